This is an optimization exercise on Yosys and OpenROAD, whose aim is small area, a short achievable clock period and few clock cycles per item, not a production implementation.
At most, simulation tests tie the RTL to the original design; equivalence was not proved.
The runs stand in the order in which they began. Some may have run side by side, so a run need not build on the results above it, and the first need not be the original design.
Some runs may be left out. An edit can pass the tests and still lose a function that they never use.
Function not checked in run 1: the RTL went through the layout flow alone.

==> flow/design.v <==
module coeff_calc (
    coeff
);
  parameter coeffIndex = 0;
  parameter ones = 0;
  output reg [16:0] coeff;
  always @ (*) begin
    if (ones) coeff = 17'd1;  
    else
      case ( coeffIndex )
        12'd0: coeff   =  17'd442;  
        12'd1: coeff   = -17'd373;
        12'd2: coeff   = -17'd169;
        12'd3: coeff   = -17'd37;
        12'd4: coeff   =  17'd20;
        12'd5: coeff   =  17'd15;
        12'd6: coeff   = -17'd21;
        12'd7: coeff   = -17'd61;
        12'd8: coeff   = -17'd80;
        12'd9: coeff   = -17'd70;
        12'd10: coeff  = -17'd37;
        12'd11: coeff  =  17'd4;
        12'd12: coeff  =  17'd35;
        12'd13: coeff  =  17'd45;
        12'd14: coeff  =  17'd32;
        12'd15: coeff  =  17'd3;
        12'd16: coeff  = -17'd29;
        12'd17: coeff  = -17'd49;
        12'd18: coeff  = -17'd49;
        12'd19: coeff  = -17'd30;
        12'd20: coeff  =  17'd0;
        12'd21: coeff  =  17'd29;
        12'd22: coeff  =  17'd44;
        12'd23: coeff  =  17'd41;
        12'd24: coeff  =  17'd22;
        12'd25: coeff  = -17'd6;
        12'd26: coeff  = -17'd31;
        12'd27: coeff  = -17'd43;
        12'd28: coeff  = -17'd37;
        12'd29: coeff  = -17'd18;
        12'd30: coeff  =  17'd8;
        12'd31: coeff  =  17'd29;
        12'd32: coeff  =  17'd38;
        12'd33: coeff  =  17'd31;
        12'd34: coeff  =  17'd13;
        12'd35: coeff  = -17'd9;
        12'd36: coeff  = -17'd25;
        12'd37: coeff  = -17'd31;
        12'd38: coeff  = -17'd24;
        12'd39: coeff  = -17'd9;
        12'd40: coeff  =  17'd8;
        12'd41: coeff  =  17'd19;
        12'd42: coeff  =  17'd21;
        12'd43: coeff  =  17'd15;
        12'd44: coeff  =  17'd4;
        12'd45: coeff  = -17'd6;
        12'd46: coeff  = -17'd11;
        12'd47: coeff  = -17'd10;
        12'd48: coeff  = -17'd4;
        12'd49: coeff  =  17'd1;
        12'd50: coeff  =  17'd3;
        12'd51: coeff  =  17'd1;
        12'd52: coeff  = -17'd4;
        12'd53: coeff  = -17'd7;
        12'd54: coeff  = -17'd7;
        12'd55: coeff  = -17'd1;
        12'd56: coeff  =  17'd10;
        12'd57: coeff  =  17'd19;
        12'd58: coeff  =  17'd21;
        12'd59: coeff  =  17'd13;
        12'd60: coeff  = -17'd3;
        12'd61: coeff  = -17'd21;
        12'd62: coeff  = -17'd34;
        12'd63: coeff  = -17'd34;
        12'd64: coeff  = -17'd19;
        12'd65: coeff  =  17'd7;
        12'd66: coeff  =  17'd33;
        12'd67: coeff  =  17'd49;
        12'd68: coeff  =  17'd47;
        12'd69: coeff  =  17'd25;
        12'd70: coeff  = -17'd10;
        12'd71: coeff  = -17'd44;
        12'd72: coeff  = -17'd63;
        12'd73: coeff  = -17'd58;
        12'd74: coeff  = -17'd29;
        12'd75: coeff  =  17'd13;
        12'd76: coeff  =  17'd52;
        12'd77: coeff  =  17'd73;
        12'd78: coeff  =  17'd66;
        12'd79: coeff  =  17'd33;
        12'd80: coeff  = -17'd15;
        12'd81: coeff  = -17'd58;
        12'd82: coeff  = -17'd80;
        12'd83: coeff  = -17'd70;
        12'd84: coeff  = -17'd34;
        12'd85: coeff  =  17'd16;
        12'd86: coeff  =  17'd60;
        12'd87: coeff  =  17'd80;
        12'd88: coeff  =  17'd69;
        12'd89: coeff  =  17'd32;
        12'd90: coeff  = -17'd16;
        12'd91: coeff  = -17'd57;
        12'd92: coeff  = -17'd75;
        12'd93: coeff  = -17'd63;
        12'd94: coeff  = -17'd29;
        12'd95: coeff  =  17'd15;
        12'd96: coeff  =  17'd50;
        12'd97: coeff  =  17'd63;
        12'd98: coeff  =  17'd51;
        12'd99: coeff  =  17'd22;
        12'd100: coeff = -17'd12;
        12'd101: coeff = -17'd37;
        12'd102: coeff = -17'd44;
        12'd103: coeff = -17'd34;
        12'd104: coeff = -17'd13;
        12'd105: coeff =  17'd7;
        12'd106: coeff =  17'd19;
        12'd107: coeff =  17'd19;
        12'd108: coeff =  17'd11;
        12'd109: coeff =  17'd2;
        12'd110: coeff = -17'd1;
        12'd111: coeff =  17'd3;
        12'd112: coeff =  17'd11;
        12'd113: coeff =  17'd16;
        12'd114: coeff =  17'd10;
        12'd115: coeff = -17'd7;
        12'd116: coeff = -17'd29;
        12'd117: coeff = -17'd46;
        12'd118: coeff = -17'd46;
        12'd119: coeff = -17'd24;
        12'd120: coeff =  17'd15;
        12'd121: coeff =  17'd56;
        12'd122: coeff =  17'd81;
        12'd123: coeff =  17'd76;
        12'd124: coeff =  17'd37;
        12'd125: coeff = -17'd24;
        12'd126: coeff = -17'd83;
        12'd127: coeff = -17'd116;
        12'd128: coeff = -17'd105;
        12'd129: coeff = -17'd50;
        12'd130: coeff =  17'd32;
        12'd131: coeff =  17'd109;
        12'd132: coeff =  17'd148;
        12'd133: coeff =  17'd131;
        12'd134: coeff =  17'd60;
        12'd135: coeff = -17'd39;
        12'd136: coeff = -17'd130;
        12'd137: coeff = -17'd173;
        12'd138: coeff = -17'd151;
        12'd139: coeff = -17'd68;
        12'd140: coeff =  17'd45;
        12'd141: coeff =  17'd144;
        12'd142: coeff =  17'd190;
        12'd143: coeff =  17'd162;
        12'd144: coeff =  17'd71;
        12'd145: coeff = -17'd48;
        12'd146: coeff = -17'd150;
        12'd147: coeff = -17'd194;
        12'd148: coeff = -17'd163;
        12'd149: coeff = -17'd70;
        12'd150: coeff =  17'd48;
        12'd151: coeff =  17'd145;
        12'd152: coeff =  17'd184;
        12'd153: coeff =  17'd152;
        12'd154: coeff =  17'd64;
        12'd155: coeff = -17'd44;
        12'd156: coeff = -17'd128;
        12'd157: coeff = -17'd159;
        12'd158: coeff = -17'd127;
        12'd159: coeff = -17'd51;
        12'd160: coeff =  17'd35;
        12'd161: coeff =  17'd98;
        12'd162: coeff =  17'd116;
        12'd163: coeff =  17'd88;
        12'd164: coeff =  17'd33;
        12'd165: coeff = -17'd22;
        12'd166: coeff = -17'd55;
        12'd167: coeff = -17'd57;
        12'd168: coeff = -17'd36;
        12'd169: coeff = -17'd10;
        12'd170: coeff =  17'd4;
        12'd171: coeff = -17'd2;
        12'd172: coeff = -17'd19;
        12'd173: coeff = -17'd30;
        12'd174: coeff = -17'd19;
        12'd175: coeff =  17'd19;
        12'd176: coeff =  17'd71;
        12'd177: coeff =  17'd110;
        12'd178: coeff =  17'd108;
        12'd179: coeff =  17'd52;
        12'd180: coeff = -17'd47;
        12'd181: coeff = -17'd151;
        12'd182: coeff = -17'd214;
        12'd183: coeff = -17'd196;
        12'd184: coeff = -17'd88;
        12'd185: coeff =  17'd78;
        12'd186: coeff =  17'd240;
        12'd187: coeff =  17'd327;
        12'd188: coeff =  17'd290;
        12'd189: coeff =  17'd126;
        12'd190: coeff = -17'd111;
        12'd191: coeff = -17'd333;
        12'd192: coeff = -17'd445;
        12'd193: coeff = -17'd387;
        12'd194: coeff = -17'd165;
        12'd195: coeff =  17'd147;
        12'd196: coeff =  17'd429;
        12'd197: coeff =  17'd564;
        12'd198: coeff =  17'd484;
        12'd199: coeff =  17'd202;
        12'd200: coeff = -17'd183;
        12'd201: coeff = -17'd523;
        12'd202: coeff = -17'd680;
        12'd203: coeff = -17'd577;
        12'd204: coeff = -17'd237;
        12'd205: coeff =  17'd217;
        12'd206: coeff =  17'd613;
        12'd207: coeff =  17'd788;
        12'd208: coeff =  17'd662;
        12'd209: coeff =  17'd269;
        12'd210: coeff = -17'd249;
        12'd211: coeff = -17'd693;
        12'd212: coeff = -17'd883;
        12'd213: coeff = -17'd736;
        12'd214: coeff = -17'd294;
        12'd215: coeff =  17'd278;
        12'd216: coeff =  17'd761;
        12'd217: coeff =  17'd962;
        12'd218: coeff =  17'd795;
        12'd219: coeff =  17'd314;
        12'd220: coeff = -17'd301;
        12'd221: coeff = -17'd813;
        12'd222: coeff = -17'd1021;
        12'd223: coeff = -17'd837;
        12'd224: coeff = -17'd326;
        12'd225: coeff =  17'd318;
        12'd226: coeff =  17'd848;
        12'd227: coeff =  17'd1057;
        12'd228: coeff =  17'd861;
        12'd229: coeff =  17'd331;
        12'd230: coeff = -17'd329;
        12'd231: coeff = -17'd865;
        12'd232: coeff =  17'd31698;
        12'd233: coeff = -17'd865;
        12'd234: coeff = -17'd329;
        12'd235: coeff =  17'd331;
        12'd236: coeff =  17'd861;
        12'd237: coeff =  17'd1057;
        12'd238: coeff =  17'd848;
        12'd239: coeff =  17'd318;
        12'd240: coeff = -17'd326;
        12'd241: coeff = -17'd837;
        12'd242: coeff = -17'd1021;
        12'd243: coeff = -17'd813;
        12'd244: coeff = -17'd301;
        12'd245: coeff =  17'd314;
        12'd246: coeff =  17'd795;
        12'd247: coeff =  17'd962;
        12'd248: coeff =  17'd761;
        12'd249: coeff =  17'd278;
        12'd250: coeff = -17'd294;
        12'd251: coeff = -17'd736;
        12'd252: coeff = -17'd883;
        12'd253: coeff = -17'd693;
        12'd254: coeff = -17'd249;
        12'd255: coeff =  17'd269;
        12'd256: coeff =  17'd662;
        12'd257: coeff =  17'd788;
        12'd258: coeff =  17'd613;
        12'd259: coeff =  17'd217;
        12'd260: coeff = -17'd237;
        12'd261: coeff = -17'd577;
        12'd262: coeff = -17'd680;
        12'd263: coeff = -17'd523;
        12'd264: coeff = -17'd183;
        12'd265: coeff =  17'd202;
        12'd266: coeff =  17'd484;
        12'd267: coeff =  17'd564;
        12'd268: coeff =  17'd429;
        12'd269: coeff =  17'd147;
        12'd270: coeff = -17'd165;
        12'd271: coeff = -17'd387;
        12'd272: coeff = -17'd445;
        12'd273: coeff = -17'd333;
        12'd274: coeff = -17'd111;
        12'd275: coeff =  17'd126;
        12'd276: coeff =  17'd290;
        12'd277: coeff =  17'd327;
        12'd278: coeff =  17'd240;
        12'd279: coeff =  17'd78;
        12'd280: coeff = -17'd88;
        12'd281: coeff = -17'd196;
        12'd282: coeff = -17'd214;
        12'd283: coeff = -17'd151;
        12'd284: coeff = -17'd47;
        12'd285: coeff =  17'd52;
        12'd286: coeff =  17'd108;
        12'd287: coeff =  17'd110;
        12'd288: coeff =  17'd71;
        12'd289: coeff =  17'd19;
        12'd290: coeff = -17'd19;
        12'd291: coeff = -17'd30;
        12'd292: coeff = -17'd19;
        12'd293: coeff = -17'd2;
        12'd294: coeff =  17'd4;
        12'd295: coeff = -17'd10;
        12'd296: coeff = -17'd36;
        12'd297: coeff = -17'd57;
        12'd298: coeff = -17'd55;
        12'd299: coeff = -17'd22;
        12'd300: coeff =  17'd33;
        12'd301: coeff =  17'd88;
        12'd302: coeff =  17'd116;
        12'd303: coeff =  17'd98;
        12'd304: coeff =  17'd35;
        12'd305: coeff = -17'd51;
        12'd306: coeff = -17'd127;
        12'd307: coeff = -17'd159;
        12'd308: coeff = -17'd128;
        12'd309: coeff = -17'd44;
        12'd310: coeff =  17'd64;
        12'd311: coeff =  17'd152;
        12'd312: coeff =  17'd184;
        12'd313: coeff =  17'd145;
        12'd314: coeff =  17'd48;
        12'd315: coeff = -17'd70;
        12'd316: coeff = -17'd163;
        12'd317: coeff = -17'd194;
        12'd318: coeff = -17'd150;
        12'd319: coeff = -17'd48;
        12'd320: coeff =  17'd71;
        12'd321: coeff =  17'd162;
        12'd322: coeff =  17'd190;
        12'd323: coeff =  17'd144;
        12'd324: coeff =  17'd45;
        12'd325: coeff = -17'd68;
        12'd326: coeff = -17'd151;
        12'd327: coeff = -17'd173;
        12'd328: coeff = -17'd130;
        12'd329: coeff = -17'd39;
        12'd330: coeff =  17'd60;
        12'd331: coeff =  17'd131;
        12'd332: coeff =  17'd148;
        12'd333: coeff =  17'd109;
        12'd334: coeff =  17'd32;
        12'd335: coeff = -17'd50;
        12'd336: coeff = -17'd105;
        12'd337: coeff = -17'd116;
        12'd338: coeff = -17'd83;
        12'd339: coeff = -17'd24;
        12'd340: coeff =  17'd37;
        12'd341: coeff =  17'd76;
        12'd342: coeff =  17'd81;
        12'd343: coeff =  17'd56;
        12'd344: coeff =  17'd15;
        12'd345: coeff = -17'd24;
        12'd346: coeff = -17'd46;
        12'd347: coeff = -17'd46;
        12'd348: coeff = -17'd29;
        12'd349: coeff = -17'd7;
        12'd350: coeff =  17'd10;
        12'd351: coeff =  17'd16;
        12'd352: coeff =  17'd11;
        12'd353: coeff =  17'd3;
        12'd354: coeff = -17'd1;
        12'd355: coeff =  17'd2;
        12'd356: coeff =  17'd11;
        12'd357: coeff =  17'd19;
        12'd358: coeff =  17'd19;
        12'd359: coeff =  17'd7;
        12'd360: coeff = -17'd13;
        12'd361: coeff = -17'd34;
        12'd362: coeff = -17'd44;
        12'd363: coeff = -17'd37;
        12'd364: coeff = -17'd12;
        12'd365: coeff =  17'd22;
        12'd366: coeff =  17'd51;
        12'd367: coeff =  17'd63;
        12'd368: coeff =  17'd50;
        12'd369: coeff =  17'd15;
        12'd370: coeff = -17'd29;
        12'd371: coeff = -17'd63;
        12'd372: coeff = -17'd75;
        12'd373: coeff = -17'd57;
        12'd374: coeff = -17'd16;
        12'd375: coeff =  17'd32;
        12'd376: coeff =  17'd69;
        12'd377: coeff =  17'd80;
        12'd378: coeff =  17'd60;
        12'd379: coeff =  17'd16;
        12'd380: coeff = -17'd34;
        12'd381: coeff = -17'd70;
        12'd382: coeff = -17'd80;
        12'd383: coeff = -17'd58;
        12'd384: coeff = -17'd15;
        12'd385: coeff =  17'd33;
        12'd386: coeff =  17'd66;
        12'd387: coeff =  17'd73;
        12'd388: coeff =  17'd52;
        12'd389: coeff =  17'd13;
        12'd390: coeff = -17'd29;
        12'd391: coeff = -17'd58;
        12'd392: coeff = -17'd63;
        12'd393: coeff = -17'd44;
        12'd394: coeff = -17'd10;
        12'd395: coeff =  17'd25;
        12'd396: coeff =  17'd47;
        12'd397: coeff =  17'd49;
        12'd398: coeff =  17'd33;
        12'd399: coeff =  17'd7;
        12'd400: coeff = -17'd19;
        12'd401: coeff = -17'd34;
        12'd402: coeff = -17'd34;
        12'd403: coeff = -17'd21;
        12'd404: coeff = -17'd3;
        12'd405: coeff =  17'd13;
        12'd406: coeff =  17'd21;
        12'd407: coeff =  17'd19;
        12'd408: coeff =  17'd10;
        12'd409: coeff = -17'd1;
        12'd410: coeff = -17'd7;
        12'd411: coeff = -17'd7;
        12'd412: coeff = -17'd4;
        12'd413: coeff =  17'd1;
        12'd414: coeff =  17'd3;
        12'd415: coeff =  17'd1;
        12'd416: coeff = -17'd4;
        12'd417: coeff = -17'd10;
        12'd418: coeff = -17'd11;
        12'd419: coeff = -17'd6;
        12'd420: coeff =  17'd4;
        12'd421: coeff =  17'd15;
        12'd422: coeff =  17'd21;
        12'd423: coeff =  17'd19;
        12'd424: coeff =  17'd8;
        12'd425: coeff = -17'd9;
        12'd426: coeff = -17'd24;
        12'd427: coeff = -17'd31;
        12'd428: coeff = -17'd25;
        12'd429: coeff = -17'd9;
        12'd430: coeff =  17'd13;
        12'd431: coeff =  17'd31;
        12'd432: coeff =  17'd38;
        12'd433: coeff =  17'd29;
        12'd434: coeff =  17'd8;
        12'd435: coeff = -17'd18;
        12'd436: coeff = -17'd37;
        12'd437: coeff = -17'd43;
        12'd438: coeff = -17'd31;
        12'd439: coeff = -17'd6;
        12'd440: coeff =  17'd22;
        12'd441: coeff =  17'd41;
        12'd442: coeff =  17'd44;
        12'd443: coeff =  17'd29;
        12'd444: coeff =  17'd0;
        12'd445: coeff = -17'd30;
        12'd446: coeff = -17'd49;
        12'd447: coeff = -17'd49;
        12'd448: coeff = -17'd29;
        12'd449: coeff =  17'd3;
        12'd450: coeff =  17'd32;
        12'd451: coeff =  17'd45;
        12'd452: coeff =  17'd35;
        12'd453: coeff =  17'd4;
        12'd454: coeff = -17'd37;
        12'd455: coeff = -17'd70;
        12'd456: coeff = -17'd80;
        12'd457: coeff = -17'd61;
        12'd458: coeff = -17'd21;
        12'd459: coeff =  17'd15;
        12'd460: coeff =  17'd20;
        12'd461: coeff = -17'd37;
        12'd462: coeff = -17'd169;
        12'd463: coeff = -17'd373;
        12'd464: coeff =  17'd442;    
        default: coeff =  17'h0000;
      endcase
  end
endmodule
module fir(
  clock,
  reset,
  calculate,
  data_in,
  data_out,
  data_good
);
  parameter width = 10;
  parameter length = 80;
  parameter n_coeffs = 465;
  parameter ones = 0;
  parameter n = 5;
  localparam lanes = length / n;
  localparam accw  = width + 17;
  input clock;
  input reset;
  input calculate;
  input      [width-1:0] data_in;
  output reg [width-1:0] data_out;
  output     data_good;
  reg run;
  reg [2:0] cycle;
  reg  [width*length-1:0] history;
  wire [width-1:0]        data_value [length-1:0];
  wire [16:0] coeff [length-1:0];
  wire signed [accw-1:0] mult_value [(length/n)-1:0];
  wire signed [accw-1:0] sum_value  [(length/n)-1:0];
  reg signed [accw-1:0] accumulator;
  assign data_good = ~run;
  always @(posedge clock or negedge reset) begin
    if (reset == 0) begin
      run         <= 0;
      cycle       <= 0;
      accumulator <= 0;
      data_out    <= 0;
      history     <= 0;
    end
    else if (run) begin
      if (cycle > n - 1) begin
        data_out <= accumulator[width+14:15];
        run      <= 0;
      end
      else begin
        cycle       <= cycle + 1;
        accumulator <= accumulator + sum_value[lanes-1];
      end
    end
    else if (calculate) begin
      history     <= {history[width*(length-1)-1:0], data_in};
      run         <= 1;
      cycle       <= 0;
      accumulator <= 0;
    end
  end
  genvar i;
  generate
    for (i = 0; i < length; i = i+1) begin:coeff_gen
      assign data_value[i] = history[width*i +: width];
      coeff_calc #((n_coeffs-1) - i, ones) ARRAY_CELL(coeff[i]);
    end
  endgenerate
  generate
    for (i = 0; i < lanes; i = i + 1) begin:fir_gen
      reg [width-1:0] mux_data;
      reg [16:0]      mux_coeff;
      integer j;
      always @(*) begin
        mux_data  = {width{1'b0}};
        mux_coeff = 17'd0;
        for (j = 0; j < n; j = j + 1) begin
          if (cycle == j) begin
            mux_data  = data_value[i*n + j];
            mux_coeff = coeff[i*n + j];
          end
        end
      end
      assign mult_value[i] = $signed({1'b0, mux_data}) * $signed(mux_coeff);
      if (i == 0) assign sum_value[i] = mult_value[i];
      else        assign sum_value[i] = sum_value[i-1] + mult_value[i];
    end
  endgenerate
endmodule
==> flow/run.sh <==
#!/bin/bash
# synth_recipe.tcl (not shown) runs the flow's synth.tcl, then flattens the netlist and writes it again
# the make line also repeats each setting of config.mk as NAME=value (left out here)
make -C /OpenROAD-flow-scripts/flow DESIGN_CONFIG=/design/flow/config.mk WORK_HOME=/design/flow/orfs CLKGATE_MAP_FILE= SYNTH_SCRIPT=/design/flow/synth_recipe.tcl finish
==> flow/config.mk <==
export PLATFORM = sky130hd
export DESIGN_NAME = fir
export DESIGN_NICKNAME = fir
export VERILOG_FILES = /design/flow/design.v
export SDC_FILE = /design/flow/constraint.sdc
export NUM_CORES = 4
export LEC_CHECK = 0
export CAP_MARGIN = 20
export CORE_MARGIN = 2
export CORE_UTILIZATION = 40
export SLEW_MARGIN = 20
==> flow/constraint.sdc <==
create_clock -name core_clock -period 13.0 [get_ports {clock}]
set_input_delay 2.6000 -clock core_clock [delete_from_list [all_inputs] [get_ports {clock}]]
set_output_delay 2.6000 -clock core_clock [all_outputs]
set_load 0.01 [all_outputs]
==> run notes, run 1 <==
metal2 WL=~140 mm; Core Footprint=0.219 sq mm; All-Layer GR Usage=27.5%; worst skew pair latency=between 700 and 800 ps; cts bufs inserted=99; I/O pins=24; most common cell after layout, fill and taps aside=nand2_1; initial core utilization=between 40 and 50%; Post-CTS Setup Inserts=0; Tcrit/Tclk final=98.0%; Worst-Margin Slew=1310 ps; # hold bufs at CTS=0; WL final=roughly 300 mm; WHS Endpoint=history[483]; worst reg2reg startpoint=cycle[1]; gpl congestion=0.988; FF-to-FF End=accumulator[18]; met3 WL=22.5 mm; Top Metal Used=met5; initial antenna violation count=24; root buf cell=clkbuf_16; FMAX=a little under 80 MHz; vias per cell=5.18; final setup vio count=0; Tmin final=approximately 13,000 ps; R2R cell count=34; HP Class=reg -> reg; clk buf depth=3; status=complete, no violations; clock-pin slew on the worst setup and hold paths=60 ps; Syn Inst Count=9,746; largest net degree at the start of global routing=232; Final nets=~12,000; Synth Area per Inst=9.04 sq um; port bufs=23; Max-slew headroom=roughly an eighth; chip width=473 um; Critical Path RT=13,680 ps; Std-Cell Rows=between 150 and 200; most frequent cells in the layout=nand2_1 (2,807), inv_1 (1,870), fa_1 (1,495), dfrtp_1 (839), ha_1 (609); Hold Path Depth=2; Layout area overhead=7.96%; layout cells sized above 1=4.90%; initial DRC count=around 6,300; max-slew violations=0; main flop type after synthesis=dfrtp_1; warnings from Yosys=81; post-route ant nets=0; via count=65,153; die area=between 0.2 and 0.25 sq mm; CTS H-tree depth=3; crit path kind=reg -> reg; crit path DAT=13,410 ps; drt wl/cell=24.2 um; Hold Vio Cnt, Final=0; asr flop ratio synth=100%; Post-CTS Resized=0; first-pass GRT wire length=453 mm; TNS Setup=0 ps; MaxCap Viol Count=0; Overflow after GRT=0; Remaining DRCs=0; Slowest cell on crit path=nor2_2; chip height=around 470 um; crit path max fanout=11; R2R setup slack=270 ps; critical path launch point type=flop; RSZ-0062 raised after global routing=no; met1 wire length=133 mm; vias in the first global route=68,416; slowest stage delay, CP=between 900 and 1000 ps; dpl cells=12,383; FF+latch count, synth=839; Post-synth EDFFs=0; Netlist cell types=79; hold_ws=464 ps; post-DP HPWL=241 mm; HP Start=history[473]; TritonRoute pass-1 iters=6; register area share after synthesis=23.8%; CTS sink cnt=839; mapped cell area=0.0881 sq mm; clock skew=51.6 ps; CTS tree=done; CP dominant cell by count=fa_1; crit end category=flop; fin cells=12,574
## synthesized netlist by cell type, types with 24 or more instances
cell      instances  area (sq um)
a21oi_1          87           435
a221o_1          28           280
a221oi_1         98           858
and2_1           39           244
and3_1           34           213
buf_1            27           101
buf_2           108           541
clkbuf_1        252           946
dfrtp_1         839         21000
fa_1           1495         29900
ha_1            611          7640
inv_1          1871          7020
mux2i_1          29           290
nand2_1        2809         10500
nand2b_1         38           238
nand3_1          25           125
nor2_1          567          2130
nor3_1           88           440
o21ai_0         174           871
o21ai_1          25           125
o31ai_1          24           180
or2_2            53           332
or3_1            86           538
xnor2_1          30           263
## registers in the layout, summed over array words and instances, names as in the netlist
register / cells
accumulator: 25
cycle: 3
data_out: 10
history: 800
run: 1
## critical path, delay by kind of cell, from the launching register on
kind / cells / cell delay [ps]
and+or+nand+nor: 6 / 2510
AOI/OAI and AO/OA: 5 / 1620
DFF: 1 / 530
buffers and inverters: 9 / 1070
adders and majority gates: 14 / 6850
## through the flow
step / instance area [sq um] / worst slack [ps] / utilization (%)
5_1_grt: 95100 / 102 / 43.4
3_5_place_dp: 91700 / 607 / 41.8
2_1_floorplan: 88100 / 1680 / -
4_1_cts: 95000 / 606 / 43.3
6_report: 95100 / 266 / 43.4
3_3_place_gp: 91700 / 683 / 41.8
## worst max-delay path by stage
| stage | endpoint | slack [ps] | startpoint |
|---|---|---|---|
| after floorplan | accumulator[21] | 1680 | cycle[1] |
| after global placement | accumulator[18] | 680 | cycle[1] |
| final | accumulator[18] | 270 | cycle[1] |
| after CTS | accumulator[18] | 610 | cycle[1] |
| after detailed placement | accumulator[18] | 610 | cycle[1] |
| after global routing | accumulator[22] | 100 | cycle[1] |
## logic make-up after synthesis
| family | synth area share [%] |
|---|---|
| xor gates and xnor gates | 0.428 |
| and+or+nand+nor | 17.2 |
| adders and majority gates | 42.7 |
| DFF | 23.8 |
| buffers and inverters | 10.1 |
| AOI/OAI and AO/OA | 5.38 |
| muxes | 0.446 |
## area by class of cell
type / count / area (sq um)
clock inverter: 44 / 536
multi-input combinational: 6621 / 58400
timing repair buffer: 182 / 1770
antenna: 9 / 22.5
tap: 2871 / 3590
fill: 21439 / 124000
sequential: 839 / 21000
inverter: 1872 / 7030
clock buffer: 136 / 2790
## metal layers
metal  global-route usage (%)  up-vias
li1                         -    28967
met2                     42.6     2263
met4                     9.14        2
met3                     5.07      408
met1                     38.8    33513
met5                        0        -
Power of run 1 is not shown: default switching activity piles up to over one toggle a cycle in this logic, so the estimate is an artifact.
## Run 2: large edit since run 1, in outline
flow/design.v: 562 -> 5426 lines; modules unchanged: 1
  fir: edited, 83 -> 4947 lines, shown in part
==> module fir, changes in run 2, first 68 of 5007 lines <==
@@ -8,9 +8,2 @@
 );
-  parameter width = 10;
-  parameter length = 80;
-  parameter n_coeffs = 465;
-  parameter ones = 0;
-  parameter n = 5;
-  localparam lanes = length / n;
-  localparam accw  = width + 17;
   input clock;
@@ -18,66 +11,4937 @@
   input calculate;
-  input      [width-1:0] data_in;
-  output reg [width-1:0] data_out;
-  output     data_good;
-  reg run;
-  reg [2:0] cycle;
-  reg  [width*length-1:0] history;
-  wire [width-1:0]        data_value [length-1:0];
-  wire [16:0] coeff [length-1:0];
-  wire signed [accw-1:0] mult_value [(length/n)-1:0];
-  wire signed [accw-1:0] sum_value  [(length/n)-1:0];
-  reg signed [accw-1:0] accumulator;
-  assign data_good = ~run;
+  input [9:0] data_in;
+  output [9:0] data_out;
+  output data_good;
+  reg [6:0] clr_cnt;
+  reg clearing;
+  assign data_good = ~clearing;
   always @(posedge clock or negedge reset) begin
     if (reset == 0) begin
-      run         <= 0;
-      cycle       <= 0;
-      accumulator <= 0;
-      data_out    <= 0;
-      history     <= 0;
-    end
-    else if (run) begin
-      if (cycle > n - 1) begin
-        data_out <= accumulator[width+14:15];
-        run      <= 0;
-      end
-      else begin
-        cycle       <= cycle + 1;
-        accumulator <= accumulator + sum_value[lanes-1];
-      end
-    end
-    else if (calculate) begin
-      history     <= {history[width*(length-1)-1:0], data_in};
-      run         <= 1;
-      cycle       <= 0;
-      accumulator <= 0;
+      clr_cnt  <= 0;
+      clearing <= 1;
+    end
+    else if (clearing) begin
+      clr_cnt <= clr_cnt + 1;
+      if (&clr_cnt) clearing <= 0;
+    end
+  end
+  wire shift = calculate | clearing;
+  reg [9:0] H0;
+  reg [9:0] H1;
+  reg [9:0] H2;
+  reg [9:0] H3;
+  reg [9:0] H4;
+  reg [9:0] H5;
==> run 2 against run 1 <==
  * Non-clock buffer count fell by 146
  * Cell area fell by 9.1%
  * Via count fell by 40%
  * Critical endpoint is now data_out[9]
  * Critical path depth fell by 25
  * Die area fell by 10%
  * Sequential share of layout area rose by 10 points
  * Register-to-register slack improved by 6300 ps
  * Highest routed layer is now met4
  * Cell count fell by 32%
  * Core utilization rose by 0.51 points
  * Maximum frequency rose by 94%
  * Global-route usage fell by 5.2 points
  * Synthesized area fell by 10%
==> run notes, run 2 <==
status=complete, no violations (unchanged); vias in the first global route=45,335 (was 68,416); register area share after synthesis=35.5% (was 23.8%); CTS H-tree depth=3 (unchanged); post-DP HPWL=185 mm (was 241 mm); TritonRoute pass-1 iters=7 (was 6); clock skew=36.6 ps (was 51.6 ps); TNS Setup=0 ps (unchanged); Netlist cell types=39 (was 79); Worst-Margin Slew=1100 ps (was 1310 ps); final setup vio count=0 (unchanged); Layout area overhead=9.09% (was 7.96%); layout cells sized above 1=3.22% (was 4.90%); clock-pin slew on the worst setup and hold paths=60 ps (about the same); most frequent cells in the layout=inv_1 (2,518), fa_1 (1,907), edfxtp_1 (931), ha_1 (220), clkbuf_16 (108) (was nand2_1 (2,807), inv_1 (1,870), fa_1 (1,495), dfrtp_1 (839), ha_1 (609)); most frequent cells after synthesis=inv_1 (2,518), fa_1 (1,907), edfxtp_1 (931) (was nand2_1 (2,809), inv_1 (1,871), fa_1 (1,495)); All-Layer GR Usage=22.3% (was 27.5%); slowest stage delay, CP=600 ps (was 970 ps); gpl congestion=0.968 (was 0.988); area share of fa/ha/maj cells after synthesis=51.7% (was 42.7%); Synth Area per Inst=13.9 sq um (was 9.04 sq um); CP bufs+invs=1 (was 9); most common cell after layout, fill and taps aside=inv_1 (was nand2_1); RSZ-0062 raised after global routing=no (unchanged); chip width=449 um (was 473 um); warnings from Yosys=1 (was 81); worst skew pair latency=760 ps (was 790 ps); top-area cell type share of the netlist area=48.2% (was 34.0%); I/O pins=24 (unchanged); crit path DAT=3950 ps (was 13,410 ps); CTS tree=done (unchanged); Remaining DRCs=0 (unchanged); post-synthesis xor/xnor area fraction=0.199% (was 0.428%); critical path launch point type=flop (unchanged); HP Class=reg -> reg (unchanged); port bufs=23 (unchanged); drt wl/cell=25.3 um (was 24.2 um); initial DRC count=3,245 (was 6,318); Final nets=7,973 (was 11,734); mapped cell area=0.0792 sq mm (was 0.0881 sq mm); post-synthesis compound-gate area fraction=0.291% (was 5.38%); Filler cells=18,019 (was 21,439); Critical Path RT=10,400 ps (was 13,680 ps); worst-path cell chain=ha_1, and3_1, or4_2, nand3_1, a21oi_1, o21ai_1, o21ai_0, xnor2_1, clkdlybuf4s50_1; initial core utilization=40.2% (about the same); Overflow after GRT=0 (unchanged); area leader, netlist=fa_1 (unchanged); # hold bufs at CTS=0 (unchanged); FF+latch count, synth=939 (was 839); register area=0.0282 sq mm (was 0.0210 sq mm); max-slew violations=0 (unchanged); chip height=449 um (was 473 um); largest net degree at the start of global routing=176 (was 232); Tcrit/Tclk final=50.4% (was 98.0%); mux share of post-synthesis cell area=0.0142% (was 0.446%); Max-slew headroom=26.7% (was 12.8%); crit path kind=reg -> out (was reg -> reg); crit end category=output port (was flop); initial antenna violation count=2 (was 24); asr flop ratio synth=0.852% (was 100%); first-pass GRT wire length=318 mm (was 453 mm); via count=39,412 (was 65,153); clk buf depth=3 (unchanged); Post-synth EDFFs=931 (was 0); Slowest cell on crit path=clkdlybuf4s50_1 (was nor2_2); cts bufs inserted=108 (was 99); Syn Inst Count=5,692 (was 9,746); Hold Vio Cnt, Final=0 (unchanged); MaxCap Viol Count=0 (unchanged); die area=0.202 sq mm (was 0.224 sq mm); CTS sink cnt=939 (was 839); Post-CTS Setup Inserts=0 (unchanged); vias per cell=4.60 (was 5.18); M1 GR Usage=29.7% (was 38.8%); post-synthesis simple-gate area fraction=0.336% (was 17.2%); main flop type after synthesis=edfxtp_1 (was dfrtp_1); crit path max fanout=4 (was 11); most frequent cell after synthesis=inv_1 (was nand2_1); FMAX=153 MHz (was 78.5 MHz); Area contributors post-synth=fa_1 (48%), edfxtp_1 (35%), inv_1 (12%) (was fa_1 (34%), dfrtp_1 (24%), nand2_1 (12%)); post-route ant nets=0 (unchanged); WL final=217 mm (was 304 mm); Post-CTS Resized=0 (unchanged); root buf cell=clkbuf_16 (unchanged); largest family of logic cells by synthesized area=adder cells (unchanged); Core Footprint=0.197 sq mm (was 0.219 sq mm); grt met3 use=3.38% (was 5.07%); Std-Cell Rows=163 (was 172); Tmin final=6550 ps (was 12,730 ps); area occupied by multi-input gates=0.0416 sq mm (was 0.0584 sq mm); grt peak-use layer=met2 (unchanged); met2 usage in global routing=37.9% (was 42.6%); CP top delay family=simple AND/OR/NAND/NOR gates (was adder cells)
## run 2: final timing paths
check | slack, ps | from | endpoint | depth (start not counted)
min in group asynchronous | 2120 | reset | clr_cnt[6] | 1
min reg2reg | 440 | clr_cnt[6] | clearing | 1
max | 6450 | O_1_1 | data_out[9] | 9
max in group asynchronous | 10570 | reset | clearing | 1
min | 440 | clr_cnt[6] | clearing | 1
max reg2reg | 6570 | H63[4] | R3_15_1 | 15
## run 2: cell families after synthesis
family / after synthesis
buffers and inverters: 2523
XOR/XNOR: 18
AO/OA/AOI/OAI: 31
AND/OR/NAND/NOR: 53
adder cells (fa/ha/maj): 2127
multiplexers: 1
flip-flops: 939
## run 2: stage by stage
stage                     utilization [%]  instance area, sq um  hold slack, ps  cells  worst slack (ps)
after floorplan                         -                 79200             407   5692              3550
after global placement               42.1                 82900             416   8362              6580
after detailed placement             42.1                 82900             422   8362              6550
after CTS                            43.9                 86400             441   8566              6420
after global routing                 43.9                 86400             452   8569              6270
final                                43.9                 86400             439   8569              6450
## run 2: routing by layer
metal | part of all wire, % | vias to the layer above
li1 | - | 16219
met1 | 40 | 21716
met2 | 51 | 1188
met3 | 5.2 | 289
met4 | 3.5 | 0
met5 | 0 | -
## run 2: final cells by class
class                   instances  area share (%)
clock inverters                80           0.897
well taps                    2640            3.82
diodes                          2         0.00579
flip-flops and latches        939            32.6
inverters                    2518            10.9
clock buffers                 124            3.20
repair buffers                 36           0.440
multi-input cells            2230            48.1
Testbench counts for the RTL of run 2, summed over its fixed seeds: cycles 4,000, items 4,000.
Power of run 2 is left out for the same reason.
==> run 3: too many edits to list; what changed since run 2 <==
flow/design.v: 5426 -> 5434 lines; modules unchanged: 1
  fir: edited, 4947 -> 4947 lines, shown in part
  fir_fa: new, 4 lines
  fir_ha: new, 4 lines
==> module fir as of run 3, first 102 of 4947 lines <==
module fir(
  clock,
  reset,
  calculate,
  data_in,
  data_out,
  data_good
);
  input clock;
  input reset;
  input calculate;
  input [9:0] data_in;
  output [9:0] data_out;
  output data_good;
  reg [6:0] clr_cnt;
  reg clearing;
  assign data_good = ~clearing;
  always @(posedge clock or negedge reset) begin
    if (reset == 0) begin
      clr_cnt  <= 0;
      clearing <= 1;
    end
    else if (clearing) begin
      clr_cnt <= clr_cnt + 1;
      if (&clr_cnt) clearing <= 0;
    end
  end
  wire shift = calculate | clearing;
  reg [9:0] H0;
  reg [9:0] H1;
  reg [9:0] H2;
  reg [9:0] H3;
  reg [9:0] H4;
  reg [9:0] H5;
  reg [9:0] H6;
  reg [9:0] H7;
  reg [9:0] H8;
  reg [9:0] H9;
  reg [9:0] H10;
  reg [9:0] H11;
  reg [9:0] H12;
  reg [9:0] H13;
  reg [9:0] H14;
  reg [9:0] H15;
  reg [9:0] H16;
  reg [9:0] H17;
  reg [9:0] H18;
  reg [9:0] H19;
  reg [9:0] H20;
  reg [9:0] H21;
  reg [9:0] H22;
  reg [9:0] H23;
  reg [9:0] H24;
  reg [9:0] H25;
  reg [9:0] H26;
  reg [9:0] H27;
  reg [9:0] H28;
  reg [9:0] H29;
  reg [9:0] H30;
  reg [9:0] H31;
  reg [9:0] H32;
  reg [9:0] H33;
  reg [9:0] H34;
  reg [9:0] H35;
  reg [9:0] H36;
  reg [9:0] H37;
  reg [9:0] H38;
  reg [9:0] H39;
  reg [9:0] H40;
  reg [9:0] H41;
  reg [9:0] H42;
  reg [9:0] H43;
  reg [9:0] H44;
  reg [9:0] H45;
  reg [9:0] H46;
  reg [9:0] H47;
  reg [9:0] H48;
  reg [9:0] H49;
  reg [9:0] H50;
  reg [9:0] H51;
  reg [9:0] H52;
  reg [9:0] H53;
  reg [9:0] H54;
  reg [9:0] H55;
  reg [9:0] H56;
  reg [9:0] H57;
  reg [9:0] H58;
  reg [9:0] H59;
  reg [9:0] H60;
  reg [9:0] H61;
  reg [9:0] H62;
  reg [9:0] H63;
  reg [9:0] H64;
  reg [9:0] H65;
  reg [9:0] H66;
  reg [9:0] H67;
  reg [9:0] H68;
  reg [9:0] H69;
  reg [9:0] H70;
  reg [9:0] H71;
  reg [9:0] H72;
  reg [9:0] H73;
==> module fir_fa as of run 3 <==
module fir_fa(input a, input b, input c, output s, output co);
  assign s = a ^ b ^ c;
  assign co = (a & b) | (a & c) | (b & c);
endmodule
==> module fir_ha as of run 3 <==
module fir_ha(input a, input b, output s, output co);
  assign s = a ^ b;
  assign co = a & b;
endmodule
--- a/flow/config.mk
+++ b/flow/config.mk
@@ -11 +11,2 @@
 export SLEW_MARGIN = 20
+export SYNTH_HIERARCHICAL = 1
==> run 3 against run 2 <==
  * Clock-buffer cell count did not move
  * Critical path depth fell by 1
  * Sequential share of layout area rose by 3.8 points
  * Synthesized cell count fell by 41%
  * Setup slack got worse by 150 ps
  * Maximum frequency fell by 2.2%
  * Global-route usage rose by 1.7 points
  * Cell area fell by 10%
  * Largest cell class unchanged
  * Core utilization rose by 0.23 points
  * Still clean on timing, DRC and antenna
  * Via count fell by 20%
  * First-iteration DRC count rose by 2.1%
==> run notes, run 3 <==
status=complete, no violations (unchanged); RSZ-0062 raised after global routing=no (unchanged); FF+latch count, synth=939 (unchanged); WHS Endpoint=clearing (unchanged); FMAX=149 MHz (was 153 MHz); TNS Setup=0 ps (unchanged); mapped cell area=0.0705 sq mm (was 0.0792 sq mm); most frequent cells in the layout=fa_1 (1,910), edfxtp_1 (931), ha_1 (222), inv_1 (166), clkbuf_16 (109) (was inv_1 (2,518), fa_1 (1,907), edfxtp_1 (931), ha_1 (220), clkbuf_16 (108)); vias per cell=5.32 (was 4.60); Std-Cell Rows=154 (was 163); most frequent cells after synthesis=fa_1 (1,910), edfxtp_1 (931), ha_1 (222) (was inv_1 (2,518), fa_1 (1,907), edfxtp_1 (931)); top-area cell type share of the netlist area=54.2% (was 48.2%); Layout area overhead=9.91% (was 9.09%); area leader, netlist=fa_1 (unchanged); Synth Area per Inst=21.0 sq um (was 13.9 sq um); WL final=205 mm (was 217 mm); post-route cell area=0.0775 sq mm (was 0.0864 sq mm); Hold Vio Cnt, Final=0 (unchanged); Remaining DRCs=0 (unchanged); via count=31,585 (was 39,412); cts bufs inserted=109 (was 108); worst setup margin=6300 ps (was 6450 ps); gpl congestion=0.932 (was 0.968); chip width=424 um (was 449 um); initial DRC count=3,312 (was 3,245); crit end category=output port (unchanged); Overflow after GRT=0 (unchanged); Area contributors post-synth=fa_1 (54%), edfxtp_1 (40%), ha_1 (3.9%) (was fa_1 (48%), edfxtp_1 (35%), inv_1 (12%)); clock skew=73.1 ps (was 36.6 ps); worst reg2reg startpoint=H53[5] (was H63[4]); All-Layer GR Usage=24.0% (was 22.3%); Post-synth EDFFs=931 (unchanged); main flop type after synthesis=edfxtp_1 (unchanged); R2R cell count=13 (was 15); critical path launch point type=flop (unchanged); chip height=424 um (was 449 um); die area=0.180 sq mm (was 0.202 sq mm); CTS sink cnt=939 (unchanged); # hold bufs at CTS=0 (unchanged); asr flop ratio synth=0.852% (unchanged); TritonRoute pass-1 iters=5 (was 7); vias in the first global route=36,991 (was 45,335); root buf cell=clkbuf_16 (unchanged); Tmin final=6700 ps (was 6550 ps); register area share after synthesis=39.9% (was 35.5%); final setup vio count=0 (unchanged); clk buf depth=3 (unchanged); Slowest cell on crit path=nor3_1 (was clkdlybuf4s50_1); first-pass GRT wire length=295 mm (was 318 mm); worst-path cell chain=ha_1, nand2_1, nor3_1, o2111ai_1, o211ai_1, nand3_1, o311ai_0, clkdlybuf4s50_1 (was ha_1, and3_1, or4_2, nand3_1, a21oi_1, o21ai_1, o21ai_0, xnor2_1, clkdlybuf4s50_1); crit path max fanout=6 (was 4); post-placement setup slack=6730 ps (was 6550 ps); HP Start=clr_cnt[6] (unchanged); Core Footprint=0.176 sq mm (was 0.197 sq mm); post-route ant nets=0 (unchanged); drt wl/cell=34.6 um (was 25.3 um); Max-slew headroom=25.4% (was 26.7%); CP bufs+invs=1 (unchanged); warnings from Yosys=7 (was 1); Final nets=5,643 (was 7,973); post-DP HPWL=173 mm (was 185 mm); FF-to-FF End=R3_14_1 (was R3_15_1); MaxCap Viol Count=0 (unchanged); max-slew violations=0 (unchanged); CTS tree=done (unchanged); initial core utilization=40.1% (was 40.2%); port bufs=23 (unchanged); slowest stage delay, CP=720 ps (was 600 ps); Post-CTS Setup Inserts=0 (unchanged); Syn Inst Count=3,359 (was 5,692); crit path kind=reg -> out (unchanged); most common cell after layout, fill and taps aside=fa_1 (was inv_1); largest net degree at the start of global routing=168 (was 176); initial antenna violation count=5 (was 2); I/O pins=24 (unchanged); CP top delay family=simple AND/OR/NAND/NOR gates (unchanged); CTS H-tree depth=3 (unchanged); Worst-Margin Slew=1120 ps (was 1100 ps); Post-DP Area=0.0738 sq mm (was 0.0829 sq mm); Hold Path Depth=1 (unchanged); R2R setup slack=6990 ps (was 6570 ps); layout cells sized above 1=5.43% (was 3.22%); most frequent cell after synthesis=fa_1 (was inv_1); Post-CTS Resized=0 (unchanged); HP Class=reg -> reg (unchanged); worst skew pair latency=780 ps (was 760 ps); Critical Path RT=10,400 ps (about the same); Filler cells=15,084 (was 18,019); clock-pin slew on the worst setup and hold paths=60 ps (about the same); crit path DAT=4100 ps (was 3950 ps); Netlist cell types=39 (unchanged); Tcrit/Tclk final=51.5% (was 50.4%)
## run 3: cell count changes in the layout (fill, tap and decap cells not counted), sizes merged, moves of 3 or more
| cell | change |
|---|---|
| nand2 | +11 |
| bufinv | +7 |
| xnor2 | -7 |
| fa | +3 |
| a41oi | +3 |
| clkinv | -5 |
| a21oi | +7 |
| buf | -3 |
| inv | -2351 |
## run 3: cells by family (layout without fill, tap and decap cells)
| kind of cell | Yosys count | after routing | share of synthesized area [%] |
|---|---|---|---|
| AND/OR/NAND/NOR | 56 | 56 | 0.362 |
| multiplexers | 1 | 1 | 0.0160 |
| XOR/XNOR | 12 | 12 | 0.149 |
| flip-flops | 939 | 939 | 39.9 |
| buffers and inverters | 171 | 404 | 0.926 |
| AO/OA/AOI/OAI | 46 | 46 | 0.438 |
| other | 2 | 4 | 0.0107 |
| adder cells (fa/ha/maj) | 2132 | 2132 | 58.2 |
## run 3: area by class of cell
cell class | instances | area (sq um) | area share [%]
multi-input cells | 2249 | 41700 | 53.8
flip-flops and latches | 939 | 28200 | 36.3
well taps | 2340 | 2930 | 3.78
clock buffers | 124 | 2780 | 3.59
clock inverters | 81 | 935 | 1.21
inverters | 166 | 623 | 0.804
repair buffers | 33 | 363 | 0.468
diodes | 2 | 5.00 | 0.00646
## run 3: how the worst max path moves through the flow
stage | startpoint | to | slack [ps] | cells after the start
after floorplan | calculate | H0[0] | 3550 | 1
after global placement | calculate | H58[8] | 6800 | 5
after detailed placement | calculate | H68[8] | 6730 | 5
after CTS | O_16_0 | data_out[9] | 6250 | 8
after global routing | O_16_0 | data_out[9] | 5940 | 8
final | O_16_0 | data_out[9] | 6300 | 8
## run 3: worst reg2reg max path: stages (launching register included)
cell and delay, ps:
edfxtp_1 590, fa_1 560, fa_1 510, fa_1 590
fa_1 470, fa_1 460, fa_1 430, fa_1 440
fa_1 520, inv_1 40, ha_1 180, inv_1 80
fa_1 420, fa_1 440
## run 3: metal layers
layer / global-route usage (%) / up-vias / wire length, um
met5: 0 / - / 0
met4: 6.11 / 0 / 5770
met1: 34.5 / 18525 / 85800
met2: 38.3 / 1229 / 101000
li1: - / 11581 / -
met3: 3.97 / 250 / 12700
## run 3: metrics by stage
step	instances	utilization [%]	hold slack (ps)
3_3_place_gp	5727	42.0	414
4_1_cts	5932	44.1	433
3_5_place_dp	5727	42.0	424
6_report	5934	44.1	434
5_1_grt	5933	44.1	450
2_1_floorplan	3359	-	407
## run 3: modules after synthesis (local to each module, per instance)
module  cells  area (sq um)
fir_fa      1          20.0
fir      1254         29800
fir_ha      1          12.5
Testbench counts for the RTL of run 3, summed over its fixed seeds: cycles 4,000, items 4,000.
Power of run 3 is left out for the same reason.
==> run 4: too many edits to list; what changed since run 3 <==
flow/design.v: 5434 -> 5541 lines; modules unchanged: 3
  fir: edited, 4947 -> 5054 lines, shown in part
==> module fir, changes in run 4, first 115 of 9657 lines <==
@@ -99,7 +99,4532 @@
   reg [9:0] H70;
-  reg [9:0] H71;
-  reg [9:0] H72;
-  reg [9:0] H73;
-  reg [9:0] H74;
-  reg [9:0] H75;
+  reg R1_0_0;
+  reg R1_0_1;
+  reg R1_1_0;
+  reg R1_1_1;
+  reg R1_2_0;
+  reg R1_2_1;
+  reg R1_3_0;
+  reg R1_3_1;
+  reg R1_4_0;
+  reg R1_4_1;
+  reg R1_5_0;
+  reg R1_5_1;
+  reg R1_6_0;
+  reg R1_6_1;
+  reg R1_7_0;
+  reg R1_7_1;
+  reg R1_8_0;
+  reg R1_8_1;
+  reg R1_9_0;
+  reg R1_9_1;
+  reg R1_10_0;
+  reg R1_10_1;
+  reg R1_11_0;
+  reg R1_11_1;
+  reg R1_12_0;
+  reg R1_12_1;
+  reg R1_13_0;
+  reg R1_13_1;
+  reg R1_14_0;
+  reg R1_14_1;
+  reg R1_15_0;
+  reg R1_15_1;
+  reg R1_16_0;
+  reg R1_16_1;
+  reg R1_17_0;
+  reg R1_17_1;
+  reg R1_18_0;
+  reg R1_18_1;
+  reg R1_19_0;
+  reg R1_19_1;
+  reg R1_20_0;
+  reg R1_20_1;
+  reg R1_21_0;
+  reg R1_21_1;
+  reg R2_0_0;
+  reg R2_0_1;
+  reg R2_1_0;
+  reg R2_1_1;
+  reg R2_2_0;
+  reg R2_2_1;
+  reg R2_3_0;
+  reg R2_3_1;
+  reg R2_4_0;
+  reg R2_4_1;
+  reg R2_5_0;
+  reg R2_5_1;
+  reg R2_6_0;
+  reg R2_6_1;
+  reg R2_7_0;
+  reg R2_7_1;
+  reg R2_8_0;
+  reg R2_8_1;
+  reg R2_9_0;
+  reg R2_9_1;
+  reg R2_10_0;
+  reg R2_10_1;
+  reg R2_11_0;
+  reg R2_11_1;
+  reg R2_12_0;
+  reg R2_12_1;
+  reg R2_13_0;
+  reg R2_13_1;
+  reg R2_14_0;
+  reg R2_14_1;
+  reg R2_15_0;
+  reg R2_15_1;
+  reg R2_16_0;
+  reg R2_16_1;
+  reg R2_17_0;
+  reg R2_17_1;
+  reg R2_18_0;
+  reg R2_18_1;
+  reg R2_19_0;
+  reg R2_19_1;
+  reg R2_20_0;
+  reg R2_20_1;
+  reg R2_21_0;
+  reg R2_21_1;
+  reg R3_0_0;
+  reg R3_0_1;
+  reg R3_1_0;
+  reg R3_1_1;
+  reg R3_2_0;
+  reg R3_2_1;
+  reg R3_3_0;
+  reg R3_3_1;
+  reg R3_4_0;
+  reg R3_4_1;
+  reg R3_5_0;
+  reg R3_5_1;
+  reg R3_6_0;
+  reg R3_6_1;
+  reg R3_7_0;
+  reg R3_7_1;
+  reg R3_8_0;
+  reg R3_8_1;
+  reg R3_9_0;
+  reg R3_9_1;
--- a/flow/config.mk
+++ b/flow/config.mk
@@ -7,5 +7,6 @@
 export LEC_CHECK = 0
+export ABC_CLOCK_PERIOD_IN_PS = 2000
 export CAP_MARGIN = 20
 export CORE_MARGIN = 2
-export CORE_UTILIZATION = 40
+export CORE_UTILIZATION = 55
 export SLEW_MARGIN = 20
==> run 4 against run 3 <==
  * Still clean
  * Maximum frequency up 15%
  * Core utilization up 16 points
  * Setup slack better by 850 ps
  * Non-clock buffer count up 1
  * Critical path depth up 4
  * Synthesized area up 6.5%
  * Clock skew down 39 ps
  * Wire length down 17%
  * Cell count down 1.4%
  * Largest cell class unchanged
  * Highest routed layer is now met5
==> run notes, run 4 <==
status=complete, no violations (unchanged); max-slew violations=0 (unchanged); post-DP HPWL=143 mm (was 173 mm); crit path max fanout=4 (was 6); Post-CTS Setup Inserts=0 (unchanged); vias per cell=5.49 (was 5.32); Overflow after GRT=0 (unchanged); Synth Area per Inst=19.7 sq um (was 21.0 sq um); metal2 WL=83.4 mm (was 101 mm); cts bufs inserted=119 (was 109); FMAX=171 MHz (was 149 MHz); Remaining DRCs=0 (unchanged); CTS H-tree depth=3 (unchanged); CTS tree=done (unchanged); first-pass GRT wire length=265 mm (was 295 mm); Area contributors post-synth=fa_1 (51%), edfxtp_1 (42%), ha_1 (3.2%) (was fa_1 (54%), edfxtp_1 (40%), ha_1 (3.9%)); mapped cell area=0.0751 sq mm (was 0.0705 sq mm); TritonRoute pass-1 iters=5 (unchanged); HP Class=reg -> reg (unchanged); All-Layer GR Usage=26.4% (was 24.0%); largest net degree at the start of global routing=180 (was 168); drt wl/cell=29.1 um (was 34.6 um); worst-path cell chain=clkdlybuf4s50_1, inv_1, fa_1, fa_1, fa_1, ha_1, fa_1, a211oi_1, nor2_1, xor2_1, nand3_1, xnor2_1 (was ha_1, nand2_1, nor3_1, o2111ai_1, o211ai_1, nand3_1, o311ai_0, clkdlybuf4s50_1); clk buf depth=3 (unchanged); HP Start=H16[1] (was clr_cnt[6]); register area share after synthesis=42.7% (was 39.9%); vias in the first global route=40,164 (was 36,991); Post-CTS Resized=0 (unchanged); slowest stage delay, CP=630 ps (was 720 ps); port bufs=23 (unchanged); Top Metal Used=met5 (was met4); R2R setup slack=7200 ps (was 6990 ps); chip height=374 um (was 424 um); top-area cell type share of the netlist area=50.5% (was 54.2%); crit end category=flop (was output port); initial DRC count=2,730 (was 3,312); main flop type after synthesis=edfxtp_1 (unchanged); warnings from Yosys=7 (unchanged); I/O pins=24 (unchanged); root buf cell=clkbuf_16 (unchanged); met3 WL=9.95 mm (was 12.7 mm); Critical Path RT=13,480 ps (was 10,400 ps); Syn Inst Count=3,814 (was 3,359); asr flop ratio synth=0.748% (was 0.852%); crit path kind=in -> reg (was reg -> out); FF+latch count, synth=1,069 (was 939); Final nets=6,063 (was 5,643); Filler cells=9,883 (was 15,084); clock-pin slew on the worst setup and hold paths=60 ps (about the same); most frequent cell after synthesis=fa_1 (unchanged); Netlist cell types=32 (was 39); chip width=374 um (was 424 um); RSZ-0062 raised after global routing=no (unchanged); most common cell after layout, fill and taps aside=fa_1 (unchanged); worst reg2reg startpoint=H0[8] (was H53[5]); TNS Setup=0 ps (unchanged); gpl congestion=0.934 (was 0.932); Post-synth EDFFs=1,061 (was 931); # hold bufs at CTS=0 (unchanged); R2R cell count=15 (was 13); via count=32,131 (was 31,585); WHS Endpoint=H17[1] (was clearing); Std-Cell Rows=135 (was 154); MaxCap Viol Count=0 (unchanged); CP bufs+invs=2 (was 1); WL final=170 mm (was 205 mm); final setup vio count=0 (unchanged); Hold Vio Cnt, Final=0 (unchanged); initial core utilization=55.5% (was 40.1%); critical path launch point type=primary input (was flop); Core Footprint=0.135 sq mm (was 0.176 sq mm); Tmin final=5850 ps (was 6700 ps); die area=0.140 sq mm (was 0.180 sq mm); CP dominant cell by count=fa_1; worst skew pair latency=750 ps (was 780 ps); Layout area overhead=8.57% (was 9.91%); area leader, netlist=fa_1 (unchanged); post-placement setup slack=6390 ps (was 6730 ps); layout cells sized above 1=4.89% (was 5.43%); post-route ant nets=0 (unchanged); CP top delay family=adder cells (was simple AND/OR/NAND/NOR gates); clock skew=34.2 ps (was 73.1 ps); CTS sink cnt=1,069 (was 939); initial antenna violation count=2 (was 5); worst setup margin=7150 ps (was 6300 ps); met1 wire length=73.5 mm (was 85.8 mm); most frequent cells in the layout=fa_1 (1,895), edfxtp_1 (1,061), inv_1 (569), ha_1 (190), clkbuf_16 (119) (was fa_1 (1,910), edfxtp_1 (931), ha_1 (222), inv_1 (166), clkbuf_16 (109)); Worst-Margin Slew=1080 ps (was 1120 ps); Hold Path Depth=0 (was 1); most frequent cells after synthesis=fa_1 (1,895), edfxtp_1 (1,061), inv_1 (569) (was fa_1 (1,910), edfxtp_1 (931), ha_1 (222)); crit path DAT=6330 ps (was 4100 ps); Slowest cell on crit path=clkdlybuf4s50_1 (was nor3_1); Tcrit/Tclk final=45.0% (was 51.5%); Max-slew headroom=28.0% (was 25.4%); FF-to-FF End=Y1[5] (was R3_14_1)
run 4: how the worst max path moves through the flow:
stage / from / endpoint / slack [ps] / cells after the start
floorplan: calculate / H0[0] / 2400 / 1
global placement: data_in[7] / Y1[5] / 6380 / 12
detailed placement: calculate / H34[5] / 6390 / 4
CTS: H0[8] / Y1[5] / 7130 / 15
global route: H0[8] / Y1[5] / 6810 / 15
finish: data_in[7] / Y1[5] / 7150 / 12
run 4: logic make-up after synthesis:
kind of cell               Yosys count  share of synthesized area (%)
and+or+nand+nor                     38                          0.250
DFF                               1069                           42.7
adders and majority gates         2085                           53.7
buffers and inverters              575                           2.89
muxes                                8                          0.120
AOI/OAI and AO/OA                   23                          0.215
xor gates and xnor gates            15                          0.175
other                                1                        0.00499
run 4: cell type report:
cell class	count	area, sq um	share of cell area (%)
tap	1781	2230	2.73
clock buffer	144	3070	3.77
sequential	1069	32100	39.3
multi-input combinational	2172	40900	50.1
clock inverter	78	807	0.989
antenna	1	2.50	0.00307
inverter	569	2140	2.62
timing repair buffer	34	354	0.434
run 4: metal layers:
metal,vias to the layer above,track usage [%]
li1,12656,-
met1,18434,39.5
met2,872,41.6
met3,167,4.75
met4,2,5.60
met5,-,0
run 4: worst register-to-register path, delay by kind of cell (launching register included):
family | cells | cell delay, ps
AO/OA/AOI/OAI | 1 | 280
flip-flops | 1 | 470
XOR/XNOR | 2 | 490
adder cells (fa/ha/maj) | 9 | 3610
AND/OR/NAND/NOR | 2 | 260
buffers and inverters | 1 | 450
run 4: stage by stage:
stage,cell area [sq um],hold WS [ps],util [%],std cells
final,81600,419,60.2,5848
after global routing,81600,426,60.2,5847
after CTS,81600,418,60.2,5847
after detailed placement,77700,405,57.3,5625
after global placement,77700,403,57.3,5625
after floorplan,75100,400,-,3816
run 4: per-module statistics from Yosys (local to each module, per instance):
module,cells inside,flops+latches,cell area (sq um),times used
fir,1760,1069,35200,1
fir_ha,1,0,12.5,160
fir_fa,1,0,20.0,1894
Testbench counts for the RTL of run 4, summed over its fixed seeds: cycles 4,000, items 4,000.
Power of run 4 is left out for the same reason.
==> run 5: changes to the inputs <==
==> flow/flow/run.sh (new file) <==
#!/bin/bash
set -euo pipefail
W=$(pwd)
MARGIN=$(cat flow/margin.txt)
# synthesis exactly as standard.sh does it
bash standard.sh synth > synth.log 2>&1
# the remaining steps: same make command with the repair margin added
sed -e "s|CLKGATE_MAP_FILE= |CLKGATE_MAP_FILE= SETUP_SLACK_MARGIN=$MARGIN TNS_END_PERCENT=100 |" \
    standard.sh > flow_layout.sh
bash flow_layout.sh finish > layout.log 2>&1
test -f out/final.def
==> flow/flow/margin.txt (new file) <==
8.8
==> flow/standard.sh (new file) <==
#!/bin/bash
# synth_recipe.tcl (not shown) runs the flow's synth.tcl, then flattens the netlist and writes it again
# the make line also repeats each setting of config.mk as NAME=value (left out here)
make -C /OpenROAD-flow-scripts/flow DESIGN_CONFIG=/design/flow/config.mk WORK_HOME=/design/flow/orfs CLKGATE_MAP_FILE= SYNTH_SCRIPT=/design/flow/synth_recipe.tcl "${@:-finish}"
removed: flow/run.sh
==> run 5 against run 4 <==
  * Die area did not move
  * Synthesized area unchanged
  * Non-clock buffer count rose by 402
  * Cell area rose by 5.5%
  * Wire length rose by 4.7%
  * Cell count up 6.8%
  * Core utilization is 3.3 points higher
  * Setup slack better by 800 ps
  * Clock-buffer cell count shrank 1
  * First-iteration DRC count decreased by 1.2%
  * Via count up 5.8%
  * Highest routed layer is now met4
==> run notes, run 5 <==
status=complete, no violations (unchanged); RSZ-0062 raised after global routing=yes (was no); final setup vio count=0 (unchanged); initial antenna violation count=1 (was 2); Critical Path RT=13,490 ps (was 13,480 ps); vias in the first global route=41,743 (was 40,164); drt wl/cell=28.5 um (was 29.1 um); Std-Cell Rows=135 (unchanged); first-pass GRT wire length=274 mm (was 265 mm); Post-synth EDFFs=1,061 (unchanged); most frequent cell after synthesis=fa_1 (unchanged); crit path max fanout=4 (unchanged); via count=34,005 (was 32,131); clk buf depth=3 (unchanged); TritonRoute pass-1 iters=5 (unchanged); main flop type after synthesis=edfxtp_1 (unchanged); worst setup margin=7950 ps (was 7150 ps); Overflow after GRT=0 (unchanged); met1 wire length=75.7 mm (was 73.5 mm); most frequent cells after synthesis=fa_1 (1,895), edfxtp_1 (1,061), inv_1 (569) (unchanged); Worst-Margin Slew=1010 ps (was 1080 ps); Max-slew headroom=32.8% (was 28.0%); critical path launch point type=flop (was primary input); cts bufs inserted=118 (was 119); largest net degree at the start of global routing=85 (was 180); Remaining DRCs=0 (unchanged); initial core utilization=55.5% (unchanged); post-DP HPWL=144 mm (was 143 mm); I/O pins=24 (unchanged); Final nets=6,466 (was 6,063); Syn Inst Count=3,814 (unchanged); top-area cell type share of the netlist area=50.5% (unchanged); crit path DAT=5540 ps (was 6330 ps); Core Footprint=0.135 sq mm (unchanged); mapped cell area=0.0751 sq mm (unchanged); CTS tree=done (unchanged); CTS H-tree depth=3 (unchanged); Tmin final=5050 ps (was 5850 ps); chip width=374 um (unchanged); asr flop ratio synth=0.748% (unchanged); max-slew violations=0 (unchanged); post-placement setup slack=6120 ps (was 6390 ps); Hold Vio Cnt, Final=0 (unchanged); Tcrit/Tclk final=38.8% (was 45.0%); HP Start=H16[6] (was H16[1]); metal2 WL=87.3 mm (was 83.4 mm); met3 WL=11.3 mm (was 9.95 mm); initial DRC count=2,698 (was 2,730); most frequent cells in the layout=fa_1 (1,542), edfxtp_1 (1,061), inv_1 (400), buf_4 (370), fa_2 (353) (was fa_1 (1,895), edfxtp_1 (1,061), inv_1 (569), ha_1 (190), clkbuf_16 (119)); area leader, netlist=fa_1 (unchanged); FF+latch count, synth=1,069 (unchanged); MaxCap Viol Count=0 (unchanged); most common cell after layout, fill and taps aside=fa_1 (unchanged); warnings from Yosys=7 (unchanged); chip height=374 um (unchanged); # diodes=0 (was 1); post-route ant nets=0 (unchanged); layout cells sized above 1=26.0% (was 4.89%); clock skew=32.4 ps (was 34.2 ps); worst skew pair latency=740 ps (was 750 ps); # hold bufs at CTS=0 (unchanged); HP Class=reg -> reg (unchanged); port bufs=23 (unchanged); worst reg2reg startpoint=H0[9] (was H0[8]); CTS sink cnt=1,069 (unchanged); fin cells=6,246 (was 5,848); Top Metal Used=met4 (was met5); Layout area overhead=14.5% (was 8.57%); WL final=178 mm (was 170 mm); FMAX=198 MHz (was 171 MHz); dpl cells=5,627 (was 5,625); Synth Area per Inst=19.7 sq um (unchanged); die area=0.140 sq mm (unchanged); register area share after synthesis=42.7% (unchanged); All-Layer GR Usage=27.5% (was 26.4%); critical path launch point=H0[9] (was data_in[7]); gpl congestion=0.946 (was 0.934); crit path kind=reg -> reg (was in -> reg); root buf cell=clkbuf_16 (unchanged); TNS Setup=0 ps (unchanged); Area contributors post-synth=fa_1 (51%), edfxtp_1 (42%), ha_1 (3.2%) (unchanged); vias per cell=5.44 (was 5.49); crit end category=flop (unchanged); Netlist cell types=32 (unchanged); clock-pin slew on the worst setup and hold paths=60 ps (about the same)
==> run 5: cell types whose count changed in the layout (fill, tap and decap cells not counted), sizes merged <==
cell and change:
buf +415, clkbuf -1, clkdlybuf4s15 +5, clkdlybuf4s50 -21, clkinvlp +22, diode -1, dlygate4sd2 +3, inv -26
or2 +2
==> run 5: logic make-up after synthesis <==
family	share of synthesized area, %
DFF	42.7
other	0.00499
adders and majority gates	53.7
xor gates and xnor gates	0.175
buffers and inverters	2.89
AOI/OAI and AO/OA	0.215
muxes	0.120
and+or+nand+nor	0.250
==> run 5: cell type report <==
| type | count | area [sq um] |
|---|---|---|
| clock buffer | 143 | 3150 |
| inverter | 569 | 2270 |
| fill | 9499 | 49500 |
| sequential | 1069 | 32100 |
| multi-input combinational | 2174 | 42000 |
| tap | 1781 | 2230 |
| timing repair buffer | 436 | 3620 |
| clock inverter | 74 | 692 |
==> run 5: metrics by stage <==
stage / util (%) / area (sq um) / hold WS (ps)
after CTS: 62.5 / 84600 / 419
after detailed placement: 57.4 / 77800 / 405
final: 63.5 / 86000 / 418
after global placement: 57.4 / 77800 / 402
after floorplan: - / 75200 / 400
after global routing: 63.5 / 86000 / 430
==> run 5: path summary, 6_finish.rpt <==
check | to | slack [ps] | cells after the start
max | C15 | 7950 | 14
min reg2reg | H17[6] | 420 | 0
max in group asynchronous | clearing | 10540 | 1
min in group asynchronous | clr_cnt[6] | 2160 | 1
min | H17[6] | 420 | 0
max reg2reg | C15 | 7950 | 14
==> run 5: what timing repair did <==
| action | in CTS | in global routing |
|---|---|---|
| gates cloned | 3 | 0 |
| setup endpoints to repair | 1158 | 409 |
| resized for setup | 467 | 212 |
| pin swaps | 134 | 121 |
| buffers inserted | 281 | 118 |
==> run 5: routing by layer <==
layer  vias up  GRT usage [%]
li1      13466              -
met1     19366           40.5
met2       982           43.2
met3       191           6.09
met4         0           5.74
met5         -              0
==> run 5: Yosys stat by module, one instance, submodules excluded <==
module / area (sq um) / times used
fir_ha: 12.5 / 160
fir: 35200 / 1
fir_fa: 20.0 / 1894
==> run 5: critical path, cell delays in order, from the launching register on <==
cell and delay [ps]:
edfxtp_1 400, clkinvlp_4 210, ha_4 270, fa_2 330, fa_1 470, fa_2 560, fa_2 440, fa_1 510
fa_1 420, ha_1 290, a21o_1 180, a21o_1 180, a221oi_2 210, o21ai_1 90, a31o_2 230
Power of run 5 is left out for the same reason.
==> run 6: too many edits to list; what changed since run 5 <==
flow/design.v: 5541 -> 5491 lines; modules unchanged: 3
  fir: edited, 5054 -> 5004 lines, shown in part
==> module fir, changes in run 6, first 80 of 7061 lines <==
@@ -100,45 +100,23 @@
   reg R1_0_0;
-  reg R1_0_1;
   reg R1_1_0;
-  reg R1_1_1;
   reg R1_2_0;
-  reg R1_2_1;
   reg R1_3_0;
-  reg R1_3_1;
   reg R1_4_0;
-  reg R1_4_1;
   reg R1_5_0;
-  reg R1_5_1;
   reg R1_6_0;
-  reg R1_6_1;
   reg R1_7_0;
-  reg R1_7_1;
   reg R1_8_0;
-  reg R1_8_1;
   reg R1_9_0;
-  reg R1_9_1;
   reg R1_10_0;
-  reg R1_10_1;
   reg R1_11_0;
-  reg R1_11_1;
   reg R1_12_0;
-  reg R1_12_1;
   reg R1_13_0;
-  reg R1_13_1;
   reg R1_14_0;
-  reg R1_14_1;
   reg R1_15_0;
-  reg R1_15_1;
   reg R1_16_0;
-  reg R1_16_1;
   reg R1_17_0;
-  reg R1_17_1;
   reg R1_18_0;
-  reg R1_18_1;
   reg R1_19_0;
-  reg R1_19_1;
   reg R1_20_0;
-  reg R1_20_1;
   reg R1_21_0;
-  reg R1_21_1;
   reg R2_0_0;
@@ -359,3 +337,3 @@
   reg R6_20_0;
-  reg R6_20_1;
+  reg R6_21_0;
   reg R7_0_0;
@@ -400,3 +378,3 @@
   reg R7_19_1;
-  reg R7_20_0;
+  reg R7_21_0;
   reg R8_0_0;
@@ -438,5 +416,4 @@
   reg R8_18_0;
-  reg R8_18_1;
   reg R8_19_0;
-  reg R8_20_0;
+  reg R8_21_0;
   reg [6:0] Y0, Y1;
@@ -497,766 +474,767 @@
   wire [9:0] nH1 = ~H1;
-  wire s8_s0 = ~(nH61[4] ^ nH61[2]);
-  wire s8_c1 = nH61[4] | nH61[2];
-  wire s8_s2, s8_c2;
-  fir_fa u_s8_s2 (.a(nH61[5]), .b(nH61[3]), .c(H62[4]), .s(s8_s2), .co(s8_c2));
+  wire s8_s0, s8_c0;
+  fir_ha u_s8_s0 (.a(nH61[4]), .b(nH61[2]), .s(s8_s0), .co(s8_c0));
+  wire s8_s1 = ~(nH61[5] ^ nH61[3]);
+  wire s8_c2 = nH61[5] | nH61[3];
   wire s8_s3, s8_c3;
-  fir_fa u_s8_s3 (.a(H62[2]), .b(nH62[0]), .c(H63[6]), .s(s8_s3), .co(s8_c3));
+  fir_fa u_s8_s3 (.a(H62[4]), .b(H62[2]), .c(nH62[0]), .s(s8_s3), .co(s8_c3));
   wire s8_s4, s8_c4;
-  fir_fa u_s8_s4 (.a(nH63[0]), .b(nH64[5]), .c(H64[3]), .s(s8_s4), .co(s8_c4));
+  fir_fa u_s8_s4 (.a(H63[6]), .b(nH63[0]), .c(nH64[5]), .s(s8_s4), .co(s8_c4));
   wire s8_s5, s8_c5;
==> flow/flow/run.sh (replaced) <==
#!/bin/bash
set -euo pipefail
MARGIN=$(cat flow/margin.txt)
# synthesis exactly as standard.sh does it
bash standard.sh synth > synth.log 2>&1
# the remaining steps: same make command with the repair margin added
sed -e "s|CLKGATE_MAP_FILE= |CLKGATE_MAP_FILE= SETUP_SLACK_MARGIN=$MARGIN TNS_END_PERCENT=100 'BUFFER_PORTS_ARGS=-buffer_cell sky130_fd_sc_hd__buf_4' |" \
    standard.sh > flow_layout.sh
bash flow_layout.sh finish > layout.log 2>&1
test -f out/final.def
==> flow/flow/margin.txt (replaced) <==
9.0
==> run 6 against run 5 <==
  * Still clean
  * Sequential share of layout area down 1.8 points
  * Cell count up 10%
  * Synthesized area up 3.2%
  * Critical path type is now in -> reg
==> run notes, run 6 <==
status=complete, no violations (unchanged); R2R setup slack=8080 ps (was 7950 ps); port bufs=23 (unchanged); drt wl/cell=26.9 um (was 28.5 um); post-synthesis xor/xnor area fraction=0.720% (was 0.175%); crit path kind=in -> reg (was reg -> reg); CTS sink cnt=1,075 (was 1,069); final setup vio count=0 (unchanged); crit path max fanout=5 (was 4); TNS Setup=0 ps (unchanged); largest net degree at the start of global routing=84 (was 85); Remaining DRCs=0 (unchanged); MaxCap Viol Count=0 (unchanged); Overflow after GRT=0 (unchanged); RSZ-0062 raised after global routing=yes (unchanged); Hold Vio Cnt, Final=0 (unchanged); Tmin final=5020 ps (was 5050 ps); most frequent cell after synthesis=fa_1 (unchanged); crit path DAT=5490 ps (was 5540 ps); asr flop ratio synth=0.744% (was 0.748%); Final nets=7,002 (was 6,466); CP bufs+invs=4 (was 1); largest family of logic cells by synthesized area=adder cells (unchanged); post-DP HPWL=146 mm (was 144 mm); mapped cell area=0.0775 sq mm (was 0.0751 sq mm); Synth Area per Inst=17.9 sq um (was 19.7 sq um); Critical Path RT=13,480 ps (was 13,490 ps); area leader, netlist=fa_1 (unchanged); I/O pins=24 (unchanged); FMAX=199 MHz (was 198 MHz); Layout area overhead=16.3% (was 14.5%); warnings from Yosys=7 (unchanged); chip width=379 um (was 374 um); most frequent cells in the layout=fa_1 (1,274), edfxtp_1 (1,037), fa_2 (558), inv_1 (399), buf_4 (398) (was fa_1 (1,542), edfxtp_1 (1,061), inv_1 (400), buf_4 (370), fa_2 (353)); gpl congestion=0.876 (was 0.946); register area share after synthesis=41.2% (was 42.7%); worst-path cell chain=buf_12, clkinvlp_4, ha_4, nor2_2, o21ai_1, o21ai_1, a21oi_2, ha_1, ha_2, fa_2, a21oi_2, nor2_1, nor2_2, buf_4, buf_6, nor2b_4, a311oi_2, mux2i_1, xor2_1 (was clkinvlp_4, ha_4, fa_2, fa_1, fa_2, fa_2, fa_1, fa_1, ha_1, a21o_1, a21o_1, a221oi_2, o21ai_1, a31o_2); HP Class=reg -> reg (unchanged); CP top delay family=adder cells (unchanged); Syn Inst Count=4,332 (was 3,814); TritonRoute pass-1 iters=6 (was 5); worst skew pair latency=750 ps (was 740 ps); Netlist cell types=64 (was 32); Area contributors post-synth=fa_1 (47%), edfxtp_1 (40%), ha_1 (3.9%) (was fa_1 (51%), edfxtp_1 (42%), ha_1 (3.2%)); layout cells sized above 1=30.5% (was 26.0%); mux share of post-synthesis cell area=0.392% (was 0.120%); Std-Cell Rows=137 (was 135); M1 GR Usage=41.4% (was 40.5%); CTS H-tree depth=4 (was 3); post-synthesis simple-gate area fraction=1.27% (was 0.250%); CTS tree=done (unchanged); cts bufs inserted=130 (was 118); clock-pin slew on the worst setup and hold paths=60 ps (about the same); WL final=185 mm (was 178 mm); top-area cell type share of the netlist area=47.3% (was 50.5%); # diodes=0 (unchanged); Tcrit/Tclk final=38.6% (was 38.8%); post-route ant nets=0 (unchanged); initial DRC count=3,035 (was 2,698); met2 usage in global routing=42.7% (was 43.2%); grt met3 use=6.28% (was 6.09%); critical path launch point type=primary input (was flop); vias in the first global route=43,403 (was 41,743); post-synthesis compound-gate area fraction=2.11% (was 0.215%); Core Footprint=0.140 sq mm (was 0.135 sq mm); most frequent cells after synthesis=fa_1 (1,832), edfxtp_1 (1,037), inv_1 (579) (was fa_1 (1,895), edfxtp_1 (1,061), inv_1 (569)); initial core utilization=55.5% (about the same); FF+latch count, synth=1,075 (was 1,069); slowest stage delay, CP=350 ps (was 560 ps); initial antenna violation count=2 (was 1); # hold bufs at CTS=0 (unchanged); clock skew=22.4 ps (was 32.4 ps); clk buf depth=3 (unchanged); crit end category=flop (unchanged); main flop type after synthesis=edfxtp_1 (unchanged); chip height=379 um (was 374 um); Max-slew headroom=45.4% (was 32.8%); vias per cell=5.40 (was 5.44); Slowest cell on crit path=fa_2 (unchanged); area share of fa/ha/maj cells after synthesis=51.3% (was 53.7%); Worst-Margin Slew=819 ps (was 1010 ps); All-Layer GR Usage=27.7% (was 27.5%); die area=0.144 sq mm (was 0.140 sq mm); grt peak-use layer=met2 (unchanged); first-pass GRT wire length=281 mm (was 274 mm); most common cell after layout, fill and taps aside=fa_1 (unchanged); max-slew violations=0 (unchanged); root buf cell=clkbuf_16 (unchanged); via count=37,216 (was 34,005); Post-synth EDFFs=1,037 (was 1,061); Filler cells=9,854 (was 9,499)
-- run 6: changes by cell type in the layout (fill, tap and decap cells not counted), moves of 16 or more --
cell,before,now
fa_2,353,558
xnor2_1,8,39
a21oi_1,5,64
buf_4,370,398
a21o_1,5,21
mux2i_1,0,17
nand2_1,4,56
buf_6,37,69
fa_1,1542,1274
edfxtp_1,1061,1037
ha_1,183,227
dfxtp_1,0,29
o21ai_0,2,44
nor2_1,19,69
-- run 6: through the flow --
stage	utilization (%)	setup slack [ps]	hold WS (ps)	std cells	cell area, sq um
finish	64.5	7980	411	6887	90100
global route	64.5	7910	425	6887	90100
CTS	63.8	8080	418	6820	89200
detailed placement	57.4	6760	406	6202	80200
global placement	57.4	6750	401	6202	80200
floorplan	-	2440	400	4333	77700
-- run 6: what timing repair did --
action / 4_1_cts / 5_1_grt
setup endpoints to repair: 1000 / 689
gates cloned: 5 / 0
gates resized for setup: 771 / 156
pin swaps: 295 / 203
buffers inserted: 383 / 67
-- run 6: layout make-up --
class	count	area, sq um	area share, %
Timing Repair Buffer	487	4230	4.70
Tap cell	1876	2350	2.60
Multi-Input combinational cell	2639	45100	50.1
Clock inverter	64	582	0.646
Inverter	580	2340	2.60
Clock buffer	166	3540	3.92
Sequential cell	1075	31900	35.4
-- run 6: per-module statistics from Yosys (local to each module, per instance) --
module  cell area [sq um]  cells  copies in the design  flip-flops and latches
fir_ha               12.5      1                   146                       0
fir_fa               20.0      1                  1829                       0
fir                 39100   2357                     1                    1075
-- run 6: logic make-up after synthesis --
| kind of cell | after synthesis |
|---|---|
| adders and majority gates | 2076 |
| DFF | 1075 |
| buffers and inverters | 620 |
| AOI/OAI and AO/OA | 254 |
| and+or+nand+nor | 216 |
| xor gates and xnor gates | 62 |
| muxes | 28 |
| other | 1 |
-- run 6: metal layers --
layer	wire length (um)	share of wire (%)
met1	81100	44
met2	88400	48
met3	12100	6.5
met4	3310	1.8
met5	0	0
-- run 6: path summary, 6_finish.rpt --
kind,to,cells after the start,start
setup / recovery,Y1[6],19,data_in[6]
min in group asynchronous,clr_cnt[1],1,reset
hold reg to reg,H17[8],0,H16[8]
max in group asynchronous,clearing,1,reset
setup reg to reg,Y1[6],21,R1_6_0
hold / removal,H17[8],0,H16[8]
-- run 6: worst reg2reg max path, stage by stage (launching register included) --
cell	delay (ps)
edfxtp_1	420
fa_1	450
ha_1	370
nand2_1	100
a2bb2oi_1	200
o211ai_1	200
a31oi_2	350
o21ai_0	150
a211oi_1	310
nor2_1	100
ha_1	310
ha_2	190
fa_2	350
a21oi_2	130
nor2_1	60
nor2_2	190
buf_4	150
buf_6	90
nor2b_4	40
a311oi_2	220
mux2i_1	130
xor2_1	170
Testbench counts for the RTL of run 6, summed over its fixed seeds: cycles 4,000, items 4,000.
Power of run 6 is left out for the same reason.
## Run 7: large edit since run 6, in outline
flow/design.v: 5491 -> 5185 lines; modules unchanged: 3
  fir: edited, 5004 -> 4698 lines, shown in part
==> module fir as of run 7, first 103 of 4698 lines <==
module fir(
  clock,
  reset,
  calculate,
  data_in,
  data_out,
  data_good
);
  input clock;
  input reset;
  input calculate;
  input [9:0] data_in;
  output [9:0] data_out;
  output data_good;
  reg [6:0] clr_cnt;
  reg clearing;
  assign data_good = ~clearing;
  always @(posedge clock or negedge reset) begin
    if (reset == 0) begin
      clr_cnt  <= 0;
      clearing <= 1;
    end
    else if (clearing) begin
      clr_cnt <= clr_cnt + 1;
      if (&clr_cnt) clearing <= 0;
    end
  end
  wire shift = calculate | clearing;
  reg [9:0] H0;
  reg [9:0] H1;
  reg [9:0] H2;
  reg [9:0] H3;
  reg [9:0] H4;
  reg [9:0] H5;
  reg [9:0] H6;
  reg [9:0] H7;
  reg [9:0] H8;
  reg [9:0] H9;
  reg [9:0] H10;
  reg [9:0] H11;
  reg [9:0] H12;
  reg [9:0] H13;
  reg [9:0] H14;
  reg [9:0] H15;
  reg [9:0] H16;
  reg [9:0] H17;
  reg [9:0] H18;
  reg [9:0] H19;
  reg [9:0] H20;
  reg [9:0] H21;
  reg [9:0] H22;
  reg [9:0] H23;
  reg [9:0] H24;
  reg [9:0] H25;
  reg [9:0] H26;
  reg [9:0] H27;
  reg [9:0] H28;
  reg [9:0] H29;
  reg [9:0] H30;
  reg [9:0] H31;
  reg [9:0] H32;
  reg [9:0] H33;
  reg [9:0] H34;
  reg [9:0] H35;
  reg [9:0] H36;
  reg [9:0] H37;
  reg [9:0] H38;
  reg [9:0] H39;
  reg [9:0] H40;
  reg [9:0] H41;
  reg [9:0] H42;
  reg [9:0] H43;
  reg [9:0] H44;
  reg [9:0] H45;
  reg [9:0] H46;
  reg [9:0] H47;
  reg [9:0] H48;
  reg [9:0] H49;
  reg [9:0] H50;
  reg [9:0] H51;
  reg [9:0] H52;
  reg [9:0] H53;
  reg [9:0] H54;
  reg [9:0] H55;
  reg [9:0] H56;
  reg [9:0] H57;
  reg [9:0] H58;
  reg [9:0] H59;
  reg [9:0] H60;
  reg [9:0] H61;
  reg [9:0] H62;
  reg [9:0] H63;
  reg [9:0] H64;
  reg [9:0] H65;
  reg [9:0] H66;
  reg [9:0] H67;
  reg [9:0] H68;
  reg [9:0] H69;
  reg [9:0] H70;
  reg [9:0] H71;
  reg [9:0] H72;
  reg R1_0_0;
  reg R1_1_0;
==> flow/flow/run.sh (replaced) <==
#!/bin/bash
set -euo pipefail
MARGIN=$(cat flow/margin.txt)
TNS=$(cat flow/tns.txt)
# synthesis exactly as standard.sh does it
bash standard.sh synth > synth.log 2>&1
# the remaining steps: the same make command with the repair target added
sed -e "s|CLKGATE_MAP_FILE= |CLKGATE_MAP_FILE= SETUP_SLACK_MARGIN=$MARGIN TNS_END_PERCENT=$TNS 'BUFFER_PORTS_ARGS=-buffer_cell sky130_fd_sc_hd__buf_4' |" \
    standard.sh > flow_layout.sh
bash flow_layout.sh finish > layout.log 2>&1
test -f out/final.def
==> flow/flow/margin.txt (replaced) <==
8.4
==> flow/flow/tns.txt (new file) <==
10
==> run 7 against run 6 <==
  * Still clean on timing, DRC and antenna
  * Flip-flop and latch count is 98 lower
  * Via count decreased by 12%
  * Critical path depth shrank 6
  * Cell area shrank 11%
  * Wire length fell by 1.9%
  * Hold slack improved by 8.3 ps
  * Clock-buffer cell count is 34 lower
  * First-iteration DRC count is 7.2% lower
  * Sequential share of layout area rose by 0.89 points
  * Setup slack gained 37 ps
  * Largest cell class unchanged
==> run notes, run 7 <==
status=complete, no violations (unchanged); warnings from Yosys=7 (unchanged); crit path kind=in -> reg (unchanged); area leader, netlist=fa_1 (unchanged); most common cell after layout, fill and taps aside=fa_1 (unchanged); mapped cell area=0.0718 sq mm (was 0.0775 sq mm); CP bufs+invs=2 (was 4); CTS tree=done (unchanged); most frequent cell after synthesis=fa_1 (unchanged); Filler cells=9,307 (was 9,854); critical path launch point type=primary input (unchanged); HP Class=reg -> reg (unchanged); # hold bufs at CTS=0 (unchanged); register area share after synthesis=40.8% (was 41.2%); Critical Path RT=13,450 ps (was 13,480 ps); CTS H-tree depth=3 (was 4); post-synthesis simple-gate area fraction=0.521% (was 1.27%); MaxCap Viol Count=0 (unchanged); Hold Vio Cnt, Final=0 (unchanged); Remaining DRCs=0 (unchanged); slowest stage delay, CP=510 ps (was 350 ps); area share of fa/ha/maj cells after synthesis=55.4% (was 51.3%); clock-pin slew on the worst setup and hold paths=60 ps (about the same); main flop type after synthesis=edfxtp_1 (unchanged); post-route ant nets=0 (unchanged); Layout area overhead=12.3% (was 16.3%); most frequent cells after synthesis=fa_1 (1,880), edfxtp_1 (969), inv_1 (363) (was fa_1 (1,832), edfxtp_1 (1,037), inv_1 (579)); Area contributors post-synth=fa_1 (52%), edfxtp_1 (41%), ha_1 (3.0%) (was fa_1 (47%), edfxtp_1 (40%), ha_1 (3.9%)); worst skew pair latency=730 ps (was 750 ps); cts bufs inserted=109 (was 130); gpl congestion=0.929 (was 0.876); RSZ-0062 raised after global routing=yes (unchanged); layout cells sized above 1=18.7% (was 30.5%); largest net degree at the start of global routing=163 (was 84); worst-path cell chain=buf_12, inv_8, fa_2, fa_2, fa_1, ha_4, fa_2, a21o_1, a21oi_4, xnor2_2, and2_4, nand4_1, xnor2_1 (was buf_12, clkinvlp_4, ha_4, nor2_2, o21ai_1, o21ai_1, a21oi_2, ha_1, ha_2, fa_2, a21oi_2, nor2_1, nor2_2, buf_4, buf_6, nor2b_4, a311oi_2, mux2i_1, xor2_1); die area=0.133 sq mm (was 0.144 sq mm); Max-slew headroom=32.7% (was 45.4%); TritonRoute pass-1 iters=5 (was 6); # diodes=0 (unchanged); most frequent cells in the layout=fa_1 (1,637), edfxtp_1 (969), inv_1 (323), buf_4 (266), fa_2 (243) (was fa_1 (1,274), edfxtp_1 (1,037), fa_2 (558), inv_1 (399), buf_4 (398)); WL final=182 mm (was 185 mm); Overflow after GRT=0 (unchanged); CTS sink cnt=977 (was 1,075); Worst-Margin Slew=1010 ps (was 819 ps); drt wl/cell=31.2 um (was 26.9 um); I/O pins=24 (unchanged); Tcrit/Tclk final=38.3% (was 38.6%); top-area cell type share of the netlist area=52.4% (was 47.3%); port bufs=23 (unchanged); crit path max fanout=2 (was 5); vias per cell=5.61 (was 5.40); CP dominant cell by count=fa_2; TNS Setup=0 ps (unchanged); vias in the first global route=39,804 (was 43,403); FF+latch count, synth=977 (was 1,075); Post-synth EDFFs=969 (was 1,037); post-DP HPWL=148 mm (was 146 mm); initial antenna violation count=0 (was 2); largest family of logic cells by synthesized area=adder cells (unchanged); clock skew=35.2 ps (was 22.4 ps); mux share of post-synthesis cell area=0.126% (was 0.392%); Slowest cell on crit path=fa_1 (was fa_2); post-synthesis xor/xnor area fraction=0.391% (was 0.720%); chip width=365 um (was 379 um); Final nets=6,049 (was 7,002); Std-Cell Rows=132 (was 137); Tmin final=4980 ps (was 5020 ps); initial core utilization=55.4% (was 55.5%); CP top delay family=adder cells (unchanged); crit path DAT=5430 ps (was 5490 ps); Syn Inst Count=3,598 (was 4,332); Netlist cell types=49 (was 64); Synth Area per Inst=19.9 sq um (was 17.9 sq um); first-pass GRT wire length=273 mm (was 281 mm); post-synthesis compound-gate area fraction=0.750% (was 2.11%); root buf cell=clkbuf_16 (unchanged); final setup vio count=0 (unchanged); via count=32,680 (was 37,216); FMAX=201 MHz (was 199 MHz); crit end category=flop (unchanged); All-Layer GR Usage=29.5% (was 27.7%); clk buf depth=3 (unchanged); chip height=365 um (was 379 um); max-slew violations=0 (unchanged); Core Footprint=0.129 sq mm (was 0.140 sq mm); initial DRC count=2,815 (was 3,035); asr flop ratio synth=0.819% (was 0.744%)
run 7: layer usage:
layer | up-vias | GRT usage [%] | share of wire, %
met1 | 18766 | 42.4 | 42
met2 | 1009 | 47.0 | 50
met4 | 0 | 9.28 | 3.6
met3 | 250 | 4.92 | 5.3
met5 | - | 0 | 0
li1 | 12655 | - | -
run 7: layout make-up:
cell class | count | area, sq um | area share, %
Multi-Input combinational cell | 2250 | 41800 | 51.8
Sequential cell | 977 | 29300 | 36.3
Clock buffer | 132 | 2860 | 3.54
Timing Repair Buffer | 284 | 2280 | 2.83
Tap cell | 1742 | 2180 | 2.70
Inverter | 363 | 1410 | 1.75
Clock inverter | 73 | 800 | 0.992
run 7: what timing repair did:
item	4_1_cts	5_1_grt
gates resized for setup	319	11
pin swaps	179	13
setup endpoints to repair	607	501
gates cloned	1	1
buffers inserted	242	7
run 7: final timing paths:
kind	startpoint	endpoint	slack [ps]	cells after the start
max	data_in[7]	Y1[6]	8020	13
min	H16[9]	H17[9]	420	0
max reg2reg	H47[6]	R5_12_1	8030	9
min reg2reg	H16[9]	H17[9]	420	0
max in group asynchronous	reset	clearing	11090	1
min in group asynchronous	reset	clr_cnt[1]	1690	1
run 7: cells by family (layout without fill, tap and decap cells):
kind of cell    count (synthesis)  after routing
buf+inv                       372            852
mux                             8              8
xor+xnor                       32             32
flops                         977            977
fa+ha+maj                    2051           2051
compound gates                 81             81
simple gates                   77             78
run 7: stage by stage:
stage | util (%) | setup WS [ps] | instances | hold WS, ps | cell area [sq um]
floorplan | - | 3080 | 3598 | 400 | 71800
global placement | 57.3 | 6880 | 5364 | 402 | 74200
detailed placement | 57.3 | 6800 | 5364 | 405 | 74200
CTS | 62.2 | 8010 | 5812 | 418 | 80500
global route | 62.3 | 7860 | 5821 | 422 | 80600
finish | 62.3 | 8020 | 5821 | 419 | 80600
run 7: modules after synthesis, one instance, submodules excluded:
module  flops+latches  times used  area, sq um  cells inside
fir               977           1        32700          1599
fir_ha              0         121         12.5             1
fir_fa              0        1878         20.0             1
Testbench counts for the RTL of run 7, summed over its fixed seeds: cycles 4,000, items 4,000.
Power of run 7 is left out for the same reason.
==> run 8: changes to the inputs <==
--- a/flow/config.mk
+++ b/flow/config.mk
@@ -11,2 +11,3 @@
 export CORE_UTILIZATION = 55
+export CTS_BUF_LIST = sky130_fd_sc_hd__clkbuf_4 sky130_fd_sc_hd__clkbuf_8
 export SLEW_MARGIN = 20
==> run 8 against run 7 <==
  * Still clean on timing, DRC and antenna
  * Critical path depth unchanged
  * Global-route usage increased by 0.16 points
  * First-iteration DRC count increased by 4.8%
  * Non-clock buffer count increased by 19
  * Critical path type unchanged
  * Critical endpoint unchanged
  * Largest cell class unchanged
==> run notes, run 8 <==
chip height=365 um (unchanged); WHS Endpoint=H17[6] (was H17[9]); fin cells=5,955 (was 5,821); CP dominant cell by count=fa_2 (unchanged); TritonRoute pass-1 iters=7 (was 5); worst-path cell chain=buf_4, inv_1, fa_2, fa_2, fa_1, ha_2, fa_2, a21o_1, a21oi_4, xnor2_2, and2_4, nand4_1, xnor2_1 (was buf_12, inv_8, fa_2, fa_2, fa_1, ha_4, fa_2, a21o_1, a21oi_4, xnor2_2, and2_4, nand4_1, xnor2_1); Hold Vio Cnt, Final=0 (unchanged); Worst-Margin Slew=1300 ps (was 1010 ps); R2R cell count=8 (was 9); HP Class=reg -> reg (unchanged); Area contributors post-synth=fa_1 (52%), edfxtp_1 (41%), ha_1 (3.0%) (unchanged); crit path max fanout=4 (was 2); I/O pins=24 (unchanged); Tmin final=4960 ps (was 4980 ps); crit path DAT=5580 ps (was 5430 ps); CTS sink cnt=977 (unchanged); All-Layer GR Usage=29.6% (was 29.5%); mapped cell area=0.0718 sq mm (unchanged); HP Start=H16[6] (was H16[9]); gpl congestion=0.929 (unchanged); most frequent cells in the layout=fa_1 (1,605), edfxtp_1 (969), inv_1 (318), fa_2 (275), buf_4 (275) (was fa_1 (1,637), edfxtp_1 (969), inv_1 (323), buf_4 (266), fa_2 (243)); Core Footprint=0.129 sq mm (unchanged); initial core utilization=55.4% (unchanged); largest net degree at the start of global routing=194 (was 163); first-pass GRT wire length=275 mm (was 273 mm); Post-synth EDFFs=969 (unchanged); vias in the first global route=40,405 (was 39,804); max-slew violations=0 (unchanged); cts bufs inserted=173 (was 109); layout cells sized above 1=22.5% (was 18.7%); Final nets=6,132 (was 6,049); most common cell after layout, fill and taps aside=fa_1 (unchanged); root buf cell=clkbuf_8 (was clkbuf_16); Netlist cell types=49 (unchanged); clk buf depth=3 (unchanged); Overflow after GRT=0 (unchanged); asr flop ratio synth=0.819% (unchanged); Syn Inst Count=3,598 (unchanged); chip width=365 um (unchanged); Remaining DRCs=0 (unchanged); slowest stage delay, CP=430 ps (was 510 ps); met3 WL=10.5 mm (was 9.64 mm); final setup vio count=0 (unchanged); most frequent cell after synthesis=fa_1 (unchanged); critical path launch point type=primary input (unchanged); warnings from Yosys=7 (unchanged); CP top delay family=adder cells (unchanged); register area share after synthesis=40.8% (unchanged); crit end category=flop (unchanged); WL final=183 mm (was 182 mm); area leader, netlist=fa_1 (unchanged); dpl cells=5,364 (unchanged); initial antenna violation count=2 (was 0); drt wl/cell=30.7 um (was 31.2 um); Tcrit/Tclk final=38.2% (was 38.3%); Finished Core Util=62.5% (was 62.3%); port bufs=23 (unchanged); via count=33,118 (was 32,680); status=complete, no violations (unchanged); CTS tree=done (unchanged); Slowest cell on crit path=fa_2 (was fa_1); FF-to-FF End=R5_12_1 (unchanged); TNS Setup=0 ps (unchanged); initial DRC count=2,951 (was 2,815); crit path kind=in -> reg (unchanged); Synth Area per Inst=19.9 sq um (unchanged); post-DP HPWL=148 mm (unchanged); FF+latch count, synth=977 (unchanged); vias per cell=5.56 (was 5.61); worst skew pair latency=900 ps (was 730 ps); clock skew=46.0 ps (was 35.2 ps); most frequent cells after synthesis=fa_1 (1,880), edfxtp_1 (969), inv_1 (363) (unchanged); Top Metal Used=met4 (unchanged); main flop type after synthesis=edfxtp_1 (unchanged); Hold Path Depth=0 (unchanged); R2R setup slack=8090 ps (was 8030 ps); Critical Path RT=13,610 ps (was 13,450 ps); CTS H-tree depth=4 (was 3); met1 wire length=75.5 mm (was 75.4 mm); post-route ant nets=0 (unchanged); worst reg2reg startpoint=H42[7] (was H47[6]); RSZ-0062 raised after global routing=yes (unchanged); CP bufs+invs=2 (unchanged); metal2 WL=90.7 mm (was 89.8 mm); clock-pin slew on the worst setup and hold paths=70 ps (was 60 ps); FMAX=202 MHz (was 201 MHz); Max-slew headroom=13.1% (was 32.7%); top-area cell type share of the netlist area=52.4% (unchanged); Layout area overhead=12.8% (was 12.3%); Std-Cell Rows=132 (unchanged); die area=0.133 sq mm (unchanged); MaxCap Viol Count=0 (unchanged)
[run 8: cell counts after synthesis]
Identical to the previous run, type by type.
[run 8: what timing repair did]
action | CTS | global route
setup endpoints to repair | 609 | 599
gates cloned | 0 | 1
hold buffers | 0 | 0
buffers inserted | 261 | 8
pin swaps | 215 | 9
resized for setup | 367 | 25
[run 8: worst max-delay path by stage]
stage,startpoint,to,slack (ps),cells after the start
after CTS,H42[2],R5_8_1,8070,8
after detailed placement,data_in[7],Y1[6],6800,13
after global placement,data_in[9],Y1[6],6880,13
after floorplan,calculate,H0[0],3080,1
after global routing,H0[8],Y1[6],7940,16
final,data_in[7],Y1[6],8040,13
[run 8: final cells by class]
cell class / instances / area (sq um)
flip-flops and latches: 977 / 29300
well taps: 1742 / 2180
clock buffers: 219 / 2730
multi-input cells: 2250 / 42000
fillers: 9354 / 48600
clock inverters: 97 / 888
inverters: 363 / 1410
repair buffers: 303 / 2440
diodes: 4 / 10.0
[run 8: kinds of logic after synthesis]
group	share of synthesized area, %
adders and majority gates	55.4
DFF	40.8
buffers and inverters	1.96
AOI/OAI and AO/OA	0.750
and+or+nand+nor	0.521
xor gates and xnor gates	0.391
muxes	0.126
[run 8: metal layers]
metal / GRT usage, % / vias up
met5: 0 / -
met4: 9.29 / 0
met3: 5.46 / 265
met2: 47.2 / 1090
met1: 42.3 / 18921
li1: - / 12842
[run 8: metrics by stage]
step	hold slack (ps)	setup WS, ps	area (sq um)
after floorplan	400	3080	71800
after global placement	402	6880	74200
after detailed placement	405	6800	74200
after CTS	417	8070	80700
after global routing	425	7940	80900
final	414	8040	80900
[run 8: Yosys stat by module (local to each module, per instance)]
module  cell area, sq um  times used  cells  flip-flops and latches
fir                32700           1   1599                     977
fir_fa              20.0        1878      1                       0
fir_ha              12.5         121      1                       0
Power of run 8 is left out for the same reason.
==> run 9: changes to the inputs <==
==> flow/flow/margin.txt (replaced) <==
8.2
==> flow/flow/tns.txt (replaced) <==
100
--- a/flow/config.mk
+++ b/flow/config.mk
@@ -10,4 +10,3 @@
 export CORE_MARGIN = 2
-export CORE_UTILIZATION = 55
-export CTS_BUF_LIST = sky130_fd_sc_hd__clkbuf_4 sky130_fd_sc_hd__clkbuf_8
+export CORE_UTILIZATION = 65
 export SLEW_MARGIN = 20
==> run 9 against run 8 <==
  * First-iteration DRC count decreased by 3.4%
  * Wire length decreased by 6.6%
  * Clock skew decreased by 14 ps
  * Still clean on timing, DRC and antenna
  * Synthesized cell count unchanged
  * Largest cell class unchanged
  * Sequential share of layout area increased by 0.53 points
  * Hold slack improved by 6.5 ps
==> run notes, run 9 <==
crit end category=flop (unchanged); mux share of post-synthesis cell area=0.126% (unchanged); post-DP HPWL=140 mm (was 148 mm); Syn Inst Count=3,598 (unchanged); initial DRC count=2,852 (was 2,951); HP Class=reg -> reg (unchanged); slowest stage delay, CP=440 ps (was 430 ps); post-placement setup slack=6930 ps (was 6800 ps); CP top delay family=adder cells (unchanged); Core Footprint=0.109 sq mm (was 0.129 sq mm); max-slew violations=0 (unchanged); TritonRoute pass-1 iters=5 (was 7); worst setup margin=8060 ps (was 8040 ps); Overflow after GRT=0 (unchanged); Slowest cell on crit path=fa_2 (unchanged); clk buf depth=3 (unchanged); post-route cell area=0.0797 sq mm (was 0.0809 sq mm); CTS tree=done (unchanged); Layout area overhead=11.1% (was 12.8%); WL final=171 mm (was 183 mm); critical path launch point type=primary input (unchanged); CP bufs+invs=2 (unchanged); root buf cell=clkbuf_16 (was clkbuf_8); layout cells sized above 1=16.1% (was 22.5%); gpl congestion=0.972 (was 0.929); CTS H-tree depth=3 (was 4); Hold Vio Cnt, Final=0 (unchanged); FF+latch count, synth=977 (unchanged); crit path max fanout=3 (was 4); Worst-Margin Slew=1110 ps (was 1300 ps); die area=0.113 sq mm (was 0.133 sq mm); area share of fa/ha/maj cells after synthesis=55.4% (unchanged); Synth Area per Inst=19.9 sq um (unchanged); All-Layer GR Usage=32.8% (was 29.6%); MaxCap Viol Count=0 (unchanged); # hold bufs at CTS=0 (unchanged); top-area cell type share of the netlist area=52.4% (unchanged); largest family of logic cells by synthesized area=adder cells (unchanged); post-synthesis simple-gate area fraction=0.521% (unchanged); CP dominant cell by count=fa_2 (unchanged); initial core utilization=65.7% (was 55.4%); most frequent cell after synthesis=fa_1 (unchanged); worst skew pair latency=720 ps (was 900 ps); drt wl/cell=31.0 um (was 30.7 um); vias per cell=5.89 (was 5.56); most frequent cells in the layout=fa_1 (1,722), edfxtp_1 (969), inv_1 (324), buf_4 (234), ha_1 (167) (was fa_1 (1,605), edfxtp_1 (969), inv_1 (318), fa_2 (275), buf_4 (275)); clock skew=32.0 ps (was 46.0 ps); status=complete, no violations (unchanged); RSZ-0062 raised after global routing=yes (unchanged); R2R cell count=15 (was 8); port bufs=23 (unchanged); Tcrit/Tclk final=38.0% (was 38.2%); register area share after synthesis=40.8% (unchanged); Critical Path RT=13,440 ps (was 13,610 ps); cts bufs inserted=107 (was 173); chip height=336 um (was 365 um); initial antenna violation count=0 (was 2); asr flop ratio synth=0.819% (unchanged); CTS sink cnt=977 (unchanged); I/O pins=24 (unchanged); vias in the first global route=38,844 (was 40,405); post-route ant nets=0 (unchanged); Post-DP Area=0.0740 sq mm (was 0.0742 sq mm); Remaining DRCs=0 (unchanged); most frequent cells after synthesis=fa_1 (1,880), edfxtp_1 (969), inv_1 (363) (unchanged); HP Start=H16[1] (was H16[6]); post-synthesis xor/xnor area fraction=0.391% (unchanged); Post-synth EDFFs=969 (unchanged); Final nets=6,011 (was 6,132); first-pass GRT wire length=257 mm (was 275 mm); Max-slew headroom=26.1% (was 13.1%); crit path kind=in -> reg (unchanged); chip width=336 um (was 365 um); largest net degree at the start of global routing=183 (was 194); post-synthesis compound-gate area fraction=0.750% (unchanged); main flop type after synthesis=edfxtp_1 (unchanged); TNS Setup=0 ps (unchanged); Hold Path Depth=0 (unchanged); Std-Cell Rows=121 (was 132); R2R setup slack=8150 ps (was 8090 ps); Tmin final=4940 ps (was 4960 ps); Netlist cell types=49 (unchanged); mapped cell area=0.0718 sq mm (unchanged); final setup vio count=0 (unchanged); Area contributors post-synth=fa_1 (52%), edfxtp_1 (41%), ha_1 (3.0%) (unchanged); area leader, netlist=fa_1 (unchanged); warnings from Yosys=7 (unchanged); worst reg2reg startpoint=H0[3] (was H42[7]); worst-path cell chain=buf_12, inv_12, fa_2, fa_2, fa_2, ha_4, fa_2, a21o_1, a21oi_4, xnor2_2, and2_4, nand4_1, xnor2_1 (was buf_4, inv_1, fa_2, fa_2, fa_1, ha_2, fa_2, a21o_1, a21oi_4, xnor2_2, and2_4, nand4_1, xnor2_1); FF-to-FF End=Y1[6] (was R5_12_1); via count=32,498 (was 33,118); most common cell after layout, fill and taps aside=fa_1 (unchanged); FMAX=203 MHz (was 202 MHz); crit path DAT=5380 ps (was 5580 ps); # diodes=0 (was 4); clock-pin slew on the worst setup and hold paths=60 ps (was 70 ps); WHS Endpoint=H17[1] (was H17[6])
-- run 9: cell types whose count changed in the layout (fill, tap and decap cells not counted), moves of 16 or more --
cell	before	now
fa_1	1605	1722
buf_6	22	6
clkinv_1	41	17
clkbuf_4	45	0
clkbuf_16	0	107
buf_4	275	234
clkbuf_1	0	22
clkbuf_8	174	2
fa_2	275	158
-- run 9: Yosys stat by module, one instance, submodules excluded --
| module | cells inside | copies in the design | flip-flops and latches |
|---|---|---|---|
| fir | 1599 | 1 | 977 |
| fir_fa | 1 | 1878 | 0 |
| fir_ha | 1 | 121 | 0 |
-- run 9: how the worst max path moves through the flow --
| stage | end | startpoint | depth (start not counted) | slack, ps |
|---|---|---|---|---|
| final | Y1[6] | data_in[7] | 13 | 8060 |
| after global routing | Y1[6] | data_in[7] | 13 | 8000 |
| after CTS | Y1[6] | data_in[9] | 13 | 8100 |
| after detailed placement | H57[9] | calculate | 5 | 6930 |
| after global placement | H60[8] | calculate | 5 | 7100 |
| after floorplan | H0[0] | calculate | 1 | 3080 |
-- run 9: kinds of logic (layout without fill, tap and decap cells) --
logic type / Yosys count / count (layout)
buffers and inverters: 372 / 812
and+or+nand+nor: 77 / 77
adders and majority gates: 2051 / 2051
muxes: 8 / 8
xor gates and xnor gates: 32 / 32
AOI/OAI and AO/OA: 81 / 81
DFF: 977 / 977
-- run 9: final cells by class --
type                       count  area [sq um]
clock buffer                 131          2790
clock inverter                69           772
fill                        6433         29400
inverter                     363          1430
multi-input combinational   2249         41600
sequential                   977         29300
tap                         1476          1850
timing repair buffer         249          1990
-- run 9: worst register-to-register path: cells and delay by family, from the launching register on --
kind                       cells  cell delay, ps
DFF                            1             400
adders and majority gates      8            3060
buffers and inverters          1             170
xor gates and xnor gates       2             300
AOI/OAI and AO/OA              2             370
and+or+nand+nor                2             290
-- run 9: layer usage --
metal	share of wire [%]	GRT usage [%]	wire [um]	vias to the layer above
li1	-	-	-	12578
met1	38	45.8	65600	18399
met2	49	51.0	83800	1237
met3	7.8	8.13	13400	284
met4	4.7	13.2	8090	0
met5	0	0	0	-
-- run 9: per-stage QoR --
step                      util (%)  cells  hold slack, ps
final                         73.1   5514             421
after detailed placement      67.8   5100             405
after global placement        67.8   5100             402
after floorplan                  -   3598             400
after CTS                     71.9   5401             419
after global routing          73.1   5514             429
-- run 9: what timing repair did --
action                                  4_1_cts  5_1_grt
endpoints found under the setup margin      181      390
pin swaps                                    21       87
buffers inserted                            101      113
resized for setup                            57      174
Power of run 9 is left out for the same reason.
## Run 10: large edit since run 9, in outline
flow/design.v: 5185 -> 5425 lines; modules unchanged: 3
  fir: edited, 4698 -> 4938 lines, shown in part
==> module fir, changes in run 10, first 111 of 8286 lines <==
@@ -99,4 +99,2 @@
   reg [9:0] H70;
-  reg [9:0] H71;
-  reg [9:0] H72;
   reg R1_0_0;
@@ -166,2 +164,3 @@
   reg R2_21_0;
+  reg R2_21_1;
   reg R3_0_0;
@@ -207,3 +206,5 @@
   reg R3_20_0;
+  reg R3_20_1;
   reg R3_21_0;
+  reg R3_21_1;
   reg R4_0_0;
@@ -248,2 +249,4 @@
   reg R4_19_1;
+  reg R4_20_0;
+  reg R4_20_1;
   reg R4_21_0;
@@ -288,2 +291,4 @@
   reg R5_19_0;
+  reg R5_19_1;
+  reg R5_20_0;
   reg R5_21_0;
@@ -327,3 +332,83 @@
   reg R6_18_1;
+  reg R6_19_0;
+  reg R6_19_1;
   reg R6_21_0;
+  reg R7_0_0;
+  reg R7_0_1;
+  reg R7_1_0;
+  reg R7_1_1;
+  reg R7_2_0;
+  reg R7_2_1;
+  reg R7_3_0;
+  reg R7_3_1;
+  reg R7_4_0;
+  reg R7_4_1;
+  reg R7_5_0;
+  reg R7_5_1;
+  reg R7_6_0;
+  reg R7_6_1;
+  reg R7_7_0;
+  reg R7_7_1;
+  reg R7_8_0;
+  reg R7_8_1;
+  reg R7_9_0;
+  reg R7_9_1;
+  reg R7_10_0;
+  reg R7_10_1;
+  reg R7_11_0;
+  reg R7_11_1;
+  reg R7_12_0;
+  reg R7_12_1;
+  reg R7_13_0;
+  reg R7_13_1;
+  reg R7_14_0;
+  reg R7_14_1;
+  reg R7_15_0;
+  reg R7_15_1;
+  reg R7_16_0;
+  reg R7_16_1;
+  reg R7_17_0;
+  reg R7_17_1;
+  reg R7_18_0;
+  reg R7_18_1;
+  reg R7_19_0;
+  reg R7_21_0;
+  reg R8_0_0;
+  reg R8_0_1;
+  reg R8_1_0;
+  reg R8_1_1;
+  reg R8_2_0;
+  reg R8_2_1;
+  reg R8_3_0;
+  reg R8_3_1;
+  reg R8_4_0;
+  reg R8_4_1;
+  reg R8_5_0;
+  reg R8_5_1;
+  reg R8_6_0;
+  reg R8_6_1;
+  reg R8_7_0;
+  reg R8_7_1;
+  reg R8_8_0;
+  reg R8_8_1;
+  reg R8_9_0;
+  reg R8_9_1;
+  reg R8_10_0;
+  reg R8_10_1;
+  reg R8_11_0;
+  reg R8_11_1;
+  reg R8_12_0;
+  reg R8_12_1;
+  reg R8_13_0;
+  reg R8_13_1;
+  reg R8_14_0;
+  reg R8_14_1;
+  reg R8_15_0;
+  reg R8_15_1;
+  reg R8_16_0;
+  reg R8_16_1;
+  reg R8_17_0;
+  reg R8_17_1;
+  reg R8_18_0;
+  reg R8_21_0;
   reg [6:0] Y0, Y1;
@@ -331,2 +416,3 @@
   wire [9:0] nH61 = ~H61;
==> run 10 against run 9 <==
  * Flip-flop and latch count grew 66
  * Synthesized area is 3.5% higher
  * Highest routed layer unchanged
  * Register-to-register slack hardly changed
  * Cell area rose by 1.1%
  * Die area is 3.4% higher
  * Setup slack worse by 9.9 ps
  * Wire length is 3.8% lower
  * Cell count is 0.45% lower
  * Sequential share of layout area is 2.0 points higher
  * Critical path type unchanged
  * Maximum frequency down 0.20%
==> run notes, run 10 <==
status=complete, no violations (unchanged); crit path DAT=5400 ps (was 5380 ps); CTS sink cnt=1,043 (was 977); most frequent cells after synthesis=fa_1 (1,876), edfxtp_1 (1,035), inv_1 (378) (was fa_1 (1,880), edfxtp_1 (969), inv_1 (363)); most frequent cells in the layout=fa_1 (1,865), edfxtp_1 (1,035), inv_1 (376), ha_1 (207), clkbuf_16 (119) (was fa_1 (1,722), edfxtp_1 (969), inv_1 (324), buf_4 (234), ha_1 (167)); Hold Vio Cnt, Final=0 (unchanged); CP dominant cell by count=fa_2 (unchanged); Hold Path Depth=0 (unchanged); drt wl/cell=29.9 um (was 31.0 um); Tmin final=4950 ps (was 4940 ps); post-route ant nets=0 (unchanged); vias per cell=5.98 (was 5.89); area share of fa/ha/maj cells after synthesis=54.1% (was 55.4%); chip height=342 um (was 336 um); gpl congestion=0.944 (was 0.972); port bufs=23 (unchanged); HP Class=reg -> reg (unchanged); slowest stage delay, CP=490 ps (was 440 ps); TritonRoute pass-1 iters=5 (unchanged); clk buf depth=3 (unchanged); Syn Inst Count=3,717 (was 3,598); TNS Setup=0 ps (unchanged); FF+latch count, synth=1,043 (was 977); worst reg2reg startpoint=H0[8] (was H0[3]); post-synthesis compound-gate area fraction=0.756% (was 0.750%); initial DRC count=2,791 (was 2,852); warnings from Yosys=7 (unchanged); Area contributors post-synth=fa_1 (51%), edfxtp_1 (42%), ha_1 (3.5%) (was fa_1 (52%), edfxtp_1 (41%), ha_1 (3.0%)); R2R setup slack=8140 ps (was 8150 ps); crit path max fanout=3 (unchanged); post-synthesis simple-gate area fraction=0.465% (was 0.521%); Slowest cell on crit path=fa_2 (unchanged); CP bufs+invs=2 (unchanged); Synth Area per Inst=20.0 sq um (was 19.9 sq um); area leader, netlist=fa_1 (unchanged); first-pass GRT wire length=254 mm (was 257 mm); Post-synth EDFFs=1,035 (was 969); register area share after synthesis=42.1% (was 40.8%); Critical Path RT=13,460 ps (was 13,440 ps); crit end category=flop (unchanged); FF-to-FF End=Y1[6] (unchanged); chip width=342 um (was 336 um); Worst-Margin Slew=1340 ps (was 1110 ps); largest family of logic cells by synthesized area=adder cells (unchanged); cts bufs inserted=113 (was 107); post-synthesis xor/xnor area fraction=0.436% (was 0.391%); clock-pin slew on the worst setup and hold paths=60 ps (about the same); CTS tree=done (unchanged); HP Start=H16[4] (was H16[1]); mux share of post-synthesis cell area=0.121% (was 0.126%); via count=32,824 (was 32,498); critical path launch point type=primary input (unchanged); largest net degree at the start of global routing=193 (was 183); Final nets=5,978 (was 6,011); Netlist cell types=47 (was 49); vias in the first global route=39,840 (was 38,844); worst skew pair latency=710 ps (was 720 ps); top-area cell type share of the netlist area=50.6% (was 52.4%); I/O pins=24 (unchanged); CTS H-tree depth=3 (unchanged); # hold bufs at CTS=0 (unchanged); mapped cell area=0.0743 sq mm (was 0.0718 sq mm); most frequent cell after synthesis=fa_1 (unchanged); worst-path cell chain=buf_12, inv_12, fa_2, fa_2, fa_2, ha_4, fa_2, a21o_1, a21oi_4, xnor2_2, and2_4, nand4_1, xnor2_1 (unchanged); max-slew violations=0 (unchanged); initial core utilization=65.2% (was 65.7%); RSZ-0062 raised after global routing=yes (unchanged); MaxCap Viol Count=0 (unchanged); clock skew=25.3 ps (was 32.0 ps); initial antenna violation count=0 (unchanged); R2R cell count=15 (unchanged); root buf cell=clkbuf_16 (unchanged); layout cells sized above 1=6.94% (was 16.1%); Layout area overhead=8.59% (was 11.1%); die area=0.117 sq mm (was 0.113 sq mm); # diodes=0 (unchanged); main flop type after synthesis=edfxtp_1 (unchanged); WL final=164 mm (was 171 mm); asr flop ratio synth=0.767% (was 0.819%); post-DP HPWL=134 mm (was 140 mm); final setup vio count=0 (unchanged); CP top delay family=adder cells (unchanged); All-Layer GR Usage=30.5% (was 32.8%); Tcrit/Tclk final=38.0% (about the same); crit path kind=in -> reg (unchanged); Remaining DRCs=0 (unchanged); Max-slew headroom=10.5% (was 26.1%); Core Footprint=0.114 sq mm (was 0.109 sq mm); most common cell after layout, fill and taps aside=fa_1 (unchanged); Std-Cell Rows=124 (was 121); Overflow after GRT=0 (unchanged); WHS Endpoint=H17[4] (was H17[1]); FMAX=202 MHz (was 203 MHz)
-- run 10: cell types whose count changed in the layout (fill, tap and decap cells not counted), sizes merged, moves of 5 or more --
cell and change:
nor2 +6, clkinv +5, buf -192, edfxtp +66
inv +25, ha +38, xnor2 +6
-- run 10: cell type report --
cell class	instances	area, sq um
Multi-Input combinational cell	2285	41600
Tap cell	1512	1890
Timing Repair Buffer	59	566
Inverter	378	1440
Clock inverter	83	870
Fill cell	7106	33200
Clock buffer	129	2970
Sequential cell	1043	31300
-- run 10: how the worst max path moves through the flow --
stage | endpoint | depth (start not counted) | slack (ps) | from
after floorplan | H0[0] | 1 | 2610 | calculate
after global placement | Y1[6] | 13 | 7230 | data_in[7]
after detailed placement | Y1[6] | 13 | 7200 | data_in[7]
after CTS | Y1[6] | 13 | 8060 | data_in[7]
after global routing | Y1[6] | 13 | 7980 | data_in[7]
final | Y1[6] | 13 | 8050 | data_in[7]
-- run 10: repair_timing --
action                     CTS  global route
buffers inserted            15            10
resized for setup           11            11
setup endpoints to repair  535           430
pin swaps                    5            14
cloned                       0             2
-- run 10: cell families (layout without fill, tap and decap cells) --
logic type / count (synthesis) / count (layout)
adder cells (fa/ha/maj): 2085 / 2085
flip-flops: 1043 / 1043
buffers and inverters: 389 / 649
AO/OA/AOI/OAI: 79 / 79
AND/OR/NAND/NOR: 75 / 75
XOR/XNOR: 37 / 37
multiplexers: 8 / 8
other: 1 / 1
-- run 10: modules after synthesis (local to each module, per instance) --
module  flip-flops and latches  cells inside  copies in the design  cell area [sq um]
fir_ha                       0             1                   156               12.5
fir_fa                       0             1                  1874               20.0
fir                       1043          1687                     1              34800
-- run 10: stage by stage --
step	cells	worst slack [ps]	util, %	cell area [sq um]	hold slack (ps)
2_1_floorplan	3717	2610	-	74400	400
3_3_place_gp	5250	7230	67.1	76500	403
3_5_place_dp	5250	7200	67.1	76500	406
4_1_cts	5477	8060	70.7	80500	419
5_1_grt	5489	7980	70.8	80600	428
6_report	5489	8050	70.8	80600	420
-- run 10: layer usage --
| layer | routed length [um] | share of wire [%] | GRT usage, % | vias to the layer above |
|---|---|---|---|---|
| met3 | 11400 | 6.9 | 5.99 | 228 |
| met5 | 0 | 0 | 0 | - |
| met2 | 82400 | 50 | 48.2 | 1205 |
| met4 | 4270 | 2.6 | 7.10 | 0 |
| met1 | 66300 | 40 | 45.4 | 18741 |
| li1 | - | - | - | 12650 |
-- run 10: worst reg2reg max path, delay by kind of cell (launching register included) --
kind	cells	cell delay [ps]
and+or+nand+nor	2	260
adders and majority gates	8	3090
DFF	1	420
buffers and inverters	1	180
xor gates and xnor gates	2	300
AOI/OAI and AO/OA	2	380
Testbench counts for the RTL of run 10, summed over its fixed seeds: cycles 4,000, items 4,000.
Power of run 10 is left out for the same reason.
## Run 11: large edit since run 10, in outline
flow/design.v: 5425 -> 5460 lines; modules unchanged: 3
  fir: edited, 4938 -> 4973 lines, shown in part
==> module fir as of run 11, first 103 of 4973 lines <==
module fir(
  clock,
  reset,
  calculate,
  data_in,
  data_out,
  data_good
);
  input clock;
  input reset;
  input calculate;
  input [9:0] data_in;
  output [9:0] data_out;
  output data_good;
  reg [6:0] clr_cnt;
  reg clearing;
  assign data_good = ~clearing;
  always @(posedge clock or negedge reset) begin
    if (reset == 0) begin
      clr_cnt  <= 0;
      clearing <= 1;
    end
    else if (clearing) begin
      clr_cnt <= clr_cnt + 1;
      if (&clr_cnt) clearing <= 0;
    end
  end
  wire shift = calculate | clearing;
  reg [9:0] H0;
  reg [9:0] H1;
  reg [9:0] H2;
  reg [9:0] H3;
  reg [9:0] H4;
  reg [9:0] H5;
  reg [9:0] H6;
  reg [9:0] H7;
  reg [9:0] H8;
  reg [9:0] H9;
  reg [9:0] H10;
  reg [9:0] H11;
  reg [9:0] H12;
  reg [9:0] H13;
  reg [9:0] H14;
  reg [9:0] H15;
  reg [9:0] H16;
  reg [9:0] H17;
  reg [9:0] H18;
  reg [9:0] H19;
  reg [9:0] H20;
  reg [9:0] H21;
  reg [9:0] H22;
  reg [9:0] H23;
  reg [9:0] H24;
  reg [9:0] H25;
  reg [9:0] H26;
  reg [9:0] H27;
  reg [9:0] H28;
  reg [9:0] H29;
  reg [9:0] H30;
  reg [9:0] H31;
  reg [9:0] H32;
  reg [9:0] H33;
  reg [9:0] H34;
  reg [9:0] H35;
  reg [9:0] H36;
  reg [9:0] H37;
  reg [9:0] H38;
  reg [9:0] H39;
  reg [9:0] H40;
  reg [9:0] H41;
  reg [9:0] H42;
  reg [9:0] H43;
  reg [9:0] H44;
  reg [9:0] H45;
  reg [9:0] H46;
  reg [9:0] H47;
  reg [9:0] H48;
  reg [9:0] H49;
  reg [9:0] H50;
  reg [9:0] H51;
  reg [9:0] H52;
  reg [9:0] H53;
  reg [9:0] H54;
  reg [9:0] H55;
  reg [9:0] H56;
  reg [9:0] H57;
  reg [9:0] H58;
  reg [9:0] H59;
  reg [9:0] H60;
  reg [9:0] H61;
  reg [9:0] H62;
  reg [9:0] H63;
  reg [9:0] H64;
  reg [9:0] H65;
  reg [9:0] H66;
  reg [9:0] H67;
  reg [9:0] H68;
  reg [9:0] H69;
  reg [9:0] H70;
  reg [9:0] H71;
  reg [9:0] H72;
  reg R1_0_0;
  reg R1_1_0;
==> run 11 against run 10 <==
  * Cell area decreased by 1.0%
  * Die area fell by 3.4%
  * Still clean
  * Largest cell class unchanged
  * Sequential share of layout area fell by 2.2 points
==> run notes, run 11 <==
FF+latch count, synth=975 (was 1,043); Worst-Margin Slew=1070 ps (was 1340 ps); CTS H-tree depth=3 (unchanged); Syn Inst Count=3,589 (was 3,717); initial antenna violation count=0 (unchanged); mapped cell area=0.0717 sq mm (was 0.0743 sq mm); HP Class=reg -> reg (unchanged); drt wl/cell=30.9 um (was 29.9 um); cts bufs inserted=108 (was 113); TritonRoute pass-1 iters=7 (was 5); Layout area overhead=11.3% (was 8.59%); status=complete, no violations (unchanged); largest net degree at the start of global routing=178 (was 193); RSZ-0062 raised after global routing=yes (unchanged); Core Footprint=0.109 sq mm (was 0.114 sq mm); asr flop ratio synth=0.821% (was 0.767%); Max-slew headroom=29.0% (was 10.5%); MaxCap Viol Count=0 (unchanged); FMAX=206 MHz (was 202 MHz); worst setup margin=8150 ps (was 8050 ps); worst-path cell chain=buf_12, inv_12, fa_2, fa_2, fa_2, ha_4, inv_2, fa_2, inv_1, a21oi_2, o21bai_2, a41oi_2, o21bai_1, a21oi_1, xnor2_1 (was buf_12, inv_12, fa_2, fa_2, fa_2, ha_4, fa_2, a21o_1, a21oi_4, xnor2_2, and2_4, nand4_1, xnor2_1); most frequent cell after synthesis=fa_1 (unchanged); crit end category=flop (unchanged); chip width=336 um (was 342 um); area leader, netlist=fa_1 (unchanged); HP Start=H16[2] (was H16[4]); TNS Setup=0 ps (unchanged); chip height=336 um (was 342 um); R2R cell count=17 (was 15); initial core utilization=65.7% (was 65.2%); All-Layer GR Usage=32.9% (was 30.5%); Hold Vio Cnt, Final=0 (unchanged); FF-to-FF End=Y1[6] (unchanged); max-slew violations=0 (unchanged); vias per cell=5.95 (was 5.98); critical path launch point type=primary input (unchanged); CP top delay family=adder cells (unchanged); slowest stage delay, CP=570 ps (was 490 ps); most frequent cells in the layout=fa_1 (1,782), edfxtp_1 (967), inv_1 (332), buf_4 (271), ha_1 (169) (was fa_1 (1,865), edfxtp_1 (1,035), inv_1 (376), ha_1 (207), clkbuf_16 (119)); Overflow after GRT=0 (unchanged); main flop type after synthesis=edfxtp_1 (unchanged); layout cells sized above 1=15.4% (was 6.94%); # hold bufs at CTS=0 (unchanged); crit path DAT=5290 ps (was 5400 ps); most frequent cells after synthesis=fa_1 (1,880), edfxtp_1 (967), inv_1 (367) (was fa_1 (1,876), edfxtp_1 (1,035), inv_1 (378)); root buf cell=clkbuf_16 (unchanged); hold_ws=420 ps (about the same); gpl congestion=0.979 (was 0.944); Slowest cell on crit path=fa_2 (unchanged); dpl cells=5,092 (was 5,250); Critical Path RT=13,450 ps (was 13,460 ps); worst skew pair latency=720 ps (was 710 ps); Synth Area per Inst=20.0 sq um (about the same); # diodes=0 (unchanged); Hold Path Depth=0 (unchanged); Post-synth EDFFs=967 (was 1,035); clock skew=29.7 ps (was 25.3 ps); first-pass GRT wire length=259 mm (was 254 mm); warnings from Yosys=7 (unchanged); die area=0.113 sq mm (was 0.117 sq mm); final setup vio count=0 (unchanged); WL final=171 mm (was 164 mm); Tmin final=4850 ps (was 4950 ps); post-DP HPWL=140 mm (was 134 mm); CP dominant cell by count=fa_2 (unchanged); Remaining DRCs=0 (unchanged); Final nets=6,038 (was 5,978); top-area cell type share of the netlist area=52.5% (was 50.6%); crit path max fanout=4 (was 3); CP bufs+invs=4 (was 2); Netlist cell types=51 (was 47); port bufs=23 (unchanged); WHS Endpoint=H17[2] (was H17[4]); crit path kind=in -> reg (unchanged); post-placement setup slack=7060 ps (was 7200 ps); fin cells=5,539 (was 5,489); Std-Cell Rows=121 (was 124); register area share after synthesis=40.8% (was 42.1%); vias in the first global route=39,221 (was 39,840); CTS sink cnt=975 (was 1,043); Tcrit/Tclk final=37.3% (was 38.0%); post-route ant nets=0 (unchanged); clock-pin slew on the worst setup and hold paths=60 ps (about the same); clk buf depth=3 (unchanged); R2R setup slack=8240 ps (was 8140 ps); CTS tree=done (unchanged); worst reg2reg startpoint=H0[8] (unchanged); initial DRC count=3,066 (was 2,791); most common cell after layout, fill and taps aside=fa_1 (unchanged); Area contributors post-synth=fa_1 (52%), edfxtp_1 (40%), ha_1 (3.0%) (was fa_1 (51%), edfxtp_1 (42%), ha_1 (3.5%)); via count=32,977 (was 32,824); I/O pins=24 (unchanged)
[run 11: area by class of cell]
type,count,area [sq um]
well taps,1476,1850
fillers,6457,29300
multi-input cells,2240,41400
clock inverters,81,1010
repair buffers,282,2200
inverters,367,1420
flip-flops and latches,975,29200
clock buffers,118,2740
[run 11: repair_timing]
action | CTS | global route
buffers inserted | 99 | 149
endpoints found under the setup margin | 377 | 347
gates resized for setup | 31 | 118
pin swaps | 2 | 58
[run 11: per-module statistics from Yosys, one instance, submodules excluded]
module  times used  flip-flops and latches  cell area [sq um]
fir              1                     975              32600
fir_ha         121                       0               12.5
fir_fa        1878                       0               20.0
[run 11: stage by stage]
step	area, sq um	util [%]
global route	79800	73.1
CTS	78400	71.9
finish	79800	73.1
detailed placement	73900	67.7
global placement	73900	67.7
floorplan	71800	-
[run 11: kinds of logic after synthesis]
family | count (synthesis) | synth area share (%)
adders and majority gates | 2051 | 55.5
DFF | 975 | 40.8
buffers and inverters | 374 | 1.97
and+or+nand+nor | 75 | 0.501
AOI/OAI and AO/OA | 73 | 0.750
xor gates and xnor gates | 33 | 0.403
muxes | 8 | 0.126
[run 11: routing by layer]
| layer | vias to the layer above | wire (um) | GRT usage, % |
|---|---|---|---|
| met5 | - | 0 | 0 |
| met4 | 0 | 7090 | 11.0 |
| met3 | 279 | 11800 | 5.72 |
| met2 | 1439 | 85700 | 52.4 |
| met1 | 18661 | 66500 | 47.7 |
| li1 | 12598 | - | - |
[run 11: worst max-delay path by stage]
| stage | startpoint | to | slack [ps] | cells after the start |
|---|---|---|---|---|
| global route | H0[3] | Y1[6] | 8100 | 17 |
| CTS | data_in[7] | Y1[6] | 8090 | 15 |
| global placement | calculate | H43[1] | 7160 | 5 |
| detailed placement | calculate | H45[1] | 7060 | 5 |
| finish | data_in[7] | Y1[6] | 8150 | 15 |
| floorplan | calculate | H0[0] | 3080 | 1 |
Testbench counts for the RTL of run 11, summed over its fixed seeds: cycles 4,000, items 4,000.
Power of run 11 is left out for the same reason.
--- run 12: outline of the changes from run 11 ---
flow/design.v: 5460 -> 5700 lines; modules unchanged: 3
  fir: edited, 4973 -> 5213 lines, shown in part
==> module fir, changes in run 12, first 111 of 8290 lines <==
@@ -99,4 +99,2 @@
   reg [9:0] H70;
-  reg [9:0] H71;
-  reg [9:0] H72;
   reg R1_0_0;
@@ -166,2 +164,3 @@
   reg R2_21_0;
+  reg R2_21_1;
   reg R3_0_0;
@@ -207,3 +206,5 @@
   reg R3_20_0;
+  reg R3_20_1;
   reg R3_21_0;
+  reg R3_21_1;
   reg R4_0_0;
@@ -248,2 +249,4 @@
   reg R4_19_1;
+  reg R4_20_0;
+  reg R4_20_1;
   reg R4_21_0;
@@ -288,2 +291,4 @@
   reg R5_19_0;
+  reg R5_19_1;
+  reg R5_20_0;
   reg R5_21_0;
@@ -327,3 +332,83 @@
   reg R6_18_1;
+  reg R6_19_0;
+  reg R6_19_1;
   reg R6_21_0;
+  reg R7_0_0;
+  reg R7_0_1;
+  reg R7_1_0;
+  reg R7_1_1;
+  reg R7_2_0;
+  reg R7_2_1;
+  reg R7_3_0;
+  reg R7_3_1;
+  reg R7_4_0;
+  reg R7_4_1;
+  reg R7_5_0;
+  reg R7_5_1;
+  reg R7_6_0;
+  reg R7_6_1;
+  reg R7_7_0;
+  reg R7_7_1;
+  reg R7_8_0;
+  reg R7_8_1;
+  reg R7_9_0;
+  reg R7_9_1;
+  reg R7_10_0;
+  reg R7_10_1;
+  reg R7_11_0;
+  reg R7_11_1;
+  reg R7_12_0;
+  reg R7_12_1;
+  reg R7_13_0;
+  reg R7_13_1;
+  reg R7_14_0;
+  reg R7_14_1;
+  reg R7_15_0;
+  reg R7_15_1;
+  reg R7_16_0;
+  reg R7_16_1;
+  reg R7_17_0;
+  reg R7_17_1;
+  reg R7_18_0;
+  reg R7_18_1;
+  reg R7_19_0;
+  reg R7_21_0;
+  reg R8_0_0;
+  reg R8_0_1;
+  reg R8_1_0;
+  reg R8_1_1;
+  reg R8_2_0;
+  reg R8_2_1;
+  reg R8_3_0;
+  reg R8_3_1;
+  reg R8_4_0;
+  reg R8_4_1;
+  reg R8_5_0;
+  reg R8_5_1;
+  reg R8_6_0;
+  reg R8_6_1;
+  reg R8_7_0;
+  reg R8_7_1;
+  reg R8_8_0;
+  reg R8_8_1;
+  reg R8_9_0;
+  reg R8_9_1;
+  reg R8_10_0;
+  reg R8_10_1;
+  reg R8_11_0;
+  reg R8_11_1;
+  reg R8_12_0;
+  reg R8_12_1;
+  reg R8_13_0;
+  reg R8_13_1;
+  reg R8_14_0;
+  reg R8_14_1;
+  reg R8_15_0;
+  reg R8_15_1;
+  reg R8_16_0;
+  reg R8_16_1;
+  reg R8_17_0;
+  reg R8_17_1;
+  reg R8_18_0;
+  reg R8_21_0;
   reg [6:0] Y0, Y1;
@@ -331,2 +416,3 @@
   wire [9:0] nH61 = ~H61;
==> run 12 against run 11 <==
  * Global-route usage decreased by 2.6 points
  * Wire length fell by 4.6%
  * Sequential share of layout area up 2.1 points
  * Critical path depth shrank 6
  * Via count fell by 0.35%
  * Hold slack worse by 7.9 ps
  * Synthesized cell count up 3.8%
  * Critical endpoint is now C15
  * First-iteration DRC count rose by 3.5%
  * Highest routed layer unchanged
  * Register-to-register slack better by 100 ps
  * Non-clock buffer count down 231
  * Still clean on timing, DRC and antenna
  * Clock-buffer cell count is 8 higher
  * Cell count decreased by 1.0%
==> run notes, run 12 <==
main flop type after synthesis=edfxtp_1 (unchanged); Layout area overhead=8.56% (was 11.3%); vias in the first global route=39,475 (was 39,221); Filler cells=6,979 (was 6,457); R2R cell count=12 (was 17); warnings from Yosys=7 (unchanged); RSZ-0062 raised after global routing=no (was yes); # hold bufs at CTS=0 (unchanged); I/O pins=24 (unchanged); asr flop ratio synth=0.768% (was 0.821%); clock skew=32.3 ps (was 29.7 ps); slowest stage delay, CP=530 ps (was 570 ps); chip width=342 um (was 336 um); cts bufs inserted=112 (was 108); CTS tree=done (unchanged); TNS Setup=0 ps (unchanged); FF+latch count, synth=1,041 (was 975); post-DP HPWL=135 mm (was 140 mm); crit end category=flop (unchanged); most frequent cells in the layout=fa_1 (1,866), edfxtp_1 (1,033), inv_1 (380), ha_1 (205), clkbuf_16 (115) (was fa_1 (1,782), edfxtp_1 (967), inv_1 (332), buf_4 (271), ha_1 (169)); worst-path cell chain=buf_4, fa_1, fa_1, fa_1, ha_1, a21o_1, a21o_1, a221oi_4, o21ai_2 (was buf_12, inv_12, fa_2, fa_2, fa_2, ha_4, inv_2, fa_2, inv_1, a21oi_2, o21bai_2, a41oi_2, o21bai_1, a21oi_1, xnor2_1); Worst-Margin Slew=921 ps (was 1070 ps); Post-synth EDFFs=1,033 (was 967); Hold Path Depth=0 (unchanged); Critical Path RT=13,440 ps (was 13,450 ps); # diodes=0 (unchanged); area leader, netlist=fa_1 (unchanged); initial core utilization=65.7% (about the same); WL final=163 mm (was 171 mm); Area contributors post-synth=fa_1 (51%), edfxtp_1 (42%), ha_1 (3.5%) (was fa_1 (52%), edfxtp_1 (40%), ha_1 (3.0%)); FMAX=210 MHz (was 206 MHz); initial DRC count=3,174 (was 3,066); max-slew violations=0 (unchanged); status=complete, no violations (unchanged); All-Layer GR Usage=30.3% (was 32.9%); post-route ant nets=0 (unchanged); first-pass GRT wire length=253 mm (was 259 mm); crit path max fanout=4 (unchanged); most frequent cells after synthesis=fa_1 (1,876), edfxtp_1 (1,033), inv_1 (383) (was fa_1 (1,880), edfxtp_1 (967), inv_1 (367)); most common cell after layout, fill and taps aside=fa_1 (unchanged); layout cells sized above 1=7.08% (was 15.4%); Final nets=5,983 (was 6,038); Syn Inst Count=3,726 (was 3,589); Core Footprint=0.113 sq mm (was 0.109 sq mm); initial antenna violation count=1 (was 0); drt wl/cell=29.8 um (was 30.9 um); CP dominant cell by count=fa_1 (was fa_2); Overflow after GRT=0 (unchanged); Post-DP Area=0.0764 sq mm (was 0.0739 sq mm); Std-Cell Rows=123 (was 121); final setup vio count=0 (unchanged); port bufs=23 (unchanged); HP Start=R5_20_0 (was H16[2]); TritonRoute pass-1 iters=7 (unchanged); chip height=342 um (was 336 um); Remaining DRCs=0 (unchanged); Synth Area per Inst=19.9 sq um (was 20.0 sq um); die area=0.117 sq mm (was 0.113 sq mm); crit path DAT=5210 ps (was 5290 ps); Tcrit/Tclk final=36.7% (was 37.3%); HP Class=reg -> reg (unchanged); CTS sink cnt=1,041 (was 975); Netlist cell types=50 (was 51); Tmin final=4770 ps (was 4850 ps); top-area cell type share of the netlist area=50.6% (was 52.5%); root buf cell=clkbuf_16 (unchanged); WHS Endpoint=R4_20_0 (was H17[2]); FF-to-FF End=C15 (was Y1[6]); worst skew pair latency=710 ps (was 720 ps); Max-slew headroom=38.6% (was 29.0%); Slowest cell on crit path=fa_1 (was fa_2); register area share after synthesis=42.1% (was 40.8%); most frequent cell after synthesis=fa_1 (unchanged); crit path kind=in -> reg (unchanged); critical path launch point type=primary input (unchanged); clk buf depth=3 (unchanged); largest net degree at the start of global routing=165 (was 178); CTS H-tree depth=3 (unchanged); Hold Vio Cnt, Final=0 (unchanged); post-placement setup slack=7230 ps (was 7060 ps); clock-pin slew on the worst setup and hold paths=60 ps (about the same); worst setup margin=8230 ps (was 8150 ps); mapped cell area=0.0742 sq mm (was 0.0717 sq mm); vias per cell=6.00 (was 5.95); via count=32,862 (was 32,977); R2R setup slack=8340 ps (was 8240 ps); MaxCap Viol Count=0 (unchanged); post-route cell area=0.0806 sq mm (was 0.0798 sq mm); worst reg2reg startpoint=H0[8] (unchanged); gpl congestion=0.958 (was 0.979)
-- run 12: per-layer routing --
layer | share of wire [%] | GRT usage [%] | wire (um)
met4 | 2.6 | 7.17 | 4320
met3 | 6.5 | 5.19 | 10600
met5 | 0 | 0 | 0
met1 | 41 | 46.2 | 67400
met2 | 50 | 47.5 | 81000
-- run 12: worst max-delay path by stage --
stage,startpoint,to,cells after the start
6_report,data_in[6],C15,9
2_1_floorplan,calculate,H0[0],1
3_3_place_gp,calculate,H39[1],4
4_1_cts,data_in[7],Y1[6],14
5_1_grt,H0[9],Y0[6],15
3_5_place_dp,calculate,H37[3],4
-- run 12: modules after synthesis (local to each module, per instance) --
module  cells  flip-flops and latches
fir_ha      1                       0
fir_fa      1                       0
fir      1696                    1041
-- run 12: area by class of cell --
class	count	area, sq um	share of cell area [%]
multi-input combinational	2296	41700	51.7
sequential	1041	31200	38.7
clock buffer	126	2920	3.62
tap	1500	1880	2.33
inverter	383	1450	1.80
clock inverter	84	993	1.23
timing repair buffer	51	469	0.582
-- run 12: cells by family after synthesis --
logic type / share of synthesized area, %
fa+ha+maj: 54.1
flops: 42.1
buf+inv: 1.99
simple gates: 0.585
compound gates: 0.716
xor+xnor: 0.413
mux: 0.121
other cells: 0.00505
-- run 12: metrics by stage --
| step | hold slack (ps) | util [%] | cells |
|---|---|---|---|
| finish | 412 | 71.3 | 5481 |
| global route | 427 | 71.3 | 5481 |
| CTS | 416 | 71.2 | 5475 |
| detailed placement | 405 | 67.7 | 5250 |
| global placement | 403 | 67.7 | 5250 |
| floorplan | 400 | - | 3726 |
-- run 12: timing repair --
action | CTS | global route
resized for setup | 4 | 12
endpoints found under the setup margin | 275 | 433
gates cloned | 0 | 1
buffers inserted | 15 | 5
pin swaps | 0 | 6
hold endpoints to repair | 0 | 0
-- run 12: critical path, delay by kind of cell --
family / cells / cell delay, ps
buffers and inverters: 1 / 140
AOI/OAI and AO/OA: 4 / 820
adders and majority gates: 4 / 1670
Testbench counts for the RTL of run 12, summed over its fixed seeds: cycles 4,000, items 4,000.
Power of run 12 is left out for the same reason.
==> run 13: changes to the inputs <==
==> flow/flow/margin.txt (replaced) <==
8.5
==> run 13 against run 12 <==
  * Still clean
  * First-iteration DRC count down 8.2%
  * Cell area up 1.1%
  * Synthesized area unchanged
  * Sequential share of layout area down 0.43 points
  * Largest cell class unchanged
==> run notes, run 13 <==
Filler cells=6,903 (was 6,979); FF-to-FF End=Y1[6] (was C15); main flop type after synthesis=edfxtp_1 (unchanged); # hold bufs at CTS=0 (unchanged); mapped cell area=0.0742 sq mm (unchanged); first-pass GRT wire length=255 mm (was 253 mm); Tmin final=4750 ps (was 4770 ps); largest net degree at the start of global routing=96 (was 165); Syn Inst Count=3,726 (unchanged); top-area cell type share of the netlist area=50.6% (unchanged); Critical Path RT=13,450 ps (was 13,440 ps); worst skew pair latency=730 ps (was 710 ps); CTS sink cnt=1,041 (unchanged); Slowest cell on crit path=fa_2 (was fa_1); FMAX=210 MHz (about the same); post-synthesis simple-gate area fraction=0.585% (unchanged); CP bufs+invs=3 (was 1); MaxCap Viol Count=0 (unchanged); most frequent cell after synthesis=fa_1 (unchanged); HP Start=R5_20_0 (unchanged); TNS Setup=0 ps (unchanged); most frequent cells in the layout=fa_1 (1,844), edfxtp_1 (1,033), inv_1 (365), ha_1 (196), buf_4 (119) (was fa_1 (1,866), edfxtp_1 (1,033), inv_1 (380), ha_1 (205), clkbuf_16 (115)); drt wl/cell=29.6 um (was 29.8 um); Worst-Margin Slew=1040 ps (was 921 ps); area share of fa/ha/maj cells after synthesis=54.1% (unchanged); warnings from Yosys=7 (unchanged); TritonRoute pass-1 iters=7 (unchanged); mux share of post-synthesis cell area=0.121% (unchanged); worst-path cell chain=buf_12, inv_12, fa_2, fa_2, fa_2, ha_4, inv_2, fa_2, nor2b_2, o21ai_2, nand3b_1, a21o_1, a21oi_1, xnor2_1 (was buf_4, fa_1, fa_1, fa_1, ha_1, a21o_1, a21o_1, a221oi_4, o21ai_2); most frequent cells after synthesis=fa_1 (1,876), edfxtp_1 (1,033), inv_1 (383) (unchanged); Layout area overhead=9.79% (was 8.56%); WHS Endpoint=R4_20_0 (unchanged); chip height=342 um (unchanged); Area contributors post-synth=fa_1 (51%), edfxtp_1 (42%), ha_1 (3.5%) (unchanged); post-route ant nets=0 (unchanged); gpl congestion=0.957 (was 0.958); Max-slew headroom=30.5% (was 38.6%); CTS H-tree depth=3 (unchanged); clk buf depth=3 (unchanged); Core Footprint=0.113 sq mm (unchanged); HP Class=reg -> reg (unchanged); register area share after synthesis=42.1% (unchanged); layout cells sized above 1=10.0% (was 7.08%); Overflow after GRT=0 (unchanged); crit end category=flop (unchanged); Synth Area per Inst=19.9 sq um (unchanged); clock skew=45.0 ps (was 32.3 ps); Hold Vio Cnt, Final=0 (unchanged); clock-pin slew on the worst setup and hold paths=60 ps (about the same); asr flop ratio synth=0.768% (unchanged); root buf cell=clkbuf_16 (unchanged); via count=33,189 (was 32,862); die area=0.117 sq mm (unchanged); Tcrit/Tclk final=36.6% (was 36.7%); worst reg2reg startpoint=H0[3] (was H0[8]); vias in the first global route=39,801 (was 39,475); R2R setup slack=8380 ps (was 8340 ps); Final nets=6,070 (was 5,983); Std-Cell Rows=123 (unchanged); I/O pins=24 (unchanged); final setup vio count=0 (unchanged); Hold Path Depth=0 (unchanged); crit path kind=in -> reg (unchanged); post-synthesis xor/xnor area fraction=0.413% (unchanged); post-DP HPWL=134 mm (was 135 mm); largest family of logic cells by synthesized area=adder cells (unchanged); status=complete, no violations (unchanged); Post-synth EDFFs=1,033 (unchanged); FF+latch count, synth=1,041 (unchanged); max-slew violations=0 (unchanged); crit path DAT=5200 ps (was 5210 ps); port bufs=23 (unchanged); Netlist cell types=50 (unchanged); R2R cell count=16 (was 12); WL final=165 mm (was 163 mm); # diodes=0 (unchanged); Crit. path cell count=14 (was 9); All-Layer GR Usage=30.6% (was 30.3%); post-synthesis compound-gate area fraction=0.716% (unchanged); area leader, netlist=fa_1 (unchanged); CTS tree=done (unchanged); RSZ-0062 raised after global routing=yes (was no); CP dominant cell by count=fa_2 (was fa_1); initial core utilization=65.7% (unchanged); crit path max fanout=2 (was 4); most common cell after layout, fill and taps aside=fa_1 (unchanged); CP top delay family=adder cells (unchanged); vias per cell=5.96 (was 6.00); cts bufs inserted=113 (was 112); critical path launch point=data_in[7] (was data_in[6]); initial DRC count=2,914 (was 3,174); chip width=342 um (unchanged); initial antenna violation count=0 (was 1); critical path launch point type=primary input (unchanged); Remaining DRCs=0 (unchanged); slowest stage delay, CP=570 ps (was 530 ps)
run 13: cell count changes in the layout (fill, tap and decap cells not counted), moves of 10 or more:
cell / before / now
inv_1: 380 / 365
fa_1: 1866 / 1844
fa_2: 10 / 32
clkbuf_1: 11 / 21
buf_4: 42 / 119
run 13: metrics by stage:
step                worst slack [ps]  hold WS [ps]  cells  area (sq um)  util (%)
finish                          8250           417   5568         81500      72.1
floorplan                       2610           400   3726         74300         -
global placement                7450           403   5253         76400      67.7
CTS                             8320           419   5503         80800      71.5
detailed placement              7390           406   5253         76400      67.7
global route                    8190           427   5568         81500      72.1
run 13: timing repair:
action                                  in CTS  in global routing
endpoints found under the setup margin     410                246
setup buffers                               37                 64
cloned                                       2                  1
pin swaps                                   11                 43
gates resized for setup                     25                 60
hold endpoints to repair                     0                  0
run 13: cell families after synthesis:
family | after synthesis
multiplexers | 8
AO/OA/AOI/OAI | 78
XOR/XNOR | 35
flip-flops | 1041
buffers and inverters | 390
adder cells (fa/ha/maj) | 2085
other | 1
AND/OR/NAND/NOR | 88
run 13: worst max-delay path by stage:
stage / to / slack [ps]
floorplan: H0[0] / 2610
global placement: C15 / 7450
detailed placement: H24[2] / 7390
CTS: Y1[6] / 8320
global route: Y1[6] / 8190
finish: Y1[6] / 8250
run 13: cell type report:
cell class | instances | area, sq um | area share, %
multi-input combinational | 2296 | 41800 | 51.3
sequential | 1041 | 31200 | 38.3
clock buffer | 138 | 2970 | 3.65
tap | 1500 | 1880 | 2.30
inverter | 383 | 1490 | 1.83
timing repair buffer | 137 | 1190 | 1.46
clock inverter | 73 | 942 | 1.16
run 13: Yosys stat by module, one instance, submodules excluded:
module / cells / cell area (sq um) / flip-flops and latches / times used
fir: 1696 / 34800 / 1041 / 1
fir_fa: 1 / 20.0 / 0 / 1874
fir_ha: 1 / 12.5 / 0 / 156
run 13: metal layers:
| metal | wire length [um] | GRT usage (%) |
|---|---|---|
| met1 | 67800 | 46.4 |
| met2 | 82800 | 48.3 |
| met3 | 10500 | 5.63 |
| met4 | 3750 | 6.51 |
| met5 | 0 | 0 |
Power of run 13 is left out for the same reason.
==> run 14: changes to the inputs <==
==> flow/flow/margin.txt (replaced) <==
8.2
--- a/flow/config.mk
+++ b/flow/config.mk
@@ -10,3 +10,3 @@
 export CORE_MARGIN = 2
-export CORE_UTILIZATION = 65
+export CORE_UTILIZATION = 75
 export SLEW_MARGIN = 20
==> run 14 against run 13 <==
  * Still clean on timing, DRC and antenna
  * Clock-buffer cell count down 16
  * Core utilization rose by 9.5 points
  * Clock skew down 20 ps
  * Register-to-register slack worse by 100 ps
  * Global-route usage grew 5.1 points
  * Non-clock buffer count down 80
  * Synthesized cell count unchanged
  * Flip-flop and latch count stayed put
  * Critical path type unchanged
==> run notes, run 14 <==
status=complete, no violations (unchanged); All-Layer GR Usage=35.8% (was 30.6%); largest net degree at the start of global routing=203 (was 96); worst skew pair latency=710 ps (was 730 ps); top-area cell type share of the netlist area=50.6% (unchanged); Hold Vio Cnt, Final=0 (unchanged); initial antenna violation count=1 (was 0); layout cells sized above 1=6.85% (was 10.0%); worst reg2reg startpoint=H0[3] (unchanged); critical path launch point type=primary input (unchanged); Post-synth EDFFs=1,033 (unchanged); warnings from Yosys=7 (unchanged); Tcrit/Tclk final=36.7% (was 36.6%); Area contributors post-synth=fa_1 (51%), edfxtp_1 (42%), ha_1 (3.5%) (unchanged); most frequent cells in the layout=fa_1 (1,865), edfxtp_1 (1,033), inv_1 (380), ha_1 (207), clkbuf_16 (111) (was fa_1 (1,844), edfxtp_1 (1,033), inv_1 (365), ha_1 (196), buf_4 (119)); asr flop ratio synth=0.768% (unchanged); root buf cell=clkbuf_16 (unchanged); Core Footprint=0.0983 sq mm (was 0.113 sq mm); TritonRoute pass-1 iters=5 (was 7); critical path launch point=data_in[7] (unchanged); CTS sink cnt=1,041 (unchanged); first-pass GRT wire length=258 mm (was 255 mm); # hold bufs at CTS=0 (unchanged); Final nets=5,987 (was 6,070); final setup vio count=0 (unchanged); HP Class=reg -> reg (unchanged); main flop type after synthesis=edfxtp_1 (unchanged); die area=0.102 sq mm (was 0.117 sq mm); Worst-Margin Slew=778 ps (was 1040 ps); Synth Area per Inst=19.9 sq um (unchanged); initial DRC count=3,718 (was 2,914); max-slew violations=0 (unchanged); register area share after synthesis=42.1% (unchanged); CTS H-tree depth=3 (unchanged); gpl congestion=0.986 (was 0.957); slowest stage delay, CP=580 ps (was 570 ps); Remaining DRCs=0 (unchanged); most frequent cells after synthesis=fa_1 (1,876), edfxtp_1 (1,033), inv_1 (383) (unchanged); post-DP HPWL=133 mm (was 134 mm); FF-to-FF End=Y1[6] (unchanged); Filler cells=4,662 (was 6,903); worst-path cell chain=buf_12, inv_12, fa_2, fa_2, fa_2, ha_4, inv_2, fa_2, nor2b_1, o21ai_1, nand3b_1, a21o_1, a21oi_1, xnor2_1 (was buf_12, inv_12, fa_2, fa_2, fa_2, ha_4, inv_2, fa_2, nor2b_2, o21ai_2, nand3b_1, a21o_1, a21oi_1, xnor2_1); Std-Cell Rows=115 (was 123); vias per cell=6.45 (was 5.96); Netlist cell types=50 (unchanged); port bufs=23 (unchanged); most common cell after layout, fill and taps aside=fa_1 (unchanged); FF+latch count, synth=1,041 (unchanged); Critical Path RT=13,450 ps (about the same); clock skew=24.9 ps (was 45.0 ps); R2R cell count=16 (unchanged); CTS tree=done (unchanged); chip height=319 um (was 342 um); post-route ant nets=0 (unchanged); Slowest cell on crit path=fa_2 (unchanged); WHS Endpoint=H17[7] (was R4_20_0); crit path kind=in -> reg (unchanged); Hold Path Depth=0 (unchanged); Overflow after GRT=0 (unchanged); chip width=319 um (was 342 um); area occupied by multi-input gates=0.0416 sq mm (was 0.0418 sq mm); TNS Setup=0 ps (unchanged); I/O pins=24 (unchanged); most frequent cell after synthesis=fa_1 (unchanged); crit end category=flop (unchanged); Layout area overhead=8.05% (was 9.79%); register area=0.0312 sq mm (unchanged); clk buf depth=3 (unchanged); R2R setup slack=8280 ps (was 8380 ps); MaxCap Viol Count=0 (unchanged); cts bufs inserted=110 (was 113); vias in the first global route=40,801 (was 39,801); FMAX=209 MHz (was 210 MHz); drt wl/cell=31.6 um (was 29.6 um); mapped cell area=0.0742 sq mm (unchanged); initial core utilization=75.5% (was 65.7%); WL final=167 mm (was 165 mm); Tmin final=4770 ps (was 4750 ps); HP Start=H16[7] (was R5_20_0); via count=34,024 (was 33,189); crit path DAT=5220 ps (was 5200 ps); CP dominant cell by count=fa_2 (unchanged); clock-pin slew on the worst setup and hold paths=60 ps (about the same); Max-slew headroom=48.1% (was 30.5%); Finished Core Util=81.6% (was 72.1%); Syn Inst Count=3,726 (unchanged); area leader, netlist=fa_1 (unchanged); crit path max fanout=4 (was 2); RSZ-0062 raised after global routing=yes (unchanged)
run 14: final cells by class:
class,instances,share of cell area (%)
Clock buffer,122,3.51
Antenna cell,1,0.00312
Multi-Input combinational cell,2296,51.9
Clock inverter,85,1.07
Inverter,383,1.81
Tap cell,1287,2.01
Sequential cell,1041,38.9
Timing Repair Buffer,57,0.786
run 14: metrics by stage:
| stage | worst slack [ps] | std cells | instance area, sq um | hold slack, ps |
|---|---|---|---|---|
| CTS | 8230 | 5262 | 80100 | 416 |
| floorplan | 2610 | 3726 | 74300 | 400 |
| global route | 8170 | 5271 | 80200 | 422 |
| global placement | 6910 | 5038 | 76200 | 402 |
| detailed placement | 6720 | 5038 | 76200 | 405 |
| finish | 8230 | 5272 | 80200 | 413 |
run 14: routing by layer:
metal	up-vias	part of all wire [%]	wire, um	GRT usage, %
met5	-	0	0	0
met4	0	3.2	5360	10.0
met3	319	8.4	14000	7.21
met2	1778	51	84600	57.0
met1	19271	38	62800	52.7
li1	12656	-	-	-
run 14: kinds of logic after synthesis:
family | synth area share (%)
simple gates | 0.585
fa+ha+maj | 54.1
buf+inv | 1.99
other cells | 0.00505
compound gates | 0.716
flops | 42.1
mux | 0.121
xor+xnor | 0.413
run 14: how the worst max path moves through the flow:
stage | to | slack [ps] | depth (start not counted)
2_1_floorplan | H0[0] | 2610 | 1
3_3_place_gp | H23[2] | 6910 | 5
3_5_place_dp | H23[2] | 6720 | 5
4_1_cts | Y1[6] | 8230 | 14
5_1_grt | Y0[6] | 8170 | 16
6_report | Y1[6] | 8230 | 14
run 14: timing repair:
| item | CTS | global route |
|---|---|---|
| buffers inserted | 13 | 8 |
| gates cloned | 4 | 0 |
| pin swaps | 2 | 3 |
| hold endpoints to repair | 0 | 0 |
| gates resized for setup | 8 | 11 |
| setup endpoints to repair | 507 | 295 |
run 14: critical path: cells and delay by family:
family	cells	cell delay [ps]
AOI/OAI and AO/OA	3	290
xor gates and xnor gates	1	130
adders and majority gates	5	1760
buffers and inverters	3	170
and+or+nand+nor	2	260
run 14: per-module statistics from Yosys, one instance, submodules excluded:
module / times used / cells
fir_ha: 156 / 1
fir: 1 / 1696
fir_fa: 1874 / 1
Power of run 14 is left out for the same reason.
==> run 15: changes to the inputs <==
--- a/flow/design.v
+++ b/flow/design.v
@@ -893,3 +893,3 @@
   reg [6:0] Y0, Y1;
-  reg C15;
+  reg GL, GH, PH;
   wire [9:0] nH61 = ~H61;
@@ -5174,92 +5174,68 @@
   wire [6:0] hg = hi_a & hi_b;
-  wire kl_g0_1 = lg[1] | (lp[1] & lg[0]);
-  wire kl_p0_1 = lp[1] & lp[0];
-  wire kl_g0_2 = lg[2] | (lp[2] & lg[1]);
-  wire kl_p0_2 = lp[2] & lp[1];
-  wire kl_g0_3 = lg[3] | (lp[3] & lg[2]);
-  wire kl_p0_3 = lp[3] & lp[2];
-  wire kl_g0_4 = lg[4] | (lp[4] & lg[3]);
-  wire kl_p0_4 = lp[4] & lp[3];
-  wire kl_g0_5 = lg[5] | (lp[5] & lg[4]);
-  wire kl_p0_5 = lp[5] & lp[4];
-  wire kl_g0_6 = lg[6] | (lp[6] & lg[5]);
-  wire kl_p0_6 = lp[6] & lp[5];
-  wire kl_g0_7 = lg[7] | (lp[7] & lg[6]);
-  wire kl_p0_7 = lp[7] & lp[6];
-  wire kl_g0_8 = lg[8] | (lp[8] & lg[7]);
-  wire kl_p0_8 = lp[8] & lp[7];
-  wire kl_g0_9 = lg[9] | (lp[9] & lg[8]);
-  wire kl_p0_9 = lp[9] & lp[8];
-  wire kl_g0_10 = lg[10] | (lp[10] & lg[9]);
-  wire kl_p0_10 = lp[10] & lp[9];
-  wire kl_g0_11 = lg[11] | (lp[11] & lg[10]);
-  wire kl_p0_11 = lp[11] & lp[10];
-  wire kl_g0_12 = lg[12] | (lp[12] & lg[11]);
-  wire kl_p0_12 = lp[12] & lp[11];
-  wire kl_g0_13 = lg[13] | (lp[13] & lg[12]);
-  wire kl_p0_13 = lp[13] & lp[12];
-  wire kl_g0_14 = lg[14] | (lp[14] & lg[13]);
-  wire kl_p0_14 = lp[14] & lp[13];
-  wire kl_g1_2 = kl_g0_2 | (kl_p0_2 & lg[0]);
-  wire kl_p1_2 = kl_p0_2 & lp[0];
-  wire kl_g1_3 = kl_g0_3 | (kl_p0_3 & kl_g0_1);
-  wire kl_p1_3 = kl_p0_3 & kl_p0_1;
-  wire kl_g1_4 = kl_g0_4 | (kl_p0_4 & kl_g0_2);
-  wire kl_p1_4 = kl_p0_4 & kl_p0_2;
-  wire kl_g1_5 = kl_g0_5 | (kl_p0_5 & kl_g0_3);
-  wire kl_p1_5 = kl_p0_5 & kl_p0_3;
-  wire kl_g1_6 = kl_g0_6 | (kl_p0_6 & kl_g0_4);
-  wire kl_p1_6 = kl_p0_6 & kl_p0_4;
-  wire kl_g1_7 = kl_g0_7 | (kl_p0_7 & kl_g0_5);
-  wire kl_p1_7 = kl_p0_7 & kl_p0_5;
-  wire kl_g1_8 = kl_g0_8 | (kl_p0_8 & kl_g0_6);
-  wire kl_p1_8 = kl_p0_8 & kl_p0_6;
-  wire kl_g1_9 = kl_g0_9 | (kl_p0_9 & kl_g0_7);
-  wire kl_p1_9 = kl_p0_9 & kl_p0_7;
-  wire kl_g1_10 = kl_g0_10 | (kl_p0_10 & kl_g0_8);
-  wire kl_p1_10 = kl_p0_10 & kl_p0_8;
-  wire kl_g1_11 = kl_g0_11 | (kl_p0_11 & kl_g0_9);
-  wire kl_p1_11 = kl_p0_11 & kl_p0_9;
-  wire kl_g1_12 = kl_g0_12 | (kl_p0_12 & kl_g0_10);
-  wire kl_p1_12 = kl_p0_12 & kl_p0_10;
-  wire kl_g1_13 = kl_g0_13 | (kl_p0_13 & kl_g0_11);
-  wire kl_p1_13 = kl_p0_13 & kl_p0_11;
-  wire kl_g1_14 = kl_g0_14 | (kl_p0_14 & kl_g0_12);
-  wire kl_p1_14 = kl_p0_14 & kl_p0_12;
-  wire kl_g2_4 = kl_g1_4 | (kl_p1_4 & lg[0]);
-  wire kl_p2_4 = kl_p1_4 & lp[0];
-  wire kl_g2_5 = kl_g1_5 | (kl_p1_5 & kl_g0_1);
-  wire kl_p2_5 = kl_p1_5 & kl_p0_1;
-  wire kl_g2_6 = kl_g1_6 | (kl_p1_6 & kl_g1_2);
-  wire kl_p2_6 = kl_p1_6 & kl_p1_2;
-  wire kl_g2_7 = kl_g1_7 | (kl_p1_7 & kl_g1_3);
-  wire kl_p2_7 = kl_p1_7 & kl_p1_3;
-  wire kl_g2_8 = kl_g1_8 | (kl_p1_8 & kl_g1_4);
-  wire kl_p2_8 = kl_p1_8 & kl_p1_4;
-  wire kl_g2_9 = kl_g1_9 | (kl_p1_9 & kl_g1_5);
-  wire kl_p2_9 = kl_p1_9 & kl_p1_5;
-  wire kl_g2_10 = kl_g1_10 | (kl_p1_10 & kl_g1_6);
-  wire kl_p2_10 = kl_p1_10 & kl_p1_6;
-  wire kl_g2_11 = kl_g1_11 | (kl_p1_11 & kl_g1_7);
-  wire kl_p2_11 = kl_p1_11 & kl_p1_7;
-  wire kl_g2_12 = kl_g1_12 | (kl_p1_12 & kl_g1_8);
-  wire kl_p2_12 = kl_p1_12 & kl_p1_8;
-  wire kl_g2_13 = kl_g1_13 | (kl_p1_13 & kl_g1_9);
-  wire kl_p2_13 = kl_p1_13 & kl_p1_9;
-  wire kl_g2_14 = kl_g1_14 | (kl_p1_14 & kl_g1_10);
-  wire kl_p2_14 = kl_p1_14 & kl_p1_10;
-  wire kl_g3_8 = kl_g2_8 | (kl_p2_8 & lg[0]);
-  wire kl_p3_8 = kl_p2_8 & lp[0];
-  wire kl_g3_9 = kl_g2_9 | (kl_p2_9 & kl_g0_1);
-  wire kl_p3_9 = kl_p2_9 & kl_p0_1;
-  wire kl_g3_10 = kl_g2_10 | (kl_p2_10 & kl_g1_2);
-  wire kl_p3_10 = kl_p2_10 & kl_p1_2;
-  wire kl_g3_11 = kl_g2_11 | (kl_p2_11 & kl_g1_3);
-  wire kl_p3_11 = kl_p2_11 & kl_p1_3;
-  wire kl_g3_12 = kl_g2_12 | (kl_p2_12 & kl_g2_4);
-  wire kl_p3_12 = kl_p2_12 & kl_p2_4;
-  wire kl_g3_13 = kl_g2_13 | (kl_p2_13 & kl_g2_5);
-  wire kl_p3_13 = kl_p2_13 & kl_p2_5;
-  wire kl_g3_14 = kl_g2_14 | (kl_p2_14 & kl_g2_6);
-  wire kl_p3_14 = kl_p2_14 & kl_p2_6;
+  wire [7:0] lpa = lp[7:0];
+  wire [7:0] lga = lg[7:0];
+  wire [6:0] lpb = lp[14:8];
+  wire [6:0] lgb = lg[14:8];
+  wire ka_g0_1 = lga[1] | (lpa[1] & lga[0]);
+  wire ka_p0_1 = lpa[1] & lpa[0];
+  wire ka_g0_2 = lga[2] | (lpa[2] & lga[1]);
+  wire ka_p0_2 = lpa[2] & lpa[1];
+  wire ka_g0_3 = lga[3] | (lpa[3] & lga[2]);
+  wire ka_p0_3 = lpa[3] & lpa[2];
+  wire ka_g0_4 = lga[4] | (lpa[4] & lga[3]);
+  wire ka_p0_4 = lpa[4] & lpa[3];
+  wire ka_g0_5 = lga[5] | (lpa[5] & lga[4]);
+  wire ka_p0_5 = lpa[5] & lpa[4];
+  wire ka_g0_6 = lga[6] | (lpa[6] & lga[5]);
+  wire ka_p0_6 = lpa[6] & lpa[5];
+  wire ka_g0_7 = lga[7] | (lpa[7] & lga[6]);
+  wire ka_p0_7 = lpa[7] & lpa[6];
+  wire ka_g1_2 = ka_g0_2 | (ka_p0_2 & lga[0]);
+  wire ka_p1_2 = ka_p0_2 & lpa[0];
+  wire ka_g1_3 = ka_g0_3 | (ka_p0_3 & ka_g0_1);
+  wire ka_p1_3 = ka_p0_3 & ka_p0_1;
+  wire ka_g1_4 = ka_g0_4 | (ka_p0_4 & ka_g0_2);
+  wire ka_p1_4 = ka_p0_4 & ka_p0_2;
+  wire ka_g1_5 = ka_g0_5 | (ka_p0_5 & ka_g0_3);
+  wire ka_p1_5 = ka_p0_5 & ka_p0_3;
+  wire ka_g1_6 = ka_g0_6 | (ka_p0_6 & ka_g0_4);
+  wire ka_p1_6 = ka_p0_6 & ka_p0_4;
+  wire ka_g1_7 = ka_g0_7 | (ka_p0_7 & ka_g0_5);
+  wire ka_p1_7 = ka_p0_7 & ka_p0_5;
+  wire ka_g2_4 = ka_g1_4 | (ka_p1_4 & lga[0]);
+  wire ka_p2_4 = ka_p1_4 & lpa[0];
+  wire ka_g2_5 = ka_g1_5 | (ka_p1_5 & ka_g0_1);
+  wire ka_p2_5 = ka_p1_5 & ka_p0_1;
+  wire ka_g2_6 = ka_g1_6 | (ka_p1_6 & ka_g1_2);
+  wire ka_p2_6 = ka_p1_6 & ka_p1_2;
+  wire ka_g2_7 = ka_g1_7 | (ka_p1_7 & ka_g1_3);
+  wire ka_p2_7 = ka_p1_7 & ka_p1_3;
+  wire kb_g0_1 = lgb[1] | (lpb[1] & lgb[0]);
+  wire kb_p0_1 = lpb[1] & lpb[0];
+  wire kb_g0_2 = lgb[2] | (lpb[2] & lgb[1]);
+  wire kb_p0_2 = lpb[2] & lpb[1];
+  wire kb_g0_3 = lgb[3] | (lpb[3] & lgb[2]);
+  wire kb_p0_3 = lpb[3] & lpb[2];
+  wire kb_g0_4 = lgb[4] | (lpb[4] & lgb[3]);
+  wire kb_p0_4 = lpb[4] & lpb[3];
+  wire kb_g0_5 = lgb[5] | (lpb[5] & lgb[4]);
+  wire kb_p0_5 = lpb[5] & lpb[4];
+  wire kb_g0_6 = lgb[6] | (lpb[6] & lgb[5]);
+  wire kb_p0_6 = lpb[6] & lpb[5];
+  wire kb_g1_2 = kb_g0_2 | (kb_p0_2 & lgb[0]);
+  wire kb_p1_2 = kb_p0_2 & lpb[0];
+  wire kb_g1_3 = kb_g0_3 | (kb_p0_3 & kb_g0_1);
+  wire kb_p1_3 = kb_p0_3 & kb_p0_1;
+  wire kb_g1_4 = kb_g0_4 | (kb_p0_4 & kb_g0_2);
+  wire kb_p1_4 = kb_p0_4 & kb_p0_2;
+  wire kb_g1_5 = kb_g0_5 | (kb_p0_5 & kb_g0_3);
+  wire kb_p1_5 = kb_p0_5 & kb_p0_3;
+  wire kb_g1_6 = kb_g0_6 | (kb_p0_6 & kb_g0_4);
+  wire kb_p1_6 = kb_p0_6 & kb_p0_4;
+  wire kb_g2_4 = kb_g1_4 | (kb_p1_4 & lgb[0]);
+  wire kb_p2_4 = kb_p1_4 & lpb[0];
+  wire kb_g2_5 = kb_g1_5 | (kb_p1_5 & kb_g0_1);
+  wire kb_p2_5 = kb_p1_5 & kb_p0_1;
+  wire kb_g2_6 = kb_g1_6 | (kb_p1_6 & kb_g1_2);
+  wire kb_p2_6 = kb_p1_6 & kb_p1_2;
   wire kh_g0_1 = hg[1] | (hp[1] & hg[0]);
@@ -5292,3 +5268,5 @@
   wire kh_p2_6 = kh_p1_6 & kh_p1_2;
-  wire c15 = kl_g3_14;
+  wire g_lo = ka_g2_7;
+  wire g_hi = kb_g2_6;
+  wire p_hi = kb_p2_6;
   wire [6:0] hi0 = {hp[6] ^ kh_g2_5, hp[5] ^ kh_g2_4, hp[4] ^ kh_g1_3, hp[3] ^ kh_g1_2, hp[2] ^ kh_g0_1, hp[1] ^ hg[0], hp[0]};
@@ -5686,6 +5664,9 @@
       Y1  <= hi1;
-      C15 <= c15;
+      GL <= g_lo;
+      GH <= g_hi;
+      PH <= p_hi;
     end
   end
-  wire [6:0] y_hi = C15 ? Y1 : Y0;
+  wire c15 = GH | (PH & GL);
+  wire [6:0] y_hi = c15 ? Y1 : Y0;
   assign data_out = {{3{y_hi[6]}}, y_hi};
==> flow/flow/margin.txt (replaced) <==
8.4
--- a/flow/config.mk
+++ b/flow/config.mk
@@ -10,3 +10,3 @@
 export CORE_MARGIN = 2
-export CORE_UTILIZATION = 75
+export CORE_UTILIZATION = 65
 export SLEW_MARGIN = 20
==> run 15 against run 14 <==
  * Clock-buffer cell count grew 12
  * Core utilization shrank 9.9 points
  * Synthesized area is essentially flat
  * Die area grew 15%
  * Hold slack gained 6.8 ps
  * Critical endpoint is now GH
  * Wire length shrank 1.1%
  * Highest routed layer unchanged
  * Non-clock buffer count grew 44
  * Synthesized cell count shrank 0.56%
  * Sequential share of layout area shrank 0.23 points
==> run notes, run 15 <==
Synth Area per Inst=20.0 sq um (was 19.9 sq um); post-DP HPWL=135 mm (was 133 mm); Max-slew headroom=36.4% (was 48.1%); Final nets=6,011 (was 5,987); vias in the first global route=39,746 (was 40,801); # hold bufs at CTS=0 (unchanged); Std-Cell Rows=123 (was 115); CTS H-tree depth=3 (unchanged); Netlist cell types=45 (was 50); crit path max fanout=4 (unchanged); asr flop ratio synth=0.767% (was 0.768%); final setup vio count=0 (unchanged); WHS Endpoint=R4_20_0 (was H17[7]); register area share after synthesis=42.2% (was 42.1%); WL final=165 mm (was 167 mm); layout cells sized above 1=8.69% (was 6.85%); TritonRoute pass-1 iters=7 (was 5); warnings from Yosys=7 (unchanged); Overflow after GRT=0 (unchanged); slowest stage delay, CP=550 ps (was 580 ps); FF-to-FF End=GH (was Y1[6]); clk buf depth=3 (unchanged); vias per cell=5.94 (was 6.45); worst-path cell chain=buf_4, fa_1, fa_1, fa_1, ha_4, a21o_1, a21o_1, a21o_1, a21oi_2, nor2b_1, o21ai_1, nand2b_1 (was buf_12, inv_12, fa_2, fa_2, fa_2, ha_4, inv_2, fa_2, nor2b_1, o21ai_1, nand3b_1, a21o_1, a21oi_1, xnor2_1); top-area cell type share of the netlist area=50.6% (about the same); critical path launch point type=primary input (unchanged); CTS sink cnt=1,043 (was 1,041); All-Layer GR Usage=30.8% (was 35.8%); MaxCap Viol Count=0 (unchanged); largest net degree at the start of global routing=157 (was 203); Remaining DRCs=0 (unchanged); post-route ant nets=0 (unchanged); I/O pins=24 (unchanged); Layout area overhead=9.00% (was 8.05%); max-slew violations=0 (unchanged); chip height=342 um (was 319 um); FF+latch count, synth=1,043 (was 1,041); drt wl/cell=30.0 um (was 31.6 um); Tmin final=4900 ps (was 4770 ps); R2R cell count=15 (was 16); first-pass GRT wire length=255 mm (was 258 mm); die area=0.117 sq mm (was 0.102 sq mm); Worst-Margin Slew=954 ps (was 778 ps); via count=32,725 (was 34,024); chip width=342 um (was 319 um); RSZ-0062 raised after global routing=yes (unchanged); root buf cell=clkbuf_16 (unchanged); Slowest cell on crit path=fa_1 (was fa_2); most frequent cells in the layout=fa_1 (1,854), edfxtp_1 (1,035), inv_1 (370), ha_1 (199), clkbuf_16 (113) (was fa_1 (1,865), edfxtp_1 (1,033), inv_1 (380), ha_1 (207), clkbuf_16 (111)); worst skew pair latency=710 ps (about the same); initial DRC count=3,184 (was 3,718); Hold Path Depth=0 (unchanged); clock-pin slew on the worst setup and hold paths=60 ps (about the same); crit path kind=in -> reg (unchanged); initial antenna violation count=0 (was 1); # diodes=0 (was 1); most frequent cells after synthesis=fa_1 (1,876), edfxtp_1 (1,035), inv_1 (384) (was fa_1 (1,876), edfxtp_1 (1,033), inv_1 (383)); HP Start=R5_20_0 (was H16[7]); Hold Vio Cnt, Final=0 (unchanged); port bufs=23 (unchanged); area leader, netlist=fa_1 (unchanged); Post-synth EDFFs=1,035 (was 1,033); CP top delay family=adder cells (unchanged); FMAX=204 MHz (was 209 MHz); cts bufs inserted=110 (unchanged); critical path launch point=data_in[8] (was data_in[7]); crit end category=flop (unchanged); crit path DAT=5350 ps (was 5220 ps); post-route cell area=0.0808 sq mm (was 0.0802 sq mm); main flop type after synthesis=edfxtp_1 (unchanged); Area contributors post-synth=fa_1 (51%), edfxtp_1 (42%), ha_1 (3.5%) (unchanged); R2R setup slack=8140 ps (was 8280 ps); Post-DP Area=0.0764 sq mm (was 0.0762 sq mm); most common cell after layout, fill and taps aside=fa_1 (unchanged); most frequent cell after synthesis=fa_1 (unchanged); status=complete, no violations (unchanged); Syn Inst Count=3,705 (was 3,726); worst reg2reg startpoint=H0[7] (was H0[3]); initial core utilization=65.7% (was 75.5%); gpl congestion=0.947 (was 0.986); Critical Path RT=13,450 ps (about the same); HP Class=reg -> reg (unchanged); clock skew=31.9 ps (was 24.9 ps); TNS Setup=0 ps (unchanged); CTS tree=done (unchanged); Core Footprint=0.113 sq mm (was 0.0983 sq mm); Tcrit/Tclk final=37.7% (was 36.7%); mapped cell area=0.0742 sq mm (about the same); CP bufs+invs=1 (was 3)
run 15: cell count changes in the layout (fill, tap and decap cells not counted), sizes merged, moves of 3 or more:
| cell | change |
|---|---|
| xnor2 | +3 |
| nor2 | -6 |
| a21o | +7 |
| clkinv | -7 |
| nand3 | -4 |
| buf | +44 |
| bufinv | -4 |
| nand2 | -9 |
| nor3 | -4 |
| inv | -6 |
| o21bai | +4 |
| xor2 | -3 |
| clkinvlp | +3 |
| clkbuf | +12 |
run 15: layer usage:
| metal | part of all wire (%) | up-vias | GRT usage (%) |
|---|---|---|---|
| met1 | 41 | 18671 | 46.2 |
| met4 | 2.5 | 0 | 7.37 |
| met5 | 0 | - | 0 |
| met3 | 6.7 | 209 | 6.08 |
| li1 | - | 12684 | - |
| met2 | 50 | 1161 | 48.2 |
run 15: timing repair:
| action | 4_1_cts | 5_1_grt |
|---|---|---|
| endpoints found under the setup margin | 581 | 474 |
| resized for setup | 24 | 39 |
| cloned | 3 | 1 |
| pin swaps | 21 | 38 |
| setup buffers | 36 | 31 |
run 15: cell type report:
cell class | count | area, sq um
clock inverter | 70 | 688
timing repair buffer | 101 | 965
inverter | 384 | 1480
tap | 1500 | 1880
clock buffer | 134 | 2930
sequential | 1043 | 31300
fill | 6757 | 32000
multi-input combinational | 2273 | 41600
run 15: per-stage QoR:
step                      util (%)  setup WS (ps)  hold WS, ps  cells
after global routing          71.7           8030          422   5505
after detailed placement      67.7           7220          405   5230
after CTS                     71.3           8060          419   5473
after global placement        67.7           7260          401   5230
after floorplan                  -           2610          400   3705
final                         71.7           8100          420   5505
run 15: worst max-delay path by stage:
stage,end,slack [ps],cells past startpoint
global route,GH,8030,15
global placement,Y1[6],7260,15
detailed placement,Y1[6],7220,15
CTS,GH,8060,15
finish,GH,8100,12
floorplan,H0[0],2610,1
run 15: modules after synthesis (local to each module, per instance):
module | flip-flops and latches | area [sq um]
fir_fa | 0 | 20.0
fir_ha | 0 | 12.5
fir | 1043 | 34700
run 15: cells by family (layout without fill, tap and decap cells):
family | Yosys count | in the layout | synth area share, %
AO/OA/AOI/OAI | 83 | 83 | 0.746
buffers and inverters | 390 | 689 | 1.99
AND/OR/NAND/NOR | 60 | 61 | 0.390
adder cells (fa/ha/maj) | 2085 | 2085 | 54.2
other | 1 | 1 | 0.00506
flip-flops | 1043 | 1043 | 42.2
multiplexers | 8 | 8 | 0.121
XOR/XNOR | 35 | 35 | 0.413
Testbench counts for the RTL of run 15, summed over its fixed seeds: cycles 4,000, items 4,000.
Power of run 15 is left out for the same reason.
==> run 16: changes to the inputs <==
==> flow/design.v: back to that of run 12 <==
==> flow/flow/margin.txt (replaced) <==
8.2
--- a/flow/config.mk
+++ b/flow/config.mk
@@ -11,2 +11,4 @@
 export CORE_UTILIZATION = 65
+export CTS_CLUSTER_DIAMETER = 100
+export CTS_CLUSTER_SIZE = 30
 export SLEW_MARGIN = 20
==> run 16 against run 15 <==
  * Die area hardly changed
  * Synthesized area barely moved
  * Sequential share of layout area increased by 1.2 points
  * Register-to-register slack better by 200 ps
  * Hold slack gained 13 ps
  * Synthesized cell count up 0.57%
  * Critical endpoint is now Y1[6]
==> run notes, run 16 <==
drt wl/cell=30.1 um (was 30.0 um); worst setup margin=8270 ps (was 8100 ps); most frequent cell after synthesis=fa_1 (unchanged); CTS tree=done (unchanged); clk buf depth=3 (unchanged); M1 GR Usage=45.8% (was 46.2%); cts bufs inserted=47 (was 110); largest net degree at the start of global routing=165 (was 157); chip width=342 um (about the same); port bufs=23 (unchanged); warnings from Yosys=7 (unchanged); Hold Vio Cnt, Final=0 (unchanged); worst reg2reg startpoint=H29[5] (was H0[7]); MaxCap Viol Count=0 (unchanged); via count=32,255 (was 32,725); CTS sink cnt=1,041 (was 1,043); crit end category=flop (unchanged); crit path kind=in -> reg (unchanged); post-DP HPWL=135 mm (about the same); TritonRoute pass-1 iters=5 (was 7); asr flop ratio synth=0.768% (was 0.767%); crit path DAT=5180 ps (was 5350 ps); most frequent cells in the layout=fa_1 (1,865), edfxtp_1 (1,033), inv_1 (379), ha_1 (207), clkbuf_16 (47) (was fa_1 (1,854), edfxtp_1 (1,035), inv_1 (370), ha_1 (199), clkbuf_16 (113)); FF-to-FF End=R5_9_1 (was GH); I/O pins=24 (unchanged); Syn Inst Count=3,726 (was 3,705); Max-slew headroom=39.5% (was 36.4%); R2R setup slack=8340 ps (was 8140 ps); Post-synth EDFFs=1,033 (was 1,035); top-area cell type share of the netlist area=50.6% (about the same); vias in the first global route=38,658 (was 39,746); die area=0.117 sq mm (about the same); first-pass GRT wire length=249 mm (was 255 mm); grt peak-use layer=met2 (unchanged); max-slew violations=0 (unchanged); FF+latch count, synth=1,041 (was 1,043); FMAX=211 MHz (was 204 MHz); Std-Cell Rows=123 (unchanged); # diodes=0 (unchanged); RSZ-0062 raised after global routing=yes (unchanged); Final nets=5,918 (was 6,011); Synth Area per Inst=19.9 sq um (was 20.0 sq um); worst skew pair latency=710 ps (about the same); Netlist cell types=50 (was 45); CTS H-tree depth=2 (was 3); met2 usage in global routing=47.6% (was 48.2%); most frequent cells after synthesis=fa_1 (1,876), edfxtp_1 (1,033), inv_1 (383) (was fa_1 (1,876), edfxtp_1 (1,035), inv_1 (384)); clock-pin slew on the worst setup and hold paths=120 ps (was 60 ps); critical path launch point type=primary input (unchanged); post-route ant nets=0 (unchanged); clock skew=42.4 ps (was 31.9 ps); critical path launch point=data_in[7] (was data_in[8]); Slowest cell on crit path=fa_2 (was fa_1); initial DRC count=3,099 (was 3,184); slowest stage delay, CP=570 ps (was 550 ps); mapped cell area=0.0742 sq mm (about the same); initial antenna violation count=0 (unchanged); most common cell after layout, fill and taps aside=fa_1 (unchanged); layout cells sized above 1=4.27% (was 8.69%); WL final=161 mm (was 165 mm); vias per cell=6.03 (was 5.94); Layout area overhead=5.34% (was 9.00%); chip height=342 um (about the same); hold_ws=433 ps (was 420 ps); main flop type after synthesis=edfxtp_1 (unchanged); Hold Path Depth=0 (unchanged); Critical Path RT=13,450 ps (about the same); fin cells=5,345 (was 5,505); All-Layer GR Usage=29.8% (was 30.8%); Tcrit/Tclk final=36.4% (was 37.7%); HP Class=reg -> reg (unchanged); CP bufs+invs=3 (was 1); gpl congestion=0.958 (was 0.947); status=complete, no violations (unchanged); crit path max fanout=4 (unchanged); Core Footprint=0.113 sq mm (about the same); Area contributors post-synth=fa_1 (51%), edfxtp_1 (42%), ha_1 (3.5%) (unchanged); R2R cell count=8 (was 15); HP Start=H16[0] (was R5_20_0); CP dominant cell by count=fa_2; CP top delay family=adder cells (unchanged); worst-path cell chain=buf_12, inv_12, fa_2, fa_2, fa_2, ha_4, inv_2, fa_2, nor2b_1, o21ai_1, nand3b_1, a21o_1, a21oi_1, xnor2_1 (was buf_4, fa_1, fa_1, fa_1, ha_4, a21o_1, a21o_1, a21o_1, a21oi_2, nor2b_1, o21ai_1, nand2b_1); register area share after synthesis=42.1% (was 42.2%); Tmin final=4730 ps (was 4900 ps); Worst-Margin Slew=908 ps (was 954 ps); initial core utilization=65.7% (about the same); post-placement setup slack=7230 ps (was 7220 ps); dpl cells=5,250 (was 5,230); grt met3 use=4.37% (was 6.08%); final setup vio count=0 (unchanged); root buf cell=clkbuf_16 (unchanged); TNS Setup=0 ps (unchanged); Remaining DRCs=0 (unchanged); Overflow after GRT=0 (unchanged); area leader, netlist=fa_1 (unchanged); WHS Endpoint=H17[0] (was R4_20_0)
[run 16: changes by cell type after synthesis, moves of 3 or more]
cell and change:
a21o_1 -5, nand3_1 +3, nor2_1 +6, nand2_1 +9, xor2_1 +3, xnor2_1 -3, o21bai_1 -4
[run 16: cell type report]
| class | instances | area, sq um |
|---|---|---|
| multi-input cells | 2296 | 41600 |
| clock buffers | 47 | 1180 |
| inverters | 383 | 1450 |
| flip-flops and latches | 1041 | 31200 |
| repair buffers | 51 | 482 |
| well taps | 1500 | 1880 |
| fillers | 7234 | 34800 |
| clock inverters | 27 | 359 |
[run 16: per-layer routing]
metal	part of all wire, %	wire length (um)	vias to the layer above
met2	50	80800	1074
met1	42	67100	18595
met3	6.1	9900	150
met4	2.0	3190	0
li1	-	-	12436
met5	0	0	-
[run 16: how the worst max path moves through the flow]
stage | to | slack, ps | cells after the start
floorplan | H0[0] | 2610 | 1
global placement | H39[1] | 7390 | 4
detailed placement | H37[3] | 7230 | 4
CTS | Y1[6] | 8220 | 14
global route | Y1[6] | 8180 | 14
finish | Y1[6] | 8270 | 14
[run 16: logic make-up (layout without fill, tap and decap cells)]
kind of cell               after synthesis  in the layout  synth area share, %
buffers and inverters                  390            508                 1.99
AOI/OAI and AO/OA                       78             78                0.716
DFF                                   1041           1041                 42.1
other                                    1              1              0.00505
xor gates and xnor gates                35             35                0.413
adders and majority gates             2085           2085                 54.1
and+or+nand+nor                         88             89                0.585
muxes                                    8              8                0.121
[run 16: worst reg2reg max path: stages, from the launching register on]
cell and delay [ps]:
edfxtp_1 560, inv_1 410, fa_1 540, fa_1 520, fa_1 540, fa_1 440, fa_1 400, fa_1 550
fa_1 450
[run 16: Yosys stat by module (local to each module, per instance)]
module  cells inside  times used  cell area (sq um)  flops+latches
fir             1696           1              34800           1041
fir_ha             1         156               12.5              0
fir_fa             1        1874               20.0              0
[run 16: stage by stage]
step	area, sq um	utilization (%)
CTS	78100	69.2
global placement	76400	67.7
floorplan	74300	-
global route	78200	69.2
detailed placement	76400	67.7
finish	78200	69.2
[run 16: what timing repair did]
| action | in CTS | in global routing |
|---|---|---|
| resized for setup | 4 | 11 |
| setup endpoints to repair | 291 | 498 |
| hold buffers | 0 | 0 |
| gates cloned | 0 | 1 |
| pin swaps | 0 | 5 |
| setup buffers | 15 | 5 |
Testbench counts for the RTL of run 16, summed over its fixed seeds: cycles 4,000, items 4,000.
Power of run 16 is left out for the same reason.
==> run 17: changes to the inputs <==
--- a/flow/config.mk
+++ b/flow/config.mk
@@ -12,3 +12,3 @@
 export CTS_CLUSTER_DIAMETER = 100
-export CTS_CLUSTER_SIZE = 30
+export CTS_CLUSTER_SIZE = 24
 export SLEW_MARGIN = 20
==> run 17 against run 16 <==
  * Synthesized area is the same
  * Wire length hardly changed
  * Clock skew is 8.7 ps lower
  * Core utilization is 0.060 points higher
  * Die area is the same
  * Still clean on timing, DRC and antenna
  * First-iteration DRC count increased by 1.5%
  * Flip-flop and latch count is the same
==> run notes, run 17 <==
layout cells sized above 1=4.41% (was 4.27%); main flop type after synthesis=edfxtp_1 (unchanged); initial core utilization=65.7% (unchanged); top-area cell type share of the netlist area=50.6% (unchanged); final setup vio count=0 (unchanged); mapped cell area=0.0742 sq mm (unchanged); Syn Inst Count=3,726 (unchanged); cts bufs inserted=53 (was 47); All-Layer GR Usage=29.9% (was 29.8%); asr flop ratio synth=0.768% (unchanged); crit path DAT=5180 ps (about the same); drt wl/cell=30.1 um (about the same); post-route ant nets=0 (unchanged); most frequent cells in the layout=fa_1 (1,865), edfxtp_1 (1,033), inv_1 (380), ha_1 (206), clkbuf_16 (55) (was fa_1 (1,865), edfxtp_1 (1,033), inv_1 (379), ha_1 (207), clkbuf_16 (47)); via count=32,298 (was 32,255); root buf cell=clkbuf_16 (unchanged); clk buf depth=3 (unchanged); vias per cell=6.03 (about the same); slowest stage delay, CP=570 ps (about the same); most frequent cells after synthesis=fa_1 (1,876), edfxtp_1 (1,033), inv_1 (383) (unchanged); crit end category=flop (unchanged); register area share after synthesis=42.1% (unchanged); Slowest cell on crit path=fa_2 (unchanged); Tmin final=4750 ps (was 4730 ps); Max-slew headroom=39.0% (was 39.5%); CTS sink cnt=1,041 (unchanged); Post-synth EDFFs=1,033 (unchanged); die area=0.117 sq mm (unchanged); Filler cells=7,228 (was 7,234); initial antenna violation count=2 (was 0); I/O pins=24 (unchanged); Core Footprint=0.113 sq mm (unchanged); worst-path cell chain=buf_12, inv_12, fa_2, fa_2, fa_2, ha_4, inv_2, fa_2, nor2b_1, o21ai_1, nand3b_1, a21o_1, a21oi_1, xnor2_1 (unchanged); TNS Setup=0 ps (unchanged); warnings from Yosys=7 (unchanged); WL final=161 mm (about the same); CTS tree=done (unchanged); RSZ-0062 raised after global routing=yes (unchanged); Synth Area per Inst=19.9 sq um (unchanged); clock-pin slew on the worst setup and hold paths=90 ps (was 120 ps); worst skew pair latency=700 ps (was 710 ps); status=complete, no violations (unchanged); chip width=342 um (unchanged); gpl congestion=0.958 (unchanged); most common cell after layout, fill and taps aside=fa_1 (unchanged); # hold bufs at CTS=0 (unchanged); CP dominant cell by count=fa_2 (unchanged); # diodes=0 (unchanged); Final nets=5,929 (was 5,918); most frequent cell after synthesis=fa_1 (unchanged); Worst-Margin Slew=915 ps (was 908 ps); Remaining DRCs=0 (unchanged); area leader, netlist=fa_1 (unchanged); clock skew=33.6 ps (was 42.4 ps); Hold Vio Cnt, Final=0 (unchanged); Area contributors post-synth=fa_1 (51%), edfxtp_1 (42%), ha_1 (3.5%) (unchanged); TritonRoute pass-1 iters=5 (unchanged); post-DP HPWL=135 mm (unchanged); critical path launch point type=primary input (unchanged); chip height=342 um (unchanged); Critical Path RT=13,430 ps (was 13,450 ps); max-slew violations=0 (unchanged); Layout area overhead=5.43% (was 5.34%); CTS H-tree depth=2 (unchanged); MaxCap Viol Count=0 (unchanged); first-pass GRT wire length=249 mm (about the same); initial DRC count=3,145 (was 3,099); HP Class=reg -> reg (unchanged); Overflow after GRT=0 (unchanged); Netlist cell types=50 (unchanged); Std-Cell Rows=123 (unchanged); crit path max fanout=4 (unchanged); vias in the first global route=38,766 (was 38,658); crit path kind=in -> reg (unchanged); largest net degree at the start of global routing=165 (unchanged); FF+latch count, synth=1,041 (unchanged); Tcrit/Tclk final=36.6% (was 36.4%); port bufs=23 (unchanged); FMAX=210 MHz (was 211 MHz)
==> run 17: cell counts after synthesis <==
Identical to the previous run, type by type.
==> run 17: metrics by stage <==
step                      utilization [%]  hold slack [ps]  worst slack, ps  std cells  instance area, sq um
after floorplan                         -              400             2610       3726                 74300
after global placement               67.7              403             7390       5250                 76400
after detailed placement             67.7              405             7230       5250                 76400
after CTS                            69.2              426             8210       5342                 78100
after global routing                 69.3              437             8170       5353                 78300
final                                69.3              427             8250       5353                 78300
==> run 17: worst paths after layout <==
| path | to | slack, ps | cells after the start | from |
|---|---|---|---|---|
| hold reg to reg | H17[0] | 430 | 0 | H16[0] |
| min in group asynchronous | clr_cnt[1] | 1720 | 1 | reset |
| max in group asynchronous | clearing | 11070 | 1 | reset |
| setup / recovery | Y1[6] | 8250 | 14 | data_in[7] |
| setup reg to reg | C15 | 8340 | 11 | H0[6] |
| hold / removal | H17[0] | 430 | 0 | H16[0] |
==> run 17: layout make-up <==
type                            instances  area (sq um)  area share, %
Sequential cell                      1041         31200           39.9
Inverter                              383          1450           1.85
Multi-Input combinational cell       2296         41600           53.2
Clock buffer                           61          1400           1.79
Timing Repair Buffer                   56           519          0.663
Tap cell                             1500          1880           2.40
Clock inverter                         16           154          0.197
==> run 17: per-module statistics from Yosys (local to each module, per instance) <==
| module | copies in the design | cell area [sq um] |
|---|---|---|
| fir_ha | 156 | 12.5 |
| fir | 1 | 34800 |
| fir_fa | 1874 | 20.0 |
==> run 17: critical path, delay by kind of cell <==
family | cells | cell delay (ps)
adder cells (fa/ha/maj) | 5 | 1730
AND/OR/NAND/NOR | 2 | 250
XOR/XNOR | 1 | 130
buffers and inverters | 3 | 170
AO/OA/AOI/OAI | 3 | 280
==> run 17: repair_timing <==
action	4_1_cts	5_1_grt
pin swaps	0	5
endpoints found under the setup margin	236	460
buffers inserted	15	10
gates cloned	0	1
gates resized for setup	4	11
==> run 17: cell families after synthesis <==
kind of cell / Yosys count / synth area share, %
other cells: 1 / 0.00505
fa+ha+maj: 2085 / 54.1
mux: 8 / 0.121
xor+xnor: 35 / 0.413
buf+inv: 390 / 1.99
simple gates: 88 / 0.585
compound gates: 78 / 0.716
flops: 1041 / 42.1
==> run 17: metal layers <==
layer | routed length [um] | global-route usage [%] | vias to the layer above
li1 | - | - | 12464
met1 | 66300 | 45.9 | 18591
met2 | 80500 | 47.2 | 1082
met3 | 10500 | 4.56 | 159
met4 | 3570 | 6.26 | 2
met5 | 15 | 0 | -
Power of run 17 is left out for the same reason.
==> run 18: changes to the inputs <==
--- a/flow/config.mk
+++ b/flow/config.mk
@@ -11,4 +11,4 @@
 export CORE_UTILIZATION = 65
-export CTS_CLUSTER_DIAMETER = 100
-export CTS_CLUSTER_SIZE = 24
+export CTS_CLUSTER_DIAMETER = 60
+export CTS_CLUSTER_SIZE = 30
 export SLEW_MARGIN = 20
==> run 18 against run 17 <==
  * Non-clock buffer count shrank 3
  * Die area is the same
  * Clock-buffer cell count grew 48
  * First-iteration DRC count shrank 6.6%
  * Register-to-register slack is essentially flat
  * Global-route usage grew 0.52 points
  * Synthesized area is the same
  * Cell area grew 2.9%
  * Clock skew grew 9.7 ps
  * Wire length grew 1.4%
  * Critical endpoint is now C15
  * Still clean
  * Via count grew 1.6%
  * Sequential share of layout area shrank 1.1 points
==> run notes, run 18 <==
Syn Inst Count=3,726 (unchanged); first-pass GRT wire length=253 mm (was 249 mm); Hold Vio Cnt, Final=0 (unchanged); chip height=342 um (unchanged); CTS sink cnt=1,041 (unchanged); top-area cell type share of the netlist area=50.6% (unchanged); post-synthesis compound-gate area fraction=0.716% (unchanged); I/O pins=24 (unchanged); # diodes=0 (unchanged); post-DP HPWL=135 mm (unchanged); post-route ant nets=0 (unchanged); initial antenna violation count=1 (was 2); root buf cell=clkbuf_16 (unchanged); post-route cell area=0.0805 sq mm (was 0.0783 sq mm); FMAX=211 MHz (was 210 MHz); FF+latch count, synth=1,041 (unchanged); hold_ws=421 ps (was 427 ps); crit end category=flop (unchanged); TritonRoute pass-1 iters=5 (unchanged); drt wl/cell=29.9 um (was 30.1 um); port bufs=23 (unchanged); warnings from Yosys=7 (unchanged); mux share of post-synthesis cell area=0.121% (unchanged); vias in the first global route=39,452 (was 38,766); max-slew violations=0 (unchanged); status=complete, no violations (unchanged); layout cells sized above 1=7.19% (was 4.41%); clock skew=43.3 ps (was 33.6 ps); CTS tree=done (unchanged); crit path DAT=5180 ps (about the same); clk buf depth=3 (unchanged); Area contributors post-synth=fa_1 (51%), edfxtp_1 (42%), ha_1 (3.5%) (unchanged); asr flop ratio synth=0.768% (unchanged); Max-slew headroom=37.1% (was 39.0%); gpl congestion=0.958 (unchanged); Core Footprint=0.113 sq mm (unchanged); HP Class=reg -> reg (unchanged); Final nets=5,975 (was 5,929); final setup vio count=0 (unchanged); area share of fa/ha/maj cells after synthesis=54.1% (unchanged); Tcrit/Tclk final=36.5% (was 36.6%); Critical Path RT=13,440 ps (was 13,430 ps); initial DRC count=2,938 (was 3,145); worst skew pair latency=730 ps (was 700 ps); Worst-Margin Slew=943 ps (was 915 ps); Netlist cell types=50 (unchanged); Overflow after GRT=0 (unchanged); main flop type after synthesis=edfxtp_1 (unchanged); die area=0.117 sq mm (unchanged); most frequent cell after synthesis=fa_1 (unchanged); largest family of logic cells by synthesized area=adder cells (unchanged); crit path kind=in -> reg (unchanged); area leader, netlist=fa_1 (unchanged); RSZ-0062 raised after global routing=yes (unchanged); Remaining DRCs=0 (unchanged); Layout area overhead=8.50% (was 5.43%); Synth Area per Inst=19.9 sq um (unchanged); mapped cell area=0.0742 sq mm (unchanged); vias per cell=6.00 (was 6.03); All-Layer GR Usage=30.4% (was 29.9%); MaxCap Viol Count=0 (unchanged); TNS Setup=0 ps (unchanged); most common cell after layout, fill and taps aside=fa_1 (unchanged); register area share after synthesis=42.1% (unchanged); Post-DP Area=0.0764 sq mm (unchanged); chip width=342 um (unchanged); critical path launch point type=primary input (unchanged); Std-Cell Rows=123 (unchanged); Tmin final=4750 ps (about the same); initial core utilization=65.7% (unchanged); CTS H-tree depth=3 (was 2); post-synthesis xor/xnor area fraction=0.413% (unchanged); most frequent cells after synthesis=fa_1 (1,876), edfxtp_1 (1,033), inv_1 (383) (unchanged); largest net degree at the start of global routing=165 (unchanged); via count=32,805 (was 32,298); WL final=163 mm (was 161 mm); Filler cells=6,974 (was 7,228); most frequent cells in the layout=fa_1 (1,866), edfxtp_1 (1,033), inv_1 (379), ha_1 (206), clkbuf_16 (104) (was fa_1 (1,865), edfxtp_1 (1,033), inv_1 (380), ha_1 (206), clkbuf_16 (55)); Post-synth EDFFs=1,033 (unchanged); cts bufs inserted=102 (was 53); crit path max fanout=4 (unchanged); clock-pin slew on the worst setup and hold paths=70 ps (was 90 ps); post-synthesis simple-gate area fraction=0.585% (unchanged)
-- run 18: cell counts after synthesis --
No cell type changed its count.
-- run 18: routing by layer --
layer	routed length, um	GRT usage [%]
met1	66600	45.9
met2	82000	48.2
met3	10700	5.48
met4	3920	6.62
met5	0	0
-- run 18: kinds of logic after synthesis --
group           count (synthesis)
buf+inv                       390
other cells                     1
flops                        1041
simple gates                   88
xor+xnor                       35
mux                             8
compound gates                 78
fa+ha+maj                    2085
-- run 18: repair_timing --
item | 4_1_cts | 5_1_grt
gates cloned | 0 | 1
resized for setup | 4 | 11
endpoints found under the setup margin | 198 | 419
setup buffers | 15 | 7
hold buffers | 0 | 0
pin swaps | 0 | 5
hold endpoints to repair | 0 | 0
-- run 18: through the flow --
stage,worst slack (ps),instances,utilization [%]
3_3_place_gp,7390,5250,67.7
6_report,8250,5466,71.3
4_1_cts,8240,5458,71.2
3_5_place_dp,7230,5250,67.7
5_1_grt,8190,5466,71.3
2_1_floorplan,2610,3726,-
-- run 18: worst paths after layout --
check / start / slack [ps] / cells after the start / end
max: data_in[6] / 8250 / 9 / C15
max reg2reg: H29[5] / 8330 / 9 / R5_7_1
max in group asynchronous: reset / 11090 / 1 / clearing
min: H16[0] / 420 / 0 / H17[0]
min in group asynchronous: reset / 1700 / 1 / clr_cnt[2]
min reg2reg: H16[0] / 420 / 0 / H17[0]
-- run 18: area by class of cell --
cell class	instances	area (sq um)	share of cell area [%]
Multi-Input combinational cell	2296	41600	51.7
Sequential cell	1041	31200	38.8
Clock buffer	109	2620	3.25
Tap cell	1500	1880	2.33
Inverter	383	1450	1.81
Clock inverter	84	1240	1.55
Timing Repair Buffer	53	484	0.601
-- run 18: modules after synthesis (local to each module, per instance) --
module / cell area, sq um / flops+latches / times used
fir: 34800 / 1041 / 1
fir_ha: 12.5 / 0 / 156
fir_fa: 20.0 / 0 / 1874
-- run 18: worst max-delay path, cell delays in order --
cell and delay, ps:
buf_4 140, fa_1 390, fa_1 530, fa_1 420, ha_1 310, a21o_1 170
a21o_1 200, a221oi_4 310, o21ai_1 110
Power of run 18 is left out for the same reason.
==> run 19: changes to the inputs <==
--- a/flow/config.mk
+++ b/flow/config.mk
@@ -11,4 +11,4 @@
 export CORE_UTILIZATION = 65
-export CTS_CLUSTER_DIAMETER = 60
-export CTS_CLUSTER_SIZE = 30
+export CTS_CLUSTER_DIAMETER = 110
+export CTS_CLUSTER_SIZE = 27
 export SLEW_MARGIN = 20
==> run 19 against run 18 <==
  * Hold slack better by 7.9 ps
  * Core utilization shrank 2.3 points
  * Flip-flop and latch count unchanged
  * Sequential share of layout area increased by 1.3 points
  * Wire length shrank 1.4%
  * Setup slack got worse by 5.8 ps
  * Via count down 2.0%
  * Clock-buffer cell count decreased by 56
  * Cell count is 2.4% lower
==> run notes, run 19 <==
CTS H-tree depth=2 (was 3); largest net degree at the start of global routing=165 (unchanged); most common cell after layout, fill and taps aside=fa_1 (unchanged); asr flop ratio synth=0.768% (unchanged); Area contributors post-synth=fa_1 (51%), edfxtp_1 (42%), ha_1 (3.5%) (unchanged); RSZ-0062 raised after global routing=yes (unchanged); max-slew violations=0 (unchanged); vias in the first global route=38,603 (was 39,452); initial antenna violation count=1 (unchanged); status=complete, no violations (unchanged); clk buf depth=3 (unchanged); Tmin final=4750 ps (about the same); port bufs=23 (unchanged); area leader, netlist=fa_1 (unchanged); vias per cell=6.03 (was 6.00); All-Layer GR Usage=29.9% (was 30.4%); I/O pins=24 (unchanged); Final nets=5,917 (was 5,975); FMAX=210 MHz (was 211 MHz); drt wl/cell=30.2 um (was 29.9 um); register area share after synthesis=42.1% (unchanged); Crit. path cell count=14 (was 9); crit path max fanout=4 (unchanged); CTS tree=done (unchanged); crit end category=flop (unchanged); Hold Vio Cnt, Final=0 (unchanged); Slowest cell on crit path=fa_2 (was fa_1); main flop type after synthesis=edfxtp_1 (unchanged); initial DRC count=2,883 (was 2,938); # diodes=0 (unchanged); post-route ant nets=0 (unchanged); clock skew=34.2 ps (was 43.3 ps); chip width=342 um (unchanged); chip height=342 um (unchanged); Max-slew headroom=35.7% (was 37.1%); CP dominant cell by count=fa_2 (was fa_1); clock-pin slew on the worst setup and hold paths=100 ps (was 70 ps); FF+latch count, synth=1,041 (unchanged); crit path DAT=5170 ps (was 5180 ps); HP Class=reg -> reg (unchanged); gpl congestion=0.958 (unchanged); slowest stage delay, CP=570 ps (was 530 ps); CP top delay family=adder cells (unchanged); WL final=161 mm (was 163 mm); Syn Inst Count=3,726 (unchanged); worst-path cell chain=buf_12, inv_12, fa_2, fa_2, fa_2, ha_4, inv_2, fa_2, nor2b_1, o21ai_1, nand3b_1, a21o_1, a21oi_1, xnor2_1 (was buf_4, fa_1, fa_1, fa_1, ha_1, a21o_1, a21o_1, a221oi_4, o21ai_1); Core Footprint=0.113 sq mm (unchanged); Remaining DRCs=0 (unchanged); most frequent cells after synthesis=fa_1 (1,876), edfxtp_1 (1,033), inv_1 (383) (unchanged); fin cells=5,333 (was 5,466); Layout area overhead=5.04% (was 8.50%); CTS sink cnt=1,041 (unchanged); Overflow after GRT=0 (unchanged); Hold Path Depth=0 (unchanged); Netlist cell types=50 (unchanged); worst skew pair latency=690 ps (was 730 ps); TritonRoute pass-1 iters=8 (was 5); CP bufs+invs=3 (was 1); warnings from Yosys=7 (unchanged); initial core utilization=65.7% (unchanged); critical path launch point type=primary input (unchanged); dpl cells=5,250 (unchanged); Filler cells=7,247 (was 6,974); most frequent cell after synthesis=fa_1 (unchanged); die area=0.117 sq mm (unchanged); Post-synth EDFFs=1,033 (unchanged); post-DP HPWL=135 mm (unchanged); MaxCap Viol Count=0 (unchanged); Critical Path RT=13,420 ps (was 13,440 ps); most frequent cells in the layout=fa_1 (1,866), edfxtp_1 (1,033), inv_1 (379), ha_1 (207), clkbuf_16 (47) (was fa_1 (1,866), edfxtp_1 (1,033), inv_1 (379), ha_1 (206), clkbuf_16 (104)); first-pass GRT wire length=249 mm (was 253 mm); cts bufs inserted=46 (was 102); R2R cell count=11 (was 9); final setup vio count=0 (unchanged); # hold bufs at CTS=0 (unchanged); Worst-Margin Slew=964 ps (was 943 ps); top-area cell type share of the netlist area=50.6% (unchanged); crit path kind=in -> reg (unchanged); Tcrit/Tclk final=36.6% (was 36.5%); TNS Setup=0 ps (unchanged); mapped cell area=0.0742 sq mm (unchanged); Synth Area per Inst=19.9 sq um (unchanged); Std-Cell Rows=123 (unchanged); via count=32,158 (was 32,805); layout cells sized above 1=3.89% (was 7.19%); root buf cell=clkbuf_16 (unchanged)
[run 19: cell counts after synthesis]
Identical to the previous run, type by type.
[run 19: kinds of logic after synthesis]
group | after synthesis | share of synthesized area, %
flip-flops | 1041 | 42.1
AO/OA/AOI/OAI | 78 | 0.716
other | 1 | 0.00505
XOR/XNOR | 35 | 0.413
AND/OR/NAND/NOR | 88 | 0.585
adder cells (fa/ha/maj) | 2085 | 54.1
multiplexers | 8 | 0.121
buffers and inverters | 390 | 1.99
[run 19: routing by layer]
| metal | vias to the layer above | routed length (um) | GRT usage, % |
|---|---|---|---|
| li1 | 12429 | - | - |
| met1 | 18504 | 67000 | 46.0 |
| met2 | 1082 | 80700 | 47.5 |
| met3 | 141 | 9850 | 4.28 |
| met4 | 2 | 3340 | 5.90 |
| met5 | - | 17 | 0 |
[run 19: worst paths after layout]
kind / startpoint / end / slack [ps]
min in group asynchronous: reset / clr_cnt[1] / 1730
min: H16[9] / H17[9] / 430
max: data_in[7] / Y1[6] / 8250
max reg2reg: H0[7] / C15 / 8340
max in group asynchronous: reset / clearing / 11070
min reg2reg: H16[9] / H17[9] / 430
[run 19: modules after synthesis (local to each module, per instance)]
module  copies in the design  cell area [sq um]  cells inside
fir                        1              34800          1696
fir_fa                  1874               20.0             1
fir_ha                   156               12.5             1
[run 19: through the flow]
| step | setup WS [ps] | util (%) | instance area, sq um | hold slack (ps) |
|---|---|---|---|---|
| 2_1_floorplan | 2610 | - | 74300 | 400 |
| 3_3_place_gp | 7390 | 67.7 | 76400 | 403 |
| 3_5_place_dp | 7230 | 67.7 | 76400 | 405 |
| 6_report | 8250 | 69.0 | 78000 | 429 |
| 4_1_cts | 8210 | 69.0 | 77900 | 431 |
| 5_1_grt | 8160 | 69.0 | 78000 | 438 |
[run 19: layout make-up]
class | instances | area, sq um | area share [%]
clock buffer | 53 | 1200 | 1.54
clock inverter | 9 | 116 | 0.149
inverter | 383 | 1450 | 1.86
multi-input combinational | 2296 | 41600 | 53.4
sequential | 1041 | 31200 | 40.0
tap | 1500 | 1880 | 2.41
timing repair buffer | 51 | 482 | 0.618
[run 19: repair_timing]
| item | in CTS | in global routing |
|---|---|---|
| pin swaps | 0 | 5 |
| endpoints found under the hold margin | 0 | 0 |
| gates cloned | 0 | 1 |
| setup buffers | 15 | 5 |
| setup endpoints to repair | 294 | 487 |
| resized for setup | 4 | 10 |
Power of run 19 is left out for the same reason.
==> run 20: changes to the inputs <==
--- a/flow/config.mk
+++ b/flow/config.mk
@@ -10,5 +10,5 @@
 export CORE_MARGIN = 2
-export CORE_UTILIZATION = 65
-export CTS_CLUSTER_DIAMETER = 110
-export CTS_CLUSTER_SIZE = 27
+export CORE_UTILIZATION = 75
+export CTS_CLUSTER_DIAMETER = 100
+export CTS_CLUSTER_SIZE = 24
 export SLEW_MARGIN = 20
==> run 20 against run 19 <==
  * Still clean
  * Non-clock buffer count increased by 7
  * Cell area about the same
  * Register-to-register slack got worse by 40 ps
  * Hold slack got worse by 2.9 ps
  * Clock-buffer cell count increased by 7
  * Cell count decreased by 3.7%
  * Wire length decreased by 0.33%
  * Core utilization increased by 10 points
  * Sequential share of layout area about the same
  * Synthesized cell count unchanged
  * Global-route usage increased by 4.7 points
==> run notes, run 20 <==
Std-Cell Rows=115 (was 123); worst skew pair latency=700 ps (was 690 ps); critical path launch point type=primary input (unchanged); CP Capture Point=Y1[6] (unchanged); initial core utilization=75.5% (was 65.7%); # hold bufs at CTS=0 (unchanged); register area share after synthesis=42.1% (unchanged); die area=0.102 sq mm (was 0.117 sq mm); area occupied by multi-input gates=0.0416 sq mm (about the same); critical path launch point=data_in[7] (unchanged); Critical Path RT=13,430 ps (was 13,420 ps); grt peak-use layer=met2 (unchanged); Synth Area per Inst=19.9 sq um (unchanged); grt met3 use=6.09% (was 4.28%); first-pass GRT wire length=250 mm (was 249 mm); cts bufs inserted=51 (was 46); Overflow after GRT=0 (unchanged); Remaining DRCs=0 (unchanged); Syn Inst Count=3,726 (unchanged); post-DP HPWL=133 mm (was 135 mm); FF-to-FF End=C15 (unchanged); Max-slew headroom=50.5% (was 35.7%); CTS H-tree depth=2 (unchanged); crit end category=flop (unchanged); Tmin final=4790 ps (was 4750 ps); most common cell after layout, fill and taps aside=fa_1 (unchanged); M1 GR Usage=52.2% (was 46.0%); I/O pins=24 (unchanged); worst reg2reg startpoint=H0[9] (was H0[7]); FMAX=209 MHz (was 210 MHz); crit path DAT=5230 ps (was 5170 ps); port bufs=23 (unchanged); crit path max fanout=4 (unchanged); CTS tree=done (unchanged); met2 usage in global routing=54.9% (was 47.5%); main flop type after synthesis=edfxtp_1 (unchanged); Area contributors post-synth=fa_1 (51%), edfxtp_1 (42%), ha_1 (3.5%) (unchanged); Final nets=5,929 (was 5,917); most frequent cells after synthesis=fa_1 (1,876), edfxtp_1 (1,033), inv_1 (383) (unchanged); MaxCap Viol Count=0 (unchanged); CP dominant cell by count=fa_2 (unchanged); Slowest cell on crit path=fa_2 (unchanged); top-area cell type share of the netlist area=50.6% (unchanged); warnings from Yosys=7 (unchanged); clock skew=42.0 ps (was 34.2 ps); RSZ-0062 raised after global routing=yes (unchanged); post-route ant nets=0 (unchanged); Post-synth EDFFs=1,033 (unchanged); TNS Setup=0 ps (unchanged); status=complete, no violations (unchanged); most frequent cell after synthesis=fa_1 (unchanged); initial DRC count=3,578 (was 2,883); CTS sink cnt=1,041 (unchanged); largest net degree at the start of global routing=203 (was 165); layout cells sized above 1=4.13% (was 3.89%); Netlist cell types=50 (unchanged); WL final=160 mm (was 161 mm); max-slew violations=0 (unchanged); area leader, netlist=fa_1 (unchanged); Hold Vio Cnt, Final=0 (unchanged); Worst-Margin Slew=743 ps (was 964 ps); final setup vio count=0 (unchanged); Layout area overhead=5.06% (was 5.04%); slowest stage delay, CP=580 ps (was 570 ps); drt wl/cell=31.2 um (was 30.2 um); Tcrit/Tclk final=36.9% (was 36.6%); worst-path cell chain=buf_12, inv_12, fa_2, fa_2, fa_2, ha_4, inv_2, fa_2, nor2b_1, o21ai_1, nand3b_1, a21o_1, a21oi_1, xnor2_1 (unchanged); asr flop ratio synth=0.768% (unchanged); register area=0.0312 sq mm (unchanged); root buf cell=clkbuf_16 (unchanged); most frequent cells in the layout=fa_1 (1,867), edfxtp_1 (1,033), inv_1 (380), ha_1 (207), clkbuf_16 (53) (was fa_1 (1,866), edfxtp_1 (1,033), inv_1 (379), ha_1 (207), clkbuf_16 (47)); TritonRoute pass-1 iters=6 (was 8); crit path kind=in -> reg (unchanged); via count=33,126 (was 32,158); chip width=319 um (was 342 um); R2R setup slack=8300 ps (was 8340 ps); chip height=319 um (was 342 um); gpl congestion=0.986 (was 0.958); All-Layer GR Usage=34.6% (was 29.9%); # diodes=0 (unchanged); Filler cells=5,009 (was 7,247); R2R cell count=11 (unchanged); Hold Path Depth=0 (unchanged); clock-pin slew on the worst setup and hold paths=100 ps (about the same); FF+latch count, synth=1,041 (unchanged); Core Footprint=0.0983 sq mm (was 0.113 sq mm); HP Class=reg -> reg (unchanged); mapped cell area=0.0742 sq mm (unchanged); vias in the first global route=39,723 (was 38,603); vias per cell=6.45 (was 6.03); clk buf depth=3 (unchanged); initial antenna violation count=1 (unchanged)
-- run 20: worst min path at each step --
stage / startpoint / to
finish: H16[7] / H17[7]
global route: H16[7] / H17[7]
CTS: H16[5] / H17[5]
detailed placement: H16[2] / H17[2]
global placement: H16[6] / H17[6]
floorplan: H16[0] / H17[0]
-- run 20: critical path: cells and delay by family --
| family | cells | cell delay, ps |
|---|---|---|
| compound gates | 3 | 290 |
| buf+inv | 3 | 170 |
| xor+xnor | 1 | 130 |
| simple gates | 2 | 260 |
| fa+ha+maj | 5 | 1770 |
-- run 20: final cells by class --
type,count,area share (%)
sequential,1041,40.0
multi-input combinational,2296,53.4
inverter,383,1.86
timing repair buffer,58,0.823
tap,1287,2.06
clock inverter,11,0.127
clock buffer,60,1.73
-- run 20: modules after synthesis, one instance, submodules excluded --
module / flip-flops and latches / times used / cells inside
fir: 1041 / 1 / 1696
fir_fa: 0 / 1874 / 1
fir_ha: 0 / 156 / 1
-- run 20: what timing repair did --
action,in CTS,in global routing
endpoints found under the setup margin,497,333
pin swaps,2,4
setup buffers,13,9
gates cloned,4,0
resized for setup,8,11
-- run 20: logic make-up (layout without fill, tap and decap cells) --
kind of cell	after synthesis	after routing	synth area share, %
xor gates and xnor gates	35	35	0.413
other	1	1	0.00505
muxes	8	8	0.121
AOI/OAI and AO/OA	78	78	0.716
and+or+nand+nor	88	89	0.585
buffers and inverters	390	512	1.99
DFF	1041	1041	42.1
adders and majority gates	2085	2085	54.1
-- run 20: per-layer routing --
layer,share of wire [%],vias to the layer above
met4,2.8,2
met5,0.0081,-
li1,-,12477
met2,51,1564
met1,39,18853
met3,7.8,230
-- run 20: metrics by stage --
stage | utilization, % | std cells | instance area [sq um] | hold slack, ps | setup WS [ps]
after global routing | 79.4 | 5136 | 78000 | 433 | 8140
after floorplan | - | 3726 | 74300 | 400 | 2610
after CTS | 79.2 | 5126 | 77900 | 427 | 8210
after detailed placement | 77.5 | 5038 | 76200 | 405 | 6720
after global placement | 77.5 | 5038 | 76200 | 402 | 6910
final | 79.4 | 5136 | 78000 | 426 | 8210
Power of run 20 is left out for the same reason.
==> run 21: changes to the inputs <==
--- a/flow/config.mk
+++ b/flow/config.mk
@@ -10,5 +10,6 @@
 export CORE_MARGIN = 2
-export CORE_UTILIZATION = 75
+export CORE_UTILIZATION = 65
 export CTS_CLUSTER_DIAMETER = 100
 export CTS_CLUSTER_SIZE = 24
+export PLACE_DENSITY = 0.75
 export SLEW_MARGIN = 20
==> run 21 against run 20 <==
  * Still clean on timing, DRC and antenna
  * Setup slack improved by 36 ps
  * Wire length decreased by 1.1%
  * Clock skew down 4.2 ps
  * Critical path depth is the same
  * Core utilization is 10 points lower
  * Synthesized cell count unchanged
  * Die area is 15% higher
  * Flip-flop and latch count stayed put
  * Via count fell by 3.7%
  * Maximum frequency increased by 0.75%
  * Register-to-register slack better by 60 ps
  * Critical path type unchanged
  * Critical endpoint unchanged
==> run notes, run 21 <==
post-route ant nets=0 (unchanged); area occupied by multi-input gates=0.0416 sq mm (about the same); met1 wire length=64.1 mm (was 62.2 mm); clock-pin slew on the worst setup and hold paths=100 ps (about the same); via count=31,899 (was 33,126); HP Class=reg -> reg (unchanged); layout cells sized above 1=4.16% (was 4.13%); Tmin final=4760 ps (was 4790 ps); TritonRoute pass-1 iters=5 (was 6); Max-slew headroom=36.3% (was 50.5%); crit end category=flop (unchanged); most frequent cell after synthesis=fa_1 (unchanged); FF+latch count, synth=1,041 (unchanged); clock skew=37.9 ps (was 42.0 ps); FMAX=210 MHz (was 209 MHz); status=complete, no violations (unchanged); gpl congestion=0.960 (was 0.986); RSZ-0062 raised after global routing=yes (unchanged); Final nets=5,920 (was 5,929); Tcrit/Tclk final=36.6% (was 36.9%); drt wl/cell=29.7 um (was 31.2 um); MaxCap Viol Count=0 (unchanged); Netlist cell types=50 (unchanged); Layout area overhead=5.37% (was 5.06%); initial core utilization=65.7% (was 75.5%); clk buf depth=3 (unchanged); die area=0.117 sq mm (was 0.102 sq mm); warnings from Yosys=7 (unchanged); most common cell after layout, fill and taps aside=fa_1 (unchanged); Overflow after GRT=0 (unchanged); largest net degree at the start of global routing=173 (was 203); WL final=159 mm (was 160 mm); asr flop ratio synth=0.768% (unchanged); Filler cells=7,167 (was 5,009); Top Metal Used=met4 (was met5); max-slew violations=0 (unchanged); Post-synth EDFFs=1,033 (unchanged); post-DP HPWL=132 mm (was 133 mm); register area share after synthesis=42.1% (unchanged); CTS H-tree depth=2 (unchanged); register area=0.0312 sq mm (unchanged); Hold Vio Cnt, Final=0 (unchanged); main flop type after synthesis=edfxtp_1 (unchanged); root buf cell=clkbuf_16 (unchanged); Std-Cell Rows=123 (was 115); metal2 WL=78.8 mm (was 81.0 mm); final setup vio count=0 (unchanged); initial antenna violation count=1 (unchanged); Syn Inst Count=3,726 (unchanged); All-Layer GR Usage=29.4% (was 34.6%); Area contributors post-synth=fa_1 (51%), edfxtp_1 (42%), ha_1 (3.5%) (unchanged); met3 WL=12.1 mm (was 12.6 mm); top-area cell type share of the netlist area=50.6% (unchanged); worst skew pair latency=710 ps (was 700 ps); port bufs=23 (unchanged); chip height=342 um (was 319 um); TNS Setup=0 ps (unchanged); critical path launch point type=primary input (unchanged); I/O pins=24 (unchanged); most frequent cells after synthesis=fa_1 (1,876), edfxtp_1 (1,033), inv_1 (383) (unchanged); CTS sink cnt=1,041 (unchanged); chip width=342 um (was 319 um); crit path max fanout=4 (unchanged); most frequent cells in the layout=fa_1 (1,866), edfxtp_1 (1,033), inv_1 (379), ha_1 (207), clkbuf_16 (53) (was fa_1 (1,867), edfxtp_1 (1,033), inv_1 (380), ha_1 (207), clkbuf_16 (53)); cts bufs inserted=52 (was 51); Critical Path RT=13,430 ps (about the same); Worst-Margin Slew=956 ps (was 743 ps); crit path kind=in -> reg (unchanged); vias in the first global route=38,675 (was 39,723); vias per cell=5.97 (was 6.45); Remaining DRCs=0 (unchanged); crit path DAT=5190 ps (was 5230 ps); initial DRC count=2,942 (was 3,578); Synth Area per Inst=19.9 sq um (unchanged); area leader, netlist=fa_1 (unchanged); mapped cell area=0.0742 sq mm (unchanged); Core Footprint=0.113 sq mm (was 0.0983 sq mm); first-pass GRT wire length=245 mm (was 250 mm); CTS tree=done (unchanged)
## run 21: layer usage
metal	GRT usage [%]	vias to the layer above
met5	0	-
met1	43.3	18165
met3	7.11	154
met4	6.41	0
li1	-	12448
met2	46.3	1132
## run 21: layout make-up
type | count | share of cell area (%)
antenna | 1 | 0.00320
clock inverter | 16 | 0.294
sequential | 1041 | 39.9
multi-input combinational | 2296 | 53.2
timing repair buffer | 48 | 0.600
inverter | 383 | 1.85
tap | 1500 | 2.40
clock buffer | 59 | 1.72
## run 21: cells by family after synthesis
group / after synthesis / share of synthesized area, %
AO/OA/AOI/OAI: 78 / 0.716
XOR/XNOR: 35 / 0.413
adder cells (fa/ha/maj): 2085 / 54.1
buffers and inverters: 390 / 1.99
flip-flops: 1041 / 42.1
multiplexers: 8 / 0.121
other: 1 / 0.00505
AND/OR/NAND/NOR: 88 / 0.585
## run 21: repair_timing
| item | CTS | global route |
|---|---|---|
| endpoints found under the setup margin | 701 | 3 |
| gates cloned | 2 | 0 |
| pin swaps | 1 | 4 |
| hold buffers | 0 | 0 |
| setup buffers | 12 | 3 |
| resized for setup | 5 | 10 |
## run 21: modules after synthesis, one instance, submodules excluded
module | cells inside | copies in the design | flops+latches
fir | 1696 | 1 | 1041
fir_fa | 1 | 1874 | 0
fir_ha | 1 | 156 | 0
## run 21: worst max-delay path: stages
cell      delay, ps
buf_8           120
inv_12           30
fa_2            330
fa_2            350
fa_2            570
ha_4            140
inv_2            30
fa_2            340
nor2b_2         120
o21ai_1          90
nand3b_1        130
a21o_1          150
a21oi_2          60
xnor2_1         130
## run 21: path summary, 6_finish.rpt
| check | startpoint | to | slack, ps | cells past startpoint |
|---|---|---|---|---|
| max in group asynchronous | reset | clearing | 11070 | 1 |
| min in group asynchronous | reset | clr_cnt[1] | 1720 | 1 |
| setup reg to reg | H0[8] | Y1[6] | 8360 | 16 |
| setup / recovery | data_in[7] | Y1[6] | 8240 | 14 |
| hold reg to reg | H16[6] | H17[6] | 430 | 0 |
| hold / removal | H16[6] | H17[6] | 430 | 0 |
## run 21: stage by stage
stage | worst slack (ps) | hold slack (ps) | util (%) | instances | instance area [sq um]
after CTS | 8120 | 429 | 69.2 | 5340 | 78200
after global routing | 8160 | 436 | 69.2 | 5343 | 78200
after detailed placement | 7160 | 405 | 67.7 | 5251 | 76400
final | 8240 | 429 | 69.2 | 5344 | 78200
after global placement | 7300 | 401 | 67.7 | 5251 | 76400
after floorplan | 2610 | 400 | - | 3726 | 74300
Power of run 21 is left out for the same reason.
==> run 22: changes to the inputs <==
==> flow/flow/margin.txt (replaced) <==
8.3
--- a/flow/config.mk
+++ b/flow/config.mk
@@ -13,3 +13,2 @@
 export CTS_CLUSTER_SIZE = 24
-export PLACE_DENSITY = 0.75
 export SLEW_MARGIN = 20
==> run 22 against run 21 <==
  * Wire length up 2.1%
  * Still clean
  * Register-to-register slack got worse by 50 ps
  * Clock skew grew 8.2 ps
  * Maximum frequency shrank 0.23%
  * Synthesized area unchanged
  * Clock-buffer cell count up 1
  * Core utilization increased by 0.10 points
  * Via count rose by 0.82%
  * Synthesized cell count did not move
  * Hold slack worse by 0.85 ps
  * Setup slack lost 11 ps
==> run notes, run 22 <==
status=complete, no violations (unchanged); CTS sink cnt=1,041 (unchanged); CTS H-tree depth=2 (unchanged); drt wl/cell=30.2 um (was 29.7 um); # hold bufs at CTS=0 (unchanged); register area share after synthesis=42.1% (unchanged); RSZ-0062 raised after global routing=yes (unchanged); chip width=342 um (unchanged); top-area cell type share of the netlist area=50.6% (unchanged); clock-pin slew on the worst setup and hold paths=100 ps (about the same); slowest stage delay, CP=570 ps (about the same); CTS tree=done (unchanged); HP Class=reg -> reg (unchanged); most frequent cell after synthesis=fa_1 (unchanged); Post-synth EDFFs=1,033 (unchanged); via count=32,162 (was 31,899); initial DRC count=3,152 (was 2,942); Synth Area per Inst=19.9 sq um (unchanged); post-DP HPWL=135 mm (was 132 mm); FF+latch count, synth=1,041 (unchanged); Tcrit/Tclk final=36.7% (was 36.6%); final setup vio count=0 (unchanged); max-slew violations=0 (unchanged); area occupied by multi-input gates=0.0416 sq mm (about the same); vias per cell=6.01 (was 5.97); Remaining DRCs=0 (unchanged); TritonRoute pass-1 iters=7 (was 5); Worst-Margin Slew=1020 ps (was 956 ps); All-Layer GR Usage=30.1% (was 29.4%); WL final=162 mm (was 159 mm); I/O pins=24 (unchanged); clk buf depth=3 (unchanged); Max-slew headroom=32.3% (was 36.3%); crit path kind=in -> reg (unchanged); FMAX=210 MHz (about the same); most common cell after layout, fill and taps aside=fa_1 (unchanged); most frequent cells in the layout=fa_1 (1,863), edfxtp_1 (1,033), inv_1 (378), ha_1 (207), clkbuf_16 (56) (was fa_1 (1,866), edfxtp_1 (1,033), inv_1 (379), ha_1 (207), clkbuf_16 (53)); crit end category=flop (unchanged); vias in the first global route=38,962 (was 38,675); # diodes=0 (was 1); critical path launch point type=primary input (unchanged); worst-path cell chain=buf_12, inv_12, fa_2, fa_2, fa_2, ha_4, inv_2, fa_2, nor2b_1, o21ai_1, nand3b_1, a21o_1, a21oi_1, xnor2_1 (was buf_8, inv_12, fa_2, fa_2, fa_2, ha_4, inv_2, fa_2, nor2b_2, o21ai_1, nand3b_1, a21o_1, a21oi_2, xnor2_1); first-pass GRT wire length=251 mm (was 245 mm); mapped cell area=0.0742 sq mm (unchanged); Layout area overhead=5.53% (was 5.37%); crit path DAT=5200 ps (was 5190 ps); worst skew pair latency=700 ps (was 710 ps); CP dominant cell by count=fa_2 (unchanged); R2R setup slack=8310 ps (was 8360 ps); Final nets=5,931 (was 5,920); MaxCap Viol Count=0 (unchanged); warnings from Yosys=7 (unchanged); most frequent cells after synthesis=fa_1 (1,876), edfxtp_1 (1,033), inv_1 (383) (unchanged); chip height=342 um (unchanged); Slowest cell on crit path=fa_2 (unchanged); asr flop ratio synth=0.768% (unchanged); initial core utilization=65.7% (unchanged); crit path max fanout=3 (was 4); Syn Inst Count=3,726 (unchanged); TNS Setup=0 ps (unchanged); register area=0.0312 sq mm (unchanged); post-route ant nets=0 (unchanged); Core Footprint=0.113 sq mm (unchanged); Overflow after GRT=0 (unchanged); Netlist cell types=50 (unchanged); layout cells sized above 1=4.51% (was 4.16%); Hold Vio Cnt, Final=0 (unchanged); Std-Cell Rows=123 (unchanged); cts bufs inserted=52 (unchanged); Tmin final=4770 ps (was 4760 ps); Area contributors post-synth=fa_1 (51%), edfxtp_1 (42%), ha_1 (3.5%) (unchanged); area leader, netlist=fa_1 (unchanged); initial antenna violation count=1 (unchanged); largest net degree at the start of global routing=176 (was 173); Filler cells=7,222 (was 7,167); port bufs=23 (unchanged); root buf cell=clkbuf_16 (unchanged); gpl congestion=0.956 (was 0.960); Critical Path RT=13,430 ps (about the same); die area=0.117 sq mm (unchanged); main flop type after synthesis=edfxtp_1 (unchanged); clock skew=46.0 ps (was 37.9 ps)
==> run 22: cell counts after synthesis <==
No cell type changed its count.
==> run 22: routing by layer <==
metal	vias to the layer above	global-route usage, %	wire, um
met2	1071	48.1	81500
met3	143	5.32	10100
li1	12469	-	-
met1	18477	45.7	67200
met5	-	0	20
met4	2	5.38	3060
==> run 22: worst max-delay path, delay by kind of cell <==
kind                       cells  cell delay [ps]
buffers and inverters          3              160
adders and majority gates      5             1740
AOI/OAI and AO/OA              3              280
and+or+nand+nor                2              270
xor gates and xnor gates       1              130
==> run 22: per-stage QoR <==
step,utilization (%),cells,hold slack [ps],worst slack (ps),area [sq um]
CTS,69.2,5341,429,8240,78200
global placement,67.7,5250,401,7280,76400
finish,69.3,5354,428,8230,78300
detailed placement,67.7,5250,406,7110,76400
floorplan,-,3726,400,2610,74300
global route,69.3,5354,439,8140,78300
==> run 22: cell families after synthesis <==
group / synth area share [%]
flip-flops: 42.1
AO/OA/AOI/OAI: 0.716
multiplexers: 0.121
XOR/XNOR: 0.413
adder cells (fa/ha/maj): 54.1
other: 0.00505
AND/OR/NAND/NOR: 0.585
buffers and inverters: 1.99
==> run 22: path summary, 6_finish.rpt <==
check / cells after the start / from / to
max reg2reg: 11 / H0[7] / C15
min in group asynchronous: 1 / reset / clr_cnt[5]
max: 14 / data_in[7] / Y1[6]
min reg2reg: 0 / H16[4] / H17[4]
min: 0 / H16[4] / H17[4]
max in group asynchronous: 1 / reset / clearing
==> run 22: what timing repair did <==
action	CTS	global route
setup endpoints to repair	651	546
resized for setup	8	15
pin swaps	3	8
cloned	1	2
buffers inserted	15	11
==> run 22: final cells by class <==
type | instances | area share (%)
Multi-Input combinational cell | 2296 | 53.1
Sequential cell | 1041 | 39.9
Tap cell | 1500 | 2.40
Inverter | 383 | 1.86
Clock buffer | 60 | 1.75
Timing Repair Buffer | 59 | 0.746
Clock inverter | 15 | 0.251
==> run 22: per-module statistics from Yosys, one instance, submodules excluded <==
module  flops+latches  cell area, sq um  cells  copies in the design
fir_fa              0              20.0      1                  1874
fir              1041             34800   1696                     1
fir_ha              0              12.5      1                   156
Power of run 22 is left out for the same reason.
==> run 23: changes to the inputs <==
==> flow/flow/margin.txt (replaced) <==
8.2
--- a/flow/config.mk
+++ b/flow/config.mk
@@ -7,3 +7,3 @@
 export LEC_CHECK = 0
-export ABC_CLOCK_PERIOD_IN_PS = 2000
+export ABC_CLOCK_PERIOD_IN_PS = 1000
 export CAP_MARGIN = 20
==> run 23 against run 22 <==
  * Critical path type unchanged
  * Register-to-register slack better by 30 ps
  * Highest routed layer unchanged
  * Critical endpoint unchanged
  * Critical path depth did not move
  * Largest cell class unchanged
  * Setup slack gained 15 ps
  * Core utilization fell by 0.063 points
  * Cell area barely moved
  * Non-clock buffer count fell by 3
==> run notes, run 23 <==
status=complete, no violations (unchanged); initial core utilization=65.7% (unchanged); warnings from Yosys=7 (unchanged); FF+latch count, synth=1,041 (unchanged); worst skew pair latency=700 ps (about the same); initial antenna violation count=2 (was 1); clk buf depth=3 (unchanged); mapped cell area=0.0742 sq mm (unchanged); R2R cell count=11 (unchanged); crit path DAT=5180 ps (was 5200 ps); critical path launch point type=primary input (unchanged); CTS tree=done (unchanged); Remaining DRCs=0 (unchanged); vias in the first global route=38,766 (was 38,962); Hold Path Depth=0 (unchanged); Worst-Margin Slew=915 ps (was 1020 ps); All-Layer GR Usage=29.9% (was 30.1%); initial DRC count=3,145 (was 3,152); TritonRoute pass-1 iters=5 (was 7); post-route ant nets=0 (unchanged); register area share after synthesis=42.1% (unchanged); HP Start=H16[0] (was H16[4]); most frequent cells after synthesis=fa_1 (1,876), edfxtp_1 (1,033), inv_1 (383) (unchanged); max-slew violations=0 (unchanged); layout cells sized above 1=4.41% (was 4.51%); RSZ-0062 raised after global routing=yes (unchanged); largest net degree at the start of global routing=165 (was 176); chip width=342 um (unchanged); WHS Endpoint=H17[0] (was H17[4]); CP dominant cell by count=fa_2 (unchanged); CTS H-tree depth=2 (unchanged); HP Class=reg -> reg (unchanged); clock skew=33.6 ps (was 46.0 ps); crit path kind=in -> reg (unchanged); Final nets=5,929 (was 5,931); MaxCap Viol Count=0 (unchanged); worst reg2reg startpoint=H0[6] (was H0[7]); I/O pins=24 (unchanged); crit end category=flop (unchanged); drt wl/cell=30.1 um (was 30.2 um); Slowest cell on crit path=fa_2 (unchanged); worst-path cell chain=buf_12, inv_12, fa_2, fa_2, fa_2, ha_4, inv_2, fa_2, nor2b_1, o21ai_1, nand3b_1, a21o_1, a21oi_1, xnor2_1 (unchanged); CP top delay family=adder cells (unchanged); Post-synth EDFFs=1,033 (unchanged); Max-slew headroom=39.0% (was 32.3%); Core Footprint=0.113 sq mm (unchanged); post-DP HPWL=135 mm (about the same); main flop type after synthesis=edfxtp_1 (unchanged); most frequent cell after synthesis=fa_1 (unchanged); Area contributors post-synth=fa_1 (51%), edfxtp_1 (42%), ha_1 (3.5%) (unchanged); top-area cell type share of the netlist area=50.6% (unchanged); most common cell after layout, fill and taps aside=fa_1 (unchanged); die area=0.117 sq mm (unchanged); FF-to-FF End=C15 (unchanged); crit path max fanout=4 (was 3); Overflow after GRT=0 (unchanged); area leader, netlist=fa_1 (unchanged); root buf cell=clkbuf_16 (unchanged); Critical Path RT=13,430 ps (about the same); # diodes=0 (unchanged); cts bufs inserted=53 (was 52); port bufs=23 (unchanged); most frequent cells in the layout=fa_1 (1,865), edfxtp_1 (1,033), inv_1 (380), ha_1 (206), clkbuf_16 (55) (was fa_1 (1,863), edfxtp_1 (1,033), inv_1 (378), ha_1 (207), clkbuf_16 (56)); via count=32,298 (was 32,162); CP bufs+invs=3 (unchanged); R2R setup slack=8340 ps (was 8310 ps); Synth Area per Inst=19.9 sq um (unchanged); Syn Inst Count=3,726 (unchanged); FMAX=210 MHz (about the same); Tcrit/Tclk final=36.6% (was 36.7%); vias per cell=6.03 (was 6.01); chip height=342 um (unchanged); first-pass GRT wire length=249 mm (was 251 mm); Layout area overhead=5.43% (was 5.53%); TNS Setup=0 ps (unchanged); WL final=161 mm (was 162 mm); Filler cells=7,228 (was 7,222); Std-Cell Rows=123 (unchanged); clock-pin slew on the worst setup and hold paths=90 ps (was 100 ps); slowest stage delay, CP=570 ps (about the same); Hold Vio Cnt, Final=0 (unchanged); asr flop ratio synth=0.768% (unchanged); Netlist cell types=50 (unchanged); CTS sink cnt=1,041 (unchanged); gpl congestion=0.958 (was 0.956); Tmin final=4750 ps (was 4770 ps); final setup vio count=0 (unchanged)
run 23: how the worst max path moves through the flow:
stage,startpoint,endpoint,cells past startpoint
detailed placement,calculate,H37[3],4
finish,data_in[7],Y1[6],14
floorplan,calculate,H0[0],1
global route,data_in[9],Y1[6],14
CTS,data_in[7],Y1[6],14
global placement,calculate,H39[1],4
run 23: area by class of cell:
cell class	instances	area, sq um	area share (%)
multi-input combinational	2296	41600	53.2
sequential	1041	31200	39.9
tap	1500	1880	2.40
inverter	383	1450	1.85
clock buffer	61	1400	1.79
timing repair buffer	56	519	0.663
clock inverter	16	154	0.197
run 23: cells by family (layout without fill, tap and decap cells):
| kind of cell | after synthesis | count (layout) | share of synthesized area (%) |
|---|---|---|---|
| fa+ha+maj | 2085 | 2085 | 54.1 |
| flops | 1041 | 1041 | 42.1 |
| buf+inv | 390 | 516 | 1.99 |
| simple gates | 88 | 89 | 0.585 |
| compound gates | 78 | 78 | 0.716 |
| xor+xnor | 35 | 35 | 0.413 |
| mux | 8 | 8 | 0.121 |
| other cells | 1 | 1 | 0.00505 |
run 23: what timing repair did:
item / in CTS / in global routing
gates cloned: 0 / 1
endpoints found under the setup margin: 236 / 460
hold buffers: 0 / 0
buffers inserted: 15 / 10
gates resized for setup: 4 / 11
endpoints found under the hold margin: 0 / 0
pin swaps: 0 / 5
run 23: stage by stage:
step	cells	util (%)	worst slack (ps)	hold WS, ps	area (sq um)
floorplan	3726	-	2610	400	74300
global placement	5250	67.7	7390	403	76400
detailed placement	5250	67.7	7230	405	76400
CTS	5342	69.2	8210	426	78100
global route	5353	69.3	8170	437	78300
finish	5353	69.3	8250	427	78300
run 23: routing by layer:
layer  vias to the layer above  share of wire (%)  GRT usage [%]
met5                         -             0.0093              0
met4                         2                2.2           6.26
met3                       159                6.5           4.56
met2                      1082                 50           47.2
met1                     18591                 41           45.9
li1                      12464                  -              -
run 23: Yosys stat by module (local to each module, per instance):
module  flops+latches  times used
fir_ha              0         156
fir_fa              0        1874
fir              1041           1
Power of run 23 is left out for the same reason.
==> run 24: changes to the inputs <==
--- a/flow/config.mk
+++ b/flow/config.mk
@@ -7,3 +7,3 @@
 export LEC_CHECK = 0
-export ABC_CLOCK_PERIOD_IN_PS = 1000
+export ABC_CLOCK_PERIOD_IN_PS = 4000
 export CAP_MARGIN = 20
==> run 24 against run 23 <==
  * First-iteration DRC count unchanged
  * Sequential share of layout area unchanged
  * Cell area unchanged
  * Register-to-register slack about the same
  * Die area unchanged
  * Highest routed layer unchanged
==> run notes, run 24 <==
Post-DP Area=0.0764 sq mm (unchanged); crit path DAT=5180 ps (about the same); crit end category=flop (unchanged); drt wl/cell=30.1 um (unchanged); via count=32,298 (unchanged); CTS H-tree depth=2 (unchanged); I/O pins=24 (unchanged); chip width=342 um (unchanged); root buf cell=clkbuf_16 (unchanged); layout cells sized above 1=4.41% (unchanged); critical path launch point type=primary input (unchanged); area leader, netlist=fa_1 (unchanged); worst reg2reg startpoint=H0[6] (unchanged); max-slew violations=0 (unchanged); RSZ-0062 raised after global routing=yes (unchanged); largest net degree at the start of global routing=165 (unchanged); TritonRoute pass-1 iters=5 (unchanged); most frequent cells in the layout=fa_1 (1,865), edfxtp_1 (1,033), inv_1 (380), ha_1 (206), clkbuf_16 (55) (unchanged); All-Layer GR Usage=29.9% (unchanged); worst skew pair latency=700 ps (about the same); R2R cell count=11 (unchanged); TNS Setup=0 ps (unchanged); Hold Path Depth=0 (unchanged); FF-to-FF End=C15 (unchanged); Std-Cell Rows=123 (unchanged); clock-pin slew on the worst setup and hold paths=90 ps (about the same); FF+latch count, synth=1,041 (unchanged); clock skew=33.6 ps (unchanged); # diodes=0 (unchanged); chip height=342 um (unchanged); Hold Vio Cnt, Final=0 (unchanged); most frequent cell after synthesis=fa_1 (unchanged); Synth Area per Inst=19.9 sq um (unchanged); Post-synth EDFFs=1,033 (unchanged); Tcrit/Tclk final=36.6% (unchanged); Critical Path RT=13,430 ps (about the same); Core Footprint=0.113 sq mm (unchanged); post-route ant nets=0 (unchanged); gpl congestion=0.958 (unchanged); initial core utilization=65.7% (unchanged); Layout area overhead=5.43% (unchanged); final setup vio count=0 (unchanged); WL final=161 mm (unchanged); asr flop ratio synth=0.768% (unchanged); mapped cell area=0.0742 sq mm (unchanged); MaxCap Viol Count=0 (unchanged); cts bufs inserted=53 (unchanged); initial antenna violation count=2 (unchanged); vias per cell=6.03 (unchanged); vias in the first global route=38,766 (unchanged); initial DRC count=3,145 (unchanged); register area=0.0312 sq mm (unchanged); post-route cell area=0.0783 sq mm (unchanged); die area=0.117 sq mm (unchanged); register area share after synthesis=42.1% (unchanged); CTS sink cnt=1,041 (unchanged); status=complete, no violations (unchanged); post-DP HPWL=135 mm (unchanged); port bufs=23 (unchanged); CTS tree=done (unchanged); top-area cell type share of the netlist area=50.6% (unchanged); most common cell after layout, fill and taps aside=fa_1 (unchanged); most frequent cells after synthesis=fa_1 (1,876), edfxtp_1 (1,033), inv_1 (383) (unchanged); clk buf depth=3 (unchanged); HP Class=reg -> reg (unchanged); Tmin final=4750 ps (unchanged); Syn Inst Count=3,726 (unchanged); Finished Core Util=69.3% (unchanged); warnings from Yosys=7 (unchanged); first-pass GRT wire length=249 mm (unchanged); Netlist cell types=50 (unchanged); WHS Endpoint=H17[0] (unchanged); Filler cells=7,228 (unchanged); crit path max fanout=4 (unchanged); Area contributors post-synth=fa_1 (51%), edfxtp_1 (42%), ha_1 (3.5%) (unchanged); Worst-Margin Slew=915 ps (unchanged); R2R setup slack=8340 ps (about the same); area occupied by multi-input gates=0.0416 sq mm (unchanged); FMAX=210 MHz (unchanged); Remaining DRCs=0 (unchanged); HP Start=H16[0] (unchanged); Max-slew headroom=39.0% (unchanged); crit path kind=in -> reg (unchanged); Overflow after GRT=0 (unchanged); Final nets=5,929 (unchanged); main flop type after synthesis=edfxtp_1 (unchanged)
==> run 24: kinds of logic (layout without fill, tap and decap cells) <==
group,count (synthesis),after routing,synth area share (%)
AO/OA/AOI/OAI,78,78,0.716
XOR/XNOR,35,35,0.413
adder cells (fa/ha/maj),2085,2085,54.1
buffers and inverters,390,516,1.99
flip-flops,1041,1041,42.1
multiplexers,8,8,0.121
other,1,1,0.00505
AND/OR/NAND/NOR,88,89,0.585
==> run 24: how the worst max path moves through the flow <==
| stage | from | end | slack [ps] | cells after the start |
|---|---|---|---|---|
| floorplan | calculate | H0[0] | 2610 | 1 |
| global placement | calculate | H39[1] | 7390 | 4 |
| detailed placement | calculate | H37[3] | 7230 | 4 |
| CTS | data_in[7] | Y1[6] | 8210 | 14 |
| global route | data_in[9] | Y1[6] | 8170 | 14 |
| finish | data_in[7] | Y1[6] | 8250 | 14 |
==> run 24: per-module statistics from Yosys, one instance, submodules excluded <==
module,cell area [sq um],copies in the design
fir_ha,12.5,156
fir,34800,1
fir_fa,20.0,1874
==> run 24: through the flow <==
step                hold WS [ps]  worst slack, ps  cells
floorplan                    400             2610   3726
global placement             403             7390   5250
detailed placement           405             7230   5250
CTS                          426             8210   5342
finish                       427             8250   5353
global route                 437             8170   5353
==> run 24: critical path, cell delays in order <==
cell      delay [ps]
buf_12           110
inv_12            30
fa_2             330
fa_2             340
fa_2             570
ha_4             140
inv_2             30
fa_2             350
nor2b_1          120
o21ai_1           90
nand3b_1         130
a21o_1           120
a21oi_1           70
xnor2_1          130
==> run 24: cell type report <==
class	instances	share of cell area, %
tap	1500	2.40
clock inverter	16	0.197
sequential	1041	39.9
inverter	383	1.85
multi-input combinational	2296	53.2
clock buffer	61	1.79
timing repair buffer	56	0.663
==> run 24: layer usage <==
metal / vias to the layer above / part of all wire (%) / track usage, % / routed length (um)
met3: 159 / 6.5 / 4.56 / 10500
met1: 18591 / 41 / 45.9 / 66300
met4: 2 / 2.2 / 6.26 / 3570
met5: - / 0.0093 / 0 / 15
li1: 12464 / - / - / -
met2: 1082 / 50 / 47.2 / 80500
==> run 24: repair_timing <==
| action | 4_1_cts | 5_1_grt |
|---|---|---|
| gates resized for setup | 4 | 11 |
| setup endpoints to repair | 236 | 460 |
| hold buffers | 0 | 0 |
| gates cloned | 0 | 1 |
| pin swaps | 0 | 5 |
| setup buffers | 15 | 10 |
Power of run 24 is left out for the same reason.
## Run 25: large edit since run 24, in outline
flow/design.v: 5700 -> 5450 lines; modules unchanged: 3
  fir: edited, 5213 -> 4963 lines, shown in part
==> module fir as of run 25, first 103 of 4963 lines <==
module fir(
  clock,
  reset,
  calculate,
  data_in,
  data_out,
  data_good
);
  input clock;
  input reset;
  input calculate;
  input [9:0] data_in;
  output [9:0] data_out;
  output data_good;
  reg [6:0] clr_cnt;
  reg clearing;
  assign data_good = ~clearing;
  always @(posedge clock or negedge reset) begin
    if (reset == 0) begin
      clr_cnt  <= 0;
      clearing <= 1;
    end
    else if (clearing) begin
      clr_cnt <= clr_cnt + 1;
      if (&clr_cnt) clearing <= 0;
    end
  end
  wire shift = calculate | clearing;
  reg [9:0] H0;
  reg [9:0] H1;
  reg [9:0] H2;
  reg [9:0] H3;
  reg [9:0] H4;
  reg [9:0] H5;
  reg [9:0] H6;
  reg [9:0] H7;
  reg [9:0] H8;
  reg [9:0] H9;
  reg [9:0] H10;
  reg [9:0] H11;
  reg [9:0] H12;
  reg [9:0] H13;
  reg [9:0] H14;
  reg [9:0] H15;
  reg [9:0] H16;
  reg [9:0] H17;
  reg [9:0] H18;
  reg [9:0] H19;
  reg [9:0] H20;
  reg [9:0] H21;
  reg [9:0] H22;
  reg [9:0] H23;
  reg [9:0] H24;
  reg [9:0] H25;
  reg [9:0] H26;
  reg [9:0] H27;
  reg [9:0] H28;
  reg [9:0] H29;
  reg [9:0] H30;
  reg [9:0] H31;
  reg [9:0] H32;
  reg [9:0] H33;
  reg [9:0] H34;
  reg [9:0] H35;
  reg [9:0] H36;
  reg [9:0] H37;
  reg [9:0] H38;
  reg [9:0] H39;
  reg [9:0] H40;
  reg [9:0] H41;
  reg [9:0] H42;
  reg [9:0] H43;
  reg [9:0] H44;
  reg [9:0] H45;
  reg [9:0] H46;
  reg [9:0] H47;
  reg [9:0] H48;
  reg [9:0] H49;
  reg [9:0] H50;
  reg [9:0] H51;
  reg [9:0] H52;
  reg [9:0] H53;
  reg [9:0] H54;
  reg [9:0] H55;
  reg [9:0] H56;
  reg [9:0] H57;
  reg [9:0] H58;
  reg [9:0] H59;
  reg [9:0] H60;
  reg [9:0] H61;
  reg [9:0] H62;
  reg [9:0] H63;
  reg [9:0] H64;
  reg [9:0] H65;
  reg [9:0] H66;
  reg [9:0] H67;
  reg [9:0] H68;
  reg [9:0] H69;
  reg [9:0] H70;
  reg R1_0_0;
  reg R1_1_0;
  reg R1_2_0;
  reg R1_3_0;
--- a/flow/config.mk
+++ b/flow/config.mk
@@ -7,3 +7,3 @@
 export LEC_CHECK = 0
-export ABC_CLOCK_PERIOD_IN_PS = 4000
+export ABC_CLOCK_PERIOD_IN_PS = 2000
 export CAP_MARGIN = 20
==> run 25 against run 24 <==
  * Register-to-register slack got worse by 70 ps
  * Cell area fell by 3.2%
  * Hold slack got worse by 4.5 ps
  * Non-clock buffer count fell by 3
  * Synthesized area fell by 3.2%
  * Core utilization barely moved
  * Flip-flop and latch count fell by 38
  * First-iteration DRC count fell by 7.0%
==> run notes, run 25 <==
CTS tree=done (unchanged); CP dominant cell by count=fa_2 (unchanged); initial DRC count=2,926 (was 3,145); Synth Area per Inst=20.1 sq um (was 19.9 sq um); Hold Path Depth=0 (unchanged); clock skew=23.7 ps (was 33.6 ps); Max-slew headroom=23.1% (was 39.0%); I/O pins=24 (unchanged); crit path max fanout=4 (unchanged); MaxCap Viol Count=0 (unchanged); WL final=156 mm (was 161 mm); gpl congestion=0.937 (was 0.958); Post-synth EDFFs=995 (was 1,033); dpl cells=5,066 (was 5,250); crit path DAT=5290 ps (was 5180 ps); RSZ-0062 raised after global routing=yes (unchanged); R2R setup slack=8270 ps (was 8340 ps); FF+latch count, synth=1,003 (was 1,041); register area share after synthesis=41.9% (was 42.1%); post-route ant nets=0 (unchanged); fin cells=5,162 (was 5,353); Slowest cell on crit path=fa_2 (unchanged); slowest stage delay, CP=580 ps (was 570 ps); area leader, netlist=fa_1 (unchanged); post-DP HPWL=130 mm (was 135 mm); Tcrit/Tclk final=37.3% (was 36.6%); drt wl/cell=30.3 um (was 30.1 um); mapped cell area=0.0718 sq mm (was 0.0742 sq mm); max-slew violations=0 (unchanged); warnings from Yosys=7 (unchanged); port bufs=23 (unchanged); FF-to-FF End=Y1[6] (was C15); top-area cell type share of the netlist area=52.6% (was 50.6%); status=complete, no violations (unchanged); most frequent cell after synthesis=fa_1 (unchanged); cts bufs inserted=52 (was 53); clock-pin slew on the worst setup and hold paths=100 ps (was 90 ps); final setup vio count=0 (unchanged); critical path launch point type=primary input (unchanged); initial antenna violation count=0 (was 2); TritonRoute pass-1 iters=5 (unchanged); FMAX=206 MHz (was 210 MHz); vias per cell=5.98 (was 6.03); Final nets=5,666 (was 5,929); chip height=336 um (was 342 um); main flop type after synthesis=edfxtp_1 (unchanged); Hold Vio Cnt, Final=0 (unchanged); most frequent cells after synthesis=fa_1 (1,887), edfxtp_1 (995), inv_1 (384) (was fa_1 (1,876), edfxtp_1 (1,033), inv_1 (383)); HP Start=R3_20_0 (was H16[0]); Remaining DRCs=0 (unchanged); CTS sink cnt=1,003 (was 1,041); crit end category=flop (unchanged); vias in the first global route=37,499 (was 38,766); largest net degree at the start of global routing=176 (was 165); Core Footprint=0.109 sq mm (was 0.113 sq mm); # diodes=0 (unchanged); Worst-Margin Slew=1150 ps (was 915 ps); Layout area overhead=5.50% (was 5.43%); WHS Endpoint=R2_20_0 (was H17[0]); layout cells sized above 1=4.40% (was 4.41%); Netlist cell types=46 (was 50); worst-path cell chain=buf_12, inv_8, fa_1, fa_2, fa_2, inv_2, fa_2, nor2b_1, o21ai_1, nand2b_1, a41o_1, a31oi_1, xnor2_1 (was buf_12, inv_12, fa_2, fa_2, fa_2, ha_4, inv_2, fa_2, nor2b_1, o21ai_1, nand3b_1, a21o_1, a21oi_1, xnor2_1); Syn Inst Count=3,567 (was 3,726); root buf cell=clkbuf_16 (unchanged); via count=30,850 (was 32,298); CTS H-tree depth=2 (unchanged); post-placement setup slack=7250 ps (was 7230 ps); Std-Cell Rows=121 (was 123); most frequent cells in the layout=fa_1 (1,878), edfxtp_1 (995), inv_1 (379), ha_1 (96), clkbuf_16 (53) (was fa_1 (1,865), edfxtp_1 (1,033), inv_1 (380), ha_1 (206), clkbuf_16 (55)); first-pass GRT wire length=242 mm (was 249 mm); Critical Path RT=13,430 ps (about the same); worst reg2reg startpoint=H0[9] (was H0[6]); worst skew pair latency=680 ps (was 700 ps); HP Class=reg -> reg (unchanged); die area=0.113 sq mm (was 0.117 sq mm); Area contributors post-synth=fa_1 (53%), edfxtp_1 (42%), inv_1 (2.0%) (was fa_1 (51%), edfxtp_1 (42%), ha_1 (3.5%)); asr flop ratio synth=0.798% (was 0.768%); chip width=336 um (was 342 um); clk buf depth=3 (unchanged); Tmin final=4850 ps (was 4750 ps); All-Layer GR Usage=30.3% (was 29.9%); R2R cell count=17 (was 11); # hold bufs at CTS=0 (unchanged); crit path kind=in -> reg (unchanged); initial core utilization=65.7% (about the same); Overflow after GRT=0 (unchanged); worst setup margin=8150 ps (was 8250 ps); TNS Setup=0 ps (unchanged); most common cell after layout, fill and taps aside=fa_1 (unchanged)
run 25: changes by cell type after synthesis, moves of 3 or more:
cell / previous run / this run
ha_1: 209 / 101
a21o_1: 13 / 10
nor2_1: 18 / 11
fa_1: 1876 / 1887
buf_6: 0 / 3
a21oi_1: 26 / 19
nand2_1: 33 / 30
nand3b_1: 3 / 0
a31oi_1: 3 / 6
nand3_1: 7 / 10
edfxtp_1: 1033 / 995
run 25: logic make-up (layout without fill, tap and decap cells):
kind of cell | Yosys count | after routing | synth area share (%)
AND/OR/NAND/NOR | 72 | 72 | 0.472
AO/OA/AOI/OAI | 69 | 69 | 0.662
XOR/XNOR | 34 | 34 | 0.415
buffers and inverters | 393 | 512 | 2.10
flip-flops | 1003 | 1003 | 41.9
multiplexers | 8 | 8 | 0.125
adder cells (fa/ha/maj) | 1988 | 1988 | 54.3
run 25: routing by layer:
metal,vias to the layer above,part of all wire (%),track usage [%]
li1,11817,-,-
met2,1173,49,47.0
met1,17675,41,45.3
met4,0,2.8,7.51
met5,-,0,0
met3,185,7.5,6.76
run 25: worst max path at each step:
| stage | from | endpoint | slack [ps] | cells past startpoint |
|---|---|---|---|---|
| final | data_in[9] | Y1[6] | 8150 | 13 |
| after global routing | H0[9] | Y1[6] | 8070 | 17 |
| after CTS | data_in[9] | Y1[6] | 8060 | 13 |
| after detailed placement | calculate | H13[6] | 7250 | 4 |
| after global placement | data_in[9] | Y1[6] | 7340 | 13 |
| after floorplan | calculate | H0[0] | 2880 | 1 |
run 25: area by class of cell:
| class | count | area, sq um |
|---|---|---|
| multi-input combinational | 2171 | 40300 |
| tap | 1476 | 1850 |
| fill | 7012 | 33500 |
| timing repair buffer | 53 | 493 |
| inverter | 384 | 1450 |
| clock inverter | 16 | 205 |
| sequential | 1003 | 30100 |
| clock buffer | 59 | 1360 |
run 25: modules after synthesis, one instance, submodules excluded:
module,flops+latches,cell area [sq um],cells inside
fir_ha,0,12.5,1
fir_fa,0,20.0,1
fir,1003,33400,1625
run 25: repair_timing:
item,in CTS,in global routing
setup endpoints to repair,177,402
setup buffers,12,9
pin swaps,1,7
resized for setup,2,33
cloned,0,0
run 25: metrics by stage:
| stage | area [sq um] | hold WS, ps | utilization, % |
|---|---|---|---|
| after floorplan | 71900 | 400 | - |
| after global placement | 73900 | 402 | 67.6 |
| after detailed placement | 73900 | 405 | 67.6 |
| after CTS | 75600 | 422 | 69.2 |
| after global routing | 75800 | 436 | 69.3 |
| final | 75800 | 422 | 69.3 |
run 25: critical path, delay by kind of cell:
kind / cells / cell delay [ps]
adders and majority gates: 4 / 1750
AOI/OAI and AO/OA: 3 / 320
and+or+nand+nor: 2 / 290
buffers and inverters: 3 / 180
xor gates and xnor gates: 1 / 140
Testbench counts for the RTL of run 25, summed over its fixed seeds: cycles 4,000, items 4,000.
Power of run 25 is left out for the same reason.
==> run 26: too many edits to list; what changed since run 25 <==
flow/design.v: 5450 -> 5286 lines; modules unchanged: 3
  fir: edited, 4963 -> 4799 lines, shown in part
==> module fir, changes in run 26, first 112 of 7854 lines <==
@@ -99,2 +99,4 @@
   reg [9:0] H70;
+  reg [9:0] H71;
+  reg [9:0] H72;
   reg R1_0_0;
@@ -122,6 +124,4 @@
   reg R2_0_0;
-  reg R2_0_1;
   reg R2_1_0;
   reg R2_2_0;
-  reg R2_2_1;
   reg R2_3_0;
@@ -129,4 +129,4 @@
   reg R2_5_0;
-  reg R2_5_1;
   reg R2_6_0;
+  reg R2_6_1;
   reg R2_7_0;
@@ -165,5 +165,5 @@
   reg R3_2_0;
+  reg R3_2_1;
   reg R3_3_0;
   reg R3_4_0;
-  reg R3_4_1;
   reg R3_5_0;
@@ -174,3 +174,2 @@
   reg R3_8_0;
-  reg R3_8_1;
   reg R3_9_0;
@@ -194,4 +193,4 @@
   reg R3_18_0;
+  reg R3_18_1;
   reg R3_19_0;
-  reg R3_19_1;
   reg R3_20_0;
@@ -199,5 +198,3 @@
   reg R4_0_0;
-  reg R4_0_1;
   reg R4_1_0;
-  reg R4_1_1;
   reg R4_2_0;
@@ -231,9 +228,10 @@
   reg R4_18_0;
+  reg R4_18_1;
   reg R4_19_0;
-  reg R4_20_0;
+  reg R4_19_1;
   reg R4_21_0;
   reg R5_0_0;
-  reg R5_0_1;
   reg R5_1_0;
   reg R5_2_0;
+  reg R5_2_1;
   reg R5_3_0;
@@ -264,2 +262,3 @@
   reg R5_16_0;
+  reg R5_16_1;
   reg R5_17_0;
@@ -267,5 +266,3 @@
   reg R5_18_0;
-  reg R5_18_1;
   reg R5_19_0;
-  reg R5_19_1;
   reg R5_21_0;
@@ -280,4 +277,4 @@
   reg R6_5_0;
-  reg R6_5_1;
   reg R6_6_0;
+  reg R6_6_1;
   reg R6_7_0;
@@ -285,3 +282,2 @@
   reg R6_8_0;
-  reg R6_8_1;
   reg R6_9_0;
@@ -303,75 +299,6 @@
   reg R6_17_0;
+  reg R6_17_1;
   reg R6_18_0;
-  reg R6_19_0;
-  reg R6_19_1;
+  reg R6_18_1;
   reg R6_21_0;
-  reg R7_0_0;
-  reg R7_1_0;
-  reg R7_2_0;
-  reg R7_2_1;
-  reg R7_3_0;
-  reg R7_4_0;
-  reg R7_5_0;
-  reg R7_5_1;
-  reg R7_6_0;
-  reg R7_6_1;
-  reg R7_7_0;
-  reg R7_8_0;
-  reg R7_8_1;
-  reg R7_9_0;
-  reg R7_9_1;
-  reg R7_10_0;
-  reg R7_10_1;
-  reg R7_11_0;
-  reg R7_11_1;
-  reg R7_12_0;
-  reg R7_12_1;
-  reg R7_13_0;
-  reg R7_13_1;
-  reg R7_14_0;
-  reg R7_14_1;
-  reg R7_15_0;
-  reg R7_15_1;
-  reg R7_16_0;
-  reg R7_16_1;
-  reg R7_17_0;
==> run 26 against run 25 <==
  * Still clean
  * Synthesized cell count is 1.7% lower
  * Clock skew rose by 21 ps
  * Setup slack improved by 58 ps
  * Maximum frequency up 1.2%
  * Clock-buffer cell count fell by 4
  * Critical path depth decreased by 3
  * Critical path type unchanged
  * Largest cell class unchanged
==> run notes, run 26 <==
Remaining DRCs=0 (unchanged); grt met3 use=7.00% (was 6.76%); worst skew pair latency=710 ps (was 680 ps); port bufs=23 (unchanged); I/O pins=24 (unchanged); Area contributors post-synth=fa_1 (54%), edfxtp_1 (40%), inv_1 (2.0%) (was fa_1 (53%), edfxtp_1 (42%), inv_1 (2.0%)); post-DP HPWL=138 mm (was 130 mm); Max-slew headroom=31.4% (was 23.1%); Layout area overhead=8.34% (was 5.50%); drt wl/cell=31.3 um (was 30.3 um); area leader, netlist=fa_1 (unchanged); crit path DAT=5230 ps (was 5290 ps); clk buf depth=3 (unchanged); most frequent cell after synthesis=fa_1 (unchanged); status=complete, no violations (unchanged); mapped cell area=0.0702 sq mm (was 0.0718 sq mm); TNS Setup=0 ps (unchanged); Core Footprint=0.107 sq mm (was 0.109 sq mm); gpl congestion=0.956 (was 0.937); crit path max fanout=4 (unchanged); top-area cell type share of the netlist area=53.9% (was 52.6%); M1 GR Usage=47.8% (was 45.3%); Synth Area per Inst=20.0 sq um (was 20.1 sq um); die area=0.111 sq mm (was 0.113 sq mm); Worst-Margin Slew=1030 ps (was 1150 ps); Filler cells=6,590 (was 7,012); vias per cell=6.00 (was 5.98); Netlist cell types=58 (was 46); crit end category=flop (unchanged); initial DRC count=2,972 (was 2,926); max-slew violations=0 (unchanged); initial core utilization=65.6% (was 65.7%); WL final=164 mm (was 156 mm); register area share after synthesis=40.6% (was 41.9%); layout cells sized above 1=13.5% (was 4.40%); RSZ-0062 raised after global routing=yes (unchanged); critical path launch point type=primary input (unchanged); first-pass GRT wire length=249 mm (was 242 mm); warnings from Yosys=7 (unchanged); asr flop ratio synth=0.842% (was 0.798%); CTS tree=done (unchanged); vias in the first global route=37,761 (was 37,499); Tcrit/Tclk final=36.9% (was 37.3%); most frequent cells in the layout=fa_1 (1,782), edfxtp_1 (942), inv_1 (332), buf_4 (252), fa_2 (106) (was fa_1 (1,878), edfxtp_1 (995), inv_1 (379), ha_1 (96), clkbuf_16 (53)); R2R cell count=10 (was 17); chip width=333 um (was 336 um); final setup vio count=0 (unchanged); post-route ant nets=0 (unchanged); Hold Path Depth=0 (unchanged); CTS H-tree depth=2 (unchanged); Critical Path RT=13,430 ps (about the same); chip height=333 um (was 336 um); Post-synth EDFFs=942 (was 995); Final nets=5,813 (was 5,666); All-Layer GR Usage=32.1% (was 30.3%); Std-Cell Rows=120 (was 121); CTS sink cnt=950 (was 1,003); FMAX=209 MHz (was 206 MHz); MaxCap Viol Count=0 (unchanged); register area=0.0285 sq mm (was 0.0301 sq mm); root buf cell=clkbuf_16 (unchanged); most frequent cells after synthesis=fa_1 (1,888), edfxtp_1 (942), inv_1 (371) (was fa_1 (1,887), edfxtp_1 (995), inv_1 (384)); main flop type after synthesis=edfxtp_1 (unchanged); Hold Vio Cnt, Final=0 (unchanged); clock-pin slew on the worst setup and hold paths=110 ps (was 100 ps); cts bufs inserted=48 (was 52); Tmin final=4800 ps (was 4850 ps); TritonRoute pass-1 iters=7 (was 5); HP Class=reg -> reg (unchanged); area occupied by multi-input gates=0.0406 sq mm (was 0.0403 sq mm); grt peak-use layer=met2 (unchanged); via count=31,502 (was 30,850); largest net degree at the start of global routing=186 (was 176); FF+latch count, synth=950 (was 1,003); most common cell after layout, fill and taps aside=fa_1 (unchanged); crit path kind=in -> reg (unchanged); initial antenna violation count=1 (was 0); Overflow after GRT=0 (unchanged); met2 usage in global routing=49.4% (was 47.0%); clock skew=44.8 ps (was 23.7 ps); Syn Inst Count=3,506 (was 3,567)
## run 26: cell count changes in the layout (fill, tap and decap cells not counted), moves of 5 or more
| cell | previous run | this run |
|---|---|---|
| ha_1 | 96 | 84 |
| buf_12 | 3 | 16 |
| clkbuf_16 | 53 | 48 |
| buf_4 | 43 | 252 |
| inv_2 | 3 | 27 |
| edfxtp_1 | 995 | 942 |
| fa_1 | 1878 | 1782 |
| fa_2 | 9 | 106 |
| inv_1 | 379 | 332 |
| clkinvlp_4 | 1 | 11 |
## run 26: repair_timing
item                                    CTS  global route
setup buffers                           106           138
pin swaps                                 8            40
gates cloned                              0             1
gates resized for setup                  36           127
hold endpoints to repair                  0             0
endpoints found under the setup margin  474           361
hold buffers                              0             0
## run 26: area by class of cell
class                   count  area share [%]
flip-flops and latches    950            37.5
clock buffers              55            1.63
diodes                      1         0.00329
clock inverters            17           0.267
repair buffers            275            3.03
inverters                 371            1.90
multi-input cells        2175            53.4
well taps                1403            2.31
## run 26: cell families (layout without fill, tap and decap cells)
logic type,Yosys count,in the layout,synth area share [%]
muxes,8,8,0.128
AOI/OAI and AO/OA,78,78,0.744
DFF,950,950,40.6
other,0,1,0
buffers and inverters,382,718,2.07
xor gates and xnor gates,31,31,0.387
and+or+nand+nor,78,79,0.587
adders and majority gates,1979,1979,55.5
## run 26: final timing paths
check,from,end,slack [ps]
min reg2reg,H16[5],H17[5],430
max reg2reg,H14[4],R3_8_0,8220
min in group asynchronous,reset,clr_cnt[1],1720
max,data_in[7],C15,8200
max in group asynchronous,reset,clearing,11070
min,H16[5],H17[5],430
## run 26: modules after synthesis, one instance, submodules excluded
module	times used	flops+latches
fir	1	950
fir_fa	1887	0
fir_ha	49	0
## run 26: per-stage QoR
step / hold WS [ps] / utilization, % / instances / cell area [sq um] / worst slack (ps)
2_1_floorplan: 400 / - / 3506 / 70200 / 3260
3_3_place_gp: 402 / 67.5 / 4929 / 72200 / 7390
3_5_place_dp: 405 / 67.5 / 4929 / 72200 / 7300
4_1_cts: 424 / 69.7 / 5107 / 74700 / 8140
5_1_grt: 445 / 71.0 / 5246 / 76000 / 8060
6_report: 426 / 71.0 / 5247 / 76000 / 8200
## run 26: critical path, cell delays in order
cell	delay (ps)
buf_4	130
inv_1	100
fa_1	450
fa_2	550
fa_1	410
ha_2	190
a21oi_2	130
o21ai_1	60
a221o_1	340
a31o_2	240
## run 26: layer usage
| layer | up-vias | wire length (um) |
|---|---|---|
| met2 | 1188 | 79800 |
| met1 | 18066 | 66100 |
| met4 | 0 | 5660 |
| li1 | 12042 | - |
| met5 | - | 0 |
| met3 | 206 | 12700 |
Testbench counts for the RTL of run 26, summed over its fixed seeds: cycles 4,000, items 4,000.
Power of run 26 is left out for the same reason.
==> run 27: changes to the inputs <==
--- a/flow/design.v
+++ b/flow/design.v
@@ -4525,161 +4525,75 @@
   wire [21:0] r1_g = r1_a & r1_b;
-  wire r1_g0_1 = r1_g[1] | (r1_p[1] & r1_g[0]);
-  wire r1_p0_1 = r1_p[1] & r1_p[0];
-  wire r1_g0_2 = r1_g[2] | (r1_p[2] & r1_g[1]);
-  wire r1_p0_2 = r1_p[2] & r1_p[1];
-  wire r1_g0_3 = r1_g[3] | (r1_p[3] & r1_g[2]);
-  wire r1_p0_3 = r1_p[3] & r1_p[2];
-  wire r1_g0_4 = r1_g[4] | (r1_p[4] & r1_g[3]);
-  wire r1_p0_4 = r1_p[4] & r1_p[3];
-  wire r1_g0_5 = r1_g[5] | (r1_p[5] & r1_g[4]);
-  wire r1_p0_5 = r1_p[5] & r1_p[4];
-  wire r1_g0_6 = r1_g[6] | (r1_p[6] & r1_g[5]);
-  wire r1_p0_6 = r1_p[6] & r1_p[5];
-  wire r1_g0_7 = r1_g[7] | (r1_p[7] & r1_g[6]);
-  wire r1_p0_7 = r1_p[7] & r1_p[6];
-  wire r1_g0_8 = r1_g[8] | (r1_p[8] & r1_g[7]);
-  wire r1_p0_8 = r1_p[8] & r1_p[7];
-  wire r1_g0_9 = r1_g[9] | (r1_p[9] & r1_g[8]);
-  wire r1_p0_9 = r1_p[9] & r1_p[8];
-  wire r1_g0_10 = r1_g[10] | (r1_p[10] & r1_g[9]);
-  wire r1_p0_10 = r1_p[10] & r1_p[9];
-  wire r1_g0_11 = r1_g[11] | (r1_p[11] & r1_g[10]);
-  wire r1_p0_11 = r1_p[11] & r1_p[10];
-  wire r1_g0_12 = r1_g[12] | (r1_p[12] & r1_g[11]);
-  wire r1_p0_12 = r1_p[12] & r1_p[11];
-  wire r1_g0_13 = r1_g[13] | (r1_p[13] & r1_g[12]);
-  wire r1_p0_13 = r1_p[13] & r1_p[12];
-  wire r1_g0_14 = r1_g[14] | (r1_p[14] & r1_g[13]);
-  wire r1_p0_14 = r1_p[14] & r1_p[13];
-  wire r1_g0_15 = r1_g[15] | (r1_p[15] & r1_g[14]);
-  wire r1_p0_15 = r1_p[15] & r1_p[14];
-  wire r1_g0_16 = r1_g[16] | (r1_p[16] & r1_g[15]);
-  wire r1_p0_16 = r1_p[16] & r1_p[15];
-  wire r1_g0_17 = r1_g[17] | (r1_p[17] & r1_g[16]);
-  wire r1_p0_17 = r1_p[17] & r1_p[16];
-  wire r1_g0_18 = r1_g[18] | (r1_p[18] & r1_g[17]);
-  wire r1_p0_18 = r1_p[18] & r1_p[17];
-  wire r1_g0_19 = r1_g[19] | (r1_p[19] & r1_g[18]);
-  wire r1_p0_19 = r1_p[19] & r1_p[18];
-  wire r1_g0_20 = r1_g[20] | (r1_p[20] & r1_g[19]);
-  wire r1_p0_20 = r1_p[20] & r1_p[19];
-  wire r1_g0_21 = r1_g[21] | (r1_p[21] & r1_g[20]);
-  wire r1_p0_21 = r1_p[21] & r1_p[20];
-  wire r1_g1_2 = r1_g0_2 | (r1_p0_2 & r1_g[0]);
-  wire r1_p1_2 = r1_p0_2 & r1_p[0];
-  wire r1_g1_3 = r1_g0_3 | (r1_p0_3 & r1_g0_1);
-  wire r1_p1_3 = r1_p0_3 & r1_p0_1;
-  wire r1_g1_4 = r1_g0_4 | (r1_p0_4 & r1_g0_2);
-  wire r1_p1_4 = r1_p0_4 & r1_p0_2;
-  wire r1_g1_5 = r1_g0_5 | (r1_p0_5 & r1_g0_3);
-  wire r1_p1_5 = r1_p0_5 & r1_p0_3;
-  wire r1_g1_6 = r1_g0_6 | (r1_p0_6 & r1_g0_4);
-  wire r1_p1_6 = r1_p0_6 & r1_p0_4;
-  wire r1_g1_7 = r1_g0_7 | (r1_p0_7 & r1_g0_5);
-  wire r1_p1_7 = r1_p0_7 & r1_p0_5;
-  wire r1_g1_8 = r1_g0_8 | (r1_p0_8 & r1_g0_6);
-  wire r1_p1_8 = r1_p0_8 & r1_p0_6;
-  wire r1_g1_9 = r1_g0_9 | (r1_p0_9 & r1_g0_7);
-  wire r1_p1_9 = r1_p0_9 & r1_p0_7;
-  wire r1_g1_10 = r1_g0_10 | (r1_p0_10 & r1_g0_8);
-  wire r1_p1_10 = r1_p0_10 & r1_p0_8;
-  wire r1_g1_11 = r1_g0_11 | (r1_p0_11 & r1_g0_9);
-  wire r1_p1_11 = r1_p0_11 & r1_p0_9;
-  wire r1_g1_12 = r1_g0_12 | (r1_p0_12 & r1_g0_10);
-  wire r1_p1_12 = r1_p0_12 & r1_p0_10;
-  wire r1_g1_13 = r1_g0_13 | (r1_p0_13 & r1_g0_11);
-  wire r1_p1_13 = r1_p0_13 & r1_p0_11;
-  wire r1_g1_14 = r1_g0_14 | (r1_p0_14 & r1_g0_12);
-  wire r1_p1_14 = r1_p0_14 & r1_p0_12;
-  wire r1_g1_15 = r1_g0_15 | (r1_p0_15 & r1_g0_13);
-  wire r1_p1_15 = r1_p0_15 & r1_p0_13;
-  wire r1_g1_16 = r1_g0_16 | (r1_p0_16 & r1_g0_14);
-  wire r1_p1_16 = r1_p0_16 & r1_p0_14;
-  wire r1_g1_17 = r1_g0_17 | (r1_p0_17 & r1_g0_15);
-  wire r1_p1_17 = r1_p0_17 & r1_p0_15;
-  wire r1_g1_18 = r1_g0_18 | (r1_p0_18 & r1_g0_16);
-  wire r1_p1_18 = r1_p0_18 & r1_p0_16;
-  wire r1_g1_19 = r1_g0_19 | (r1_p0_19 & r1_g0_17);
-  wire r1_p1_19 = r1_p0_19 & r1_p0_17;
-  wire r1_g1_20 = r1_g0_20 | (r1_p0_20 & r1_g0_18);
-  wire r1_p1_20 = r1_p0_20 & r1_p0_18;
-  wire r1_g1_21 = r1_g0_21 | (r1_p0_21 & r1_g0_19);
-  wire r1_p1_21 = r1_p0_21 & r1_p0_19;
-  wire r1_g2_4 = r1_g1_4 | (r1_p1_4 & r1_g[0]);
-  wire r1_p2_4 = r1_p1_4 & r1_p[0];
-  wire r1_g2_5 = r1_g1_5 | (r1_p1_5 & r1_g0_1);
-  wire r1_p2_5 = r1_p1_5 & r1_p0_1;
-  wire r1_g2_6 = r1_g1_6 | (r1_p1_6 & r1_g1_2);
-  wire r1_p2_6 = r1_p1_6 & r1_p1_2;
-  wire r1_g2_7 = r1_g1_7 | (r1_p1_7 & r1_g1_3);
-  wire r1_p2_7 = r1_p1_7 & r1_p1_3;
-  wire r1_g2_8 = r1_g1_8 | (r1_p1_8 & r1_g1_4);
-  wire r1_p2_8 = r1_p1_8 & r1_p1_4;
-  wire r1_g2_9 = r1_g1_9 | (r1_p1_9 & r1_g1_5);
-  wire r1_p2_9 = r1_p1_9 & r1_p1_5;
-  wire r1_g2_10 = r1_g1_10 | (r1_p1_10 & r1_g1_6);
-  wire r1_p2_10 = r1_p1_10 & r1_p1_6;
-  wire r1_g2_11 = r1_g1_11 | (r1_p1_11 & r1_g1_7);
-  wire r1_p2_11 = r1_p1_11 & r1_p1_7;
-  wire r1_g2_12 = r1_g1_12 | (r1_p1_12 & r1_g1_8);
-  wire r1_p2_12 = r1_p1_12 & r1_p1_8;
-  wire r1_g2_13 = r1_g1_13 | (r1_p1_13 & r1_g1_9);
-  wire r1_p2_13 = r1_p1_13 & r1_p1_9;
-  wire r1_g2_14 = r1_g1_14 | (r1_p1_14 & r1_g1_10);
-  wire r1_p2_14 = r1_p1_14 & r1_p1_10;
-  wire r1_g2_15 = r1_g1_15 | (r1_p1_15 & r1_g1_11);
-  wire r1_p2_15 = r1_p1_15 & r1_p1_11;
-  wire r1_g2_16 = r1_g1_16 | (r1_p1_16 & r1_g1_12);
-  wire r1_p2_16 = r1_p1_16 & r1_p1_12;
-  wire r1_g2_17 = r1_g1_17 | (r1_p1_17 & r1_g1_13);
-  wire r1_p2_17 = r1_p1_17 & r1_p1_13;
-  wire r1_g2_18 = r1_g1_18 | (r1_p1_18 & r1_g1_14);
-  wire r1_p2_18 = r1_p1_18 & r1_p1_14;
-  wire r1_g2_19 = r1_g1_19 | (r1_p1_19 & r1_g1_15);
-  wire r1_p2_19 = r1_p1_19 & r1_p1_15;
-  wire r1_g2_20 = r1_g1_20 | (r1_p1_20 & r1_g1_16);
-  wire r1_p2_20 = r1_p1_20 & r1_p1_16;
-  wire r1_g2_21 = r1_g1_21 | (r1_p1_21 & r1_g1_17);
-  wire r1_p2_21 = r1_p1_21 & r1_p1_17;
-  wire r1_g3_8 = r1_g2_8 | (r1_p2_8 & r1_g[0]);
-  wire r1_p3_8 = r1_p2_8 & r1_p[0];
-  wire r1_g3_9 = r1_g2_9 | (r1_p2_9 & r1_g0_1);
-  wire r1_p3_9 = r1_p2_9 & r1_p0_1;
-  wire r1_g3_10 = r1_g2_10 | (r1_p2_10 & r1_g1_2);
-  wire r1_p3_10 = r1_p2_10 & r1_p1_2;
-  wire r1_g3_11 = r1_g2_11 | (r1_p2_11 & r1_g1_3);
-  wire r1_p3_11 = r1_p2_11 & r1_p1_3;
-  wire r1_g3_12 = r1_g2_12 | (r1_p2_12 & r1_g2_4);
-  wire r1_p3_12 = r1_p2_12 & r1_p2_4;
-  wire r1_g3_13 = r1_g2_13 | (r1_p2_13 & r1_g2_5);
-  wire r1_p3_13 = r1_p2_13 & r1_p2_5;
-  wire r1_g3_14 = r1_g2_14 | (r1_p2_14 & r1_g2_6);
-  wire r1_p3_14 = r1_p2_14 & r1_p2_6;
-  wire r1_g3_15 = r1_g2_15 | (r1_p2_15 & r1_g2_7);
-  wire r1_p3_15 = r1_p2_15 & r1_p2_7;
-  wire r1_g3_16 = r1_g2_16 | (r1_p2_16 & r1_g2_8);
-  wire r1_p3_16 = r1_p2_16 & r1_p2_8;
-  wire r1_g3_17 = r1_g2_17 | (r1_p2_17 & r1_g2_9);
-  wire r1_p3_17 = r1_p2_17 & r1_p2_9;
-  wire r1_g3_18 = r1_g2_18 | (r1_p2_18 & r1_g2_10);
-  wire r1_p3_18 = r1_p2_18 & r1_p2_10;
-  wire r1_g3_19 = r1_g2_19 | (r1_p2_19 & r1_g2_11);
-  wire r1_p3_19 = r1_p2_19 & r1_p2_11;
-  wire r1_g3_20 = r1_g2_20 | (r1_p2_20 & r1_g2_12);
-  wire r1_p3_20 = r1_p2_20 & r1_p2_12;
-  wire r1_g3_21 = r1_g2_21 | (r1_p2_21 & r1_g2_13);
-  wire r1_p3_21 = r1_p2_21 & r1_p2_13;
-  wire r1_g4_16 = r1_g3_16 | (r1_p3_16 & r1_g[0]);
-  wire r1_p4_16 = r1_p3_16 & r1_p[0];
-  wire r1_g4_17 = r1_g3_17 | (r1_p3_17 & r1_g0_1);
-  wire r1_p4_17 = r1_p3_17 & r1_p0_1;
-  wire r1_g4_18 = r1_g3_18 | (r1_p3_18 & r1_g1_2);
-  wire r1_p4_18 = r1_p3_18 & r1_p1_2;
-  wire r1_g4_19 = r1_g3_19 | (r1_p3_19 & r1_g1_3);
-  wire r1_p4_19 = r1_p3_19 & r1_p1_3;
-  wire r1_g4_20 = r1_g3_20 | (r1_p3_20 & r1_g2_4);
-  wire r1_p4_20 = r1_p3_20 & r1_p2_4;
-  wire r1_g4_21 = r1_g3_21 | (r1_p3_21 & r1_g2_5);
-  wire r1_p4_21 = r1_p3_21 & r1_p2_5;
-  wire [21:0] r1_sum = {r1_p[21] ^ r1_g4_20, r1_p[20] ^ r1_g4_19, r1_p[19] ^ r1_g4_18, r1_p[18] ^ r1_g4_17, r1_p[17] ^ r1_g4_16, r1_p[16] ^ r1_g3_15, r1_p[15] ^ r1_g3_14, r1_p[14] ^ r1_g3_13, r1_p[13] ^ r1_g3_12, r1_p[12] ^ r1_g3_11, r1_p[11] ^ r1_g3_10, r1_p[10] ^ r1_g3_9, r1_p[9] ^ r1_g3_8, r1_p[8] ^ r1_g2_7, r1_p[7] ^ r1_g2_6, r1_p[6] ^ r1_g2_5, r1_p[5] ^ r1_g2_4, r1_p[4] ^ r1_g1_3, r1_p[3] ^ r1_g1_2, r1_p[2] ^ r1_g0_1, r1_p[1] ^ r1_g[0], r1_p[0]};
+  wire r1_bg0 = r1_g[1] | (r1_p[1] & r1_g[0]);
+  wire r1_bp0 = r1_p[1] & r1_p[0];
+  wire r1_bg1 = r1_g[3] | (r1_p[3] & r1_g[2]);
+  wire r1_bp1 = r1_p[3] & r1_p[2];
+  wire r1_bg2 = r1_g[5] | (r1_p[5] & r1_g[4]);
+  wire r1_bp2 = r1_p[5] & r1_p[4];
+  wire r1_bg3 = r1_g[7] | (r1_p[7] & r1_g[6]);
+  wire r1_bp3 = r1_p[7] & r1_p[6];
+  wire r1_bg4 = r1_g[9] | (r1_p[9] & r1_g[8]);
+  wire r1_bp4 = r1_p[9] & r1_p[8];
+  wire r1_bg5 = r1_g[11] | (r1_p[11] & r1_g[10]);
+  wire r1_bp5 = r1_p[11] & r1_p[10];
+  wire r1_bg6 = r1_g[13] | (r1_p[13] & r1_g[12]);
+  wire r1_bp6 = r1_p[13] & r1_p[12];
+  wire r1_bg7 = r1_g[15] | (r1_p[15] & r1_g[14]);
+  wire r1_bp7 = r1_p[15] & r1_p[14];
+  wire r1_bg8 = r1_g[17] | (r1_p[17] & r1_g[16]);
+  wire r1_bp8 = r1_p[17] & r1_p[16];
+  wire r1_bg9 = r1_g[19] | (r1_p[19] & r1_g[18]);
+  wire r1_bp9 = r1_p[19] & r1_p[18];
+  wire r1_bg10 = r1_g[21] | (r1_p[21] & r1_g[20]);
+  wire r1_bp10 = r1_p[21] & r1_p[20];
+  wire r1_bg11 = r1_bg1 | (r1_bp1 & r1_bg0);
+  wire r1_bp11 = r1_bp1 & r1_bp0;
+  wire r1_bg12 = r1_bg3 | (r1_bp3 & r1_bg2);
+  wire r1_bp12 = r1_bp3 & r1_bp2;
+  wire r1_bg13 = r1_bg5 | (r1_bp5 & r1_bg4);
+  wire r1_bp13 = r1_bp5 & r1_bp4;
+  wire r1_bg14 = r1_bg7 | (r1_bp7 & r1_bg6);
+  wire r1_bp14 = r1_bp7 & r1_bp6;
+  wire r1_bg15 = r1_bg9 | (r1_bp9 & r1_bg8);
+  wire r1_bp15 = r1_bp9 & r1_bp8;
+  wire r1_bg16 = r1_bg12 | (r1_bp12 & r1_bg11);
+  wire r1_bp16 = r1_bp12 & r1_bp11;
+  wire r1_bg17 = r1_bg14 | (r1_bp14 & r1_bg13);
+  wire r1_bp17 = r1_bp14 & r1_bp13;
+  wire r1_bg18 = r1_bg17 | (r1_bp17 & r1_bg16);
+  wire r1_bp18 = r1_bp17 & r1_bp16;
+  wire r1_bg19 = r1_bg13 | (r1_bp13 & r1_bg16);
+  wire r1_bp19 = r1_bp13 & r1_bp16;
+  wire r1_bg20 = r1_bg15 | (r1_bp15 & r1_bg18);
+  wire r1_bp20 = r1_bp15 & r1_bp18;
+  wire r1_bg21 = r1_bg2 | (r1_bp2 & r1_bg11);
+  wire r1_bp21 = r1_bp2 & r1_bp11;
+  wire r1_bg22 = r1_bg4 | (r1_bp4 & r1_bg16);
+  wire r1_bp22 = r1_bp4 & r1_bp16;
+  wire r1_bg23 = r1_bg6 | (r1_bp6 & r1_bg19);
+  wire r1_bp23 = r1_bp6 & r1_bp19;
+  wire r1_bg24 = r1_bg8 | (r1_bp8 & r1_bg18);
+  wire r1_bp24 = r1_bp8 & r1_bp18;
+  wire r1_bg25 = r1_bg10 | (r1_bp10 & r1_bg20);
+  wire r1_bp25 = r1_bp10 & r1_bp20;
+  wire r1_bg26 = r1_g[2] | (r1_p[2] & r1_bg0);
+  wire r1_bp26 = r1_p[2] & r1_bp0;
+  wire r1_bg27 = r1_g[4] | (r1_p[4] & r1_bg11);
+  wire r1_bp27 = r1_p[4] & r1_bp11;
+  wire r1_bg28 = r1_g[6] | (r1_p[6] & r1_bg21);
+  wire r1_bp28 = r1_p[6] & r1_bp21;
+  wire r1_bg29 = r1_g[8] | (r1_p[8] & r1_bg16);
+  wire r1_bp29 = r1_p[8] & r1_bp16;
+  wire r1_bg30 = r1_g[10] | (r1_p[10] & r1_bg22);
+  wire r1_bp30 = r1_p[10] & r1_bp22;
+  wire r1_bg31 = r1_g[12] | (r1_p[12] & r1_bg19);
+  wire r1_bp31 = r1_p[12] & r1_bp19;
+  wire r1_bg32 = r1_g[14] | (r1_p[14] & r1_bg23);
+  wire r1_bp32 = r1_p[14] & r1_bp23;
+  wire r1_bg33 = r1_g[16] | (r1_p[16] & r1_bg18);
+  wire r1_bp33 = r1_p[16] & r1_bp18;
+  wire r1_bg34 = r1_g[18] | (r1_p[18] & r1_bg24);
+  wire r1_bp34 = r1_p[18] & r1_bp24;
+  wire r1_bg35 = r1_g[20] | (r1_p[20] & r1_bg20);
+  wire r1_bp35 = r1_p[20] & r1_bp20;
+  wire [21:0] r1_sum = {r1_p[21] ^ r1_bg35, r1_p[20] ^ r1_bg20, r1_p[19] ^ r1_bg34, r1_p[18] ^ r1_bg24, r1_p[17] ^ r1_bg33, r1_p[16] ^ r1_bg18, r1_p[15] ^ r1_bg32, r1_p[14] ^ r1_bg23, r1_p[13] ^ r1_bg31, r1_p[12] ^ r1_bg19, r1_p[11] ^ r1_bg30, r1_p[10] ^ r1_bg22, r1_p[9] ^ r1_bg29, r1_p[8] ^ r1_bg16, r1_p[7] ^ r1_bg28, r1_p[6] ^ r1_bg21, r1_p[5] ^ r1_bg27, r1_p[4] ^ r1_bg11, r1_p[3] ^ r1_bg26, r1_p[2] ^ r1_bg0, r1_p[1] ^ r1_g[0], r1_p[0]};
   wire [9:0] nH0 = ~H0;
==> run 27 against run 26 <==
  * Critical path depth is 3 higher
  * First-iteration DRC count is 2.2% lower
  * Critical path type is now reg -> reg
  * Cell area is 0.67% lower
  * Setup slack better by 19 ps
==> run notes, run 27 <==
status=complete, no violations (unchanged); vias per cell=5.93 (was 6.00); register area share after synthesis=40.8% (was 40.6%); Synth Area per Inst=20.3 sq um (was 20.0 sq um); Netlist cell types=37 (was 58); crit end category=flop (unchanged); TritonRoute pass-1 iters=7 (unchanged); Hold Path Depth=0 (unchanged); RSZ-0062 raised after global routing=yes (unchanged); vias in the first global route=37,213 (was 37,761); clock-pin slew on the worst setup and hold paths=90 ps (was 110 ps); post-DP HPWL=137 mm (was 138 mm); gpl congestion=0.932 (was 0.956); Area contributors post-synth=fa_1 (54%), edfxtp_1 (41%), inv_1 (2.0%) (was fa_1 (54%), edfxtp_1 (40%), inv_1 (2.0%)); warnings from Yosys=7 (unchanged); initial core utilization=65.4% (was 65.6%); root buf cell=clkbuf_16 (unchanged); HP Start=H16[1] (was H16[5]); # hold bufs at CTS=0 (unchanged); most frequent cell after synthesis=fa_1 (unchanged); port bufs=23 (unchanged); Overflow after GRT=0 (unchanged); Core Footprint=0.107 sq mm (about the same); crit path max fanout=3 (was 4); Syn Inst Count=3,437 (was 3,506); layout cells sized above 1=13.4% (was 13.5%); R2R setup slack=8220 ps (about the same); Tmin final=4780 ps (was 4800 ps); mapped cell area=0.0698 sq mm (was 0.0702 sq mm); WL final=163 mm (was 164 mm); HP Class=reg -> reg (unchanged); max-slew violations=0 (unchanged); largest net degree at the start of global routing=174 (was 186); chip width=332 um (was 333 um); Hold Vio Cnt, Final=0 (unchanged); Post-synth EDFFs=942 (unchanged); CTS sink cnt=950 (unchanged); crit path DAT=5190 ps (was 5230 ps); post-route ant nets=0 (unchanged); top-area cell type share of the netlist area=54.4% (was 53.9%); All-Layer GR Usage=31.9% (was 32.1%); most frequent cells in the layout=fa_1 (1,786), edfxtp_1 (942), inv_1 (344), buf_4 (257), fa_2 (110) (was fa_1 (1,782), edfxtp_1 (942), inv_1 (332), buf_4 (252), fa_2 (106)); FF+latch count, synth=950 (unchanged); die area=0.110 sq mm (was 0.111 sq mm); critical path launch point type=flop (was primary input); most common cell after layout, fill and taps aside=fa_1 (unchanged); Remaining DRCs=0 (unchanged); most frequent cells after synthesis=fa_1 (1,896), edfxtp_1 (942), inv_1 (378) (was fa_1 (1,888), edfxtp_1 (942), inv_1 (371)); first-pass GRT wire length=246 mm (was 249 mm); Max-slew headroom=25.7% (was 31.4%); area leader, netlist=fa_1 (unchanged); CTS tree=done (unchanged); Layout area overhead=8.14% (was 8.34%); Filler cells=6,574 (was 6,590); critical path launch point=H0[5] (was data_in[7]); Worst-Margin Slew=1110 ps (was 1030 ps); cts bufs inserted=48 (unchanged); MaxCap Viol Count=0 (unchanged); clock skew=38.7 ps (was 44.8 ps); Tcrit/Tclk final=36.7% (was 36.9%); FMAX=209 MHz (about the same); post-placement setup slack=7230 ps (was 7300 ps); I/O pins=24 (unchanged); chip height=332 um (was 333 um); worst setup margin=8220 ps (was 8200 ps); Critical Path RT=13,410 ps (was 13,430 ps); R2R cell count=13 (was 10); crit path kind=reg -> reg (was in -> reg); WHS Endpoint=H17[1] (was H17[5]); clk buf depth=3 (unchanged); main flop type after synthesis=edfxtp_1 (unchanged); Std-Cell Rows=120 (unchanged); CTS H-tree depth=2 (unchanged); worst skew pair latency=710 ps (about the same); drt wl/cell=31.4 um (was 31.3 um); worst reg2reg startpoint=H0[5] (was H14[4]); FF-to-FF End=C15 (was R3_8_0); via count=30,727 (was 31,502); TNS Setup=0 ps (unchanged); initial DRC count=2,907 (was 2,972); Final nets=5,753 (was 5,813); asr flop ratio synth=0.842% (unchanged); initial antenna violation count=1 (unchanged); final setup vio count=0 (unchanged)
run 27: layout make-up:
cell class | count | area, sq um | share of cell area (%)
diodes | 1 | 2.50 | 0.00331
repair buffers | 271 | 2160 | 2.86
inverters | 378 | 1460 | 1.94
clock inverters | 15 | 124 | 0.164
flip-flops and latches | 950 | 28500 | 37.7
multi-input cells | 2104 | 40300 | 53.3
clock buffers | 59 | 1260 | 1.67
well taps | 1403 | 1760 | 2.32
run 27: layer usage:
metal	part of all wire [%]	track usage, %	vias to the layer above
met5	0	0	-
met4	3.5	9.10	0
met3	7.6	7.68	193
met2	49	49.0	1087
met1	40	47.2	17695
li1	-	-	11752
run 27: stage by stage:
step / util (%) / instances / instance area (sq um) / hold WS, ps
floorplan: - / 3437 / 69900 / 400
global placement: 67.3 / 4867 / 71900 / 404
detailed placement: 67.3 / 4867 / 71900 / 406
CTS: 69.5 / 5050 / 74200 / 429
global route: 70.7 / 5180 / 75500 / 437
finish: 70.7 / 5181 / 75500 / 429
run 27: worst max-delay path by stage:
stage                     endpoint  slack [ps]  cells past startpoint
after floorplan              H0[0]        3260                      1
after global routing           C15        8040                     13
after CTS                      C15        8170                     13
final                          C15        8220                     13
after global placement      H39[2]        7360                      4
after detailed placement    H35[1]        7230                      4
run 27: worst max-delay path: stages (launching register included):
cell and delay, ps:
edfxtp_1 510, buf_4 220, fa_1 450, fa_1 440, fa_1 560, fa_2 450
fa_2 370, fa_1 470, ha_1 320, a21oi_1 150, nor2_1 80, a211oi_2 150
o31a_1 200, o21ai_0 140
run 27: timing repair:
action / CTS / global route
setup endpoints to repair: 450 / 278
cloned: 0 / 1
buffers inserted: 109 / 129
hold endpoints to repair: 0 / 0
gates resized for setup: 32 / 126
pin swaps: 4 / 44
run 27: cells by family (layout without fill, tap and decap cells):
family / after synthesis / count (layout) / share of synthesized area, %
AO/OA/AOI/OAI: 36 / 36 / 0.351
flip-flops: 950 / 950 / 40.8
AND/OR/NAND/NOR: 45 / 46 / 0.314
other: 0 / 1 / 0
XOR/XNOR: 27 / 27 / 0.339
buffers and inverters: 384 / 723 / 2.08
multiplexers: 8 / 8 / 0.129
adder cells (fa/ha/maj): 1987 / 1987 / 56.0
run 27: per-module statistics from Yosys, one instance, submodules excluded:
module | cells | cell area [sq um]
fir_ha | 1 | 12.5
fir_fa | 1 | 20.0
fir | 1501 | 31400
Testbench counts for the RTL of run 27, summed over its fixed seeds: cycles 4,000, items 4,000.
Power of run 27 is left out for the same reason.
==> run 28: changes to the inputs <==
==> flow/flow/margin.txt (replaced) <==
8.35
==> run 28 against run 27 <==
  * Setup slack improved by 73 ps
  * Largest cell class unchanged
  * Clock skew grew 0.82 ps
  * Clock-buffer cell count increased by 8
  * Highest routed layer unchanged
  * Flip-flop and latch count stayed put
==> run notes, run 28 <==
port bufs=23 (unchanged); drt wl/cell=30.9 um (was 31.4 um); Slowest cell on crit path=fa_1 (unchanged); RSZ-0062 raised after global routing=yes (unchanged); post-DP HPWL=136 mm (was 137 mm); clock skew=39.5 ps (was 38.7 ps); clock-pin slew on the worst setup and hold paths=100 ps (was 90 ps); register area share after synthesis=40.8% (unchanged); hold_ws=424 ps (was 429 ps); post-route ant nets=0 (unchanged); All-Layer GR Usage=32.4% (was 31.9%); worst-path cell chain=buf_12, inv_8, fa_1, fa_2, ha_4, ha_4, inv_2, fa_2, nor2b_2, o21ai_2, nand3b_1, a31oi_1, xnor2_1 (was buf_4, fa_1, fa_1, fa_1, fa_2, fa_2, fa_1, ha_1, a21oi_1, nor2_1, a211oi_2, o31a_1, o21ai_0); main flop type after synthesis=edfxtp_1 (unchanged); worst reg2reg startpoint=H14[3] (was H0[5]); CTS sink cnt=950 (unchanged); status=complete, no violations (unchanged); worst skew pair latency=700 ps (was 710 ps); WL final=166 mm (was 163 mm); crit path kind=in -> reg (was reg -> reg); largest net degree at the start of global routing=184 (was 174); warnings from Yosys=7 (unchanged); initial DRC count=3,138 (was 2,907); final setup vio count=0 (unchanged); R2R setup slack=8310 ps (was 8220 ps); initial core utilization=65.4% (unchanged); top-area cell type share of the netlist area=54.4% (unchanged); Overflow after GRT=0 (unchanged); initial antenna violation count=1 (unchanged); vias per cell=5.89 (was 5.93); R2R cell count=9 (was 13); layout cells sized above 1=26.7% (was 13.4%); HP Class=reg -> reg (unchanged); crit end category=flop (unchanged); Synth Area per Inst=20.3 sq um (unchanged); TNS Setup=0 ps (unchanged); most frequent cell after synthesis=fa_1 (unchanged); cts bufs inserted=49 (was 48); critical path launch point type=primary input (was flop); asr flop ratio synth=0.842% (unchanged); mapped cell area=0.0698 sq mm (unchanged); area leader, netlist=fa_1 (unchanged); Critical Path RT=13,420 ps (was 13,410 ps); chip width=332 um (unchanged); chip height=332 um (unchanged); # diodes=0 (was 1); most frequent cells in the layout=fa_1 (1,468), edfxtp_1 (942), fa_2 (428), buf_4 (422), inv_1 (318) (was fa_1 (1,786), edfxtp_1 (942), inv_1 (344), buf_4 (257), fa_2 (110)); crit path max fanout=3 (unchanged); root buf cell=clkbuf_16 (unchanged); Hold Vio Cnt, Final=0 (unchanged); Core Footprint=0.107 sq mm (unchanged); Tcrit/Tclk final=36.2% (was 36.7%); clk buf depth=3 (unchanged); # hold bufs at CTS=0 (unchanged); WHS Endpoint=H17[5] (was H17[1]); FF+latch count, synth=950 (unchanged); most frequent cells after synthesis=fa_1 (1,896), edfxtp_1 (942), inv_1 (378) (unchanged); HP Start=H16[5] (was H16[1]); gpl congestion=0.940 (was 0.932); FMAX=213 MHz (was 209 MHz); die area=0.110 sq mm (unchanged); Syn Inst Count=3,437 (unchanged); Std-Cell Rows=120 (unchanged); I/O pins=24 (unchanged); Max-slew headroom=29.8% (was 25.7%); TritonRoute pass-1 iters=5 (was 7); vias in the first global route=37,614 (was 37,213); slowest stage delay, CP=490 ps (was 560 ps); Post-synth EDFFs=942 (unchanged); CP top delay family=adder cells (unchanged); max-slew violations=0 (unchanged); FF-to-FF End=R3_11_1 (was C15); Layout area overhead=12.1% (was 8.14%); Tmin final=4700 ps (was 4780 ps); most common cell after layout, fill and taps aside=fa_1 (unchanged); CTS H-tree depth=2 (unchanged); MaxCap Viol Count=0 (unchanged); Worst-Margin Slew=1050 ps (was 1110 ps); CTS tree=done (unchanged); CP bufs+invs=3 (was 1); Netlist cell types=37 (unchanged); Remaining DRCs=0 (unchanged); Final nets=5,948 (was 5,753); Hold Path Depth=0 (unchanged); Area contributors post-synth=fa_1 (54%), edfxtp_1 (41%), inv_1 (2.0%) (unchanged); crit path DAT=5130 ps (was 5190 ps); via count=31,681 (was 30,727); first-pass GRT wire length=249 mm (was 246 mm)
run 28: cell counts after synthesis:
No cell type changed its count.
run 28: what timing repair did:
item | 4_1_cts | 5_1_grt
setup endpoints to repair | 594 | 536
cloned | 0 | 1
hold endpoints to repair | 0 | 0
setup buffers | 284 | 150
gates resized for setup | 243 | 305
pin swaps | 72 | 171
run 28: final cells by class:
| cell class | instances | area (sq um) |
|---|---|---|
| Multi-Input combinational cell | 2104 | 41200 |
| Fill cell | 6263 | 28500 |
| Sequential cell | 950 | 28500 |
| Timing Repair Buffer | 465 | 3810 |
| Tap cell | 1403 | 1760 |
| Inverter | 378 | 1480 |
| Clock buffer | 67 | 1360 |
| Clock inverter | 16 | 166 |
run 28: how the worst max path moves through the flow:
stage	start	end	slack (ps)	depth (start not counted)
floorplan	calculate	H0[0]	3260	1
global placement	calculate	H14[2]	7410	4
detailed placement	calculate	H15[1]	7250	4
CTS	data_in[9]	Y1[6]	8290	12
global route	H0[6]	C15	8180	14
finish	data_in[9]	Y1[6]	8300	13
run 28: metrics by stage:
| step | setup slack [ps] | cells | utilization (%) | area [sq um] |
|---|---|---|---|---|
| detailed placement | 7250 | 4865 | 67.3 | 71900 |
| global route | 8180 | 5383 | 73.3 | 78300 |
| global placement | 7410 | 4865 | 67.3 | 71900 |
| CTS | 8290 | 5232 | 71.5 | 76300 |
| floorplan | 3260 | 3437 | - | 69900 |
| finish | 8300 | 5383 | 73.3 | 78300 |
run 28: modules after synthesis (local to each module, per instance):
| module | flip-flops and latches | cell area, sq um | times used | cells |
|---|---|---|---|---|
| fir | 950 | 31400 | 1 | 1501 |
| fir_fa | 0 | 20.0 | 1887 | 1 |
| fir_ha | 0 | 12.5 | 49 | 1 |
run 28: cells by family (layout without fill, tap and decap cells):
logic type               count (synthesis)  count (layout)  share of synthesized area (%)
AO/OA/AOI/OAI                           36              36                          0.351
XOR/XNOR                                27              27                          0.339
adder cells (fa/ha/maj)               1987            1987                           56.0
buffers and inverters                  384             926                           2.08
flip-flops                             950             950                           40.8
multiplexers                             8               8                          0.129
AND/OR/NAND/NOR                         45              46                          0.314
run 28: worst register-to-register path, cell delays in order (launching register included):
cell and delay (ps):
edfxtp_1 470, clkinvlp_4 260, fa_2 520, fa_2 580, fa_1 430, fa_2 350
fa_2 360, fa_2 480, fa_1 530, fa_2 450
run 28: routing by layer:
layer | vias up | GRT usage [%] | share of wire, %
li1 | 12158 | - | -
met1 | 18124 | 48.0 | 40
met2 | 1196 | 49.9 | 49
met3 | 203 | 8.01 | 8.1
met4 | 0 | 8.17 | 3.1
met5 | - | 0 | 0
Power of run 28 is left out for the same reason.
==> run 29: changes to the inputs <==
==> flow/flow/margin.txt (replaced) <==
8.1
==> run 29 against run 28 <==
  * Wire length down 3.2%
  * Synthesized cell count unchanged
  * Clock skew up 9.9 ps
  * Non-clock buffer count down 297
  * First-iteration DRC count down 1.3%
  * Register-to-register slack worse by 190 ps
  * Critical path type is now reg -> reg
  * Critical endpoint is now R6_12_1
==> run notes, run 29 <==
crit path max fanout=4 (was 3); R2R setup slack=8120 ps (was 8310 ps); cts bufs inserted=48 (was 49); final setup vio count=0 (unchanged); status=complete, no violations (unchanged); post-route ant nets=0 (unchanged); max-slew violations=0 (unchanged); critical path launch point type=flop (was primary input); via count=30,389 (was 31,681); die area=0.110 sq mm (unchanged); clock skew=49.4 ps (was 39.5 ps); vias per cell=5.99 (was 5.89); Syn Inst Count=3,437 (unchanged); initial DRC count=3,096 (was 3,138); first-pass GRT wire length=245 mm (was 249 mm); worst-path cell chain=inv_1, fa_1, fa_1, fa_1, fa_1, fa_1, fa_1, fa_1, fa_1 (was buf_12, inv_8, fa_1, fa_2, ha_4, ha_4, inv_2, fa_2, nor2b_2, o21ai_2, nand3b_1, a31oi_1, xnor2_1); layout cells sized above 1=8.26% (was 26.7%); clk buf depth=3 (unchanged); FMAX=205 MHz (was 213 MHz); initial core utilization=65.4% (unchanged); Finished Core Util=69.8% (was 73.3%); Core Footprint=0.107 sq mm (unchanged); Area contributors post-synth=fa_1 (54%), edfxtp_1 (41%), inv_1 (2.0%) (unchanged); Critical Path RT=13,420 ps (about the same); Worst-Margin Slew=1030 ps (was 1050 ps); warnings from Yosys=7 (unchanged); CP dominant cell by count=fa_1; Tcrit/Tclk final=37.5% (was 36.2%); Hold Path Depth=0 (unchanged); CTS sink cnt=950 (unchanged); Final nets=5,650 (was 5,948); MaxCap Viol Count=0 (unchanged); R2R cell count=9 (unchanged); gpl congestion=0.970 (was 0.940); Max-slew headroom=31.2% (was 29.8%); TritonRoute pass-1 iters=5 (unchanged); worst reg2reg startpoint=H64[3] (was H14[3]); root buf cell=clkbuf_16 (unchanged); area leader, netlist=fa_1 (unchanged); most frequent cells after synthesis=fa_1 (1,896), edfxtp_1 (942), inv_1 (378) (unchanged); post-route cell area=0.0745 sq mm (was 0.0783 sq mm); most frequent cell after synthesis=fa_1 (unchanged); largest net degree at the start of global routing=173 (was 184); HP Start=H16[6] (was H16[5]); FF+latch count, synth=950 (unchanged); top-area cell type share of the netlist area=54.4% (unchanged); Slowest cell on crit path=fa_1 (unchanged); crit path DAT=5300 ps (was 5130 ps); worst setup margin=8120 ps (was 8300 ps); most frequent cells in the layout=fa_1 (1,869), edfxtp_1 (942), inv_1 (356), buf_4 (156), ha_1 (89) (was fa_1 (1,468), edfxtp_1 (942), fa_2 (428), buf_4 (422), inv_1 (318)); All-Layer GR Usage=31.6% (was 32.4%); clock-pin slew on the worst setup and hold paths=110 ps (was 100 ps); Netlist cell types=37 (unchanged); Tmin final=4880 ps (was 4700 ps); WL final=161 mm (was 166 mm); CTS tree=done (unchanged); mapped cell area=0.0698 sq mm (unchanged); drt wl/cell=31.7 um (was 30.9 um); Post-synth EDFFs=942 (unchanged); Layout area overhead=6.71% (was 12.1%); chip height=332 um (unchanged); # diodes=0 (unchanged); Overflow after GRT=0 (unchanged); main flop type after synthesis=edfxtp_1 (unchanged); CP bufs+invs=1 (was 3); TNS Setup=0 ps (unchanged); WHS Endpoint=H17[6] (was H17[5]); register area share after synthesis=40.8% (unchanged); asr flop ratio synth=0.842% (unchanged); vias in the first global route=36,793 (was 37,614); worst skew pair latency=700 ps (about the same); crit end category=flop (unchanged); HP Class=reg -> reg (unchanged); initial antenna violation count=1 (unchanged); Hold Vio Cnt, Final=0 (unchanged); Std-Cell Rows=120 (unchanged); I/O pins=24 (unchanged); most common cell after layout, fill and taps aside=fa_1 (unchanged); port bufs=23 (unchanged); # hold bufs at CTS=0 (unchanged); Synth Area per Inst=20.3 sq um (unchanged); post-DP HPWL=136 mm (about the same); CP top delay family=adder cells (unchanged); crit path kind=reg -> reg (was in -> reg); Post-DP Area=0.0719 sq mm (about the same); CTS H-tree depth=2 (unchanged); FF-to-FF End=R6_12_1 (was R3_11_1); RSZ-0062 raised after global routing=yes (unchanged); post-placement setup slack=7280 ps (was 7250 ps); chip width=332 um (unchanged); Filler cells=6,656 (was 6,263); slowest stage delay, CP=580 ps (was 490 ps); Remaining DRCs=0 (unchanged)
-- run 29: modules after synthesis, one instance, submodules excluded --
module / cells inside / flops+latches
fir: 1501 / 950
fir_ha: 1 / 0
fir_fa: 1 / 0
-- run 29: cell type report --
type | count | area, sq um | share of cell area, %
clock inverters | 14 | 146 | 0.196
clock buffers | 55 | 1260 | 1.69
inverters | 378 | 1460 | 1.95
well taps | 1403 | 1760 | 2.36
repair buffers | 168 | 1400 | 1.88
flip-flops and latches | 950 | 28500 | 38.2
multi-input cells | 2104 | 40000 | 53.7
-- run 29: worst max path at each step --
stage              start  endpoint  slack, ps  cells after the start
3_3_place_gp   calculate   R2_11_0       7410                      4
3_5_place_dp   calculate   R2_11_0       7280                      4
6_report          H64[3]   R6_12_1       8120                      9
5_1_grt           H64[3]   R6_12_1       8070                      9
2_1_floorplan  calculate     H0[0]       3260                      1
4_1_cts            H0[0]   R1_21_0       8100                     12
-- run 29: through the flow --
| step | instances | hold WS [ps] |
|---|---|---|
| finish | 5072 | 420 |
| CTS | 4999 | 424 |
| global placement | 4863 | 404 |
| detailed placement | 4863 | 405 |
| floorplan | 3437 | 400 |
| global route | 5072 | 446 |
-- run 29: layer usage --
| metal | vias up | share of wire (%) | wire, um | GRT usage [%] |
|---|---|---|---|---|
| met4 | 2 | 2.4 | 3910 | 7.00 |
| met1 | 17585 | 41 | 66000 | 48.3 |
| li1 | 11533 | - | - | - |
| met2 | 1123 | 49 | 79400 | 49.0 |
| met3 | 146 | 7.3 | 11700 | 6.46 |
| met5 | - | 0.0081 | 13 | 0 |
-- run 29: kinds of logic after synthesis --
family	synth area share [%]
buffers and inverters	2.08
muxes	0.129
DFF	40.8
xor gates and xnor gates	0.339
AOI/OAI and AO/OA	0.351
and+or+nand+nor	0.314
adders and majority gates	56.0
-- run 29: timing repair --
item | CTS | global route
buffers inserted | 66 | 73
resized for setup | 10 | 38
cloned | 1 | 0
setup endpoints to repair | 261 | 59
pin swaps | 1 | 7
Power of run 29 is left out for the same reason.
==> run 30: changes to the inputs <==
==> flow/flow/margin.txt (replaced) <==
8.2
==> flow/flow/tns.txt (replaced) <==
20
==> run 30 against run 29 <==
  * Still clean on timing, DRC and antenna
  * Die area stayed put
  * Critical endpoint is now R3_9_1
  * Wire length down 0.82%
  * Clock-buffer cell count increased by 6
  * Maximum frequency decreased by 2.4%
  * Flip-flop and latch count stayed put
  * Critical path depth stayed put
  * Highest routed layer is now met4
  * Cell area decreased by 0.76%
==> run notes, run 30 <==
status=complete, no violations (unchanged); # diodes=0 (unchanged); chip height=332 um (unchanged); Tmin final=5000 ps (was 4880 ps); CTS H-tree depth=2 (unchanged); worst skew pair latency=690 ps (was 700 ps); Max-slew headroom=20.7% (was 31.2%); Post-DP Area=0.0718 sq mm (was 0.0719 sq mm); crit path DAT=5430 ps (was 5300 ps); gpl congestion=0.943 (was 0.970); vias per cell=6.01 (was 5.99); grt peak-use layer=met2 (unchanged); initial core utilization=65.4% (unchanged); RSZ-0062 raised after global routing=yes (unchanged); clk buf depth=3 (unchanged); worst reg2reg startpoint=H14[4] (was H64[3]); Overflow after GRT=0 (unchanged); first-pass GRT wire length=244 mm (was 245 mm); Syn Inst Count=3,437 (unchanged); CTS sink cnt=950 (unchanged); top-area cell type share of the netlist area=54.4% (unchanged); crit end category=flop (unchanged); Final nets=5,571 (was 5,650); MaxCap Viol Count=0 (unchanged); most common cell after layout, fill and taps aside=fa_1 (unchanged); Worst-Margin Slew=1190 ps (was 1030 ps); Filler cells=6,693 (was 6,656); max-slew violations=0 (unchanged); Std-Cell Rows=120 (unchanged); All-Layer GR Usage=31.6% (about the same); Tcrit/Tclk final=38.5% (was 37.5%); critical path launch point=H14[4] (was H64[3]); chip width=332 um (unchanged); Synth Area per Inst=20.3 sq um (unchanged); final setup vio count=0 (unchanged); Hold Vio Cnt, Final=0 (unchanged); grt met3 use=7.05% (was 6.46%); clock skew=25.6 ps (was 49.4 ps); port bufs=23 (unchanged); CTS tree=done (unchanged); Critical Path RT=13,430 ps (was 13,420 ps); M1 GR Usage=46.7% (was 48.3%); die area=0.110 sq mm (unchanged); Layout area overhead=5.89% (was 6.71%); TritonRoute pass-1 iters=5 (unchanged); HP Start=H16[1] (was H16[6]); initial DRC count=2,742 (was 3,096); register area share after synthesis=40.8% (unchanged); TNS Setup=0 ps (unchanged); HP Class=reg -> reg (unchanged); FMAX=200 MHz (was 205 MHz); met2 usage in global routing=49.7% (was 49.0%); crit path kind=reg -> reg (unchanged); Netlist cell types=37 (unchanged); largest net degree at the start of global routing=180 (was 173); root buf cell=clkbuf_16 (unchanged); Area contributors post-synth=fa_1 (54%), edfxtp_1 (41%), inv_1 (2.0%) (unchanged); most frequent cell after synthesis=fa_1 (unchanged); Core Footprint=0.107 sq mm (unchanged); via count=30,046 (was 30,389); layout cells sized above 1=5.03% (was 8.26%); # hold bufs at CTS=0 (unchanged); initial antenna violation count=0 (was 1); vias in the first global route=36,644 (was 36,793); CP top delay family=adder cells (unchanged); post-route ant nets=0 (unchanged); post-DP HPWL=136 mm (about the same); area occupied by multi-input gates=0.0399 sq mm (was 0.0400 sq mm); FF+latch count, synth=950 (unchanged); register area=0.0285 sq mm (unchanged); most frequent cells in the layout=fa_1 (1,895), edfxtp_1 (942), inv_1 (373), ha_1 (91), buf_4 (75) (was fa_1 (1,869), edfxtp_1 (942), inv_1 (356), buf_4 (156), ha_1 (89)); CP bufs+invs=1 (unchanged); post-route cell area=0.0739 sq mm (was 0.0745 sq mm); area leader, netlist=fa_1 (unchanged); mapped cell area=0.0698 sq mm (unchanged); most frequent cells after synthesis=fa_1 (1,896), edfxtp_1 (942), inv_1 (378) (unchanged); cts bufs inserted=50 (was 48); Post-synth EDFFs=942 (unchanged); slowest stage delay, CP=580 ps (about the same); main flop type after synthesis=edfxtp_1 (unchanged); clock-pin slew on the worst setup and hold paths=100 ps (was 110 ps); asr flop ratio synth=0.842% (unchanged); I/O pins=24 (unchanged); worst-path cell chain=clkinvlp_4, fa_1, fa_1, fa_1, fa_1, fa_1, fa_1, fa_1, fa_1 (was inv_1, fa_1, fa_1, fa_1, fa_1, fa_1, fa_1, fa_1, fa_1); CP dominant cell by count=fa_1 (unchanged); WL final=160 mm (was 161 mm); Slowest cell on crit path=fa_1 (unchanged); warnings from Yosys=7 (unchanged); critical path launch point type=flop (unchanged); Remaining DRCs=0 (unchanged); drt wl/cell=31.9 um (was 31.7 um); crit path max fanout=4 (unchanged)
[run 30: changes by cell type in the layout (fill, tap and decap cells not counted), sizes merged]
| cell | delta |
|---|---|
| buf | -81 |
| clkbuf | +6 |
| inv | +4 |
| bufinv | +1 |
| clkinvlp | +1 |
[run 30: cells by family (layout without fill, tap and decap cells)]
group / Yosys count / after routing / share of synthesized area, %
compound gates: 36 / 36 / 0.351
simple gates: 45 / 46 / 0.314
buf+inv: 384 / 546 / 2.08
fa+ha+maj: 1987 / 1987 / 56.0
flops: 950 / 950 / 40.8
xor+xnor: 27 / 27 / 0.339
mux: 8 / 8 / 0.129
[run 30: cell type report]
class / count / area share [%]
inverters: 378 / 1.94
clock buffers: 61 / 1.83
flip-flops and latches: 950 / 38.5
clock inverters: 20 / 0.289
multi-input cells: 2104 / 54.0
well taps: 1403 / 2.37
repair buffers: 87 / 1.07
[run 30: per-layer routing]
metal	wire length [um]	up-vias	share of wire, %
met3	12200	175	7.6
li1	-	11381	-
met4	4430	0	2.8
met2	79500	1105	50
met5	0	-	0
met1	63600	17385	40
[run 30: through the flow]
stage / hold WS (ps) / cells / setup WS [ps] / util (%)
final: 428 / 5003 / 8000 / 69.3
after global routing: 435 / 5003 / 7910 / 69.3
after CTS: 427 / 4982 / 8000 / 69.1
after detailed placement: 405 / 4864 / 7190 / 67.3
after global placement: 403 / 4864 / 7320 / 67.3
after floorplan: 400 / 3437 / 3260 / -
[run 30: final timing paths]
| path | endpoint | slack (ps) | cells after the start |
|---|---|---|---|
| setup / recovery | R3_9_1 | 8000 | 9 |
| hold / removal | H17[1] | 430 | 0 |
| setup reg to reg | R3_9_1 | 8000 | 9 |
| hold reg to reg | H17[1] | 430 | 0 |
| max in group asynchronous | clearing | 11080 | 1 |
| min in group asynchronous | clr_cnt[1] | 1710 | 1 |
[run 30: Yosys stat by module (local to each module, per instance)]
module  copies in the design  area (sq um)
fir_ha                    49          12.5
fir_fa                  1887          20.0
fir                        1         31400
[run 30: what timing repair did]
action                     CTS  global route
cloned                       0             1
pin swaps                    2             1
buffers inserted            37            20
resized for setup            3             9
setup endpoints to repair  460           548
Power of run 30 is left out for the same reason.

-- what the ideal ports hide --
The results above use ideal ports. As a check the final layouts listed here were re-extracted and re-timed, cells and wires unchanged.
Step 1, drivers: a clkbuf_16 drives clock and a buf_2 each remaining input, both assumed.
Step 2 also shifts input and output timing later by t, the mid clock arrival at the registers, as if the neighbouring blocks saw the same clock.
a / b / c = ideal / step 1 / step 2; a / b = the first two.
run	shift t [ns]	setup slack, ns	clock arrival spread, ns	slew at the worst register clock pin (ns)
run 1	0.877	0.266 / 0.266 / 0.266	0.058 / 0.059	0.07 / 0.07
run 2	0.835	6.446 / 6.357 / 6.568	0.038 / 0.038	0.07 / 0.07
run 3	0.829	6.300 / 6.212 / 6.721	0.075 / 0.075	0.07 / 0.07
run 4	0.805	7.151 / 7.191 / 6.385	0.036 / 0.037	0.07 / 0.07
run 5	0.794	7.953 / 7.953 / 7.223	0.035 / 0.035	0.07 / 0.07
run 6	0.814	7.983 / 7.992 / 7.178	0.026 / 0.026	0.07 / 0.07
run 7	0.787	8.021 / 8.025 / 7.243	0.036 / 0.036	0.07 / 0.07
run 8	0.945	8.038 / 8.081 / 7.136	0.049 / 0.048	0.07 / 0.07
run 9	0.764	8.065 / 8.071 / 7.307	0.043 / 0.044	0.07 / 0.07
run 10	0.776	8.055 / 8.063 / 7.286	0.038 / 0.037	0.07 / 0.07
run 11	0.770	8.154 / 8.153 / 7.382	0.034 / 0.033	0.07 / 0.07
run 12	0.767	8.227 / 8.272 / 7.505	0.041 / 0.040	0.07 / 0.07
run 13	0.778	8.248 / 8.253 / 7.475	0.045 / 0.045	0.07 / 0.07
run 14	0.771	8.227 / 8.237 / 7.466	0.027 / 0.028	0.07 / 0.07
run 15	0.766	8.102 / 8.111 / 7.346	0.037 / 0.037	0.07 / 0.07
run 16	0.764	8.266 / 8.266 / 7.502	0.053 / 0.053	0.12 / 0.12
run 17	0.758	8.246 / 8.245 / 7.487	0.037 / 0.037	0.11 / 0.11
run 18	0.778	8.254 / 8.270 / 7.492	0.061 / 0.061	0.10 / 0.10
run 19	0.750	8.248 / 8.247 / 7.496	0.037 / 0.037	0.12 / 0.12
run 20	0.756	8.207 / 8.214 / 7.458	0.045 / 0.046	0.11 / 0.11
run 21	0.752	8.243 / 8.246 / 7.494	0.048 / 0.047	0.11 / 0.11
run 22	0.754	8.232 / 8.236 / 7.481	0.061 / 0.061	0.11 / 0.11
run 23	0.758	8.246 / 8.245 / 7.487	0.037 / 0.037	0.11 / 0.11
run 24	0.758	8.246 / 8.245 / 7.487	0.037 / 0.037	0.11 / 0.11
run 25	0.742	8.147 / 8.136 / 7.394	0.024 / 0.024	0.11 / 0.11
run 26	0.762	8.204 / 8.198 / 7.437	0.046 / 0.045	0.11 / 0.11
run 27	0.752	8.223 / 8.223 / 7.489	0.043 / 0.043	0.11 / 0.11
run 28	0.745	8.297 / 8.300 / 7.555	0.055 / 0.054	0.11 / 0.11
run 29	0.744	8.121 / 8.121 / 7.435	0.051 / 0.051	0.11 / 0.11
run 30	0.760	8.001 / 8.001 / 7.406	0.033 / 0.033	0.11 / 0.11
After both steps setup and hold are still met in every run listed. For run 8, which loses most, drivers alone change the setup slack by +0.043 ns; drivers and shift together by -0.902 ns.
